What follows belongs to an exercise in optimizing a design on an open flow for small area; a production flow would make more cautious choices.
RTL that was checked went through simulation tests only; none was proved equivalent to the original.
The runs stand in the order in which they began. Some may have run side by side, so a run need not build on the results above it, and the first need not be the original design.
Some runs may be left out. An edit can pass the tests and still lose a function that they never use.
For runs 1 to 6, 11 and 26 to 28, only the layout was checked, not whether the RTL still works.
No activity file was given, so power comes from the tool's default toggle rates.

File: run.sh
#!/bin/bash
# synth_recipe.tcl (not shown) runs the flow's synth.tcl, then flattens the netlist and writes it again
# the make line also repeats each setting of config.mk as NAME=value (left out here)
make -C /OpenROAD-flow-scripts/flow DESIGN_CONFIG=/design/flow/config.mk WORK_HOME=/design/flow/orfs CLKGATE_MAP_FILE= SYNTH_SCRIPT=/design/flow/synth_recipe.tcl finish
File: config.mk
export PLATFORM = sky130hd
export DESIGN_NAME = Median_Filter
export DESIGN_NICKNAME = Median_Filter
export VERILOG_FILES = /design/flow/design.v
export SDC_FILE = /design/flow/constraint.sdc
export NUM_CORES = 4
export LEC_CHECK = 0
export CAP_MARGIN = 20
export CORE_MARGIN = 2
export CORE_UTILIZATION = 40
export SLEW_MARGIN = 20
File: constraint.sdc
create_clock -name core_clock -period 2.8 [get_ports {clk}]
set_input_delay 0.5600 -clock core_clock [delete_from_list [all_inputs] [get_ports {clk}]]
set_output_delay 0.5600 -clock core_clock [all_outputs]
set_load 0.01 [all_outputs]
File: design.v
module Ascending_Sorter_3inputs_8bits(min, mid, max, 
                                      in0, in1, in2,
                                      clk);
    input   wire        clk;
    input   wire [7:0]  in0, in1, in2;
    output  reg  [7:0]  min, mid, max;
    reg [7:0] rin0, rin1, rin2;
    reg       cmp0, cmp1, cmp2;   
    always @(posedge clk) begin
        rin0 <= in0;
        rin1 <= in1;
        rin2 <= in2;
        cmp0 <= (in0 < in1);
        cmp1 <= (in1 < in2);
        cmp2 <= (in2 < in0);
        case ({cmp0, cmp1, cmp2})
            3'b110: begin min <= rin0; mid <= rin1; max <= rin2; end 
            3'b100: begin min <= rin0; mid <= rin2; max <= rin1; end 
            3'b010: begin min <= rin1; mid <= rin0; max <= rin2; end 
            3'b011: begin min <= rin1; mid <= rin2; max <= rin0; end 
            3'b101: begin min <= rin2; mid <= rin0; max <= rin1; end 
            3'b001: begin min <= rin2; mid <= rin1; max <= rin0; end 
            default: begin min <= rin0; mid <= rin1; max <= rin2; end
        endcase
    end 
endmodule
module Median_Finder_9inputs_8bits(
    output wire [7:0] median_pixel,
    output wire       out_valid,
    input  wire [7:0] pixel0, pixel1, pixel2,
    input  wire [7:0] pixel3, pixel4, pixel5,
    input  wire [7:0] pixel6, pixel7, pixel8,
    input  wire       in_valid,
    input  wire       rst,
    input  wire       clk
);
    wire    [7:0] wmin0, wmid0, wmax0;
    wire    [7:0] wmin1, wmid1, wmax1;
    wire    [7:0] wmin2, wmid2, wmax2;
    wire    [7:0] wmax_col0, wmid_col1, wmin_col2;
    reg     [5:0] valid_pipe;
    always @(posedge clk) begin
        if (rst)
            valid_pipe <= 6'b0;
        else
            valid_pipe <= {valid_pipe[4:0], in_valid};
    end
    assign out_valid = valid_pipe[5];
    Ascending_Sorter_3inputs_8bits Row0(
        .min(wmin0), .mid(wmid0), .max(wmax0),
        .in0(pixel0), .in1(pixel1), .in2(pixel2),
        .clk(clk)
    );
    Ascending_Sorter_3inputs_8bits Row1(
        .min(wmin1), .mid(wmid1), .max(wmax1),
        .in0(pixel3), .in1(pixel4), .in2(pixel5),
        .clk(clk)
    );
    Ascending_Sorter_3inputs_8bits Row2(
        .min(wmin2), .mid(wmid2), .max(wmax2),
        .in0(pixel6), .in1(pixel7), .in2(pixel8),
        .clk(clk)
    );
    Ascending_Sorter_3inputs_8bits FindMax(
        .min(), .mid(), .max(wmax_col0),
        .in0(wmin0), .in1(wmin1), .in2(wmin2),        
        .clk(clk)
    );
    Ascending_Sorter_3inputs_8bits FindMid(
        .min(), .mid(wmid_col1), .max(),
        .in0(wmid0), .in1(wmid1), .in2(wmid2),        
        .clk(clk)
    );
    Ascending_Sorter_3inputs_8bits FindMin(
        .min(wmin_col2), .mid(), .max(),
        .in0(wmax0), .in1(wmax1), .in2(wmax2),        
        .clk(clk)
    );
    Ascending_Sorter_3inputs_8bits FindMedian(
        .min(), .mid(median_pixel), .max(),
        .in0(wmax_col0), .in1(wmid_col1), .in2(wmin_col2),
        .clk(clk)
    );
endmodule
module Median_Filter #(
    parameter WIDTH  = 32,
    parameter HEIGHT = 24
)(
    output wire [7:0] median_pixel,
    output wire       out_valid,
    input  wire [7:0] pixel_in,
    input  wire       in_valid,
    input  wire       rst,
    input  wire       clk
);
    reg  [7:0] lb1 [0:WIDTH-1];
    reg  [7:0] lb2 [0:WIDTH-1];
    reg  [7:0] win00, win01, win02;
    reg  [7:0] win10, win11, win12;
    reg  [7:0] win20, win21, win22;
    reg  [$clog2(WIDTH+2)-1:0] primed;
    reg                        win_valid;
    reg  [$clog2(HEIGHT)-1:0]  crow;
    reg  [$clog2(WIDTH)-1:0]   ccol;
    integer i;
    always @(posedge clk) begin
        if (in_valid) begin
            lb1[0] <= pixel_in;
            lb2[0] <= lb1[WIDTH-1];
            for (i = 1; i < WIDTH; i = i + 1) begin
                lb1[i] <= lb1[i-1];
                lb2[i] <= lb2[i-1];
            end
            win00 <= win01; win01 <= win02; win02 <= lb2[WIDTH-1];
            win10 <= win11; win11 <= win12; win12 <= lb1[WIDTH-1];
            win20 <= win21; win21 <= win22; win22 <= pixel_in;
        end
    end
    always @(posedge clk) begin
        if (rst) begin
            primed    <= 0;
            win_valid <= 1'b0;
            crow      <= 0;
            ccol      <= 0;
        end else begin
            win_valid <= in_valid && (primed == WIDTH + 1);
            if (in_valid && (primed != WIDTH + 1))
                primed <= primed + 1'b1;
            if (win_valid) begin
                if (ccol == WIDTH - 1) begin
                    ccol <= 0;
                    crow <= (crow == HEIGHT - 1) ? 0 : crow + 1'b1;
                end else begin
                    ccol <= ccol + 1'b1;
                end
            end
        end
    end
    wire top_pad    = (crow == 0);
    wire bottom_pad = (crow == HEIGHT - 1);
    wire left_pad   = (ccol == 0);
    wire right_pad  = (ccol == WIDTH - 1);
    wire [7:0] p0 = (top_pad    || left_pad)  ? 8'd0 : win00;
    wire [7:0] p1 = (top_pad)                 ? 8'd0 : win01;
    wire [7:0] p2 = (top_pad    || right_pad) ? 8'd0 : win02;
    wire [7:0] p3 = (left_pad)                ? 8'd0 : win10;
    wire [7:0] p4 =                                    win11;
    wire [7:0] p5 = (right_pad)               ? 8'd0 : win12;
    wire [7:0] p6 = (bottom_pad || left_pad)  ? 8'd0 : win20;
    wire [7:0] p7 = (bottom_pad)              ? 8'd0 : win21;
    wire [7:0] p8 = (bottom_pad || right_pad) ? 8'd0 : win22;
    Median_Finder_9inputs_8bits Kernel(
        .median_pixel(median_pixel),
        .out_valid(out_valid),
        .pixel0(p0), .pixel1(p1), .pixel2(p2),
        .pixel3(p3), .pixel4(p4), .pixel5(p5),
        .pixel6(p6), .pixel7(p7), .pixel8(p8),
        .in_valid(win_valid),
        .rst(rst),
        .clk(clk)
    );
endmodule
==> results.py, run 1 <==
metrics = {
    "clock_tree": {
        "cts_hold_buf": 0,
        "cts_buffers": 83,
        "clk_latency_ns": 0.63,
        "cts_tree": "done",
        "cts_max_level": 3,
        "cts_root_buffer": "clkbuf_16",
        "clkSinkCount": 852,
        "path_clk_slew_ns": 0.06,
        "postCtsSetupBuffers": 0,
        "clockBufferDepth": 3,
    },
    "setup_path": {
        "critPathLaunchType": "flop",
        "path_max_fanout": 7,
        "critical_path_class": "flop to flop",
        "crit_required_ns": 3.37,
        "cp_data_arrival_time_ns": 3.14,
        "cp-end-kind": "flop",
        "rr_startpoint": "ccol[0]",
        "r2r_end": "Kernel.Row1.cmp1",
        "r2r_cells": 11,
        "r2r_slack_ns": 0.23,
    },
    "final_layout": {
        "multi_input_area_um2": 7159,
        "final_common_cell": "edfxtp_1",
        "seq_area_um2": 22420,
        "reg_top3": "lb1: 256 flops, lb2: 256 flops",
        "area_delta_synth_final_pct": 13.62,
        "drive_gt1_share_pct": 7.162,
        "instances_no_fill": 3199,
        "fillers": 6575,
        "final_cell_mix": "edfxtp_1 (536), dfxtp_1 (316), inv_1 (154)",
        "final_nets": 2315,
    },
    "floorplan": {
        "die_h_um": 279.9,
        "rows": 101,
        "die_w_um": 279.9,
        "core_um2": 75700,
        "start_util_pct": 40.23,
        "die_area_um2": 78350,
        "io_pins": 20,
    },
    "run_status": {
        "status": "complete, no violations",
    },
    "routing": {
        "dr.pass1.iters": 8,
        "drt-total-wl_mm": 53.43,
        "drc_errors": 0,
        "ant_nets": 0,
        "route.vias.total": 15990,
        "wl_per_cell_um": 16.70,
        "via_per_inst": 4.998,
        "detail_route.iter0.violations": 1093,
    },
    "hold_path": {
        "holdPathEnd": "lb1[19][5]",
        "hp-class": "input port to flop",
        "worstHoldStart": "in_valid",
        "holdPathStages": 1,
    },
    "yosys": {
        "netlist_area_um2": 30450,
        "synth-async-reset-ratio_pct": 0,
        "ys_ff_latch": 852,
        "synth_cells": 2101,
        "yosys.cell_types.count": 53,
        "synth-seq-area-share_pct": 73.63,
        "synth-edff-count": 536,
        "yosysWarningCount": 5,
        "synth_flop_cell": "edfxtp_1",
        "syn_avg_cell_area_um2": 14.49,
        "synth_nets": 2261,
    },
    "power_and_ir_drop": {
        "p_total_mw": 29.29,
        "power_density_nw_per_um2": 846.5,
        "ir_drop_uv": 435.3,
        "p_leak_nw": 13.45,
    },
    "placement": {
        "port-buffer-count": 19,
        "gp_congestion": 0.8182,
        "placed_cells": 3048,
        "hpwl_mm": 35.23,
    },
    "timing": {
        "hold_viol": 0,
        "skew_ns": 0.03187,
        "setup_viol": 0,
        "grt_setup_unrepaired": "no",
        "final.min_clock_period_ns": 2.566,
        "finalCritPeriodShare_pct": 91.64,
        "maxSlewHeadroom_pct": 39.77,
        "worst_hold_slack_ns": 0.3640,
        "worst_pin_slew_ns": 0.9007,
        "tns_ns": 0,
        "drv_slew": 0,
        "fmax_mhz": 389.7,
    },
    "grt": {
        "first_global_vias": 15920,
        "grt.overflow.total": 0,
        "grt_usage_pct": 13.63,
        "antenna_found_initial": 1,
        "grt_max_degree": 88,
        "grt_pass1_wl_mm": 84.97,
    },
    "flow_run": {
        "cap_violations": 0,
    },
}
how the worst max path moves through the flow:
| stage | from | to | slack, ns | cells past startpoint |
|---|---|---|---|---|
| CTS | ccol[0] | Kernel.Row2.cmp1 | 0.05 | 12 |
| global placement | ccol[0] | Kernel.Row2.cmp1 | 0.22 | 12 |
| detailed placement | ccol[0] | Kernel.Row2.cmp1 | 0.06 | 12 |
| floorplan | ccol[0] | Kernel.Row0.cmp2 | 0.35 | 12 |
| global route | crow[0] | Kernel.Row0.cmp2 | 0.03 | 11 |
| finish | ccol[0] | Kernel.Row1.cmp1 | 0.23 | 11 |
stage by stage:
stage	util, %	area, µm²	setup slack (ns)
5_1_grt	45.70	34590	0.03129
3_5_place_dp	42.09	31860	0.06441
3_3_place_gp	42.09	31860	0.2235
2_1_floorplan	-	30450	0.3489
4_1_cts	45.67	34570	0.05005
6_report	45.70	34600	0.2341
power breakdown:
| group | switching (mW) | leakage [nW] | internal, mW | total (mW) |
|---|---|---|---|---|
| Sequential | 0.958 | 7.86 | 14.6 | 15.6 |
| Clock | 4.56 | 1.31 | 6.38 | 10.9 |
| Combinational | 1.45 | 4.27 | 1.32 | 2.77 |
per-layer routing:
layer / track usage, % / part of all wire (%) / wire [µm]
met1: 18.97 / 47 / 25380
met2: 21.51 / 46 / 24550
met3: 2.752 / 4.0 / 2123
met4: 4.278 / 2.6 / 1380
met5: 0 / 0 / 0
timing repair:
action                                 4_1_cts  5_1_grt
gates resized for setup                      0        5
endpoints found under the hold margin        0        0
setup endpoints to repair                    0        5
worst max-delay path, stage by stage, from the launching register on:
cell and delay [ns]:
dfxtp_1 0.39, ha_1 0.21, and3_1 0.18, ha_2 0.28, clkinvlp_4 0.22, nand2_1 0.13
ha_1 0.24, a211o_1 0.27, a21oi_1 0.10, o21ai_0 0.10, a31o_2 0.25, a21oi_1 0.13
cells by family after synthesis:
group                      after synthesis  share of synthesized area [%]
xor gates and xnor gates                 7                         0.2013
and+or+nand+nor                        324                          5.531
AOI/OAI and AO/OA                      488                          10.12
adders and majority gates              151                          6.188
muxes                                   43                          1.413
DFF                                    852                          73.63
buffers and inverters                  236                          2.913
Yosys cell counts, drive strengths merged (16+ instances only):
cell	instances	share of area, %
a211oi	69	1.7
a21o	41	1.0
a21oi	150	2.5
buf	17	0.21
clkbuf	62	0.76
dfxtp	316	21
edfxtp	536	53
ha	149	6.1
inv	154	1.9
mux2i	43	1.4
nand2	92	1.1
nand2b	53	1.1
nand3	16	0.26
nor2	48	0.59
nor2b	75	1.5
o21a	22	0.54
o21ai	76	1.2
o221ai	17	0.49
o22a	24	0.69
o22ai	58	1.2
layout make-up:
class / instances / share of cell area [%]
Sequential cell: 852 / 64.81
Multi-Input combinational cell: 1013 / 20.69
Clock buffer: 121 / 6.734
Tap cell: 978 / 3.537
Inverter: 157 / 1.714
Timing Repair Buffer: 48 / 1.410
Clock inverter: 29 / 1.096
Antenna cell: 1 / 0.007233
==> run 2, diff against run 1 <==
==> design.v (replaced) <==
module Ascending_Sorter_3inputs_8bits(
    output wire [2:0] sel_min,    
    output wire [2:0] sel_mid,
    output wire [2:0] sel_max,
    input  wire       xab, xbc, xac
);
    assign sel_min = { ~xac & ~xbc,  ~xab &  xbc,  xab &  xac };
    assign sel_max = {  xac &  xbc,   xab & ~xbc, ~xab & ~xac };
    assign sel_mid = {  xac ^  xbc, ~(xab ^ xbc),  xab ^  xac };
endmodule
module Le_8bits(output wire le, input wire [7:0] a, input wire [7:0] b);
    wire [8:0] br;
    assign br[0] = 1'b0;
    genvar i;
    generate
        for (i = 0; i < 8; i = i + 1) begin : g
            assign br[i+1] = (a[i] & ~b[i]) | (a[i] & br[i]) | (~b[i] & br[i]);
        end
    endgenerate
    assign le = ~br[8];
endmodule
module Sel3_8bits(output wire [7:0] y, input wire [2:0] s,
                  input wire [7:0] a, input wire [7:0] b, input wire [7:0] c);
    assign y = ({8{s[0]}} & a) | ({8{s[1]}} & b) | ({8{s[2]}} & c);
endmodule
module Median_Finder_9inputs_8bits(
    output wire [7:0] med,
    input  wire [7:0] x, y, z
);
    wire xy, yz, xz;
    wire [2:0] smin, smid, smax;
    Le_8bits Cxy(.le(xy), .a(x), .b(y));
    Le_8bits Cyz(.le(yz), .a(y), .b(z));
    Le_8bits Cxz(.le(xz), .a(x), .b(z));
    Ascending_Sorter_3inputs_8bits Ord(.sel_min(smin), .sel_mid(smid), .sel_max(smax),
                                       .xab(xy), .xbc(yz), .xac(xz));
    Sel3_8bits Mux(.y(med), .s(smid), .a(x), .b(y), .c(z));
endmodule
module Median_Filter #(
    parameter WIDTH  = 32,
    parameter HEIGHT = 24
)(
    output wire [7:0] median_pixel,
    output wire       out_valid,
    input  wire [7:0] pixel_in,
    input  wire       in_valid,
    input  wire       rst,
    input  wire       clk
);
    localparam N = 2 * WIDTH + 2;
    reg  [7:0] sr [0:N-1];
    integer i;
    always @(posedge clk)
        if (in_valid) begin
            sr[0] <= pixel_in;
            for (i = 1; i < N; i = i + 1) sr[i] <= sr[i-1];
        end
    reg  [$clog2(WIDTH)-1:0]  col;
    reg  [$clog2(HEIGHT)-1:0] row;
    reg                       primed;    
    reg                       valid1;
    wire last_col = (col == WIDTH - 1);
    always @(posedge clk) begin
        if (rst) begin
            col    <= 0;
            row    <= 0;
            primed <= 1'b0;
            valid1 <= 1'b0;
        end else begin
            valid1 <= in_valid & primed;
            if (in_valid) begin
                col <= col + 1'b1;
                if (last_col) row <= (row == HEIGHT - 1) ? 0 : row + 1'b1;
                if (row == 1 && col == 0) primed <= 1'b1;
            end
        end
    end
    wire c0    = (col == 0);
    wire lmask = (col == 1);            
    wire rmask = c0;                    
    wire r0    = (row == 0);
    wire r1    = (row == 1);
    wire r2    = (row == 2);
    wire ptop  = r1;
    wire pbot  = r0;
    wire wtop  = c0 ? r2 : r1;
    wire wbot  = c0 ? r1 : r0;
    wire [7:0] pa = sr[2*WIDTH-1], pb = sr[WIDTH-1], pc = pixel_in;
    wire le_ab, le_bc, le_ac;
    Le_8bits Cab(.le(le_ab), .a(pa), .b(pb));
    Le_8bits Cbc(.le(le_bc), .a(pb), .b(pc));
    Le_8bits Cac(.le(le_ac), .a(pa), .b(pc));
    wire pxab = ptop | le_ab;
    wire pxbc = ~pbot & le_bc;
    wire pxac = ptop | (~pbot & le_ac);
    reg  [2:0] mx, lx;
    always @(posedge clk)
        if (in_valid) begin
            mx <= {pxac, pxbc, pxab};
            lx <= mx;
        end
    wire [2:0] ps_min, ps_mid, ps_max, ms_min, ms_mid, ms_max, ls_min, ls_mid, ls_max;
    Ascending_Sorter_3inputs_8bits OP(.sel_min(ps_min), .sel_mid(ps_mid), .sel_max(ps_max),
                                      .xab(pxab), .xbc(pxbc), .xac(pxac));
    Ascending_Sorter_3inputs_8bits OM(.sel_min(ms_min), .sel_mid(ms_mid), .sel_max(ms_max),
                                      .xab(mx[0]), .xbc(mx[1]), .xac(mx[2]));
    Ascending_Sorter_3inputs_8bits OL(.sel_min(ls_min), .sel_mid(ls_mid), .sel_max(ls_max),
                                      .xab(lx[0]), .xbc(lx[1]), .xac(lx[2]));
    wire [7:0] p_min, p_mid, p_max, m_min, m_mid, m_max, l_min, l_mid, l_max;
    Sel3_8bits SPn(.y(p_min), .s(ps_min & {~pbot, 1'b1, ~ptop}), .a(pa), .b(pb), .c(pc));
    Sel3_8bits SPd(.y(p_mid), .s(ps_mid), .a(pa), .b(pb), .c(pc));
    Sel3_8bits SPx(.y(p_max), .s(ps_max), .a(pa), .b(pb), .c(pc));
    Sel3_8bits SMn(.y(m_min), .s(ms_min & {~wbot, 1'b1, ~wtop}),
                   .a(sr[2*WIDTH]), .b(sr[WIDTH]), .c(sr[0]));
    Sel3_8bits SMd(.y(m_mid), .s(ms_mid), .a(sr[2*WIDTH]), .b(sr[WIDTH]), .c(sr[0]));
    Sel3_8bits SMx(.y(m_max), .s(ms_max), .a(sr[2*WIDTH]), .b(sr[WIDTH]), .c(sr[0]));
    Sel3_8bits SLn(.y(l_min), .s(ls_min & {~wbot, 1'b1, ~wtop}),
                   .a(sr[2*WIDTH+1]), .b(sr[WIDTH+1]), .c(sr[1]));
    Sel3_8bits SLd(.y(l_mid), .s(ls_mid), .a(sr[2*WIDTH+1]), .b(sr[WIDTH+1]), .c(sr[1]));
    Sel3_8bits SLx(.y(l_max), .s(ls_max), .a(sr[2*WIDTH+1]), .b(sr[WIDTH+1]), .c(sr[1]));
    wire n_mp, n_lp, d_mp, d_lp, x_mp, x_lp;
    Le_8bits Cn1(.le(n_mp), .a(m_min), .b(p_min));
    Le_8bits Cn2(.le(n_lp), .a(l_min), .b(p_min));
    Le_8bits Cd1(.le(d_mp), .a(m_mid), .b(p_mid));
    Le_8bits Cd2(.le(d_lp), .a(l_mid), .b(p_mid));
    Le_8bits Cx1(.le(x_mp), .a(m_max), .b(p_max));
    Le_8bits Cx2(.le(x_lp), .a(l_max), .b(p_max));
    reg n_lm, d_lm, x_lm;
    always @(posedge clk)
        if (in_valid) begin
            n_lm <= n_mp;
            d_lm <= d_mp;
            x_lm <= x_mp;
        end
    wire [2:0] nmin, nmid, nmax, dmin, dmid, dmax, xmin, xmid, xmax;
    Ascending_Sorter_3inputs_8bits ON(.sel_min(nmin), .sel_mid(nmid), .sel_max(nmax),
        .xab(lmask | n_lm), .xbc(~rmask & n_mp), .xac(lmask | (~rmask & n_lp)));
    Ascending_Sorter_3inputs_8bits OD(.sel_min(dmin), .sel_mid(dmid), .sel_max(dmax),
        .xab(lmask | d_lm), .xbc(~rmask & d_mp), .xac(lmask | (~rmask & d_lp)));
    Ascending_Sorter_3inputs_8bits OX(.sel_min(xmin), .sel_mid(xmid), .sel_max(xmax),
        .xab(lmask | x_lm), .xbc(~rmask & x_mp), .xac(lmask | (~rmask & x_lp)));
    wire [7:0] max_of_min, mid_of_mid, min_of_max;
    Sel3_8bits SN(.y(max_of_min), .s(nmax), .a(l_min), .b(m_min), .c(p_min));
    Sel3_8bits SD(.y(mid_of_mid), .s(dmid), .a(l_mid), .b(m_mid), .c(p_mid));
    Sel3_8bits SX(.y(min_of_max), .s(xmin & {~rmask, 1'b1, ~lmask}),
                  .a(l_max), .b(m_max), .c(p_max));
    reg [7:0] s_x, s_y, s_z;
    always @(posedge clk) begin
        s_x <= max_of_min;
        s_y <= mid_of_mid;
        s_z <= min_of_max;
    end
    Median_Finder_9inputs_8bits Kernel(.med(median_pixel), .x(s_x), .y(s_y), .z(s_z));
    assign out_valid = valid1;
endmodule
==> run 2 against run 1 <==
Now fails the layout checks on negative setup slack. Non-clock buffer count rose by 292. Register-to-register slack got worse by 3.2 ns. Synthesized cell count fell by 45%. Area after synthesis fell by 32%. Combinational power fell by 3%. Global-route usage rose by 2.9 points. Critical path depth rose by 11. Critical path type unchanged. Flip-flop and latch count fell by 279. Clock power fell by 29%. Largest power group unchanged. Die area fell by 31%.
==> results.py, run 2 <==
metrics = {
    "yosys": {
        "yosys.cell_types.count": 68,
        "yosys.area.top_type": "edfxtp_1",
        "synthAdderAreaFrac_pct": 3.744,
        "synth_nets": 1201,
        "yosysWarningCount": 3,
        "synth-compound-area-share_pct": 7.831,
        "yosys.area_share.simple_pct": 5.269,
        "ys_ff_latch": 573,
        "synth_cells": 1164,
        "synth_top_area_share_pct": 77.34,
        "synth_most_common_cell": "edfxtp_1",
        "netlist_area_um2": 20850,
        "synth_top_family_by_area": "compound AO/OA/AOI/OAI gates",
        "synth_area_leaders": "edfxtp_1 (77%), dfxtp_1 (3.5%), a222oi_1 (2.3%)",
        "ys_top_cells_by_count": "edfxtp_1 (537), nand2_1 (73), inv_1 (58)",
        "synth-async-reset-ratio_pct": 0,
        "synth_flop_cell": "edfxtp_1",
        "synth_xor_area_share_pct": 0.3720,
        "synth-edff-count": 537,
        "synth-seq-area-share_pct": 80.79,
        "syn_avg_cell_area_um2": 17.91,
        "synthMuxAreaShare_pct": 0.2460,
    },
    "clock_tree": {
        "cts_max_level": 2,
        "clk_latency_ns": 0.63,
        "cts_tree": "done",
        "cts_hold_buf": 0,
        "clkSinkCount": 573,
        "cts_root_buffer": "clkbuf_16",
        "cts_buffers": 56,
        "clockBufferDepth": 3,
        "path_clk_slew_ns": 0.07,
    },
    "final_layout": {
        "fillers": 4202,
        "final_nets": 1566,
        "area_delta_synth_final_pct": 27.94,
        "multi_input_area_um2": 4136,
        "regMostFlops": "sr",
        "final_common_cell": "edfxtp_1",
        "drive_gt1_share_pct": 34.37,
        "largest_reg_flops": 528,
        "seq_area_um2": 16850,
        "instances_no_fill": 2252,
        "final_cell_mix": "edfxtp_1 (537), buf_4 (297), nand2_1 (67)",
    },
    "placement": {
        "placed_cells": 2118,
        "gp_congestion": 0.9523,
        "port-buffer-count": 19,
        "hpwl_mm": 29.43,
    },
    "run_status": {
        "so_faults": "negative setup slack",
        "status": "failed layout checks",
    },
    "power_and_ir_drop": {
        "ir_drop_uv": 566.1,
        "power_density_nw_per_um2": 774.3,
        "p_leak_nw": 9.831,
    },
    "setup_path": {
        "r2r_slack_ns": -2.93,
        "critPathLaunchType": "flop",
        "crit_required_ns": 3.34,
        "path_max_fanout": 8,
        "critical_path_class": "flop to flop",
        "cp_data_arrival_time_ns": 6.27,
        "cp-end-kind": "flop",
        "crit_start": "sr[63][1]",
        "r2r_end": "s_z[3]",
        "rr_startpoint": "sr[63][1]",
        "r2r_cells": 22,
        "cp-endpoint": "s_z[3]",
    },
    "grt": {
        "grt_usage_pct": 16.49,
        "grt_max_degree": 143,
        "grt.overflow.total": 0,
        "grt_pass1_wl_mm": 67.20,
        "first_global_vias": 11270,
        "antenna_found_initial": 1,
    },
    "timing": {
        "worst_hold_slack_ns": 0.3138,
        "setup_viol": 38,
        "maxSlewHeadroom_pct": 48.72,
        "setup_ws_ns": -2.928,
        "final.min_clock_period_ns": 5.728,
        "grt_setup_unrepaired": "yes",
        "drv_slew": 0,
        "hold_viol": 0,
        "finalCritPeriodShare_pct": 204.6,
        "fmax_mhz": 174.6,
        "skew_ns": 0.03577,
        "worst_pin_slew_ns": 0.7692,
    },
    "floorplan": {
        "die_w_um": 232.3,
        "io_pins": 20,
        "core_um2": 51410,
        "die_h_um": 232.3,
        "rows": 83,
        "start_util_pct": 40.56,
        "die_area_um2": 53970,
    },
    "routing": {
        "via_per_inst": 5.111,
        "drt-total-wl_mm": 44.18,
        "ant_nets": 0,
        "detail_route.iter0.violations": 1230,
        "dr.pass1.iters": 9,
        "drc_errors": 0,
        "wl_per_cell_um": 19.62,
        "route.vias.total": 11510,
    },
    "flow_run": {
        "cap_violations": 0,
    },
    "hold_path": {
        "hp-class": "input port to flop",
    },
}
run 2: cell count changes after synthesis, moves of 49 or more:
cell      change
o22ai_1      -49
inv_1        -96
a21oi_1     -127
o21ai_0      -60
dfxtp_1     -280
ha_1        -123
a211oi_1     -67
nor2b_1      -65
run 2: metrics by stage:
step           setup slack (ns)  TNS, ns  util, %  cell area (µm²)  power [mW]
2_1_floorplan            -3.058   -71.86        -            21000       11.34
6_report                 -2.928   -81.84    51.89            26680       20.66
3_5_place_dp             -3.731  -101.09    46.84            24080       12.70
4_1_cts                  -2.913   -82.61    51.39            26420       20.82
5_1_grt                  -3.152   -90.86    51.89            26670       21.47
3_3_place_gp             -3.700  -100.34    46.84            24080       12.67
run 2: worst min path at each step:
stage	startpoint	end	slack, ns	cells past startpoint
after global placement	sr[44][5]	sr[45][5]	0.40	0
after global routing	in_valid	d_lm	0.32	1
after floorplan	sr[9][0]	sr[10][0]	0.40	0
final	in_valid	valid1	0.31	3
after detailed placement	sr[12][4]	sr[13][4]	0.40	0
after CTS	in_valid	valid1	0.29	3
run 2: report_power, final:
| group | total (mW) | internal (mW) | switching [mW] |
|---|---|---|---|
| clock network | 7.73 | 4.59 | 3.14 |
| registers | 10.2 | 9.97 | 0.261 |
| logic | 2.69 | 1.32 | 1.37 |
run 2: layout make-up:
type / instances / share of cell area, %
antenna: 1 / 0.009380
clock buffer: 71 / 5.539
clock inverter: 29 / 1.628
inverter: 58 / 0.8255
multi-input combinational: 500 / 15.51
sequential: 573 / 63.16
tap: 680 / 3.189
timing repair buffer: 340 / 10.14
run 2: what timing repair did:
item | CTS | global route
buffers inserted | 26 | 13
endpoints found under the setup margin | 38 | 38
gates resized for setup | 94 | 52
pin swaps | 41 | 44
run 2: metal layers:
layer  GRT usage (%)  vias up  part of all wire, %
met1           24.32     5727                   48
met3           2.542       89                  4.3
met2           24.09      311                   43
met5               0        -                    0
met4           7.512        0                  4.4
li1                -     5384                    -
run 2: kinds of logic (layout without fill, tap and decap cells):
| kind of cell | Yosys count | count (layout) |
|---|---|---|
| mux | 5 | 5 |
| compound gates | 206 | 206 |
| fa+ha+maj | 70 | 70 |
| other cells | 0 | 1 |
| xor+xnor | 8 | 8 |
| simple gates | 211 | 211 |
| flops | 573 | 573 |
| buf+inv | 91 | 498 |
run 2: worst max-delay path, cell delays in order, from the launching register on:
cell      delay, ns
edfxtp_1       0.44
inv_2          0.07
maj3_2         0.31
maj3_2         0.30
maj3_2         0.29
maj3_2         0.29
maj3_2         0.30
maj3_2         0.30
o21ai_1        0.12
a21boi_2       0.20
o21ai_2        0.07
ha_2           0.20
a222oi_1       0.35
buf_4          0.21
inv_4          0.04
maj3_2         0.30
maj3_2         0.31
maj3_2         0.31
maj3_2         0.33
nor2_4         0.10
nor2_1         0.05
or4_4          0.51
o221ai_2       0.22
==> run 3, diff against run 2 <==
--- a/design.v
+++ b/design.v
@@ -11,11 +11,17 @@
 module Le_8bits(output wire le, input wire [7:0] a, input wire [7:0] b);
-    wire [8:0] br;
-    assign br[0] = 1'b0;
+    wire [7:0] l1 = ~a & b, g1 = a & ~b;
+    wire [3:0] l2, g2;
+    wire [1:0] l4, g4;
     genvar i;
     generate
-        for (i = 0; i < 8; i = i + 1) begin : g
-            assign br[i+1] = (a[i] & ~b[i]) | (a[i] & br[i]) | (~b[i] & br[i]);
+        for (i = 0; i < 4; i = i + 1) begin : t2
+            assign l2[i] = l1[2*i+1] | (~g1[2*i+1] & l1[2*i]);
+            assign g2[i] = g1[2*i+1] | (~l1[2*i+1] & g1[2*i]);
+        end
+        for (i = 0; i < 2; i = i + 1) begin : t4
+            assign l4[i] = l2[2*i+1] | (~g2[2*i+1] & l2[2*i]);
+            assign g4[i] = g2[2*i+1] | (~l2[2*i+1] & g2[2*i]);
         end
     endgenerate
-    assign le = ~br[8];
+    assign le = ~(g4[1] | (~l4[1] & g4[0]));
 endmodule
==> run 3 against run 2 <==
Count of clock-buffer cells in the layout fell by 9. First-iteration DRC count fell by 1.3%. Total power fell by 2.3%. Largest power group unchanged. Sequential share of layout area rose by 0.14 points. Fmax rose by 5.6%. The layout still fails its checks (negative setup slack). Global-route usage rose by 1.1 points. Die area rose by 1.0%. Setup slack improved by 0.30 ns. Cell area fell by 0.22%.
==> results.py, run 3 <==
metrics = {
    "yosys": {
        "synth_most_common_cell": "edfxtp_1",
        "synth_area_leaders": "edfxtp_1 (77%), dfxtp_1 (3.4%), a222oi_1 (1.7%)",
        "synth_nets": 1239,
        "synth-seq-area-share_pct": 79.98,
        "yosys.area.top_type": "edfxtp_1",
        "syn_avg_cell_area_um2": 17.52,
        "synth-async-reset-ratio_pct": 0,
        "ys_ff_latch": 573,
        "yosys.cell_types.count": 69,
        "synth_top_area_share_pct": 76.55,
        "synth_cells": 1202,
        "synth_flop_cell": "edfxtp_1",
        "synth-edff-count": 537,
        "yosysWarningCount": 3,
        "netlist_area_um2": 21060,
        "ys_top_cells_by_count": "edfxtp_1 (537), nand2_1 (64), inv_1 (53)",
    },
    "routing": {
        "drt-total-wl_mm": 47.32,
        "drc_errors": 0,
        "detail_route.iter0.violations": 1214,
        "via_per_inst": 5.260,
        "wl_per_cell_um": 20.71,
        "route.vias.total": 12020,
        "ant_nets": 0,
        "dr.pass1.iters": 7,
    },
    "power_and_ir_drop": {
        "p_int_mw": 15.29,
        "combPwrFrac_pct": 13.8,
        "p_total_mw": 20.19,
        "ir_drop_uv": 589.8,
        "p_sw_mw": 4.891,
        "p_leak_nw": 9.820,
        "switching_share_pct": 24.23,
        "pwr-share-clk_pct": 35.4,
        "pwr-share-seq_pct": 50.8,
        "power_density_nw_per_um2": 758.3,
    },
    "floorplan": {
        "rows": 84,
        "die_h_um": 233.5,
        "die_area_um2": 54510,
        "io_pins": 20,
        "core_um2": 52340,
        "die_w_um": 233.5,
        "start_util_pct": 40.24,
    },
    "final_layout": {
        "final_common_cell": "edfxtp_1",
        "regMostFlops": "sr",
        "area_delta_synth_final_pct": 26.37,
        "largest_reg_flops": 528,
        "drive_gt1_share_pct": 30.76,
        "final_nets": 1587,
        "final_cell_mix": "edfxtp_1 (537), buf_4 (285), nand2_1 (62)",
    },
    "flow_run": {
        "cap_violations": 0,
    },
    "grt": {
        "grt_usage_pct": 17.57,
        "grt.overflow.total": 0,
        "antenna_found_initial": 5,
        "grt_max_degree": 98,
        "first_global_vias": 11700,
        "grt_pass1_wl_mm": 71.41,
    },
    "timing": {
        "tns_ns": -77.08,
        "setup_viol": 36,
        "grt_setup_unrepaired": "yes",
        "worst_pin_slew_ns": 0.7384,
        "setup_ws_ns": -2.624,
        "hold_viol": 0,
        "final.min_clock_period_ns": 5.424,
        "fmax_mhz": 184.4,
        "skew_ns": 0.02187,
        "finalCritPeriodShare_pct": 193.7,
        "drv_slew": 0,
        "maxSlewHeadroom_pct": 50.77,
    },
    "setup_path": {
        "crit_family": "adder cells",
        "critPathLaunchType": "flop",
        "critPathSlowestCell": "edfxtp_1",
        "critical_path_class": "flop to flop",
        "crit_path_frequent_cell": "maj3_2",
        "r2r_slack_ns": -2.62,
        "cp_data_arrival_time_ns": 5.91,
        "max_stage_delay_ns": 0.40,
        "rr_startpoint": "sr[63][0]",
        "cp_num_buf_inv": 5,
        "cp-end-kind": "flop",
        "crit_start": "sr[63][0]",
        "crit_required_ns": 3.28,
        "path_cells": "inv_2 > o21ai_2 > a22oi_2 > maj3_2 > maj3_2 > maj3_2 > maj3_2 > maj3_2 > maj3_2 > a21oi_4 > ha_4 > a222oi_1 > buf_4 > inv_2 > maj3_2 > o221ai_2 > a21oi_1 > o31a_1 > a211oi_2 > buf_6 > o41ai_2 > buf_4 > a221o_1",
        "path_max_fanout": 16,
    },
    "run_status": {
        "so_faults": "negative setup slack",
        "status": "failed layout checks",
    },
    "hold_path": {
        "worstHoldStart": "in_valid",
        "hp-class": "input port to flop",
    },
    "placement": {
        "gp_congestion": 0.9731,
        "preCtsSetupSlack_ns": -3.298,
        "port-buffer-count": 19,
        "hpwl_mm": 31.81,
    },
    "clock_tree": {
        "clk_latency_ns": 0.61,
        "clockBufferDepth": 3,
        "clkSinkCount": 573,
        "cts_root_buffer": "clkbuf_16",
        "cts_buffers": 56,
        "cts_max_level": 2,
        "cts_tree": "done",
        "path_clk_slew_ns": 0.06,
    },
}
==> run 3: final cells by class <==
cell class	instances	area (µm²)
fillers	4333	25720
flip-flops and latches	573	16850
multi-input cells	534	4232
repair buffers	331	2706
clock buffers	62	1424
well taps	688	860.8
clock inverters	42	342.8
inverters	54	202.7
diodes	1	2.502
==> run 3: power by group through the flow <==
| stage | registers [mW] | logic (mW) | clock network (mW) |
|---|---|---|---|
| floorplan | 10.3 | 1.23 | 0 |
| detailed placement | 10.4 | 2.60 | 0 |
| global route | 10.3 | 3.00 | 7.75 |
| CTS | 10.2 | 2.71 | 7.39 |
| global placement | 10.4 | 2.57 | 0 |
| finish | 10.2 | 2.79 | 7.15 |
==> run 3: logic make-up after synthesis <==
| kind of cell | count (synthesis) | synth area share, % |
|---|---|---|
| simple gates | 234 | 5.619 |
| xor+xnor | 9 | 0.3742 |
| fa+ha+maj | 56 | 2.982 |
| buf+inv | 95 | 1.847 |
| flops | 573 | 79.98 |
| mux | 10 | 0.4752 |
| compound gates | 225 | 8.726 |
==> run 3: stage by stage <==
step | instances | cell area [µm²] | util (%) | hold slack (ns)
3_5_place_dp | 2164 | 24500 | 46.81 | 0.4045
2_1_floorplan | 1202 | 21310 | - | 0.4003
5_1_grt | 2284 | 26620 | 50.85 | 0.3621
3_3_place_gp | 2164 | 24500 | 46.81 | 0.4010
4_1_cts | 2280 | 26450 | 50.54 | 0.3368
6_report | 2285 | 26620 | 50.86 | 0.3689
==> run 3: worst paths after layout <==
path,end,cells past startpoint
min,sr[14][6],1
min reg2reg,sr[48][1],0
max,s_y[5],23
max reg2reg,s_y[5],23
==> run 3: timing repair <==
action	in CTS	in global routing
pin swaps	25	40
hold buffers	0	0
buffers inserted	12	7
resized for setup	59	35
setup endpoints to repair	37	37
endpoints found under the hold margin	0	0
==> run 3: routing by layer <==
metal	GRT usage (%)	vias to the layer above	share of wire, %
met5	0	-	0.063
met4	6.606	4	3.5
met1	26.11	6022	47
li1	-	5498	-
met2	25.71	383	43
met3	3.247	112	6.5
==> run 4, diff against run 3 <==
==> design.v (replaced) <==
module Ascending_Sorter_3inputs_8bits(
    output wire [2:0] sel_min,    
    output wire [2:0] sel_mid,
    output wire [2:0] sel_max,
    input  wire       xab, xbc, xac
);
    assign sel_min = { ~xac & ~xbc,  ~xab &  xbc,  xab &  xac };
    assign sel_max = {  xac &  xbc,   xab & ~xbc, ~xab & ~xac };
    assign sel_mid = {  xac ^  xbc, ~(xab ^ xbc),  xab ^  xac };
endmodule
module Le_8bits(output wire le, input wire [7:0] a, input wire [7:0] b);
    wire [7:0] l1 = ~a & b, g1 = a & ~b;
    wire [3:0] l2, g2;
    wire [1:0] l4, g4;
    genvar i;
    generate
        for (i = 0; i < 4; i = i + 1) begin : t2
            assign l2[i] = l1[2*i+1] | (~g1[2*i+1] & l1[2*i]);
            assign g2[i] = g1[2*i+1] | (~l1[2*i+1] & g1[2*i]);
        end
        for (i = 0; i < 2; i = i + 1) begin : t4
            assign l4[i] = l2[2*i+1] | (~g2[2*i+1] & l2[2*i]);
            assign g4[i] = g2[2*i+1] | (~l2[2*i+1] & g2[2*i]);
        end
    endgenerate
    assign le = ~(g4[1] | (~l4[1] & g4[0]));
endmodule
module Sel3_8bits(output wire [7:0] y, input wire [2:0] s,
                  input wire [7:0] a, input wire [7:0] b, input wire [7:0] c);
    assign y = ({8{s[0]}} & a) | ({8{s[1]}} & b) | ({8{s[2]}} & c);
endmodule
module Median_Finder_9inputs_8bits(
    output wire [7:0] med,
    input  wire [7:0] x, y, z
);
    wire xy, yz, xz;
    wire [2:0] smin, smid, smax;
    Le_8bits Cxy(.le(xy), .a(x), .b(y));
    Le_8bits Cyz(.le(yz), .a(y), .b(z));
    Le_8bits Cxz(.le(xz), .a(x), .b(z));
    Ascending_Sorter_3inputs_8bits Ord(.sel_min(smin), .sel_mid(smid), .sel_max(smax),
                                       .xab(xy), .xbc(yz), .xac(xz));
    Sel3_8bits Mux(.y(med), .s(smid), .a(x), .b(y), .c(z));
endmodule
module Median_Filter #(
    parameter WIDTH  = 32,
    parameter HEIGHT = 24
)(
    output wire [7:0] median_pixel,
    output wire       out_valid,
    input  wire [7:0] pixel_in,
    input  wire       in_valid,
    input  wire       rst,
    input  wire       clk
);
    localparam N = 2 * WIDTH + 3;
    reg  [7:0] sr [0:N-1];
    integer i;
    always @(posedge clk)
        if (in_valid) begin
            sr[0] <= pixel_in;
            for (i = 1; i < N; i = i + 1) sr[i] <= sr[i-1];
        end
    reg  [$clog2(WIDTH)-1:0]  col;
    reg  [$clog2(HEIGHT)-1:0] row;
    reg                       primed;    
    reg                       valid0, valid1;
    wire last_col = (col == WIDTH - 1);
    always @(posedge clk) begin
        if (rst) begin
            col    <= 0;
            row    <= 0;
            primed <= 1'b0;
            valid0 <= 1'b0;
            valid1 <= 1'b0;
        end else begin
            valid0 <= in_valid & primed;
            valid1 <= valid0;
            if (in_valid) begin
                col <= col + 1'b1;
                if (last_col) row <= (row == HEIGHT - 1) ? 0 : row + 1'b1;
                if (row == 1 && col == 0) primed <= 1'b1;
            end
        end
    end
    wire r0 = (row == 0);
    wire r1 = (row == 1);
    wire r2 = (row == 2);
    wire c0 = (col == 0);
    wire c1 = (col == 1);
    wire ptop = r1;
    wire pbot = r0;
    wire [7:0] qa = sr[2*WIDTH-1], qb = sr[WIDTH-1], qc = pixel_in;
    wire le_ab, le_bc, le_ac;
    Le_8bits Cab(.le(le_ab), .a(qa), .b(qb));
    Le_8bits Cbc(.le(le_bc), .a(qb), .b(qc));
    Le_8bits Cac(.le(le_ac), .a(qa), .b(qc));
    wire qxab = ptop | le_ab;
    wire qxbc = ~pbot & le_bc;
    wire qxac = ptop | (~pbot & le_ac);
    reg  [2:0] rx, mx, lx;
    always @(posedge clk)
        if (in_valid) begin
            rx <= {qxac, qxbc, qxab};
            mx <= rx;
            lx <= mx;
        end
    wire lmask = (col == 2);            
    wire rmask = c1;                    
    wire back2 = c0 | c1;               
    wire wtop  = back2 ? r2 : r1;
    wire wbot  = back2 ? r1 : r0;
    wire [2:0] rs_min, rs_mid, rs_max, ms_min, ms_mid, ms_max, ls_min, ls_mid, ls_max;
    Ascending_Sorter_3inputs_8bits OR_(.sel_min(rs_min), .sel_mid(rs_mid), .sel_max(rs_max),
                                       .xab(rx[0]), .xbc(rx[1]), .xac(rx[2]));
    Ascending_Sorter_3inputs_8bits OM(.sel_min(ms_min), .sel_mid(ms_mid), .sel_max(ms_max),
                                      .xab(mx[0]), .xbc(mx[1]), .xac(mx[2]));
    Ascending_Sorter_3inputs_8bits OL(.sel_min(ls_min), .sel_mid(ls_mid), .sel_max(ls_max),
                                      .xab(lx[0]), .xbc(lx[1]), .xac(lx[2]));
    wire [2:0] tb = {~wbot, 1'b1, ~wtop};
    wire [7:0] r_min, r_mid, r_max, m_min, m_mid, m_max, l_min, l_mid, l_max;
    Sel3_8bits SRn(.y(r_min), .s(rs_min & tb), .a(sr[2*WIDTH]), .b(sr[WIDTH]), .c(sr[0]));
    Sel3_8bits SRd(.y(r_mid), .s(rs_mid), .a(sr[2*WIDTH]), .b(sr[WIDTH]), .c(sr[0]));
    Sel3_8bits SRx(.y(r_max), .s(rs_max), .a(sr[2*WIDTH]), .b(sr[WIDTH]), .c(sr[0]));
    Sel3_8bits SMn(.y(m_min), .s(ms_min & tb), .a(sr[2*WIDTH+1]), .b(sr[WIDTH+1]), .c(sr[1]));
    Sel3_8bits SMd(.y(m_mid), .s(ms_mid), .a(sr[2*WIDTH+1]), .b(sr[WIDTH+1]), .c(sr[1]));
    Sel3_8bits SMx(.y(m_max), .s(ms_max), .a(sr[2*WIDTH+1]), .b(sr[WIDTH+1]), .c(sr[1]));
    Sel3_8bits SLn(.y(l_min), .s(ls_min & tb), .a(sr[2*WIDTH+2]), .b(sr[WIDTH+2]), .c(sr[2]));
    Sel3_8bits SLd(.y(l_mid), .s(ls_mid), .a(sr[2*WIDTH+2]), .b(sr[WIDTH+2]), .c(sr[2]));
    Sel3_8bits SLx(.y(l_max), .s(ls_max), .a(sr[2*WIDTH+2]), .b(sr[WIDTH+2]), .c(sr[2]));
    wire n_mr, n_lr, d_mr, d_lr, x_mr, x_lr;
    Le_8bits Cn1(.le(n_mr), .a(m_min), .b(r_min));
    Le_8bits Cn2(.le(n_lr), .a(l_min), .b(r_min));
    Le_8bits Cd1(.le(d_mr), .a(m_mid), .b(r_mid));
    Le_8bits Cd2(.le(d_lr), .a(l_mid), .b(r_mid));
    Le_8bits Cx1(.le(x_mr), .a(m_max), .b(r_max));
    Le_8bits Cx2(.le(x_lr), .a(l_max), .b(r_max));
    reg n_lm, d_lm, x_lm;
    always @(posedge clk)
        if (in_valid) begin
            n_lm <= n_mr;
            d_lm <= d_mr;
            x_lm <= x_mr;
        end
    wire [2:0] nmin, nmid, nmax, dmin, dmid, dmax, xmin, xmid, xmax;
    Ascending_Sorter_3inputs_8bits ON(.sel_min(nmin), .sel_mid(nmid), .sel_max(nmax),
        .xab(lmask | n_lm), .xbc(~rmask & n_mr), .xac(lmask | (~rmask & n_lr)));
    Ascending_Sorter_3inputs_8bits OD(.sel_min(dmin), .sel_mid(dmid), .sel_max(dmax),
        .xab(lmask | d_lm), .xbc(~rmask & d_mr), .xac(lmask | (~rmask & d_lr)));
    Ascending_Sorter_3inputs_8bits OX(.sel_min(xmin), .sel_mid(xmid), .sel_max(xmax),
        .xab(lmask | x_lm), .xbc(~rmask & x_mr), .xac(lmask | (~rmask & x_lr)));
    wire [7:0] max_of_min, mid_of_mid, min_of_max;
    Sel3_8bits SN(.y(max_of_min), .s(nmax), .a(l_min), .b(m_min), .c(r_min));
    Sel3_8bits SD(.y(mid_of_mid), .s(dmid), .a(l_mid), .b(m_mid), .c(r_mid));
    Sel3_8bits SX(.y(min_of_max), .s(xmin & {~rmask, 1'b1, ~lmask}),
                  .a(l_max), .b(m_max), .c(r_max));
    reg [7:0] s_x, s_y, s_z;
    always @(posedge clk) begin
        s_x <= max_of_min;
        s_y <= mid_of_mid;
        s_z <= min_of_max;
    end
    Median_Finder_9inputs_8bits Kernel(.med(median_pixel), .x(s_x), .y(s_y), .z(s_z));
    assign out_valid = valid1;
endmodule
==> run 4 against run 3 <==
Setup slack gained 1.4 ns. Critical endpoint is now median_pixel[1]. Wire length shrank 3.7%. Critical path depth shrank 11. Non-clock buffer count shrank 12. Synthesized cell count shrank 2.2%. Combinational power grew about 30%. Die area grew 0.62%. Sequential share of layout area shrank 0.51 points. Clock skew shrank 0.0081 ns. Sequential power is essentially flat. Still fails the layout checks on negative setup slack. Area after synthesis grew 0.63%. Register-to-register slack gained 1.7 ns.
==> results.py, run 4 <==
metrics = {
    "run_status": {
        "status": "failed layout checks",
        "so_faults": "negative setup slack",
    },
    "floorplan": {
        "start_util_pct": 40.42,
        "die_area_um2": 54850,
        "io_pins": 20,
        "core_um2": 52450,
        "die_h_um": 234.2,
        "rows": 84,
        "die_w_um": 234.2,
    },
    "yosys": {
        "synth-seq-area-share_pct": 81.13,
        "ys_top_cells_by_count": "edfxtp_1 (548), nand2_1 (75), inv_1 (50)",
        "synth-edff-count": 548,
        "syn_avg_cell_area_um2": 18.02,
        "yosysWarningCount": 3,
        "synth_area_leaders": "edfxtp_1 (78%), dfxtp_1 (3.5%), maj3_1 (1.7%)",
        "yosys.cell_types.count": 68,
        "synth-async-reset-ratio_pct": 0,
        "yosys.area.top_type": "edfxtp_1",
        "synth_flop_cell": "edfxtp_1",
        "netlist_area_um2": 21200,
        "synth_cells": 1176,
        "synth_nets": 1214,
        "ys_ff_latch": 585,
        "synth_most_common_cell": "edfxtp_1",
        "synth_top_area_share_pct": 77.63,
    },
    "power_and_ir_drop": {
        "p_sw_mw": 5.304,
        "p_int_mw": 16.52,
        "p_leak_nw": 9.957,
        "switching_share_pct": 24.31,
        "ir_drop_uv": 585.2,
        "pwr-share-seq_pct": 48.3,
        "pwr-share-clk_pct": 35.1,
        "p_total_mw": 21.82,
        "combPwrFrac_pct": 16.7,
        "power_density_nw_per_um2": 796.1,
    },
    "timing": {
        "skew_ns": 0.01381,
        "setup_viol": 35,
        "hold_viol": 0,
        "setup_ws_ns": -1.176,
        "maxSlewHeadroom_pct": 49.19,
        "finalCritPeriodShare_pct": 142.0,
        "fmax_mhz": 251.5,
        "worst_pin_slew_ns": 0.7621,
        "grt_setup_unrepaired": "yes",
        "tns_ns": -25.39,
        "final.min_clock_period_ns": 3.976,
        "drv_slew": 0,
    },
    "clock_tree": {
        "cts_tree": "done",
        "cts_buffers": 56,
        "clk_latency_ns": 0.60,
        "clkSinkCount": 585,
        "cts_hold_buf": 0,
        "cts_root_buffer": "clkbuf_16",
        "clockBufferDepth": 3,
        "path_clk_slew_ns": 0.06,
        "cts_max_level": 2,
    },
    "setup_path": {
        "path_max_fanout": 6,
        "cp-end-kind": "primary output",
        "critPathLaunchType": "flop",
        "critPathSlowestCell": "maj3_2",
        "cp_data_arrival_time_ns": 3.42,
        "crit_required_ns": 2.24,
        "path_cells": "nor2b_4 > maj3_2 > maj3_2 > maj3_2 > a221oi_2 > or2_1 > nand2_1 > maj3_2 > buf_12 > xor2_4 > a221o_1 > buf_2",
        "crit_path_frequent_cell": "maj3_2",
        "critical_path_class": "flop to primary output",
        "max_stage_delay_ns": 0.37,
    },
    "placement": {
        "preCtsSetupSlack_ns": -1.048,
        "hpwl_mm": 30.03,
        "gp_congestion": 0.9222,
        "placed_area_um2": 24580,
        "port-buffer-count": 19,
    },
    "final_layout": {
        "final_common_cell": "edfxtp_1",
        "diodes": 0,
        "largest_reg_flops": 536,
        "final_nets": 1567,
        "fillers": 4181,
        "stdcell_area_um2": 27410,
        "drive_gt1_share_pct": 35.17,
        "area_delta_synth_final_pct": 29.32,
        "regMostFlops": "sr",
        "final_cell_mix": "edfxtp_1 (548), buf_4 (263), nand2_1 (72)",
    },
    "routing": {
        "drc_errors": 0,
        "detail_route.iter0.violations": 1040,
        "wl_per_cell_um": 20.13,
        "via_per_inst": 5.138,
        "route.vias.total": 11630,
        "drt-total-wl_mm": 45.55,
        "ant_nets": 0,
        "dr.pass1.iters": 6,
    },
    "grt": {
        "grt_pass1_wl_mm": 69.48,
        "grt_max_degree": 97,
        "first_global_vias": 11890,
        "grt_usage_pct": 16.83,
        "antenna_found_initial": 2,
        "grt.overflow.total": 0,
    },
    "flow_run": {
        "cap_violations": 0,
    },
    "hold_path": {
        "hp-class": "input port to flop",
    },
}
[run 4: layer usage]
layer	routed length [µm]	GRT usage (%)	part of all wire [%]
met1	21230	23.63	47
met2	20550	26.35	45
met3	2330	3.198	5.1
met4	1411	5.894	3.1
met5	30	0	0.066
[run 4: repair_timing]
| item | 4_1_cts | 5_1_grt |
|---|---|---|
| buffers inserted | 31 | 7 |
| gates resized for setup | 139 | 33 |
| pin swaps | 83 | 44 |
| gates cloned | 2 | 0 |
| endpoints found under the setup margin | 37 | 37 |
[run 4: worst paths after layout]
kind | start | endpoint | slack [ns] | cells after the start
max | s_x[0] | median_pixel[1] | -1.18 | 12
min | in_valid | sr[26][5] | 0.39 | 1
max reg2reg | rx[2] | s_z[0] | -0.91 | 13
min reg2reg | sr[12][5] | sr[13][5] | 0.41 | 0
[run 4: cell type report]
cell class,instances,area [µm²],share of cell area (%)
Sequential cell,585,17210,62.78
Clock inverter,45,462.9,1.689
Timing Repair Buffer,319,2730,9.960
Multi-Input combinational cell,517,4546,16.58
Inverter,50,190.2,0.6938
Tap cell,688,860.8,3.140
Clock buffer,59,1413,5.153
[run 4: logic make-up after synthesis]
family          after synthesis  share of synthesized area (%)
fa+ha+maj                    65                          3.406
mux                           3                         0.1417
compound gates              199                          7.550
flops                       585                          81.13
buf+inv                      76                          1.434
simple gates                237                          5.885
xor+xnor                     11                         0.4546
[run 4: power groups by stage]
stage | Sequential (mW) | Combinational (mW) | Clock (mW)
after global routing | 10.6 | 3.93 | 8.19
after global placement | 10.7 | 3.18 | 0
after floorplan | 10.6 | 1.51 | 0
after CTS | 10.5 | 3.54 | 7.88
after detailed placement | 10.7 | 3.21 | 0
final | 10.5 | 3.64 | 7.65
[run 4: critical path: cells and delay by family, from the launching register on]
kind	cells	cell delay (ns)
DFF	1	0.33
and+or+nand+nor	3	0.32
buffers and inverters	2	0.29
xor gates and xnor gates	1	0.16
adders and majority gates	4	1.24
AOI/OAI and AO/OA	2	0.48
[run 4: metrics by stage]
step	utilization [%]	cells	hold WS (ns)
6_report	52.27	2263	0.3912
5_1_grt	52.27	2263	0.3689
4_1_cts	51.92	2260	0.3558
3_5_place_dp	46.87	2126	0.4045
3_3_place_gp	46.87	2126	0.4014
2_1_floorplan	-	1176	0.4003
==> run 5, diff against run 4 <==
--- a/design.v
+++ b/design.v
@@ -1,2 +1,2 @@
-module Ascending_Sorter_3inputs_8bits(
+module Order3(
     output wire [2:0] sel_min,    
@@ -10,4 +10,13 @@
 endmodule
+module Ascending_Sorter_3inputs_8bits(
+    output wire [2:0] sel_min,    
+    output wire [2:0] sel_mid,
+    output wire [2:0] sel_max,
+    input  wire       xab, ma, mb
+);
+    assign sel_min = { xab ? ma : mb, ~xab & ~mb,  xab & ~ma };
+    assign sel_max = { xab ? mb : ma,  xab & ~mb, ~xab & ~ma };
+    assign sel_mid = { ~ma & ~mb,      mb,         ma        };
+endmodule
 module Le_8bits(output wire le, input wire [7:0] a, input wire [7:0] b);
-    wire [7:0] l1 = ~a & b, g1 = a & ~b;
     wire [3:0] l2, g2;
@@ -17,4 +26,4 @@
         for (i = 0; i < 4; i = i + 1) begin : t2
-            assign l2[i] = l1[2*i+1] | (~g1[2*i+1] & l1[2*i]);
-            assign g2[i] = g1[2*i+1] | (~l1[2*i+1] & g1[2*i]);
+            assign l2[i] = (~a[2*i+1] & b[2*i+1]) | (~a[2*i+1] & ~a[2*i] & b[2*i]) | (b[2*i+1] & ~a[2*i] & b[2*i]);
+            assign g2[i] = (a[2*i+1] & ~b[2*i+1]) | (a[2*i+1] & a[2*i] & ~b[2*i]) | (~b[2*i+1] & a[2*i] & ~b[2*i]);
         end
@@ -40,4 +49,4 @@
     Le_8bits Cxz(.le(xz), .a(x), .b(z));
-    Ascending_Sorter_3inputs_8bits Ord(.sel_min(smin), .sel_mid(smid), .sel_max(smax),
-                                       .xab(xy), .xbc(yz), .xac(xz));
+    Order3 Ord(.sel_min(smin), .sel_mid(smid), .sel_max(smax),
+                     .xab(xy), .xbc(yz), .xac(xz));
     Sel3_8bits Mux(.y(med), .s(smid), .a(x), .b(y), .c(z));
@@ -66,3 +75,3 @@
     reg                       primed;    
-    reg                       valid0, valid1;
+    reg                       valid0, valid1, valid2;
     wire last_col = (col == WIDTH - 1);
@@ -75,2 +84,3 @@
             valid1 <= 1'b0;
+            valid2 <= 1'b0;
         end else begin
@@ -78,2 +88,3 @@
             valid1 <= valid0;
+            valid2 <= valid1;
             if (in_valid) begin
@@ -103,3 +114,3 @@
         if (in_valid) begin
-            rx <= {qxac, qxbc, qxab};
+            rx <= {~(qxab ^ qxbc), qxab ^ qxac, qxab};
             mx <= rx;
@@ -107,14 +118,17 @@
         end
-    wire lmask = (col == 2);            
-    wire rmask = c1;                    
-    wire back2 = c0 | c1;               
-    wire wtop  = back2 ? r2 : r1;
-    wire wbot  = back2 ? r1 : r0;
+    reg lmask, rmask, wtop, wbot;
+    always @(posedge clk)
+        if (in_valid) begin
+            lmask <= c1;                
+            rmask <= c0;                
+            wtop  <= c0 ? r2 : r1;      
+            wbot  <= c0 ? r1 : r0;      
+        end
     wire [2:0] rs_min, rs_mid, rs_max, ms_min, ms_mid, ms_max, ls_min, ls_mid, ls_max;
     Ascending_Sorter_3inputs_8bits OR_(.sel_min(rs_min), .sel_mid(rs_mid), .sel_max(rs_max),
-                                       .xab(rx[0]), .xbc(rx[1]), .xac(rx[2]));
+                                       .xab(rx[0]), .ma(rx[1]), .mb(rx[2]));
     Ascending_Sorter_3inputs_8bits OM(.sel_min(ms_min), .sel_mid(ms_mid), .sel_max(ms_max),
-                                      .xab(mx[0]), .xbc(mx[1]), .xac(mx[2]));
+                                      .xab(mx[0]), .ma(mx[1]), .mb(mx[2]));
     Ascending_Sorter_3inputs_8bits OL(.sel_min(ls_min), .sel_mid(ls_mid), .sel_max(ls_max),
-                                      .xab(lx[0]), .xbc(lx[1]), .xac(lx[2]));
+                                      .xab(lx[0]), .ma(lx[1]), .mb(lx[2]));
     wire [2:0] tb = {~wbot, 1'b1, ~wtop};
@@ -145,7 +159,7 @@
     wire [2:0] nmin, nmid, nmax, dmin, dmid, dmax, xmin, xmid, xmax;
-    Ascending_Sorter_3inputs_8bits ON(.sel_min(nmin), .sel_mid(nmid), .sel_max(nmax),
+    Order3 ON(.sel_min(nmin), .sel_mid(nmid), .sel_max(nmax),
         .xab(lmask | n_lm), .xbc(~rmask & n_mr), .xac(lmask | (~rmask & n_lr)));
-    Ascending_Sorter_3inputs_8bits OD(.sel_min(dmin), .sel_mid(dmid), .sel_max(dmax),
+    Order3 OD(.sel_min(dmin), .sel_mid(dmid), .sel_max(dmax),
         .xab(lmask | d_lm), .xbc(~rmask & d_mr), .xac(lmask | (~rmask & d_lr)));
-    Ascending_Sorter_3inputs_8bits OX(.sel_min(xmin), .sel_mid(xmid), .sel_max(xmax),
+    Order3 OX(.sel_min(xmin), .sel_mid(xmid), .sel_max(xmax),
         .xab(lmask | x_lm), .xbc(~rmask & x_mr), .xac(lmask | (~rmask & x_lr)));
@@ -162,4 +176,8 @@
     end
-    Median_Finder_9inputs_8bits Kernel(.med(median_pixel), .x(s_x), .y(s_y), .z(s_z));
-    assign out_valid = valid1;
+    wire [7:0] med;
+    Median_Finder_9inputs_8bits Kernel(.med(med), .x(s_x), .y(s_y), .z(s_z));
+    reg [7:0] med_q;
+    always @(posedge clk) med_q <= med;
+    assign median_pixel = med_q;
+    assign out_valid    = valid2;
 endmodule
==> run 5 against run 4 <==
Still fails the layout checks on negative setup slack. Cell area rose by 2.1%. Combinational power is 9.1% lower. Hold slack worse by 0.021 ns. Setup slack gained 0.89 ns. Clock power up 2%. First-iteration DRC count is 3.6% higher. Largest power group unchanged.
==> results.py, run 5 <==
metrics = {
    "timing": {
        "worst_hold_slack_ns": 0.3703,
        "finalCritPeriodShare_pct": 110.4,
        "skew_ns": 0.03318,
        "drv_slew": 0,
        "setup_ws_ns": -0.2910,
        "maxSlewHeadroom_pct": 49.36,
        "setup_viol": 25,
        "worst_pin_slew_ns": 0.7539,
        "fmax_mhz": 323.5,
        "grt_setup_unrepaired": "yes",
        "final.min_clock_period_ns": 3.091,
        "hold_viol": 0,
    },
    "routing": {
        "wl_per_cell_um": 20.73,
        "route.vias.total": 12290,
        "drc_errors": 0,
        "via_per_inst": 5.291,
        "detail_route.iter0.violations": 1077,
        "ant_nets": 0,
        "drt-total-wl_mm": 48.14,
        "dr.pass1.iters": 7,
    },
    "setup_path": {
        "cp-end-kind": "flop",
        "cp_data_arrival_time_ns": 3.60,
        "critical_path_class": "flop to flop",
        "crit_required_ns": 3.31,
        "critPathSlowestCell": "edfxtp_1",
        "path_max_fanout": 11,
        "path_cells": "buf_4 > buf_4 > or3_4 > o221ai_4 > buf_6 > o22ai_4 > nor4_2 > nor4b_2 > maj3_2 > o21a_4 > buf_6 > mux2_4 > o32ai_2",
        "critPathLaunchType": "flop",
        "max_stage_delay_ns": 0.43,
    },
    "power_and_ir_drop": {
        "pwr-share-seq_pct": 49.5,
        "ir_drop_uv": 507.3,
        "p_sw_mw": 5.412,
        "power_density_nw_per_um2": 784.9,
        "switching_share_pct": 24.64,
        "p_leak_nw": 10.11,
        "p_int_mw": 16.55,
        "pwr-share-clk_pct": 35.5,
        "combPwrFrac_pct": 15.1,
    },
    "clock_tree": {
        "clockBufferDepth": 3,
        "cts_buffers": 60,
        "cts_root_buffer": "clkbuf_16",
        "cts_hold_buf": 0,
        "cts_tree": "done",
        "cts_max_level": 2,
        "path_clk_slew_ns": 0.06,
        "clk_latency_ns": 0.63,
        "clkSinkCount": 598,
    },
    "yosys": {
        "synth_flop_cell": "edfxtp_1",
        "yosys.area.top_type": "edfxtp_1",
        "synth-edff-count": 552,
        "synthAdderAreaFrac_pct": 1.810,
        "yosys.cell_types.count": 85,
        "yosys.area_share.simple_pct": 5.670,
        "netlist_area_um2": 21910,
        "synth_xor_area_share_pct": 0.5539,
        "syn_avg_cell_area_um2": 17.74,
        "synth_most_common_cell": "edfxtp_1",
        "synth_top_family_by_area": "compound AO/OA/AOI/OAI gates",
        "ys_ff_latch": 598,
        "synth_area_leaders": "edfxtp_1 (76%), dfxtp_1 (4.2%), maj3_1 (1.1%)",
        "synth_nets": 1254,
        "synth-compound-area-share_pct": 9.011,
        "yosysWarningCount": 3,
        "ys_top_cells_by_count": "edfxtp_1 (552), nor2_1 (54), inv_1 (47)",
        "synth-async-reset-ratio_pct": 0,
        "synth-seq-area-share_pct": 79.85,
        "synth_cells": 1235,
        "synth_top_area_share_pct": 75.65,
        "synthMuxAreaShare_pct": 1.410,
    },
    "grt": {
        "grt_max_degree": 86,
        "first_global_vias": 12090,
        "antenna_found_initial": 2,
        "grt_pass1_wl_mm": 71.87,
        "grt.overflow.total": 0,
        "grt_usage_pct": 16.80,
    },
    "floorplan": {
        "die_area_um2": 56670,
        "die_w_um": 238.0,
        "io_pins": 20,
        "start_util_pct": 40.56,
        "core_um2": 54030,
        "die_h_um": 238.0,
        "rows": 85,
    },
    "final_layout": {
        "final_nets": 1601,
        "regMostFlops": "sr",
        "final_cell_mix": "edfxtp_1 (552), buf_4 (257), clkbuf_16 (61)",
        "diodes": 0,
        "final_common_cell": "edfxtp_1",
        "largest_reg_flops": 536,
        "area_delta_synth_final_pct": 27.67,
        "drive_gt1_share_pct": 32.47,
    },
    "flow_run": {
        "cap_violations": 0,
    },
    "placement": {
        "port-buffer-count": 19,
        "gp_congestion": 0.9286,
        "hpwl_mm": 31.79,
        "preCtsSetupSlack_ns": -0.6829,
    },
    "run_status": {
        "status": "failed layout checks",
        "so_faults": "negative setup slack",
    },
    "hold_path": {
        "hp-class": "input port to flop",
    },
}
[run 5: cell count changes after synthesis, moves of 10 or more]
cell | before | now
nand2_1 | 75 | 40
and2_1 | 36 | 12
a222oi_1 | 33 | 11
a21oi_1 | 19 | 40
a22o_1 | 3 | 24
nor2_1 | 34 | 54
ha_1 | 27 | 8
mux2i_1 | 3 | 20
a21o_1 | 4 | 15
a221o_1 | 17 | 6
maj3_1 | 35 | 24
nand3_1 | 10 | 21
a22oi_1 | 25 | 15
o221ai_1 | 18 | 8
[run 5: critical path: cells and delay by family, from the launching register on]
kind	cells	cell delay [ns]
AOI/OAI and AO/OA	4	0.60
DFF	1	0.43
buffers and inverters	4	0.61
and+or+nand+nor	3	0.76
adders and majority gates	1	0.32
muxes	1	0.25
[run 5: cells by family (layout without fill, tap and decap cells)]
| kind of cell | count (synthesis) | after routing |
|---|---|---|
| DFF | 598 | 598 |
| AOI/OAI and AO/OA | 248 | 248 |
| and+or+nand+nor | 231 | 231 |
| buffers and inverters | 81 | 472 |
| adders and majority gates | 37 | 37 |
| muxes | 27 | 27 |
| xor gates and xnor gates | 13 | 13 |
[run 5: area by class of cell]
type | instances | area [µm²]
Inverter | 48 | 180.2
Multi-Input combinational cell | 556 | 4765
Clock inverter | 33 | 356.6
Tap cell | 696 | 870.8
Timing Repair Buffer | 318 | 2733
Sequential cell | 598 | 17500
Clock buffer | 73 | 1572
Fill cell | 4358 | 26050
[run 5: metrics by stage]
stage	cells	utilization, %	setup TNS [ns]	instance area (µm²)	power (mW)
final	2322	51.78	-5.400	27970	21.96
after global routing	2322	51.78	-8.720	27970	22.83
after CTS	2309	50.92	-4.843	27510	21.90
after detailed placement	2164	45.96	-11.96	24830	13.69
after global placement	2164	45.96	-9.139	24830	13.64
after floorplan	1235	-	0	21910	12.26
[run 5: routing by layer]
metal  track usage (%)  share of wire [%]  vias to the layer above
met5                 0              0.023                        -
met4             8.561                4.6                        2
met3             2.776                4.3                      126
met2             25.88                 46                      342
met1             23.18                 45                     6162
li1                  -                  -                     5653
[run 5: power groups by stage]
stage	clock, mW	sequential, mW	combinational, mW
floorplan	0	10.9	1.38
global placement	0	11.0	2.62
detailed placement	0	11.0	2.66
CTS	8.02	10.9	3.01
global route	8.38	10.9	3.53
finish	7.79	10.9	3.31
[run 5: what timing repair did]
| item | 4_1_cts | 5_1_grt |
|---|---|---|
| pin swaps | 49 | 29 |
| setup buffers | 39 | 14 |
| resized for setup | 106 | 70 |
| endpoints found under the setup margin | 36 | 35 |
| cloned | 1 | 0 |
[run 5: path summary, 6_finish.rpt]
check / startpoint / end / slack (ns) / depth (start not counted)
setup / recovery: rx[0] / s_z[7] / -0.29 / 13
hold / removal: in_valid / sr[16][7] / 0.37 / 1
setup reg to reg: rx[0] / s_z[7] / -0.29 / 13
hold reg to reg: sr[21][2] / sr[22][2] / 0.41 / 0
==> run 6, diff against run 5 <==
--- a/config.mk
+++ b/config.mk
@@ -9,3 +9,3 @@
 export CORE_MARGIN = 2
-export CORE_UTILIZATION = 40
+export CORE_UTILIZATION = 65
 export SLEW_MARGIN = 20
==> run 6 against run 5 <==
Global-route usage up 10 points. Combinational power down 2%. Synthesized cell count unchanged. Non-clock buffer count fell by 89. Flip-flop and latch count is the same. The layout still fails its checks (negative setup slack). Fmax up 1.1%.
==> results.py, run 6 <==
metrics = {
    "yosys": {
        "syn_avg_cell_area_um2": 17.74,
        "synth-async-reset-ratio_pct": 0,
        "synth-seq-area-share_pct": 79.85,
        "synth_cells": 1235,
        "yosys.area.top_type": "edfxtp_1",
        "synth_flop_cell": "edfxtp_1",
        "netlist_area_um2": 21910,
        "synth_most_common_cell": "edfxtp_1",
        "yosysWarningCount": 3,
        "ys_ff_latch": 598,
        "synth_nets": 1254,
        "synth_area_leaders": "edfxtp_1 (76%), dfxtp_1 (4.2%), maj3_1 (1.1%)",
        "synth-edff-count": 552,
        "ys_top_cells_by_count": "edfxtp_1 (552), nor2_1 (54), inv_1 (47)",
        "synth_top_area_share_pct": 75.65,
        "yosys.cell_types.count": 85,
    },
    "timing": {
        "worst_pin_slew_ns": 1.004,
        "setup_viol": 28,
        "drv_slew": 0,
        "fmax_mhz": 327.1,
        "skew_ns": 0.04936,
        "finalCritPeriodShare_pct": 109.2,
        "grt_setup_unrepaired": "yes",
        "setup_ws_ns": -0.2569,
        "maxSlewHeadroom_pct": 32.56,
        "hold_viol": 0,
        "final.min_clock_period_ns": 3.057,
        "tns_ns": -3.807,
        "worst_hold_slack_ns": 0.3484,
    },
    "setup_path": {
        "cp-end-kind": "flop",
        "r2r_slack_ns": -0.26,
        "r2r_cells": 9,
        "cp_data_arrival_time_ns": 3.53,
        "crit_required_ns": 3.27,
        "r2r_end": "s_y[0]",
        "path_max_fanout": 7,
        "critPathLaunchType": "flop",
        "rr_startpoint": "mx[1]",
        "critical_path_class": "flop to flop",
    },
    "floorplan": {
        "die_h_um": 187.6,
        "die_area_um2": 35190,
        "die_w_um": 187.6,
        "start_util_pct": 65.67,
        "io_pins": 20,
        "rows": 67,
        "core_um2": 33360,
    },
    "placement": {
        "preCtsSetupSlack_ns": -0.7300,
        "hpwl_mm": 27.13,
        "placed_cells": 1847,
        "gp_congestion": 0.9297,
        "placed_area_um2": 23960,
        "port-buffer-count": 19,
    },
    "run_status": {
        "status": "failed layout checks",
        "so_faults": "negative setup slack",
    },
    "routing": {
        "drt-total-wl_mm": 47.11,
        "wl_per_cell_um": 23.82,
        "ant_nets": 0,
        "dr.pass1.iters": 6,
        "via_per_inst": 6.183,
        "detail_route.iter0.violations": 1167,
        "drc_errors": 0,
        "route.vias.total": 12230,
    },
    "power_and_ir_drop": {
        "pwr-share-clk_pct": 33.8,
        "p_sw_mw": 5.337,
        "pwr-share-seq_pct": 51.0,
        "power_density_nw_per_um2": 794.7,
        "p_leak_nw": 9.614,
        "ir_drop_uv": 731.4,
        "p_total_mw": 21.33,
        "p_int_mw": 15.99,
        "combPwrFrac_pct": 15.2,
        "switching_share_pct": 25.02,
    },
    "flow_run": {
        "cap_violations": 0,
    },
    "clock_tree": {
        "cts_root_buffer": "clkbuf_16",
        "cts_buffers": 55,
        "cts_max_level": 2,
        "path_clk_slew_ns": 0.06,
        "cts_tree": "done",
        "clk_latency_ns": 0.62,
        "clkSinkCount": 598,
        "clockBufferDepth": 3,
    },
    "final_layout": {
        "largest_reg_flops": 536,
        "stdcell_area_um2": 26840,
        "instances_no_fill": 1978,
        "final_common_cell": "edfxtp_1",
        "fin_util_pct": 80.44,
        "final_cell_mix": "edfxtp_1 (552), buf_4 (179), clkbuf_16 (55)",
        "area_delta_synth_final_pct": 22.49,
        "final_nets": 1507,
        "drive_gt1_share_pct": 28.12,
        "regMostFlops": "sr",
    },
    "grt": {
        "grt_pass1_wl_mm": 71.00,
        "antenna_found_initial": 1,
        "grt_max_degree": 87,
        "grt_usage_pct": 26.78,
        "first_global_vias": 12160,
        "grt.overflow.total": 0,
    },
    "hold_path": {
        "hp-class": "input port to flop",
        "holdPathEnd": "sr[24][6]",
        "worstHoldStart": "in_valid",
        "holdPathStages": 1,
    },
}
==> run 6: timing repair <==
action,in CTS,in global routing
buffers inserted,16,16
endpoints found under the setup margin,29,32
pin swaps,43,49
gates cloned,1,0
hold buffers,0,0
gates resized for setup,120,57
==> run 6: worst max-delay path by stage <==
stage                start  endpoint  slack [ns]  cells after the start
6_report             mx[1]    s_y[0]       -0.26                      9
5_1_grt              mx[1]    s_y[0]       -0.33                      9
4_1_cts              mx[1]    s_y[0]       -0.15                      9
3_5_place_dp   pixel_in[0]     rx[2]       -0.73                     10
3_3_place_gp   pixel_in[0]     rx[2]       -0.57                     10
2_1_floorplan        rx[1]    s_y[0]        0.07                     11
==> run 6: area by class of cell <==
cell class                 count  area (µm²)
multi-input combinational    556        4875
sequential                   598       17500
timing repair buffer         229        2011
clock buffer                  70        1433
inverter                      48       180.2
tap                          448       560.5
antenna                        1       2.502
fill                        1720        6525
clock inverter                28       281.5
==> run 6: kinds of logic (layout without fill, tap and decap cells) <==
group | count (synthesis) | after routing | share of synthesized area (%)
compound gates | 248 | 248 | 9.011
xor+xnor | 13 | 13 | 0.5539
fa+ha+maj | 37 | 37 | 1.810
buf+inv | 81 | 375 | 1.690
flops | 598 | 598 | 79.85
mux | 27 | 27 | 1.410
other cells | 0 | 1 | 0
simple gates | 231 | 231 | 5.670
==> run 6: routing by layer <==
layer	vias up	global-route usage (%)	wire, µm
met4	0	9.085	1293
met5	-	0	0
met3	101	4.136	2601
li1	5442	-	-
met2	447	43.52	23080
met1	6240	37.84	20140
==> run 6: critical path: stages (launching register included) <==
cell and delay [ns]:
edfxtp_1 0.53, a22o_1 0.33, a21o_1 0.17, maj3_2 0.33
maj3_2 0.31, maj3_2 0.39, o22ai_4 0.19, o21ai_2 0.11
a2bb2oi_4 0.20, a221o_1 0.37
==> run 6: power by group through the flow <==
| stage | Clock (mW) | Sequential, mW | Combinational (mW) |
|---|---|---|---|
| floorplan | 0 | 10.9 | 1.38 |
| global placement | 0 | 11.0 | 2.44 |
| detailed placement | 0 | 11.0 | 2.52 |
| CTS | 7.34 | 10.9 | 2.85 |
| global route | 7.69 | 10.9 | 3.42 |
| finish | 7.21 | 10.9 | 3.24 |
==> run 7, diff against run 6 <==
--- a/design.v
+++ b/design.v
@@ -64,3 +64,3 @@
 );
-    localparam N = 2 * WIDTH + 3;
+    localparam N = 2 * WIDTH;
     reg  [7:0] sr [0:N-1];
@@ -98,23 +98,26 @@
     wire r1 = (row == 1);
-    wire r2 = (row == 2);
     wire c0 = (col == 0);
     wire c1 = (col == 1);
-    wire ptop = r1;
-    wire pbot = r0;
-    wire [7:0] qa = sr[2*WIDTH-1], qb = sr[WIDTH-1], qc = pixel_in;
-    wire le_ab, le_bc, le_ac;
-    Le_8bits Cab(.le(le_ab), .a(qa), .b(qb));
-    Le_8bits Cbc(.le(le_bc), .a(qb), .b(qc));
-    Le_8bits Cac(.le(le_ac), .a(qa), .b(qc));
-    wire qxab = ptop | le_ab;
-    wire qxbc = ~pbot & le_bc;
-    wire qxac = ptop | (~pbot & le_ac);
-    reg  [2:0] rx, mx, lx;
+    wire [7:0] qa = r1 ? 8'd0 : sr[2*WIDTH-1];
+    wire [7:0] qb = sr[WIDTH-1];
+    wire [7:0] qc = r0 ? 8'd0 : pixel_in;
+    wire xab, xbc, xac;
+    Le_8bits Cab(.le(xab), .a(qa), .b(qb));
+    Le_8bits Cbc(.le(xbc), .a(qb), .b(qc));
+    Le_8bits Cac(.le(xac), .a(qa), .b(qc));
+    wire [2:0] qs_min, qs_mid, qs_max;
+    Order3 OQ(.sel_min(qs_min), .sel_mid(qs_mid), .sel_max(qs_max),
+              .xab(xab), .xbc(xbc), .xac(xac));
+    wire [7:0] q_min, q_mid, q_max;
+    Sel3_8bits SQn(.y(q_min), .s(qs_min), .a(qa), .b(qb), .c(qc));
+    Sel3_8bits SQd(.y(q_mid), .s(qs_mid), .a(qa), .b(qb), .c(qc));
+    Sel3_8bits SQx(.y(q_max), .s(qs_max), .a(qa), .b(qb), .c(qc));
+    reg [7:0] r_min, r_mid, r_max, m_min, m_mid, m_max, l_min, l_mid, l_max;
     always @(posedge clk)
         if (in_valid) begin
-            rx <= {~(qxab ^ qxbc), qxab ^ qxac, qxab};
-            mx <= rx;
-            lx <= mx;
+            r_min <= q_min;  r_mid <= q_mid;  r_max <= q_max;
+            m_min <= r_min;  m_mid <= r_mid;  m_max <= r_max;
+            l_min <= m_min;  l_mid <= m_mid;  l_max <= m_max;
         end
-    reg lmask, rmask, wtop, wbot;
+    reg lmask, rmask;
     always @(posedge clk)
@@ -123,23 +126,3 @@
             rmask <= c0;                
-            wtop  <= c0 ? r2 : r1;      
-            wbot  <= c0 ? r1 : r0;      
         end
-    wire [2:0] rs_min, rs_mid, rs_max, ms_min, ms_mid, ms_max, ls_min, ls_mid, ls_max;
-    Ascending_Sorter_3inputs_8bits OR_(.sel_min(rs_min), .sel_mid(rs_mid), .sel_max(rs_max),
-                                       .xab(rx[0]), .ma(rx[1]), .mb(rx[2]));
-    Ascending_Sorter_3inputs_8bits OM(.sel_min(ms_min), .sel_mid(ms_mid), .sel_max(ms_max),
-                                      .xab(mx[0]), .ma(mx[1]), .mb(mx[2]));
-    Ascending_Sorter_3inputs_8bits OL(.sel_min(ls_min), .sel_mid(ls_mid), .sel_max(ls_max),
-                                      .xab(lx[0]), .ma(lx[1]), .mb(lx[2]));
-    wire [2:0] tb = {~wbot, 1'b1, ~wtop};
-    wire [7:0] r_min, r_mid, r_max, m_min, m_mid, m_max, l_min, l_mid, l_max;
-    Sel3_8bits SRn(.y(r_min), .s(rs_min & tb), .a(sr[2*WIDTH]), .b(sr[WIDTH]), .c(sr[0]));
-    Sel3_8bits SRd(.y(r_mid), .s(rs_mid), .a(sr[2*WIDTH]), .b(sr[WIDTH]), .c(sr[0]));
-    Sel3_8bits SRx(.y(r_max), .s(rs_max), .a(sr[2*WIDTH]), .b(sr[WIDTH]), .c(sr[0]));
-    Sel3_8bits SMn(.y(m_min), .s(ms_min & tb), .a(sr[2*WIDTH+1]), .b(sr[WIDTH+1]), .c(sr[1]));
-    Sel3_8bits SMd(.y(m_mid), .s(ms_mid), .a(sr[2*WIDTH+1]), .b(sr[WIDTH+1]), .c(sr[1]));
-    Sel3_8bits SMx(.y(m_max), .s(ms_max), .a(sr[2*WIDTH+1]), .b(sr[WIDTH+1]), .c(sr[1]));
-    Sel3_8bits SLn(.y(l_min), .s(ls_min & tb), .a(sr[2*WIDTH+2]), .b(sr[WIDTH+2]), .c(sr[2]));
-    Sel3_8bits SLd(.y(l_mid), .s(ls_mid), .a(sr[2*WIDTH+2]), .b(sr[WIDTH+2]), .c(sr[2]));
-    Sel3_8bits SLx(.y(l_max), .s(ls_max), .a(sr[2*WIDTH+2]), .b(sr[WIDTH+2]), .c(sr[2]));
     wire n_mr, n_lr, d_mr, d_lr, x_mr, x_lr;
--- a/config.mk
+++ b/config.mk
@@ -9,3 +9,3 @@
 export CORE_MARGIN = 2
-export CORE_UTILIZATION = 65
+export CORE_UTILIZATION = 40
 export SLEW_MARGIN = 20
==> run 7 against run 6 <==
Now clean on timing, DRC and antenna. Sequential share of layout area rose by 6.3 points. Combinational power shrank 62%. Critical path depth increased by 1. Largest power group unchanged. Sequential power up 5%. Clock skew decreased by 0.030 ns. Critical path type unchanged. First-iteration DRC count shrank 9.9%.
==> results.py, run 7 <==
metrics = {
    "final_layout": {
        "largest_reg_flops": 512,
        "final_common_cell": "edfxtp_1",
        "final_cell_mix": "edfxtp_1 (589), inv_1 (72), clkbuf_16 (68)",
        "stdcell_area_um2": 26020,
        "instances_no_fill": 2124,
        "regMostFlops": "sr",
        "drive_gt1_share_pct": 15.12,
        "diodes": 0,
        "fin_util_pct": 47.31,
        "final_nets": 1340,
        "area_delta_synth_final_pct": 17.12,
    },
    "timing": {
        "grt_setup_unrepaired": "yes",
        "tns_ns": 0,
        "hold_viol": 0,
        "setup_viol": 0,
        "skew_ns": 0.01972,
        "final.min_clock_period_ns": 2.732,
        "worst_hold_slack_ns": 0.3505,
        "setup_ws_ns": 0.06768,
        "finalCritPeriodShare_pct": 97.58,
        "fmax_mhz": 366.0,
        "drv_slew": 0,
        "maxSlewHeadroom_pct": 56.53,
        "worst_pin_slew_ns": 0.6521,
    },
    "clock_tree": {
        "clkSinkCount": 635,
        "cts_root_buffer": "clkbuf_16",
        "path_clk_slew_ns": 0.06,
        "cts_max_level": 3,
        "cts_buffers": 67,
        "cts_tree": "done",
        "cts_hold_buf": 0,
        "clk_latency_ns": 0.59,
        "clockBufferDepth": 3,
    },
    "setup_path": {
        "cp-end-kind": "flop",
        "crit_required_ns": 3.14,
        "critical_path_class": "flop to flop",
        "crit_start": "row[0]",
        "path_max_fanout": 8,
        "rr_startpoint": "row[0]",
        "cp_data_arrival_time_ns": 3.07,
        "critPathLaunchType": "flop",
    },
    "placement": {
        "port-buffer-count": 19,
        "gp_congestion": 0.8659,
        "placed_cells": 1994,
        "placed_area_um2": 23770,
        "hpwl_mm": 21.56,
        "preCtsSetupSlack_ns": -0.5575,
    },
    "yosys": {
        "syn_avg_cell_area_um2": 18.78,
        "synth_flop_cell": "edfxtp_1",
        "ys_top_cells_by_count": "edfxtp_1 (589), inv_1 (73), nor2_1 (56)",
        "synth-seq-area-share_pct": 83.77,
        "synth-edff-count": 589,
        "synth_most_common_cell": "edfxtp_1",
        "yosys.cell_types.count": 75,
        "synth_top_area_share_pct": 79.63,
        "ys_ff_latch": 635,
        "yosys.area.top_type": "edfxtp_1",
        "netlist_area_um2": 22210,
        "synth_cells": 1183,
        "yosysWarningCount": 2,
        "synth-async-reset-ratio_pct": 0,
        "synth_nets": 1201,
        "synth_area_leaders": "edfxtp_1 (80%), dfxtp_1 (4.1%), a221o_1 (1.4%)",
    },
    "grt": {
        "grt_usage_pct": 12.82,
        "first_global_vias": 10360,
        "grt_max_degree": 124,
        "grt_pass1_wl_mm": 57.15,
        "antenna_found_initial": 0,
        "grt.overflow.total": 0,
    },
    "power_and_ir_drop": {
        "ir_drop_uv": 598.8,
        "p_total_mw": 20.99,
        "p_leak_nw": 9.075,
        "power_density_nw_per_um2": 806.7,
    },
    "routing": {
        "via_per_inst": 4.966,
        "dr.pass1.iters": 7,
        "drc_errors": 0,
        "drt-total-wl_mm": 36.30,
        "route.vias.total": 10550,
        "detail_route.iter0.violations": 1051,
        "ant_nets": 0,
        "wl_per_cell_um": 17.09,
    },
    "floorplan": {
        "core_um2": 54990,
        "start_util_pct": 40.40,
        "die_h_um": 239.7,
        "io_pins": 20,
        "die_w_um": 239.7,
        "rows": 86,
        "die_area_um2": 57430,
    },
    "hold_path": {
        "worstHoldStart": "in_valid",
        "hp-class": "input port to flop",
    },
    "run_status": {
        "status": "complete, no violations",
    },
    "flow_run": {
        "cap_violations": 0,
    },
}
run 7: changes by cell type in the layout (fill, tap and decap cells not counted), sizes merged, moves of 11 or more:
cell | before | now
buf | 211 | 72
edfxtp | 552 | 589
inv | 48 | 77
a221o | 6 | 32
a21oi | 41 | 21
clkbuf | 70 | 86
nor2b | 17 | 32
a22o | 24 | 10
a22oi | 15 | 3
mux2i | 22 | 11
nand3 | 21 | 10
or3 | 12 | 1
run 7: kinds of logic (layout without fill, tap and decap cells):
kind of cell             count (synthesis)  after routing  synth area share [%]
XOR/XNOR                                11             11                0.5520
buffers and inverters                   93            286                 1.724
AND/OR/NAND/NOR                        213            213                 5.120
AO/OA/AOI/OAI                          188            188                 6.799
adder cells (fa/ha/maj)                 32             32                 1.538
flip-flops                             635            635                 83.77
multiplexers                            11             11                0.4957
run 7: worst paths after layout:
path | endpoint | slack, ns | cells past startpoint
worst min-delay path | sr[48][6] | 0.35 | 1
worst min register to register | sr[58][5] | 0.41 | 0
worst max-delay path | r_mid[0] | 0.07 | 10
worst max register to register | r_mid[0] | 0.07 | 10
run 7: routing by layer:
layer  track usage, %  vias to the layer above  wire length [µm]
met5                0                        -                 0
met2            18.40                      242             15620
met3            2.777                       58              1753
li1                 -                     4942                 -
met1            18.94                     5305             18160
met4            5.246                        0               771
run 7: where the power goes:
part | internal (mW) | leakage [nW] | switching, mW
logic | 0.517 | 1.89 | 0.725
registers | 11.1 | 6.16 | 0.313
clock network | 4.87 | 1.02 | 3.49
total | 16.5 | 9.07 | 4.53
run 7: area by class of cell:
class | count | area, µm²
Inverter | 73 | 274.0
Multi-Input combinational cell | 455 | 3297
Fill cell | 4555 | 28970
Sequential cell | 635 | 18610
Timing Repair Buffer | 90 | 787.0
Clock buffer | 86 | 1799
Tap cell | 748 | 935.9
Clock inverter | 37 | 311.5
run 7: what timing repair did:
action | in CTS | in global routing
cloned | 0 | 1
resized for setup | 7 | 18
setup buffers | 1 | 5
pin swaps | 3 | 8
endpoints found under the setup margin | 13 | 33
run 7: worst max-delay path, cell delays in order (launching register included):
cell and delay (ns):
dfxtp_2 0.33, inv_1 0.05, ha_2 0.17, or4b_4 0.49
buf_2 0.17, a21oi_1 0.31, nor3_1 0.09, buf_4 0.20
buf_4 0.15, a221o_1 0.31, a22o_1 0.20
==> run 8, diff against run 7 <==
--- a/config.mk
+++ b/config.mk
@@ -10,2 +10,5 @@
 export CORE_UTILIZATION = 40
+export CTS_BUF_LIST = sky130_fd_sc_hd__clkbuf_16
+export CTS_CLUSTER_DIAMETER = 60
+export CTS_CLUSTER_SIZE = 25
 export SLEW_MARGIN = 20
==> run 8 against run 7 <==
Still clean on timing, DRC and antenna. Count of clock-buffer cells in the layout shrank 44. Area after synthesis did not move. Via count shrank 1.6%. Wire length down 1.3%. Largest cell class unchanged.
==> results.py, run 8 <==
metrics = {
    "hold_path": {
        "hp-class": "input port to flop",
        "holdPathStages": 1,
        "worstHoldStart": "in_valid",
        "holdPathEnd": "sr[45][6]",
    },
    "timing": {
        "worst_pin_slew_ns": 0.6635,
        "maxSlewHeadroom_pct": 55.77,
        "grt_setup_unrepaired": "yes",
        "hold_viol": 0,
        "skew_ns": 0.02183,
        "final.min_clock_period_ns": 2.744,
        "fmax_mhz": 364.4,
        "worst_hold_slack_ns": 0.3234,
        "drv_slew": 0,
        "setup_viol": 0,
        "finalCritPeriodShare_pct": 98.02,
        "tns_ns": 0,
    },
    "power_and_ir_drop": {
        "ir_drop_uv": 729.2,
        "p_leak_nw": 8.752,
        "power_density_nw_per_um2": 752.4,
        "p_total_mw": 19.08,
    },
    "floorplan": {
        "rows": 86,
        "start_util_pct": 40.40,
        "io_pins": 20,
        "core_um2": 54990,
        "die_h_um": 239.7,
        "die_area_um2": 57430,
        "die_w_um": 239.7,
    },
    "final_layout": {
        "diodes": 0,
        "regMostFlops": "sr",
        "final_nets": 1315,
        "final_cell_mix": "edfxtp_1 (589), inv_1 (73), buf_4 (61)",
        "final_common_cell": "edfxtp_1",
        "fin_util_pct": 46.13,
        "largest_reg_flops": 512,
        "area_delta_synth_final_pct": 14.19,
        "drive_gt1_share_pct": 13.88,
        "fillers": 4623,
    },
    "clock_tree": {
        "cts_root_buffer": "clkbuf_16",
        "cts_hold_buf": 0,
        "clk_latency_ns": 0.60,
        "cts_tree": "done",
        "cts_buffers": 42,
        "cts_max_level": 2,
        "clockBufferDepth": 3,
        "clkSinkCount": 635,
        "path_clk_slew_ns": 0.09,
    },
    "yosys": {
        "synth-edff-count": 589,
        "yosys.cell_types.count": 75,
        "synth_area_leaders": "edfxtp_1 (80%), dfxtp_1 (4.1%), a221o_1 (1.4%)",
        "synthMuxAreaShare_pct": 0.4957,
        "synth_cells": 1183,
        "yosys.area_share.simple_pct": 5.120,
        "synth-compound-area-share_pct": 6.799,
        "synth-async-reset-ratio_pct": 0,
        "netlist_area_um2": 22210,
        "synth_top_family_by_area": "compound AO/OA/AOI/OAI gates",
        "synth_most_common_cell": "edfxtp_1",
        "synth_nets": 1201,
        "ys_top_cells_by_count": "edfxtp_1 (589), inv_1 (73), nor2_1 (56)",
        "yosys.area.top_type": "edfxtp_1",
        "synth_xor_area_share_pct": 0.5520,
        "ys_ff_latch": 635,
        "synthAdderAreaFrac_pct": 1.538,
        "synth_flop_cell": "edfxtp_1",
        "yosysWarningCount": 2,
        "synth-seq-area-share_pct": 83.77,
        "synth_top_area_share_pct": 79.63,
        "syn_avg_cell_area_um2": 18.78,
    },
    "routing": {
        "detail_route.iter0.violations": 1083,
        "route.vias.total": 10380,
        "drc_errors": 0,
        "ant_nets": 0,
        "wl_per_cell_um": 17.28,
        "dr.pass1.iters": 5,
        "via_per_inst": 5.003,
        "drt-total-wl_mm": 35.83,
    },
    "setup_path": {
        "crit_required_ns": 3.14,
        "path_cells": "inv_2 > buf_4 > ha_1 > or4b_4 > and2_4 > a21o_1 > a41o_1 > a21oi_4 > buf_6 > xnor2_4 > nor2_1 > a221o_1",
        "r2r_slack_ns": 0.06,
        "max_stage_delay_ns": 0.47,
        "cp_data_arrival_time_ns": 3.09,
        "critPathLaunchType": "flop",
        "critical_path_class": "flop to flop",
        "rr_startpoint": "row[1]",
        "cp-end-kind": "flop",
        "crit_start": "row[1]",
        "critPathSlowestCell": "or4b_4",
        "r2r_end": "r_mid[6]",
        "path_max_fanout": 5,
        "r2r_cells": 12,
    },
    "grt": {
        "grt.overflow.total": 0,
        "grt_pass1_wl_mm": 56.07,
        "antenna_found_initial": 0,
        "grt_usage_pct": 12.54,
        "grt_max_degree": 124,
        "first_global_vias": 10040,
    },
    "run_status": {
        "status": "complete, no violations",
    },
    "flow_run": {
        "cap_violations": 0,
    },
    "placement": {
        "hpwl_mm": 21.56,
        "port-buffer-count": 19,
        "gp_congestion": 0.8659,
    },
}
## run 8: cell types whose count changed in the layout (fill, tap and decap cells not counted), sizes merged
| cell | before | now |
|---|---|---|
| bufinv | 3 | 1 |
| clkbuf | 86 | 42 |
| buf | 72 | 71 |
| clkinv | 26 | 12 |
| clkdlybuf4s15 | 0 | 1 |
| clkinvlp | 4 | 3 |
| inv | 77 | 88 |
## run 8: what timing repair did
action / in CTS / in global routing
gates cloned: 0 / 2
endpoints found under the hold margin: 0 / 0
endpoints found under the setup margin: 13 / 36
setup buffers: 1 / 4
pin swaps: 3 / 10
gates resized for setup: 8 / 19
## run 8: routing by layer
metal  global-route usage, %  wire length (µm)  part of all wire [%]  vias up
met5                       0                 0                     0        -
met2                   18.13             15190                    42      226
li1                        -                 -                     -     4852
met4                   4.848               988                   2.8        0
met1                   18.87             18010                    50     5229
met3                   2.236              1650                   4.6       69
## run 8: stage by stage
| stage | instances | cell area (µm²) | worst slack [ns] |
|---|---|---|---|
| 2_1_floorplan | 1183 | 22210 | 0.1163 |
| 3_3_place_gp | 1994 | 23770 | -0.4533 |
| 3_5_place_dp | 1994 | 23770 | -0.5575 |
| 4_1_cts | 2068 | 25250 | 0.005349 |
| 5_1_grt | 2074 | 25360 | -0.05097 |
| 6_report | 2074 | 25360 | 0.05556 |
## run 8: how the worst max path moves through the flow
| stage | end | slack [ns] | cells after the start |
|---|---|---|---|
| global placement | r_mid[2] | -0.45 | 9 |
| global route | r_mid[6] | -0.05 | 12 |
| floorplan | r_mid[6] | 0.12 | 11 |
| finish | r_mid[6] | 0.06 | 12 |
| detailed placement | r_mid[6] | -0.56 | 9 |
| CTS | r_mid[6] | 0.005 | 12 |
## run 8: worst max-delay path, delay by kind of cell, from the launching register on
family / cells / cell delay (ns)
and+or+nand+nor: 3 / 0.72
xor gates and xnor gates: 1 / 0.13
DFF: 1 / 0.33
buffers and inverters: 3 / 0.29
adders and majority gates: 1 / 0.13
AOI/OAI and AO/OA: 4 / 0.87
## run 8: cell families after synthesis
family                   after synthesis
flip-flops                           635
AND/OR/NAND/NOR                      213
AO/OA/AOI/OAI                        188
buffers and inverters                 93
adder cells (fa/ha/maj)               32
XOR/XNOR                              11
multiplexers                          11
## run 8: report_power, final
group          leakage [nW]  switching, mW  internal, mW
clock                 0.702           3.40          3.07
combinational          1.89          0.723         0.518
sequential             6.16          0.315          11.1
total                  8.75           4.44          14.6
## run 8: area by class of cell
class | count | area (µm²) | share of cell area (%)
Sequential cell | 635 | 18610 | 73.37
Multi-Input combinational cell | 455 | 3303 | 13.02
Clock buffer | 42 | 1051 | 4.144
Tap cell | 748 | 935.9 | 3.690
Timing Repair Buffer | 90 | 794.5 | 3.132
Clock inverter | 31 | 395.4 | 1.559
Inverter | 73 | 274.0 | 1.080
==> run 9, diff against run 8 <==
--- a/config.mk
+++ b/config.mk
@@ -10,5 +10,5 @@
 export CORE_UTILIZATION = 40
-export CTS_BUF_LIST = sky130_fd_sc_hd__clkbuf_16
-export CTS_CLUSTER_DIAMETER = 60
-export CTS_CLUSTER_SIZE = 25
+export CTS_BUF_LIST = sky130_fd_sc_hd__clkbuf_8
+export CTS_CLUSTER_DIAMETER = 40
+export CTS_CLUSTER_SIZE = 12
 export SLEW_MARGIN = 20
==> run 9 against run 8 <==
Via count rose by 2.9%. Global-route usage up 0.20 points. Sequential power is essentially flat. Area after synthesis unchanged. Cell area is 1.1% higher. Critical path depth unchanged. Die area is the same. Non-clock buffer count up 3. Core utilization up 0.49 points. Critical path type unchanged. Critical endpoint unchanged.
==> results.py, run 9 <==
metrics = {
    "floorplan": {
        "die_w_um": 239.7,
        "die_area_um2": 57430,
        "core_um2": 54990,
        "start_util_pct": 40.40,
        "die_h_um": 239.7,
        "io_pins": 20,
        "rows": 86,
    },
    "setup_path": {
        "cp_data_arrival_time_ns": 3.14,
        "path_max_fanout": 5,
        "critPathLaunchType": "flop",
        "cp-end-kind": "flop",
        "crit_required_ns": 3.18,
        "path_cells": "inv_2 > buf_6 > ha_4 > or4b_4 > and2_4 > a21o_1 > a41o_1 > a21oi_4 > buf_6 > xnor2_4 > nor2_1 > a221o_1",
        "crit_path_frequent_cell": "buf_6",
        "critical_path_class": "flop to flop",
        "max_stage_delay_ns": 0.46,
        "critPathSlowestCell": "or4b_4",
    },
    "timing": {
        "final.min_clock_period_ns": 2.751,
        "worst_pin_slew_ns": 0.6318,
        "maxSlewHeadroom_pct": 57.68,
        "hold_viol": 0,
        "finalCritPeriodShare_pct": 98.27,
        "drv_slew": 0,
        "skew_ns": 0.02216,
        "grt_setup_unrepaired": "yes",
        "fmax_mhz": 363.4,
        "setup_viol": 0,
    },
    "flow_run": {
        "cap_violations": 0,
    },
    "clock_tree": {
        "cts_buffers": 80,
        "clk_latency_ns": 0.66,
        "clockBufferDepth": 3,
        "cts_tree": "done",
        "clkSinkCount": 635,
        "cts_max_level": 3,
        "path_clk_slew_ns": 0.07,
        "cts_root_buffer": "clkbuf_8",
    },
    "power_and_ir_drop": {
        "ir_drop_uv": 701.4,
        "p_leak_nw": 8.938,
        "p_total_mw": 19.37,
        "power_density_nw_per_um2": 755.6,
    },
    "grt": {
        "grt_pass1_wl_mm": 56.83,
        "antenna_found_initial": 0,
        "grt_usage_pct": 12.74,
        "grt_max_degree": 124,
        "grt.overflow.total": 0,
        "first_global_vias": 10360,
    },
    "routing": {
        "detail_route.iter0.violations": 1071,
        "drt-total-wl_mm": 36.26,
        "drc_errors": 0,
        "dr.pass1.iters": 7,
        "via_per_inst": 4.976,
        "route.vias.total": 10670,
        "ant_nets": 0,
        "wl_per_cell_um": 16.90,
    },
    "final_layout": {
        "final_cell_mix": "edfxtp_1 (589), inv_1 (82), clkbuf_8 (82)",
        "area_delta_synth_final_pct": 15.41,
        "regMostFlops": "sr",
        "diodes": 0,
        "final_common_cell": "edfxtp_1",
        "largest_reg_flops": 512,
        "drive_gt1_share_pct": 17.18,
        "final_nets": 1356,
        "instances_no_fill": 2145,
        "fillers": 4621,
    },
    "placement": {
        "port-buffer-count": 19,
        "placed_cells": 1994,
        "gp_congestion": 0.8659,
        "hpwl_mm": 21.56,
    },
    "yosys": {
        "synth_cells": 1183,
        "ys_top_cells_by_count": "edfxtp_1 (589), inv_1 (73), nor2_1 (56)",
        "synth_area_leaders": "edfxtp_1 (80%), dfxtp_1 (4.1%), a221o_1 (1.4%)",
        "synth_flop_cell": "edfxtp_1",
        "syn_avg_cell_area_um2": 18.78,
        "yosysWarningCount": 2,
        "yosys.area.top_type": "edfxtp_1",
        "ys_ff_latch": 635,
        "netlist_area_um2": 22210,
        "synth-seq-area-share_pct": 83.77,
        "synth_nets": 1201,
        "synth_most_common_cell": "edfxtp_1",
        "yosys.cell_types.count": 75,
        "synth-edff-count": 589,
        "synth_top_area_share_pct": 79.63,
        "synth-async-reset-ratio_pct": 0,
    },
    "run_status": {
        "status": "complete, no violations",
    },
    "hold_path": {
        "hp-class": "input port to flop",
    },
}
==> run 9: logic make-up after synthesis <==
group,count (synthesis),share of synthesized area (%)
and+or+nand+nor,213,5.120
adders and majority gates,32,1.538
buffers and inverters,93,1.724
muxes,11,0.4957
xor gates and xnor gates,11,0.5520
DFF,635,83.77
AOI/OAI and AO/OA,188,6.799
==> run 9: area by class of cell <==
| class | count | area (µm²) | share of cell area [%] |
|---|---|---|---|
| flip-flops and latches | 635 | 18610 | 72.61 |
| multi-input cells | 455 | 3339 | 13.03 |
| clock buffers | 82 | 1129 | 4.403 |
| well taps | 748 | 935.9 | 3.651 |
| repair buffers | 93 | 824.5 | 3.217 |
| clock inverters | 59 | 519.2 | 2.026 |
| inverters | 73 | 274.0 | 1.069 |
==> run 9: worst paths after layout <==
path | from | endpoint | slack [ns] | depth (start not counted)
setup / recovery | row[1] | r_mid[6] | 0.05 | 12
hold / removal | in_valid | sr[50][6] | 0.28 | 1
setup reg to reg | row[1] | r_mid[6] | 0.05 | 12
hold reg to reg | sr[36][5] | sr[37][5] | 0.41 | 0
==> run 9: power by group <==
group | internal [mW] | switching, mW | total [mW] | leakage [nW]
Clock | 3.39 | 3.35 | 6.74 | 0.862
Combinational | 0.521 | 0.730 | 1.25 | 1.91
Sequential | 11.1 | 0.314 | 11.4 | 6.16
==> run 9: metrics by stage <==
step	setup TNS (ns)	setup slack [ns]	hold WS (ns)	utilization (%)	area, µm²
finish	0	0.04850	0.2793	46.62	25630
floorplan	0	0.1163	0.4003	-	22210
detailed placement	-10.20	-0.5575	0.4045	43.22	23770
CTS	0	0.01914	0.2245	46.28	25450
global placement	-8.990	-0.4533	0.4027	43.22	23770
global route	-0.04674	-0.02759	0.2374	46.62	25630
==> run 9: per-layer routing <==
layer  vias up  part of all wire, %  track usage [%]
met5         -                    0                0
met4         0                  2.4            4.489
met3        87                  5.3            3.285
met2       287                   43            18.25
met1      5348                   49            18.80
li1       4952                    -                -
==> run 9: worst max-delay path: cells and delay by family (launching register included) <==
kind	cells	cell delay, ns
and+or+nand+nor	3	0.73
adders and majority gates	1	0.11
DFF	1	0.33
buffers and inverters	3	0.31
xor gates and xnor gates	1	0.14
AOI/OAI and AO/OA	4	0.87
==> run 9: timing repair <==
action | in CTS | in global routing
resized for setup | 7 | 30
buffers inserted | 1 | 7
endpoints found under the setup margin | 13 | 36
pin swaps | 3 | 11
hold buffers | 0 | 0
gates cloned | 0 | 2
endpoints found under the hold margin | 0 | 0
==> run 10, diff against run 9 <==
--- a/config.mk
+++ b/config.mk
@@ -9,6 +9,6 @@
 export CORE_MARGIN = 2
-export CORE_UTILIZATION = 40
-export CTS_BUF_LIST = sky130_fd_sc_hd__clkbuf_8
-export CTS_CLUSTER_DIAMETER = 40
-export CTS_CLUSTER_SIZE = 12
+export CORE_UTILIZATION = 65
+export CTS_BUF_LIST = sky130_fd_sc_hd__clkbuf_16
+export CTS_CLUSTER_DIAMETER = 60
+export CTS_CLUSTER_SIZE = 25
 export SLEW_MARGIN = 20
==> run 10 against run 9 <==
Cell count fell by 18%. Via count down 2.7%. Hold slack improved by 0.12 ns. Clock power shrank 13%. Synthesized cell count did not move. Total power shrank 4.6%.
==> results.py, run 10 <==
metrics = {
    "timing": {
        "grt_setup_unrepaired": "no",
        "tns_ns": 0,
        "maxSlewHeadroom_pct": 55.56,
        "hold_viol": 0,
        "final.min_clock_period_ns": 2.726,
        "drv_slew": 0,
        "worst_pin_slew_ns": 0.6642,
        "skew_ns": 0.02175,
        "worst_hold_slack_ns": 0.3983,
        "setup_viol": 0,
        "finalCritPeriodShare_pct": 97.37,
        "fmax_mhz": 366.8,
    },
    "final_layout": {
        "final_common_cell": "edfxtp_1",
        "diodes": 0,
        "final_nets": 1311,
        "area_delta_synth_final_pct": 11.72,
        "drive_gt1_share_pct": 12.61,
        "largest_reg_flops": 512,
        "final_cell_mix": "edfxtp_1 (589), inv_1 (76), buf_4 (60)",
        "regMostFlops": "sr",
    },
    "clock_tree": {
        "clockBufferDepth": 3,
        "cts_hold_buf": 0,
        "cts_max_level": 2,
        "cts_root_buffer": "clkbuf_16",
        "clk_latency_ns": 0.54,
        "cts_buffers": 38,
        "clkSinkCount": 635,
        "cts_tree": "done",
        "path_clk_slew_ns": 0.09,
    },
    "setup_path": {
        "r2r_slack_ns": 0.07,
        "critPathLaunchType": "flop",
        "cp-end-kind": "flop",
        "r2r_cells": 12,
        "path_max_fanout": 5,
        "critPathSlowestCell": "or4b_4",
        "cp_data_arrival_time_ns": 3.02,
        "max_stage_delay_ns": 0.48,
        "crit_required_ns": 3.09,
        "critical_path_class": "flop to flop",
        "path_cells": "inv_2 > buf_4 > ha_1 > or4b_4 > and2_4 > a21o_1 > a41o_1 > a21oi_4 > buf_6 > xnor2_2 > nor2_1 > a221o_1",
    },
    "yosys": {
        "yosys.cell_types.count": 75,
        "synth-async-reset-ratio_pct": 0,
        "yosys.area.top_type": "edfxtp_1",
        "synth_most_common_cell": "edfxtp_1",
        "synth-seq-area-share_pct": 83.77,
        "synth_cells": 1183,
        "synth_nets": 1201,
        "ys_top_cells_by_count": "edfxtp_1 (589), inv_1 (73), nor2_1 (56)",
        "netlist_area_um2": 22210,
        "synth_top_area_share_pct": 79.63,
        "yosysWarningCount": 2,
        "syn_avg_cell_area_um2": 18.78,
        "synth_area_leaders": "edfxtp_1 (80%), dfxtp_1 (4.1%), a221o_1 (1.4%)",
        "synth-edff-count": 589,
        "ys_ff_latch": 635,
        "synth_flop_cell": "edfxtp_1",
    },
    "routing": {
        "route.vias.total": 10380,
        "drc_errors": 0,
        "via_per_inst": 5.887,
        "dr.pass1.iters": 8,
        "ant_nets": 0,
        "detail_route.iter0.violations": 919,
        "wl_per_cell_um": 19.60,
        "drt-total-wl_mm": 34.57,
    },
    "floorplan": {
        "rows": 67,
        "start_util_pct": 66.08,
        "die_w_um": 188.9,
        "core_um2": 33620,
        "io_pins": 20,
        "die_area_um2": 35670,
        "die_h_um": 188.9,
    },
    "grt": {
        "grt_max_degree": 123,
        "first_global_vias": 9634,
        "grt_usage_pct": 19.40,
        "grt_pass1_wl_mm": 53.66,
        "grt.overflow.total": 0,
        "antenna_found_initial": 1,
    },
    "placement": {
        "hpwl_mm": 21.13,
        "gp_congestion": 0.8612,
        "port-buffer-count": 19,
    },
    "hold_path": {
        "hp-class": "input port to flop",
        "holdPathStages": 1,
    },
    "run_status": {
        "status": "complete, no violations",
    },
    "power_and_ir_drop": {
        "power_density_nw_per_um2": 744.7,
        "ir_drop_uv": 614.8,
        "p_leak_nw": 8.682,
    },
    "flow_run": {
        "cap_violations": 0,
    },
}
[run 10: metrics by stage]
step                      util (%)  instances  setup WS (ns)  total power, mW  area [µm²]
final                        73.82       1764        0.07373            18.48       24820
after floorplan                  -       1183         0.1163            12.14       22210
after CTS                    73.53       1759       0.002087            18.64       24720
after global routing         73.82       1764       0.008568            19.16       24820
after detailed placement     69.74       1696        -0.5123            12.80       23440
after global placement       69.74       1696        -0.4094            12.76       23440
[run 10: critical path: cells and delay by family (launching register included)]
| family | cells | cell delay, ns |
|---|---|---|
| simple gates | 3 | 0.74 |
| fa+ha+maj | 1 | 0.14 |
| xor+xnor | 1 | 0.15 |
| flops | 1 | 0.33 |
| compound gates | 4 | 0.84 |
| buf+inv | 3 | 0.27 |
[run 10: what timing repair did]
action	CTS	global route
gates cloned	0	1
pin swaps	0	4
endpoints found under the setup margin	13	32
resized for setup	3	16
setup buffers	0	4
[run 10: path summary, 6_finish.rpt]
kind,startpoint,end
max,row[1],r_mid[2]
min,in_valid,sr[45][2]
max reg2reg,row[1],r_mid[2]
min reg2reg,sr[13][7],sr[14][7]
[run 10: cell families (layout without fill, tap and decap cells)]
group                      count (synthesis)  count (layout)  share of synthesized area, %
and+or+nand+nor                          213             213                         5.120
adders and majority gates                 32              32                         1.538
buffers and inverters                     93             226                         1.724
DFF                                      635             635                         83.77
xor gates and xnor gates                  11              11                        0.5520
muxes                                     11              11                        0.4957
AOI/OAI and AO/OA                        188             188                         6.799
[run 10: routing by layer]
metal  global-route usage (%)  wire length, µm  part of all wire (%)
met5                        0                0                     0
met4                    5.499              862                   2.5
met3                    2.725             1727                   5.0
met2                    28.79            15420                    45
met1                    30.82            16560                    48
[run 10: area by class of cell]
type                            count  area (µm²)
Multi-Input combinational cell    455        3276
Timing Repair Buffer               90       830.8
Fill cell                        1941        8800
Tap cell                          448       560.5
Clock inverter                     22       239.0
Sequential cell                   635       18610
Clock buffer                       41        1026
Inverter                           73       274.0
[run 10: power breakdown]
group	switching (mW)	total, mW	internal [mW]
combinational	0.715	1.24	0.526
clock	3.00	5.86	2.86
sequential	0.323	11.4	11.1
==> run 11, diff against run 10 <==
--- a/design.v
+++ b/design.v
@@ -74,2 +74,3 @@
     reg  [$clog2(HEIGHT)-1:0] row;
+    reg                       row0, row1;    
     reg                       primed;    
@@ -81,2 +82,4 @@
             row    <= 0;
+            row0   <= 1'b1;
+            row1   <= 1'b0;
             primed <= 1'b0;
@@ -91,4 +94,8 @@
                 col <= col + 1'b1;
-                if (last_col) row <= (row == HEIGHT - 1) ? 0 : row + 1'b1;
-                if (row == 1 && col == 0) primed <= 1'b1;
+                if (last_col) begin
+                    row  <= (row == HEIGHT - 1) ? 0 : row + 1'b1;
+                    row0 <= (row == HEIGHT - 1);
+                    row1 <= row0;
+                end
+                if (row1 && col == 0) primed <= 1'b1;
             end
@@ -96,9 +103,5 @@
     end
-    wire r0 = (row == 0);
-    wire r1 = (row == 1);
-    wire c0 = (col == 0);
-    wire c1 = (col == 1);
-    wire [7:0] qa = r1 ? 8'd0 : sr[2*WIDTH-1];
+    wire [7:0] qa = row1 ? 8'd0 : sr[2*WIDTH-1];
     wire [7:0] qb = sr[WIDTH-1];
-    wire [7:0] qc = r0 ? 8'd0 : pixel_in;
+    wire [7:0] qc = row0 ? 8'd0 : pixel_in;
     wire xab, xbc, xac;
@@ -121,8 +124,4 @@
         end
-    reg lmask, rmask;
-    always @(posedge clk)
-        if (in_valid) begin
-            lmask <= c1;                
-            rmask <= c0;                
-        end
+    wire lmask = (col == 2);            
+    wire rmask = (col == 1);            
     wire n_mr, n_lr, d_mr, d_lr, x_mr, x_lr;
==> run 11 against run 10 <==
The layout now fails its checks (negative setup slack). Sequential power hardly changed. Cell count fell by 2.2%. Non-clock buffer count down 13. Synthesized cell count shrank 1.8%. Sequential share of layout area rose by 1.2 points. Die area decreased by 0.82%. Highest routed layer unchanged. Clock power is about 10% lower.
==> results.py, run 11 <==
metrics = {
    "routing": {
        "dr.pass1.iters": 9,
        "route.vias.total": 9977,
        "routed.top_layer": "met4",
        "via_per_inst": 5.780,
        "ant_nets": 0,
        "wl_per_cell_um": 19.91,
        "drc_errors": 0,
        "dr_wl_met3_mm": 1.842,
        "m1WireLength_mm": 16.11,
        "detail_route.iter0.violations": 1050,
        "drt-total-wl_mm": 34.37,
        "dr_wl_met2_mm": 15.86,
    },
    "clock_tree": {
        "clk_latency_ns": 0.55,
        "cts_buffers": 35,
        "path_clk_slew_ns": 0.09,
        "cts_max_level": 2,
        "clockBufferDepth": 3,
        "cts_root_buffer": "clkbuf_16",
        "cts_hold_buf": 0,
        "clkSinkCount": 635,
        "cts_tree": "done",
    },
    "yosys": {
        "synth-edff-count": 587,
        "synth_cells": 1162,
        "ys_ff_latch": 635,
        "yosysWarningCount": 2,
        "synth-seq-area-share_pct": 84.39,
        "synth_top_area_share_pct": 80.03,
        "synth_most_common_cell": "edfxtp_1",
        "synth-async-reset-ratio_pct": 0,
        "synth_flop_cell": "edfxtp_1",
        "synth_nets": 1185,
        "synth_area_leaders": "edfxtp_1 (80%), dfxtp_1 (4.4%), inv_1 (1.4%)",
        "ys_top_cells_by_count": "edfxtp_1 (587), inv_1 (82), nor2_1 (51)",
        "syn_avg_cell_area_um2": 18.96,
        "yosys.area.top_type": "edfxtp_1",
        "netlist_area_um2": 22030,
        "yosys.cell_types.count": 76,
    },
    "setup_path": {
        "critPathSlowestCell": "edfxtp_1",
        "crit_path_frequent_cell": "maj3_2",
        "r2r_slack_ns": -0.18,
        "rr_startpoint": "sr[31][0]",
        "r2r_cells": 11,
        "cp_num_buf_inv": 2,
        "path_cells": "buf_6 > o21ai_1 > a22oi_1 > maj3_2 > maj3_2 > o22ai_2 > maj3_2 > a31oi_4 > ha_4 > a222oi_1 > inv_1",
        "crit_start": "sr[31][0]",
        "crit_family": "adder cells",
        "cp-end-kind": "flop",
        "critical_path_class": "flop to flop",
        "path_max_fanout": 8,
        "r2r_end": "r_mid[5]",
        "max_stage_delay_ns": 0.45,
        "crit_required_ns": 3.08,
        "critPathLaunchType": "flop",
        "cp_data_arrival_time_ns": 3.25,
    },
    "timing": {
        "drv_slew": 0,
        "grt_setup_unrepaired": "yes",
        "final.min_clock_period_ns": 2.978,
        "worst_pin_slew_ns": 0.7672,
        "fmax_mhz": 335.8,
        "setup_ws_ns": -0.1775,
        "hold_viol": 0,
        "setup_viol": 24,
        "skew_ns": 0.02234,
        "maxSlewHeadroom_pct": 48.61,
        "finalCritPeriodShare_pct": 106.3,
    },
    "final_layout": {
        "largest_reg_flops": 512,
        "fillers": 1986,
        "final_common_cell": "edfxtp_1",
        "multi_input_area_um2": 3206,
        "final_cell_mix": "edfxtp_1 (587), inv_1 (92), buf_4 (51)",
        "regMostFlops": "sr",
        "final_nets": 1279,
        "area_delta_synth_final_pct": 10.75,
        "diodes": 0,
        "seq_area_um2": 18590,
        "drive_gt1_share_pct": 13.07,
        "fin_util_pct": 72.93,
    },
    "flow_run": {
        "cap_violations": 0,
    },
    "power_and_ir_drop": {
        "p_leak_nw": 8.638,
        "power_density_nw_per_um2": 756.4,
        "ir_drop_uv": 698.2,
    },
    "hold_path": {
        "holdPathEnd": "sr[42][2]",
        "holdPathStages": 0,
        "worstHoldStart": "sr[41][2]",
        "hp-class": "flop to flop",
    },
    "floorplan": {
        "io_pins": 20,
        "core_um2": 33450,
        "die_h_um": 188.1,
        "die_w_um": 188.1,
        "die_area_um2": 35370,
        "rows": 67,
        "start_util_pct": 65.85,
    },
    "run_status": {
        "so_faults": "negative setup slack",
        "status": "failed layout checks",
    },
    "grt": {
        "grt_usage_pct": 19.75,
        "grt_max_degree": 93,
        "grt_pass1_wl_mm": 53.20,
        "first_global_vias": 9510,
        "grt.overflow.total": 0,
        "antenna_found_initial": 0,
    },
    "placement": {
        "preCtsSetupSlack_ns": -0.8066,
        "port-buffer-count": 19,
        "gp_congestion": 0.8443,
        "hpwl_mm": 20.34,
    },
}
-- run 11: changes by cell type after synthesis, moves of 9 or more --
| cell | previous run | this run |
|---|---|---|
| a222oi_1 | 10 | 25 |
| a22o_1 | 10 | 1 |
| inv_1 | 73 | 82 |
| maj3_2 | 3 | 16 |
| o211ai_1 | 12 | 2 |
-- run 11: cells by family after synthesis --
kind of cell,Yosys count,share of synthesized area [%]
compound gates,160,6.158
flops,635,84.39
xor+xnor,9,0.3578
mux,3,0.1363
simple gates,207,4.885
fa+ha+maj,46,2.318
buf+inv,102,1.755
-- run 11: timing repair --
action / CTS / global route
setup buffers: 3 / 0
setup endpoints to repair: 24 / 32
pin swaps: 18 / 11
gates resized for setup: 27 / 7
endpoints found under the hold margin: 0 / 0
-- run 11: how the worst max path moves through the flow --
stage | cells past startpoint | end | slack [ns]
6_report | 11 | r_mid[5] | -0.18
2_1_floorplan | 12 | r_mid[6] | -0.06
4_1_cts | 12 | r_mid[5] | -0.17
3_3_place_gp | 12 | r_mid[6] | -0.76
5_1_grt | 11 | r_mid[5] | -0.35
3_5_place_dp | 12 | r_mid[5] | -0.81
-- run 11: area by class of cell --
cell class	instances	share of cell area (%)
flip-flops and latches	635	76.20
clock buffers	35	3.590
inverters	82	1.262
multi-input cells	425	13.14
well taps	448	2.298
clock inverters	24	0.7130
repair buffers	77	2.795
-- run 11: per-layer routing --
metal,up-vias,global-route usage [%]
met5,-,0
met4,0,4.149
li1,4677,-
met3,43,3.444
met2,274,30.51
met1,4983,30.39
-- run 11: per-stage QoR --
step | instances | setup TNS (ns) | hold WS [ns] | area, µm² | power, mW
2_1_floorplan | 1162 | -0.5019 | 0.4003 | 22060 | 12.59
3_3_place_gp | 1664 | -16.20 | 0.4015 | 23170 | 13.32
3_5_place_dp | 1664 | -16.67 | 0.4045 | 23170 | 13.35
4_1_cts | 1726 | -2.453 | 0.4167 | 24360 | 18.60
5_1_grt | 1726 | -5.141 | 0.4069 | 24390 | 19.16
6_report | 1726 | -2.020 | 0.4157 | 24390 | 18.45
-- run 11: power breakdown --
| part | internal [mW] | switching (mW) |
|---|---|---|
| Combinational | 0.764 | 0.979 |
| Clock | 2.44 | 2.82 |
| Sequential | 11.1 | 0.363 |
| Total | 14.3 | 4.16 |
==> run 12, diff against run 11 <==
--- a/design.v
+++ b/design.v
@@ -74,3 +74,2 @@
     reg  [$clog2(HEIGHT)-1:0] row;
-    reg                       row0, row1;    
     reg                       primed;    
@@ -82,4 +81,2 @@
             row    <= 0;
-            row0   <= 1'b1;
-            row1   <= 1'b0;
             primed <= 1'b0;
@@ -94,8 +91,4 @@
                 col <= col + 1'b1;
-                if (last_col) begin
-                    row  <= (row == HEIGHT - 1) ? 0 : row + 1'b1;
-                    row0 <= (row == HEIGHT - 1);
-                    row1 <= row0;
-                end
-                if (row1 && col == 0) primed <= 1'b1;
+                if (last_col) row <= (row == HEIGHT - 1) ? 0 : row + 1'b1;
+                if (row == 1 && col == 0) primed <= 1'b1;
             end
@@ -103,5 +96,9 @@
     end
-    wire [7:0] qa = row1 ? 8'd0 : sr[2*WIDTH-1];
+    wire r0 = (row == 0);
+    wire r1 = (row == 1);
+    wire c0 = (col == 0);
+    wire c1 = (col == 1);
+    wire [7:0] qa = r1 ? 8'd0 : sr[2*WIDTH-1];
     wire [7:0] qb = sr[WIDTH-1];
-    wire [7:0] qc = row0 ? 8'd0 : pixel_in;
+    wire [7:0] qc = r0 ? 8'd0 : pixel_in;
     wire xab, xbc, xac;
@@ -124,4 +121,8 @@
         end
-    wire lmask = (col == 2);            
-    wire rmask = (col == 1);            
+    reg lmask, rmask;
+    always @(posedge clk)
+        if (in_valid) begin
+            lmask <= c1;                
+            rmask <= c0;                
+        end
     wire n_mr, n_lr, d_mr, d_lr, x_mr, x_lr;
--- a/config.mk
+++ b/config.mk
@@ -13,2 +13,3 @@
 export CTS_CLUSTER_SIZE = 25
+export GPL_TIMING_DRIVEN = 0
 export SLEW_MARGIN = 20
==> run 12 against run 11 <==
Now clean on timing, DRC and antenna. Die area is 0.83% higher. Synthesized cell count up 1.8%. Non-clock buffer count decreased by 6. Core utilization is 0.74 points higher. Cell count grew 0.87%. Critical path type unchanged. Critical endpoint unchanged. Highest routed layer unchanged.
==> results.py, run 12 <==
metrics = {
    "run_status": {
        "status": "complete, no violations",
    },
    "clock_tree": {
        "clkSinkCount": 635,
        "cts_buffers": 36,
        "cts_tree": "done",
        "clk_latency_ns": 0.54,
        "cts_max_level": 2,
        "cts_root_buffer": "clkbuf_16",
        "clockBufferDepth": 3,
        "path_clk_slew_ns": 0.09,
    },
    "yosys": {
        "yosysWarningCount": 2,
        "yosys.cell_types.count": 75,
        "ys_ff_latch": 635,
        "synthMuxAreaShare_pct": 0.4957,
        "synth_most_common_cell": "edfxtp_1",
        "synth_top_family_by_area": "compound AO/OA/AOI/OAI gates",
        "synth_top_area_share_pct": 79.63,
        "synth-async-reset-ratio_pct": 0,
        "yosys.area.top_type": "edfxtp_1",
        "netlist_area_um2": 22210,
        "synth-edff-count": 589,
        "synth-seq-area-share_pct": 83.77,
        "yosys.area_share.simple_pct": 5.120,
        "synth_cells": 1183,
        "synth_area_leaders": "edfxtp_1 (80%), dfxtp_1 (4.1%), a221o_1 (1.4%)",
        "synth_xor_area_share_pct": 0.5520,
        "syn_avg_cell_area_um2": 18.78,
        "synthAdderAreaFrac_pct": 1.538,
        "synth_flop_cell": "edfxtp_1",
        "ys_top_cells_by_count": "edfxtp_1 (589), inv_1 (73), nor2_1 (56)",
        "synth-compound-area-share_pct": 6.799,
        "synth_nets": 1201,
    },
    "power_and_ir_drop": {
        "p_total_mw": 18.14,
        "ir_drop_uv": 612.2,
        "p_leak_nw": 8.656,
        "power_density_nw_per_um2": 732.4,
    },
    "floorplan": {
        "start_util_pct": 66.08,
        "die_w_um": 188.9,
        "die_h_um": 188.9,
        "core_um2": 33620,
        "die_area_um2": 35670,
        "rows": 67,
        "io_pins": 20,
    },
    "setup_path": {
        "cp_data_arrival_time_ns": 3.05,
        "path_depth": 12,
        "cp-endpoint": "r_mid[5]",
        "r2r_slack_ns": 0.02,
        "path_max_fanout": 5,
        "r2r_end": "r_mid[5]",
        "r2r_cells": 12,
        "critPathLaunchType": "flop",
        "cp_num_buf_inv": 3,
        "critPathSlowestCell": "or4b_4",
        "cp-end-kind": "flop",
        "path_cells": "inv_4 > ha_4 > or4b_4 > buf_12 > nand2_4 > a22oi_2 > a21oi_2 > a21oi_4 > buf_8 > xnor2_4 > nor2_1 > a221o_1",
        "crit_required_ns": 3.07,
        "rr_startpoint": "row[0]",
        "critical_path_class": "flop to flop",
        "crit_family": "compound AO/OA/AOI/OAI gates",
        "max_stage_delay_ns": 0.52,
        "crit_start": "row[0]",
    },
    "timing": {
        "final.min_clock_period_ns": 2.777,
        "worst_pin_slew_ns": 0.7107,
        "fmax_mhz": 360.1,
        "skew_ns": 0.01740,
        "maxSlewHeadroom_pct": 52.45,
        "finalCritPeriodShare_pct": 99.19,
        "worst_hold_slack_ns": 0.4165,
        "drv_slew": 0,
        "hold_viol": 0,
        "setup_viol": 0,
        "grt_setup_unrepaired": "yes",
        "setup_ws_ns": 0.02263,
    },
    "final_layout": {
        "final_nets": 1290,
        "final_cell_mix": "edfxtp_1 (589), inv_1 (77), nor2_1 (56)",
        "largest_reg_flops": 512,
        "fillers": 1959,
        "area_delta_synth_final_pct": 11.49,
        "fin_util_pct": 73.67,
        "regMostFlops": "sr",
        "drive_gt1_share_pct": 11.52,
        "diodes": 0,
        "final_common_cell": "edfxtp_1",
        "stdcell_area_um2": 24760,
    },
    "grt": {
        "grt_usage_pct": 18.40,
        "grt_pass1_wl_mm": 51.09,
        "grt_max_degree": 115,
        "grt.overflow.total": 0,
        "first_global_vias": 9501,
        "antenna_found_initial": 0,
    },
    "hold_path": {
        "hp-class": "flop to flop",
    },
    "routing": {
        "dr.pass1.iters": 7,
        "route.vias.total": 10160,
        "drt-total-wl_mm": 33.05,
        "detail_route.iter0.violations": 1060,
        "wl_per_cell_um": 18.98,
        "via_per_inst": 5.836,
        "ant_nets": 0,
        "drc_errors": 0,
    },
    "placement": {
        "hpwl_mm": 18.88,
        "preCtsSetupSlack_ns": -0.8887,
        "placed_area_um2": 23110,
        "gp_congestion": 0.8463,
        "port-buffer-count": 19,
    },
    "flow_run": {
        "cap_violations": 0,
    },
}
## run 12: cell types whose count changed after synthesis, sizes merged, moves of 9 or more
| cell | change |
|---|---|
| a222oi | -15 |
| o211ai | +11 |
| inv | -9 |
| maj3 | -9 |
## run 12: metal layers
metal  vias to the layer above  part of all wire, %  GRT usage [%]  wire, µm
met3                        57                  3.9          2.669      1302
met2                       240                   44          26.74     14470
met5                         -                    0              0         0
li1                       4801                    -              -         -
met4                         0                  3.0          6.731      1001
met1                      5063                   49          29.07     16270
## run 12: power breakdown
| group | total, mW | leakage, nW | switching, mW | internal, mW |
|---|---|---|---|---|
| Clock | 5.54 | 0.582 | 2.92 | 2.62 |
| Combinational | 1.24 | 1.91 | 0.731 | 0.505 |
| Sequential | 11.4 | 6.17 | 0.303 | 11.1 |
| Total | 18.1 | 8.66 | 3.96 | 14.2 |
## run 12: layout make-up
class | count | area [µm²] | share of cell area [%]
Inverter | 73 | 279.0 | 1.127
Multi-Input combinational cell | 455 | 3422 | 13.82
Sequential cell | 635 | 18620 | 75.17
Timing Repair Buffer | 55 | 621.8 | 2.511
Clock inverter | 22 | 231.5 | 0.9347
Clock buffer | 37 | 925.9 | 3.739
Tap cell | 448 | 560.5 | 2.264
Buffer | 16 | 107.6 | 0.4345
## run 12: worst min-delay path by stage
stage / startpoint / endpoint / slack, ns / cells after the start
after global placement: sr[12][2] / sr[13][2] / 0.40 / 0
after global routing: pixel_in[1] / sr[0][1] / 0.42 / 1
final: sr[55][6] / sr[56][6] / 0.42 / 0
after CTS: sr[41][0] / sr[42][0] / 0.42 / 0
after detailed placement: sr[14][2] / sr[15][2] / 0.40 / 0
after floorplan: sr[9][0] / sr[10][0] / 0.40 / 0
## run 12: cells by family (layout without fill, tap and decap cells)
logic type,count (synthesis),count (layout)
flip-flops,635,635
AND/OR/NAND/NOR,213,213
AO/OA/AOI/OAI,188,188
buffers and inverters,93,203
adder cells (fa/ha/maj),32,32
XOR/XNOR,11,11
multiplexers,11,11
## run 12: metrics by stage
step | TNS (ns) | std cells
after floorplan | 0 | 1183
after global placement | - | 1650
after detailed placement | -26.26 | 1655
after CTS | -0.009490 | 1730
after global routing | -0.1022 | 1741
final | 0 | 1741
## run 12: repair_timing
action | 4_1_cts | 5_1_grt
buffers inserted | 17 | 12
gates resized for setup | 38 | 25
hold buffers | 0 | 0
gates cloned | 1 | 1
endpoints found under the hold margin | 0 | 0
pin swaps | 15 | 13
endpoints found under the setup margin | 31 | 32
==> run 13, diff against run 12 <==
--- a/config.mk
+++ b/config.mk
@@ -12,4 +12,3 @@
 export CTS_CLUSTER_DIAMETER = 60
-export CTS_CLUSTER_SIZE = 25
-export GPL_TIMING_DRIVEN = 0
+export CTS_CLUSTER_SIZE = 32
 export SLEW_MARGIN = 20
==> run 13 against run 12 <==
Still clean. Clock skew increased by 0.015 ns. Critical path depth unchanged. Area after synthesis unchanged. Cell count increased by 1.3%. Cell area increased by 0.38%. Sequential share of layout area decreased by 0.30 points. Critical endpoint is now r_mid[2].
==> results.py, run 13 <==
metrics = {
    "yosys": {
        "synth_area_leaders": "edfxtp_1 (80%), dfxtp_1 (4.1%), a221o_1 (1.4%)",
        "ys_top_cells_by_count": "edfxtp_1 (589), inv_1 (73), nor2_1 (56)",
        "netlist_area_um2": 22210,
        "synth_top_area_share_pct": 79.63,
        "syn_avg_cell_area_um2": 18.78,
        "synth_cells": 1183,
        "yosys.area.top_type": "edfxtp_1",
        "synth-async-reset-ratio_pct": 0,
        "synth-edff-count": 589,
        "synth-seq-area-share_pct": 83.77,
        "yosysWarningCount": 2,
        "synth_nets": 1201,
        "synth_most_common_cell": "edfxtp_1",
        "synth_flop_cell": "edfxtp_1",
        "ys_ff_latch": 635,
        "yosys.cell_types.count": 75,
    },
    "setup_path": {
        "critPathSlowestCell": "or4b_4",
        "max_stage_delay_ns": 0.48,
        "path_max_fanout": 5,
        "cp-end-kind": "flop",
        "critical_path_class": "flop to flop",
        "r2r_cells": 12,
        "cp_num_buf_inv": 3,
        "crit_family": "compound AO/OA/AOI/OAI gates",
        "crit_required_ns": 3.10,
        "crit_start": "row[1]",
        "r2r_slack_ns": 0.07,
        "cp-endpoint": "r_mid[2]",
        "r2r_end": "r_mid[2]",
        "cp_data_arrival_time_ns": 3.03,
        "path_cells": "inv_2 > buf_4 > ha_1 > or4b_4 > and2_4 > a21o_1 > a41o_1 > a21oi_4 > buf_6 > xnor2_2 > nor2_1 > a221o_1",
        "rr_startpoint": "row[1]",
        "path_depth": 12,
        "critPathLaunchType": "flop",
    },
    "final_layout": {
        "final_cell_mix": "edfxtp_1 (589), inv_1 (74), buf_4 (60)",
        "seq_area_um2": 18610,
        "largest_reg_flops": 512,
        "final_nets": 1310,
        "multi_input_area_um2": 3292,
        "diodes": 0,
        "final_common_cell": "edfxtp_1",
        "fillers": 1949,
        "fin_util_pct": 73.95,
        "drive_gt1_share_pct": 13.07,
        "regMostFlops": "sr",
        "area_delta_synth_final_pct": 11.91,
        "stdcell_area_um2": 24860,
    },
    "placement": {
        "gp_congestion": 0.8612,
        "hpwl_mm": 21.13,
        "placed_area_um2": 23440,
        "port-buffer-count": 19,
    },
    "timing": {
        "fmax_mhz": 366.4,
        "worst_pin_slew_ns": 0.6724,
        "hold_viol": 0,
        "grt_setup_unrepaired": "no",
        "final.min_clock_period_ns": 2.730,
        "drv_slew": 0,
        "maxSlewHeadroom_pct": 55.01,
        "finalCritPeriodShare_pct": 97.49,
        "worst_hold_slack_ns": 0.3966,
        "skew_ns": 0.03191,
        "setup_viol": 0,
    },
    "power_and_ir_drop": {
        "p_leak_nw": 8.684,
        "power_density_nw_per_um2": 748.1,
        "p_total_mw": 18.60,
        "ir_drop_uv": 714.6,
    },
    "grt": {
        "grt_usage_pct": 19.54,
        "grt.overflow.total": 0,
        "antenna_found_initial": 1,
        "grt_pass1_wl_mm": 53.68,
        "first_global_vias": 9644,
        "grt_max_degree": 123,
    },
    "routing": {
        "drt-total-wl_mm": 34.74,
        "via_per_inst": 5.856,
        "wl_per_cell_um": 19.69,
        "drc_errors": 0,
        "dr.pass1.iters": 8,
        "detail_route.iter0.violations": 1027,
        "route.vias.total": 10330,
        "ant_nets": 0,
    },
    "clock_tree": {
        "clk_latency_ns": 0.56,
        "clkSinkCount": 635,
        "cts_root_buffer": "clkbuf_16",
        "cts_buffers": 37,
        "path_clk_slew_ns": 0.09,
        "cts_tree": "done",
        "cts_hold_buf": 0,
        "clockBufferDepth": 3,
        "cts_max_level": 2,
    },
    "hold_path": {
        "worstHoldStart": "in_valid",
        "hp-class": "input port to flop",
    },
    "floorplan": {
        "die_area_um2": 35670,
        "io_pins": 20,
        "die_w_um": 188.9,
        "start_util_pct": 66.08,
        "rows": 67,
        "core_um2": 33620,
        "die_h_um": 188.9,
    },
    "flow_run": {
        "cap_violations": 0,
    },
    "run_status": {
        "status": "complete, no violations",
    },
}
## run 13: how the worst min path moves through the flow
stage / cells past startpoint / slack [ns] / to
CTS: 1 / 0.39 / sr[45][2]
global placement: 0 / 0.40 / sr[1][2]
detailed placement: 0 / 0.40 / sr[11][2]
finish: 1 / 0.40 / sr[41][2]
floorplan: 0 / 0.40 / sr[10][0]
global route: 1 / 0.40 / sr[41][2]
## run 13: metrics by stage
| stage | setup WS (ns) | cells | setup TNS, ns |
|---|---|---|---|
| 4_1_cts | 0.005443 | 1759 | 0 |
| 2_1_floorplan | 0.1163 | 1183 | 0 |
| 3_3_place_gp | -0.4094 | 1696 | -8.437 |
| 5_1_grt | 0.003078 | 1764 | 0 |
| 6_report | 0.07042 | 1764 | 0 |
| 3_5_place_dp | -0.5123 | 1696 | -9.589 |
## run 13: power by group
part	switching (mW)	total, mW	leakage (nW)	internal [mW]
registers	0.324	11.4	6.16	11.1
logic	0.719	1.25	1.90	0.527
clock network	3.16	5.97	0.622	2.81
total	4.20	18.6	8.68	14.4
## run 13: final cells by class
| cell class | count | share of cell area, % |
|---|---|---|
| well taps | 448 | 2.255 |
| clock inverters | 26 | 1.465 |
| repair buffers | 90 | 3.342 |
| multi-input cells | 455 | 13.24 |
| flip-flops and latches | 635 | 74.87 |
| clock buffers | 37 | 3.725 |
| inverters | 73 | 1.102 |
## run 13: cells by family (layout without fill, tap and decap cells)
kind of cell | Yosys count | after routing | share of synthesized area [%]
compound gates | 188 | 188 | 6.799
xor+xnor | 11 | 11 | 0.5520
fa+ha+maj | 32 | 32 | 1.538
buf+inv | 93 | 226 | 1.724
flops | 635 | 635 | 83.77
mux | 11 | 11 | 0.4957
simple gates | 213 | 213 | 5.120
## run 13: per-layer routing
layer	wire length [µm]	GRT usage, %	vias up	part of all wire, %
li1	-	-	4840	-
met1	16860	31.07	5158	49
met2	15330	28.55	257	44
met3	1563	2.780	75	4.5
met4	987	6.370	0	2.8
met5	0	0	-	0
## run 13: timing repair
item | 4_1_cts | 5_1_grt
endpoints found under the setup margin | 9 | 37
gates cloned | 0 | 1
setup buffers | 0 | 4
resized for setup | 3 | 19
pin swaps | 0 | 6
==> run 14, diff against run 13 <==
--- a/design.v
+++ b/design.v
@@ -64,3 +64,3 @@
 );
-    localparam N = 2 * WIDTH;
+    localparam N = 2 * WIDTH + 1;
     reg  [7:0] sr [0:N-1];
@@ -75,3 +75,3 @@
     reg                       primed;    
-    reg                       valid0, valid1, valid2;
+    reg                       valid0, valid1, valid2, valid3;
     wire last_col = (col == WIDTH - 1);
@@ -85,2 +85,3 @@
             valid2 <= 1'b0;
+            valid3 <= 1'b0;
         end else begin
@@ -89,2 +90,3 @@
             valid2 <= valid1;
+            valid3 <= valid2;
             if (in_valid) begin
@@ -96,18 +98,28 @@
     end
-    wire r0 = (row == 0);
-    wire r1 = (row == 1);
-    wire c0 = (col == 0);
-    wire c1 = (col == 1);
-    wire [7:0] qa = r1 ? 8'd0 : sr[2*WIDTH-1];
-    wire [7:0] qb = sr[WIDTH-1];
-    wire [7:0] qc = r0 ? 8'd0 : pixel_in;
-    wire xab, xbc, xac;
-    Le_8bits Cab(.le(xab), .a(qa), .b(qb));
-    Le_8bits Cbc(.le(xbc), .a(qb), .b(qc));
-    Le_8bits Cac(.le(xac), .a(qa), .b(qc));
+    wire ntop = (row == 1);
+    wire nbot = (row == 0);
+    wire [7:0] na = sr[2*WIDTH-1], nb = sr[WIDTH-1], nc = pixel_in;
+    wire le_ab, le_bc, le_ac;
+    Le_8bits Cab(.le(le_ab), .a(na), .b(nb));
+    Le_8bits Cbc(.le(le_bc), .a(nb), .b(nc));
+    Le_8bits Cac(.le(le_ac), .a(na), .b(nc));
+    wire nxab = ntop | le_ab;
+    wire nxbc = ~nbot & le_bc;
+    wire nxac = ntop | (~nbot & le_ac);
+    reg ptop, pbot, moved;
+    reg [2:0] qx;
+    always @(posedge clk) begin
+        if (in_valid) begin
+            ptop <= ntop;
+            pbot <= nbot;
+            qx   <= {~(nxab ^ nxbc), nxab ^ nxac, nxab};
+        end
+        moved <= in_valid;
+    end
+    wire [7:0] qa = sr[2*WIDTH], qb = sr[WIDTH], qc = sr[0];
     wire [2:0] qs_min, qs_mid, qs_max;
-    Order3 OQ(.sel_min(qs_min), .sel_mid(qs_mid), .sel_max(qs_max),
-              .xab(xab), .xbc(xbc), .xac(xac));
+    Ascending_Sorter_3inputs_8bits OQ(.sel_min(qs_min), .sel_mid(qs_mid), .sel_max(qs_max),
+                                      .xab(qx[0]), .ma(qx[1]), .mb(qx[2]));
     wire [7:0] q_min, q_mid, q_max;
-    Sel3_8bits SQn(.y(q_min), .s(qs_min), .a(qa), .b(qb), .c(qc));
+    Sel3_8bits SQn(.y(q_min), .s(qs_min & {~pbot, 1'b1, ~ptop}), .a(qa), .b(qb), .c(qc));
     Sel3_8bits SQd(.y(q_mid), .s(qs_mid), .a(qa), .b(qb), .c(qc));
@@ -115,5 +127,5 @@
     reg [7:0] r_min, r_mid, r_max, m_min, m_mid, m_max, l_min, l_mid, l_max;
-    always @(posedge clk)
-        if (in_valid) begin
-            r_min <= q_min;  r_mid <= q_mid;  r_max <= q_max;
+    always @(posedge clk) begin
+        r_min <= q_min;  r_mid <= q_mid;  r_max <= q_max;
+        if (moved) begin
             m_min <= r_min;  m_mid <= r_mid;  m_max <= r_max;
@@ -121,8 +133,8 @@
         end
+    end
     reg lmask, rmask;
-    always @(posedge clk)
-        if (in_valid) begin
-            lmask <= c1;                
-            rmask <= c0;                
-        end
+    always @(posedge clk) begin
+        lmask <= (col == 2);            
+        rmask <= (col == 1);            
+    end
     wire n_mr, n_lr, d_mr, d_lr, x_mr, x_lr;
@@ -136,3 +148,3 @@
     always @(posedge clk)
-        if (in_valid) begin
+        if (moved) begin
             n_lm <= n_mr;
@@ -164,3 +176,3 @@
     assign median_pixel = med_q;
-    assign out_valid    = valid2;
+    assign out_valid    = valid3;
 endmodule
--- a/config.mk
+++ b/config.mk
@@ -11,4 +11,4 @@
 export CTS_BUF_LIST = sky130_fd_sc_hd__clkbuf_16
-export CTS_CLUSTER_DIAMETER = 60
-export CTS_CLUSTER_SIZE = 32
+export CTS_CLUSTER_DIAMETER = 75
+export CTS_CLUSTER_SIZE = 34
 export SLEW_MARGIN = 20
==> run 14 against run 13 <==
Still clean on timing, DRC and antenna. Setup slack better by 0.062 ns. Cell area decreased by 1.5%. Critical path depth down 3. Area after synthesis about the same. Fmax grew 2.3%. Combinational power up about 70%. Highest routed layer unchanged.
==> results.py, run 14 <==
metrics = {
    "run_status": {
        "status": "complete, no violations",
    },
    "floorplan": {
        "core_um2": 33620,
        "die_h_um": 188.8,
        "die_w_um": 188.8,
        "die_area_um2": 35650,
        "rows": 67,
        "io_pins": 20,
        "start_util_pct": 66.04,
    },
    "yosys": {
        "ys_ff_latch": 650,
        "syn_avg_cell_area_um2": 18.44,
        "synth_most_common_cell": "edfxtp_1",
        "synth_top_area_share_pct": 77.92,
        "netlist_area_um2": 22200,
        "synth-async-reset-ratio_pct": 0,
        "yosysWarningCount": 2,
        "ys_top_cells_by_count": "edfxtp_1 (576), dfxtp_1 (74), inv_1 (72)",
        "synth-edff-count": 576,
        "yosys.area.top_type": "edfxtp_1",
        "yosys.cell_types.count": 64,
        "synth-seq-area-share_pct": 84.59,
        "synth_area_leaders": "edfxtp_1 (78%), dfxtp_1 (6.7%), inv_1 (1.2%)",
        "synth_cells": 1204,
        "synth_nets": 1223,
        "synth_flop_cell": "edfxtp_1",
    },
    "clock_tree": {
        "cts_buffers": 31,
        "clk_latency_ns": 0.59,
        "clkSinkCount": 650,
        "cts_tree": "done",
        "clockBufferDepth": 3,
        "cts_root_buffer": "clkbuf_16",
        "cts_max_level": 1,
        "path_clk_slew_ns": 0.11,
    },
    "timing": {
        "drv_slew": 0,
        "finalCritPeriodShare_pct": 95.26,
        "fmax_mhz": 374.9,
        "maxSlewHeadroom_pct": 37.61,
        "grt_setup_unrepaired": "no",
        "final.min_clock_period_ns": 2.667,
        "setup_ws_ns": 0.1327,
        "worst_pin_slew_ns": 0.9286,
        "hold_viol": 0,
        "skew_ns": 0.01894,
        "setup_viol": 0,
    },
    "setup_path": {
        "cp-end-kind": "flop",
        "crit_required_ns": 3.29,
        "path_depth": 9,
        "max_stage_delay_ns": 0.39,
        "path_cells": "nor2b_2 > nor2_2 > o21ai_1 > maj3_2 > maj3_2 > a221o_1 > maj3_2 > and4_1 > a211o_1",
        "r2r_cells": 9,
        "r2r_slack_ns": 0.13,
        "cp_num_buf_inv": 0,
        "cp_data_arrival_time_ns": 3.15,
        "path_max_fanout": 5,
        "critPathLaunchType": "flop",
        "critPathSlowestCell": "edfxtp_1",
        "crit_family": "adder cells",
        "critical_path_class": "flop to flop",
        "r2r_end": "s_z[6]",
        "crit_path_frequent_cell": "maj3_2",
        "rr_startpoint": "l_max[0]",
    },
    "placement": {
        "port-buffer-count": 19,
        "preCtsSetupSlack_ns": -0.3144,
        "gp_congestion": 0.8277,
        "placed_cells": 1692,
        "hpwl_mm": 19.70,
    },
    "final_layout": {
        "largest_reg_flops": 520,
        "final_cell_mix": "edfxtp_1 (576), dfxtp_1 (73), inv_1 (72)",
        "fillers": 2007,
        "final_nets": 1299,
        "instances_no_fill": 1750,
        "diodes": 0,
        "regMostFlops": "sr",
        "final_common_cell": "edfxtp_1",
        "drive_gt1_share_pct": 8.756,
        "area_delta_synth_final_pct": 10.30,
    },
    "power_and_ir_drop": {
        "p_sw_mw": 4.932,
        "ir_drop_uv": 737.6,
        "p_total_mw": 19.72,
        "pwr-share-clk_pct": 29.0,
        "combPwrFrac_pct": 10.8,
        "switching_share_pct": 25.01,
        "pwr-share-seq_pct": 60.2,
        "power_density_nw_per_um2": 805.2,
        "p_leak_nw": 8.563,
        "p_int_mw": 14.78,
    },
    "grt": {
        "antenna_found_initial": 0,
        "first_global_vias": 9563,
        "grt_usage_pct": 18.75,
        "grt.overflow.total": 0,
        "grt_max_degree": 82,
        "grt_pass1_wl_mm": 52.05,
    },
    "hold_path": {
        "worstHoldStart": "in_valid",
        "holdPathStages": 1,
        "holdPathEnd": "sr[43][0]",
        "hp-class": "input port to flop",
    },
    "flow_run": {
        "cap_violations": 0,
    },
    "routing": {
        "via_per_inst": 5.771,
        "ant_nets": 0,
        "wl_per_cell_um": 18.96,
        "route.vias.total": 10100,
        "drt-total-wl_mm": 33.18,
        "drc_errors": 0,
        "dr.pass1.iters": 5,
        "detail_route.iter0.violations": 900,
    },
}
run 14: cell types whose count changed after synthesis, sizes merged, moves of 8 or more:
cell     previous run  this run
o2bb2ai             8         0
dfxtp              46        74
o21ai              18        32
a311oi              0         8
o211ai             13         3
a221o              32        11
nand2              44        59
a21oi              21        33
a22o               10         0
a22oi               3        25
nand3              10        21
nor3                6        19
edfxtp            589       576
run 14: cell families after synthesis:
family / Yosys count / share of synthesized area, %
compound gates: 175 / 5.727
mux: 11 / 0.4960
xor+xnor: 14 / 0.6708
fa+ha+maj: 40 / 1.933
flops: 650 / 84.59
simple gates: 226 / 5.011
buf+inv: 88 / 1.573
run 14: worst max path at each step:
stage	from	endpoint	slack (ns)
floorplan	l_max[0]	s_z[5]	0.32
CTS	l_max[0]	s_z[6]	0.13
global placement	pixel_in[0]	qx[2]	-0.22
finish	l_max[0]	s_z[6]	0.13
global route	l_max[0]	s_z[5]	0.003
detailed placement	pixel_in[0]	qx[2]	-0.31
run 14: per-layer routing:
| layer | vias to the layer above | routed length (µm) | GRT usage (%) |
|---|---|---|---|
| met1 | 5066 | 16360 | 29.76 |
| met2 | 207 | 14820 | 28.27 |
| met4 | 0 | 637 | 4.357 |
| li1 | 4776 | - | - |
| met3 | 50 | 1362 | 2.645 |
| met5 | - | 0 | 0 |
run 14: repair_timing:
item,4_1_cts,5_1_grt
gates resized for setup,0,3
endpoints found under the setup margin,0,5
hold buffers,0,0
buffers inserted,0,2
run 14: final cells by class:
class	instances	area [µm²]	area share, %
clock inverters	24	412.9	1.686
well taps	448	560.5	2.289
flip-flops and latches	650	18780	76.69
repair buffers	58	600.6	2.453
inverters	72	270.3	1.104
clock buffers	31	775.7	3.168
multi-input cells	467	3087	12.61
run 14: power by group through the flow:
| stage | logic (mW) | registers (mW) | clock network [mW] |
|---|---|---|---|
| after CTS | 2.09 | 11.9 | 5.91 |
| after global routing | 2.34 | 12.0 | 6.21 |
| after global placement | 2.04 | 12.1 | 0 |
| after detailed placement | 2.08 | 12.1 | 0 |
| after floorplan | 1.31 | 11.9 | 0 |
| final | 2.13 | 11.9 | 5.72 |
run 14: per-stage QoR:
stage | setup TNS [ns] | instance area (µm²) | hold slack, ns | util, %
after floorplan | 0 | 22200 | 0.4003 | -
after global placement | -0.2195 | 23270 | 0.4021 | 69.22
after detailed placement | -0.3144 | 23270 | 0.4045 | 69.22
after CTS | 0 | 24460 | 0.3369 | 72.75
after global routing | 0 | 24490 | 0.3360 | 72.84
final | 0 | 24490 | 0.3540 | 72.84
==> run 15, diff against run 14 <==
--- a/config.mk
+++ b/config.mk
@@ -11,4 +11,4 @@
 export CTS_BUF_LIST = sky130_fd_sc_hd__clkbuf_16
-export CTS_CLUSTER_DIAMETER = 75
-export CTS_CLUSTER_SIZE = 34
+export CTS_CLUSTER_DIAMETER = 60
+export CTS_CLUSTER_SIZE = 25
 export SLEW_MARGIN = 20
==> run 15 against run 14 <==
Still clean on timing, DRC and antenna. First-iteration DRC count rose by 0.33%. Wire length up 1.0%. Global-route usage increased by 0.37 points. Critical path depth did not move. Count of clock-buffer cells in the layout up 9. Clock skew shrank 0.0018 ns. Hold slack better by 0.043 ns. Combinational power barely moved. Total power increased by 0.53%. Clock power grew 2%. Register-to-register slack better by 0.02 ns. Cell count grew 0.34%. Critical endpoint unchanged.
==> results.py, run 15 <==
metrics = {
    "floorplan": {
        "die_w_um": 188.8,
        "core_um2": 33620,
        "die_h_um": 188.8,
        "die_area_um2": 35650,
        "rows": 67,
        "io_pins": 20,
        "start_util_pct": 66.04,
    },
    "timing": {
        "drv_slew": 0,
        "setup_viol": 0,
        "finalCritPeriodShare_pct": 94.56,
        "final.min_clock_period_ns": 2.648,
        "maxSlewHeadroom_pct": 38.98,
        "skew_ns": 0.01718,
        "hold_viol": 0,
        "grt_setup_unrepaired": "no",
        "fmax_mhz": 377.7,
        "worst_pin_slew_ns": 0.9083,
    },
    "final_layout": {
        "final_nets": 1303,
        "diodes": 0,
        "regMostFlops": "sr",
        "final_common_cell": "edfxtp_1",
        "drive_gt1_share_pct": 8.716,
        "largest_reg_flops": 520,
        "instances_no_fill": 1756,
        "area_delta_synth_final_pct": 10.38,
        "final_cell_mix": "edfxtp_1 (576), inv_1 (78), dfxtp_1 (73)",
        "fillers": 2018,
    },
    "power_and_ir_drop": {
        "combPwrFrac_pct": 10.7,
        "pwr-share-clk_pct": 29.4,
        "ir_drop_uv": 718.7,
        "p_total_mw": 19.82,
        "power_density_nw_per_um2": 808.9,
        "pwr-share-seq_pct": 59.9,
        "p_sw_mw": 4.796,
        "switching_share_pct": 24.20,
        "p_leak_nw": 8.611,
        "p_int_mw": 15.02,
    },
    "yosys": {
        "ys_ff_latch": 650,
        "netlist_area_um2": 22200,
        "synth_flop_cell": "edfxtp_1",
        "synth-edff-count": 576,
        "synth_area_leaders": "edfxtp_1 (78%), dfxtp_1 (6.7%), inv_1 (1.2%)",
        "yosysWarningCount": 2,
        "synth-seq-area-share_pct": 84.59,
        "synth_most_common_cell": "edfxtp_1",
        "ys_top_cells_by_count": "edfxtp_1 (576), dfxtp_1 (74), inv_1 (72)",
        "syn_avg_cell_area_um2": 18.44,
        "yosys.cell_types.count": 64,
        "synth_nets": 1223,
        "yosys.area.top_type": "edfxtp_1",
        "synth_top_area_share_pct": 77.92,
        "synth-async-reset-ratio_pct": 0,
        "synth_cells": 1204,
    },
    "setup_path": {
        "critPathLaunchType": "flop",
        "cp_data_arrival_time_ns": 3.08,
        "rr_startpoint": "l_max[0]",
        "crit_required_ns": 3.24,
        "path_max_fanout": 9,
        "critical_path_class": "flop to flop",
        "cp-end-kind": "flop",
        "r2r_end": "s_z[6]",
        "r2r_cells": 9,
        "r2r_slack_ns": 0.15,
    },
    "placement": {
        "port-buffer-count": 19,
        "placed_cells": 1692,
        "gp_congestion": 0.8277,
        "hpwl_mm": 19.70,
    },
    "clock_tree": {
        "cts_root_buffer": "clkbuf_16",
        "cts_max_level": 2,
        "clkSinkCount": 650,
        "cts_buffers": 38,
        "cts_tree": "done",
        "clockBufferDepth": 3,
        "clk_latency_ns": 0.56,
        "path_clk_slew_ns": 0.09,
    },
    "flow_run": {
        "cap_violations": 0,
    },
    "grt": {
        "grt_usage_pct": 19.12,
        "grt_max_degree": 82,
        "antenna_found_initial": 0,
        "first_global_vias": 9681,
        "grt.overflow.total": 0,
        "grt_pass1_wl_mm": 52.63,
    },
    "hold_path": {
        "hp-class": "input port to flop",
        "holdPathStages": 1,
        "worstHoldStart": "in_valid",
        "holdPathEnd": "sr[43][0]",
    },
    "routing": {
        "drc_errors": 0,
        "dr.pass1.iters": 5,
        "ant_nets": 0,
        "route.vias.total": 10160,
        "wl_per_cell_um": 19.09,
        "detail_route.iter0.violations": 903,
        "via_per_inst": 5.784,
        "drt-total-wl_mm": 33.52,
    },
    "run_status": {
        "status": "complete, no violations",
    },
}
run 15: changes by cell type in the layout (fill, tap and decap cells not counted), moves of 2 or more:
cell,delta
buf_4,-2
bufinv_16,-2
clkbuf_16,+9
clkinv_16,-4
clkinv_2,+4
clkinv_4,+2
clkinv_8,+3
inv_1,+6
inv_12,-4
inv_6,-2
inv_8,-2
run 15: stage by stage:
| stage | TNS [ns] | utilization, % | hold slack (ns) | cell area (µm²) | setup slack [ns] |
|---|---|---|---|---|---|
| 2_1_floorplan | 0 | - | 0.4003 | 22200 | 0.3192 |
| 3_3_place_gp | -0.2195 | 69.22 | 0.4021 | 23270 | -0.2195 |
| 3_5_place_dp | -0.3144 | 69.22 | 0.4045 | 23270 | -0.3144 |
| 4_1_cts | 0 | 72.89 | 0.3795 | 24500 | 0.1465 |
| 5_1_grt | 0 | 72.89 | 0.3877 | 24500 | 0.0002471 |
| 6_report | 0 | 72.89 | 0.3965 | 24500 | 0.1523 |
run 15: cells by family (layout without fill, tap and decap cells):
logic type | count (synthesis) | after routing | share of synthesized area, %
AOI/OAI and AO/OA | 175 | 175 | 5.727
buffers and inverters | 88 | 192 | 1.573
adders and majority gates | 40 | 40 | 1.933
xor gates and xnor gates | 14 | 14 | 0.6708
muxes | 11 | 11 | 0.4960
DFF | 650 | 650 | 84.59
and+or+nand+nor | 226 | 226 | 5.011
run 15: worst max path at each step:
stage	from	endpoint	cells after the start
after floorplan	l_max[0]	s_z[5]	9
after global placement	pixel_in[0]	qx[2]	9
after detailed placement	pixel_in[0]	qx[2]	9
after CTS	r_mid[0]	s_y[1]	10
after global routing	r_mid[0]	s_y[4]	10
final	l_max[0]	s_z[6]	9
run 15: area by class of cell:
cell class	count	area (µm²)	area share, %
timing repair buffer	56	585.6	2.390
sequential	650	18780	76.64
clock buffer	40	1001	4.085
multi-input combinational	466	3073	12.54
tap	448	560.5	2.288
clock inverter	24	232.7	0.9498
inverter	72	270.3	1.103
run 15: power by group through the flow:
| stage | sequential [mW] | clock (mW) | combinational [mW] |
|---|---|---|---|
| 6_report | 11.9 | 5.84 | 2.11 |
| 4_1_cts | 11.9 | 6.04 | 2.09 |
| 3_3_place_gp | 12.1 | 0 | 2.04 |
| 2_1_floorplan | 11.9 | 0 | 1.31 |
| 5_1_grt | 12.0 | 6.35 | 2.32 |
| 3_5_place_dp | 12.1 | 0 | 2.08 |
run 15: routing by layer:
layer  wire length, µm  vias to the layer above  GRT usage (%)
li1                  -                     4787              -
met1             16470                     5056          29.73
met2             14900                      264          28.48
met3              1591                       49          3.539
met4               553                        0          5.168
met5                 0                        -              0
run 15: worst max-delay path: stages (launching register included):
cell	delay [ns]
edfxtp_1	0.38
nor2b_1	0.17
nor2_2	0.09
o21ai_1	0.08
maj3_2	0.31
maj3_2	0.30
a221o_1	0.33
maj3_2	0.39
and4_1	0.23
a211o_1	0.26
run 15: repair_timing:
item | in CTS | in global routing
hold buffers | 0 | 0
setup buffers | 0 | 0
resized for setup | 0 | 1
endpoints found under the setup margin | 0 | 2
==> run 16, diff against run 15 <==
--- a/design.v
+++ b/design.v
@@ -139,15 +139,15 @@
     end
-    wire n_mr, n_lr, d_mr, d_lr, x_mr, x_lr;
-    Le_8bits Cn1(.le(n_mr), .a(m_min), .b(r_min));
-    Le_8bits Cn2(.le(n_lr), .a(l_min), .b(r_min));
-    Le_8bits Cd1(.le(d_mr), .a(m_mid), .b(r_mid));
-    Le_8bits Cd2(.le(d_lr), .a(l_mid), .b(r_mid));
-    Le_8bits Cx1(.le(x_mr), .a(m_max), .b(r_max));
-    Le_8bits Cx2(.le(x_lr), .a(l_max), .b(r_max));
-    reg n_lm, d_lm, x_lm;
+    wire n_mr_d, n_lr_d, d_mr_d, d_lr_d, x_mr_d, x_lr_d;
+    Le_8bits Cn1(.le(n_mr_d), .a(r_min), .b(q_min));
+    Le_8bits Cn2(.le(n_lr_d), .a(m_min), .b(q_min));
+    Le_8bits Cd1(.le(d_mr_d), .a(r_mid), .b(q_mid));
+    Le_8bits Cd2(.le(d_lr_d), .a(m_mid), .b(q_mid));
+    Le_8bits Cx1(.le(x_mr_d), .a(r_max), .b(q_max));
+    Le_8bits Cx2(.le(x_lr_d), .a(m_max), .b(q_max));
+    reg n_lm, d_lm, x_lm, n_mr, d_mr, x_mr, n_lr, d_lr, x_lr;
     always @(posedge clk)
         if (moved) begin
-            n_lm <= n_mr;
-            d_lm <= d_mr;
-            x_lm <= x_mr;
+            n_lm <= n_mr;    d_lm <= d_mr;    x_lm <= x_mr;
+            n_mr <= n_mr_d;  d_mr <= d_mr_d;  x_mr <= x_mr_d;
+            n_lr <= n_lr_d;  d_lr <= d_lr_d;  x_lr <= x_lr_d;
         end
==> run 16 against run 15 <==
Still clean on timing, DRC and antenna. Hold slack better by 0.020 ns. Global-route usage is 0.63 points lower. Synthesized cell count is 5.0% lower. First-iteration DRC count is 1.0% lower. Core utilization is 0.13 points lower. Total power is 4.1% lower.
==> results.py, run 16 <==
metrics = {
    "grt": {
        "grt_pass1_wl_mm": 50.56,
        "first_global_vias": 9292,
        "grt_usage_pct": 18.49,
        "grt_max_degree": 59,
        "antenna_found_initial": 0,
        "grt.overflow.total": 0,
    },
    "yosys": {
        "synth-async-reset-ratio_pct": 0,
        "synth_area_leaders": "edfxtp_1 (79%), dfxtp_1 (6.7%), inv_1 (1.5%)",
        "synth_most_common_cell": "edfxtp_1",
        "synth_cells": 1144,
        "synth-edff-count": 582,
        "yosys.cell_types.count": 54,
        "synth_top_area_share_pct": 79.42,
        "yosys.area.top_type": "edfxtp_1",
        "netlist_area_um2": 22010,
        "synth_flop_cell": "edfxtp_1",
        "yosys.area_share.simple_pct": 3.133,
        "syn_avg_cell_area_um2": 19.24,
        "ys_top_cells_by_count": "edfxtp_1 (582), inv_1 (90), dfxtp_1 (74)",
        "synth-seq-area-share_pct": 86.15,
        "synth_nets": 1163,
        "synth-compound-area-share_pct": 5.532,
        "synthMuxAreaShare_pct": 1.012,
        "synthAdderAreaFrac_pct": 1.922,
        "ys_ff_latch": 656,
        "synth_xor_area_share_pct": 0.4776,
        "yosysWarningCount": 2,
        "synth_top_family_by_area": "compound AO/OA/AOI/OAI gates",
    },
    "floorplan": {
        "die_w_um": 188,
        "io_pins": 20,
        "die_h_um": 188,
        "start_util_pct": 65.79,
        "rows": 67,
        "core_um2": 33450,
        "die_area_um2": 35340,
    },
    "routing": {
        "wl_per_cell_um": 18.83,
        "ant_nets": 0,
        "detail_route.iter0.violations": 894,
        "via_per_inst": 5.674,
        "drt-total-wl_mm": 32.06,
        "drc_errors": 0,
        "route.vias.total": 9657,
        "dr.pass1.iters": 6,
    },
    "clock_tree": {
        "clockBufferDepth": 3,
        "cts_max_level": 2,
        "cts_tree": "done",
        "clk_latency_ns": 0.54,
        "cts_buffers": 37,
        "cts_root_buffer": "clkbuf_16",
        "path_clk_slew_ns": 0.09,
        "cts_hold_buf": 0,
        "clkSinkCount": 656,
    },
    "final_layout": {
        "drive_gt1_share_pct": 9.410,
        "final_common_cell": "edfxtp_1",
        "fin_util_pct": 72.76,
        "diodes": 0,
        "instances_no_fill": 1702,
        "final_cell_mix": "edfxtp_1 (582), inv_1 (92), dfxtp_1 (73)",
        "final_nets": 1257,
        "largest_reg_flops": 520,
        "regMostFlops": "sr",
        "area_delta_synth_final_pct": 10.59,
        "stdcell_area_um2": 24340,
    },
    "setup_path": {
        "rr_startpoint": "qx[1]",
        "cp-endpoint": "x_lr",
        "r2r_end": "x_lr",
        "critPathLaunchType": "flop",
        "crit_start": "qx[1]",
        "r2r_cells": 7,
        "cp-end-kind": "flop",
        "crit_required_ns": 3.07,
        "critical_path_class": "flop to flop",
        "path_max_fanout": 7,
        "r2r_slack_ns": 0.04,
        "cp_data_arrival_time_ns": 3.03,
    },
    "flow_run": {
        "cap_violations": 0,
    },
    "run_status": {
        "status": "complete, no violations",
    },
    "power_and_ir_drop": {
        "power_density_nw_per_um2": 781.4,
        "p_leak_nw": 8.606,
        "p_total_mw": 19.02,
        "ir_drop_uv": 552.6,
    },
    "timing": {
        "worst_pin_slew_ns": 0.9543,
        "setup_ws_ns": 0.04244,
        "maxSlewHeadroom_pct": 35.89,
        "fmax_mhz": 362.6,
        "tns_ns": 0,
        "hold_viol": 0,
        "drv_slew": 0,
        "skew_ns": 0.02505,
        "final.min_clock_period_ns": 2.758,
        "finalCritPeriodShare_pct": 98.48,
        "setup_viol": 0,
        "worst_hold_slack_ns": 0.4163,
        "grt_setup_unrepaired": "yes",
    },
    "placement": {
        "hpwl_mm": 19.12,
        "placed_area_um2": 23170,
        "port-buffer-count": 19,
        "gp_congestion": 0.8404,
        "placed_cells": 1645,
        "preCtsSetupSlack_ns": -0.2133,
    },
    "hold_path": {
        "hp-class": "flop to flop",
    },
}
[run 16: cell types whose count changed after synthesis, moves of 11 or more]
cell      previous run  this run
nor2b_1             26        13
a221o_1             11         0
nand2_1             59        40
inv_1               72        90
nor2_1              53        36
a222oi_1             9        25
a22oi_1             25        13
nor3_1              19         7
[run 16: logic make-up after synthesis]
family                   after synthesis
flip-flops                           656
buffers and inverters                101
multiplexers                          21
adder cells (fa/ha/maj)               40
AO/OA/AOI/OAI                        170
XOR/XNOR                              12
AND/OR/NAND/NOR                      144
[run 16: cell type report]
cell class / instances / area [µm²]
repair buffers: 66 / 673.1
clock inverters: 18 / 191.4
inverters: 90 / 337.8
fillers: 1997 / 9112
multi-input cells: 387 / 2688
flip-flops and latches: 656 / 18960
well taps: 448 / 560.5
clock buffers: 37 / 925.9
[run 16: worst min path at each step]
stage                    from        end  cells past startpoint
global route         sr[4][1]   sr[5][1]                      0
global placement    sr[29][5]  sr[30][5]                      0
CTS                 sr[13][7]  sr[14][7]                      0
finish              sr[39][2]  sr[40][2]                      0
floorplan            sr[9][0]  sr[10][0]                      0
detailed placement   sr[9][6]  sr[10][6]                      0
[run 16: worst max-delay path: stages, from the launching register on]
cell and delay [ns]:
edfxtp_1 0.55, mux2_2 0.38, o21ai_1 0.29, nor2_1 0.08, maj3_1 0.38, a211o_1 0.27
and3_1 0.18, maj3_1 0.36
[run 16: where the power goes]
group          internal [mW]  switching (mW)
Sequential              11.4           0.389
Combinational          0.683           0.928
Clock                   2.66            2.91
Total                   14.8            4.22
[run 16: per-layer routing]
layer | up-vias | GRT usage [%] | part of all wire (%)
met5 | - | 0 | 0
li1 | 4602 | - | -
met1 | 4805 | 28.75 | 50
met3 | 63 | 2.826 | 3.2
met4 | 0 | 6.572 | 2.9
met2 | 187 | 27.29 | 44
[run 16: what timing repair did]
action                                  CTS  global route
endpoints found under the setup margin    0             4
resized for setup                         0             8
buffers inserted                          0             2
==> run 17, diff against run 16 <==
--- a/design.v
+++ b/design.v
@@ -139,15 +139,15 @@
     end
-    wire n_mr_d, n_lr_d, d_mr_d, d_lr_d, x_mr_d, x_lr_d;
-    Le_8bits Cn1(.le(n_mr_d), .a(r_min), .b(q_min));
-    Le_8bits Cn2(.le(n_lr_d), .a(m_min), .b(q_min));
-    Le_8bits Cd1(.le(d_mr_d), .a(r_mid), .b(q_mid));
-    Le_8bits Cd2(.le(d_lr_d), .a(m_mid), .b(q_mid));
-    Le_8bits Cx1(.le(x_mr_d), .a(r_max), .b(q_max));
-    Le_8bits Cx2(.le(x_lr_d), .a(m_max), .b(q_max));
-    reg n_lm, d_lm, x_lm, n_mr, d_mr, x_mr, n_lr, d_lr, x_lr;
+    wire n_mr, n_lr, d_mr, d_lr, x_mr, x_lr;
+    Le_8bits Cn1(.le(n_mr), .a(m_min), .b(r_min));
+    Le_8bits Cn2(.le(n_lr), .a(l_min), .b(r_min));
+    Le_8bits Cd1(.le(d_mr), .a(m_mid), .b(r_mid));
+    Le_8bits Cd2(.le(d_lr), .a(l_mid), .b(r_mid));
+    Le_8bits Cx1(.le(x_mr), .a(m_max), .b(r_max));
+    Le_8bits Cx2(.le(x_lr), .a(l_max), .b(r_max));
+    reg n_lm, d_lm, x_lm;
     always @(posedge clk)
         if (moved) begin
-            n_lm <= n_mr;    d_lm <= d_mr;    x_lm <= x_mr;
-            n_mr <= n_mr_d;  d_mr <= d_mr_d;  x_mr <= x_mr_d;
-            n_lr <= n_lr_d;  d_lr <= d_lr_d;  x_lr <= x_lr_d;
+            n_lm <= n_mr;
+            d_lm <= d_mr;
+            x_lm <= x_mr;
         end
==> flow/run.sh (new file) <==
#!/bin/bash
# The standard layout (standard.sh), with clock tree synthesis told not to
# add dummy loads. The make output goes to standard.log; each tool's own log
# is under orfs/logs/.
set -euo pipefail
export CTS_ARGS="-sink_clustering_enable -repair_clock_nets -sink_clustering_size 25 -sink_clustering_max_diameter 60 -buf_list sky130_fd_sc_hd__clkbuf_16 -dont_use_dummy_load"
bash standard.sh > standard.log 2>&1
==> standard.sh (new file) <==
#!/bin/bash
# synth_recipe.tcl (not shown) runs the flow's synth.tcl, then flattens the netlist and writes it again
# the make line also repeats each setting of config.mk as NAME=value (left out here)
make -C /OpenROAD-flow-scripts/flow DESIGN_CONFIG=/design/flow/config.mk WORK_HOME=/design/flow/orfs CLKGATE_MAP_FILE= SYNTH_SCRIPT=/design/flow/synth_recipe.tcl "${@:-finish}"
removed: run.sh
==> run 17 against run 16 <==
Hold slack got worse by 0.014 ns. Via count grew 4.2%. Fmax up 3.9%. Clock skew increased by 0.024 ns. Core utilization shrank 0.69 points. Count of clock-buffer cells in the layout increased by 1. Wire length up 3.8%. Cell count rose by 1.7%. Critical endpoint is now s_z[6]. Largest cell class unchanged.
==> results.py, run 17 <==
metrics = {
    "yosys": {
        "synth-async-reset-ratio_pct": 0,
        "netlist_area_um2": 22200,
        "yosys.cell_types.count": 64,
        "synth_cells": 1204,
        "synth_area_leaders": "edfxtp_1 (78%), dfxtp_1 (6.7%), inv_1 (1.2%)",
        "syn_avg_cell_area_um2": 18.44,
        "ys_top_cells_by_count": "edfxtp_1 (576), dfxtp_1 (74), inv_1 (72)",
        "yosys.area.top_type": "edfxtp_1",
        "synth_top_area_share_pct": 77.92,
        "yosysWarningCount": 2,
        "synth-edff-count": 576,
        "ys_ff_latch": 650,
        "synth_flop_cell": "edfxtp_1",
        "synth-seq-area-share_pct": 84.59,
        "synth_most_common_cell": "edfxtp_1",
        "synth_nets": 1223,
    },
    "placement": {
        "port-buffer-count": 19,
        "hpwl_mm": 19.70,
        "gp_congestion": 0.8277,
    },
    "final_layout": {
        "final_nets": 1304,
        "final_common_cell": "edfxtp_1",
        "fillers": 2041,
        "drive_gt1_share_pct": 7.405,
        "final_cell_mix": "edfxtp_1 (576), dfxtp_1 (73), inv_1 (72)",
        "diodes": 0,
        "area_delta_synth_final_pct": 9.137,
        "multi_input_area_um2": 3073,
        "regMostFlops": "sr",
        "largest_reg_flops": 520,
        "seq_area_um2": 18780,
    },
    "power_and_ir_drop": {
        "power_density_nw_per_um2": 788.2,
        "pwr-share-clk_pct": 26.8,
        "switching_share_pct": 22.93,
        "p_total_mw": 19.10,
        "p_sw_mw": 4.379,
        "ir_drop_uv": 718.8,
        "p_int_mw": 14.72,
        "combPwrFrac_pct": 11.0,
        "pwr-share-seq_pct": 62.2,
        "p_leak_nw": 8.454,
    },
    "setup_path": {
        "cp-end-kind": "flop",
        "r2r_end": "s_z[6]",
        "cp_data_arrival_time_ns": 3.06,
        "rr_startpoint": "l_max[0]",
        "critPathLaunchType": "flop",
        "path_max_fanout": 9,
        "r2r_slack_ns": 0.15,
        "critical_path_class": "flop to flop",
        "r2r_cells": 9,
        "crit_required_ns": 3.20,
    },
    "floorplan": {
        "rows": 67,
        "core_um2": 33620,
        "die_h_um": 188.8,
        "start_util_pct": 66.04,
        "die_w_um": 188.8,
        "die_area_um2": 35650,
        "io_pins": 20,
    },
    "routing": {
        "via_per_inst": 5.811,
        "dr.pass1.iters": 5,
        "ant_nets": 0,
        "wl_per_cell_um": 19.23,
        "detail_route.iter0.violations": 939,
        "drc_errors": 0,
        "drt-total-wl_mm": 33.29,
        "route.vias.total": 10060,
    },
    "timing": {
        "maxSlewHeadroom_pct": 38.06,
        "fmax_mhz": 376.9,
        "worst_pin_slew_ns": 0.9220,
        "worst_hold_slack_ns": 0.4020,
        "final.min_clock_period_ns": 2.654,
        "drv_slew": 0,
        "finalCritPeriodShare_pct": 94.77,
        "setup_viol": 0,
        "skew_ns": 0.04947,
        "grt_setup_unrepaired": "no",
        "hold_viol": 0,
    },
    "clock_tree": {
        "clockBufferDepth": 3,
        "clkSinkCount": 650,
        "cts_max_level": 2,
        "clk_latency_ns": 0.55,
        "path_clk_slew_ns": 0.08,
        "cts_hold_buf": 0,
        "cts_tree": "done",
        "cts_root_buffer": "clkbuf_16",
        "cts_buffers": 38,
    },
    "hold_path": {
        "holdPathStages": 1,
        "worstHoldStart": "in_valid",
        "hp-class": "input port to flop",
        "holdPathEnd": "sr[43][0]",
    },
    "run_status": {
        "status": "complete, no violations",
    },
    "grt": {
        "first_global_vias": 9601,
        "antenna_found_initial": 0,
        "grt_max_degree": 82,
        "grt_pass1_wl_mm": 52.11,
        "grt_usage_pct": 18.93,
        "grt.overflow.total": 0,
    },
    "flow_run": {
        "cap_violations": 0,
    },
}
[run 17: changes by cell type in the layout (fill, tap and decap cells not counted), sizes merged, moves of 11 or more]
cell,before,now
nor2b,13,26
nand2,40,59
a22oi,13,25
inv,98,72
nor2,36,55
a221o,0,11
nor3,7,19
a222oi,25,9
[run 17: logic make-up after synthesis]
logic type	Yosys count	synth area share [%]
DFF	650	84.59
muxes	11	0.4960
buffers and inverters	88	1.573
xor gates and xnor gates	14	0.6708
AOI/OAI and AO/OA	175	5.727
adders and majority gates	40	1.933
and+or+nand+nor	226	5.011
[run 17: worst max-delay path, cell delays in order, from the launching register on]
cell and delay, ns:
edfxtp_1 0.37, nor2b_1 0.17, nor2_2 0.09, o21ai_1 0.08
maj3_2 0.31, maj3_2 0.30, a221o_1 0.33, maj3_2 0.39
and4_1 0.23, a211o_1 0.26
[run 17: through the flow]
step	utilization [%]	instance area (µm²)	std cells	worst slack, ns	setup TNS [ns]
global route	72.07	24230	1731	0.001037	0
finish	72.07	24230	1731	0.1465	0
floorplan	-	22200	1204	0.3192	0
global placement	69.22	23270	1692	-0.2195	-0.2195
detailed placement	69.22	23270	1692	-0.3144	-0.3144
CTS	72.04	24220	1730	0.1236	0
[run 17: cell type report]
cell class	instances	area share, %
Clock buffer	38	3.925
Sequential cell	650	77.51
Inverter	72	1.116
Multi-Input combinational cell	466	12.68
Timing Repair Buffer	57	2.448
Tap cell	448	2.314
[run 17: worst max-delay path by stage]
stage | from | endpoint | cells past startpoint
after floorplan | l_max[0] | s_z[5] | 9
after global placement | pixel_in[0] | qx[2] | 9
after detailed placement | pixel_in[0] | qx[2] | 9
after CTS | r_mid[0] | s_y[1] | 10
after global routing | l_max[0] | s_z[5] | 9
final | l_max[0] | s_z[6] | 9
[run 17: what timing repair did]
item,4_1_cts,5_1_grt
setup buffers,0,1
endpoints found under the setup margin,0,3
resized for setup,0,1
[run 17: layer usage]
layer	GRT usage [%]	wire length, µm	up-vias
met5	0	0	-
met4	5.439	644	0
met3	3.427	1656	49
met2	28.05	14600	242
met1	29.50	16390	5007
li1	-	-	4761
[run 17: power by group through the flow]
| stage | Clock [mW] | Combinational, mW | Sequential, mW |
|---|---|---|---|
| 2_1_floorplan | 0 | 1.31 | 11.9 |
| 3_3_place_gp | 0 | 2.04 | 12.1 |
| 3_5_place_dp | 0 | 2.08 | 12.1 |
| 4_1_cts | 5.32 | 2.09 | 11.9 |
| 5_1_grt | 5.60 | 2.32 | 12.0 |
| 6_report | 5.12 | 2.10 | 11.9 |
==> run 18, diff against run 17 <==
--- a/design.v
+++ b/design.v
@@ -139,15 +139,15 @@
     end
-    wire n_mr, n_lr, d_mr, d_lr, x_mr, x_lr;
-    Le_8bits Cn1(.le(n_mr), .a(m_min), .b(r_min));
-    Le_8bits Cn2(.le(n_lr), .a(l_min), .b(r_min));
-    Le_8bits Cd1(.le(d_mr), .a(m_mid), .b(r_mid));
-    Le_8bits Cd2(.le(d_lr), .a(l_mid), .b(r_mid));
-    Le_8bits Cx1(.le(x_mr), .a(m_max), .b(r_max));
-    Le_8bits Cx2(.le(x_lr), .a(l_max), .b(r_max));
-    reg n_lm, d_lm, x_lm;
+    wire n_mr_d, n_lr_d, d_mr_d, d_lr_d, x_mr_d, x_lr_d;
+    Le_8bits Cn1(.le(n_mr_d), .a(r_min), .b(q_min));
+    Le_8bits Cn2(.le(n_lr_d), .a(m_min), .b(q_min));
+    Le_8bits Cd1(.le(d_mr_d), .a(r_mid), .b(q_mid));
+    Le_8bits Cd2(.le(d_lr_d), .a(m_mid), .b(q_mid));
+    Le_8bits Cx1(.le(x_mr_d), .a(r_max), .b(q_max));
+    Le_8bits Cx2(.le(x_lr_d), .a(m_max), .b(q_max));
+    reg n_lm, d_lm, x_lm, n_mr, d_mr, x_mr, n_lr, d_lr, x_lr;
     always @(posedge clk)
         if (moved) begin
-            n_lm <= n_mr;
-            d_lm <= d_mr;
-            x_lm <= x_mr;
+            n_lm <= n_mr;    d_lm <= d_mr;    x_lm <= x_mr;
+            n_mr <= n_mr_d;  d_mr <= d_mr_d;  x_mr <= x_mr_d;
+            n_lr <= n_lr_d;  d_lr <= d_lr_d;  x_lr <= x_lr_d;
         end
==> run.sh (new file) <==
#!/bin/bash
# synth_recipe.tcl (not shown) runs the flow's synth.tcl, then flattens the netlist and writes it again
# the make line also repeats each setting of config.mk as NAME=value (left out here)
make -C /OpenROAD-flow-scripts/flow DESIGN_CONFIG=/design/flow/config.mk WORK_HOME=/design/flow/orfs CLKGATE_MAP_FILE= SYNTH_SCRIPT=/design/flow/synth_recipe.tcl finish
--- a/config.mk
+++ b/config.mk
@@ -9,3 +9,3 @@
 export CORE_MARGIN = 2
-export CORE_UTILIZATION = 65
+export CORE_UTILIZATION = 80
 export CTS_BUF_LIST = sky130_fd_sc_hd__clkbuf_16
removed: flow/run.sh
removed: standard.sh
==> run 18 against run 17 <==
Area after synthesis down 0.87%. Synthesized cell count down 5.0%. The flow now stops in clock tree synthesis.
==> results.py, run 18 <==
metrics = {
    "run_status": {
        "status": "stopped before the end",
        "stop_stage": "clock tree synthesis",
        "stop_error": "[ERROR DPL-0033] detailed placement checks failed during check placement.",
    },
    "clock_tree": {
        "post_cts_resized": 23,
        "clkSinkCount": 656,
        "cts_buffers": 35,
        "postCtsSetupBuffers": 8,
        "cts_root_buffer": "clkbuf_16",
        "cts_max_level": 2,
        "clockBufferDepth": 3,
        "cts_hold_buf": 0,
    },
    "floorplan": {
        "start_util_pct": 81.65,
        "die_h_um": 169.9,
        "die_w_um": 169.9,
        "rows": 60,
        "io_pins": 20,
    },
    "yosys": {
        "synth-edff-count": 582,
        "yosys.cell_types.count": 54,
        "synth_area_leaders": "edfxtp_1 (79%), dfxtp_1 (6.7%), inv_1 (1.5%)",
        "synth_most_common_cell": "edfxtp_1",
        "synth-seq-area-share_pct": 86.15,
        "ys_ff_latch": 656,
        "synth-async-reset-ratio_pct": 0,
        "synth_cells": 1144,
        "yosysWarningCount": 2,
        "ys_top_cells_by_count": "edfxtp_1 (582), inv_1 (90), dfxtp_1 (74)",
        "syn_avg_cell_area_um2": 19.24,
        "netlist_area_um2": 22010,
        "yosys.area.top_type": "edfxtp_1",
        "synth_flop_cell": "edfxtp_1",
        "synth_top_area_share_pct": 79.42,
        "synth_nets": 1163,
    },
    "placement": {
        "gp_congestion": 0.8531,
        "preCtsSetupSlack_ns": -0.4567,
        "port-buffer-count": 19,
        "hpwl_mm": 23.44,
    },
}
run 18: cell types whose count changed after synthesis, sizes merged, moves of 12 or more:
cell,before,now
nand2,59,40
nor2,55,36
inv,72,90
a222oi,9,25
nor2b,26,13
a22oi,25,13
nor3,19,7
run 18: worst max path at each step:
stage	startpoint	slack, ns	depth (start not counted)	to
2_1_floorplan	qx[2]	0.008	8	n_mr
3_3_place_gp	pixel_in[0]	-0.20	9	qx[2]
3_5_place_dp	pixel_in[0]	-0.46	9	qx[2]
run 18: metrics by stage:
stage / instances / instance area (µm²)
2_1_floorplan: 1144 / 22010
3_5_place_dp: 1522 / 22890
3_3_place_gp: 1522 / 22890
run 18: power groups by stage:
stage | clock network, mW | registers, mW | logic [mW]
2_1_floorplan | 0 | 11.9 | 0.928
3_5_place_dp | 0 | 12.1 | 1.57
3_3_place_gp | 0 | 12.0 | 1.48
run 18: kinds of logic after synthesis:
family / share of synthesized area, %
AOI/OAI and AO/OA: 5.532
xor gates and xnor gates: 0.4776
adders and majority gates: 1.922
buffers and inverters: 1.774
DFF: 86.15
muxes: 1.012
and+or+nand+nor: 3.133
==> run 19, diff against run 18 <==
==> flow/run.sh (new file) <==
#!/bin/bash
# The standard layout (standard.sh), with clock tree synthesis told not to
# add dummy loads. The make output goes to standard.log; each tool's own log
# is under orfs/logs/.
set -euo pipefail
export CTS_ARGS="-sink_clustering_enable -repair_clock_nets -sink_clustering_size 25 -sink_clustering_max_diameter 60 -buf_list sky130_fd_sc_hd__clkbuf_16 -dont_use_dummy_load"
bash standard.sh > standard.log 2>&1
==> standard.sh (new file) <==
#!/bin/bash
# synth_recipe.tcl (not shown) runs the flow's synth.tcl, then flattens the netlist and writes it again
# the make line also repeats each setting of config.mk as NAME=value (left out here)
make -C /OpenROAD-flow-scripts/flow DESIGN_CONFIG=/design/flow/config.mk WORK_HOME=/design/flow/orfs CLKGATE_MAP_FILE= SYNTH_SCRIPT=/design/flow/synth_recipe.tcl "${@:-finish}"
--- a/config.mk
+++ b/config.mk
@@ -9,6 +9,4 @@
 export CORE_MARGIN = 2
-export CORE_UTILIZATION = 80
-export CTS_BUF_LIST = sky130_fd_sc_hd__clkbuf_16
-export CTS_CLUSTER_DIAMETER = 60
-export CTS_CLUSTER_SIZE = 25
+export CORE_UTILIZATION = 70
+export GPL_TIMING_DRIVEN = 0
 export SLEW_MARGIN = 20
removed: run.sh
==> run 19 against run 18 <==
The flow stops in detailed placement. Synthesized cell count unchanged. Area after synthesis unchanged.
==> results.py, run 19 <==
metrics = {
    "yosys": {
        "yosys.area.top_type": "edfxtp_1",
        "synth-edff-count": 582,
        "synth_top_area_share_pct": 79.42,
        "synth-async-reset-ratio_pct": 0,
        "netlist_area_um2": 22010,
        "yosysWarningCount": 2,
        "ys_ff_latch": 656,
        "synth-seq-area-share_pct": 86.15,
        "synth_flop_cell": "edfxtp_1",
        "syn_avg_cell_area_um2": 19.24,
        "ys_top_cells_by_count": "edfxtp_1 (582), inv_1 (90), dfxtp_1 (74)",
        "yosys.cell_types.count": 54,
        "synth_nets": 1163,
        "synth_area_leaders": "edfxtp_1 (79%), dfxtp_1 (6.7%), inv_1 (1.5%)",
        "synth_most_common_cell": "edfxtp_1",
        "synth_cells": 1144,
    },
    "floorplan": {
        "rows": 64,
        "die_h_um": 181.3,
        "die_w_um": 181.3,
        "start_util_pct": 71.57,
        "io_pins": 20,
    },
    "placement": {
        "gp_congestion": 0.8006,
        "hpwl_mm": 19.23,
        "port-buffer-count": 19,
    },
    "run_status": {
        "stop_stage": "detailed placement",
        "status": "stopped before the end",
        "stop_error": "[ERROR DPL-0033] detailed placement checks failed during check placement.",
    },
}
-- run 19: power groups by stage --
stage	combinational, mW	clock [mW]	sequential (mW)
2_1_floorplan	0.928	0	11.9
3_3_place_gp	1.45	0	12.3
-- run 19: worst min-delay path by stage --
stage / endpoint / cells past startpoint / slack [ns] / start
after floorplan: sr[10][0] / 0 / 0.40 / sr[9][0]
after global placement: sr[34][3] / 0 / 0.40 / sr[33][3]
-- run 19: cell families after synthesis --
family | share of synthesized area [%]
adder cells (fa/ha/maj) | 1.922
XOR/XNOR | 0.4776
AO/OA/AOI/OAI | 5.532
flip-flops | 86.15
multiplexers | 1.012
AND/OR/NAND/NOR | 3.133
buffers and inverters | 1.774
==> run 20, diff against run 19 <==
==> flow/run.sh (replaced) <==
#!/bin/bash
# The standard layout (standard.sh), with clock tree synthesis told to
# cluster the flip-flops under clkbuf_8 leaf buffers and not to add dummy
# loads. The make output goes to standard.log; each tool's own log is under
# orfs/logs/.
set -euo pipefail
export CTS_ARGS="-sink_clustering_enable -repair_clock_nets -sink_clustering_size 18 -sink_clustering_max_diameter 50 -sink_clustering_buffer sky130_fd_sc_hd__clkbuf_8 -buf_list sky130_fd_sc_hd__clkbuf_16 -dont_use_dummy_load"
bash standard.sh > standard.log 2>&1
--- a/config.mk
+++ b/config.mk
@@ -9,4 +9,6 @@
 export CORE_MARGIN = 2
-export CORE_UTILIZATION = 70
-export GPL_TIMING_DRIVEN = 0
+export CORE_UTILIZATION = 65
+export CTS_BUF_LIST = sky130_fd_sc_hd__clkbuf_16
+export CTS_CLUSTER_DIAMETER = 60
+export CTS_CLUSTER_SIZE = 25
 export SLEW_MARGIN = 20
==> run 20 against run 19 <==
The run now finishes clean. Synthesized cell count unchanged. Area after synthesis stayed put.
==> results.py, run 20 <==
metrics = {
    "run_status": {
        "status": "complete, no violations",
    },
    "setup_path": {
        "crit_family": "adder cells",
        "path_cells": "mux2_2 > o21ai_1 > nor2_1 > maj3_1 > a211o_1 > and3_1 > maj3_1",
        "cp_data_arrival_time_ns": 2.97,
        "path_max_fanout": 7,
        "max_stage_delay_ns": 0.54,
        "critical_path_class": "flop to flop",
        "cp_num_buf_inv": 0,
        "critPathLaunchType": "flop",
        "critPathSlowestCell": "edfxtp_1",
        "cp-end-kind": "flop",
        "crit_required_ns": 3.07,
        "crit_path_frequent_cell": "maj3_1",
    },
    "timing": {
        "drv_slew": 0,
        "hold_viol": 0,
        "final.min_clock_period_ns": 2.697,
        "tns_ns": 0,
        "finalCritPeriodShare_pct": 96.31,
        "setup_viol": 0,
        "grt_setup_unrepaired": "no",
        "skew_ns": 0.04435,
        "fmax_mhz": 370.8,
        "maxSlewHeadroom_pct": 38.70,
        "setup_ws_ns": 0.1034,
        "worst_hold_slack_ns": 0.3974,
        "worst_pin_slew_ns": 0.9124,
    },
    "routing": {
        "wl_per_cell_um": 18.85,
        "drc_errors": 0,
        "drt-total-wl_mm": 31.94,
        "route.vias.total": 9613,
        "dr.pass1.iters": 7,
        "via_per_inst": 5.671,
        "ant_nets": 0,
        "detail_route.iter0.violations": 843,
    },
    "yosys": {
        "synth_area_leaders": "edfxtp_1 (79%), dfxtp_1 (6.7%), inv_1 (1.5%)",
        "yosys.cell_types.count": 54,
        "synth_top_area_share_pct": 79.42,
        "synth_flop_cell": "edfxtp_1",
        "netlist_area_um2": 22010,
        "yosys.area.top_type": "edfxtp_1",
        "synth-seq-area-share_pct": 86.15,
        "synth-edff-count": 582,
        "ys_top_cells_by_count": "edfxtp_1 (582), inv_1 (90), dfxtp_1 (74)",
        "ys_ff_latch": 656,
        "yosysWarningCount": 2,
        "synth-async-reset-ratio_pct": 0,
        "synth_cells": 1144,
        "synth_most_common_cell": "edfxtp_1",
        "synth_nets": 1163,
        "syn_avg_cell_area_um2": 19.24,
    },
    "final_layout": {
        "largest_reg_flops": 520,
        "final_common_cell": "edfxtp_1",
        "drive_gt1_share_pct": 9.142,
        "final_nets": 1268,
        "regMostFlops": "sr",
        "final_cell_mix": "edfxtp_1 (582), inv_1 (90), dfxtp_1 (73)",
        "stdcell_area_um2": 23930,
        "area_delta_synth_final_pct": 8.739,
        "diodes": 0,
    },
    "floorplan": {
        "core_um2": 33450,
        "die_w_um": 188,
        "die_h_um": 188,
        "io_pins": 20,
        "start_util_pct": 65.79,
        "rows": 67,
        "die_area_um2": 35340,
    },
    "clock_tree": {
        "cts_max_level": 2,
        "cts_root_buffer": "clkbuf_16",
        "clockBufferDepth": 3,
        "clk_latency_ns": 0.52,
        "path_clk_slew_ns": 0.10,
        "cts_tree": "done",
        "cts_hold_buf": 0,
        "clkSinkCount": 656,
        "cts_buffers": 48,
    },
    "grt": {
        "antenna_found_initial": 0,
        "grt_max_degree": 59,
        "grt_usage_pct": 18.37,
        "grt.overflow.total": 0,
        "grt_pass1_wl_mm": 50.28,
        "first_global_vias": 9260,
    },
    "power_and_ir_drop": {
        "p_total_mw": 17.77,
        "ir_drop_uv": 531.2,
        "p_leak_nw": 8.422,
        "power_density_nw_per_um2": 742.8,
    },
    "hold_path": {
        "hp-class": "flop to flop",
    },
    "placement": {
        "hpwl_mm": 19.12,
        "gp_congestion": 0.8404,
        "placed_area_um2": 23170,
        "preCtsSetupSlack_ns": -0.2133,
        "port-buffer-count": 19,
    },
    "flow_run": {
        "cap_violations": 0,
    },
}
==> run 20: cell counts after synthesis <==
No cell type changed its count.
==> run 20: power by group <==
part / total (mW) / switching (mW) / internal, mW / leakage, nW
clock network: 4.33 / 2.63 / 1.71 / 0.371
logic: 1.60 / 0.923 / 0.682 / 1.74
registers: 11.8 / 0.386 / 11.4 / 6.31
total: 17.8 / 3.93 / 13.8 / 8.42
==> run 20: what timing repair did <==
item	CTS	global route
buffers inserted	0	2
setup endpoints to repair	0	2
gates resized for setup	0	6
==> run 20: cell type report <==
cell class,instances,area (µm²)
well taps,448,560.5
fillers,2034,9519
clock buffers,48,716.9
repair buffers,66,673.1
flip-flops and latches,656,18960
inverters,90,337.8
multi-input cells,387,2681
==> run 20: logic make-up after synthesis <==
kind of cell	synth area share, %
flip-flops	86.15
AO/OA/AOI/OAI	5.532
AND/OR/NAND/NOR	3.133
buffers and inverters	1.774
adder cells (fa/ha/maj)	1.922
multiplexers	1.012
XOR/XNOR	0.4776
==> run 20: final timing paths <==
path	from	end	slack (ns)	cells after the start
worst min register to register	sr[13][6]	sr[14][6]	0.40	0
worst max register to register	qx[1]	x_lr	0.10	7
worst max-delay path	qx[1]	x_lr	0.10	7
worst min-delay path	sr[13][6]	sr[14][6]	0.40	0
==> run 20: per-stage QoR <==
stage,cells,util (%)
5_1_grt,1695,71.54
4_1_cts,1693,71.42
3_3_place_gp,1645,69.28
6_report,1695,71.54
2_1_floorplan,1144,-
3_5_place_dp,1645,69.28
==> run 20: worst register-to-register path, stage by stage, from the launching register on <==
cell      delay [ns]
edfxtp_1        0.54
mux2_2          0.38
o21ai_1         0.27
nor2_1          0.09
maj3_1          0.37
a211o_1         0.27
and3_1          0.17
maj3_1          0.36
==> run 20: routing by layer <==
| layer | global-route usage, % | up-vias | wire [µm] |
|---|---|---|---|
| met5 | 0 | - | 0 |
| met4 | 6.208 | 0 | 780 |
| met3 | 3.069 | 51 | 1286 |
| met2 | 27.16 | 219 | 14210 |
| met1 | 28.48 | 4756 | 15670 |
| li1 | - | 4587 | - |
==> run 21, diff against run 20 <==
==> flow/run.sh (replaced) <==
#!/bin/bash
# The standard layout (standard.sh), with clock tree synthesis told not to
# add dummy loads. The make output goes to standard.log; each tool's own log
# is under orfs/logs/.
set -euo pipefail
export CTS_ARGS="-sink_clustering_enable -repair_clock_nets -sink_clustering_size 25 -sink_clustering_max_diameter 60 -buf_list sky130_fd_sc_hd__clkbuf_16 -dont_use_dummy_load"
bash standard.sh > standard.log 2>&1
==> run 21 against run 20 <==
Cell area up 0.87%. Critical path type unchanged. Critical path depth stayed put. Via count is 0.10% lower. Combinational power about the same. Core utilization rose by 0.62 points. Largest power group unchanged.
==> results.py, run 21 <==
metrics = {
    "final_layout": {
        "seq_area_um2": 18960,
        "multi_input_area_um2": 2681,
        "final_common_cell": "edfxtp_1",
        "final_cell_mix": "edfxtp_1 (582), inv_1 (90), dfxtp_1 (73)",
        "regMostFlops": "sr",
        "diodes": 0,
        "fillers": 2010,
        "drive_gt1_share_pct": 8.333,
        "area_delta_synth_final_pct": 9.689,
        "final_nets": 1257,
        "largest_reg_flops": 520,
        "instances_no_fill": 1684,
    },
    "routing": {
        "detail_route.iter0.violations": 954,
        "drc_errors": 0,
        "route.vias.total": 9603,
        "dr.pass1.iters": 7,
        "drt-total-wl_mm": 31.80,
        "wl_per_cell_um": 18.88,
        "via_per_inst": 5.702,
        "ant_nets": 0,
    },
    "clock_tree": {
        "clk_latency_ns": 0.54,
        "cts_max_level": 2,
        "cts_hold_buf": 0,
        "cts_tree": "done",
        "cts_root_buffer": "clkbuf_16",
        "clkSinkCount": 656,
        "path_clk_slew_ns": 0.08,
        "clockBufferDepth": 3,
        "cts_buffers": 37,
    },
    "power_and_ir_drop": {
        "p_sw_mw": 3.983,
        "combPwrFrac_pct": 8.7,
        "power_density_nw_per_um2": 765.3,
        "ir_drop_uv": 581.7,
        "p_int_mw": 14.49,
        "pwr-share-clk_pct": 27.2,
        "switching_share_pct": 21.56,
        "pwr-share-seq_pct": 64.1,
        "p_leak_nw": 8.507,
        "p_total_mw": 18.47,
    },
    "placement": {
        "preCtsSetupSlack_ns": -0.2133,
        "gp_congestion": 0.8404,
        "port-buffer-count": 19,
        "placed_cells": 1645,
        "hpwl_mm": 19.12,
    },
    "setup_path": {
        "r2r_cells": 7,
        "r2r_end": "x_lr",
        "critPathLaunchType": "flop",
        "rr_startpoint": "qx[1]",
        "cp-end-kind": "flop",
        "crit_required_ns": 3.07,
        "path_max_fanout": 7,
        "critical_path_class": "flop to flop",
        "r2r_slack_ns": 0.09,
        "cp_data_arrival_time_ns": 2.98,
    },
    "floorplan": {
        "die_area_um2": 35340,
        "die_h_um": 188,
        "rows": 67,
        "io_pins": 20,
        "die_w_um": 188,
        "core_um2": 33450,
        "start_util_pct": 65.79,
    },
    "yosys": {
        "synth-edff-count": 582,
        "synth-async-reset-ratio_pct": 0,
        "ys_ff_latch": 656,
        "ys_top_cells_by_count": "edfxtp_1 (582), inv_1 (90), dfxtp_1 (74)",
        "synth_top_area_share_pct": 79.42,
        "synth_flop_cell": "edfxtp_1",
        "yosys.cell_types.count": 54,
        "netlist_area_um2": 22010,
        "synth_cells": 1144,
        "syn_avg_cell_area_um2": 19.24,
        "synth_most_common_cell": "edfxtp_1",
        "synth_area_leaders": "edfxtp_1 (79%), dfxtp_1 (6.7%), inv_1 (1.5%)",
        "synth-seq-area-share_pct": 86.15,
        "yosys.area.top_type": "edfxtp_1",
        "yosysWarningCount": 2,
        "synth_nets": 1163,
    },
    "timing": {
        "hold_viol": 0,
        "final.min_clock_period_ns": 2.705,
        "worst_hold_slack_ns": 0.3990,
        "setup_ws_ns": 0.09465,
        "fmax_mhz": 369.6,
        "drv_slew": 0,
        "maxSlewHeadroom_pct": 37.57,
        "setup_viol": 0,
        "finalCritPeriodShare_pct": 96.62,
        "worst_pin_slew_ns": 0.9293,
        "tns_ns": 0,
        "skew_ns": 0.04039,
    },
    "grt": {
        "antenna_found_initial": 0,
        "grt_usage_pct": 18.37,
        "first_global_vias": 9270,
        "grt_max_degree": 59,
        "grt_pass1_wl_mm": 50.19,
        "grt.overflow.total": 0,
    },
    "hold_path": {
        "hp-class": "flop to flop",
        "holdPathEnd": "sr[9][1]",
        "worstHoldStart": "sr[8][1]",
        "holdPathStages": 0,
    },
    "flow_run": {
        "cap_violations": 0,
    },
    "run_status": {
        "status": "complete, no violations",
    },
}
[run 21: timing repair]
action	in CTS	in global routing
setup buffers	0	2
gates resized for setup	0	6
setup endpoints to repair	0	2
[run 21: through the flow]
stage | util [%] | cell area [µm²]
2_1_floorplan | - | 22010
3_3_place_gp | 69.28 | 23170
3_5_place_dp | 69.28 | 23170
4_1_cts | 72.05 | 24100
5_1_grt | 72.17 | 24140
6_report | 72.17 | 24140
[run 21: area by class of cell]
type | instances | area share, %
multi-input cells | 387 | 11.11
well taps | 448 | 2.322
clock buffers | 37 | 3.836
flip-flops and latches | 656 | 78.55
repair buffers | 66 | 2.789
inverters | 90 | 1.400
[run 21: worst max-delay path by stage]
stage / from / endpoint / slack (ns) / depth (start not counted)
finish: qx[1] / x_lr / 0.09 / 7
CTS: qx[1] / n_mr / 0.09 / 8
global placement: pixel_in[0] / qx[2] / -0.18 / 9
floorplan: qx[2] / n_mr / 0.008 / 8
global route: qx[1] / x_lr / -0.0002 / 7
detailed placement: pixel_in[0] / qx[2] / -0.21 / 9
[run 21: layer usage]
metal	vias to the layer above	share of wire, %	global-route usage (%)
li1	4577	-	-
met1	4766	49	28.37
met2	199	45	27.25
met3	61	3.6	2.920
met4	0	2.8	6.481
met5	-	0	0
[run 21: power by group through the flow]
stage | logic [mW] | clock network, mW | registers, mW
finish | 1.61 | 5.03 | 11.8
detailed placement | 1.58 | 0 | 12.0
global placement | 1.53 | 0 | 12.0
floorplan | 0.928 | 0 | 11.9
global route | 1.77 | 5.53 | 11.9
CTS | 1.58 | 5.21 | 11.8
[run 21: cells by family (layout without fill, tap and decap cells)]
| family | count (synthesis) | after routing | share of synthesized area (%) |
|---|---|---|---|
| muxes | 21 | 21 | 1.012 |
| DFF | 656 | 656 | 86.15 |
| buffers and inverters | 101 | 193 | 1.774 |
| AOI/OAI and AO/OA | 170 | 170 | 5.532 |
| xor gates and xnor gates | 12 | 12 | 0.4776 |
| and+or+nand+nor | 144 | 144 | 3.133 |
| adders and majority gates | 40 | 40 | 1.922 |
[run 21: critical path: stages (launching register included)]
cell and delay, ns:
edfxtp_1 0.54, mux2_2 0.38, o21ai_1 0.29, nor2_1 0.08, maj3_1 0.37, a211o_1 0.27, and3_1 0.18, maj3_1 0.36
==> run 22, diff against run 21 <==
==> flow/run.sh (replaced) <==
#!/bin/bash
# The standard layout (standard.sh), with clock tree synthesis told to
# cluster the flip-flops under clkbuf_8 leaf buffers and not to add dummy
# loads. The make output goes to standard.log; each tool's own log is under
# orfs/logs/.
set -euo pipefail
export CTS_ARGS="-sink_clustering_enable -repair_clock_nets -sink_clustering_size 18 -sink_clustering_max_diameter 50 -sink_clustering_buffer sky130_fd_sc_hd__clkbuf_8 -buf_list sky130_fd_sc_hd__clkbuf_16 -dont_use_dummy_load"
bash standard.sh > standard.log 2>&1
--- a/config.mk
+++ b/config.mk
@@ -7,3 +7,3 @@
 export LEC_CHECK = 0
-export CAP_MARGIN = 20
+export CAP_MARGIN = 5
 export CORE_MARGIN = 2
@@ -13,2 +13,2 @@
 export CTS_CLUSTER_SIZE = 25
-export SLEW_MARGIN = 20
+export SLEW_MARGIN = 5
==> run 22 against run 21 <==
First-iteration DRC count fell by 12%. Setup slack improved by 0.0088 ns. Total power fell by 3.8%. Via count rose by 0.10%. Non-clock buffer count did not move. Sequential power barely moved. Cell count rose by 0.65%. Global-route usage barely moved. Combinational power barely moved. Count of clock-buffer cells in the layout rose by 11. Critical endpoint unchanged.
==> results.py, run 22 <==
metrics = {
    "timing": {
        "worst_pin_slew_ns": 0.9124,
        "maxSlewHeadroom_pct": 38.70,
        "grt_setup_unrepaired": "no",
        "finalCritPeriodShare_pct": 96.31,
        "drv_slew": 0,
        "hold_viol": 0,
        "worst_hold_slack_ns": 0.3974,
        "final.min_clock_period_ns": 2.697,
        "skew_ns": 0.04435,
        "fmax_mhz": 370.8,
        "setup_viol": 0,
    },
    "hold_path": {
        "worstHoldStart": "sr[13][6]",
        "hp-class": "flop to flop",
    },
    "yosys": {
        "synth_top_area_share_pct": 79.42,
        "ys_top_cells_by_count": "edfxtp_1 (582), inv_1 (90), dfxtp_1 (74)",
        "synth_nets": 1163,
        "netlist_area_um2": 22010,
        "synth_cells": 1144,
        "yosys.cell_types.count": 54,
        "yosysWarningCount": 2,
        "synth-edff-count": 582,
        "syn_avg_cell_area_um2": 19.24,
        "synth_most_common_cell": "edfxtp_1",
        "yosys.area.top_type": "edfxtp_1",
        "synth_flop_cell": "edfxtp_1",
        "synth-seq-area-share_pct": 86.15,
        "ys_ff_latch": 656,
        "synth_area_leaders": "edfxtp_1 (79%), dfxtp_1 (6.7%), inv_1 (1.5%)",
        "synth-async-reset-ratio_pct": 0,
    },
    "floorplan": {
        "core_um2": 33450,
        "die_w_um": 188,
        "die_h_um": 188,
        "io_pins": 20,
        "start_util_pct": 65.79,
        "rows": 67,
        "die_area_um2": 35340,
    },
    "setup_path": {
        "crit_start": "qx[1]",
        "cp-end-kind": "flop",
        "path_max_fanout": 7,
        "rr_startpoint": "qx[1]",
        "critPathLaunchType": "flop",
        "cp_data_arrival_time_ns": 2.97,
        "critical_path_class": "flop to flop",
        "crit_required_ns": 3.07,
    },
    "final_layout": {
        "drive_gt1_share_pct": 9.142,
        "final_cell_mix": "edfxtp_1 (582), inv_1 (90), dfxtp_1 (73)",
        "stdcell_area_um2": 23930,
        "diodes": 0,
        "regMostFlops": "sr",
        "fin_util_pct": 71.54,
        "area_delta_synth_final_pct": 8.739,
        "final_nets": 1268,
        "fillers": 2034,
        "final_common_cell": "edfxtp_1",
        "largest_reg_flops": 520,
    },
    "clock_tree": {
        "clk_latency_ns": 0.52,
        "path_clk_slew_ns": 0.10,
        "clockBufferDepth": 3,
        "cts_tree": "done",
        "cts_max_level": 2,
        "cts_buffers": 48,
        "clkSinkCount": 656,
        "cts_hold_buf": 0,
        "cts_root_buffer": "clkbuf_16",
    },
    "placement": {
        "gp_congestion": 0.8404,
        "placed_area_um2": 23170,
        "port-buffer-count": 19,
        "hpwl_mm": 19.12,
    },
    "grt": {
        "use_met2_pct": 27.16,
        "first_global_vias": 9260,
        "grt_use_met1_pct": 28.48,
        "grt_max_degree": 59,
        "met3_usage_pct": 3.069,
        "grt_pass1_wl_mm": 50.28,
        "top_usage_layer": "met1",
        "grt.overflow.total": 0,
        "antenna_found_initial": 0,
        "grt_usage_pct": 18.37,
    },
    "routing": {
        "dr.pass1.iters": 7,
        "wl_per_cell_um": 18.85,
        "via_per_inst": 5.671,
        "drt-total-wl_mm": 31.94,
        "drc_errors": 0,
        "ant_nets": 0,
        "detail_route.iter0.violations": 843,
        "route.vias.total": 9613,
    },
    "power_and_ir_drop": {
        "p_leak_nw": 8.422,
        "ir_drop_uv": 531.2,
        "power_density_nw_per_um2": 742.8,
        "p_total_mw": 17.77,
    },
    "run_status": {
        "status": "complete, no violations",
    },
    "flow_run": {
        "cap_violations": 0,
    },
}
-- run 22: cell counts after synthesis --
No cell type changed its count.
-- run 22: area by class of cell --
type                       instances  area, µm²  share of cell area (%)
sequential                       656      18960                   79.23
clock buffer                      48      716.9                   2.996
multi-input combinational        387       2681                   11.21
timing repair buffer              66      673.1                   2.813
inverter                          90      337.8                   1.412
tap                              448      560.5                   2.342
-- run 22: final timing paths --
| kind | slack (ns) | depth (start not counted) | end |
|---|---|---|---|
| worst min register to register | 0.40 | 0 | sr[14][6] |
| worst min-delay path | 0.40 | 0 | sr[14][6] |
| worst max register to register | 0.10 | 7 | x_lr |
| worst max-delay path | 0.10 | 7 | x_lr |
-- run 22: power breakdown --
part           total, mW  switching, mW  internal [mW]
combinational       1.60          0.923          0.682
clock               4.33           2.63           1.71
sequential          11.8          0.386           11.4
total               17.8           3.93           13.8
-- run 22: worst max-delay path, stage by stage, from the launching register on --
cell and delay [ns]:
edfxtp_1 0.54, mux2_2 0.38, o21ai_1 0.27, nor2_1 0.08, maj3_1 0.37, a211o_1 0.27, and3_1 0.17, maj3_1 0.36
-- run 22: kinds of logic after synthesis --
kind of cell,Yosys count,share of synthesized area [%]
simple gates,144,3.133
compound gates,170,5.532
fa+ha+maj,40,1.922
xor+xnor,12,0.4776
mux,21,1.012
flops,656,86.15
buf+inv,101,1.774
-- run 22: metal layers --
metal,vias up,routed length [µm]
li1,4587,-
met1,4756,15670
met2,219,14210
met3,51,1286
met4,0,780
met5,-,0
-- run 22: what timing repair did --
item / CTS / global route
endpoints found under the setup margin: 0 / 2
buffers inserted: 0 / 2
resized for setup: 0 / 6
-- run 22: stage by stage --
step / setup WS (ns) / std cells / TNS, ns
after floorplan: 0.007656 / 1144 / 0
after global placement: -0.1754 / 1645 / -0.2663
after detailed placement: -0.2133 / 1645 / -0.3091
after CTS: 0.1060 / 1693 / 0
after global routing: 0.006332 / 1695 / 0
final: 0.1034 / 1695 / 0
==> run 23, diff against run 22 <==
==> flow/run.sh (replaced) <==
#!/bin/bash
# The standard layout (standard.sh), with clock tree synthesis told to
# cluster the flip-flops under clkbuf_8 leaf buffers and not to add dummy
# loads. The make output goes to standard.log; each tool's own log is under
# orfs/logs/.
set -euo pipefail
export CTS_ARGS="-sink_clustering_enable -repair_clock_nets -sink_clustering_size 22 -sink_clustering_max_diameter 60 -sink_clustering_buffer sky130_fd_sc_hd__clkbuf_8 -buf_list sky130_fd_sc_hd__clkbuf_16 -dont_use_dummy_load"
bash standard.sh > standard.log 2>&1
--- a/config.mk
+++ b/config.mk
@@ -7,3 +7,3 @@
 export LEC_CHECK = 0
-export CAP_MARGIN = 5
+export CAP_MARGIN = 20
 export CORE_MARGIN = 2
@@ -13,2 +13,2 @@
 export CTS_CLUSTER_SIZE = 25
-export SLEW_MARGIN = 5
+export SLEW_MARGIN = 20
==> run 23 against run 22 <==
Largest power group unchanged. Sequential share of layout area grew 0.33 points. Non-clock buffer count grew 1. First-iteration DRC count grew 3.0%. Clock skew grew 0.011 ns. Combinational power is essentially flat. Count of clock-buffer cells in the layout shrank 8. Still clean on timing, DRC and antenna. Via count shrank 0.21%. Largest cell class unchanged. Wire length shrank 1.3%. Critical path depth is the same. Fmax grew 0.28%. Register-to-register slack is essentially flat.
==> results.py, run 23 <==
metrics = {
    "yosys": {
        "ys_top_cells_by_count": "edfxtp_1 (582), inv_1 (90), dfxtp_1 (74)",
        "synth-async-reset-ratio_pct": 0,
        "synth_flop_cell": "edfxtp_1",
        "synth_most_common_cell": "edfxtp_1",
        "syn_avg_cell_area_um2": 19.24,
        "synth-edff-count": 582,
        "netlist_area_um2": 22010,
        "synth-seq-area-share_pct": 86.15,
        "synth_area_leaders": "edfxtp_1 (79%), dfxtp_1 (6.7%), inv_1 (1.5%)",
        "ys_ff_latch": 656,
        "yosysWarningCount": 2,
        "yosys.area.top_type": "edfxtp_1",
        "synth_top_area_share_pct": 79.42,
        "yosys.cell_types.count": 54,
        "synth_nets": 1163,
        "synth_cells": 1144,
    },
    "final_layout": {
        "fin_util_pct": 71.25,
        "final_cell_mix": "edfxtp_1 (582), inv_1 (90), dfxtp_1 (73)",
        "stdcell_area_um2": 23830,
        "final_common_cell": "edfxtp_1",
        "final_nets": 1261,
        "largest_reg_flops": 520,
        "diodes": 0,
        "instances_no_fill": 1688,
        "regMostFlops": "sr",
        "area_delta_synth_final_pct": 8.290,
        "fillers": 2049,
        "drive_gt1_share_pct": 8.710,
    },
    "routing": {
        "wl_per_cell_um": 18.67,
        "drc_errors": 0,
        "via_per_inst": 5.683,
        "route.vias.total": 9593,
        "ant_nets": 0,
        "dr.pass1.iters": 8,
        "drt-total-wl_mm": 31.52,
        "detail_route.iter0.violations": 868,
    },
    "power_and_ir_drop": {
        "ir_drop_uv": 460.8,
        "p_total_mw": 17.44,
        "p_leak_nw": 8.371,
        "power_density_nw_per_um2": 731.9,
    },
    "setup_path": {
        "path_cells": "mux2_2 > o21ai_1 > nor2_1 > maj3_1 > a211o_1 > and3_1 > maj3_1",
        "crit_start": "qx[1]",
        "critPathLaunchType": "flop",
        "r2r_slack_ns": 0.11,
        "crit_path_frequent_cell": "maj3_1",
        "critical_path_class": "flop to flop",
        "crit_required_ns": 3.06,
        "cp_data_arrival_time_ns": 2.95,
        "r2r_cells": 7,
        "cp-end-kind": "flop",
        "critPathSlowestCell": "edfxtp_1",
        "max_stage_delay_ns": 0.55,
        "r2r_end": "x_lr",
        "path_max_fanout": 7,
        "rr_startpoint": "qx[1]",
    },
    "floorplan": {
        "io_pins": 20,
        "core_um2": 33450,
        "rows": 67,
        "die_h_um": 188,
        "start_util_pct": 65.79,
        "die_w_um": 188,
        "die_area_um2": 35340,
    },
    "grt": {
        "first_global_vias": 9193,
        "antenna_found_initial": 0,
        "grt_pass1_wl_mm": 49.69,
        "grt_max_degree": 59,
        "grt_usage_pct": 18.08,
        "grt.overflow.total": 0,
    },
    "placement": {
        "placed_area_um2": 23170,
        "hpwl_mm": 19.12,
        "placed_cells": 1645,
        "gp_congestion": 0.8404,
        "port-buffer-count": 19,
    },
    "hold_path": {
        "holdPathStages": 0,
        "worstHoldStart": "sr[2][1]",
        "holdPathEnd": "sr[3][1]",
        "hp-class": "flop to flop",
    },
    "timing": {
        "setup_viol": 0,
        "worst_pin_slew_ns": 0.9224,
        "tns_ns": 0,
        "final.min_clock_period_ns": 2.689,
        "drv_slew": 0,
        "skew_ns": 0.05486,
        "hold_viol": 0,
        "maxSlewHeadroom_pct": 38.03,
        "grt_setup_unrepaired": "yes",
        "finalCritPeriodShare_pct": 96.04,
        "fmax_mhz": 371.9,
    },
    "clock_tree": {
        "clockBufferDepth": 3,
        "path_clk_slew_ns": 0.11,
        "cts_tree": "done",
        "cts_max_level": 2,
        "cts_buffers": 40,
        "clkSinkCount": 656,
        "cts_root_buffer": "clkbuf_16",
        "cts_hold_buf": 0,
        "clk_latency_ns": 0.52,
    },
    "flow_run": {
        "cap_violations": 0,
    },
    "run_status": {
        "status": "complete, no violations",
    },
}
==> run 23: cell counts after synthesis <==
No cell type changed its count.
==> run 23: where the power goes <==
group | leakage (nW) | total [mW] | internal [mW] | switching [mW]
sequential | 6.31 | 11.8 | 11.4 | 0.387
clock | 0.313 | 4.00 | 1.46 | 2.54
combinational | 1.74 | 1.61 | 0.682 | 0.923
total | 8.37 | 17.4 | 13.6 | 3.85
==> run 23: cell type report <==
type	instances	area, µm²	share of cell area [%]
sequential	656	18960	79.56
clock buffer	40	606.8	2.546
timing repair buffer	67	680.7	2.856
multi-input combinational	387	2685	11.27
tap	448	560.5	2.352
inverter	90	337.8	1.418
==> run 23: through the flow <==
step	hold WS [ns]	setup WS, ns
after floorplan	0.4003	0.007656
after global placement	0.4004	-0.1754
after detailed placement	0.4045	-0.2133
after CTS	0.3965	0.08193
after global routing	0.4032	-0.007349
final	0.3913	0.1109
==> run 23: metal layers <==
layer  part of all wire (%)  global-route usage [%]
met1                     50                   28.26
met2                     44                   26.97
met3                    3.6                   2.714
met4                    2.4                   5.542
met5                      0                       0
==> run 23: kinds of logic (layout without fill, tap and decap cells) <==
group / count (synthesis) / count (layout) / share of synthesized area (%)
DFF: 656 / 656 / 86.15
AOI/OAI and AO/OA: 170 / 170 / 5.532
and+or+nand+nor: 144 / 144 / 3.133
buffers and inverters: 101 / 197 / 1.774
adders and majority gates: 40 / 40 / 1.922
muxes: 21 / 21 / 1.012
xor gates and xnor gates: 12 / 12 / 0.4776
==> run 23: worst max path at each step <==
stage            end  slack [ns]  cells after the start
6_report        x_lr        0.11                      7
5_1_grt         d_mr      -0.007                      9
4_1_cts         n_mr        0.08                      8
3_5_place_dp   qx[2]       -0.21                      9
3_3_place_gp   qx[2]       -0.18                      9
2_1_floorplan   n_mr       0.008                      8
==> run 23: repair_timing <==
| action | CTS | global route |
|---|---|---|
| endpoints found under the setup margin | 0 | 3 |
| buffers inserted | 0 | 3 |
| gates resized for setup | 0 | 7 |
==> run 23: critical path: cells and delay by family (launching register included) <==
kind	cells	cell delay, ns
adder cells (fa/ha/maj)	2	0.72
multiplexers	1	0.38
flip-flops	1	0.55
AND/OR/NAND/NOR	2	0.25
AO/OA/AOI/OAI	2	0.54
==> run 24, diff against run 23 <==
==> flow/run.sh (replaced) <==
#!/bin/bash
# The standard layout (standard.sh), with clock tree synthesis told to
# cluster the flip-flops under clkbuf_8 leaf buffers and not to add dummy
# loads. The make output goes to standard.log; each tool's own log is under
# orfs/logs/.
set -euo pipefail
export CTS_ARGS="-sink_clustering_enable -repair_clock_nets -sink_clustering_size 18 -sink_clustering_max_diameter 50 -sink_clustering_buffer sky130_fd_sc_hd__clkbuf_8 -buf_list sky130_fd_sc_hd__clkbuf_16 -dont_use_dummy_load"
bash standard.sh > standard.log 2>&1
--- a/config.mk
+++ b/config.mk
@@ -10,5 +10,3 @@
 export CORE_UTILIZATION = 65
-export CTS_BUF_LIST = sky130_fd_sc_hd__clkbuf_16
-export CTS_CLUSTER_DIAMETER = 60
-export CTS_CLUSTER_SIZE = 25
+export GPL_TIMING_DRIVEN = 0
 export SLEW_MARGIN = 20
==> run 24 against run 23 <==
First-iteration DRC count fell by 0.69%. Setup slack worse by 0.076 ns. Flip-flop and latch count unchanged. Largest cell class unchanged. Total power up 2.1%. Register-to-register slack got worse by 0.08 ns. Core utilization hardly changed. Count of clock-buffer cells in the layout increased by 8. Fmax is 2.7% lower. Non-clock buffer count is 19 lower.
==> results.py, run 24 <==
metrics = {
    "routing": {
        "wl_per_cell_um": 18.76,
        "detail_route.iter0.violations": 862,
        "via_per_inst": 5.719,
        "ant_nets": 0,
        "route.vias.total": 9597,
        "dr.pass1.iters": 8,
        "drc_errors": 0,
        "drt-total-wl_mm": 31.49,
    },
    "setup_path": {
        "cp_data_arrival_time_ns": 3.05,
        "cp-end-kind": "flop",
        "crit_path_frequent_cell": "maj3_1",
        "crit_family": "adder cells",
        "critPathSlowestCell": "edfxtp_1",
        "path_cells": "buf_6 > mux2_2 > o21ai_4 > nor2_1 > maj3_1 > a211o_1 > and3_1 > maj3_1",
        "critical_path_class": "flop to flop",
        "critPathLaunchType": "flop",
        "path_max_fanout": 9,
        "max_stage_delay_ns": 0.46,
        "crit_required_ns": 3.09,
        "cp_num_buf_inv": 1,
    },
    "timing": {
        "maxSlewHeadroom_pct": 36.50,
        "grt_setup_unrepaired": "yes",
        "finalCritPeriodShare_pct": 98.74,
        "setup_viol": 0,
        "fmax_mhz": 361.7,
        "skew_ns": 0.04200,
        "worst_hold_slack_ns": 0.3982,
        "worst_pin_slew_ns": 0.9425,
        "hold_viol": 0,
        "drv_slew": 0,
        "final.min_clock_period_ns": 2.765,
    },
    "grt": {
        "first_global_vias": 9059,
        "grt_pass1_wl_mm": 48.96,
        "grt.overflow.total": 0,
        "grt_max_degree": 111,
        "antenna_found_initial": 3,
        "grt_usage_pct": 18.00,
    },
    "final_layout": {
        "instances_no_fill": 1678,
        "fillers": 2058,
        "fin_util_pct": 71.26,
        "regMostFlops": "sr",
        "final_nets": 1250,
        "largest_reg_flops": 520,
        "final_common_cell": "edfxtp_1",
        "final_cell_mix": "edfxtp_1 (582), inv_1 (90), dfxtp_1 (73)",
        "drive_gt1_share_pct": 8.299,
        "area_delta_synth_final_pct": 8.307,
    },
    "yosys": {
        "ys_ff_latch": 656,
        "yosys.cell_types.count": 54,
        "netlist_area_um2": 22010,
        "yosys.area.top_type": "edfxtp_1",
        "synth_most_common_cell": "edfxtp_1",
        "synth_nets": 1163,
        "synth_top_area_share_pct": 79.42,
        "synth_flop_cell": "edfxtp_1",
        "synth-seq-area-share_pct": 86.15,
        "ys_top_cells_by_count": "edfxtp_1 (582), inv_1 (90), dfxtp_1 (74)",
        "synth-edff-count": 582,
        "yosysWarningCount": 2,
        "synth_cells": 1144,
        "synth-async-reset-ratio_pct": 0,
        "synth_area_leaders": "edfxtp_1 (79%), dfxtp_1 (6.7%), inv_1 (1.5%)",
        "syn_avg_cell_area_um2": 19.24,
    },
    "clock_tree": {
        "cts_max_level": 2,
        "path_clk_slew_ns": 0.10,
        "clockBufferDepth": 3,
        "clk_latency_ns": 0.55,
        "cts_buffers": 48,
        "cts_tree": "done",
        "cts_root_buffer": "clkbuf_16",
        "clkSinkCount": 656,
    },
    "floorplan": {
        "start_util_pct": 65.79,
        "io_pins": 20,
        "die_area_um2": 35340,
        "rows": 67,
        "die_w_um": 188,
        "core_um2": 33450,
        "die_h_um": 188,
    },
    "flow_run": {
        "cap_violations": 0,
    },
    "placement": {
        "gp_congestion": 0.7808,
        "port-buffer-count": 19,
        "hpwl_mm": 18.33,
        "placed_cells": 1615,
    },
    "hold_path": {
        "hp-class": "flop to flop",
    },
    "power_and_ir_drop": {
        "p_leak_nw": 8.326,
        "ir_drop_uv": 510.3,
        "power_density_nw_per_um2": 746.8,
    },
    "run_status": {
        "status": "complete, no violations",
    },
}
## run 24: cell count changes in the layout (fill, tap and decap cells not counted), moves of 4 or more
cell	before	now
clkbuf_8	35	43
buf_16	0	4
clkbuf_1	0	4
buf_4	38	13
buf_12	10	1
## run 24: area by class of cell
class	instances	area [µm²]	share of cell area (%)
clock buffer	48	716.9	3.008
timing repair buffer	37	422.9	1.774
multi-input combinational	387	2770	11.62
tap	448	560.5	2.352
sequential	656	18960	79.56
antenna	1	2.502	0.01050
buffer	11	61.31	0.2572
inverter	90	337.8	1.417
## run 24: logic make-up after synthesis
group | share of synthesized area, %
flops | 86.15
compound gates | 5.532
simple gates | 3.133
buf+inv | 1.774
fa+ha+maj | 1.922
mux | 1.012
xor+xnor | 0.4776
## run 24: worst paths after layout
kind                            startpoint         to  slack [ns]  cells after the start
worst min-delay path             sr[57][1]  sr[58][1]        0.40                      0
worst min register to register   sr[57][1]  sr[58][1]        0.40                      0
worst max register to register       qx[1]       x_lr        0.04                      8
worst max-delay path                 qx[1]       x_lr        0.04                      8
## run 24: through the flow
stage	TNS (ns)	cell area (µm²)	power (mW)	worst slack [ns]
global placement	-8144.53	22760	13.79	-15.73
global route	-0.1117	23830	18.56	-0.08188
detailed placement	-30.58	22890	13.57	-0.5378
CTS	-0.005168	23650	17.95	-0.005168
finish	0	23830	17.80	0.03526
floorplan	0	22010	12.86	0.007656
## run 24: timing repair
action                                  4_1_cts  5_1_grt
gates cloned                                  0        0
endpoints found under the setup margin        6        7
setup buffers                                 2       12
pin swaps                                     1        6
gates resized for setup                       8       17
endpoints found under the hold margin         0        0
hold buffers                                  0        0
## run 24: per-layer routing
metal,vias to the layer above,GRT usage [%],share of wire (%),wire (µm)
met5,-,0,0,0
met4,0,7.753,3.2,1022
met3,58,3.144,4.6,1440
met2,215,25.31,43,13500
met1,4769,28.30,49,15530
li1,4555,-,-,-
## run 24: worst reg2reg max path: cells and delay by family (launching register included)
kind	cells	cell delay [ns]
AO/OA/AOI/OAI	2	0.51
adder cells (fa/ha/maj)	2	0.71
buffers and inverters	1	0.18
flip-flops	1	0.46
multiplexers	1	0.37
AND/OR/NAND/NOR	2	0.27
## run 24: power breakdown
group	total (mW)	switching (mW)	internal, mW	leakage [nW]
combinational	1.61	0.947	0.663	1.64
clock	4.35	2.64	1.71	0.371
sequential	11.8	0.388	11.5	6.31
==> run 25, diff against run 24 <==
==> flow/run.sh (replaced) <==
#!/bin/bash
# The standard layout (standard.sh) with two changes: every port still gets
# its own buffer, but a plain buf_1; and clock tree synthesis clusters the
# flip-flops under clkbuf_8 leaf buffers and adds no dummy loads. The make
# output goes to standard.log; each tool's own log is under orfs/logs/.
set -euo pipefail
export BUFFER_PORTS_ARGS="-buffer_cell sky130_fd_sc_hd__buf_1"
export CTS_ARGS="-sink_clustering_enable -repair_clock_nets -sink_clustering_size 18 -sink_clustering_max_diameter 50 -sink_clustering_buffer sky130_fd_sc_hd__clkbuf_8 -buf_list sky130_fd_sc_hd__clkbuf_16 -dont_use_dummy_load"
bash standard.sh > standard.log 2>&1
--- a/config.mk
+++ b/config.mk
@@ -10,3 +10,5 @@
 export CORE_UTILIZATION = 65
-export GPL_TIMING_DRIVEN = 0
+export CTS_BUF_LIST = sky130_fd_sc_hd__clkbuf_16
+export CTS_CLUSTER_DIAMETER = 60
+export CTS_CLUSTER_SIZE = 25
 export SLEW_MARGIN = 20
==> run 25 against run 24 <==
Die area did not move. Non-clock buffer count rose by 12. Combinational power fell by 6%. Critical path type unchanged. Cell area barely moved. Area after synthesis did not move. Hold slack got worse by 0.14 ns. Cell count rose by 0.72%. First-iteration DRC count fell by 19%. Register-to-register slack improved by 0.10 ns. Fmax rose by 3.8%. Wire length rose by 3.0%. Critical endpoint is now n_mr.
==> results.py, run 25 <==
metrics = {
    "yosys": {
        "synth_flop_cell": "edfxtp_1",
        "yosys.cell_types.count": 54,
        "yosys.area.top_type": "edfxtp_1",
        "synth_most_common_cell": "edfxtp_1",
        "synth_nets": 1163,
        "synth_area_leaders": "edfxtp_1 (79%), dfxtp_1 (6.7%), inv_1 (1.5%)",
        "syn_avg_cell_area_um2": 19.24,
        "synth_top_area_share_pct": 79.42,
        "synth-seq-area-share_pct": 86.15,
        "netlist_area_um2": 22010,
        "yosysWarningCount": 2,
        "synth_cells": 1144,
        "synth-edff-count": 582,
        "ys_ff_latch": 656,
        "synth-async-reset-ratio_pct": 0,
        "ys_top_cells_by_count": "edfxtp_1 (582), inv_1 (90), dfxtp_1 (74)",
    },
    "final_layout": {
        "final_nets": 1263,
        "area_delta_synth_final_pct": 8.210,
        "multi_input_area_um2": 2666,
        "diodes": 0,
        "final_common_cell": "edfxtp_1",
        "final_cell_mix": "edfxtp_1 (582), inv_1 (90), dfxtp_1 (73)",
        "regMostFlops": "sr",
        "largest_reg_flops": 520,
        "fillers": 2032,
        "seq_area_um2": 18960,
        "drive_gt1_share_pct": 8.535,
    },
    "clock_tree": {
        "clockBufferDepth": 3,
        "cts_root_buffer": "clkbuf_16",
        "cts_buffers": 49,
        "clkSinkCount": 656,
        "clk_latency_ns": 0.55,
        "cts_max_level": 2,
        "cts_tree": "done",
        "path_clk_slew_ns": 0.09,
        "cts_hold_buf": 0,
    },
    "floorplan": {
        "core_um2": 33450,
        "io_pins": 20,
        "die_h_um": 188,
        "die_area_um2": 35340,
        "die_w_um": 188,
        "start_util_pct": 65.79,
        "rows": 67,
    },
    "hold_path": {
        "worstHoldStart": "pixel_in[3]",
        "hp-class": "input port to flop",
        "holdPathStages": 1,
    },
    "placement": {
        "hpwl_mm": 19.49,
        "gp_congestion": 0.8500,
        "port-buffer-count": 19,
    },
    "grt": {
        "antenna_found_initial": 0,
        "grt.overflow.total": 0,
        "grt_pass1_wl_mm": 50.67,
        "grt_max_degree": 78,
        "grt_usage_pct": 18.67,
        "first_global_vias": 9269,
    },
    "setup_path": {
        "critPathLaunchType": "flop",
        "critical_path_class": "flop to flop",
        "r2r_slack_ns": 0.14,
        "rr_startpoint": "qx[0]",
        "cp_data_arrival_time_ns": 2.94,
        "cp-end-kind": "flop",
        "crit_required_ns": 3.08,
        "r2r_cells": 8,
        "crit_start": "qx[0]",
        "path_max_fanout": 6,
    },
    "power_and_ir_drop": {
        "p_leak_nw": 8.366,
        "switching_share_pct": 22.25,
        "p_total_mw": 17.74,
        "power_density_nw_per_um2": 745.0,
        "ir_drop_uv": 530.0,
        "combPwrFrac_pct": 8.5,
        "pwr-share-clk_pct": 24.7,
        "p_int_mw": 13.79,
        "p_sw_mw": 3.948,
        "pwr-share-seq_pct": 66.8,
    },
    "routing": {
        "detail_route.iter0.violations": 697,
        "ant_nets": 0,
        "route.vias.total": 9748,
        "wl_per_cell_um": 19.19,
        "drc_errors": 0,
        "drt-total-wl_mm": 32.43,
        "dr.pass1.iters": 7,
        "via_per_inst": 5.768,
    },
    "timing": {
        "final.min_clock_period_ns": 2.662,
        "drv_slew": 0,
        "worst_pin_slew_ns": 1.064,
        "maxSlewHeadroom_pct": 28.53,
        "fmax_mhz": 375.6,
        "setup_viol": 0,
        "hold_viol": 0,
        "finalCritPeriodShare_pct": 95.09,
        "skew_ns": 0.05900,
        "grt_setup_unrepaired": "no",
        "tns_ns": 0,
    },
    "flow_run": {
        "cap_violations": 0,
    },
    "run_status": {
        "status": "complete, no violations",
    },
}
==> run 25: repair_timing <==
item / in CTS / in global routing
gates resized for setup: 0 / 2
hold endpoints to repair: 0 / 0
endpoints found under the setup margin: 0 / 1
buffers inserted: 0 / 4
==> run 25: layer usage <==
metal	GRT usage, %	vias up	part of all wire, %
li1	-	4578	-
met1	29.33	4913	50
met2	27.11	205	44
met3	3.650	52	4.2
met4	5.633	0	1.9
met5	0	-	0
==> run 25: logic make-up after synthesis <==
logic type	Yosys count	synth area share, %
and+or+nand+nor	144	3.133
adders and majority gates	40	1.922
xor gates and xnor gates	12	0.4776
DFF	656	86.15
AOI/OAI and AO/OA	170	5.532
muxes	21	1.012
buffers and inverters	101	1.774
==> run 25: cell type report <==
cell class	count	share of cell area, %
Clock buffer	49	3.069
Inverter	90	1.419
Multi-Input combinational cell	387	11.20
Sequential cell	656	79.62
Tap cell	448	2.354
Timing Repair Buffer	60	2.343
==> run 25: stage by stage <==
stage | worst slack (ns) | hold slack, ns | area (µm²) | utilization (%) | std cells
2_1_floorplan | 0.007656 | 0.4003 | 22010 | - | 1144
3_3_place_gp | 0.1424 | 0.4011 | 23040 | 68.89 | 1637
3_5_place_dp | 0.1140 | 0.4045 | 23040 | 68.89 | 1637
4_1_cts | 0.1104 | 0.2306 | 23770 | 71.08 | 1686
5_1_grt | 0.01497 | 0.2420 | 23810 | 71.19 | 1690
6_report | 0.1375 | 0.2612 | 23810 | 71.19 | 1690
==> run 25: power by group through the flow <==
stage / logic [mW] / clock network, mW / registers [mW]
finish: 1.51 / 4.38 / 11.9
global route: 1.69 / 4.92 / 11.9
CTS: 1.49 / 4.59 / 11.9
detailed placement: 1.49 / 0 / 12.1
global placement: 1.46 / 0 / 12.0
floorplan: 0.928 / 0 / 11.9
==> run 25: path summary, 6_finish.rpt <==
path | endpoint
setup / recovery | n_mr
hold / removal | sr[0][3]
setup reg to reg | n_mr
hold reg to reg | sr[46][4]
==> run 25: critical path, stage by stage (launching register included) <==
cell and delay, ns:
edfxtp_1 0.46, mux2_4 0.36, and2_4 0.17, a222oi_1 0.24, buf_4 0.20, a211oi_1 0.08, a211o_1 0.29, maj3_2 0.31
maj3_2 0.30
==> run 26, diff against run 25 <==
--- a/design.v
+++ b/design.v
@@ -42,11 +42,8 @@
     output wire [7:0] med,
-    input  wire [7:0] x, y, z
+    input  wire [7:0] x, y, z,
+    input  wire       xy, yz, xz
 );
-    wire xy, yz, xz;
     wire [2:0] smin, smid, smax;
-    Le_8bits Cxy(.le(xy), .a(x), .b(y));
-    Le_8bits Cyz(.le(yz), .a(y), .b(z));
-    Le_8bits Cxz(.le(xz), .a(x), .b(z));
     Order3 Ord(.sel_min(smin), .sel_mid(smid), .sel_max(smax),
-                     .xab(xy), .xbc(yz), .xac(xz));
+               .xab(xy), .xbc(yz), .xac(xz));
     Sel3_8bits Mux(.y(med), .s(smid), .a(x), .b(y), .c(z));
@@ -75,3 +72,3 @@
     reg                       primed;    
-    reg                       valid0, valid1, valid2, valid3;
+    reg                       valid0, valid1, valid2;
     wire last_col = (col == WIDTH - 1);
@@ -85,3 +82,2 @@
             valid2 <= 1'b0;
-            valid3 <= 1'b0;
         end else begin
@@ -90,3 +86,2 @@
             valid2 <= valid1;
-            valid3 <= valid2;
             if (in_valid) begin
@@ -165,14 +160,19 @@
                   .a(l_max), .b(m_max), .c(r_max));
+    wire s_xy_d, s_yz_d, s_xz_d;
+    Le_8bits Cxy(.le(s_xy_d), .a(max_of_min), .b(mid_of_mid));
+    Le_8bits Cyz(.le(s_yz_d), .a(mid_of_mid), .b(min_of_max));
+    Le_8bits Cxz(.le(s_xz_d), .a(max_of_min), .b(min_of_max));
     reg [7:0] s_x, s_y, s_z;
+    reg       s_xy, s_yz, s_xz;
     always @(posedge clk) begin
-        s_x <= max_of_min;
-        s_y <= mid_of_mid;
-        s_z <= min_of_max;
+        s_x  <= max_of_min;
+        s_y  <= mid_of_mid;
+        s_z  <= min_of_max;
+        s_xy <= s_xy_d;
+        s_yz <= s_yz_d;
+        s_xz <= s_xz_d;
     end
-    wire [7:0] med;
-    Median_Finder_9inputs_8bits Kernel(.med(med), .x(s_x), .y(s_y), .z(s_z));
-    reg [7:0] med_q;
-    always @(posedge clk) med_q <= med;
-    assign median_pixel = med_q;
-    assign out_valid    = valid3;
+    Median_Finder_9inputs_8bits Kernel(.med(median_pixel), .x(s_x), .y(s_y), .z(s_z),
+                                       .xy(s_xy), .yz(s_yz), .xz(s_xz));
+    assign out_valid = valid2;
 endmodule
==> run 26 against run 25 <==
First-iteration DRC count is 6.3% higher. Hold slack worse by 0.048 ns. Total power is 0.21% higher. Area after synthesis is 0.40% higher. Cell area is 1.4% higher. Die area is 0.39% higher. Setup slack worse by 0.029 ns. Sequential power hardly changed. Flip-flop and latch count is 6 lower. Cell count is 3.1% higher. Clock power is 3% lower.
==> results.py, run 26 <==
metrics = {
    "run_status": {
        "status": "complete, no violations",
    },
    "floorplan": {
        "core_um2": 33530,
        "rows": 67,
        "die_h_um": 188.4,
        "die_area_um2": 35480,
        "io_pins": 20,
        "start_util_pct": 65.89,
        "die_w_um": 188.4,
    },
    "clock_tree": {
        "clockBufferDepth": 3,
        "cts_max_level": 2,
        "cts_root_buffer": "clkbuf_16",
        "cts_tree": "done",
        "clk_latency_ns": 0.56,
        "cts_buffers": 46,
        "clkSinkCount": 650,
        "path_clk_slew_ns": 0.11,
    },
    "final_layout": {
        "regMostFlops": "sr",
        "final_nets": 1315,
        "largest_reg_flops": 520,
        "drive_gt1_share_pct": 12.75,
        "fillers": 2050,
        "final_cell_mix": "edfxtp_1 (582), inv_1 (80), buf_4 (70)",
        "final_common_cell": "edfxtp_1",
        "instances_no_fill": 1743,
        "fin_util_pct": 72.01,
        "area_delta_synth_final_pct": 9.299,
    },
    "power_and_ir_drop": {
        "power_density_nw_per_um2": 736.2,
        "p_leak_nw": 8.499,
        "ir_drop_uv": 460.6,
    },
    "yosys": {
        "yosys.cell_types.count": 66,
        "synth_top_area_share_pct": 79.10,
        "synth_nets": 1184,
        "synth-edff-count": 582,
        "yosysWarningCount": 2,
        "synth_cells": 1165,
        "yosys.area.top_type": "edfxtp_1",
        "syn_avg_cell_area_um2": 18.96,
        "netlist_area_um2": 22090,
        "synth_area_leaders": "edfxtp_1 (79%), dfxtp_1 (6.2%), inv_1 (1.4%)",
        "ys_ff_latch": 650,
        "synth-async-reset-ratio_pct": 0,
        "synth-seq-area-share_pct": 85.26,
        "synth_most_common_cell": "edfxtp_1",
        "synth_flop_cell": "edfxtp_1",
        "ys_top_cells_by_count": "edfxtp_1 (582), inv_1 (80), dfxtp_1 (68)",
    },
    "placement": {
        "gp_congestion": 0.8189,
        "preCtsSetupSlack_ns": -0.1120,
        "port-buffer-count": 19,
        "placed_cells": 1685,
        "hpwl_mm": 19.91,
    },
    "flow_run": {
        "cap_violations": 0,
    },
    "grt": {
        "grt_usage_pct": 18.89,
        "grt_max_degree": 111,
        "first_global_vias": 9482,
        "grt.overflow.total": 0,
        "grt_pass1_wl_mm": 51.23,
        "antenna_found_initial": 2,
    },
    "routing": {
        "wl_per_cell_um": 18.85,
        "via_per_inst": 5.697,
        "drc_errors": 0,
        "drt-total-wl_mm": 32.86,
        "dr.pass1.iters": 5,
        "route.vias.total": 9930,
        "ant_nets": 0,
        "detail_route.iter0.violations": 741,
    },
    "timing": {
        "skew_ns": 0.06453,
        "setup_viol": 0,
        "final.min_clock_period_ns": 2.691,
        "grt_setup_unrepaired": "yes",
        "finalCritPeriodShare_pct": 96.11,
        "fmax_mhz": 371.6,
        "hold_viol": 0,
        "setup_ws_ns": 0.1090,
        "worst_pin_slew_ns": 0.8739,
        "maxSlewHeadroom_pct": 41.74,
        "drv_slew": 0,
    },
    "setup_path": {
        "crit_required_ns": 3.18,
        "critPathLaunchType": "flop",
        "cp_data_arrival_time_ns": 3.07,
        "critical_path_class": "flop to flop",
        "cp-end-kind": "flop",
        "path_max_fanout": 4,
    },
    "hold_path": {
        "hp-class": "input port to flop",
    },
}
[run 26: final timing paths]
path / endpoint / start / cells past startpoint / slack (ns)
worst min-delay path: sr[0][0] / pixel_in[0] / 1 / 0.21
worst max-delay path: d_lr / qx[1] / 8 / 0.11
worst max register to register: d_lr / qx[1] / 8 / 0.11
worst min register to register: sr[52][3] / sr[51][3] / 0 / 0.40
[run 26: worst max-delay path, cell delays in order (launching register included)]
cell	delay, ns
edfxtp_1	0.47
or3b_4	0.42
nand3_2	0.09
maj3_2	0.18
o31ai_1	0.07
or4b_2	0.62
maj3_2	0.35
o221ai_2	0.13
and3_1	0.18
[run 26: power breakdown]
| group | internal, mW | leakage, nW | switching, mW |
|---|---|---|---|
| clock network | 1.65 | 0.356 | 2.59 |
| logic | 0.801 | 1.88 | 1.06 |
| registers | 11.3 | 6.26 | 0.352 |
[run 26: repair_timing]
item	CTS	global route
hold buffers	0	0
resized for setup	2	26
pin swaps	1	17
setup endpoints to repair	1	6
setup buffers	0	11
[run 26: cells by family (layout without fill, tap and decap cells)]
kind of cell | Yosys count | after routing | share of synthesized area [%]
flops | 650 | 650 | 85.26
other cells | 0 | 1 | 0
compound gates | 168 | 168 | 5.624
xor+xnor | 11 | 11 | 0.4361
fa+ha+maj | 39 | 39 | 1.875
mux | 23 | 23 | 1.099
simple gates | 176 | 176 | 3.964
buf+inv | 98 | 227 | 1.739
[run 26: cell type report]
cell class | count | area, µm² | area share [%]
diodes | 1 | 2.502 | 0.01036
clock buffers | 46 | 689.4 | 2.855
inverters | 80 | 300.3 | 1.244
multi-input cells | 417 | 2958 | 12.25
flip-flops and latches | 650 | 18840 | 78.02
well taps | 448 | 560.5 | 2.321
repair buffers | 101 | 797.0 | 3.301
[run 26: routing by layer]
| layer | track usage, % | wire length, µm | vias to the layer above |
|---|---|---|---|
| met5 | 0 | 24 | - |
| met4 | 7.482 | 946 | 4 |
| met3 | 3.669 | 1385 | 63 |
| met2 | 27.48 | 14430 | 185 |
| met1 | 28.91 | 16060 | 4939 |
| li1 | - | - | 4739 |
[run 26: through the flow]
step | total power [mW] | hold WS [ns] | instance area (µm²) | setup TNS (ns)
after floorplan | 12.88 | 0.4003 | 22090 | 0
after global placement | 13.63 | 0.4014 | 23270 | -0.1017
after detailed placement | 13.69 | 0.4045 | 23270 | -0.1310
after CTS | 17.94 | 0.1860 | 23960 | 0
after global routing | 18.56 | 0.2170 | 24150 | -0.04641
final | 17.78 | 0.2129 | 24150 | 0
==> run 27, diff against run 26 <==
--- a/design.v
+++ b/design.v
@@ -36,2 +36,12 @@
 endmodule
+module Le_fast_8bits(output wire le, input wire [7:0] a, input wire [7:0] b);
+    wire [7:0] e = ~(a ^ b), l = ~a & b;
+    wire [8:0] r;
+    assign r[0] = 1'b1;
+    genvar i;
+    generate for (i = 0; i < 8; i = i + 1) begin : g
+        assign r[i+1] = l[i] | (e[i] & r[i]);
+    end endgenerate
+    assign le = r[8];
+endmodule
 module Sel3_8bits(output wire [7:0] y, input wire [2:0] s,
@@ -42,8 +52,11 @@
     output wire [7:0] med,
-    input  wire [7:0] x, y, z,
-    input  wire       xy, yz, xz
+    input  wire [7:0] x, y, z
 );
+    wire xy, yz, xz;
     wire [2:0] smin, smid, smax;
+    Le_fast_8bits Cxy(.le(xy), .a(x), .b(y));
+    Le_fast_8bits Cyz(.le(yz), .a(y), .b(z));
+    Le_fast_8bits Cxz(.le(xz), .a(x), .b(z));
     Order3 Ord(.sel_min(smin), .sel_mid(smid), .sel_max(smax),
-               .xab(xy), .xbc(yz), .xac(xz));
+                     .xab(xy), .xbc(yz), .xac(xz));
     Sel3_8bits Mux(.y(med), .s(smid), .a(x), .b(y), .c(z));
@@ -96,4 +109,7 @@
     wire [7:0] na = sr[2*WIDTH-1], nb = sr[WIDTH-1], nc = pixel_in;
-    wire le_ab, le_bc, le_ac;
-    Le_8bits Cab(.le(le_ab), .a(na), .b(nb));
+    reg  le_ab;
+    wire le_ab_d, le_bc, le_ac;
+    Le_8bits Cab(.le(le_ab_d), .a(sr[2*WIDTH-2]), .b(sr[WIDTH-2]));
+    always @(posedge clk)
+        if (in_valid) le_ab <= le_ab_d;
     Le_8bits Cbc(.le(le_bc), .a(nb), .b(nc));
@@ -129,7 +145,2 @@
     end
-    reg lmask, rmask;
-    always @(posedge clk) begin
-        lmask <= (col == 2);            
-        rmask <= (col == 1);            
-    end
     wire n_mr_d, n_lr_d, d_mr_d, d_lr_d, x_mr_d, x_lr_d;
@@ -141,38 +152,30 @@
     Le_8bits Cx2(.le(x_lr_d), .a(m_max), .b(q_max));
-    reg n_lm, d_lm, x_lm, n_mr, d_mr, x_mr, n_lr, d_lr, x_lr;
+    wire lmask = (col == 2);            
+    wire rmask = (col == 1);            
+    reg n_mr, d_mr, x_mr;
+    wire [2:0] nmin, nmid, nmax, dmin, dmid, dmax, xmin, xmid, xmax;
+    Order3 ON(.sel_min(nmin), .sel_mid(nmid), .sel_max(nmax),
+        .xab(lmask | n_mr), .xbc(~rmask & n_mr_d), .xac(lmask | (~rmask & n_lr_d)));
+    Order3 OD(.sel_min(dmin), .sel_mid(dmid), .sel_max(dmax),
+        .xab(lmask | d_mr), .xbc(~rmask & d_mr_d), .xac(lmask | (~rmask & d_lr_d)));
+    Order3 OX(.sel_min(xmin), .sel_mid(xmid), .sel_max(xmax),
+        .xab(lmask | x_mr), .xbc(~rmask & x_mr_d), .xac(lmask | (~rmask & x_lr_d)));
+    reg [2:0] s_n, s_d, s_x;
     always @(posedge clk)
         if (moved) begin
-            n_lm <= n_mr;    d_lm <= d_mr;    x_lm <= x_mr;
             n_mr <= n_mr_d;  d_mr <= d_mr_d;  x_mr <= x_mr_d;
-            n_lr <= n_lr_d;  d_lr <= d_lr_d;  x_lr <= x_lr_d;
+            s_n  <= nmax;
+            s_d  <= dmid;
+            s_x  <= xmin & {~rmask, 1'b1, ~lmask};
         end
-    wire [2:0] nmin, nmid, nmax, dmin, dmid, dmax, xmin, xmid, xmax;
-    Order3 ON(.sel_min(nmin), .sel_mid(nmid), .sel_max(nmax),
-        .xab(lmask | n_lm), .xbc(~rmask & n_mr), .xac(lmask | (~rmask & n_lr)));
-    Order3 OD(.sel_min(dmin), .sel_mid(dmid), .sel_max(dmax),
-        .xab(lmask | d_lm), .xbc(~rmask & d_mr), .xac(lmask | (~rmask & d_lr)));
-    Order3 OX(.sel_min(xmin), .sel_mid(xmid), .sel_max(xmax),
-        .xab(lmask | x_lm), .xbc(~rmask & x_mr), .xac(lmask | (~rmask & x_lr)));
     wire [7:0] max_of_min, mid_of_mid, min_of_max;
-    Sel3_8bits SN(.y(max_of_min), .s(nmax), .a(l_min), .b(m_min), .c(r_min));
-    Sel3_8bits SD(.y(mid_of_mid), .s(dmid), .a(l_mid), .b(m_mid), .c(r_mid));
-    Sel3_8bits SX(.y(min_of_max), .s(xmin & {~rmask, 1'b1, ~lmask}),
-                  .a(l_max), .b(m_max), .c(r_max));
-    wire s_xy_d, s_yz_d, s_xz_d;
-    Le_8bits Cxy(.le(s_xy_d), .a(max_of_min), .b(mid_of_mid));
-    Le_8bits Cyz(.le(s_yz_d), .a(mid_of_mid), .b(min_of_max));
-    Le_8bits Cxz(.le(s_xz_d), .a(max_of_min), .b(min_of_max));
-    reg [7:0] s_x, s_y, s_z;
-    reg       s_xy, s_yz, s_xz;
-    always @(posedge clk) begin
-        s_x  <= max_of_min;
-        s_y  <= mid_of_mid;
-        s_z  <= min_of_max;
-        s_xy <= s_xy_d;
-        s_yz <= s_yz_d;
-        s_xz <= s_xz_d;
-    end
-    Median_Finder_9inputs_8bits Kernel(.med(median_pixel), .x(s_x), .y(s_y), .z(s_z),
-                                       .xy(s_xy), .yz(s_yz), .xz(s_xz));
-    assign out_valid = valid2;
+    Sel3_8bits SN(.y(max_of_min), .s(s_n), .a(l_min), .b(m_min), .c(r_min));
+    Sel3_8bits SD(.y(mid_of_mid), .s(s_d), .a(l_mid), .b(m_mid), .c(r_mid));
+    Sel3_8bits SX(.y(min_of_max), .s(s_x), .a(l_max), .b(m_max), .c(r_max));
+    wire [7:0] med;
+    Median_Finder_9inputs_8bits Kernel(.med(med), .x(max_of_min), .y(mid_of_mid), .z(min_of_max));
+    reg [7:0] med_q;
+    always @(posedge clk) med_q <= med;
+    assign median_pixel = med_q;
+    assign out_valid    = valid2;
 endmodule
==> run 27 against run 26 <==
The layout now fails its checks (negative setup slack). Fmax is 9.9% lower. Largest cell class unchanged. Die area is 1.4% lower. Setup slack worse by 0.29 ns. Critical path type unchanged. Area after synthesis is 1.4% lower. Cell area is 1.9% higher. Count of clock-buffer cells in the layout is 2 higher. Critical endpoint is now s_d[0]. Largest power group unchanged. Core utilization is 1.9 points higher.
==> results.py, run 27 <==
metrics = {
    "final_layout": {
        "final_nets": 1330,
        "regMostFlops": "sr",
        "area_delta_synth_final_pct": 13.02,
        "fin_util_pct": 73.96,
        "final_common_cell": "edfxtp_1",
        "drive_gt1_share_pct": 21.43,
        "stdcell_area_um2": 24610,
        "final_cell_mix": "edfxtp_1 (586), buf_4 (126), inv_1 (60)",
        "largest_reg_flops": 520,
    },
    "floorplan": {
        "die_h_um": 187.1,
        "rows": 67,
        "die_w_um": 187.1,
        "start_util_pct": 65.44,
        "core_um2": 33280,
        "io_pins": 20,
        "die_area_um2": 34990,
    },
    "routing": {
        "detail_route.iter0.violations": 838,
        "drt-total-wl_mm": 33.58,
        "wl_per_cell_um": 19.33,
        "via_per_inst": 5.687,
        "route.vias.total": 9878,
        "drc_errors": 0,
        "dr.pass1.iters": 7,
        "ant_nets": 0,
    },
    "timing": {
        "setup_viol": 7,
        "maxSlewHeadroom_pct": 52.60,
        "worst_pin_slew_ns": 0.7110,
        "fmax_mhz": 334.9,
        "drv_slew": 0,
        "worst_hold_slack_ns": 0.2159,
        "grt_setup_unrepaired": "yes",
        "setup_ws_ns": -0.1858,
        "finalCritPeriodShare_pct": 106.6,
        "skew_ns": 0.05636,
        "hold_viol": 0,
        "final.min_clock_period_ns": 2.986,
    },
    "clock_tree": {
        "clk_latency_ns": 0.55,
        "clkSinkCount": 633,
        "cts_buffers": 48,
        "cts_hold_buf": 0,
        "cts_tree": "done",
        "cts_root_buffer": "clkbuf_16",
        "cts_max_level": 2,
        "path_clk_slew_ns": 0.09,
        "clockBufferDepth": 3,
    },
    "setup_path": {
        "critPathSlowestCell": "edfxtp_1",
        "critPathLaunchType": "flop",
        "cp-end-kind": "flop",
        "cp_num_buf_inv": 4,
        "crit_family": "compound AO/OA/AOI/OAI gates",
        "cp_data_arrival_time_ns": 3.25,
        "critical_path_class": "flop to flop",
        "max_stage_delay_ns": 0.41,
        "crit_required_ns": 3.06,
        "r2r_slack_ns": -0.19,
        "path_cells": "buf_6 > buf_6 > o31a_1 > a31oi_4 > a2111oi_4 > buf_4 > buf_4 > o211ai_1 > nand3_1 > a211oi_2 > o21ai_1 > mux2_4",
        "path_max_fanout": 8,
    },
    "grt": {
        "grt_max_degree": 82,
        "antenna_found_initial": 1,
        "grt_usage_pct": 19.37,
        "first_global_vias": 9504,
        "grt_pass1_wl_mm": 51.66,
        "grt.overflow.total": 0,
    },
    "yosys": {
        "netlist_area_um2": 21780,
        "yosys.cell_types.count": 62,
        "syn_avg_cell_area_um2": 19.82,
        "ys_top_cells_by_count": "edfxtp_1 (586), inv_1 (63), dfxtp_1 (47)",
        "synth_top_area_share_pct": 80.80,
        "synth_area_leaders": "edfxtp_1 (81%), dfxtp_1 (4.3%), ha_1 (1.7%)",
        "synth-edff-count": 586,
        "yosys.area.top_type": "edfxtp_1",
        "ys_ff_latch": 633,
        "yosysWarningCount": 3,
        "synth_flop_cell": "edfxtp_1",
        "synth_cells": 1099,
        "synth_nets": 1139,
        "synth_most_common_cell": "edfxtp_1",
        "synth-async-reset-ratio_pct": 0,
        "synth-seq-area-share_pct": 85.12,
    },
    "placement": {
        "port-buffer-count": 19,
        "preCtsSetupSlack_ns": -0.3046,
        "gp_congestion": 0.8235,
        "placed_area_um2": 23340,
        "hpwl_mm": 20.54,
    },
    "run_status": {
        "so_faults": "negative setup slack",
        "status": "failed layout checks",
    },
    "power_and_ir_drop": {
        "p_total_mw": 17.77,
        "ir_drop_uv": 586.0,
        "power_density_nw_per_um2": 722.0,
        "p_leak_nw": 8.783,
    },
    "flow_run": {
        "cap_violations": 0,
    },
    "hold_path": {
        "hp-class": "input port to flop",
    },
}
==> run 27: worst paths after layout <==
path | cells after the start | start | end
setup / recovery | 12 | qx[2] | s_d[0]
hold / removal | 1 | pixel_in[1] | sr[0][1]
setup reg to reg | 12 | qx[2] | s_d[0]
hold reg to reg | 0 | sr[27][3] | sr[28][3]
==> run 27: repair_timing <==
| item | CTS | global route |
|---|---|---|
| buffers inserted | 8 | 13 |
| endpoints found under the setup margin | 20 | 22 |
| gates resized for setup | 54 | 43 |
| pin swaps | 38 | 45 |
==> run 27: area by class of cell <==
type                       count  area [µm²]
timing repair buffer         162        1274
sequential                   633       18540
clock buffer                  48       716.9
inverter                      63       239.0
antenna                        1       2.502
multi-input combinational    382        3283
tap                          448       560.5
fill                        1979        8666
==> run 27: layer usage <==
layer | global-route usage (%) | vias up | wire [µm]
li1 | - | 4692 | -
met1 | 29.69 | 4979 | 16690
met2 | 28.78 | 158 | 14930
met3 | 3.302 | 49 | 1207
met4 | 6.990 | 0 | 746
met5 | 0 | - | 0
==> run 27: per-stage QoR <==
| stage | TNS, ns | instances |
|---|---|---|
| after detailed placement | -3.854 | 1667 |
| after global routing | -2.819 | 1736 |
| after global placement | -2.994 | 1667 |
| after floorplan | -0.003551 | 1099 |
| after CTS | -0.5489 | 1723 |
| final | -0.6398 | 1737 |
==> run 27: logic make-up (layout without fill, tap and decap cells) <==
family                     after synthesis  in the layout  synth area share [%]
xor gates and xnor gates                 8              8                0.3906
adders and majority gates               51             51                 2.735
buffers and inverters                   84            273                 1.540
other                                    0              1                     0
AOI/OAI and AO/OA                      178            178                 6.239
muxes                                   22             22                 1.040
and+or+nand+nor                        123            123                 2.941
DFF                                    633            633                 85.12
==> run 27: power by group <==
part / total, mW / switching (mW) / internal, mW
registers: 11.3 / 0.290 / 11.0
clock network: 4.26 / 2.56 / 1.71
logic: 2.17 / 1.12 / 1.05
==> run 28, diff against run 27 <==
--- a/design.v
+++ b/design.v
@@ -36,12 +36,2 @@
 endmodule
-module Le_fast_8bits(output wire le, input wire [7:0] a, input wire [7:0] b);
-    wire [7:0] e = ~(a ^ b), l = ~a & b;
-    wire [8:0] r;
-    assign r[0] = 1'b1;
-    genvar i;
-    generate for (i = 0; i < 8; i = i + 1) begin : g
-        assign r[i+1] = l[i] | (e[i] & r[i]);
-    end endgenerate
-    assign le = r[8];
-endmodule
 module Sel3_8bits(output wire [7:0] y, input wire [2:0] s,
@@ -56,5 +46,5 @@
     wire [2:0] smin, smid, smax;
-    Le_fast_8bits Cxy(.le(xy), .a(x), .b(y));
-    Le_fast_8bits Cyz(.le(yz), .a(y), .b(z));
-    Le_fast_8bits Cxz(.le(xz), .a(x), .b(z));
+    Le_8bits Cxy(.le(xy), .a(x), .b(y));
+    Le_8bits Cyz(.le(yz), .a(y), .b(z));
+    Le_8bits Cxz(.le(xz), .a(x), .b(z));
     Order3 Ord(.sel_min(smin), .sel_mid(smid), .sel_max(smax),
@@ -109,7 +99,4 @@
     wire [7:0] na = sr[2*WIDTH-1], nb = sr[WIDTH-1], nc = pixel_in;
-    reg  le_ab;
-    wire le_ab_d, le_bc, le_ac;
-    Le_8bits Cab(.le(le_ab_d), .a(sr[2*WIDTH-2]), .b(sr[WIDTH-2]));
-    always @(posedge clk)
-        if (in_valid) le_ab <= le_ab_d;
+    wire le_ab, le_bc, le_ac;
+    Le_8bits Cab(.le(le_ab), .a(na), .b(nb));
     Le_8bits Cbc(.le(le_bc), .a(nb), .b(nc));
==> run 28 against run 27 <==
Still fails the layout checks on negative setup slack. Synthesized cell count shrank 2.0%. Setup slack lost 0.16 ns. Non-clock buffer count up 24. Combinational power increased by 12%. Total power up 1.0%. Fmax decreased by 5.2%. Area after synthesis decreased by 2.0%. Hold slack improved by 0.047 ns. Clock power shrank 2%. Wire length is 2.3% lower. Clock skew up 0.0018 ns. First-iteration DRC count fell by 11%.
==> results.py, run 28 <==
metrics = {
    "run_status": {
        "status": "failed layout checks",
        "so_faults": "negative setup slack",
    },
    "grt": {
        "grt_max_degree": 140,
        "antenna_found_initial": 1,
        "grt.overflow.total": 0,
        "first_global_vias": 9427,
        "grt_pass1_wl_mm": 50.24,
        "grt_usage_pct": 19.49,
    },
    "setup_path": {
        "path_cells": "buf_6 > buf_4 > a222oi_1 > buf_4 > or2b_1 > a31oi_4 > a22oi_2 > o2111ai_2 > a221oi_2 > a211oi_4 > buf_6 > xnor2_4 > buf_12 > o221ai_2",
        "cp_data_arrival_time_ns": 3.51,
        "path_max_fanout": 7,
        "critPathLaunchType": "flop",
        "crit_required_ns": 3.16,
        "critical_path_class": "flop to flop",
        "cp-end-kind": "flop",
        "max_stage_delay_ns": 0.45,
        "critPathSlowestCell": "edfxtp_1",
    },
    "timing": {
        "grt_setup_unrepaired": "yes",
        "setup_ws_ns": -0.3491,
        "final.min_clock_period_ns": 3.149,
        "worst_pin_slew_ns": 0.7803,
        "tns_ns": -3.731,
        "drv_slew": 0,
        "maxSlewHeadroom_pct": 47.98,
        "worst_hold_slack_ns": 0.2633,
        "finalCritPeriodShare_pct": 112.5,
        "skew_ns": 0.05819,
        "fmax_mhz": 317.6,
        "setup_viol": 17,
        "hold_viol": 0,
    },
    "routing": {
        "ant_nets": 0,
        "dr.pass1.iters": 5,
        "route.vias.total": 9770,
        "wl_per_cell_um": 18.91,
        "detail_route.iter0.violations": 749,
        "drt-total-wl_mm": 32.80,
        "drc_errors": 0,
        "via_per_inst": 5.634,
    },
    "final_layout": {
        "regMostFlops": "sr",
        "instances_no_fill": 1734,
        "largest_reg_flops": 520,
        "diodes": 0,
        "fillers": 1801,
        "final_cell_mix": "edfxtp_1 (585), buf_4 (143), nand2_1 (61)",
        "area_delta_synth_final_pct": 14.58,
        "final_nets": 1313,
        "final_common_cell": "edfxtp_1",
        "drive_gt1_share_pct": 24.54,
    },
    "floorplan": {
        "core_um2": 32450,
        "io_pins": 20,
        "die_h_um": 185.2,
        "start_util_pct": 65.80,
        "rows": 66,
        "die_area_um2": 34320,
        "die_w_um": 185.2,
    },
    "placement": {
        "port-buffer-count": 19,
        "gp_congestion": 0.8107,
        "placed_cells": 1646,
        "hpwl_mm": 19.52,
    },
    "clock_tree": {
        "path_clk_slew_ns": 0.10,
        "clockBufferDepth": 3,
        "cts_tree": "done",
        "cts_root_buffer": "clkbuf_16",
        "cts_hold_buf": 0,
        "clkSinkCount": 632,
        "cts_max_level": 2,
        "clk_latency_ns": 0.55,
        "cts_buffers": 47,
    },
    "yosys": {
        "syn_avg_cell_area_um2": 19.83,
        "synth-async-reset-ratio_pct": 0,
        "synth_cells": 1077,
        "yosys.area.top_type": "edfxtp_1",
        "synth_flop_cell": "edfxtp_1",
        "ys_top_cells_by_count": "edfxtp_1 (585), nand2_1 (62), inv_1 (50)",
        "synth_most_common_cell": "edfxtp_1",
        "synth-edff-count": 585,
        "synth_area_leaders": "edfxtp_1 (82%), dfxtp_1 (4.4%), maj3_1 (1.4%)",
        "synth-seq-area-share_pct": 86.68,
        "synth_nets": 1096,
        "ys_ff_latch": 632,
        "yosys.cell_types.count": 66,
        "synth_top_area_share_pct": 82.27,
        "yosysWarningCount": 2,
        "netlist_area_um2": 21350,
    },
    "flow_run": {
        "cap_violations": 0,
    },
    "power_and_ir_drop": {
        "power_density_nw_per_um2": 733.9,
        "p_leak_nw": 8.648,
        "ir_drop_uv": 550.5,
    },
    "hold_path": {
        "hp-class": "input port to flop",
    },
}
run 28: cell types whose count changed after synthesis, moves of 7 or more:
cell      delta
nand2_1     +38
ha_1        -21
maj3_1      +18
inv_1       -13
mux2i_1     -13
maj3_2      -10
a222oi_1     -9
a22oi_1      +9
o22a_1       -9
o22ai_1      +8
nor2_1       +7
o221ai_1     +7
run 28: path summary, 6_finish.rpt:
| check | end | cells past startpoint | slack (ns) | startpoint |
|---|---|---|---|---|
| setup / recovery | med_q[2] | 14 | -0.35 | s_d[0] |
| hold / removal | sr[0][5] | 1 | 0.26 | pixel_in[5] |
| setup reg to reg | med_q[2] | 14 | -0.35 | s_d[0] |
| hold reg to reg | sr[44][1] | 0 | 0.40 | sr[43][1] |
run 28: critical path, delay by kind of cell, from the launching register on:
family	cells	cell delay, ns
flops	1	0.45
buf+inv	5	0.79
simple gates	1	0.15
xor+xnor	1	0.20
compound gates	7	1.42
run 28: cells by family (layout without fill, tap and decap cells):
group | count (synthesis) | in the layout | synth area share (%)
AO/OA/AOI/OAI | 160 | 160 | 5.614
XOR/XNOR | 12 | 12 | 0.5625
adder cells (fa/ha/maj) | 38 | 38 | 1.875
buffers and inverters | 68 | 283 | 1.365
flip-flops | 632 | 632 | 86.68
multiplexers | 6 | 6 | 0.2930
AND/OR/NAND/NOR | 161 | 161 | 3.615
run 28: repair_timing:
action,4_1_cts,5_1_grt
gates cloned,0,0
setup endpoints to repair,22,23
pin swaps,51,53
buffers inserted,25,17
endpoints found under the hold margin,0,0
resized for setup,73,39
run 28: layout make-up:
type | instances | area [µm²] | share of cell area [%]
Tap cell | 442 | 553.0 | 2.260
Sequential cell | 632 | 18510 | 75.65
Timing Repair Buffer | 186 | 1498 | 6.121
Clock buffer | 47 | 703.2 | 2.874
Inverter | 50 | 190.2 | 0.7773
Multi-Input combinational cell | 377 | 3014 | 12.32
run 28: metal layers:
metal,vias to the layer above,global-route usage [%],share of wire [%]
li1,4630,-,-
met1,4856,30.04,49
met2,203,27.60,43
met3,79,3.696,4.5
met4,2,8.603,3.5
met5,-,0,0.040
run 28: report_power, final:
| part | switching [mW] | internal [mW] | total, mW |
|---|---|---|---|
| clock | 2.52 | 1.67 | 4.19 |
| combinational | 1.25 | 1.17 | 2.43 |
| sequential | 0.298 | 11.0 | 11.3 |
| total | 4.07 | 13.9 | 18.0 |
run 28: per-stage QoR:
step / util [%] / total power [mW] / cell area (µm²) / setup slack, ns
2_1_floorplan: - / 12.51 / 21420 / -0.3112
3_3_place_gp: 70.82 / 13.36 / 22980 / -0.2762
3_5_place_dp: 70.82 / 13.41 / 22980 / -0.3588
4_1_cts: 74.46 / 17.90 / 24170 / -0.2314
5_1_grt: 75.39 / 18.76 / 24470 / -0.5018
6_report: 75.39 / 17.96 / 24470 / -0.3491
==> run 29, diff against run 28 <==
==> design.v: back to that of run 16 <==
==> flow/run.sh (replaced) <==
#!/bin/bash
# The standard layout (standard.sh) with two changes: every port still gets
# its own buffer, but a plain buf_1; and clock tree synthesis clusters the
# flip-flops under clkbuf_4 leaf buffers and adds no dummy loads. The make
# output goes to standard.log; each tool's own log is under orfs/logs/.
set -euo pipefail
export BUFFER_PORTS_ARGS="-buffer_cell sky130_fd_sc_hd__buf_1"
export CTS_ARGS="-sink_clustering_enable -repair_clock_nets -sink_clustering_size 10 -sink_clustering_max_diameter 35 -sink_clustering_buffer sky130_fd_sc_hd__clkbuf_4 -buf_list sky130_fd_sc_hd__clkbuf_16 -dont_use_dummy_load"
bash standard.sh > standard.log 2>&1
==> run 29 against run 28 <==
Now clean on timing, DRC and antenna. Via count is 1.3% higher. Critical path depth fell by 6. Total power up 0.30%. Die area is 3.0% higher. Core utilization fell by 4.0 points. Largest cell class unchanged.
==> results.py, run 29 <==
metrics = {
    "timing": {
        "hold_viol": 0,
        "grt_setup_unrepaired": "no",
        "tns_ns": 0,
        "fmax_mhz": 377.0,
        "maxSlewHeadroom_pct": 30.89,
        "skew_ns": 0.05284,
        "setup_viol": 0,
        "drv_slew": 0,
        "setup_ws_ns": 0.1475,
        "finalCritPeriodShare_pct": 94.73,
        "worst_pin_slew_ns": 1.029,
        "worst_hold_slack_ns": 0.2358,
        "final.min_clock_period_ns": 2.653,
    },
    "grt": {
        "grt.overflow.total": 0,
        "antenna_found_initial": 0,
        "grt_pass1_wl_mm": 51.81,
        "first_global_vias": 9614,
        "grt_max_degree": 78,
        "grt_usage_pct": 19.18,
    },
    "final_layout": {
        "fillers": 2056,
        "area_delta_synth_final_pct": 8.460,
        "diodes": 0,
        "final_nets": 1298,
        "final_cell_mix": "edfxtp_1 (582), inv_1 (90), clkbuf_4 (80)",
        "largest_reg_flops": 520,
        "final_common_cell": "edfxtp_1",
        "regMostFlops": "sr",
        "seq_area_um2": 18960,
        "stdcell_area_um2": 23870,
        "drive_gt1_share_pct": 10.96,
        "multi_input_area_um2": 2664,
    },
    "setup_path": {
        "critPathLaunchType": "flop",
        "r2r_slack_ns": 0.15,
        "cp_num_buf_inv": 1,
        "crit_required_ns": 3.11,
        "path_depth": 8,
        "r2r_end": "n_mr",
        "cp-end-kind": "flop",
        "r2r_cells": 8,
        "path_cells": "mux2_4 > and2_4 > a222oi_1 > buf_4 > a211oi_1 > a211o_1 > maj3_2 > maj3_2",
        "max_stage_delay_ns": 0.46,
        "critPathSlowestCell": "edfxtp_1",
        "cp_data_arrival_time_ns": 2.97,
        "crit_family": "compound AO/OA/AOI/OAI gates",
        "path_max_fanout": 7,
        "crit_path_frequent_cell": "maj3_2",
        "critical_path_class": "flop to flop",
        "crit_start": "qx[0]",
        "cp-endpoint": "n_mr",
        "rr_startpoint": "qx[0]",
    },
    "placement": {
        "hpwl_mm": 19.49,
        "gp_congestion": 0.8500,
        "port-buffer-count": 19,
        "preCtsSetupSlack_ns": 0.1140,
        "placed_area_um2": 23040,
    },
    "routing": {
        "route.vias.total": 9894,
        "drt-total-wl_mm": 32.88,
        "via_per_inst": 5.736,
        "drc_errors": 0,
        "wl_per_cell_um": 19.06,
        "ant_nets": 0,
        "detail_route.iter0.violations": 783,
        "dr.pass1.iters": 5,
    },
    "yosys": {
        "synth_most_common_cell": "edfxtp_1",
        "yosys.cell_types.count": 54,
        "synth-edff-count": 582,
        "synth-seq-area-share_pct": 86.15,
        "synth_flop_cell": "edfxtp_1",
        "synth_area_leaders": "edfxtp_1 (79%), dfxtp_1 (6.7%), inv_1 (1.5%)",
        "yosysWarningCount": 2,
        "synth_cells": 1144,
        "ys_ff_latch": 656,
        "ys_top_cells_by_count": "edfxtp_1 (582), inv_1 (90), dfxtp_1 (74)",
        "synth-async-reset-ratio_pct": 0,
        "yosys.area.top_type": "edfxtp_1",
        "synth_top_area_share_pct": 79.42,
        "syn_avg_cell_area_um2": 19.24,
        "synth_nets": 1163,
        "netlist_area_um2": 22010,
    },
    "hold_path": {
        "hp-class": "input port to flop",
    },
    "floorplan": {
        "start_util_pct": 65.79,
        "core_um2": 33450,
        "die_w_um": 188,
        "die_h_um": 188,
        "io_pins": 20,
        "die_area_um2": 35340,
        "rows": 67,
    },
    "clock_tree": {
        "clkSinkCount": 656,
        "cts_buffers": 88,
        "clk_latency_ns": 0.56,
        "cts_root_buffer": "clkbuf_16",
        "cts_max_level": 3,
        "cts_tree": "done",
        "cts_hold_buf": 0,
        "path_clk_slew_ns": 0.11,
        "clockBufferDepth": 3,
    },
    "power_and_ir_drop": {
        "p_total_mw": 18.01,
        "ir_drop_uv": 539.4,
        "p_leak_nw": 8.444,
        "power_density_nw_per_um2": 754.6,
    },
    "flow_run": {
        "cap_violations": 0,
    },
    "run_status": {
        "status": "complete, no violations",
    },
}
-- run 29: metal layers --
metal | share of wire, % | track usage (%) | vias to the layer above
met2 | 44 | 27.18 | 235
met4 | 1.9 | 7.389 | 0
met3 | 5.0 | 4.323 | 53
met1 | 49 | 29.63 | 4920
met5 | 0 | 0 | -
li1 | - | - | 4686
-- run 29: timing repair --
action,in CTS,in global routing
resized for setup,0,1
setup buffers,0,0
setup endpoints to repair,0,1
-- run 29: worst min path at each step --
stage                start         to  slack, ns  cells after the start
4_1_cts        pixel_in[3]   sr[0][3]       0.22                      1
2_1_floorplan     sr[9][0]  sr[10][0]       0.40                      0
3_5_place_dp      sr[9][2]  sr[10][2]       0.40                      0
5_1_grt        pixel_in[3]   sr[0][3]       0.21                      1
6_report       pixel_in[3]   sr[0][3]       0.24                      1
3_3_place_gp     sr[30][3]  sr[31][3]       0.40                      0
-- run 29: report_power, final --
group          switching, mW  leakage, nW  total [mW]  internal, mW
registers              0.401         6.31        11.9          11.5
clock network           2.77        0.474        4.66          1.89
logic                  0.904         1.66        1.50         0.598
-- run 29: area by class of cell --
type / instances / share of cell area (%)
Clock buffer: 88 / 3.428
Sequential cell: 656 / 79.43
Multi-Input combinational cell: 387 / 11.16
Timing Repair Buffer: 56 / 2.212
Inverter: 90 / 1.415
Tap cell: 448 / 2.349
-- run 29: metrics by stage --
step,std cells,utilization [%]
after floorplan,1144,-
after global placement,1637,68.89
after detailed placement,1637,68.89
after CTS,1725,71.34
after global routing,1725,71.36
final,1725,71.36
-- run 29: cell families after synthesis --
group	synth area share, %
flops	86.15
compound gates	5.532
simple gates	3.133
buf+inv	1.774
fa+ha+maj	1.922
mux	1.012
xor+xnor	0.4776
-- run 29: worst register-to-register path: stages, from the launching register on --
cell and delay, ns:
edfxtp_1 0.46, mux2_4 0.37, and2_4 0.17, a222oi_1 0.25, buf_4 0.20, a211oi_1 0.08, a211o_1 0.29, maj3_2 0.31
maj3_2 0.30
==> run 30, diff against run 29 <==
==> flow/run.sh (replaced) <==
#!/bin/bash
# The standard layout (standard.sh) with two changes: every port still gets
# its own buffer, but a plain buf_1; and clock tree synthesis clusters the
# flip-flops under clkbuf_8 leaf buffers and adds no dummy loads. The make
# output goes to standard.log; each tool's own log is under orfs/logs/.
set -euo pipefail
export BUFFER_PORTS_ARGS="-buffer_cell sky130_fd_sc_hd__buf_1"
export CTS_ARGS="-sink_clustering_enable -repair_clock_nets -sink_clustering_size 18 -sink_clustering_max_diameter 50 -sink_clustering_buffer sky130_fd_sc_hd__clkbuf_8 -buf_list sky130_fd_sc_hd__clkbuf_16 -dont_use_dummy_load"
bash standard.sh > standard.log 2>&1
--- a/config.mk
+++ b/config.mk
@@ -9,3 +9,3 @@
 export CORE_MARGIN = 2
-export CORE_UTILIZATION = 65
+export CORE_UTILIZATION = 60
 export CTS_BUF_LIST = sky130_fd_sc_hd__clkbuf_16
==> run 30 against run 29 <==
Die area is 8.1% higher. Count of clock-buffer cells in the layout is 39 lower. Hold slack better by 0.027 ns. Cell area is 0.67% lower. Global-route usage is 2.2 points lower. Flip-flop and latch count stayed put. Sequential share of layout area is 0.53 points higher. Clock power is 5.6% lower. Area after synthesis stayed put.
==> results.py, run 30 <==
metrics = {
    "run_status": {
        "status": "complete, no violations",
    },
    "timing": {
        "final.min_clock_period_ns": 2.669,
        "setup_viol": 0,
        "skew_ns": 0.04974,
        "finalCritPeriodShare_pct": 95.32,
        "setup_ws_ns": 0.1311,
        "drv_slew": 0,
        "maxSlewHeadroom_pct": 49.59,
        "hold_viol": 0,
        "tns_ns": 0,
        "grt_setup_unrepaired": "no",
        "fmax_mhz": 374.7,
        "worst_pin_slew_ns": 0.7561,
    },
    "routing": {
        "via_per_inst": 5.612,
        "detail_route.iter0.violations": 736,
        "drt-total-wl_mm": 32.14,
        "ant_nets": 0,
        "drc_errors": 0,
        "route.vias.total": 9558,
        "wl_per_cell_um": 18.87,
        "dr.pass1.iters": 5,
    },
    "setup_path": {
        "path_max_fanout": 7,
        "crit_required_ns": 3.08,
        "cp_data_arrival_time_ns": 2.95,
        "critical_path_class": "flop to flop",
        "crit_family": "compound AO/OA/AOI/OAI gates",
        "cp_num_buf_inv": 1,
        "path_cells": "mux2_4 > and2_4 > a222oi_1 > buf_4 > a211oi_1 > a211o_1 > maj3_2 > maj3_2",
        "r2r_cells": 8,
        "path_depth": 8,
        "max_stage_delay_ns": 0.48,
        "crit_path_frequent_cell": "maj3_2",
        "rr_startpoint": "qx[1]",
        "critPathSlowestCell": "edfxtp_1",
        "critPathLaunchType": "flop",
        "r2r_slack_ns": 0.13,
        "cp-end-kind": "flop",
        "r2r_end": "n_mr",
    },
    "placement": {
        "placed_cells": 1653,
        "hpwl_mm": 19.07,
        "gp_congestion": 0.8265,
        "preCtsSetupSlack_ns": 0.06568,
        "port-buffer-count": 19,
    },
    "floorplan": {
        "die_w_um": 195.5,
        "start_util_pct": 60.54,
        "die_area_um2": 38220,
        "core_um2": 36350,
        "rows": 70,
        "die_h_um": 195.5,
        "io_pins": 20,
    },
    "yosys": {
        "synth_nets": 1163,
        "yosys.cell_types.count": 54,
        "synth_flop_cell": "edfxtp_1",
        "yosysWarningCount": 2,
        "synth_top_area_share_pct": 79.42,
        "syn_avg_cell_area_um2": 19.24,
        "synth_most_common_cell": "edfxtp_1",
        "ys_top_cells_by_count": "edfxtp_1 (582), inv_1 (90), dfxtp_1 (74)",
        "synth-seq-area-share_pct": 86.15,
        "synth_area_leaders": "edfxtp_1 (79%), dfxtp_1 (6.7%), inv_1 (1.5%)",
        "synth-edff-count": 582,
        "yosys.area.top_type": "edfxtp_1",
        "ys_ff_latch": 656,
        "synth-async-reset-ratio_pct": 0,
        "synth_cells": 1144,
        "netlist_area_um2": 22010,
    },
    "flow_run": {
        "cap_violations": 0,
    },
    "final_layout": {
        "area_delta_synth_final_pct": 7.738,
        "instances_no_fill": 1703,
        "largest_reg_flops": 520,
        "fillers": 2434,
        "diodes": 0,
        "regMostFlops": "sr",
        "final_nets": 1256,
        "final_cell_mix": "edfxtp_1 (582), inv_1 (90), dfxtp_1 (73)",
        "drive_gt1_share_pct": 8.016,
        "final_common_cell": "edfxtp_1",
    },
    "power_and_ir_drop": {
        "p_int_mw": 13.78,
        "p_sw_mw": 3.940,
        "pwr-share-seq_pct": 66.8,
        "switching_share_pct": 22.23,
        "ir_drop_uv": 461.5,
        "combPwrFrac_pct": 8.4,
        "power_density_nw_per_um2": 747.5,
        "p_leak_nw": 8.307,
        "pwr-share-clk_pct": 24.8,
    },
    "clock_tree": {
        "cts_max_level": 2,
        "cts_buffers": 49,
        "path_clk_slew_ns": 0.10,
        "clkSinkCount": 656,
        "clk_latency_ns": 0.56,
        "cts_tree": "done",
        "cts_root_buffer": "clkbuf_16",
        "cts_hold_buf": 0,
        "clockBufferDepth": 3,
    },
    "hold_path": {
        "hp-class": "input port to flop",
        "worstHoldStart": "pixel_in[3]",
        "holdPathEnd": "sr[0][3]",
        "holdPathStages": 1,
    },
    "grt": {
        "grt_max_degree": 102,
        "first_global_vias": 9177,
        "grt_pass1_wl_mm": 49.69,
        "antenna_found_initial": 1,
        "grt_usage_pct": 16.98,
        "grt.overflow.total": 0,
    },
}
[run 30: metal layers]
layer	wire [µm]	share of wire, %	up-vias	global-route usage (%)
met2	13900	43	177	24.58
met1	16060	50	4762	26.18
met4	758	2.4	2	5.457
met5	7	0.022	-	0
met3	1416	4.4	56	3.713
li1	-	-	4561	-
[run 30: area by class of cell]
class / count / area [µm²] / area share [%]
multi-input cells: 387 / 2665 / 11.24
inverters: 90 / 337.8 / 1.425
repair buffers: 53 / 430.4 / 1.815
clock buffers: 49 / 730.7 / 3.082
flip-flops and latches: 656 / 18960 / 79.97
well taps: 468 / 585.6 / 2.470
[run 30: worst max-delay path by stage]
stage / from / to / slack, ns
4_1_cts: qx[1] / n_mr / 0.07
3_5_place_dp: qx[1] / n_mr / 0.07
6_report: qx[1] / n_mr / 0.13
5_1_grt: qx[0] / n_mr / 0.009
3_3_place_gp: qx[1] / n_mr / 0.1
2_1_floorplan: qx[2] / n_mr / 0.008
[run 30: logic make-up (layout without fill, tap and decap cells)]
logic type               count (synthesis)  count (layout)  synth area share (%)
AO/OA/AOI/OAI                          170             170                 5.532
XOR/XNOR                                12              12                0.4776
adder cells (fa/ha/maj)                 40              40                 1.922
buffers and inverters                  101             192                 1.774
flip-flops                             656             656                 86.15
multiplexers                            21              21                 1.012
AND/OR/NAND/NOR                        144             144                 3.133
[run 30: worst register-to-register path, stage by stage (launching register included)]
cell and delay, ns:
edfxtp_1 0.48, mux2_4 0.34, and2_4 0.17, a222oi_1 0.28, buf_4 0.21, a211oi_1 0.07, a211o_1 0.28, maj3_2 0.31
maj3_2 0.30
[run 30: power groups by stage]
stage                     registers, mW  clock network, mW  logic [mW]
after floorplan                    11.9                  0       0.928
after global placement             12.0                  0        1.46
after detailed placement           12.1                  0        1.47
after CTS                          11.8               4.65        1.48
after global routing               11.9               4.94        1.67
final                              11.8               4.40        1.48
[run 30: stage by stage]
step | cell area [µm²] | hold slack (ns) | power, mW | utilization [%]
after floorplan | 22010 | 0.4003 | 12.86 | -
after global placement | 22960 | 0.4013 | 13.51 | 63.18
after detailed placement | 22960 | 0.4045 | 13.53 | 63.18
after CTS | 23690 | 0.2195 | 17.98 | 65.19
after global routing | 23710 | 0.2375 | 18.54 | 65.23
final | 23710 | 0.2632 | 17.72 | 65.23
[run 30: repair_timing]
| action | 4_1_cts | 5_1_grt |
|---|---|---|
| hold endpoints to repair | 0 | 0 |
| gates resized for setup | 0 | 1 |
| setup buffers | 0 | 1 |
| endpoints found under the setup margin | 0 | 2 |
==> run 31, diff against run 30 <==
--- a/config.mk
+++ b/config.mk
@@ -9,6 +9,3 @@
 export CORE_MARGIN = 2
-export CORE_UTILIZATION = 60
-export CTS_BUF_LIST = sky130_fd_sc_hd__clkbuf_16
-export CTS_CLUSTER_DIAMETER = 60
-export CTS_CLUSTER_SIZE = 25
+export CORE_UTILIZATION = 55
 export SLEW_MARGIN = 20
==> run 31 against run 30 <==
Flip-flop and latch count did not move. Critical path depth did not move. Cell area rose by 0.52%. Clock power barely moved. Core utilization fell by 5.1 points. Wire length rose by 2.1%. Critical endpoint unchanged.
==> results.py, run 31 <==
metrics = {
    "power_and_ir_drop": {
        "power_density_nw_per_um2": 745.4,
        "ir_drop_uv": 496.7,
        "p_leak_nw": 8.316,
    },
    "setup_path": {
        "path_max_fanout": 6,
        "cp-end-kind": "flop",
        "crit_required_ns": 3.06,
        "rr_startpoint": "qx[2]",
        "critical_path_class": "flop to flop",
        "cp_data_arrival_time_ns": 2.97,
        "critPathLaunchType": "flop",
        "r2r_cells": 8,
        "r2r_end": "n_mr",
        "r2r_slack_ns": 0.09,
    },
    "yosys": {
        "synth-edff-count": 582,
        "syn_avg_cell_area_um2": 19.24,
        "synth_cells": 1144,
        "synth_top_family_by_area": "compound AO/OA/AOI/OAI gates",
        "synth_area_leaders": "edfxtp_1 (79%), dfxtp_1 (6.7%), inv_1 (1.5%)",
        "synthAdderAreaFrac_pct": 1.922,
        "yosys.cell_types.count": 54,
        "synth_xor_area_share_pct": 0.4776,
        "synth_flop_cell": "edfxtp_1",
        "netlist_area_um2": 22010,
        "synth_nets": 1163,
        "synth_most_common_cell": "edfxtp_1",
        "synth-compound-area-share_pct": 5.532,
        "ys_ff_latch": 656,
        "synthMuxAreaShare_pct": 1.012,
        "synth_top_area_share_pct": 79.42,
        "synth-seq-area-share_pct": 86.15,
        "synth-async-reset-ratio_pct": 0,
        "yosys.area_share.simple_pct": 3.133,
        "yosys.area.top_type": "edfxtp_1",
        "ys_top_cells_by_count": "edfxtp_1 (582), inv_1 (90), dfxtp_1 (74)",
        "yosysWarningCount": 2,
    },
    "timing": {
        "worst_pin_slew_ns": 0.7484,
        "drv_slew": 0,
        "fmax_mhz": 369.4,
        "skew_ns": 0.07347,
        "setup_viol": 0,
        "hold_viol": 0,
        "maxSlewHeadroom_pct": 49.75,
        "final.min_clock_period_ns": 2.707,
        "tns_ns": 0,
        "finalCritPeriodShare_pct": 96.69,
    },
    "placement": {
        "gp_congestion": 0.8215,
        "placed_cells": 1709,
        "hpwl_mm": 19.37,
        "port-buffer-count": 19,
    },
    "clock_tree": {
        "cts_tree": "done",
        "cts_hold_buf": 0,
        "clockBufferDepth": 3,
        "clk_latency_ns": 0.56,
        "clkSinkCount": 656,
        "cts_max_level": 2,
        "cts_buffers": 48,
        "cts_root_buffer": "clkbuf_16",
        "path_clk_slew_ns": 0.11,
    },
    "run_status": {
        "status": "complete, no violations",
    },
    "hold_path": {
        "holdPathStages": 1,
        "hp-class": "input port to flop",
        "worstHoldStart": "pixel_in[1]",
        "holdPathEnd": "sr[0][1]",
    },
    "routing": {
        "ant_nets": 0,
        "dr.pass1.iters": 5,
        "drt-total-wl_mm": 32.83,
        "wl_per_cell_um": 18.67,
        "detail_route.iter0.violations": 901,
        "route.vias.total": 9657,
        "drc_errors": 0,
        "via_per_inst": 5.490,
    },
    "floorplan": {
        "rows": 73,
        "die_w_um": 204.0,
        "start_util_pct": 55.51,
        "die_area_um2": 41630,
        "io_pins": 20,
        "core_um2": 39640,
        "die_h_um": 204.0,
    },
    "final_layout": {
        "final_common_cell": "edfxtp_1",
        "drive_gt1_share_pct": 8.347,
        "fillers": 2851,
        "diodes": 0,
        "multi_input_area_um2": 2693,
        "instances_no_fill": 1759,
        "area_delta_synth_final_pct": 8.295,
        "regMostFlops": "sr",
        "seq_area_um2": 18960,
        "final_nets": 1255,
        "largest_reg_flops": 520,
        "final_cell_mix": "edfxtp_1 (582), inv_1 (90), dfxtp_1 (73)",
    },
    "grt": {
        "grt_max_degree": 60,
        "grt_usage_pct": 16.10,
        "first_global_vias": 9279,
        "grt.overflow.total": 0,
        "grt_pass1_wl_mm": 51.55,
        "antenna_found_initial": 1,
    },
    "flow_run": {
        "cap_violations": 0,
    },
}
## run 31: changes by cell type in the layout (fill, tap and decap cells not counted), moves of 2 or more
cell / before / now
nor2_1: 36 / 34
nor2_2: 0 / 2
a22oi_2: 0 / 2
buf_4: 26 / 23
buf_12: 8 / 11
a22oi_1: 13 / 11
## run 31: worst max path at each step
stage	startpoint	end	slack [ns]
floorplan	qx[2]	n_mr	0.008
detailed placement	pixel_in[0]	qx[2]	0.02
global route	qx[2]	n_mr	-0.02
finish	qx[2]	n_mr	0.09
CTS	qx[2]	n_mr	0.09
global placement	pixel_in[0]	qx[2]	0.11
## run 31: cells by family after synthesis
group / count (synthesis)
buf+inv: 101
xor+xnor: 12
compound gates: 170
flops: 656
fa+ha+maj: 40
mux: 21
simple gates: 144
## run 31: area by class of cell
cell class / instances / share of cell area, %
Clock buffer: 48 / 3.008
Inverter: 90 / 1.418
Multi-Input combinational cell: 387 / 11.30
Sequential cell: 656 / 79.56
Tap cell: 525 / 2.756
Timing Repair Buffer: 53 / 1.964
## run 31: layer usage
metal | wire length (µm) | share of wire (%) | global-route usage [%]
met5 | 16 | 0.049 | 0
met3 | 1499 | 4.6 | 3.492
met1 | 16430 | 50 | 25.15
met4 | 757 | 2.3 | 5.228
met2 | 14130 | 43 | 22.78
## run 31: stage by stage
stage	total power, mW	cell area [µm²]	hold slack, ns	setup slack (ns)	util [%]
final	17.76	23830	0.2470	0.09280	60.12
after global routing	18.60	23830	0.2345	-0.02164	60.12
after CTS	17.99	23780	0.2068	0.08839	59.99
after detailed placement	13.54	23060	0.4045	0.01635	58.18
after global placement	13.50	23060	0.4022	0.1075	58.18
after floorplan	12.86	22010	0.4003	0.007656	-
## run 31: where the power goes
part / internal [mW] / switching, mW
Combinational: 0.604 / 0.924
Clock: 1.71 / 2.69
Sequential: 11.5 / 0.389
Total: 13.8 / 4.00
## run 31: critical path, stage by stage, from the launching register on
cell	delay [ns]
edfxtp_1	0.48
mux2_4	0.34
and2_4	0.17
a222oi_1	0.23
buf_4	0.20
a211oi_1	0.07
a211o_1	0.29
maj3_2	0.31
maj3_2	0.31
## run 31: what timing repair did
| item | in CTS | in global routing |
|---|---|---|
| resized for setup | 0 | 8 |
| buffers inserted | 0 | 2 |
| endpoints found under the setup margin | 0 | 6 |
==> run 32, diff against run 31 <==
--- a/config.mk
+++ b/config.mk
@@ -9,3 +9,3 @@
 export CORE_MARGIN = 2
-export CORE_UTILIZATION = 55
+export CORE_UTILIZATION = 50
 export SLEW_MARGIN = 20
==> run 32 against run 31 <==
Still clean. Synthesized cell count stayed put. Total power grew 0.46%. Setup slack improved by 0.0055 ns. Critical path depth unchanged. Cell area up 0.15%. Non-clock buffer count down 8. Sequential share of layout area down 0.12 points. Area after synthesis did not move. Wire length barely moved. First-iteration DRC count is 4.0% higher. Critical path type unchanged. Largest cell class unchanged.
==> results.py, run 32 <==
metrics = {
    "placement": {
        "placed_cells": 1763,
        "gp_congestion": 0.8247,
        "port-buffer-count": 19,
        "hpwl_mm": 19.06,
    },
    "routing": {
        "wl_per_cell_um": 18.12,
        "route.vias.total": 9737,
        "detail_route.iter0.violations": 937,
        "ant_nets": 0,
        "via_per_inst": 5.371,
        "dr.pass1.iters": 7,
        "drt-total-wl_mm": 32.86,
        "drc_errors": 0,
    },
    "floorplan": {
        "die_area_um2": 45710,
        "start_util_pct": 50.86,
        "die_w_um": 213.8,
        "rows": 76,
        "io_pins": 20,
        "die_h_um": 213.8,
        "core_um2": 43270,
    },
    "timing": {
        "worst_pin_slew_ns": 0.9872,
        "grt_setup_unrepaired": "yes",
        "tns_ns": 0,
        "worst_hold_slack_ns": 0.2493,
        "skew_ns": 0.07029,
        "drv_slew": 0,
        "final.min_clock_period_ns": 2.702,
        "maxSlewHeadroom_pct": 33.68,
        "fmax_mhz": 370.1,
        "setup_viol": 0,
        "hold_viol": 0,
        "finalCritPeriodShare_pct": 96.49,
    },
    "clock_tree": {
        "clockBufferDepth": 3,
        "cts_tree": "done",
        "postCtsSetupBuffers": 0,
        "clkSinkCount": 656,
        "cts_max_level": 2,
        "cts_buffers": 50,
        "cts_root_buffer": "clkbuf_16",
        "cts_hold_buf": 0,
        "clk_latency_ns": 0.57,
        "path_clk_slew_ns": 0.10,
        "post_cts_resized": 0,
    },
    "setup_path": {
        "cp_data_arrival_time_ns": 2.97,
        "rr_startpoint": "qx[1]",
        "r2r_cells": 8,
        "r2r_slack_ns": 0.1,
        "cp-end-kind": "flop",
        "critical_path_class": "flop to flop",
        "r2r_end": "n_mr",
        "path_max_fanout": 7,
        "crit_required_ns": 3.07,
        "critPathLaunchType": "flop",
    },
    "hold_path": {
        "holdPathEnd": "sr[0][2]",
        "holdPathStages": 1,
        "worstHoldStart": "pixel_in[2]",
        "hp-class": "input port to flop",
    },
    "final_layout": {
        "area_delta_synth_final_pct": 8.454,
        "diodes": 0,
        "regMostFlops": "sr",
        "instances_no_fill": 1813,
        "final_nets": 1249,
        "largest_reg_flops": 520,
        "fillers": 3288,
        "final_cell_mix": "edfxtp_1 (582), inv_1 (90), dfxtp_1 (73)",
        "drive_gt1_share_pct": 7.818,
        "final_common_cell": "edfxtp_1",
    },
    "yosys": {
        "synth_most_common_cell": "edfxtp_1",
        "synth_flop_cell": "edfxtp_1",
        "synth_cells": 1144,
        "synth-seq-area-share_pct": 86.15,
        "synth_top_area_share_pct": 79.42,
        "synth_area_leaders": "edfxtp_1 (79%), dfxtp_1 (6.7%), inv_1 (1.5%)",
        "yosysWarningCount": 2,
        "synth_nets": 1163,
        "yosys.area.top_type": "edfxtp_1",
        "ys_top_cells_by_count": "edfxtp_1 (582), inv_1 (90), dfxtp_1 (74)",
        "netlist_area_um2": 22010,
        "syn_avg_cell_area_um2": 19.24,
        "yosys.cell_types.count": 54,
        "synth-async-reset-ratio_pct": 0,
        "ys_ff_latch": 656,
        "synth-edff-count": 582,
    },
    "power_and_ir_drop": {
        "p_total_mw": 17.85,
        "power_density_nw_per_um2": 747.7,
        "ir_drop_uv": 477.0,
        "p_leak_nw": 8.293,
    },
    "run_status": {
        "status": "complete, no violations",
    },
    "grt": {
        "antenna_found_initial": 2,
        "grt_pass1_wl_mm": 51.59,
        "grt_max_degree": 78,
        "grt.overflow.total": 0,
        "first_global_vias": 9389,
        "grt_usage_pct": 14.73,
    },
    "flow_run": {
        "cap_violations": 0,
    },
}
## run 32: power breakdown
part           switching, mW  internal (mW)
clock                   2.74           1.77
sequential             0.386           11.5
combinational          0.914          0.585
total                   4.04           13.8
## run 32: cell families after synthesis
group	Yosys count	share of synthesized area, %
buffers and inverters	101	1.774
xor gates and xnor gates	12	0.4776
DFF	656	86.15
muxes	21	1.012
and+or+nand+nor	144	3.133
AOI/OAI and AO/OA	170	5.532
adders and majority gates	40	1.922
## run 32: how the worst max path moves through the flow
stage                      startpoint     to  slack (ns)  cells past startpoint
after global routing            qx[1]   n_mr      -0.003                      8
after floorplan                 qx[2]   n_mr       0.008                      8
after detailed placement  pixel_in[0]  qx[2]        0.10                      9
final                           qx[1]   n_mr         0.1                      8
after CTS                       qx[1]   n_mr        0.05                      9
after global placement    pixel_in[0]  qx[2]        0.13                      9
## run 32: critical path, stage by stage, from the launching register on
cell,delay [ns]
edfxtp_1,0.46
mux2_4,0.33
and2_4,0.17
a222oi_1,0.25
buf_4,0.21
a211oi_1,0.07
a211o_1,0.29
maj3_2,0.31
maj3_2,0.31
## run 32: cell type report
type                       instances  area [µm²]  share of cell area (%)
inverter                          90       337.8                   1.415
sequential                       656       18960                   79.44
timing repair buffer              45       407.9                   1.709
tap                              585       732.0                   3.067
clock buffer                      50       744.5                   3.119
multi-input combinational        387        2685                   11.25
## run 32: layer usage
metal	wire length (µm)	track usage (%)	up-vias
met5	27	0	-
met4	870	5.412	4
met1	16340	22.20	4856
met2	13790	20.88	255
li1	-	-	4550
met3	1828	3.705	72
## run 32: stage by stage
| step | worst slack (ns) | util (%) | area (µm²) |
|---|---|---|---|
| after global routing | -0.002863 | 55.16 | 23870 |
| after CTS | 0.04610 | 55.10 | 23840 |
| after floorplan | 0.007656 | - | 22010 |
| after global placement | 0.1323 | 53.38 | 23090 |
| after detailed placement | 0.1016 | 53.38 | 23090 |
| final | 0.09832 | 55.16 | 23870 |
==> run 33, diff against run 32 <==
--- a/config.mk
+++ b/config.mk
@@ -9,3 +9,3 @@
 export CORE_MARGIN = 2
-export CORE_UTILIZATION = 50
+export CORE_UTILIZATION = 60
 export SLEW_MARGIN = 20
==> run 33 against run 32 <==
Clock skew down 0.021 ns. First-iteration DRC count decreased by 21%. Flip-flop and latch count unchanged. Via count decreased by 1.8%. Wire length fell by 2.2%. Combinational power is essentially flat. Total power fell by 0.69%. Count of clock-buffer cells in the layout is 1 lower. Fmax increased by 1.2%. Sequential share of layout area is 0.53 points higher. Non-clock buffer count grew 8.
==> results.py, run 33 <==
metrics = {
    "run_status": {
        "status": "complete, no violations",
    },
    "grt": {
        "antenna_found_initial": 1,
        "grt_pass1_wl_mm": 49.69,
        "grt_usage_pct": 16.98,
        "use_met2_pct": 24.58,
        "grt_max_degree": 102,
        "top_usage_layer": "met1",
        "first_global_vias": 9177,
        "grt_use_met1_pct": 26.18,
        "met3_usage_pct": 3.713,
        "grt.overflow.total": 0,
    },
    "routing": {
        "via_per_inst": 5.612,
        "route.vias.total": 9558,
        "drt-total-wl_mm": 32.14,
        "ant_nets": 0,
        "wl_per_cell_um": 18.87,
        "drc_errors": 0,
        "detail_route.iter0.violations": 736,
        "dr.pass1.iters": 5,
    },
    "setup_path": {
        "critical_path_class": "flop to flop",
        "path_max_fanout": 7,
        "path_cells": "mux2_4 > and2_4 > a222oi_1 > buf_4 > a211oi_1 > a211o_1 > maj3_2 > maj3_2",
        "cp_data_arrival_time_ns": 2.95,
        "r2r_slack_ns": 0.13,
        "crit_start": "qx[1]",
        "cp-end-kind": "flop",
        "r2r_end": "n_mr",
        "critPathLaunchType": "flop",
        "crit_required_ns": 3.08,
        "r2r_cells": 8,
        "crit_path_frequent_cell": "maj3_2",
        "critPathSlowestCell": "edfxtp_1",
        "rr_startpoint": "qx[1]",
        "max_stage_delay_ns": 0.48,
    },
    "yosys": {
        "synth_top_area_share_pct": 79.42,
        "synth-seq-area-share_pct": 86.15,
        "synth_nets": 1163,
        "synth_area_leaders": "edfxtp_1 (79%), dfxtp_1 (6.7%), inv_1 (1.5%)",
        "ys_top_cells_by_count": "edfxtp_1 (582), inv_1 (90), dfxtp_1 (74)",
        "netlist_area_um2": 22010,
        "synth_cells": 1144,
        "syn_avg_cell_area_um2": 19.24,
        "synth_most_common_cell": "edfxtp_1",
        "synth-async-reset-ratio_pct": 0,
        "synth-edff-count": 582,
        "yosys.cell_types.count": 54,
        "yosys.area.top_type": "edfxtp_1",
        "ys_ff_latch": 656,
        "synth_flop_cell": "edfxtp_1",
        "yosysWarningCount": 2,
    },
    "hold_path": {
        "holdPathEnd": "sr[0][3]",
        "holdPathStages": 1,
        "hp-class": "input port to flop",
        "worstHoldStart": "pixel_in[3]",
    },
    "placement": {
        "port-buffer-count": 19,
        "gp_congestion": 0.8265,
        "preCtsSetupSlack_ns": 0.06568,
        "hpwl_mm": 19.07,
    },
    "timing": {
        "maxSlewHeadroom_pct": 49.59,
        "grt_setup_unrepaired": "no",
        "tns_ns": 0,
        "setup_viol": 0,
        "setup_ws_ns": 0.1311,
        "finalCritPeriodShare_pct": 95.32,
        "drv_slew": 0,
        "skew_ns": 0.04974,
        "hold_viol": 0,
        "final.min_clock_period_ns": 2.669,
        "worst_pin_slew_ns": 0.7561,
        "fmax_mhz": 374.7,
    },
    "clock_tree": {
        "path_clk_slew_ns": 0.10,
        "clkSinkCount": 656,
        "cts_max_level": 2,
        "cts_root_buffer": "clkbuf_16",
        "clk_latency_ns": 0.56,
        "cts_tree": "done",
        "cts_buffers": 49,
        "clockBufferDepth": 3,
    },
    "floorplan": {
        "rows": 70,
        "die_area_um2": 38220,
        "start_util_pct": 60.54,
        "io_pins": 20,
        "core_um2": 36350,
        "die_w_um": 195.5,
        "die_h_um": 195.5,
    },
    "final_layout": {
        "largest_reg_flops": 520,
        "final_nets": 1256,
        "final_cell_mix": "edfxtp_1 (582), inv_1 (90), dfxtp_1 (73)",
        "final_common_cell": "edfxtp_1",
        "diodes": 0,
        "regMostFlops": "sr",
        "fin_util_pct": 65.23,
        "area_delta_synth_final_pct": 7.738,
        "drive_gt1_share_pct": 8.016,
    },
    "power_and_ir_drop": {
        "ir_drop_uv": 461.5,
        "p_leak_nw": 8.307,
        "power_density_nw_per_um2": 747.5,
    },
    "flow_run": {
        "cap_violations": 0,
    },
}
==> run 33: how the worst max path moves through the flow <==
stage	to	depth (start not counted)
2_1_floorplan	n_mr	8
3_3_place_gp	n_mr	8
3_5_place_dp	n_mr	8
4_1_cts	n_mr	8
5_1_grt	n_mr	8
6_report	n_mr	8
==> run 33: area by class of cell <==
type,count,area (µm²)
clock buffers,49,730.7
fillers,2434,12640
inverters,90,337.8
multi-input cells,387,2665
flip-flops and latches,656,18960
well taps,468,585.6
repair buffers,53,430.4
==> run 33: power breakdown <==
group / total (mW) / internal, mW / switching, mW
registers: 11.8 / 11.5 / 0.386
clock network: 4.40 / 1.74 / 2.66
logic: 1.48 / 0.590 / 0.892
==> run 33: per-stage QoR <==
| stage | area, µm² | power, mW | hold WS (ns) | instances |
|---|---|---|---|---|
| detailed placement | 22960 | 13.53 | 0.4045 | 1653 |
| global route | 23710 | 18.54 | 0.2375 | 1703 |
| global placement | 22960 | 13.51 | 0.4013 | 1653 |
| CTS | 23690 | 17.98 | 0.2195 | 1702 |
| floorplan | 22010 | 12.86 | 0.4003 | 1144 |
| finish | 23710 | 17.72 | 0.2632 | 1703 |
==> run 33: cell families (layout without fill, tap and decap cells) <==
| group | count (synthesis) | count (layout) | synth area share [%] |
|---|---|---|---|
| fa+ha+maj | 40 | 40 | 1.922 |
| buf+inv | 101 | 192 | 1.774 |
| flops | 656 | 656 | 86.15 |
| compound gates | 170 | 170 | 5.532 |
| xor+xnor | 12 | 12 | 0.4776 |
| simple gates | 144 | 144 | 3.133 |
| mux | 21 | 21 | 1.012 |
==> run 33: repair_timing <==
action | 4_1_cts | 5_1_grt
setup buffers | 0 | 1
setup endpoints to repair | 0 | 2
gates resized for setup | 0 | 1
hold buffers | 0 | 0
hold endpoints to repair | 0 | 0
==> run 33: worst max-delay path, delay by kind of cell (launching register included) <==
kind | cells | cell delay [ns]
AOI/OAI and AO/OA | 3 | 0.63
adders and majority gates | 2 | 0.61
DFF | 1 | 0.48
muxes | 1 | 0.34
buffers and inverters | 1 | 0.21
and+or+nand+nor | 1 | 0.17
==> run 33: per-layer routing <==
| metal | share of wire (%) | wire length, µm |
|---|---|---|
| met1 | 50 | 16060 |
| met2 | 43 | 13900 |
| met4 | 2.4 | 758 |
| met5 | 0.022 | 7 |
| met3 | 4.4 | 1416 |
==> run 34, diff against run 33 <==
==> flow/run.sh (replaced) <==
#!/bin/bash
# The standard layout (standard.sh) with three changes: every port still
# gets its own buffer, but a plain buf_1; clock tree synthesis clusters the
# flip-flops under clkbuf_8 leaf buffers and adds no dummy loads; and after
# global routing the resizer downsizes gates on paths with slack to spare
# (ORFS's RECOVER_POWER step, on 30% of them). The make output goes to standard.log; each
# tool's own log is under orfs/logs/.
set -euo pipefail
export BUFFER_PORTS_ARGS="-buffer_cell sky130_fd_sc_hd__buf_1"
export CTS_ARGS="-sink_clustering_enable -repair_clock_nets -sink_clustering_size 18 -sink_clustering_max_diameter 50 -sink_clustering_buffer sky130_fd_sc_hd__clkbuf_8 -buf_list sky130_fd_sc_hd__clkbuf_16 -dont_use_dummy_load"
export RECOVER_POWER=30
bash standard.sh > standard.log 2>&1
==> run 34 against run 33 <==
Still clean on timing, DRC and antenna. Die area stayed put. First-iteration DRC count stayed put. Cell area stayed put. Global-route usage stayed put. Critical path type unchanged. Largest power group unchanged.
==> results.py, run 34 <==
metrics = {
    "run_status": {
        "status": "complete, no violations",
    },
    "grt": {
        "grt_usage_pct": 16.98,
        "grt.overflow.total": 0,
        "grt_pass1_wl_mm": 49.69,
        "first_global_vias": 9177,
        "antenna_found_initial": 1,
        "grt_max_degree": 102,
    },
    "setup_path": {
        "cp-end-kind": "flop",
        "cp_num_buf_inv": 1,
        "cp_data_arrival_time_ns": 2.95,
        "crit_required_ns": 3.08,
        "max_stage_delay_ns": 0.48,
        "path_max_fanout": 7,
        "crit_family": "compound AO/OA/AOI/OAI gates",
        "critical_path_class": "flop to flop",
        "critPathLaunchType": "flop",
        "crit_path_frequent_cell": "maj3_2",
        "critPathSlowestCell": "edfxtp_1",
        "path_cells": "mux2_4 > and2_4 > a222oi_1 > buf_4 > a211oi_1 > a211o_1 > maj3_2 > maj3_2",
    },
    "timing": {
        "grt_setup_unrepaired": "no",
        "fmax_mhz": 374.7,
        "worst_pin_slew_ns": 0.7561,
        "worst_hold_slack_ns": 0.2632,
        "setup_viol": 0,
        "tns_ns": 0,
        "skew_ns": 0.04974,
        "setup_ws_ns": 0.1311,
        "maxSlewHeadroom_pct": 49.59,
        "final.min_clock_period_ns": 2.669,
        "hold_viol": 0,
        "drv_slew": 0,
        "finalCritPeriodShare_pct": 95.32,
    },
    "routing": {
        "wl_per_cell_um": 18.87,
        "ant_nets": 0,
        "drt-total-wl_mm": 32.14,
        "route.vias.total": 9558,
        "drc_errors": 0,
        "dr.pass1.iters": 5,
        "detail_route.iter0.violations": 736,
        "via_per_inst": 5.612,
    },
    "floorplan": {
        "start_util_pct": 60.54,
        "die_h_um": 195.5,
        "die_area_um2": 38220,
        "io_pins": 20,
        "core_um2": 36350,
        "rows": 70,
        "die_w_um": 195.5,
    },
    "clock_tree": {
        "clockBufferDepth": 3,
        "cts_buffers": 49,
        "cts_tree": "done",
        "clk_latency_ns": 0.56,
        "cts_root_buffer": "clkbuf_16",
        "path_clk_slew_ns": 0.10,
        "cts_max_level": 2,
        "clkSinkCount": 656,
        "cts_hold_buf": 0,
    },
    "power_and_ir_drop": {
        "p_int_mw": 13.78,
        "ir_drop_uv": 461.5,
        "combPwrFrac_pct": 8.4,
        "power_density_nw_per_um2": 747.5,
        "p_leak_nw": 8.307,
        "pwr-share-clk_pct": 24.8,
        "p_sw_mw": 3.940,
        "pwr-share-seq_pct": 66.8,
        "switching_share_pct": 22.23,
    },
    "final_layout": {
        "largest_reg_flops": 520,
        "fillers": 2434,
        "final_common_cell": "edfxtp_1",
        "diodes": 0,
        "final_nets": 1256,
        "final_cell_mix": "edfxtp_1 (582), inv_1 (90), dfxtp_1 (73)",
        "drive_gt1_share_pct": 8.016,
        "regMostFlops": "sr",
        "area_delta_synth_final_pct": 7.738,
    },
    "yosys": {
        "synth_most_common_cell": "edfxtp_1",
        "synth-async-reset-ratio_pct": 0,
        "yosys.cell_types.count": 54,
        "yosysWarningCount": 2,
        "ys_top_cells_by_count": "edfxtp_1 (582), inv_1 (90), dfxtp_1 (74)",
        "yosys.area.top_type": "edfxtp_1",
        "synth_nets": 1163,
        "syn_avg_cell_area_um2": 19.24,
        "synth-edff-count": 582,
        "synth_top_area_share_pct": 79.42,
        "ys_ff_latch": 656,
        "synth_area_leaders": "edfxtp_1 (79%), dfxtp_1 (6.7%), inv_1 (1.5%)",
        "synth_flop_cell": "edfxtp_1",
        "synth_cells": 1144,
        "netlist_area_um2": 22010,
        "synth-seq-area-share_pct": 86.15,
    },
    "hold_path": {
        "hp-class": "input port to flop",
    },
    "placement": {
        "preCtsSetupSlack_ns": 0.06568,
        "port-buffer-count": 19,
        "hpwl_mm": 19.07,
        "gp_congestion": 0.8265,
    },
    "flow_run": {
        "cap_violations": 0,
    },
}
## run 34: cell counts after synthesis
No cell type changed its count.
## run 34: area by class of cell
cell class / count / area [µm²] / share of cell area, %
Sequential cell: 656 / 18960 / 79.97
Timing Repair Buffer: 53 / 430.4 / 1.815
Multi-Input combinational cell: 387 / 2665 / 11.24
Clock buffer: 49 / 730.7 / 3.082
Tap cell: 468 / 585.6 / 2.470
Inverter: 90 / 337.8 / 1.425
## run 34: path summary, 6_finish.rpt
kind | from | end | slack [ns] | cells after the start
setup / recovery | qx[1] | n_mr | 0.13 | 8
setup reg to reg | qx[1] | n_mr | 0.13 | 8
hold reg to reg | sr[18][2] | sr[19][2] | 0.39 | 0
hold / removal | pixel_in[3] | sr[0][3] | 0.26 | 1
## run 34: layer usage
layer  track usage (%)  share of wire, %
met5                 0             0.022
met4             5.457               2.4
met3             3.713               4.4
met2             24.58                43
met1             26.18                50
## run 34: cell families after synthesis
| kind of cell | after synthesis | share of synthesized area, % |
|---|---|---|
| compound gates | 170 | 5.532 |
| flops | 656 | 86.15 |
| buf+inv | 101 | 1.774 |
| mux | 21 | 1.012 |
| simple gates | 144 | 3.133 |
| xor+xnor | 12 | 0.4776 |
| fa+ha+maj | 40 | 1.922 |
## run 34: timing repair
action | in CTS | in global routing
hold endpoints to repair | 0 | 0
endpoints found under the setup margin | 0 | 2
gates resized for setup | 0 | 1
buffers inserted | 0 | 1
## run 34: per-stage QoR
step	power (mW)	std cells	utilization [%]	instance area, µm²
after floorplan	12.86	1144	-	22010
after global placement	13.51	1653	63.18	22960
after detailed placement	13.53	1653	63.18	22960
after CTS	17.98	1702	65.19	23690
after global routing	18.54	1703	65.23	23710
final	17.72	1703	65.23	23710
## run 34: power groups by stage
stage	clock [mW]	sequential, mW	combinational, mW
2_1_floorplan	0	11.9	0.928
3_3_place_gp	0	12.0	1.46
3_5_place_dp	0	12.1	1.47
4_1_cts	4.65	11.8	1.48
5_1_grt	4.94	11.9	1.67
6_report	4.40	11.8	1.48
==> run 35, diff against run 34 <==
==> flow/run.sh (replaced) <==
#!/bin/bash
# The standard layout (standard.sh) with these changes: every port still
# gets its own buffer, but a plain buf_1; clock tree synthesis clusters the
# flip-flops under clkbuf_8 leaf buffers and adds no dummy loads; after global
# routing the resizer downsizes gates on paths with slack to spare (ORFS's
# RECOVER_POWER step), and flow/post_grt.tcl then repairs slew and
# capacitance again. The make output goes to standard.log; each tool's own
# log is under orfs/logs/.
set -euo pipefail
export BUFFER_PORTS_ARGS="-buffer_cell sky130_fd_sc_hd__buf_1"
export CTS_ARGS="-sink_clustering_enable -repair_clock_nets -sink_clustering_size 18 -sink_clustering_max_diameter 50 -sink_clustering_buffer sky130_fd_sc_hd__clkbuf_8 -buf_list sky130_fd_sc_hd__clkbuf_16 -dont_use_dummy_load"
export RECOVER_POWER=100
export POST_GLOBAL_ROUTE_TCL="$PWD/flow/post_grt.tcl"
bash standard.sh > standard.log 2>&1
==> flow/post_grt.tcl (new file) <==
# Run after ORFS's global route step, which ends with its RECOVER_POWER
# downsizing: repair any slew or capacitance the downsizing broke, then
# legalise, reroute the changed nets and write the route guides again.
global_route -start_incremental
repair_design -verbose -slew_margin 20 -cap_margin 20
detailed_placement
global_route -end_incremental
estimate_parasitics -global_routing
write_guides $::env(RESULTS_DIR)/route.guide
==> run 35 against run 34 <==
Still clean. Area after synthesis did not move. Fmax down 0.16%. Cell count is the same. Sequential share of layout area rose by 0.37 points. Register-to-register slack hardly changed. Clock power about the same. Die area is the same. Synthesized cell count did not move. Critical endpoint unchanged.
==> results.py, run 35 <==
metrics = {
    "yosys": {
        "synth-seq-area-share_pct": 86.15,
        "synth_most_common_cell": "edfxtp_1",
        "synth_top_area_share_pct": 79.42,
        "syn_avg_cell_area_um2": 19.24,
        "synth-async-reset-ratio_pct": 0,
        "yosys.area.top_type": "edfxtp_1",
        "synth_flop_cell": "edfxtp_1",
        "synth_nets": 1163,
        "ys_top_cells_by_count": "edfxtp_1 (582), inv_1 (90), dfxtp_1 (74)",
        "ys_ff_latch": 656,
        "netlist_area_um2": 22010,
        "yosysWarningCount": 2,
        "synth_area_leaders": "edfxtp_1 (79%), dfxtp_1 (6.7%), inv_1 (1.5%)",
        "yosys.cell_types.count": 54,
        "synth-edff-count": 582,
        "synth_cells": 1144,
    },
    "floorplan": {
        "io_pins": 20,
        "die_h_um": 195.5,
        "core_um2": 36350,
        "die_w_um": 195.5,
        "rows": 70,
        "die_area_um2": 38220,
        "start_util_pct": 60.54,
    },
    "placement": {
        "placed_area_um2": 22960,
        "preCtsSetupSlack_ns": 0.06568,
        "gp_congestion": 0.8265,
        "hpwl_mm": 19.07,
        "port-buffer-count": 19,
    },
    "clock_tree": {
        "cts_hold_buf": 0,
        "cts_buffers": 49,
        "post_cts_resized": 0,
        "clk_latency_ns": 0.56,
        "clkSinkCount": 656,
        "cts_max_level": 2,
        "path_clk_slew_ns": 0.10,
        "cts_tree": "done",
        "clockBufferDepth": 3,
        "cts_root_buffer": "clkbuf_16",
        "postCtsSetupBuffers": 0,
    },
    "timing": {
        "drv_slew": 0,
        "setup_viol": 0,
        "worst_pin_slew_ns": 0.9226,
        "skew_ns": 0.04878,
        "final.min_clock_period_ns": 2.673,
        "maxSlewHeadroom_pct": 38.49,
        "hold_viol": 0,
        "tns_ns": 0,
        "worst_hold_slack_ns": 0.2645,
        "fmax_mhz": 374.1,
        "setup_ws_ns": 0.1268,
        "finalCritPeriodShare_pct": 95.47,
    },
    "grt": {
        "antenna_found_initial": 1,
        "grt_max_degree": 102,
        "grt_pass1_wl_mm": 49.69,
        "first_global_vias": 9177,
        "grt_usage_pct": 16.98,
        "grt.overflow.total": 0,
    },
    "run_status": {
        "status": "complete, no violations",
    },
    "setup_path": {
        "cp-endpoint": "n_mr",
        "critical_path_class": "flop to flop",
        "critPathLaunchType": "flop",
        "rr_startpoint": "qx[1]",
        "crit_start": "qx[1]",
        "r2r_slack_ns": 0.13,
        "path_max_fanout": 7,
        "r2r_cells": 8,
        "r2r_end": "n_mr",
        "crit_required_ns": 3.08,
        "cp-end-kind": "flop",
        "cp_data_arrival_time_ns": 2.96,
    },
    "routing": {
        "detail_route.iter0.violations": 778,
        "drc_errors": 0,
        "route.vias.total": 9577,
        "drt-total-wl_mm": 32.16,
        "via_per_inst": 5.624,
        "wl_per_cell_um": 18.89,
        "dr.pass1.iters": 6,
        "ant_nets": 0,
    },
    "final_layout": {
        "final_nets": 1256,
        "largest_reg_flops": 520,
        "seq_area_um2": 18960,
        "fillers": 2459,
        "drive_gt1_share_pct": 7.126,
        "final_common_cell": "edfxtp_1",
        "area_delta_synth_final_pct": 7.238,
        "diodes": 0,
        "stdcell_area_um2": 23600,
        "regMostFlops": "sr",
        "final_cell_mix": "edfxtp_1 (582), inv_1 (90), dfxtp_1 (73)",
        "multi_input_area_um2": 2665,
    },
    "power_and_ir_drop": {
        "power_density_nw_per_um2": 750.0,
        "p_leak_nw": 8.242,
        "ir_drop_uv": 459.6,
    },
    "flow_run": {
        "cap_violations": 0,
    },
    "hold_path": {
        "worstHoldStart": "pixel_in[3]",
        "hp-class": "input port to flop",
    },
}
[run 35: cell types whose count changed in the layout (fill, tap and decap cells not counted), sizes merged]
cell	previous run	this run
clkbuf	51	69
buf	51	33
[run 35: worst max-delay path, stage by stage, from the launching register on]
cell	delay, ns
edfxtp_1	0.48
mux2_4	0.33
and2_4	0.17
a222oi_1	0.28
buf_4	0.21
a211oi_1	0.07
a211o_1	0.28
maj3_2	0.31
maj3_2	0.30
[run 35: area by class of cell]
cell class / count / area share [%]
Sequential cell: 656 / 80.34
Tap cell: 468 / 2.481
Inverter: 90 / 1.432
Clock buffer: 49 / 3.096
Multi-Input combinational cell: 387 / 11.29
Timing Repair Buffer: 53 / 1.357
[run 35: through the flow]
| stage | utilization [%] | std cells | power, mW |
|---|---|---|---|
| after global placement | 63.18 | 1653 | 13.51 |
| final | 64.93 | 1703 | 17.70 |
| after detailed placement | 63.18 | 1653 | 13.53 |
| after floorplan | - | 1144 | 12.86 |
| after CTS | 65.19 | 1702 | 17.98 |
[run 35: cells by family after synthesis]
logic type	count (synthesis)	synth area share (%)
and+or+nand+nor	144	3.133
buffers and inverters	101	1.774
AOI/OAI and AO/OA	170	5.532
xor gates and xnor gates	12	0.4776
DFF	656	86.15
adders and majority gates	40	1.922
muxes	21	1.012
[run 35: worst min path at each step]
stage	to	slack, ns	depth (start not counted)
floorplan	sr[10][0]	0.40	0
finish	sr[0][3]	0.26	1
CTS	sr[0][3]	0.22	1
global placement	sr[25][4]	0.40	0
detailed placement	sr[13][3]	0.40	0
[run 35: where the power goes]
group          switching (mW)  leakage (nW)  total [mW]  internal (mW)
sequential              0.386          6.31        11.8           11.5
combinational           0.891          1.55        1.46          0.567
clock                    2.66         0.378        4.40           1.74
[run 35: metal layers]
metal | vias up | routed length [µm] | part of all wire, % | GRT usage (%)
li1 | 4564 | - | - | -
met2 | 193 | 13900 | 43 | 24.58
met4 | 2 | 731 | 2.3 | 5.457
met3 | 53 | 1447 | 4.5 | 3.713
met5 | - | 11 | 0.034 | 0
met1 | 4765 | 16070 | 50 | 26.18

[re-timing with driven ports]
How much do the figures lean on ideal ports? The routed layouts below were timed once more, with nothing changed but the port constraints. Step 1 (the two cells are an assumption about what drives the block):
set clk [get_ports {clk}]
set_driving_cell -lib_cell sky130_fd_sc_hd__clkbuf_16 $clk
set_driving_cell -lib_cell sky130_fd_sc_hd__buf_2 [delete_from_list [all_inputs] $clk]
Step 2 moves the port delays by t, midway between the first and last clock arrival at a register: inputs arrive t later, outputs are due t later. That takes back most of the time a late clock gives input paths. a / b / c = no drivers / after step 1 / after step 2; a / b = the first two.
| run | t, ns | setup slack, ns | latest minus earliest clock arrival (ns) |
|---|---|---|---|
| run 1 | 0.679 | 0.234 / 0.234 / 0.234 | 0.035 / 0.034 |
| run 2 | 0.671 | -2.928 / -2.928 / -3.355 | 0.041 / 0.041 |
| run 3 | 0.657 | -2.624 / -2.624 / -3.138 | 0.023 / 0.022 |
| run 4 | 0.652 | -1.176 / -1.235 / -0.907 | 0.016 / 0.016 |
| run 5 | 0.667 | -0.291 / -0.291 / -0.516 | 0.034 / 0.034 |
| run 6 | 0.649 | -0.257 / -0.257 / -0.774 | 0.050 / 0.051 |
| run 7 | 0.635 | 0.068 / 0.068 / -0.514 | 0.023 / 0.023 |
| run 8 | 0.647 | 0.056 / 0.056 / -0.491 | 0.030 / 0.031 |
| run 9 | 0.695 | 0.049 / 0.049 / -0.439 | 0.026 / 0.025 |
| run 10 | 0.585 | 0.074 / 0.074 / -0.459 | 0.027 / 0.028 |
| run 11 | 0.591 | -0.178 / -0.178 / -0.718 | 0.024 / 0.025 |
| run 12 | 0.584 | 0.023 / 0.023 / -0.502 | 0.020 / 0.020 |
| run 13 | 0.594 | 0.070 / 0.070 / -0.464 | 0.040 / 0.040 |
| run 14 | 0.641 | 0.133 / 0.133 / -0.298 | 0.030 / 0.029 |
| run 15 | 0.601 | 0.152 / 0.152 / -0.312 | 0.020 / 0.020 |
| run 16 | 0.580 | 0.042 / 0.042 / -0.270 | 0.029 / 0.028 |
| run 17 | 0.583 | 0.146 / 0.146 / -0.310 | 0.053 / 0.053 |
| run 20 | 0.565 | 0.103 / 0.103 / -0.243 | 0.059 / 0.058 |
| run 21 | 0.572 | 0.095 / 0.095 / -0.227 | 0.044 / 0.044 |
| run 22 | 0.565 | 0.103 / 0.103 / -0.243 | 0.059 / 0.058 |
| run 23 | 0.551 | 0.111 / 0.111 / -0.208 | 0.058 / 0.058 |
| run 24 | 0.588 | 0.035 / 0.035 / -0.326 | 0.044 / 0.044 |
| run 25 | 0.574 | 0.138 / 0.138 / 0.078 | 0.067 / 0.067 |
| run 26 | 0.589 | 0.109 / 0.109 / -0.103 | 0.065 / 0.065 |
| run 27 | 0.582 | -0.186 / -0.186 / -0.218 | 0.065 / 0.064 |
| run 28 | 0.560 | -0.349 / -0.349 / -0.349 | 0.080 / 0.080 |
| run 29 | 0.593 | 0.147 / 0.147 / 0.059 | 0.055 / 0.055 |
| run 30 | 0.589 | 0.131 / 0.131 / 0.043 | 0.052 / 0.052 |
| run 31 | 0.578 | 0.093 / 0.093 / 0.047 | 0.080 / 0.080 |
| run 32 | 0.589 | 0.098 / 0.098 / 0.068 | 0.084 / 0.084 |
| run 33 | 0.589 | 0.131 / 0.131 / 0.043 | 0.052 / 0.052 |
| run 34 | 0.589 | 0.131 / 0.131 / 0.043 | 0.052 / 0.052 |
| run 35 | 0.588 | 0.127 / 0.127 / 0.045 | 0.050 / 0.050 |
Met with ideal ports but missed after step 2: setup timing in 16 of these runs. The setup slack of run 7, which loses most, moves by 0.000 ns with the drivers and by -0.582 ns with both steps.
